Source: an optimization exercise on an open RTL-to-GDS flow (aim: small area, a short achievable clock period and few clock cycles). Production flows keep margins and buffers that such runs may drop.
Where RTL was checked, it was by simulation tests only, not by an equivalence proof against the original.
The runs stand in the order in which they began. Some may have run side by side, so a run need not build on the results above it, and the first need not be the original design.
Some runs may be left out. An edit can pass the tests and still lose a function that they never use.
Only the layout flow was run in runs 1 to 17, 21, 23, 24, 26, 32, 33, 37, 38 and 42; the RTL was not checked for function there.
Power and IR drop assume default switching activity.

**flow/design.v**
```verilog
module and4(in1, in2, out);
	input [3:0] in1, in2;
	output[3:0] out;
	and a1(out[0], in1[0], in2[0]);
	and a2(out[1], in1[1], in2[1]);
	and a3(out[2], in1[2], in2[2]);
	and a4(out[3], in1[3], in2[3]);
endmodule
module and16(in1, in2, out);
	input [15:0] in1, in2;
	output[15:0] out;
	and4 a11(.in1(in1[3:0]), .in2(in2[3:0]), .out(out[3:0]));
	and4 a12(.in1(in1[7:4]), .in2(in2[7:4]), .out(out[7:4]));
	and4 a13(.in1(in1[11:8]), .in2(in2[11:8]), .out(out[11:8]));
	and4 a14(.in1(in1[15:12]), .in2(in2[15:12]), .out(out[15:12]));
endmodule
module or4(in1, in2, out);
	input [3:0] in1, in2;
	output[3:0] out;
	or a1(out[0], in1[0], in2[0]);
	or a2(out[1], in1[1], in2[1]);
	or a3(out[2], in1[2], in2[2]);
	or a4(out[3], in1[3], in2[3]);
endmodule
module or16(in1, in2, out);
	input [15:0] in1, in2;
	output[15:0] out;
	or4 a11(.in1(in1[3:0]), .in2(in2[3:0]), .out(out[3:0]));
	or4 a12(.in1(in1[7:4]), .in2(in2[7:4]), .out(out[7:4]));
	or4 a13(.in1(in1[11:8]), .in2(in2[11:8]), .out(out[11:8]));
	or4 a14(.in1(in1[15:12]), .in2(in2[15:12]), .out(out[15:12]));
endmodule
module complent(in, go, CK, reset, out, busy, fin);
	input  [15:0] in;
	input  go;
	input  CK, reset;
	output reg [15:0] out;
	output reg busy;
	output reg fin;
	reg [15:0] m;
	reg [15:0] o, mm, c;
	always@(posedge CK) begin
		if(reset) begin
			busy <= 1'b0;
			fin  <= 1'b0;
		end
		else begin
			fin <= 1'b0;
			if(busy == 1'b0) begin
				if(go) begin
					o  = 16'hffff ^ in;
					mm = 16'h0001;
					c  = o & mm;
					o  = o ^ mm;
					mm = c << 1;
					out  <= o;
					m    <= mm;
					busy <= 1'b1;
				end
			end
			else if(m == 16'h0000) begin
				busy <= 1'b0;
				fin  <= 1'b1;
			end
			else begin
				out <= out ^ m;
				m   <= (out & m) << 1;
			end
		end
	end
endmodule
module adder(in1, in2, go, CK, reset, out, busy, fin);
	input [15:0] in1, in2;
	input go;
	input CK, reset;
	output reg [15:0] out;
	output reg busy;
	output reg fin;
	reg [15:0] cc;
	reg [15:0] o, c, m;
	always@(posedge CK) begin
		if(reset) begin
			busy <= 1'b0;
			fin  <= 1'b0;
		end
		else begin
			fin <= 1'b0;
			if(busy == 1'b0) begin
				if(go) begin
					o = in1 ^ in2;
					c = in1 & in2;
					c = c << 1;
					if(c == 16'h0000) begin
						busy <= 1'b0;
						fin  <= 1'b1;
					end
					else begin
						m = o & c;
						o = o ^ c;
						c = m << 1;
						busy <= 1'b1;
					end
					out <= o;
					cc  <= c;
				end
			end
			else if(cc == 16'h0000) begin
				busy <= 1'b0;
				fin  <= 1'b1;
			end
			else begin
				out <= out ^ cc;
				cc  <= (out & cc) << 1;
			end
		end
	end
endmodule
module muler(in1, in2, go, CK, reset, out, busy, fin);
	input		[15:0] in1, in2;
	input		go;
	input  		CK, reset;
	output reg	[15:0] out;
	output reg  busy;
	output reg  fin;
	reg[15:0] m1, m2;
	reg[15:0] a1, a2, o;
	always @(posedge CK) begin
		if(reset) begin
			busy <= 1'b0;
			fin  <= 1'b0;
		end
		else begin
			fin <= 1'b0;
			if(busy == 1'b0 && go == 1'b0) begin
			end
			else begin
				if(busy == 1'b0) begin
					a1 = in1;
					a2 = in2;
					o  = 16'h0000;
				end
				else begin
					a1 = m1;
					a2 = m2;
					o  = out;
				end
				if(a2[0] == 1'b1)
					o = o + a1;
				a1 = a1 << 1;
				a2 = a2 >> 1;
				m1  <= a1;
				m2  <= a2;
				out <= o;
				if(a2 == 16'h0000) begin
					busy <= 1'b0;
					fin  <= 1'b1;
				end
				else
					busy <= 1'b1;
			end
		end
	end
endmodule
module diver(in1, in2, go, CK, reset, reminder, quotient, busy, fin);
	input [15:0] in1, in2;
	input go;
	input CK, reset;
	output reg [15:0] reminder, quotient;
	output reg busy;
	output reg fin;
	reg [31:0] m1, m2;
	reg [15:0] divisor;
	reg [4:0]  cnt;
	reg [31:0] t1, t2;
	reg [15:0] d;
	reg [4:0]  n;
	always @(posedge CK) begin
		if(reset) begin
			busy <= 1'b0;
			fin  <= 1'b0;
		end
		else begin
			fin <= 1'b0;
			if(busy == 1'b0 && go == 1'b0) begin
			end
			else begin
				if(busy == 1'b0) begin
					t1 = {16'h0000, in1};
					t2 = {in2, 16'h0000};
					d  = in2;
					n  = 5'b00000;
				end
				else begin
					t1 = m1;
					t2 = m2;
					d  = divisor;
					n  = cnt;
				end
				if(n < 5'b10001) begin
					if(t1[31:16] >= d)
						t1 = t1 - t2 + 1'b1;
					t1 = t1 << 1;
					n  = n + 1'b1;
					busy <= 1'b1;
				end
				else begin
					busy <= 1'b0;
					fin  <= 1'b1;
				end
				if(n == 5'b10000) begin
					if(t1[31:16] >= d)
						t1 = t1 - t2 + 1'b1;
					reminder <= t1[31:16];
					quotient <= t1[15:0];
				end
				m1      <= t1;
				m2      <= t2;
				divisor <= d;
				cnt     <= n;
			end
		end
	end
endmodule
module mux3to8(in, in1, in2, in3, in4, in5, in6, in7, select, out);
	input [15:0] in, in1, in2, in3, in4, in5, in6, in7;
	input [2:0]  select;
	output reg [15:0] out;
	always @(*) begin
		case(select)
			3'b000:out = in;
			3'b001:out = in1;
			3'b010:out = in2;
			3'b011:out = in3;
			3'b100:out = in4;
			3'b101:out = in5;
			3'b110:out = in6;
			3'b111:out = in7;
		endcase
	end
endmodule
module alu16(CK, reset, start, instruction, inputR1, inputR2, outputR, busy, done);
	input [15:0] inputR1, inputR2;
	input [2:0] instruction;
	input CK, reset, start;
	output[15:0] outputR;
	output busy;
	output done;
	reg  [2:0]  op;
	reg  [15:0] out5, out6;
	reg         finL;
	wire [3:0]  busyL;
	wire [3:0]  finU;
	wire        go;
	wire  [15:0] out, out1, out2, out3, out4, and_o, or_o;
	assign go = start & ~busy;
	adder add(
		.in1(inputR1),
		.in2(inputR2),
		.go(go & (instruction == 3'b000)),
		.CK(CK),
		.reset(reset),
		.out(out),
		.busy(busyL[0]),
		.fin(finU[0])
	);
	complent com(
		.in(inputR1),
		.go(go & (instruction == 3'b001)),
		.CK(CK),
		.reset(reset),
		.out(out1),
		.busy(busyL[1]),
		.fin(finU[1])
	);
	muler mul(
		.in1(inputR1),
		.in2(inputR2),
		.go(go & (instruction == 3'b010)),
		.CK(CK),
		.reset(reset),
		.out(out2),
		.busy(busyL[2]),
		.fin(finU[2])
	);
	diver div(
		.in1(inputR1),
		.in2(inputR2),
		.go(go & ((instruction == 3'b011) | (instruction == 3'b100))),
		.CK(CK),
		.reset(reset),
		.reminder(out3),
		.quotient(out4),
		.busy(busyL[3]),
		.fin(finU[3])
	);
	and16 and1(inputR1, inputR2, and_o);
	or16 or1(inputR1, inputR2, or_o);
	mux3to8 outp(
		.in(out),
		.in1(out1),
		.in2(out2),
		.in3(out3),
		.in4(out4),
		.in5(out5),
		.in6(out6),
		.in7(16'h0000),
		.select(op),
		.out(outputR)
	);
	always @(posedge CK) begin
		if(reset) begin
			finL <= 1'b0;
		end
		else begin
			finL <= go & ((instruction == 3'b101) | (instruction == 3'b110) | (instruction == 3'b111));
			if(go) begin
				op   <= instruction;
				out5 <= and_o;
				out6 <= or_o;
			end
		end
	end
	assign busy = busyL[0] | busyL[1] | busyL[2] | busyL[3];
	assign done = finL | finU[0] | finU[1] | finU[2] | finU[3];
endmodule
```
**flow/run.sh**
```bash
#!/bin/bash
# synth_recipe.tcl (not shown) runs the flow's synth.tcl, then flattens the netlist and writes it again
# the make line also repeats each setting of config.mk as NAME=value (left out here)
make -C /OpenROAD-flow-scripts/flow DESIGN_CONFIG=/design/flow/config.mk WORK_HOME=/design/flow/orfs CLKGATE_MAP_FILE= SYNTH_SCRIPT=/design/flow/synth_recipe.tcl finish
```
**flow/config.mk**
```make
export PLATFORM = sky130hd
export DESIGN_NAME = alu16
export DESIGN_NICKNAME = alu16
export VERILOG_FILES = /design/flow/design.v
export SDC_FILE = /design/flow/constraint.sdc
export NUM_CORES = 4
export LEC_CHECK = 0
export CAP_MARGIN = 20
export CORE_MARGIN = 2
export CORE_UTILIZATION = 40
export SLEW_MARGIN = 20
```
**flow/constraint.sdc**
```tcl
create_clock -name core_clock -period 7.5 [get_ports {CK}]
set_input_delay 1.5000 -clock core_clock [delete_from_list [all_inputs] [get_ports {CK}]]
set_output_delay 1.5000 -clock core_clock [all_outputs]
set_load 0.01 [all_outputs]
```
==> parameters.txt, run 1 <==
Parameter                              Value

Status
  Status  no timing/DRC/antenna violations

Power
  Power Dens Cells    205 nW/um^2
  Worst vdd ir    0.135 mV
  Sequential group share of total power    37.1%
  Combinational Power Share    26.6%
  Internal power    0.00331 W
  Net switching share of the total power    29.7%
  Switching Power    0.00140 W
  Leakage power    9.92 nW
  Clock Power Share    36.3%

Die
  Die Y-Extent    222 um
  Top-level I/O count    56
  Placeable Area    46800 sq um
  Die Wd    222 um
  Number of core rows    79
  Effective utilization at floorplan    40.7%
  Die area    49300 sq um

Timing
  Min Tclk post-route    7240 ps
  Setup total negative slack    0 ps
  Fin. Hold Viols    0
  Fin Hold WS    566 ps
  Max-slew headroom at the worst pin    26.5%
  Final Max Slew Viols    0
  Highest achievable clock rate    0.138 GHz
  Clock skew    28.8 ps
  # setup viols final    0
  Least-Margin Pin Slew    1090 ps
  Crit share post-route    96.6%

Worst setup path
  Number of cells on the worst reg-to-reg path    25
  Startpoint of the worst register-to-register path    div.busy
  Max stage delay on crit path    570 ps
  Critical path's most frequent cell    ha_1
  Worst setup startpoint    inputR2[7]
  Startpoint kind of the worst setup timing path    input port
  Worst setup path category    in -> reg
  Standard cell with the maximum stage delay on the critical path    clkdlybuf4s50_1
  FF-to-FF End    div.reminder[4]
  Crit Path Max Fanout    12
  CP required    7800 ps
  Worst reg-to-reg setup slack    810 ps
  CP Data Arrival Time    7540 ps
  Nature of the critical path endpoint    register

Global routing
  Maximum number of pins on one net before global-route repair    61
  Initial antenna violation count    0
  Via count of the first global-routing pass    14900
  Remaining Overflow, GRT    0
  First-pass GRT wire length    89900 um
  Global-route total usage across every layer    23.9%

Hold path
  Hold WC Path Type    reg -> reg
  Cells on Worst Hold Path    2
  Beginning of the worst hold path    mul.out[14]
  Worst min-delay path endpoint    mul.out[14]

Routing
  Ratio of routed vias to standard cells    5.48
  Total detailed-routing wirelength    59000 um
  DR vias    15200
  DRC violation count after routing    0
  Routed len/inst    21.3 um
  Number of DRC markers in iteration 0    1205
  Antenna Nets Post-Route    0
  Router iterations before antenna repair    5

Clocking
  Max H-tree Level    2
  Clock-pin slew on the worst setup and hold paths    60 ps
  Worst skew pair latency    560 ps
  Clock Tree Root    clkbuf_16
  Max clock buf depth    3
  Post-CTS Setup Repair Bufs    0
  Number of buffers added to fix hold violations after cts    0
  Clock buffers created by TritonCTS    34
  CTS sink count    269
  Clock tree from TritonCTS    built

Cells and area
  Fin util    49.3%
  Synthesis-to-finish area growth    21.0%
  Count of inserted antenna diode cells    0
  Area of the multi-input gates    10200 sq um
  Post-layout nets    2418
  Area of all sequential standard cells    7990 sq um
  Count of placed standard cells in the final layout, fillers left out    2771
  Filler Cells Inserted    4347
  Share of cells above drive strength 1    15.9%

Placement
  GP Congestion    0.955
  Inst Count DP    2709
  Port bufs    55
  Detailed placer's ending HPWL    46500 um

Yosys
  Average size of a mapped cell    10.0 sq um
  Syn Inst Count    1895
  Sequential fraction of the synthesis area    42.0%
  Combined area of all synthesized cells    19000 sq um
  Number of flops mapped to enable cells by yosys    260
  Share of flip-flops with an asynchronous set or reset    0%
  Net count after synthesis    2175
  Synth Register Bits    269
  Number of distinct library cell variants in the gate-level netlist after synthesis    78
  Synth warn    6
  Predominant post-synthesis flop cell    edfxtp_1

Flow run
  Maximum Capacitance Violations    0
## final cells by class
class	count	share of cell area (%)
inverters	164	2.68
flip-flops and latches	269	34.7
clock buffers	48	4.10
clock inverters	14	0.875
repair buffers	281	10.1
multi-input cells	1388	44.3
well taps	607	3.30
## critical path, delay by kind of cell
| kind | cells | cell delay (ps) |
|---|---|---|
| AOI/OAI and AO/OA | 14 | 3110 |
| xor gates and xnor gates | 1 | 150 |
| adders and majority gates | 3 | 1010 |
| buffers and inverters | 4 | 940 |
| muxes | 1 | 290 |
| and+or+nand+nor | 4 | 520 |
## through the flow
step | instance area [sq um] | power [W] | setup slack, ps
global route | 23000 | 0.00492 | -13.0
floorplan | 19000 | 0.00250 | 785
CTS | 23000 | 0.00473 | 75.8
global placement | 21800 | 0.00299 | -526
finish | 23000 | 0.00472 | 257
detailed placement | 21800 | 0.00301 | -554
## kinds of logic (layout without fill, tap and decap cells)
| group | Yosys count | count (layout) | share of synthesized area (%) |
|---|---|---|---|
| simple gates | 498 | 498 | 12.1 |
| compound gates | 461 | 461 | 14.7 |
| flops | 269 | 269 | 42.0 |
| fa+ha+maj | 242 | 242 | 16.0 |
| buf+inv | 238 | 507 | 4.79 |
| mux | 112 | 112 | 6.96 |
| xor+xnor | 73 | 73 | 3.36 |
| other cells | 2 | 2 | 0.0395 |
## layer usage
layer / track usage [%] / share of wire, % / vias to the layer above
met3: 2.62 / 5.5 / 86
met4: 9.70 / 3.8 / 0
li1: - / - / 7360
met1: 32.8 / 45 / 7270
met5: 0 / 0 / -
met2: 38.6 / 46 / 458
## worst max path at each step
stage,endpoint,cells past startpoint
after floorplan,div.reminder[15],31
after global placement,div.m1[24],27
after detailed placement,div.reminder[8],28
after CTS,div.reminder[8],28
after global routing,div.reminder[13],29
final,div.reminder[4],27
## layout by cell type, fill, tap and decap left out, drive strengths merged, types with 7 or more instances in the layout
cell / count
edfxtp: 260
ha: 239
buf: 226
nand2: 197
inv: 163
o21ai: 156
a21oi: 145
nor2: 123
mux2i: 76
clkdlybuf4s50: 55
and2: 50
clkbuf: 48
a21o: 43
xnor2: 41
xor2: 32
mux2: 22
nor3: 20
nor4: 19
nand2b: 16
nand3: 16
a31oi: 16
o211ai: 15
mux4: 14
nor2b: 13
o21a: 12
o21bai: 11
and3: 9
nand4: 9
dfxtp: 9
clkinv: 9
a211oi: 7
## flip-flops by register name (all words and copies together) (netlist names), 16 cells and up, named ones only
register      cells
add.out          16
div.reminder     16
div.m2           32
div.quotient     16
div.divisor      16
div.m1           32
out6             16
com.out          16
out5             16
## cell usage after synthesis (all sizes together) (11+ instances only)
master  count  area, sq um
o211ai     15          113
ha        239         2990
clkbuf     55          206
xnor2      41          359
a21oi     145          729
nand2     197          739
mux2i      76          761
nand2b     16          100
o21ai     156          785
edfxtp    260         7810
nand3      16         85.1
nor4       19          119
buf        19         90.1
mux2       22          248
and2       50          313
mux4       14          315
nor2      123          462
a31oi      16          121
inv       164          616
nor3       20          100
nor2b      13         81.3
xor2       32          280
o21a       12         90.1
a21o       43          323
o21bai     11         82.6
## repair_timing
item                                    4_1_cts  5_1_grt
hold endpoints to repair                      0        0
resized for setup                             1       13
endpoints found under the setup margin        2       18
## power groups by stage
stage          Combinational, W  Clock, W  Sequential, W
2_1_floorplan          0.000740         0        0.00176
3_3_place_gp            0.00122         0        0.00178
3_5_place_dp            0.00123         0        0.00178
4_1_cts                 0.00124   0.00174        0.00175
5_1_grt                 0.00138   0.00179        0.00175
6_report                0.00125   0.00171        0.00175
==> run 2: changes to the inputs <==
==> flow/design.v (replaced) <==
module alu16(CK, reset, start, instruction, inputR1, inputR2, outputR, busy, done);
	input [15:0] inputR1, inputR2;
	input [2:0] instruction;
	input CK, reset, start;
	output [15:0] outputR;
	output reg busy;
	output reg done;
	reg [15:0] ra, rb, rc;
	reg        st_alu, st_mul, st_pre, st_div;
	reg        sub, osel;
	reg [3:0]  cnt;
	wire go = start & ~busy;
	function [3:0] msb;
		input [15:0] v;
		integer i;
		begin
			msb = 4'd0;
			for (i = 0; i < 16; i = i + 1)
				if (v[i]) msb = i;
		end
	endfunction
	wire        m   = st_mul ? rb[0] : 1'b1;
	wire [16:0] P   = st_div ? {rc, ra[15]} : {1'b0, rc};
	wire [16:0] Q   = sub ? {1'b1, ~rb} : {1'b0, ra & {16{m}}};
	wire        cin = sub | st_pre;
	wire [17:0] S   = {1'b0, P} + {1'b0, Q} + {17'd0, cin};
	wire        ge  = S[17];
	wire [3:0]  pa = msb(ra);
	wire [3:0]  pb = msb(rb);
	wire        za = (ra == 16'd0);
	wire        zb = (rb == 16'd0);
	wire [4:0]  k  = (za | (pa < pb)) ? 5'd0 : {1'b0, pa} - {1'b0, pb} + 5'd1;
	wire [31:0] ini = {ra, 16'd0} >> k;
	wire sw = (inputR1 < inputR2);
	assign outputR = osel ? ra : rc;
	always @(posedge CK) begin
		if (reset) begin
			busy   <= 1'b0;
			done   <= 1'b0;
			st_alu <= 1'b0;
			st_mul <= 1'b0;
			st_pre <= 1'b0;
			st_div <= 1'b0;
		end
		else begin
			done <= 1'b0;
			if (go) begin
				ra   <= (instruction == 3'b010 && sw) ? inputR2 : inputR1;
				rb   <= (instruction == 3'b001 || (instruction == 3'b010 && sw)) ? inputR1 : inputR2;
				sub  <= (instruction == 3'b001);
				osel <= (instruction == 3'b100);
				case (instruction)
					3'b000, 3'b011, 3'b100: rc <= inputR2;
					3'b101: rc <= inputR1 & inputR2;
					3'b110: rc <= inputR1 | inputR2;
					default: rc <= 16'd0;
				endcase
				st_alu <= (instruction == 3'b000) | (instruction == 3'b001);
				st_mul <= (instruction == 3'b010);
				st_pre <= (instruction == 3'b011) | (instruction == 3'b100);
				busy   <= (instruction[2] == 1'b0) | (instruction == 3'b100);
				done   <= (instruction[2] == 1'b1) & (instruction != 3'b100);
			end
			else if (st_alu) begin
				rc     <= S[15:0];
				st_alu <= 1'b0;
				busy   <= 1'b0;
				done   <= 1'b1;
			end
			else if (st_mul) begin
				rc <= S[15:0];
				ra <= ra << 1;
				rb <= rb >> 1;
				if (rb[15:1] == 15'd0) begin
					st_mul <= 1'b0;
					busy   <= 1'b0;
					done   <= 1'b1;
				end
			end
			else if (st_pre) begin
				st_pre <= 1'b0;
				if (zb) begin
					rc   <= S[15:0];
					ra   <= 16'hffff;
					busy <= 1'b0;
					done <= 1'b1;
				end
				else begin
					{rc, ra} <= ini;
					cnt <= k[3:0] - 4'd1;
					sub <= 1'b1;
					if (k == 5'd0) begin
						busy <= 1'b0;
						done <= 1'b1;
					end
					else
						st_div <= 1'b1;
				end
			end
			else if (st_div) begin
				rc  <= ge ? S[15:0] : {rc[14:0], ra[15]};
				ra  <= {ra[14:0], ge};
				cnt <= cnt - 4'd1;
				if (cnt == 4'd0) begin
					st_div <= 1'b0;
					busy   <= 1'b0;
					done   <= 1'b1;
				end
			end
		end
	end
endmodule
==> parameters.txt, run 2 <==
Parameter                              Value

Power
  Worst vdd ir    0.114 mV (-16%)
  Leakage power    3.45 nW (-65%)
  Power Dens Cells    213 nW/um^2 (+3.9%)

Routing
  Total detailed-routing wirelength    29900 um (-49%)
  Antenna Nets Post-Route    0 (unchanged)
  DR vias    8154 (-46%)
  DRC violation count after routing    0 (unchanged)
  Routed len/inst    23.4 um (+9.8%)
  Ratio of routed vias to standard cells    6.39 (+17%)
  Router iterations before antenna repair    6 (+1)
  Number of DRC markers in iteration 0    903 (-25%)

Worst setup path
  Critical path's most frequent cell    a21boi_0
  Cells traversed along the worst timing path    or4_1 -> a21boi_0 -> ha_1 -> inv_1 -> fa_1 -> a21boi_0 -> a21oi_1 -> o211a_1 -> nor2_1 -> nand3_1 -> o31ai_1 -> a2111oi_0 -> o22ai_1
  Startpoint kind of the worst setup timing path    register
  Max stage delay on crit path    710 ps (+140 ps)
  Crit Path Max Fanout    16 (+4)
  Nature of the critical path endpoint    register
  CP required    7560 ps (-240 ps)
  CP Data Arrival Time    5620 ps (-1920 ps)
  Standard cell with the maximum stage delay on the critical path    a21oi_1
  Worst setup path category    reg -> reg

Global routing
  First-pass GRT wire length    45500 um (-49%)
  Met2 capacity usage during global routing    46.9% (+8.3 points)
  Via count of the first global-routing pass    7683 (-48%)
  Initial antenna violation count    2 (+2)
  Global-route total usage across every layer    29.3% (+5.3 points)
  Global routing's busiest layer    met2
  Met1 layer usage reported by global route    38.6% (+5.8 points)
  Remaining Overflow, GRT    0 (unchanged)
  Maximum number of pins on one net before global-route repair    56 (-8.2%)
  Met3 Usage GRT    5.00% (+2.4 points)

Timing
  Min Tclk post-route    5550 ps (-1690 ps)
  Final worst slack    1950 ps (+1690 ps)
  Clock skew    11.6 ps (-17.2 ps)
  Highest achievable clock rate    0.180 GHz (+30%)
  Crit share post-route    74.1% (-23 points)
  Max-slew headroom at the worst pin    32.3% (+5.8 points)
  Fin. Hold Viols    0 (unchanged)
  Least-Margin Pin Slew    1010 ps (-78.6 ps)
  Setup total negative slack    0 ps (unchanged)
  Setup repair after global routing missed its margin    no
  # setup viols final    0 (unchanged)
  Final Max Slew Viols    0 (unchanged)

Cells and area
  Post-layout nets    1119 (-54%)
  Registers with the most flip-flops    ra: 16 flops, rb: 16 flops, rc: 16 flops
  Share of cells above drive strength 1    8.01% (-7.8 points)
  Synthesis-to-finish area growth    13.6%
  Most frequent standard cell in the layout excluding fill and tap cells    nand2_1
  Commonest non-fill, non-tap cells in the layout    99 x nand2_1, 92 x o21ai_0, 89 x nor2_1, 71 x ha_1, 66 x inv_1
  Final instance area    8890 sq um (-61%)
  Count of placed standard cells in the final layout, fillers left out    1277 (-54%)

Yosys
  Most numerous cell in the Yosys netlist    nand2_1
  Predominant post-synthesis flop cell    edfxtp_1
  Syn Inst Count    992 (-48%)
  Combined area of all synthesized cells    7820 sq um (-59%)
  Number of flops mapped to enable cells by yosys    54 (-79%)
  Library cell with the largest summed area after synthesis    edfxtp_1
  Share of flip-flops with an asynchronous set or reset    0% (unchanged)
  Post-synth top cells    99 x nand2_1, 93 x o21ai_0, 89 x nor2_1
  Cells taking the most area after synthesis    edfxtp_1 21%, ha_1 11%, o21ai_0 5.9%
  Net count after synthesis    1105 (-49%)
  Synth Register Bits    60 (-78%)
  Average size of a mapped cell    7.89 sq um (-21%)
  Number of distinct library cell variants in the gate-level netlist after synthesis    76 (-2.6%)
  Synth warn    1 (-5)
  Sequential fraction of the synthesis area    22.3% (-20 points)
  Share of the synthesized area in the top cell type    20.7% (-20 points)

Clocking
  Clock tree from TritonCTS    built
  Worst skew pair latency    340 ps (-220 ps)
  Number of buffers added to fix hold violations after cts    0 (unchanged)
  Max H-tree Level    3 (+1)
  Clock-pin slew on the worst setup and hold paths    50 ps (about the same)
  Total of cells resized after clock tree synthesis    0 (-1)
  Post-CTS Setup Repair Bufs    0 (unchanged)
  CTS sink count    60 (-78%)
  Clock buffers created by TritonCTS    9 (-74%)
  Max clock buf depth    2 (-1)
  Clock Tree Root    clkbuf_16

Die
  Placeable Area    19300 sq um (-59%)
  Number of core rows    51 (-35%)
  Die Wd    144 um (-35%)
  Effective utilization at floorplan    40.5% (-0.25 points)
  Die area    20700 sq um (-58%)
  Die Y-Extent    144 um (-35%)
  Top-level I/O count    56 (unchanged)

Placement
  Detailed placer's ending HPWL    23100 um (-50%)
  Port bufs    55 (unchanged)
  Placed cell area    8550 sq um (-61%)
  Inst Count DP    1260 (-53%)
  GP Congestion    1.03 (+7.3%)
  Pre-CTS worst setup slack    2170 ps (+2730 ps)

Hold path
  Hold WC Path Type    reg -> reg

Flow run
  Maximum Capacitance Violations    0 (unchanged)

Status
  Status  no timing/DRC/antenna violations
## run 2: changes by cell type after synthesis, moves of 46 or more
cell,change
edfxtp_1,-206
ha_1,-168
inv_1,-98
nand2_1,-98
a21oi_1,-97
o21ai_0,-58
and2_1,-46
## run 2: layout make-up
cell class	count	area, sq um
Timing Repair Buffer	71	671
Antenna cell	1	2.50
Fill cell	1944	10400
Tap cell	265	332
Clock inverter	6	103
Clock buffer	10	229
Sequential cell	60	1740
Multi-Input combinational cell	797	5560
Inverter	67	251
## run 2: layer usage
layer	part of all wire [%]	up-vias
met5	0	-
met4	5.1	0
met2	45	471
met1	42	3844
li1	-	3737
met3	8.0	102
## run 2: metrics by stage
| step | hold slack [ps] | utilization [%] | total power (W) |
|---|---|---|---|
| floorplan | 518 | - | 0.00108 |
| global placement | 512 | 44.2 | 0.00139 |
| detailed placement | 511 | 44.2 | 0.00138 |
| CTS | 519 | 45.9 | 0.00186 |
| global route | 544 | 45.9 | 0.00198 |
| finish | 515 | 46.0 | 0.00189 |
## run 2: critical path, delay by kind of cell (launching register included)
kind,cells,cell delay [ps]
buffers and inverters,1,70
AO/OA/AOI/OAI,7,2940
AND/OR/NAND/NOR,3,1040
adder cells (fa/ha/maj),2,750
flip-flops,1,460
## run 2: cell families (layout without fill, tap and decap cells)
kind of cell             count (synthesis)  count (layout)  share of synthesized area, %
buffers and inverters                  135             154                          6.91
adder cells (fa/ha/maj)                 75              75                          12.4
multiplexers                            73              73                          10.0
other                                    0               1                             0
AO/OA/AOI/OAI                          326             326                          28.2
AND/OR/NAND/NOR                        309             309                          18.7
XOR/XNOR                                14              14                          1.57
flip-flops                              60              60                          22.3
## run 2: final timing paths
check / from / end / slack, ps / cells after the start
min reg2reg: busy / busy / 520 / 2
max reg2reg: rb[7] / ra[11] / 1950 / 13
max: rb[7] / ra[11] / 1950 / 13
min: busy / busy / 520 / 2
## run 2: power by group
group / internal, W / switching, W / total, W
Clock: 0.000322 / 0.000154 / 0.000476
Sequential: 0.000416 / 0.0000720 / 0.000488
Combinational: 0.000346 / 0.000581 / 0.000927
==> run 3: changes to the inputs <==
--- a/flow/config.mk
+++ b/flow/config.mk
@@ -5,7 +5,9 @@
 export SDC_FILE = /design/flow/constraint.sdc
 export NUM_CORES = 4
 export LEC_CHECK = 0
+export ABC_CLOCK_PERIOD_IN_PS = 3000
 export CAP_MARGIN = 20
 export CORE_MARGIN = 2
 export CORE_UTILIZATION = 40
+export SETUP_SLACK_MARGIN = 4.5
 export SLEW_MARGIN = 20
==> parameters.txt, run 3 <==
Parameter                              Value

Status
  Status  no timing/DRC/antenna violations

Placement
  Port bufs    55 (unchanged)
  GP Congestion    1.05 (+2.5%)
  Detailed placer's ending HPWL    24000 um (+3.8%)

Power
  Net switching share of the total power    43.9% (+1.2 points)
  Sequential group share of total power    18.4% (-7.4 points)
  Leakage power    4.71 nW (+37%)
  Internal power    0.00141 W (+30%)
  Power Dens Cells    209 nW/um^2 (-1.7%)
  Combinational Power Share    63.0% (+14 points)
  Worst vdd ir    0.127 mV (+12%)
  Clock Power Share    18.6% (-6.6 points)
  Switching Power    0.00110 W (+37%)

Yosys
  Number of flops mapped to enable cells by yosys    54 (unchanged)
  Net count after synthesis    1105 (unchanged)
  Share of the synthesized area in the top cell type    20.7% (unchanged)
  Share of flip-flops with an asynchronous set or reset    0% (unchanged)
  Library cell with the largest summed area after synthesis    edfxtp_1
  Synth warn    1 (unchanged)
  Predominant post-synthesis flop cell    edfxtp_1
  Syn Inst Count    992 (unchanged)
  Most numerous cell in the Yosys netlist    nand2_1
  Average size of a mapped cell    7.89 sq um (unchanged)
  Cells taking the most area after synthesis    edfxtp_1 21%, ha_1 11%, o21ai_0 5.9%
  Synth Register Bits    60 (unchanged)
  Combined area of all synthesized cells    7820 sq um (unchanged)
  Sequential fraction of the synthesis area    22.3% (unchanged)
  Number of distinct library cell variants in the gate-level netlist after synthesis    76 (unchanged)
  Post-synth top cells    99 x nand2_1, 93 x o21ai_0, 89 x nor2_1

Clocking
  Clock tree from TritonCTS    built
  CTS sink count    60 (unchanged)
  Worst skew pair latency    340 ps (about the same)
  Max clock buf depth    2 (unchanged)
  Clock Tree Root    clkbuf_16
  Clock buffers created by TritonCTS    9 (unchanged)
  Max H-tree Level    3 (unchanged)
  Clock-pin slew on the worst setup and hold paths    50 ps (about the same)

Die
  Die area    20700 sq um (unchanged)
  Placeable Area    19300 sq um (unchanged)
  Effective utilization at floorplan    40.5% (unchanged)
  Top-level I/O count    56 (unchanged)
  Die Wd    144 um (unchanged)
  Die Y-Extent    144 um (unchanged)
  Number of core rows    51 (unchanged)

Worst setup path
  Crit path buf inv count    3 (+2)
  Startpoint kind of the worst setup timing path    register
  CP required    7570 ps (about the same)
  Cells traversed along the worst timing path    nor2_1 -> o21ai_1 -> a211oi_1 -> nor3_1 -> o31a_1 -> ha_4 -> inv_2 -> ha_4 -> fa_2 -> buf_4 -> buf_6 -> nand3_4 -> o21ai_1 -> o22ai_2 -> nor2_2 -> nor3_2 -> or4_1
  Cell family with the largest share of critical-path delay    adder cells
  Worst setup path category    reg -> reg
  Max stage delay on crit path    660 ps (-50 ps)
  Nature of the critical path endpoint    register
  CP Data Arrival Time    4160 ps (-1460 ps)
  Crit Path Max Fanout    6 (-10)
  Standard cell with the maximum stage delay on the critical path    fa_2

Cells and area
  Post-layout nets    1289 (+15%)
  Registers with the most flip-flops    ra: 16 flops, rb: 16 flops, rc: 16 flops
  Synthesis-to-finish area growth    53.7%
  Commonest non-fill, non-tap cells in the layout    135 x buf_4, 89 x nand2_1, 69 x nor2_1, 63 x o21ai_0
  Share of cells above drive strength 1    42.6% (+35 points)
  Most frequent standard cell in the layout excluding fill and tap cells    buf_4
  Count of inserted antenna diode cells    0 (-1)
  Fin util    62.2% (+16 points)

Global routing
  Via count of the first global-routing pass    8878 (+16%)
  Initial antenna violation count    0 (-2)
  Global-route total usage across every layer    34.7% (+5.4 points)
  First-pass GRT wire length    53500 um (+18%)
  Maximum number of pins on one net before global-route repair    56 (unchanged)
  Remaining Overflow, GRT    0 (unchanged)

Timing
  Final Max Slew Viols    0 (unchanged)
  # setup viols final    0 (unchanged)
  Fin. Hold Viols    0 (unchanged)
  Setup repair after global routing missed its margin    yes
  Max-slew headroom at the worst pin    39.1% (+6.8 points)
  Least-Margin Pin Slew    913 ps (-100 ps)
  Min Tclk post-route    4090 ps (-1470 ps)
  Highest achievable clock rate    0.245 GHz (+36%)
  Crit share post-route    54.5% (-20 points)
  Clock skew    6.43 ps (-5.14 ps)
  Setup total negative slack    0 ps (unchanged)
  Fin Hold WS    517 ps (+2.48 ps)

Routing
  Router iterations before antenna repair    7 (+1)
  Antenna Nets Post-Route    0 (unchanged)
  Ratio of routed vias to standard cells    6.51 (+1.9%)
  Routed len/inst    25.8 um (+10%)
  DRC violation count after routing    0 (unchanged)
  Number of DRC markers in iteration 0    1089 (+21%)
  DR vias    9407 (+15%)
  Total detailed-routing wirelength    37400 um (+25%)

Hold path
  Hold WC Path Type    reg -> reg

Flow run
  Maximum Capacitance Violations    0 (unchanged)
-- run 3: power by group through the flow --
stage	clock, W	sequential, W	combinational (W)
final	0.000468	0.000462	0.00158
after floorplan	0	0.000442	0.000705
after detailed placement	0	0.000480	0.000969
after global placement	0	0.000479	0.000974
after CTS	0.000467	0.000456	0.00133
after global routing	0.000480	0.000464	0.00164
-- run 3: area by class of cell --
type                            instances  area (sq um)
Clock inverter                          4          72.6
Tap cell                              265           332
Multi-Input combinational cell        800          7100
Inverter                               67           293
Fill cell                            1607          7310
Clock buffer                           12           256
Timing Repair Buffer                  238          2230
Sequential cell                        60          1750
-- run 3: worst paths after layout --
path	start	to	slack (ps)	cells after the start
max	rb[4]	rc[0]	3410	17
min	busy	busy	520	2
max reg2reg	rb[4]	rc[0]	3410	17
min reg2reg	busy	busy	520	2
-- run 3: worst reg2reg max path: cells and delay by family (launching register included) --
family / cells / cell delay [ps]
buffers and inverters: 3 / 280
adder cells (fa/ha/maj): 3 / 1120
flip-flops: 1 / 470
AND/OR/NAND/NOR: 6 / 960
AO/OA/AOI/OAI: 5 / 1000
-- run 3: routing by layer --
metal	wire, um	global-route usage [%]	vias to the layer above
li1	-	-	4091
met1	13700	42.0	4499
met2	16500	55.0	614
met3	4350	9.63	203
met4	2770	20.5	0
met5	0	0	-
-- run 3: what timing repair did --
item,in CTS,in global routing
endpoints found under the setup margin,107,103
buffers inserted,118,46
cloned,3,3
resized for setup,409,126
hold buffers,0,0
pin swaps,60,64
-- run 3: cells by family after synthesis --
group	Yosys count	synth area share (%)
compound gates	326	28.2
simple gates	309	18.7
buf+inv	135	6.91
fa+ha+maj	75	12.4
mux	73	10.0
flops	60	22.3
xor+xnor	14	1.57
-- run 3: stage by stage --
step                cell area [sq um]  setup slack, ps  std cells  total power (W)
floorplan                        8250             3810        992          0.00115
global placement                 8850             2690       1260          0.00145
detailed placement               8850             2700       1260          0.00145
CTS                             11100             3510       1397          0.00226
global route                    12000             3340       1446          0.00259
finish                          12000             3410       1446          0.00251
==> run 4: changes to the inputs <==
==> flow/design.v (replaced) <==
module alu16(CK, reset, start, instruction, inputR1, inputR2, outputR, busy, done);
	input [15:0] inputR1, inputR2;
	input [2:0] instruction;
	input CK, reset, start;
	output [15:0] outputR;
	output reg busy;
	output reg done;
	reg [15:0] ra, rb, rc;
	reg        st_alu, st_mul, st_pre, st_div;
	reg        sub, osel;
	reg [3:0]  cnt;
	wire go = start & ~busy;
	function [3:0] msb;
		input [15:0] v;
		integer i;
		begin
			msb = 4'd0;
			for (i = 0; i < 16; i = i + 1)
				if (v[i]) msb = i;
		end
	endfunction
	function [3:0] nib;
		input [15:0] v;
		begin
			nib[3] = |v[15:12];
			nib[2] = |v[15:8];
			nib[1] = |v[15:4];
			nib[0] = |v;
		end
	endfunction
	wire        m   = ~st_mul | rb[0];
	wire [15:0] Q   = sub ? ~rb : (ra & {16{m}});
	wire        cin = sub | st_pre;
	wire [17:0] S2  = {1'b0, rc, 1'b1} + {1'b0, Q, cin};
	wire [15:0] S   = S2[16:1];
	wire        ge  = S2[17];
	wire [3:0]  pa = msb(rc);
	wire [3:0]  pb = msb(rb);
	wire        zb = (rb == 16'd0);
	wire        triv = (rc == 16'd0) | (pa < pb);
	wire [3:0]  d  = pa - pb;
	wire [3:0]  na = nib(inputR1);
	wire [3:0]  nb = nib(inputR2);
	wire        sw = ((na & ~nb) == 4'd0);    
	assign outputR = osel ? ra : rc;
	always @(posedge CK) begin
		if (reset) begin
			busy   <= 1'b0;
			done   <= 1'b0;
			st_alu <= 1'b0;
			st_mul <= 1'b0;
			st_pre <= 1'b0;
			st_div <= 1'b0;
		end
		else begin
			done <= 1'b0;
			if (go) begin
				sub  <= (instruction == 3'b001);
				osel <= (instruction == 3'b100);
				case (instruction)
					3'b000: begin ra <= inputR1; rc <= inputR2; end
					3'b001: begin rb <= inputR1; rc <= 16'd0; end
					3'b010: begin
						ra <= sw ? inputR2 : inputR1;
						rb <= sw ? inputR1 : inputR2;
						rc <= 16'd0;
					end
					3'b011, 3'b100: begin ra <= 16'd0; rb <= inputR2; rc <= inputR1; end
					3'b101: rc <= inputR1 & inputR2;
					3'b110: rc <= inputR1 | inputR2;
					default: rc <= 16'd0;
				endcase
				st_alu <= (instruction == 3'b000) | (instruction == 3'b001);
				st_mul <= (instruction == 3'b010);
				st_pre <= (instruction == 3'b011) | (instruction == 3'b100);
				busy   <= (instruction[2] == 1'b0) | (instruction == 3'b100);
				done   <= (instruction[2] == 1'b1) & (instruction != 3'b100);
			end
			else if (st_alu) begin
				rc     <= S;
				st_alu <= 1'b0;
				busy   <= 1'b0;
				done   <= 1'b1;
			end
			else if (st_mul) begin
				rc <= S;
				ra <= ra << 1;
				rb <= rb >> 1;
				if (rb[15:1] == 15'd0) begin
					st_mul <= 1'b0;
					busy   <= 1'b0;
					done   <= 1'b1;
				end
			end
			else if (st_pre) begin
				st_pre <= 1'b0;
				if (zb) begin
					rc   <= S;
					ra   <= 16'hffff;
					busy <= 1'b0;
					done <= 1'b1;
				end
				else if (triv) begin
					busy <= 1'b0;
					done <= 1'b1;
				end
				else begin
					rb     <= rb << d;
					cnt    <= d;
					sub    <= 1'b1;
					st_div <= 1'b1;
				end
			end
			else if (st_div) begin
				if (ge) rc <= S;
				ra  <= {ra[14:0], ge};
				rb  <= rb >> 1;
				cnt <= cnt - 4'd1;
				if (cnt == 4'd0) begin
					st_div <= 1'b0;
					busy   <= 1'b0;
					done   <= 1'b1;
				end
			end
		end
	end
endmodule
==> flow/config.mk (replaced) <==
export PLATFORM = sky130hd
export DESIGN_NAME = alu16
export DESIGN_NICKNAME = alu16
export VERILOG_FILES = /design/flow/design.v
export SDC_FILE = /design/flow/constraint.sdc
export NUM_CORES = 4
export LEC_CHECK = 0
export CAP_MARGIN = 20
export CORE_MARGIN = 2
export CORE_UTILIZATION = 40
export SETUP_SLACK_MARGIN = 2.5
export SLEW_MARGIN = 20
==> parameters.txt, run 4 <==
Parameter                              Value

Worst setup path
  CP required    7550 ps (-20 ps)
  Number of cells on the worst reg-to-reg path    12 (-5)
  CP Data Arrival Time    4460 ps (+300 ps)
  Nature of the critical path endpoint    register
  Worst reg-to-reg setup slack    3090 ps (-330 ps)
  Crit Path Max Fanout    13 (+7)
  FF-to-FF End    rb[13]
  Startpoint of the worst register-to-register path    rc[3]
  Startpoint kind of the worst setup timing path    register
  Worst setup path category    reg -> reg

Yosys
  Number of distinct library cell variants in the gate-level netlist after synthesis    59 (-22%)
  Library cell with the largest summed area after synthesis    edfxtp_1
  Share of flip-flops with an asynchronous set or reset    0% (unchanged)
  Synth warn    1 (unchanged)
  Share of the synthesized area in the top cell type    26.5% (+5.7 points)
  Synth Register Bits    60 (unchanged)
  Cells taking the most area after synthesis    edfxtp_1 26%, a21oi_1 7.4%, nand2_1 6.4%
  Sequential fraction of the synthesis area    28.4% (+6.2 points)
  Net count after synthesis    837 (-24%)
  Post-synth top cells    105 x nand2_1, 91 x a21oi_1, 54 x edfxtp_1, 54 x nor2_1, 49 x o21ai_0
  Most numerous cell in the Yosys netlist    nand2_1
  Predominant post-synthesis flop cell    edfxtp_1
  Syn Inst Count    776 (-22%)
  Average size of a mapped cell    7.90 sq um (+0.13%)
  Combined area of all synthesized cells    6130 sq um (-22%)
  Number of flops mapped to enable cells by yosys    54 (unchanged)

Global routing
  First-pass GRT wire length    36100 um (-33%)
  Maximum number of pins on one net before global-route repair    66 (+18%)
  Global-route total usage across every layer    28.8% (-5.9 points)
  Initial antenna violation count    0 (unchanged)
  Via count of the first global-routing pass    6266 (-29%)
  Remaining Overflow, GRT    0 (unchanged)

Clocking
  Number of buffers added to fix hold violations after cts    0 (unchanged)
  Clock-pin slew on the worst setup and hold paths    60 ps (about the same)
  Max clock buf depth    2 (unchanged)
  Clock Tree Root    clkbuf_16
  Total of cells resized after clock tree synthesis    0 (-100%)
  Post-CTS Setup Repair Bufs    0 (-100%)
  Clock tree from TritonCTS    built
  Clock buffers created by TritonCTS    9 (unchanged)
  Worst skew pair latency    350 ps (about the same)
  CTS sink count    60 (unchanged)
  Max H-tree Level    3 (unchanged)

Routing
  Router iterations before antenna repair    5 (-2)
  DR vias    6571 (-30%)
  Total detailed-routing wirelength    23600 um (-37%)
  Ratio of routed vias to standard cells    6.68 (+2.8%)
  DRC violation count after routing    0 (unchanged)
  Routed len/inst    24.0 um (-7.2%)
  Antenna Nets Post-Route    0 (unchanged)
  Number of DRC markers in iteration 0    858 (-21%)

Hold path
  Hold WC Path Type    reg -> reg
  Worst min-delay path endpoint    st_div
  Cells on Worst Hold Path    2 (unchanged)
  Beginning of the worst hold path    st_div

Timing
  Fin Hold WS    533 ps (+15.2 ps)
  Max-slew headroom at the worst pin    29.0% (-10 points)
  Crit share post-route    58.9% (+4.3 points)
  Highest achievable clock rate    0.227 GHz (-7.4%)
  Clock skew    11.5 ps (+5.10 ps)
  Min Tclk post-route    4410 ps (+326 ps)
  Least-Margin Pin Slew    1060 ps (+151 ps)
  Setup repair after global routing missed its margin    no
  Fin. Hold Viols    0 (unchanged)
  # setup viols final    0 (unchanged)
  Setup total negative slack    0 ps (unchanged)
  Final Max Slew Viols    0 (unchanged)

Flow run
  Maximum Capacitance Violations    0 (unchanged)

Placement
  Detailed placer's ending HPWL    17500 um (-27%)
  Port bufs    55 (unchanged)
  Placed cell area    6740 sq um (-24%)
  GP Congestion    0.980 (-6.8%)

Cells and area
  Commonest non-fill, non-tap cells in the layout    105 x nand2_1, 91 x a21oi_1, 55 x clkdlybuf4s50_1, 54 x edfxtp_1, 52 x nor2_1
  Count of inserted antenna diode cells    0 (unchanged)
  Synthesis-to-finish area growth    14.7%
  Post-layout nets    851 (-34%)
  Most frequent standard cell in the layout excluding fill and tap cells    nand2_1
  Registers with the most flip-flops    ra: 16 flops, rb: 16 flops, rc: 16 flops
  Share of cells above drive strength 1    7.42% (-35 points)
  Final instance area    7030 sq um (-42%)

Power
  Worst vdd ir    0.0994 mV (-22%)
  Leakage power    2.51 nW (-47%)
  Power Dens Cells    191 nW/um^2 (-8.6%)

Die
  Placeable Area    15100 sq um (-22%)
  Number of core rows    45 (-12%)
  Die area    16300 sq um (-21%)
  Effective utilization at floorplan    40.6% (+0.15 points)
  Die Y-Extent    128 um (-11%)
  Die Wd    128 um (-11%)
  Top-level I/O count    56 (unchanged)

Status
  Status  no timing/DRC/antenna violations
[run 4: worst max path at each step]
stage | start | to | slack [ps] | cells past startpoint
final | rc[3] | rb[13] | 3090 | 12
after global routing | sub | rc[6] | 2800 | 11
after CTS | instruction[2] | rb[14] | 2900 | 9
after detailed placement | instruction[2] | rb[14] | 2550 | 9
after global placement | instruction[2] | rb[15] | 2650 | 9
after floorplan | start | ra[0] | 3500 | 5
[run 4: cell families (layout without fill, tap and decap cells)]
family	Yosys count	in the layout	share of synthesized area, %
multiplexers	48	48	8.64
AND/OR/NAND/NOR	261	261	20.0
adder cells (fa/ha/maj)	23	23	4.94
buffers and inverters	77	96	5.06
XOR/XNOR	17	17	2.43
AO/OA/AOI/OAI	290	290	30.5
flip-flops	60	60	28.4
[run 4: stage by stage]
step | utilization, % | power (W) | cells | setup slack, ps
final | 46.6 | 0.00134 | 983 | 3090
after global placement | 44.7 | 0.000921 | 967 | 2650
after floorplan | - | 0.000770 | 776 | 3500
after CTS | 46.5 | 0.00133 | 983 | 2900
after global routing | 46.6 | 0.00140 | 983 | 2800
after detailed placement | 44.7 | 0.000932 | 967 | 2550
[run 4: cell type report]
class | instances | area (sq um)
clock buffer | 11 | 243
timing repair buffer | 62 | 603
fill | 1472 | 8060
inverter | 18 | 67.6
sequential | 60 | 1740
clock inverter | 5 | 27.5
multi-input combinational | 639 | 4110
tap | 188 | 235
[run 4: worst max-delay path, stage by stage (launching register included)]
cell      delay, ps
edfxtp_1        480
a21oi_1         200
o21bai_1         90
a21oi_1         210
o31ai_1         140
a221oi_1        400
ha_1            240
inv_1            60
fa_1            510
xnor2_1         840
o21ai_0         310
a222oi_1        460
a22oi_1         170
[run 4: routing by layer]
metal	GRT usage [%]	routed length [um]	part of all wire [%]
met4	12.0	875	3.7
met1	39.1	9700	41
met5	0	0	0
met2	45.1	10600	45
met3	5.30	2410	10
[run 4: power breakdown]
group | internal, W | switching, W
Sequential | 0.000401 | 0.0000364
Combinational | 0.000199 | 0.000308
Clock | 0.000230 | 0.000168
==> run 5: changes to the inputs <==
--- a/flow/config.mk
+++ b/flow/config.mk
@@ -8,5 +8,4 @@
 export CAP_MARGIN = 20
 export CORE_MARGIN = 2
 export CORE_UTILIZATION = 40
-export SETUP_SLACK_MARGIN = 2.5
 export SLEW_MARGIN = 20
==> parameters.txt, run 5 <==
Parameter                              Value

Clocking
  Worst skew pair latency    350 ps (about the same)
  Post-CTS Setup Repair Bufs    0 (unchanged)
  Clock buffers created by TritonCTS    9 (unchanged)
  CTS sink count    60 (unchanged)
  Total of cells resized after clock tree synthesis    0 (unchanged)
  Clock-pin slew on the worst setup and hold paths    60 ps (about the same)
  Max H-tree Level    3 (unchanged)
  Max clock buf depth    2 (unchanged)
  Number of buffers added to fix hold violations after cts    0 (unchanged)
  Clock Tree Root    clkbuf_16
  Clock tree from TritonCTS    built

Placement
  Port bufs    55 (unchanged)
  GP Congestion    0.980 (unchanged)
  Detailed placer's ending HPWL    17500 um (unchanged)
  Pre-CTS worst setup slack    2550 ps (unchanged)

Worst setup path
  Nature of the critical path endpoint    register
  Number of cells on the worst reg-to-reg path    12 (unchanged)
  Worst setup path category    reg -> reg
  CP Data Arrival Time    4460 ps (about the same)
  Startpoint kind of the worst setup timing path    register
  Crit Path Max Fanout    13 (unchanged)
  FF-to-FF End    rb[13]
  CP required    7550 ps (about the same)
  Startpoint of the worst register-to-register path    rc[3]
  Worst reg-to-reg setup slack    3090 ps (about the same)

Yosys
  Average size of a mapped cell    7.90 sq um (unchanged)
  Share of flip-flops with an asynchronous set or reset    0% (unchanged)
  Syn Inst Count    776 (unchanged)
  Most numerous cell in the Yosys netlist    nand2_1
  Library cell with the largest summed area after synthesis    edfxtp_1
  Combined area of all synthesized cells    6130 sq um (unchanged)
  Sequential fraction of the synthesis area    28.4% (unchanged)
  Synth Register Bits    60 (unchanged)
  Post-synth top cells    105 x nand2_1, 91 x a21oi_1, 54 x edfxtp_1, 54 x nor2_1, 49 x o21ai_0
  Net count after synthesis    837 (unchanged)
  Cells taking the most area after synthesis    edfxtp_1 26%, a21oi_1 7.4%, nand2_1 6.4%
  Synth warn    1 (unchanged)
  Number of distinct library cell variants in the gate-level netlist after synthesis    59 (unchanged)
  Share of the synthesized area in the top cell type    26.5% (unchanged)
  Predominant post-synthesis flop cell    edfxtp_1
  Number of flops mapped to enable cells by yosys    54 (unchanged)

Die
  Top-level I/O count    56 (unchanged)
  Die Wd    128 um (unchanged)
  Effective utilization at floorplan    40.6% (unchanged)
  Die area    16300 sq um (unchanged)
  Number of core rows    45 (unchanged)
  Placeable Area    15100 sq um (unchanged)
  Die Y-Extent    128 um (unchanged)

Routing
  Number of DRC markers in iteration 0    858 (unchanged)
  Routed len/inst    24.0 um (unchanged)
  Antenna Nets Post-Route    0 (unchanged)
  Ratio of routed vias to standard cells    6.68 (unchanged)
  Router iterations before antenna repair    5 (unchanged)
  DR vias    6571 (unchanged)
  DRC violation count after routing    0 (unchanged)
  Total detailed-routing wirelength    23600 um (unchanged)

Power
  Leakage power    2.51 nW (unchanged)
  Power Dens Cells    191 nW/um^2 (unchanged)
  Worst vdd ir    0.0994 mV (unchanged)
  Power, Total    0.00134 W (unchanged)

Global routing
  Global routing's busiest layer    met2
  Met3 Usage GRT    5.30% (unchanged)
  Maximum number of pins on one net before global-route repair    66 (unchanged)
  Met1 layer usage reported by global route    39.1% (unchanged)
  Met2 capacity usage during global routing    45.1% (unchanged)
  Remaining Overflow, GRT    0 (unchanged)
  Initial antenna violation count    0 (unchanged)
  Global-route total usage across every layer    28.8% (unchanged)
  First-pass GRT wire length    36100 um (unchanged)
  Via count of the first global-routing pass    6266 (unchanged)

Cells and area
  Post-layout nets    851 (unchanged)
  Area of all sequential standard cells    1740 sq um (unchanged)
  Registers with the most flip-flops    ra: 16 flops, rb: 16 flops, rc: 16 flops
  Area of the multi-input gates    4110 sq um (unchanged)
  Count of inserted antenna diode cells    0 (unchanged)
  Synthesis-to-finish area growth    14.7% (unchanged)
  Commonest non-fill, non-tap cells in the layout    105 x nand2_1, 91 x a21oi_1, 55 x clkdlybuf4s50_1, 54 x edfxtp_1, 52 x nor2_1
  Share of cells above drive strength 1    7.42% (unchanged)
  Filler Cells Inserted    1472 (unchanged)
  Most frequent standard cell in the layout excluding fill and tap cells    nand2_1

Hold path
  Beginning of the worst hold path    st_div
  Worst min-delay path endpoint    st_div
  Cells on Worst Hold Path    2 (unchanged)
  Hold WC Path Type    reg -> reg

Timing
  Final Max Slew Viols    0 (unchanged)
  Least-Margin Pin Slew    1060 ps (unchanged)
  Setup repair after global routing missed its margin    no
  Crit share post-route    58.9% (unchanged)
  Highest achievable clock rate    0.227 GHz (unchanged)
  # setup viols final    0 (unchanged)
  Max-slew headroom at the worst pin    29.0% (unchanged)
  Min Tclk post-route    4410 ps (unchanged)
  Setup total negative slack    0 ps (unchanged)
  Clock skew    11.5 ps (unchanged)
  Final worst slack    3090 ps (unchanged)
  Fin. Hold Viols    0 (unchanged)

Flow run
  Maximum Capacitance Violations    0 (unchanged)

Status
  Status  no timing/DRC/antenna violations
==> run 5: cell counts after synthesis <==
Identical to the previous run, type by type.
==> run 5: how the worst max path moves through the flow <==
stage                         from  endpoint  slack [ps]  depth (start not counted)
floorplan                    start     ra[0]        3500                          5
global placement    instruction[2]    rb[15]        2650                          9
detailed placement  instruction[2]    rb[14]        2550                          9
CTS                 instruction[2]    rb[14]        2900                          9
global route                   sub     rc[6]        2800                         11
finish                       rc[3]    rb[13]        3090                         12
==> run 5: cell type report <==
class | count | area share [%]
sequential | 60 | 24.8
multi-input combinational | 639 | 58.5
inverter | 18 | 0.962
timing repair buffer | 62 | 8.58
clock inverter | 5 | 0.392
clock buffer | 11 | 3.45
tap | 188 | 3.35
==> run 5: worst max-delay path: stages (launching register included) <==
cell and delay [ps]:
edfxtp_1 480, a21oi_1 200, o21bai_1 90, a21oi_1 210, o31ai_1 140, a221oi_1 400, ha_1 240, inv_1 60
fa_1 510, xnor2_1 840, o21ai_0 310, a222oi_1 460, a22oi_1 170
==> run 5: power by group <==
part,total [W],internal [W],leakage (nW),switching [W]
sequential,0.000438,0.000401,0.544,0.0000364
combinational,0.000507,0.000199,1.83,0.000308
clock,0.000398,0.000230,0.135,0.000168
==> run 5: per-layer routing <==
metal	vias up	routed length, um
met4	0	875
met3	60	2410
met5	-	0
li1	3015	-
met2	424	10600
met1	3072	9700
==> run 5: cell families after synthesis <==
family	Yosys count	synth area share [%]
AO/OA/AOI/OAI	290	30.5
AND/OR/NAND/NOR	261	20.0
buffers and inverters	77	5.06
flip-flops	60	28.4
multiplexers	48	8.64
adder cells (fa/ha/maj)	23	4.94
XOR/XNOR	17	2.43
==> run 5: through the flow <==
| step | hold slack [ps] | std cells | utilization (%) | instance area, sq um |
|---|---|---|---|---|
| 4_1_cts | 521 | 983 | 46.5 | 7010 |
| 3_3_place_gp | 492 | 967 | 44.7 | 6740 |
| 3_5_place_dp | 512 | 967 | 44.7 | 6740 |
| 6_report | 533 | 983 | 46.6 | 7030 |
| 2_1_floorplan | 472 | 776 | - | 6130 |
| 5_1_grt | 542 | 983 | 46.6 | 7030 |
==> run 6: changes to the inputs <==
--- a/flow/config.mk
+++ b/flow/config.mk
@@ -8,4 +8,5 @@
 export CAP_MARGIN = 20
 export CORE_MARGIN = 2
 export CORE_UTILIZATION = 40
+export SETUP_SLACK_MARGIN = 3.3
 export SLEW_MARGIN = 20
==> parameters.txt, run 6 <==
Parameter                              Value

Die
  Die Y-Extent    128 um (unchanged)
  Placeable Area    15100 sq um (unchanged)
  Effective utilization at floorplan    40.6% (unchanged)
  Die area    16300 sq um (unchanged)
  Number of core rows    45 (unchanged)
  Top-level I/O count    56 (unchanged)
  Die Wd    128 um (unchanged)

Timing
  Setup repair after global routing missed its margin    yes
  Crit share post-route    54.5% (-4.4 points)
  Min Tclk post-route    4090 ps (-328 ps)
  Least-Margin Pin Slew    985 ps (-79.9 ps)
  Max-slew headroom at the worst pin    34.1% (+5.1 points)
  Final worst slack    3410 ps (+328 ps)
  Setup total negative slack    0 ps (unchanged)
  # setup viols final    0 (unchanged)
  Final Max Slew Viols    0 (unchanged)
  Clock skew    8.21 ps (-3.32 ps)
  Fin. Hold Viols    0 (unchanged)
  Highest achievable clock rate    0.245 GHz (+8.0%)

Flow run
  Maximum Capacitance Violations    0 (unchanged)

Yosys
  Share of flip-flops with an asynchronous set or reset    0% (unchanged)
  Syn Inst Count    776 (unchanged)
  Net count after synthesis    837 (unchanged)
  Sequential fraction of the synthesis area    28.4% (unchanged)
  Most numerous cell in the Yosys netlist    nand2_1
  Post-synth top cells    105 x nand2_1, 91 x a21oi_1, 54 x edfxtp_1, 54 x nor2_1, 49 x o21ai_0
  Number of flops mapped to enable cells by yosys    54 (unchanged)
  Combined area of all synthesized cells    6130 sq um (unchanged)
  Share of the synthesized area in the top cell type    26.5% (unchanged)
  Library cell with the largest summed area after synthesis    edfxtp_1
  Predominant post-synthesis flop cell    edfxtp_1
  Cells taking the most area after synthesis    edfxtp_1 26%, a21oi_1 7.4%, nand2_1 6.4%
  Average size of a mapped cell    7.90 sq um (unchanged)
  Number of distinct library cell variants in the gate-level netlist after synthesis    59 (unchanged)
  Synth warn    1 (unchanged)
  Synth Register Bits    60 (unchanged)

Routing
  Router iterations before antenna repair    8 (+3)
  Number of DRC markers in iteration 0    909 (+5.9%)
  Routed len/inst    24.0 um (+0.14%)
  Ratio of routed vias to standard cells    6.77 (+1.2%)
  DRC violation count after routing    0 (unchanged)
  DR vias    6673 (+1.6%)
  Antenna Nets Post-Route    0 (unchanged)
  Total detailed-routing wirelength    23700 um (+0.45%)

Clocking
  Worst skew pair latency    350 ps (about the same)
  Number of buffers added to fix hold violations after cts    0 (unchanged)
  Max clock buf depth    2 (unchanged)
  Clock-pin slew on the worst setup and hold paths    60 ps (about the same)
  CTS sink count    60 (unchanged)
  Max H-tree Level    3 (unchanged)
  Clock Tree Root    clkbuf_16
  Clock tree from TritonCTS    built
  Clock buffers created by TritonCTS    9 (unchanged)

Cells and area
  Count of inserted antenna diode cells    0 (unchanged)
  Synthesis-to-finish area growth    15.5%
  Commonest non-fill, non-tap cells in the layout    105 x nand2_1, 91 x a21oi_1, 54 x edfxtp_1, 54 x clkdlybuf4s50_1, 52 x nor2_1
  Registers with the most flip-flops    ra: 16 flops, rb: 16 flops, rc: 16 flops
  Count of placed standard cells in the final layout, fillers left out    986 (+0.31%)
  Share of cells above drive strength 1    8.77% (+1.4 points)
  Filler Cells Inserted    1468 (-0.27%)
  Most frequent standard cell in the layout excluding fill and tap cells    nand2_1
  Post-layout nets    854 (+0.35%)

Placement
  Detailed placer's ending HPWL    17500 um (unchanged)
  GP Congestion    0.980 (unchanged)
  Inst Count DP    967 (unchanged)
  Pre-CTS worst setup slack    2550 ps (unchanged)
  Port bufs    55 (unchanged)

Global routing
  Global-route total usage across every layer    28.8% (about the same)
  Maximum number of pins on one net before global-route repair    66 (unchanged)
  Initial antenna violation count    1 (+1)
  Via count of the first global-routing pass    6255 (-0.18%)
  First-pass GRT wire length    36100 um (about the same)
  Remaining Overflow, GRT    0 (unchanged)

Power
  Leakage power    2.53 nW (+0.67%)
  Power Dens Cells    191 nW/um^2 (-0.25%)
  Power, Total    0.00135 W (+0.46%)
  Worst vdd ir    0.0996 mV (+0.23%)

Worst setup path
  Cell family with the largest share of critical-path delay    compound AO/OA/AOI/OAI gates
  Worst setup startpoint    rc[3]
  Startpoint of the worst register-to-register path    rc[3]
  Max stage delay on crit path    780 ps (-60 ps)
  Standard cell with the maximum stage delay on the critical path    fa_2
  Crit path buf inv count    2 (+1)
  Crit Path Max Fanout    16 (+3)
  Startpoint kind of the worst setup timing path    register
  Nature of the critical path endpoint    register
  CP Data Arrival Time    4140 ps (-320 ps)
  CP required    7550 ps (about the same)
  Worst setup path category    reg -> reg
  Cells traversed along the worst timing path    a21oi_1 -> o21bai_1 -> a21oi_1 -> o31ai_1 -> a221oi_1 -> ha_1 -> inv_1 -> fa_2 -> inv_2 -> mux2i_1 -> nand2_1 -> nand2_1 -> a222oi_1 -> a22oi_1

Status
  Status  no timing/DRC/antenna violations

Hold path
  Hold WC Path Type    reg -> reg
  Beginning of the worst hold path    st_div
[run 6: cell counts after synthesis]
Identical to the previous run, type by type.
[run 6: routing by layer]
metal  vias to the layer above  track usage, %  part of all wire, %
met1                      3160            39.3                   41
met4                         0            10.1                  3.4
met3                        66            6.01                  9.9
li1                       3015               -                    -
met2                       432            45.1                   45
met5                         -               0                    0
[run 6: final timing paths]
path	to	slack (ps)	cells past startpoint
hold / removal	st_div	530	2
hold reg to reg	st_div	530	2
setup reg to reg	rb[13]	3410	14
setup / recovery	rb[13]	3410	14
[run 6: worst min-delay path: cells and delay by family, from the launching register on]
kind               cells  cell delay (ps)
DFF                    1              350
AOI/OAI and AO/OA      1               60
and+or+nand+nor        1               70
[run 6: what timing repair did]
action | CTS | global route
resized for setup | 6 | 8
setup endpoints to repair | 46 | 51
buffers inserted | 0 | 2
gates cloned | 0 | 1
[run 6: power breakdown]
group	internal [W]	switching, W
Sequential	0.000401	0.0000361
Combinational	0.000202	0.000311
Clock	0.000230	0.000168
[run 6: area by class of cell]
class                   count  area, sq um  share of cell area [%]
multi-input cells         639         4140                    58.5
repair buffers             64          613                    8.66
inverters                  18         71.3                    1.01
clock buffers              11          243                    3.43
well taps                 188          235                    3.32
repair inverters            1         5.00                  0.0707
flip-flops and latches     60         1740                    24.6
clock inverters             5         27.5                   0.389
[run 6: logic make-up after synthesis]
family                   count (synthesis)  share of synthesized area [%]
AND/OR/NAND/NOR                        261                           20.0
multiplexers                            48                           8.64
adder cells (fa/ha/maj)                 23                           4.94
buffers and inverters                   77                           5.06
AO/OA/AOI/OAI                          290                           30.5
flip-flops                              60                           28.4
XOR/XNOR                                17                           2.43
[run 6: metrics by stage]
stage	cell area [sq um]	hold WS, ps	util (%)
floorplan	6130	472	-
global placement	6740	492	44.7
detailed placement	6740	512	44.7
CTS	7040	521	46.6
global route	7080	542	46.9
finish	7080	526	46.9
==> run 7: changes to the inputs <==
--- a/flow/config.mk
+++ b/flow/config.mk
@@ -8,5 +8,5 @@
 export CAP_MARGIN = 20
 export CORE_MARGIN = 2
 export CORE_UTILIZATION = 40
-export SETUP_SLACK_MARGIN = 3.3
+export SETUP_SLACK_MARGIN = 3.8
 export SLEW_MARGIN = 20
==> parameters.txt, run 7 <==
Parameter                              Value

Status
  Status  no timing/DRC/antenna violations

Yosys
  Library cell with the largest summed area after synthesis    edfxtp_1
  Post-synth top cells    105 x nand2_1, 91 x a21oi_1, 54 x edfxtp_1, 54 x nor2_1, 49 x o21ai_0
  Sequential fraction of the synthesis area    28.4% (unchanged)
  Cells taking the most area after synthesis    edfxtp_1 26%, a21oi_1 7.4%, nand2_1 6.4%
  Number of distinct library cell variants in the gate-level netlist after synthesis    59 (unchanged)
  Most numerous cell in the Yosys netlist    nand2_1
  Average size of a mapped cell    7.90 sq um (unchanged)
  Predominant post-synthesis flop cell    edfxtp_1
  Share of flip-flops with an asynchronous set or reset    0% (unchanged)
  Net count after synthesis    837 (unchanged)
  Synth warn    1 (unchanged)
  Share of the synthesized area in the top cell type    26.5% (unchanged)
  Number of flops mapped to enable cells by yosys    54 (unchanged)
  Syn Inst Count    776 (unchanged)
  Combined area of all synthesized cells    6130 sq um (unchanged)
  Synth Register Bits    60 (unchanged)

Hold path
  Hold WC Path Type    reg -> reg

Cells and area
  Final instance area    7420 sq um (+4.8%)
  Count of placed standard cells in the final layout, fillers left out    1001 (+1.5%)
  Registers with the most flip-flops    ra: 16 flops, rb: 16 flops, rc: 16 flops
  Synthesis-to-finish area growth    21.0%
  Share of cells above drive strength 1    12.8% (+4.0 points)
  Post-layout nets    869 (+1.8%)
  Count of inserted antenna diode cells    0 (unchanged)
  Filler Cells Inserted    1504 (+2.5%)
  Commonest non-fill, non-tap cells in the layout    104 x nand2_1, 89 x a21oi_1, 54 x edfxtp_1, 51 x nor2_1
  Fin util    49.1% (+2.2 points)
  Most frequent standard cell in the layout excluding fill and tap cells    nand2_1

Routing
  Total detailed-routing wirelength    23500 um (-0.58%)
  Router iterations before antenna repair    7 (-1)
  DR vias    6755 (+1.2%)
  Number of DRC markers in iteration 0    913 (+0.44%)
  DRC violation count after routing    0 (unchanged)
  Routed len/inst    23.5 um (-2.1%)
  Ratio of routed vias to standard cells    6.75 (-0.29%)
  Antenna Nets Post-Route    0 (unchanged)

Clocking
  Clock-pin slew on the worst setup and hold paths    60 ps (about the same)
  Worst skew pair latency    340 ps (about the same)
  Clock Tree Root    clkbuf_16
  Clock buffers created by TritonCTS    9 (unchanged)
  CTS sink count    60 (unchanged)
  Max H-tree Level    3 (unchanged)
  Clock tree from TritonCTS    built
  Number of buffers added to fix hold violations after cts    0 (unchanged)
  Max clock buf depth    2 (unchanged)

Timing
  # setup viols final    0 (unchanged)
  Clock skew    10.8 ps (+2.62 ps)
  Final Max Slew Viols    0 (unchanged)
  Min Tclk post-route    3670 ps (-414 ps)
  Setup total negative slack    0 ps (unchanged)
  Crit share post-route    49.0% (-5.5 points)
  Fin. Hold Viols    0 (unchanged)
  Highest achievable clock rate    0.272 GHz (+11%)
  Fin Hold WS    521 ps (-5.20 ps)
  Setup repair after global routing missed its margin    yes
  Least-Margin Pin Slew    855 ps (-129 ps)
  Max-slew headroom at the worst pin    42.8% (+8.7 points)

Global routing
  Global-route total usage across every layer    28.7% (-0.087 points)
  First-pass GRT wire length    35900 um (-0.44%)
  Via count of the first global-routing pass    6120 (-2.2%)
  Initial antenna violation count    1 (unchanged)
  Maximum number of pins on one net before global-route repair    66 (unchanged)
  Remaining Overflow, GRT    0 (unchanged)

Worst setup path
  CP Data Arrival Time    3800 ps (-340 ps)
  Cells traversed along the worst timing path    clkdlybuf4s50_1 -> or4_1 -> nor2_2 -> nand4_4 -> nand3b_1 -> buf_4 -> a211oi_1 -> nor3_1
  Crit path buf inv count    2 (unchanged)
  Startpoint kind of the worst setup timing path    input port
  CP required    7620 ps (+70 ps)
  Max stage delay on crit path    590 ps (-190 ps)
  Crit Path Max Fanout    12 (-4)
  Standard cell with the maximum stage delay on the critical path    or4_1
  Nature of the critical path endpoint    register
  Worst setup path category    in -> reg
  Cell family with the largest share of critical-path delay    simple AND/OR/NAND/NOR gates

Die
  Placeable Area    15100 sq um (unchanged)
  Die area    16300 sq um (unchanged)
  Top-level I/O count    56 (unchanged)
  Die Wd    128 um (unchanged)
  Number of core rows    45 (unchanged)
  Die Y-Extent    128 um (unchanged)
  Effective utilization at floorplan    40.6% (unchanged)

Placement
  GP Congestion    0.944 (-3.6%)
  Placed cell area    6740 sq um (unchanged)
  Port bufs    55 (unchanged)
  Detailed placer's ending HPWL    17000 um (-2.6%)
  Inst Count DP    967 (unchanged)

Power
  Worst vdd ir    0.146 mV (+46%)
  Leakage power    2.68 nW (+6.0%)
  Power Dens Cells    187 nW/um^2 (-1.9%)

Flow run
  Maximum Capacitance Violations    0 (unchanged)
==> run 7: cell families (layout without fill, tap and decap cells) <==
kind of cell / after synthesis / count (layout) / synth area share [%]
xor+xnor: 17 / 17 / 2.43
simple gates: 261 / 263 / 20.0
buf+inv: 77 / 112 / 5.06
flops: 60 / 60 / 28.4
compound gates: 290 / 290 / 30.5
mux: 48 / 48 / 8.64
fa+ha+maj: 23 / 23 / 4.94
==> run 7: timing repair <==
| action | 4_1_cts | 5_1_grt |
|---|---|---|
| endpoints found under the setup margin | 81 | 75 |
| gates cloned | 3 | 0 |
| resized for setup | 26 | 31 |
| buffers inserted | 13 | 2 |
| pin swaps | 5 | 3 |
==> run 7: power breakdown <==
part / switching, W / leakage (nW) / internal, W
combinational: 0.000319 / 2.00 / 0.000221
clock: 0.000155 / 0.137 / 0.000254
sequential: 0.0000370 / 0.544 / 0.000401
total: 0.000511 / 2.68 / 0.000876
==> run 7: metal layers <==
metal	vias up	global-route usage [%]	wire length, um
li1	3056	-	-
met4	0	12.2	963
met1	3210	38.2	9650
met3	76	4.72	2230
met2	413	46.1	10700
met5	-	0	0
==> run 7: cell type report <==
cell class              instances  area [sq um]  area share [%]
repair inverters                1          5.00          0.0675
clock inverters                 6          55.1           0.742
inverters                      18          75.1            1.01
clock buffers                  10           229            3.09
well taps                     188           235            3.17
multi-input cells             641          4320            58.2
repair buffers                 77           756            10.2
flip-flops and latches         60          1740            23.5
==> run 7: worst min-delay path, delay by kind of cell (launching register included) <==
family / cells / cell delay (ps)
flops: 1 / 340
simple gates: 1 / 70
compound gates: 1 / 60
==> run 7: metrics by stage <==
stage | setup WS [ps] | total power (W)
after floorplan | 4020 | 0.000770
after global placement | 2630 | 0.000923
after detailed placement | 2540 | 0.000930
after CTS | 3790 | 0.00136
after global routing | 3710 | 0.00145
final | 3830 | 0.00139
==> run 7: final timing paths <==
kind	start	endpoint	slack, ps	cells after the start
hold / removal	st_div	st_div	520	2
hold reg to reg	st_div	st_div	520	2
setup / recovery	inputR2[0]	ra[13]	3830	8
setup reg to reg	rc[3]	rb[13]	3910	14
==> run 8: changes to the inputs <==
--- a/flow/config.mk
+++ b/flow/config.mk
@@ -8,5 +8,5 @@
 export CAP_MARGIN = 20
 export CORE_MARGIN = 2
 export CORE_UTILIZATION = 40
-export SETUP_SLACK_MARGIN = 3.8
+export SETUP_SLACK_MARGIN = 4.3
 export SLEW_MARGIN = 20
==> parameters.txt, run 8 <==
Parameter                              Value

Global routing
  Initial antenna violation count    0 (-1)
  Maximum number of pins on one net before global-route repair    66 (unchanged)
  Global routing's busiest layer    met2
  Met3 Usage GRT    6.26% (+1.5 points)
  Remaining Overflow, GRT    0 (unchanged)
  Met1 layer usage reported by global route    41.2% (+3.0 points)
  Via count of the first global-routing pass    6905 (+13%)
  First-pass GRT wire length    39800 um (+11%)
  Met2 capacity usage during global routing    50.5% (+4.3 points)
  Global-route total usage across every layer    32.1% (+3.4 points)

Timing
  Fin. Hold Viols    0 (unchanged)
  Setup total negative slack    0 ps (unchanged)
  Clock skew    11.5 ps (+0.680 ps)
  Fin Hold WS    519 ps (-2.19 ps)
  Final Max Slew Viols    0 (unchanged)
  Setup repair after global routing missed its margin    yes
  # setup viols final    0 (unchanged)
  Crit share post-route    46.2% (-2.7 points)
  Least-Margin Pin Slew    703 ps (-152 ps)
  Highest achievable clock rate    0.288 GHz (+5.9%)
  Min Tclk post-route    3470 ps (-204 ps)
  Max-slew headroom at the worst pin    52.7% (+9.9 points)

Yosys
  Sequential fraction of the synthesis area    28.4% (unchanged)
  Number of flops mapped to enable cells by yosys    54 (unchanged)
  Number of distinct library cell variants in the gate-level netlist after synthesis    59 (unchanged)
  Synth Register Bits    60 (unchanged)
  Average size of a mapped cell    7.90 sq um (unchanged)
  Combined area of all synthesized cells    6130 sq um (unchanged)
  Cells taking the most area after synthesis    edfxtp_1 26%, a21oi_1 7.4%, nand2_1 6.4%
  Synth warn    1 (unchanged)
  Share of the synthesized area in the top cell type    26.5% (unchanged)
  Library cell with the largest summed area after synthesis    edfxtp_1
  Post-synth top cells    105 x nand2_1, 91 x a21oi_1, 54 x edfxtp_1, 54 x nor2_1, 49 x o21ai_0
  Most numerous cell in the Yosys netlist    nand2_1
  Predominant post-synthesis flop cell    edfxtp_1
  Syn Inst Count    776 (unchanged)
  Share of flip-flops with an asynchronous set or reset    0% (unchanged)
  Net count after synthesis    837 (unchanged)

Power
  Sequential group share of total power    28.5% (-3.1 points)
  Clock Power Share    27.3% (-2.2 points)
  Switching Power    0.000585 W (+14%)
  Power Dens Cells    184 nW/um^2 (-1.7%)
  Net switching share of the total power    38.2% (+1.4 points)
  Internal power    0.000946 W (+8.0%)
  Combinational Power Share    44.2% (+5.3 points)
  Worst vdd ir    0.118 mV (-19%)
  Leakage power    3.12 nW (+17%)

Die
  Die Y-Extent    128 um (unchanged)
  Die Wd    128 um (unchanged)
  Number of core rows    45 (unchanged)
  Effective utilization at floorplan    40.6% (unchanged)
  Placeable Area    15100 sq um (unchanged)
  Top-level I/O count    56 (unchanged)
  Die area    16300 sq um (unchanged)

Routing
  DR vias    7278 (+7.7%)
  Ratio of routed vias to standard cells    6.84 (+1.4%)
  Routed len/inst    25.1 um (+6.9%)
  DRC violation count after routing    0 (unchanged)
  Antenna Nets Post-Route    0 (unchanged)
  Number of DRC markers in iteration 0    1039 (+14%)
  Router iterations before antenna repair    5 (-2)
  Total detailed-routing wirelength    26800 um (+14%)

Placement
  GP Congestion    0.966 (+2.3%)
  Detailed placer's ending HPWL    17400 um (+2.1%)
  Placed cell area    6770 sq um (+0.35%)
  Port bufs    55 (unchanged)

Flow run
  Maximum Capacitance Violations    0 (unchanged)

Cells and area
  Filler Cells Inserted    1365 (-9.2%)
  Area of all sequential standard cells    1740 sq um (about the same)
  Area of the multi-input gates    4780 sq um (+11%)
  Synthesis-to-finish area growth    36.0%
  Final instance area    8330 sq um (+12%)
  Post-layout nets    933 (+7.4%)
  Commonest non-fill, non-tap cells in the layout    101 x nand2_1, 83 x a21oi_1, 66 x buf_4, 54 x edfxtp_1, 47 x nor2_1
  Count of inserted antenna diode cells    0 (unchanged)
  Registers with the most flip-flops    ra: 16 flops, rb: 16 flops, rc: 16 flops
  Fin util    55.2% (+6.1 points)
  Share of cells above drive strength 1    27.4% (+15 points)
  Most frequent standard cell in the layout excluding fill and tap cells    nand2_1

Worst setup path
  Worst setup path category    reg -> reg
  Number of cells on the worst reg-to-reg path    14 (unchanged)
  CP required    7570 ps (-50 ps)
  Crit Path Max Fanout    7 (-5)
  Startpoint kind of the worst setup timing path    register
  Nature of the critical path endpoint    register
  CP Data Arrival Time    3540 ps (-260 ps)

Clocking
  CTS sink count    60 (unchanged)
  Max H-tree Level    3 (unchanged)
  Clock tree from TritonCTS    built
  Max clock buf depth    2 (unchanged)
  Clock-pin slew on the worst setup and hold paths    60 ps (about the same)
  Clock buffers created by TritonCTS    9 (unchanged)
  Clock Tree Root    clkbuf_16
  Worst skew pair latency    350 ps (about the same)

Hold path
  Hold WC Path Type    reg -> reg
  Cells on Worst Hold Path    2 (unchanged)

Status
  Status  no timing/DRC/antenna violations
run 8: logic make-up (layout without fill, tap and decap cells):
family,count (synthesis),in the layout,share of synthesized area (%)
compound gates,290,290,30.5
xor+xnor,17,17,2.43
fa+ha+maj,23,23,4.94
buf+inv,77,172,5.06
flops,60,60,28.4
mux,48,48,8.64
simple gates,261,266,20.0
run 8: layout make-up:
type,count,share of cell area (%)
Timing Repair Buffer,138,14.5
Clock buffer,10,2.75
Tap cell,188,2.82
Timing Repair inverter,1,0.0901
Clock inverter,5,0.646
Inverter,18,0.961
Sequential cell,60,20.9
Multi-Input combinational cell,644,57.3
run 8: power by group through the flow:
stage	Combinational (W)	Clock [W]	Sequential (W)
after global routing	0.000721	0.000431	0.000437
after floorplan	0.000350	0	0.000424
after CTS	0.000609	0.000415	0.000433
after detailed placement	0.000490	0	0.000444
after global placement	0.000479	0	0.000443
final	0.000677	0.000418	0.000437
run 8: worst max-delay path: stages, from the launching register on:
cell,delay [ps]
edfxtp_1,430
a21oi_2,150
o21bai_1,100
a21oi_2,230
o31ai_4,100
a221oi_4,290
ha_4,180
inv_2,40
fa_2,720
inv_6,90
mux2i_1,160
nand2_1,100
nand2_1,80
a222oi_1,380
a22oi_1,140
run 8: per-stage QoR:
| step | power [W] | cells | setup slack [ps] |
|---|---|---|---|
| 5_1_grt | 0.00159 | 1064 | 3850 |
| 2_1_floorplan | 0.000773 | 776 | 4160 |
| 3_5_place_dp | 0.000934 | 965 | 2760 |
| 6_report | 0.00153 | 1064 | 4030 |
| 3_3_place_gp | 0.000922 | 965 | 2900 |
| 4_1_cts | 0.00146 | 1041 | 4030 |
run 8: final timing paths:
path	start	endpoint	slack, ps
worst min-delay path	st_div	st_div	520
worst min register to register	st_div	st_div	520
worst max-delay path	rc[1]	rb[13]	4030
worst max register to register	rc[1]	rb[13]	4030
run 8: layer usage:
metal  vias to the layer above  share of wire (%)
met5                         -                  0
li1                       3187                  -
met2                       515                 45
met1                      3461                 39
met4                         0                5.9
met3                       115                 10
run 8: timing repair:
action,4_1_cts,5_1_grt
gates cloned,6,2
setup endpoints to repair,124,109
resized for setup,178,81
endpoints found under the hold margin,0,0
pin swaps,35,31
hold buffers,0,0
setup buffers,55,21
==> run 9: changes to the inputs <==
--- a/flow/config.mk
+++ b/flow/config.mk
@@ -8,5 +8,5 @@
 export CAP_MARGIN = 20
 export CORE_MARGIN = 2
 export CORE_UTILIZATION = 40
-export SETUP_SLACK_MARGIN = 4.3
+export SETUP_SLACK_MARGIN = 4.8
 export SLEW_MARGIN = 20
==> parameters.txt, run 9 <==
Parameter                              Value

Die
  Effective utilization at floorplan    40.6% (unchanged)
  Top-level I/O count    56 (unchanged)
  Die Wd    128 um (unchanged)
  Number of core rows    45 (unchanged)
  Die area    16300 sq um (unchanged)
  Die Y-Extent    128 um (unchanged)
  Placeable Area    15100 sq um (unchanged)

Global routing
  Remaining Overflow, GRT    0 (unchanged)
  Maximum number of pins on one net before global-route repair    42 (-36%)
  Initial antenna violation count    0 (unchanged)
  Via count of the first global-routing pass    6876 (-0.42%)
  First-pass GRT wire length    40500 um (+1.6%)
  Global-route total usage across every layer    32.6% (+0.53 points)

Worst setup path
  Crit Path Max Fanout    4 (-3)
  Worst setup path category    reg -> reg
  CP required    7560 ps (about the same)
  Startpoint kind of the worst setup timing path    register
  CP Data Arrival Time    3580 ps (+40 ps)
  Nature of the critical path endpoint    register

Routing
  Total detailed-routing wirelength    28800 um (+7.6%)
  DRC violation count after routing    0 (unchanged)
  Ratio of routed vias to standard cells    6.96 (+1.7%)
  Number of DRC markers in iteration 0    1076 (+3.6%)
  Antenna Nets Post-Route    0 (unchanged)
  DR vias    7750 (+6.5%)
  Router iterations before antenna repair    5 (unchanged)
  Routed len/inst    25.8 um (+2.8%)

Clocking
  Clock buffers created by TritonCTS    9 (unchanged)
  Number of buffers added to fix hold violations after cts    0 (unchanged)
  Clock Tree Root    clkbuf_16
  Max H-tree Level    3 (unchanged)
  Clock-pin slew on the worst setup and hold paths    60 ps (about the same)
  Worst skew pair latency    340 ps (about the same)
  Max clock buf depth    2 (unchanged)
  CTS sink count    60 (unchanged)
  Clock tree from TritonCTS    built

Power
  Net switching share of the total power    39.2% (+0.96 points)
  Internal power    0.00100 W (+5.7%)
  Combinational Power Share    50.4% (+6.2 points)
  Switching Power    0.000644 W (+10%)
  Worst vdd ir    0.107 mV (-9.5%)
  Power Dens Cells    175 nW/um^2 (-4.8%)
  Sequential group share of total power    26.4% (-2.1 points)
  Clock Power Share    23.2% (-4.1 points)
  Leakage power    3.53 nW (+13%)

Cells and area
  Registers with the most flip-flops    ra: 16 flops, rb: 16 flops, rc: 16 flops
  Count of inserted antenna diode cells    0 (unchanged)
  Count of placed standard cells in the final layout, fillers left out    1114 (+4.7%)
  Post-layout nets    982 (+5.3%)
  Synthesis-to-finish area growth    53.5%
  Most frequent standard cell in the layout excluding fill and tap cells    nand2_1
  Share of cells above drive strength 1    42.5% (+15 points)
  Commonest non-fill, non-tap cells in the layout    92 x nand2_1, 85 x buf_4, 73 x a21oi_1, 54 x edfxtp_1, 45 x nor2_1

Timing
  Max-slew headroom at the worst pin    32.9% (-20 points)
  # setup viols final    0 (unchanged)
  Min Tclk post-route    3510 ps (+44.3 ps)
  Setup total negative slack    0 ps (unchanged)
  Least-Margin Pin Slew    1000 ps (+301 ps)
  Highest achievable clock rate    0.285 GHz (-1.3%)
  Clock skew    9.07 ps (-2.44 ps)
  Setup repair after global routing missed its margin    yes
  Crit share post-route    46.8% (+0.59 points)
  Fin. Hold Viols    0 (unchanged)
  Final Max Slew Viols    0 (unchanged)

Yosys
  Synth warn    1 (unchanged)
  Number of distinct library cell variants in the gate-level netlist after synthesis    59 (unchanged)
  Share of flip-flops with an asynchronous set or reset    0% (unchanged)
  Sequential fraction of the synthesis area    28.4% (unchanged)
  Combined area of all synthesized cells    6130 sq um (unchanged)
  Post-synth top cells    105 x nand2_1, 91 x a21oi_1, 54 x edfxtp_1, 54 x nor2_1, 49 x o21ai_0
  Cells taking the most area after synthesis    edfxtp_1 26%, a21oi_1 7.4%, nand2_1 6.4%
  Net count after synthesis    837 (unchanged)
  Synth Register Bits    60 (unchanged)
  Share of the synthesized area in the top cell type    26.5% (unchanged)
  Average size of a mapped cell    7.90 sq um (unchanged)
  Syn Inst Count    776 (unchanged)
  Most numerous cell in the Yosys netlist    nand2_1
  Predominant post-synthesis flop cell    edfxtp_1
  Library cell with the largest summed area after synthesis    edfxtp_1
  Number of flops mapped to enable cells by yosys    54 (unchanged)

Placement
  Detailed placer's ending HPWL    17100 um (-1.7%)
  Inst Count DP    965 (unchanged)
  GP Congestion    0.994 (+2.9%)
  Port bufs    55 (unchanged)

Hold path
  Hold WC Path Type    reg -> reg

Flow run
  Maximum Capacitance Violations    0 (unchanged)

Status
  Status  no timing/DRC/antenna violations
run 9: cell counts after synthesis:
Identical to the previous run, type by type.
run 9: timing repair:
action / in CTS / in global routing
setup buffers: 74 / 44
endpoints found under the setup margin: 128 / 120
gates cloned: 12 / 3
endpoints found under the hold margin: 0 / 0
pin swaps: 45 / 53
resized for setup: 307 / 158
run 9: cells by family after synthesis:
family	share of synthesized area [%]
adders and majority gates	4.94
DFF	28.4
AOI/OAI and AO/OA	30.5
muxes	8.64
and+or+nand+nor	20.0
xor gates and xnor gates	2.43
buffers and inverters	5.06
run 9: final timing paths:
kind	end	slack [ps]	start	depth (start not counted)
min reg2reg	st_div	550	st_div	2
min	st_div	550	st_div	2
max reg2reg	rb[11]	3990	rc[1]	14
max	rb[11]	3990	rc[1]	14
run 9: per-layer routing:
metal	global-route usage, %	vias up	share of wire, %
met3	5.38	160	12
met5	0	-	0
li1	-	3292	-
met1	43.3	3638	37
met2	51.2	660	45
met4	16.9	0	6.6
run 9: area by class of cell:
class | instances | area, sq um
Tap cell | 188 | 235
Multi-Input combinational cell | 648 | 5310
Timing Repair Buffer | 184 | 1770
Fill cell | 1254 | 5680
Clock inverter | 6 | 31.3
Clock buffer | 10 | 229
Inverter | 18 | 87.6
Sequential cell | 60 | 1750
run 9: worst max-delay path, cell delays in order (launching register included):
cell,delay (ps)
edfxtp_1,440
a21oi_2,150
o21bai_1,80
a21oi_2,180
o31ai_2,100
a221oi_2,400
ha_4,200
inv_2,30
fa_2,620
buf_4,150
mux4_2,300
nand2_1,80
nand2_1,60
a221oi_2,330
a22oi_1,100
run 9: per-stage QoR:
step	area, sq um	util, %	hold slack (ps)	setup slack (ps)	power (W)
2_1_floorplan	6500	-	481	4180	0.000802
3_3_place_gp	6990	46.3	503	2970	0.000947
3_5_place_dp	6990	46.3	513	2850	0.000953
4_1_cts	8570	56.8	524	4110	0.00146
5_1_grt	9410	62.3	567	3890	0.00169
6_report	9410	62.3	550	3990	0.00164
run 9: power by group through the flow:
stage	logic, W	clock network [W]	registers (W)
5_1_grt	0.000870	0.000387	0.000435
3_3_place_gp	0.000505	0	0.000442
2_1_floorplan	0.000378	0	0.000424
6_report	0.000829	0.000381	0.000435
3_5_place_dp	0.000510	0	0.000442
4_1_cts	0.000662	0.000373	0.000428
==> run 10: changes to the inputs <==
==> flow/design.v (replaced) <==
module alu16(CK, reset, start, instruction, inputR1, inputR2, outputR, busy, done);
	input [15:0] inputR1, inputR2;
	input [2:0] instruction;
	input CK, reset, start;
	output [15:0] outputR;
	output reg busy;
	output reg done;
	reg [15:0] ra;		 
	reg [15:0] rb;		 
	reg [15:0] rc;		 
	reg        st_mul, st_pre, st_div, osel;
	wire go = start & ~busy;
	function [3:0] msb;
		input [15:0] v;
		integer i;
		begin
			msb = 4'd0;
			for (i = 0; i < 16; i = i + 1)
				if (v[i]) msb = i;
		end
	endfunction
	function [3:0] nib;
		input [15:0] v;
		begin
			nib[3] = |v[15:12];
			nib[2] = |v[15:8];
			nib[1] = |v[15:4];
			nib[0] = |v;
		end
	endfunction
	wire [15:0] A = inputR1;
	wire [15:0] B = inputR2;
	wire op_add = (instruction == 3'b000);
	wire op_neg = (instruction == 3'b001);
	wire op_mul = (instruction == 3'b010);
	wire op_div = (instruction == 3'b011) | (instruction == 3'b100);
	wire [15:0] ia  = op_neg ? ~A : A;
	wire [15:0] ib  = op_add ? B : 16'd0;
	wire [16:0] is2 = {ia, 1'b1} + {ib, ~op_add};
	wire [15:0] isum = is2[16:1];
	wire [3:0]  na = nib(A);
	wire [3:0]  nb = nib(B);
	wire        sw = ((na & ~nb) == 4'd0);    
	wire [15:0] mc = sw ? B : A;              
	wire [15:0] mp = sw ? A : B;              
	wire        mul1 = (mp[15:1] == 15'd0);   
	wire        bz   = (B == 16'd0);
	wire        dv0  = ((nb & ~na) != 4'd0);  
	wire        slow = (op_mul & ~mul1) | (op_div & ~bz & ~dv0);
	wire [15:0] Q   = st_div ? ~rb : (ra & {16{rb[0]}});
	wire [17:0] S2  = {1'b0, rc, 1'b1} + {1'b0, Q, st_div};
	wire [15:0] S   = S2[16:1];
	wire        ge  = S2[17];
	wire [3:0]  pa = msb(rc);
	wire [3:0]  pb = msb(rb);
	wire        triv = (pa < pb);
	wire [3:0]  d  = pa - pb;
	assign outputR = osel ? ra : rc;
	always @(posedge CK) begin
		if (reset) begin
			busy   <= 1'b0;
			done   <= 1'b0;
			st_mul <= 1'b0;
			st_pre <= 1'b0;
			st_div <= 1'b0;
		end
		else begin
			done <= 1'b0;
			if (go) begin
				osel   <= (instruction == 3'b100);
				st_mul <= op_mul & ~mul1;
				st_pre <= op_div & ~bz & ~dv0;
				busy   <= slow;
				done   <= ~slow;
				case (instruction)
					3'b000, 3'b001: rc <= isum;
					3'b010: begin
						ra <= {mc[14:0], 1'b0};
						rb <= {1'b0, mp[15:1]};
						rc <= mc & {16{mp[0]}};
					end
					3'b011, 3'b100: begin
						ra <= bz ? 16'hffff : 16'd0;
						rb <= B;
						rc <= bz ? isum : A;
					end
					3'b101: rc <= A & B;
					3'b110: rc <= A | B;
					default: rc <= 16'd0;
				endcase
			end
			else if (st_mul) begin
				rc <= S;
				ra <= ra << 1;
				rb <= rb >> 1;
				if (rb[15:1] == 15'd0) begin
					st_mul <= 1'b0;
					busy   <= 1'b0;
					done   <= 1'b1;
				end
			end
			else if (st_pre) begin
				st_pre <= 1'b0;
				if (triv) begin
					busy <= 1'b0;
					done <= 1'b1;
				end
				else begin
					rb     <= rb << d;
					ra     <= 16'h8000 >> d;
					st_div <= 1'b1;
				end
			end
			else if (st_div) begin
				if (ge) rc <= S;
				ra <= {ra[14:0], ge};
				rb <= rb >> 1;
				if (ra[15]) begin
					st_div <= 1'b0;
					busy   <= 1'b0;
					done   <= 1'b1;
				end
			end
		end
	end
endmodule
--- a/flow/config.mk
+++ b/flow/config.mk
@@ -8,5 +8,5 @@
 export CAP_MARGIN = 20
 export CORE_MARGIN = 2
 export CORE_UTILIZATION = 40
-export SETUP_SLACK_MARGIN = 4.8
+export SETUP_SLACK_MARGIN = 3.8
 export SLEW_MARGIN = 20
==> parameters.txt, run 10 <==
Parameter                              Value

Timing
  Clock skew    11.3 ps (+2.25 ps)
  Min Tclk post-route    4020 ps (+511 ps)
  Fin. Hold Viols    0 (unchanged)
  Setup repair after global routing missed its margin    yes
  Least-Margin Pin Slew    1000 ps (-3.59 ps)
  Highest achievable clock rate    0.248 GHz (-13%)
  Max-slew headroom at the worst pin    32.4% (-0.48 points)
  Final Max Slew Viols    0 (unchanged)
  Crit share post-route    53.7% (+6.8 points)
  # setup viols final    0 (unchanged)
  Setup total negative slack    0 ps (unchanged)

Die
  Die Y-Extent    134 um (+5.0%)
  Number of core rows    47 (+4.4%)
  Top-level I/O count    56 (unchanged)
  Die Wd    134 um (+5.0%)
  Die area    18000 sq um (+10%)
  Effective utilization at floorplan    40.9% (+0.27 points)
  Placeable Area    16600 sq um (+9.9%)

Cells and area
  Share of cells above drive strength 1    26.6% (-16 points)
  Registers with the most flip-flops    ra: 16 flops, rb: 16 flops, rc: 16 flops
  Post-layout nets    1018 (+3.7%)
  Fin util    53.5% (-8.8 points)
  Commonest non-fill, non-tap cells in the layout    74 x nand2_1, 69 x nor2_1, 68 x buf_4, 56 x a21oi_1, 49 x edfxtp_1
  Most frequent standard cell in the layout excluding fill and tap cells    nand2_1
  Count of placed standard cells in the final layout, fillers left out    1163 (+4.4%)
  Synthesis-to-finish area growth    30.9%
  Count of inserted antenna diode cells    0 (unchanged)

Flow run
  Maximum Capacitance Violations    0 (unchanged)

Routing
  Ratio of routed vias to standard cells    6.42 (-7.7%)
  DR vias    7466 (-3.7%)
  Total detailed-routing wirelength    26900 um (-6.6%)
  Routed len/inst    23.1 um (-11%)
  DRC violation count after routing    0 (unchanged)
  Number of DRC markers in iteration 0    828 (-23%)
  Antenna Nets Post-Route    0 (unchanged)
  Router iterations before antenna repair    6 (+1)

Yosys
  Share of the synthesized area in the top cell type    21.7% (-4.8 points)
  Synth Register Bits    54 (-10%)
  Combined area of all synthesized cells    6780 sq um (+11%)
  Predominant post-synthesis flop cell    edfxtp_1
  Number of flops mapped to enable cells by yosys    49 (-9.3%)
  Average size of a mapped cell    7.96 sq um (+0.77%)
  Library cell with the largest summed area after synthesis    edfxtp_1
  Most numerous cell in the Yosys netlist    nand2_1
  Synth warn    1 (unchanged)
  Number of distinct library cell variants in the gate-level netlist after synthesis    65 (+10%)
  Cells taking the most area after synthesis    edfxtp_1 22%, ha_1 6.5%, mux2i_1 6.2%
  Net count after synthesis    928 (+11%)
  Post-synth top cells    79 x nand2_1, 75 x nor2_1, 72 x a21oi_1
  Syn Inst Count    852 (+9.8%)
  Sequential fraction of the synthesis area    23.2% (-5.2 points)
  Share of flip-flops with an asynchronous set or reset    0% (unchanged)

Global routing
  Initial antenna violation count    0 (unchanged)
  Via count of the first global-routing pass    6675 (-2.9%)
  First-pass GRT wire length    39600 um (-2.0%)
  Maximum number of pins on one net before global-route repair    43 (+2.4%)
  Remaining Overflow, GRT    0 (unchanged)
  Global-route total usage across every layer    28.7% (-3.9 points)

Worst setup path
  Worst setup path category    in -> reg
  Startpoint kind of the worst setup timing path    input port
  CP required    7530 ps (-30 ps)
  Nature of the critical path endpoint    register
  Crit Path Max Fanout    7 (+3)
  CP Data Arrival Time    4060 ps (+480 ps)

Status
  Status  no timing/DRC/antenna violations

Placement
  Port bufs    55 (unchanged)
  GP Congestion    0.950 (-4.4%)
  Detailed placer's ending HPWL    18800 um (+10%)
  Inst Count DP    1085 (+12%)

Clocking
  Max H-tree Level    2 (-1)
  Max clock buf depth    2 (unchanged)
  Number of buffers added to fix hold violations after cts    0 (unchanged)
  CTS sink count    54 (-10%)
  Clock Tree Root    clkbuf_16
  Worst skew pair latency    310 ps (-30 ps)
  Clock-pin slew on the worst setup and hold paths    80 ps (+20 ps)
  Clock buffers created by TritonCTS    5 (-4)
  Clock tree from TritonCTS    built

Hold path
  Hold WC Path Type    reg -> reg

Power
  Leakage power    3.36 nW (-4.7%)
  Power Dens Cells    155 nW/um^2 (-11%)
  Worst vdd ir    0.100 mV (-5.9%)
run 10: metrics by stage:
stage | cell area, sq um | power [W] | hold slack, ps | worst slack [ps]
floorplan | 6930 | 0.000775 | 523 | 3510
global placement | 7590 | 0.000953 | 542 | 1530
detailed placement | 7590 | 0.000951 | 551 | 1530
CTS | 8350 | 0.00126 | 565 | 3540
global route | 8880 | 0.00144 | 595 | 3360
finish | 8880 | 0.00138 | 558 | 3480
run 10: worst paths after layout:
kind              cells after the start      startpoint  slack (ps)      to
hold reg to reg                       2            busy         560    busy
setup / recovery                     15  instruction[0]        3480  rc[13]
setup reg to reg                     18           rb[4]        3790  rb[10]
hold / removal                        2            busy         560    busy
run 10: what timing repair did:
item                                    CTS  global route
buffers inserted                         40            26
gates resized for setup                 242            64
endpoints found under the setup margin  100            92
cloned                                    1             3
pin swaps                                33            43
run 10: power by group:
group	switching [W]	internal, W
clock	0.000124	0.000147
sequential	0.0000371	0.000362
combinational	0.000401	0.000306
run 10: cells by family (layout without fill, tap and decap cells):
| logic type | Yosys count | in the layout | share of synthesized area, % |
|---|---|---|---|
| AOI/OAI and AO/OA | 294 | 295 | 28.3 |
| xor gates and xnor gates | 44 | 44 | 5.68 |
| adders and majority gates | 38 | 38 | 7.34 |
| buffers and inverters | 68 | 158 | 3.82 |
| DFF | 54 | 54 | 23.2 |
| muxes | 76 | 76 | 11.8 |
| and+or+nand+nor | 278 | 278 | 19.8 |
run 10: layout make-up:
cell class,count,area [sq um]
fill,1570,7710
multi-input combinational,731,5520
sequential,54,1570
timing repair buffer,133,1260
tap,220,275
clock buffer,6,150
inverter,17,80.1
clock inverter,2,17.5
run 10: layer usage:
metal	up-vias	routed length, um	global-route usage (%)
li1	3423	-	-
met1	3502	11400	42.2
met2	477	11600	43.1
met3	64	2970	4.04
met4	0	878	9.71
met5	-	0	0
run 10: worst max-delay path: stages:
cell	delay, ps
buf_16	100
clkinv_8	50
nor3_4	210
buf_12	150
xor2_2	140
inv_1	70
fa_2	330
nand2b_4	160
a21oi_4	170
o211ai_1	140
nand3_1	160
a41oi_2	110
xnor2_1	160
a222oi_1	480
o22ai_1	120
==> run 11: changes to the inputs <==
--- a/flow/config.mk
+++ b/flow/config.mk
@@ -8,5 +8,5 @@
 export CAP_MARGIN = 20
 export CORE_MARGIN = 2
 export CORE_UTILIZATION = 40
-export SETUP_SLACK_MARGIN = 3.8
+export SETUP_SLACK_MARGIN = 4.3
 export SLEW_MARGIN = 20
==> parameters.txt, run 11 <==
Parameter                              Value

Yosys
  Share of the synthesized netlist area taken by xor and xnor gates    5.68% (unchanged)
  Simple logic cell fraction of the synthesized area    19.8% (unchanged)
  Synth Register Bits    54 (unchanged)
  Number of distinct library cell variants in the gate-level netlist after synthesis    65 (unchanged)
  Syn Inst Count    852 (unchanged)
  Number of flops mapped to enable cells by yosys    49 (unchanged)
  Predominant post-synthesis flop cell    edfxtp_1
  Combined area of all synthesized cells    6780 sq um (unchanged)
  Share of flip-flops with an asynchronous set or reset    0% (unchanged)
  Fraction of the mapped netlist area in compound gates    28.3% (unchanged)
  Net count after synthesis    928 (unchanged)
  Library cell with the largest summed area after synthesis    edfxtp_1
  Cells taking the most area after synthesis    edfxtp_1 22%, ha_1 6.5%, mux2i_1 6.2%
  Average size of a mapped cell    7.96 sq um (unchanged)
  Multiplexer share of the synthesized area    11.8% (unchanged)
  Synth warn    1 (unchanged)
  Share of synthesized cell area in full adder, half adder and majority cells    7.34% (unchanged)
  Share of the synthesized area in the top cell type    21.7% (unchanged)
  Most numerous cell in the Yosys netlist    nand2_1
  Dominant combinational cell family by area after synthesis    compound AO/OA/AOI/OAI gates
  Sequential fraction of the synthesis area    23.2% (unchanged)
  Post-synth top cells    79 x nand2_1, 75 x nor2_1, 72 x a21oi_1

Cells and area
  Share of cells above drive strength 1    39.4% (+13 points)
  Filler Cells Inserted    1403 (-11%)
  Commonest non-fill, non-tap cells in the layout    99 x buf_4, 70 x nand2_1, 60 x nor2_1, 55 x a21oi_1, 49 x edfxtp_1
  Most frequent standard cell in the layout excluding fill and tap cells    buf_4
  Registers with the most flip-flops    ra: 16 flops, rb: 16 flops, rc: 16 flops
  Count of placed standard cells in the final layout, fillers left out    1231 (+5.8%)
  Count of inserted antenna diode cells    0 (unchanged)
  Synthesis-to-finish area growth    50.2%
  Post-layout nets    1086 (+6.7%)

Timing
  Crit share post-route    53.3% (-0.33 points)
  Least-Margin Pin Slew    1180 ps (+181 ps)
  Fin. Hold Viols    0 (unchanged)
  Setup total negative slack    0 ps (unchanged)
  Min Tclk post-route    4000 ps (-24.6 ps)
  Fin Hold WS    553 ps (-5.32 ps)
  Max-slew headroom at the worst pin    21.1% (-11 points)
  Final Max Slew Viols    0 (unchanged)
  Highest achievable clock rate    0.250 GHz (+0.62%)
  # setup viols final    0 (unchanged)
  Clock skew    11.9 ps (+0.604 ps)
  Setup repair after global routing missed its margin    yes

Global routing
  Global-route total usage across every layer    31.3% (+2.6 points)
  Remaining Overflow, GRT    0 (unchanged)
  Maximum number of pins on one net before global-route repair    43 (unchanged)
  Via count of the first global-routing pass    7226 (+8.3%)
  Initial antenna violation count    0 (unchanged)
  First-pass GRT wire length    43200 um (+8.9%)

Routing
  DRC violation count after routing    0 (unchanged)
  Antenna Nets Post-Route    0 (unchanged)
  DR vias    7892 (+5.7%)
  Number of DRC markers in iteration 0    972 (+17%)
  Routed len/inst    23.6 um (+2.3%)
  Total detailed-routing wirelength    29100 um (+8.3%)
  Router iterations before antenna repair    8 (+2)
  Ratio of routed vias to standard cells    6.41 (-0.13%)

Worst setup path
  CP Data Arrival Time    4040 ps (-20 ps)
  Worst reg-to-reg setup slack    3820 ps (+30 ps)
  FF-to-FF End    rb[8]
  Crit path buf inv count    5 (+1)
  Worst setup path category    in -> reg
  Max stage delay on crit path    350 ps (-130 ps)
  Cell family with the largest share of critical-path delay    compound AO/OA/AOI/OAI gates
  Crit Path Max Fanout    5 (-2)
  CP required    7540 ps (about the same)
  Cells traversed along the worst timing path    buf_16 -> clkinv_8 -> nor3_4 -> buf_6 -> xor2_2 -> inv_2 -> fa_2 -> nand2b_4 -> a21oi_4 -> o211ai_1 -> nand3_1 -> buf_4 -> nand2_4 -> xnor2_1 -> a222oi_1 -> o22ai_1
  Nature of the critical path endpoint    register
  Startpoint kind of the worst setup timing path    input port
  Startpoint of the worst register-to-register path    rb[2]
  Standard cell with the maximum stage delay on the critical path    fa_2
  Number of cells on the worst reg-to-reg path    25 (+7)

Placement
  Inst Count DP    1084 (-0.092%)
  Port bufs    55 (unchanged)
  GP Congestion    0.976 (+2.8%)
  Detailed placer's ending HPWL    19000 um (+0.72%)

Power
  Leakage power    3.97 nW (+18%)
  Power Dens Cells    148 nW/um^2 (-4.4%)
  Worst vdd ir    0.100 mV (-0.10%)

Clocking
  CTS sink count    54 (unchanged)
  Clock buffers created by TritonCTS    5 (unchanged)
  Max clock buf depth    2 (unchanged)
  Clock tree from TritonCTS    built
  Number of buffers added to fix hold violations after cts    0 (unchanged)
  Clock Tree Root    clkbuf_16
  Clock-pin slew on the worst setup and hold paths    90 ps (about the same)
  Worst skew pair latency    330 ps (+20 ps)
  Max H-tree Level    2 (unchanged)

Hold path
  Worst min-delay path endpoint    busy
  Cells on Worst Hold Path    2 (unchanged)
  Hold WC Path Type    reg -> reg
  Beginning of the worst hold path    busy

Flow run
  Maximum Capacitance Violations    0 (unchanged)

Die
  Top-level I/O count    56 (unchanged)
  Effective utilization at floorplan    40.9% (unchanged)
  Number of core rows    47 (unchanged)
  Die Y-Extent    134 um (unchanged)
  Die Wd    134 um (unchanged)
  Placeable Area    16600 sq um (unchanged)
  Die area    18000 sq um (unchanged)

Status
  Status  no timing/DRC/antenna violations
[run 11: cell type report]
class	instances	area, sq um	area share, %
Multi-Input combinational cell	730	6010	59.0
Timing Repair Buffer	202	2090	20.5
Sequential cell	54	1570	15.4
Tap cell	220	275	2.70
Clock buffer	5	125	1.23
Inverter	17	83.8	0.823
Clock inverter	3	28.8	0.283
[run 11: worst max path at each step]
| stage | from | end | slack, ps | cells after the start |
|---|---|---|---|---|
| global route | instruction[0] | rc[13] | 3440 | 15 |
| CTS | instruction[2] | rc[13] | 3730 | 14 |
| floorplan | instruction[1] | rc[13] | 3510 | 13 |
| finish | instruction[0] | rc[11] | 3500 | 16 |
| global placement | instruction[0] | rc[14] | 1850 | 13 |
| detailed placement | instruction[0] | rc[13] | 1730 | 14 |
[run 11: cell families after synthesis]
| kind of cell | count (synthesis) |
|---|---|
| xor gates and xnor gates | 44 |
| and+or+nand+nor | 278 |
| DFF | 54 |
| buffers and inverters | 68 |
| adders and majority gates | 38 |
| muxes | 76 |
| AOI/OAI and AO/OA | 294 |
[run 11: metal layers]
layer | global-route usage, % | part of all wire, % | vias to the layer above
met4 | 10.1 | 3.6 | 0
met2 | 49.1 | 45 | 455
met5 | 0 | 0 | -
li1 | - | - | 3577
met1 | 44.8 | 43 | 3773
met3 | 3.89 | 8.8 | 87
[run 11: power breakdown]
group | total [W] | switching (W) | internal [W]
Sequential | 0.000397 | 0.0000350 | 0.000362
Clock | 0.000266 | 0.000137 | 0.000129
Combinational | 0.000847 | 0.000458 | 0.000389
Total | 0.00151 | 0.000630 | 0.000880
[run 11: stage by stage]
stage	power, W	util [%]	worst slack (ps)	cell area, sq um
after floorplan	0.000791	-	3510	7130
after global placement	0.000969	46.7	1850	7740
after detailed placement	0.000968	46.7	1730	7740
after CTS	0.00140	57.0	3730	9450
after global routing	0.00158	61.4	3440	10200
final	0.00151	61.4	3500	10200
[run 11: tightest hold or removal path, cell delays in order, from the launching register on]
cell	delay, ps
dfxtp_1	360
a21oi_2	120
nor2_1	40
[run 11: repair_timing]
item / in CTS / in global routing
resized for setup: 386 / 104
buffers inserted: 86 / 41
setup endpoints to repair: 117 / 110
pin swaps: 89 / 69
cloned: 10 / 2
==> run 12: changes to the inputs <==
==> flow/design.v (replaced) <==
module alu16(CK, reset, start, instruction, inputR1, inputR2, outputR, busy, done);
	input [15:0] inputR1, inputR2;
	input [2:0] instruction;
	input CK, reset, start;
	output [15:0] outputR;
	output reg busy;
	output reg done;
	reg [15:0] ra, rb, rc;
	reg        st_alu, st_mul, st_pre, st_div;
	reg        sub, osel;
	reg [3:0]  cnt;
	wire go = start & ~busy;
	function [3:0] msb;
		input [15:0] v;
		integer i;
		begin
			msb = 4'd0;
			for (i = 0; i < 16; i = i + 1)
				if (v[i]) msb = i;
		end
	endfunction
	function [3:0] nib;
		input [15:0] v;
		begin
			nib[3] = |v[15:12];
			nib[2] = |v[15:8];
			nib[1] = |v[15:4];
			nib[0] = |v;
		end
	endfunction
	wire        m   = ~st_mul | rb[0];
	wire [15:0] Q   = sub ? ~rb : (ra & {16{m}});
	wire        cin = sub | st_pre;
	wire [17:0] S2  = {1'b0, rc, 1'b1} + {1'b0, Q, cin};
	wire [15:0] S   = S2[16:1];
	wire        ge  = S2[17];
	wire [3:0]  pa = msb(rc);
	wire [3:0]  pb = msb(rb);
	wire        zb = (rb == 16'd0);
	wire        triv = (pa < pb);
	wire [3:0]  d  = pa - pb;
	wire [3:0]  na = nib(inputR1);
	wire [3:0]  nb = nib(inputR2);
	wire        sw = ((na & ~nb) == 4'd0);    
	wire [15:0] mc = sw ? inputR2 : inputR1;  
	wire [15:0] mp = sw ? inputR1 : inputR2;  
	wire        mul1 = (mp[15:1] == 15'd0);   
	wire        dv0  = ((nb & ~na) != 4'd0);  
	wire        fast = ((instruction == 3'b010) & mul1) | (((instruction == 3'b011) | (instruction == 3'b100)) & dv0);
	assign outputR = osel ? ra : rc;
	always @(posedge CK) begin
		if (reset) begin
			busy   <= 1'b0;
			done   <= 1'b0;
			st_alu <= 1'b0;
			st_mul <= 1'b0;
			st_pre <= 1'b0;
			st_div <= 1'b0;
		end
		else begin
			done <= 1'b0;
			if (go) begin
				sub  <= (instruction == 3'b001);
				osel <= (instruction == 3'b100);
				case (instruction)
					3'b000: begin ra <= inputR1; rc <= inputR2; end
					3'b001: begin rb <= inputR1; rc <= 16'd0; end
					3'b010: begin
						ra <= {mc[14:0], 1'b0};
						rb <= {1'b0, mp[15:1]};
						rc <= mc & {16{mp[0]}};
					end
					3'b011, 3'b100: begin ra <= 16'd0; rb <= inputR2; rc <= inputR1; end
					3'b101: rc <= inputR1 & inputR2;
					3'b110: rc <= inputR1 | inputR2;
					default: rc <= 16'd0;
				endcase
				st_alu <= (instruction == 3'b000) | (instruction == 3'b001);
				st_mul <= (instruction == 3'b010) & ~mul1;
				st_pre <= ((instruction == 3'b011) | (instruction == 3'b100)) & ~dv0;
				busy   <= ((instruction[2] == 1'b0) | (instruction == 3'b100)) & ~fast;
				done   <= ((instruction[2] == 1'b1) & (instruction != 3'b100)) | fast;
			end
			else if (st_alu) begin
				rc     <= S;
				st_alu <= 1'b0;
				busy   <= 1'b0;
				done   <= 1'b1;
			end
			else if (st_mul) begin
				rc <= S;
				ra <= ra << 1;
				rb <= rb >> 1;
				if (rb[15:1] == 15'd0) begin
					st_mul <= 1'b0;
					busy   <= 1'b0;
					done   <= 1'b1;
				end
			end
			else if (st_pre) begin
				st_pre <= 1'b0;
				if (zb) begin
					rc   <= S;
					ra   <= 16'hffff;
					busy <= 1'b0;
					done <= 1'b1;
				end
				else if (triv) begin
					busy <= 1'b0;
					done <= 1'b1;
				end
				else begin
					rb     <= rb << d;
					cnt    <= d;
					sub    <= 1'b1;
					st_div <= 1'b1;
				end
			end
			else if (st_div) begin
				if (ge) rc <= S;
				ra  <= {ra[14:0], ge};
				rb  <= rb >> 1;
				cnt <= cnt - 4'd1;
				if (cnt == 4'd0) begin
					st_div <= 1'b0;
					busy   <= 1'b0;
					done   <= 1'b1;
				end
			end
		end
	end
endmodule
--- a/flow/config.mk
+++ b/flow/config.mk
@@ -8,5 +8,5 @@
 export CAP_MARGIN = 20
 export CORE_MARGIN = 2
 export CORE_UTILIZATION = 40
-export SETUP_SLACK_MARGIN = 4.3
+export SETUP_SLACK_MARGIN = 3.8
 export SLEW_MARGIN = 20
==> parameters.txt, run 12 <==
Parameter                              Value

Timing
  Fin. Hold Viols    0 (unchanged)
  Setup total negative slack    0 ps (unchanged)
  Final Max Slew Viols    0 (unchanged)
  Min Tclk post-route    3700 ps (-301 ps)
  Setup repair after global routing missed its margin    yes
  Clock skew    10.5 ps (-1.45 ps)
  Max-slew headroom at the worst pin    40.8% (+20 points)
  # setup viols final    0 (unchanged)
  Highest achievable clock rate    0.270 GHz (+8.1%)
  Crit share post-route    49.3% (-4.0 points)
  Least-Margin Pin Slew    886 ps (-295 ps)

Die
  Effective utilization at floorplan    41.1% (+0.17 points)
  Die Y-Extent    132 um (-1.7%)
  Die area    17400 sq um (-3.4%)
  Top-level I/O count    56 (unchanged)
  Number of core rows    46 (-2.1%)
  Die Wd    132 um (-1.7%)
  Placeable Area    15900 sq um (-3.9%)

Global routing
  Global routing's busiest layer    met1
  Initial antenna violation count    0 (unchanged)
  First-pass GRT wire length    37900 um (-12%)
  Remaining Overflow, GRT    0 (unchanged)
  Maximum number of pins on one net before global-route repair    49 (+14%)
  Via count of the first global-routing pass    6251 (-13%)
  Met2 capacity usage during global routing    39.6% (-9.5 points)
  Met3 Usage GRT    4.34% (+0.45 points)
  Met1 layer usage reported by global route    42.2% (-2.6 points)
  Global-route total usage across every layer    28.1% (-3.2 points)

Yosys
  Share of the synthesized area in the top cell type    24.8% (+3.1 points)
  Synth Register Bits    60 (+11%)
  Net count after synthesis    837 (-9.8%)
  Cells taking the most area after synthesis    edfxtp_1 25%, a21oi_1 5.4%, mux2i_1 5.2%
  Predominant post-synthesis flop cell    edfxtp_1
  Sequential fraction of the synthesis area    26.6% (+3.4 points)
  Average size of a mapped cell    8.43 sq um (+6.0%)
  Syn Inst Count    776 (-8.9%)
  Combined area of all synthesized cells    6550 sq um (-3.5%)
  Number of distinct library cell variants in the gate-level netlist after synthesis    78 (+20%)
  Share of flip-flops with an asynchronous set or reset    0% (unchanged)
  Library cell with the largest summed area after synthesis    edfxtp_1
  Number of flops mapped to enable cells by yosys    54 (+10%)
  Post-synth top cells    71 x a21oi_1, 67 x nand2_1, 64 x nor2_1
  Most numerous cell in the Yosys netlist    a21oi_1
  Synth warn    1 (unchanged)

Worst setup path
  Startpoint of the worst register-to-register path    rc[3]
  Number of cells on the worst reg-to-reg path    15 (-40%)
  Crit Path Max Fanout    13 (+8)
  End of the critical path    rb[5]
  Worst reg-to-reg setup slack    3820 ps (about the same)
  Startpoint kind of the worst setup timing path    input port
  Nature of the critical path endpoint    register
  CP Data Arrival Time    3790 ps (-250 ps)
  FF-to-FF End    rb[13]
  Worst setup startpoint    inputR1[4]
  Worst setup path category    in -> reg
  CP required    7590 ps (+50 ps)

Cells and area
  Registers with the most flip-flops    ra: 16 flops, rb: 16 flops, rc: 16 flops
  Most frequent standard cell in the layout excluding fill and tap cells    a21oi_1
  Commonest non-fill, non-tap cells in the layout    70 x a21oi_1, 65 x nand2_1, 60 x nor2_1, 54 x edfxtp_1, 46 x o21ai_0
  Share of cells above drive strength 1    20.4% (-19 points)
  Synthesis-to-finish area growth    22.7%
  Count of placed standard cells in the final layout, fillers left out    1054 (-14%)
  Count of inserted antenna diode cells    0 (unchanged)
  Post-layout nets    894 (-18%)

Clocking
  Clock buffers created by TritonCTS    9 (+4)
  Clock tree from TritonCTS    built
  Number of buffers added to fix hold violations after cts    0 (unchanged)
  Worst skew pair latency    340 ps (about the same)
  CTS sink count    60 (+11%)
  Clock Tree Root    clkbuf_16
  Max clock buf depth    2 (unchanged)
  Clock-pin slew on the worst setup and hold paths    60 ps (-30 ps)
  Max H-tree Level    3 (+1)

Placement
  Port bufs    55 (unchanged)
  Detailed placer's ending HPWL    17600 um (-7.0%)
  Inst Count DP    999 (-7.8%)
  GP Congestion    0.974 (-0.20%)

Status
  Status  no timing/DRC/antenna violations

Routing
  Total detailed-routing wirelength    25000 um (-14%)
  Router iterations before antenna repair    5 (-3)
  Number of DRC markers in iteration 0    991 (+2.0%)
  Ratio of routed vias to standard cells    6.63 (+3.4%)
  DR vias    6985 (-11%)
  DRC violation count after routing    0 (unchanged)
  Routed len/inst    23.7 um (+0.34%)
  Antenna Nets Post-Route    0 (unchanged)

Hold path
  Hold WC Path Type    reg -> reg

Power
  Leakage power    2.93 nW (-26%)
  Power Dens Cells    185 nW/um^2 (+25%)
  Worst vdd ir    0.166 mV (+66%)

Flow run
  Maximum Capacitance Violations    0 (unchanged)
## run 12: cell type report
type,count,area [sq um]
Fill cell,1525,7920
Multi-Input combinational cell,640,4750
Sequential cell,60,1740
Timing Repair Buffer,102,887
Tap cell,216,270
Clock buffer,9,225
Inverter,20,78.8
Clock inverter,7,76.3
## run 12: timing repair
| item | 4_1_cts | 5_1_grt |
|---|---|---|
| gates resized for setup | 81 | 50 |
| pin swaps | 13 | 17 |
| endpoints found under the setup margin | 84 | 80 |
| gates cloned | 2 | 0 |
| buffers inserted | 16 | 21 |
## run 12: routing by layer
layer,routed length [um],part of all wire [%],vias to the layer above
met4,1040,4.2,0
met5,0,0,-
met1,10900,43,3332
met3,2680,11,56
li1,-,-,3171
met2,10400,42,426
## run 12: kinds of logic after synthesis
group	synth area share, %
fa+ha+maj	4.63
xor+xnor	2.01
buf+inv	4.65
mux	11.2
flops	26.6
simple gates	20.0
compound gates	31.0
## run 12: critical path, stage by stage
cell and delay, ps:
buf_2 140, or4_4 590, buf_4 170, a211oi_4 320, o22ai_4 150, bufbuf_16 320, mux2_4 300, a221oi_2 220
a21oi_1 60
## run 12: through the flow
| step | hold WS, ps | instance area, sq um | total power [W] | worst slack [ps] | util [%] |
|---|---|---|---|---|---|
| floorplan | 537 | 6570 | 0.000832 | 3810 | - |
| global placement | 569 | 7240 | 0.00101 | 2400 | 45.4 |
| detailed placement | 577 | 7240 | 0.00101 | 2290 | 45.4 |
| CTS | 584 | 7800 | 0.00145 | 3800 | 48.9 |
| global route | 615 | 8030 | 0.00156 | 3720 | 50.4 |
| finish | 582 | 8030 | 0.00149 | 3800 | 50.4 |
## run 12: worst min path at each step
stage	from	endpoint	slack, ps	cells after the start
after floorplan	st_div	st_div	540	2
after global placement	st_div	st_div	570	2
after detailed placement	busy	busy	580	1
after CTS	st_div	st_div	580	2
after global routing	busy	busy	610	1
final	busy	busy	580	1
## run 12: power by group
group / switching, W / internal [W]
clock: 0.000168 / 0.000259
combinational: 0.000359 / 0.000264
sequential: 0.0000361 / 0.000402
total: 0.000563 / 0.000925
==> run 13: changes to the inputs <==
==> flow/design.v: back to that of run 10 <==
--- a/flow/config.mk
+++ b/flow/config.mk
@@ -8,5 +8,5 @@
 export CAP_MARGIN = 20
 export CORE_MARGIN = 2
 export CORE_UTILIZATION = 40
-export SETUP_SLACK_MARGIN = 3.8
+export SETUP_SLACK_MARGIN = 3.0
 export SLEW_MARGIN = 20
==> parameters.txt, run 13 <==
Parameter                              Value

Yosys
  Syn Inst Count    852 (+9.8%)
  Share of flip-flops with an asynchronous set or reset    0% (unchanged)
  Share of the synthesized area in the top cell type    21.7% (-3.1 points)
  Net count after synthesis    928 (+11%)
  Predominant post-synthesis flop cell    edfxtp_1
  Number of distinct library cell variants in the gate-level netlist after synthesis    65 (-17%)
  Most numerous cell in the Yosys netlist    nand2_1
  Library cell with the largest summed area after synthesis    edfxtp_1
  Sequential fraction of the synthesis area    23.2% (-3.4 points)
  Synth warn    1 (unchanged)
  Average size of a mapped cell    7.96 sq um (-5.6%)
  Number of flops mapped to enable cells by yosys    49 (-9.3%)
  Cells taking the most area after synthesis    edfxtp_1 22%, ha_1 6.5%, mux2i_1 6.2%
  Post-synth top cells    79 x nand2_1, 75 x nor2_1, 72 x a21oi_1
  Combined area of all synthesized cells    6780 sq um (+3.6%)
  Synth Register Bits    54 (-10%)

Worst setup path
  CP required    7530 ps (-60 ps)
  Nature of the critical path endpoint    register
  Max stage delay on crit path    680 ps (+90 ps)
  End of the critical path    rc[13]
  Depth of the critical timing path with buffers and inverters included    12 (+3)
  Crit Path Max Fanout    6 (-7)
  CP Data Arrival Time    4420 ps (+630 ps)
  Cell family with the largest share of critical-path delay    compound AO/OA/AOI/OAI gates
  Crit path buf inv count    2 (-1)
  Worst setup startpoint    inputR1[0]
  Worst reg-to-reg setup slack    3290 ps (-530 ps)
  Cells traversed along the worst timing path    clkdlybuf4s50_1 -> xor2_1 -> inv_1 -> fa_1 -> nand2b_1 -> a21oi_2 -> o211ai_1 -> nand3_1 -> a41oi_1 -> xnor2_1 -> a222oi_1 -> o22ai_1
  Startpoint kind of the worst setup timing path    input port
  FF-to-FF End    rb[10]
  Worst setup path category    in -> reg
  Standard cell with the maximum stage delay on the critical path    clkdlybuf4s50_1
  Startpoint of the worst register-to-register path    rb[2]
  Number of cells on the worst reg-to-reg path    18 (+3)

Cells and area
  Count of inserted antenna diode cells    0 (unchanged)
  Share of cells above drive strength 1    9.95% (-10 points)
  Commonest non-fill, non-tap cells in the layout    79 x nand2_1, 75 x nor2_1, 71 x a21oi_1, 56 x o21ai_0, 49 x edfxtp_1
  Area of the multi-input gates    5060 sq um (+6.5%)
  Post-layout nets    959 (+7.3%)
  Registers with the most flip-flops    ra: 16 flops, rb: 16 flops, rc: 16 flops
  Synthesis-to-finish area growth    15.8%
  Filler Cells Inserted    1651 (+8.3%)
  Most frequent standard cell in the layout excluding fill and tap cells    nand2_1
  Final instance area    7850 sq um (-2.2%)
  Area of all sequential standard cells    1570 sq um (-9.8%)

Power
  Worst vdd ir    0.0916 mV (-45%)
  Combinational Power Share    46.5% (+4.6 points)
  Internal power    0.000712 W (-23%)
  Net switching share of the total power    41.3% (+3.5 points)
  Power Dens Cells    155 nW/um^2 (-17%)
  Switching Power    0.000502 W (-11%)
  Clock Power Share    20.4% (-8.2 points)
  Leakage power    3.02 nW (+3.1%)
  Sequential group share of total power    33.0% (+3.5 points)
  Power, Total    0.00121 W (-18%)

Routing
  Antenna Nets Post-Route    0 (unchanged)
  DRC violation count after routing    0 (unchanged)
  DR vias    7109 (+1.8%)
  Total detailed-routing wirelength    25200 um (+0.59%)
  Ratio of routed vias to standard cells    6.44 (-2.8%)
  Routed len/inst    22.8 um (-4.0%)
  Number of DRC markers in iteration 0    694 (-30%)
  Router iterations before antenna repair    5 (unchanged)

Clocking
  Max H-tree Level    2 (-1)
  CTS sink count    54 (-10%)
  Clock tree from TritonCTS    built
  Clock buffers created by TritonCTS    5 (-4)
  Clock Tree Root    clkbuf_16
  Worst skew pair latency    320 ps (-20 ps)
  Number of buffers added to fix hold violations after cts    0 (unchanged)
  Clock-pin slew on the worst setup and hold paths    80 ps (+20 ps)
  Max clock buf depth    2 (unchanged)

Global routing
  Remaining Overflow, GRT    0 (unchanged)
  Initial antenna violation count    0 (unchanged)
  First-pass GRT wire length    39300 um (+3.7%)
  Via count of the first global-routing pass    6662 (+6.6%)
  Global-route total usage across every layer    28.1% (about the same)
  Maximum number of pins on one net before global-route repair    43 (-12%)

Timing
  Max-slew headroom at the worst pin    27.4% (-13 points)
  Fin. Hold Viols    0 (unchanged)
  Least-Margin Pin Slew    1080 ps (+189 ps)
  Clock skew    15.6 ps (+5.15 ps)
  Min Tclk post-route    4390 ps (+692 ps)
  Final Max Slew Viols    0 (unchanged)
  Setup total negative slack    0 ps (unchanged)
  # setup viols final    0 (unchanged)
  Crit share post-route    58.5% (+9.2 points)
  Setup repair after global routing missed its margin    yes
  Highest achievable clock rate    0.228 GHz (-16%)

Flow run
  Maximum Capacitance Violations    0 (unchanged)

Placement
  Detailed placer's ending HPWL    18700 um (+6.1%)
  Placed cell area    7540 sq um (+4.1%)
  GP Congestion    0.946 (-2.8%)
  Port bufs    55 (unchanged)

Die
  Effective utilization at floorplan    40.9% (-0.17 points)
  Number of core rows    47 (+2.2%)
  Placeable Area    16600 sq um (+4.0%)
  Top-level I/O count    56 (unchanged)
  Die Y-Extent    134 um (+1.7%)
  Die area    18000 sq um (+3.5%)
  Die Wd    134 um (+1.7%)

Hold path
  Beginning of the worst hold path    busy
  Hold WC Path Type    reg -> reg

Status
  Status  no timing/DRC/antenna violations
[run 13: changes by cell type in the layout (fill, tap and decap cells not counted), sizes merged, moves of 17 or more]
cell           change
and2              +17
a221oi            -17
xor2              +18
a22oi             +17
a211oi            +18
buf               -33
clkdlybuf4s50     +17
[run 13: logic make-up (layout without fill, tap and decap cells)]
group,Yosys count,in the layout,share of synthesized area (%)
compound gates,294,294,28.3
xor+xnor,44,44,5.68
fa+ha+maj,38,38,7.34
buf+inv,68,100,3.82
flops,54,54,23.2
mux,76,76,11.8
simple gates,278,278,19.8
[run 13: worst min-delay path, delay by kind of cell, from the launching register on]
| family | cells | cell delay [ps] |
|---|---|---|
| simple gates | 1 | 40 |
| compound gates | 1 | 130 |
| flops | 1 | 340 |
[run 13: power groups by stage]
stage	registers [W]	logic (W)	clock network (W)
2_1_floorplan	0.000386	0.000381	0
3_3_place_gp	0.000406	0.000544	0
3_5_place_dp	0.000405	0.000541	0
4_1_cts	0.000399	0.000546	0.000250
5_1_grt	0.000402	0.000619	0.000260
6_report	0.000401	0.000565	0.000248
[run 13: final cells by class]
cell class | instances | area share [%]
tap | 220 | 3.51
timing repair buffer | 75 | 9.39
multi-input combinational | 730 | 64.4
clock buffer | 6 | 1.64
clock inverter | 2 | 0.175
sequential | 54 | 20.0
inverter | 17 | 0.829
[run 13: metrics by stage]
stage                     setup slack, ps  util (%)  cells  hold WS, ps
after floorplan                      3050         -    852          523
after global placement               1820      45.5   1088          536
after detailed placement             1780      45.5   1088          539
after CTS                            3000      46.5   1097          554
after global routing                 2820      47.3   1104          605
final                                3110      47.3   1104          550
[run 13: timing repair]
action                     in CTS  in global routing
hold endpoints to repair        0                  0
setup endpoints to repair      38                 33
pin swaps                       2                  5
buffers inserted                1                  7
gates resized for setup        15                 25
[run 13: worst min-delay path by stage]
stage / to / slack (ps) / cells after the start
final: busy / 550 / 2
after global routing: busy / 600 / 2
after CTS: busy / 550 / 2
after detailed placement: busy / 540 / 2
after global placement: busy / 540 / 2
after floorplan: st_pre / 520 / 2
[run 13: routing by layer]
| metal | GRT usage [%] | up-vias | wire length [um] |
|---|---|---|---|
| met1 | 40.7 | 3376 | 11200 |
| met3 | 4.69 | 25 | 2350 |
| met4 | 6.43 | 0 | 428 |
| met2 | 43.8 | 396 | 11100 |
| met5 | 0 | - | 0 |
| li1 | - | 3312 | - |
==> run 14: changes to the inputs <==
==> flow/design.v (replaced) <==
module alu16(CK, reset, start, instruction, inputR1, inputR2, outputR, busy, done);
	input [15:0] inputR1, inputR2;
	input [2:0] instruction;
	input CK, reset, start;
	output [15:0] outputR;
	output reg busy;
	output reg done;
	reg [15:0] ra;		 
	reg [15:0] rb;		 
	reg [15:0] rc;		 
	reg        st_alu, st_mul, st_pre, st_div, sub, osel;
	wire go = start & ~busy;
	function [3:0] msb;
		input [15:0] v;
		integer i;
		begin
			msb = 4'd0;
			for (i = 0; i < 16; i = i + 1)
				if (v[i]) msb = i;
		end
	endfunction
	function [3:0] nib;
		input [15:0] v;
		begin
			nib[3] = |v[15:12];
			nib[2] = |v[15:8];
			nib[1] = |v[15:4];
			nib[0] = |v;
		end
	endfunction
	wire [15:0] A = inputR1;
	wire [15:0] B = inputR2;
	wire op_mul = (instruction == 3'b010);
	wire op_div = (instruction == 3'b011) | (instruction == 3'b100);
	wire        mul1 = (B[15:1] == 15'd0);    
	wire        dv0  = ((nib(B) & ~nib(A)) != 4'd0);  
	wire        fast = (op_mul & mul1) | (op_div & dv0);
	wire [15:0] x   = sub ? ~rb : (ra & {16{~st_mul | rb[0]}});
	wire [15:0] y   = (ra << 1) & {16{st_mul & rb[1]}};
	wire [15:0] cs  = rc ^ x ^ y;
	wire [16:0] cc  = {(rc & x) | (rc & y) | (x & y), 1'b0};
	wire [17:0] S2  = {1'b0, cs, 1'b1} + {cc, sub | st_pre};
	wire [15:0] S   = S2[16:1];
	wire        ge  = S2[17];
	wire [3:0]  pa = msb(rc);
	wire [3:0]  pb = msb(rb);
	wire        zb = (rb == 16'd0);
	wire        triv = (pa < pb);
	wire [3:0]  d  = pa - pb;
	assign outputR = osel ? ra : rc;
	always @(posedge CK) begin
		if (reset) begin
			busy   <= 1'b0;
			done   <= 1'b0;
			st_alu <= 1'b0;
			st_mul <= 1'b0;
			st_pre <= 1'b0;
			st_div <= 1'b0;
		end
		else begin
			done <= 1'b0;
			if (go) begin
				sub  <= (instruction == 3'b001);
				osel <= (instruction == 3'b100);
				case (instruction)
					3'b000: begin ra <= A; rc <= B; end
					3'b001: begin rb <= A; rc <= 16'd0; end
					3'b010: begin
						ra <= {A[14:0], 1'b0};
						rb <= {1'b0, B[15:1]};
						rc <= A & {16{B[0]}};
					end
					3'b011, 3'b100: begin ra <= 16'd0; rb <= B; rc <= A; end
					3'b101: rc <= A & B;
					3'b110: rc <= A | B;
					default: rc <= 16'd0;
				endcase
				st_alu <= (instruction == 3'b000) | (instruction == 3'b001);
				st_mul <= op_mul & ~mul1;
				st_pre <= op_div & ~dv0;
				busy   <= ((instruction[2] == 1'b0) | (instruction == 3'b100)) & ~fast;
				done   <= ((instruction[2] == 1'b1) & (instruction != 3'b100)) | fast;
			end
			else if (st_alu) begin
				rc     <= S;
				st_alu <= 1'b0;
				busy   <= 1'b0;
				done   <= 1'b1;
			end
			else if (st_mul) begin
				rc <= S;
				ra <= ra << 2;
				rb <= rb >> 2;
				if (rb[15:2] == 14'd0) begin
					st_mul <= 1'b0;
					busy   <= 1'b0;
					done   <= 1'b1;
				end
			end
			else if (st_pre) begin
				st_pre <= 1'b0;
				if (zb) begin
					rc   <= S;
					ra   <= 16'hffff;
					busy <= 1'b0;
					done <= 1'b1;
				end
				else if (triv) begin
					busy <= 1'b0;
					done <= 1'b1;
				end
				else begin
					rb     <= rb << d;
					ra     <= 16'h8000 >> d;
					sub    <= 1'b1;
					st_div <= 1'b1;
				end
			end
			else if (st_div) begin
				if (ge) rc <= S;
				ra <= {ra[14:0], ge};
				rb <= rb >> 1;
				if (ra[15]) begin
					st_div <= 1'b0;
					busy   <= 1'b0;
					done   <= 1'b1;
				end
			end
		end
	end
endmodule
--- a/flow/config.mk
+++ b/flow/config.mk
@@ -8,5 +8,5 @@
 export CAP_MARGIN = 20
 export CORE_MARGIN = 2
 export CORE_UTILIZATION = 40
-export SETUP_SLACK_MARGIN = 3.0
+export SETUP_SLACK_MARGIN = 3.8
 export SLEW_MARGIN = 20
==> parameters.txt, run 14 <==
Parameter                              Value

Status
  Status  no timing/DRC/antenna violations

Yosys
  Number of distinct library cell variants in the gate-level netlist after synthesis    76 (+17%)
  Post-synth top cells    81 x nand2_1, 65 x o21ai_0, 53 x a21oi_1
  Syn Inst Count    802 (-5.9%)
  Share of flip-flops with an asynchronous set or reset    0% (unchanged)
  Average size of a mapped cell    8.14 sq um (+2.3%)
  Sequential fraction of the synthesis area    24.8% (+1.7 points)
  Net count after synthesis    877 (-5.5%)
  Predominant post-synthesis flop cell    edfxtp_1
  Synth warn    1 (unchanged)
  Combined area of all synthesized cells    6530 sq um (-3.7%)
  Number of flops mapped to enable cells by yosys    50 (+2.0%)
  Share of the synthesized area in the top cell type    23.0% (+1.3 points)
  Most numerous cell in the Yosys netlist    nand2_1
  Synth Register Bits    56 (+3.7%)
  Library cell with the largest summed area after synthesis    edfxtp_1
  Cells taking the most area after synthesis    edfxtp_1 23%, o21ai_0 5.0%, fa_1 4.9%

Timing
  Clock skew    8.86 ps (-6.76 ps)
  Crit share post-route    50.8% (-7.7 points)
  Min Tclk post-route    3810 ps (-579 ps)
  Max-slew headroom at the worst pin    34.4% (+7.0 points)
  Setup total negative slack    0 ps (unchanged)
  Fin. Hold Viols    0 (unchanged)
  Final Max Slew Viols    0 (unchanged)
  Fin Hold WS    630 ps (+80.2 ps)
  Setup repair after global routing missed its margin    yes
  # setup viols final    0 (unchanged)
  Highest achievable clock rate    0.262 GHz (+15%)
  Least-Margin Pin Slew    984 ps (-91.1 ps)

Cells and area
  Area of all sequential standard cells    1630 sq um (+3.4%)
  Area of the multi-input gates    5160 sq um (+2.0%)
  Share of cells above drive strength 1    24.3% (+14 points)
  Fin util    53.7% (+6.4 points)
  Commonest non-fill, non-tap cells in the layout    73 x nand2_1, 53 x clkdlybuf4s50_1, 51 x buf_4, 50 x edfxtp_1, 47 x o21ai_0
  Synthesis-to-finish area growth    31.1%
  Count of inserted antenna diode cells    0 (unchanged)
  Most frequent standard cell in the layout excluding fill and tap cells    nand2_1
  Post-layout nets    941 (-1.9%)
  Registers with the most flip-flops    ra: 16 flops, rb: 16 flops, rc: 16 flops
  Filler Cells Inserted    1423 (-14%)

Worst setup path
  Max stage delay on crit path    560 ps (-120 ps)
  Standard cell with the maximum stage delay on the critical path    fa_2
  Startpoint kind of the worst setup timing path    register
  Critical path's most frequent cell    a21oi_2
  Startpoint of the worst register-to-register path    rb[2]
  CP Data Arrival Time    3840 ps (-580 ps)
  Worst setup path category    reg -> reg
  Nature of the critical path endpoint    register
  CP required    7530 ps (about the same)
  Cells traversed along the worst timing path    nand2b_4 -> a21oi_2 -> nor2_1 -> o21bai_1 -> a221oi_2 -> o31ai_1 -> ha_2 -> inv_2 -> fa_2 -> buf_8 -> mux4_2 -> nor2_4 -> a21oi_2 -> nand3_1 -> o311a_1 -> o22ai_1
  Crit Path Max Fanout    7 (+1)
  Worst setup startpoint    rb[2]

Routing
  Ratio of routed vias to standard cells    6.93 (+7.5%)
  Antenna Nets Post-Route    0 (unchanged)
  DR vias    7500 (+5.5%)
  Total detailed-routing wirelength    27700 um (+10%)
  DRC violation count after routing    0 (unchanged)
  Number of DRC markers in iteration 0    947 (+36%)
  Router iterations before antenna repair    7 (+2)
  Routed len/inst    25.6 um (+12%)

Die
  Number of core rows    46 (-2.1%)
  Placeable Area    15900 sq um (-3.9%)
  Die Y-Extent    132 um (-1.8%)
  Top-level I/O count    56 (unchanged)
  Die area    17400 sq um (-3.6%)
  Die Wd    132 um (-1.8%)
  Effective utilization at floorplan    41.0% (+0.073 points)

Power
  Leakage power    3.15 nW (+4.6%)
  Power Dens Cells    205 nW/um^2 (+32%)
  Worst vdd ir    0.0976 mV (+6.6%)

Global routing
  Initial antenna violation count    0 (unchanged)
  Maximum number of pins on one net before global-route repair    57 (+33%)
  Via count of the first global-routing pass    6840 (+2.7%)
  First-pass GRT wire length    41000 um (+4.4%)
  Remaining Overflow, GRT    0 (unchanged)
  Global-route total usage across every layer    29.9% (+1.8 points)

Hold path
  Hold WC Path Type    reg -> reg
  Beginning of the worst hold path    st_alu

Placement
  Port bufs    55 (unchanged)
  Detailed placer's ending HPWL    19100 um (+2.3%)
  GP Congestion    0.975 (+3.1%)

Clocking
  Number of buffers added to fix hold violations after cts    0 (unchanged)
  Clock Tree Root    clkbuf_16
  Clock buffers created by TritonCTS    5 (unchanged)
  Max H-tree Level    2 (unchanged)
  CTS sink count    56 (+3.7%)
  Clock-pin slew on the worst setup and hold paths    80 ps (about the same)
  Max clock buf depth    2 (unchanged)
  Clock tree from TritonCTS    built
  Worst skew pair latency    300 ps (-20 ps)

Flow run
  Maximum Capacitance Violations    0 (unchanged)
[run 14: cell count changes in the layout (fill, tap and decap cells not counted), moves of 22 or more]
| cell | delta |
|---|---|
| buf_4 | +33 |
| mux2i_1 | -31 |
| nor2_1 | -30 |
| ha_1 | -28 |
| a21oi_1 | -25 |
| mux2_2 | -25 |
| o21ai_1 | +22 |
[run 14: area by class of cell]
type,instances,area share (%)
Clock buffer,6,1.51
Clock inverter,2,0.409
Multi-Input combinational cell,649,60.3
Tap cell,216,3.16
Timing Repair Buffer,122,14.2
Inverter,32,1.52
Sequential cell,56,19.0
[run 14: logic make-up (layout without fill, tap and decap cells)]
group                      after synthesis  count (layout)  synth area share (%)
DFF                                     56              56                  24.8
muxes                                   30              30                  5.67
AOI/OAI and AO/OA                      338             339                  35.5
xor gates and xnor gates                15              15                  2.01
and+or+nand+nor                        228             228                  17.0
buffers and inverters                   98             162                  6.05
adders and majority gates               37              37                  8.93
[run 14: through the flow]
stage | area [sq um] | total power [W] | cells | setup WS, ps
global placement | 7260 | 0.00120 | 1017 | 2760
global route | 8560 | 0.00182 | 1083 | 3590
detailed placement | 7270 | 0.00121 | 1017 | 2700
CTS | 8130 | 0.00161 | 1063 | 3740
finish | 8560 | 0.00175 | 1083 | 3690
floorplan | 6680 | 0.000979 | 802 | 3790
[run 14: critical path: cells and delay by family, from the launching register on]
family	cells	cell delay, ps
compound gates	7	970
fa+ha+maj	2	800
mux	1	550
flops	1	520
simple gates	4	490
buf+inv	2	190
[run 14: power by group]
group	leakage (nW)	switching, W	internal, W	total, W
sequential	0.519	0.0000577	0.000386	0.000444
clock	0.0808	0.000119	0.000158	0.000277
combinational	2.55	0.000570	0.000461	0.00103
total	3.15	0.000747	0.00101	0.00175
[run 14: timing repair]
item | 4_1_cts | 5_1_grt
pin swaps | 20 | 38
buffers inserted | 34 | 19
gates resized for setup | 77 | 73
gates cloned | 4 | 1
setup endpoints to repair | 96 | 68
[run 14: routing by layer]
metal,share of wire [%],track usage [%]
met5,0,0
met3,11,5.81
met2,45,47.7
met4,5.0,11.0
met1,39,40.4
[run 14: path summary, 6_finish.rpt]
| kind | endpoint | slack (ps) | depth (start not counted) |
|---|---|---|---|
| hold reg to reg | st_pre | 630 | 2 |
| hold / removal | st_pre | 630 | 2 |
| setup reg to reg | rb[14] | 3690 | 16 |
| setup / recovery | rb[14] | 3690 | 16 |
==> run 15: changes to the inputs <==
==> flow/design.v (replaced) <==
module alu16(CK, reset, start, instruction, inputR1, inputR2, outputR, busy, done);
	input [15:0] inputR1, inputR2;
	input [2:0] instruction;
	input CK, reset, start;
	output [15:0] outputR;
	output reg busy;
	output reg done;
	reg [15:0] ra, rb, rc;
	reg        st_alu, st_mul, st_pre, st_div;
	reg        sub, osel;
	reg [3:0]  cnt;
	reg        triv;
	wire go = start & ~busy;
	function [3:0] msb;
		input [15:0] v;
		integer i;
		begin
			msb = 4'd0;
			for (i = 0; i < 16; i = i + 1)
				if (v[i]) msb = i;
		end
	endfunction
	function [3:0] nib;
		input [15:0] v;
		begin
			nib[3] = |v[15:12];
			nib[2] = |v[15:8];
			nib[1] = |v[15:4];
			nib[0] = |v;
		end
	endfunction
	wire        m   = ~st_mul | rb[0];
	wire [15:0] Q   = sub ? ~rb : (ra & {16{m}});
	wire        cin = sub | st_pre;
	wire [17:0] S2  = {1'b0, rc, 1'b1} + {1'b0, Q, cin};
	wire [15:0] S   = S2[16:1];
	wire        ge  = S2[17];
	wire [3:0]  pa = msb(inputR1);
	wire [3:0]  pb = msb(inputR2);
	wire        zb = (rb == 16'd0);
	wire [3:0]  na = nib(inputR1);
	wire [3:0]  nb = nib(inputR2);
	wire        sw = ((na & ~nb) == 4'd0);    
	wire [15:0] mc = sw ? inputR2 : inputR1;  
	wire [15:0] mp = sw ? inputR1 : inputR2;  
	wire        mul1 = (mp[15:1] == 15'd0);   
	wire        dv0  = ((nb & ~na) != 4'd0);  
	wire        fast = ((instruction == 3'b010) & mul1) | (((instruction == 3'b011) | (instruction == 3'b100)) & dv0);
	assign outputR = osel ? ra : rc;
	always @(posedge CK) begin
		if (reset) begin
			busy   <= 1'b0;
			done   <= 1'b0;
			st_alu <= 1'b0;
			st_mul <= 1'b0;
			st_pre <= 1'b0;
			st_div <= 1'b0;
		end
		else begin
			done <= 1'b0;
			if (go) begin
				sub  <= (instruction == 3'b001);
				osel <= (instruction == 3'b100);
				case (instruction)
					3'b000: begin ra <= inputR1; rc <= inputR2; end
					3'b001: begin rb <= inputR1; rc <= 16'd0; end
					3'b010: begin
						ra <= {mc[14:0], 1'b0};
						rb <= {1'b0, mp[15:1]};
						rc <= mc & {16{mp[0]}};
					end
					3'b011, 3'b100: begin
						ra   <= 16'd0;
						rb   <= inputR2;
						rc   <= inputR1;
						cnt  <= pa - pb;
						triv <= (pa < pb);
					end
					3'b101: rc <= inputR1 & inputR2;
					3'b110: rc <= inputR1 | inputR2;
					default: rc <= 16'd0;
				endcase
				st_alu <= (instruction == 3'b000) | (instruction == 3'b001);
				st_mul <= (instruction == 3'b010) & ~mul1;
				st_pre <= ((instruction == 3'b011) | (instruction == 3'b100)) & ~dv0;
				busy   <= ((instruction[2] == 1'b0) | (instruction == 3'b100)) & ~fast;
				done   <= ((instruction[2] == 1'b1) & (instruction != 3'b100)) | fast;
			end
			else if (st_alu) begin
				rc     <= S;
				st_alu <= 1'b0;
				busy   <= 1'b0;
				done   <= 1'b1;
			end
			else if (st_mul) begin
				rc <= S;
				ra <= ra << 1;
				rb <= rb >> 1;
				if (rb[15:1] == 15'd0) begin
					st_mul <= 1'b0;
					busy   <= 1'b0;
					done   <= 1'b1;
				end
			end
			else if (st_pre) begin
				st_pre <= 1'b0;
				if (zb) begin
					rc   <= S;
					ra   <= 16'hffff;
					busy <= 1'b0;
					done <= 1'b1;
				end
				else if (triv) begin
					busy <= 1'b0;
					done <= 1'b1;
				end
				else begin
					rb     <= rb << cnt;
					sub    <= 1'b1;
					st_div <= 1'b1;
				end
			end
			else if (st_div) begin
				if (ge) rc <= S;
				ra  <= {ra[14:0], ge};
				rb  <= rb >> 1;
				cnt <= cnt - 4'd1;
				if (cnt == 4'd0) begin
					st_div <= 1'b0;
					busy   <= 1'b0;
					done   <= 1'b1;
				end
			end
		end
	end
endmodule
==> parameters.txt, run 15 <==
Parameter                              Value

Status
  Status  no timing/DRC/antenna violations

Yosys
  Synth warn    1 (unchanged)
  Number of flops mapped to enable cells by yosys    55 (+10%)
  Number of distinct library cell variants in the gate-level netlist after synthesis    64 (-16%)
  Sequential fraction of the synthesis area    28.1% (+3.2 points)
  Average size of a mapped cell    8.09 sq um (-0.63%)
  Share of flip-flops with an asynchronous set or reset    0% (unchanged)
  Most numerous cell in the Yosys netlist    a21oi_1
  Combined area of all synthesized cells    6310 sq um (-3.4%)
  Net count after synthesis    842 (-4.0%)
  Post-synth top cells    94 x a21oi_1, 67 x nor2_1, 60 x o21ai_0
  Cells taking the most area after synthesis    edfxtp_1 26%, a21oi_1 7.5%, a221oi_1 5.4%
  Library cell with the largest summed area after synthesis    edfxtp_1
  Synth Register Bits    61 (+8.9%)
  Predominant post-synthesis flop cell    edfxtp_1
  Share of the synthesized area in the top cell type    26.2% (+3.2 points)
  Syn Inst Count    780 (-2.7%)

Cells and area
  Registers with the most flip-flops    ra: 16 flops, rb: 16 flops, rc: 16 flops
  Filler Cells Inserted    1476 (+3.7%)
  Post-layout nets    880 (-6.5%)
  Count of inserted antenna diode cells    0 (unchanged)
  Most frequent standard cell in the layout excluding fill and tap cells    a21oi_1
  Fin util    50.9% (-2.8 points)
  Share of cells above drive strength 1    20.9% (-3.4 points)
  Commonest non-fill, non-tap cells in the layout    81 x a21oi_1, 64 x nor2_1, 56 x o21ai_0, 55 x edfxtp_1, 50 x nand2_1
  Synthesis-to-finish area growth    23.4%

Die
  Die area    16800 sq um (-3.3%)
  Top-level I/O count    56 (unchanged)
  Die Y-Extent    130 um (-1.6%)
  Die Wd    130 um (-1.6%)
  Number of core rows    45 (-2.2%)
  Placeable Area    15300 sq um (-3.9%)
  Effective utilization at floorplan    41.2% (+0.25 points)

Clocking
  Clock buffers created by TritonCTS    9 (+4)
  Number of buffers added to fix hold violations after cts    0 (unchanged)
  Clock Tree Root    clkbuf_16
  CTS sink count    61 (+8.9%)
  Max H-tree Level    3 (+1)
  Worst skew pair latency    340 ps (+40 ps)
  Clock-pin slew on the worst setup and hold paths    60 ps (-20 ps)
  Clock tree from TritonCTS    built
  Max clock buf depth    2 (unchanged)

Global routing
  Via count of the first global-routing pass    6040 (-12%)
  Remaining Overflow, GRT    0 (unchanged)
  Maximum number of pins on one net before global-route repair    56 (-1.8%)
  Initial antenna violation count    0 (unchanged)
  First-pass GRT wire length    35900 um (-13%)
  Global-route total usage across every layer    28.0% (-1.9 points)

Power
  Combinational Power Share    34.4% (-25 points)
  Worst vdd ir    0.127 mV (+30%)
  Clock Power Share    32.9% (+17 points)
  Sequential group share of total power    32.7% (+7.4 points)
  Net switching share of the total power    33.8% (-8.8 points)
  Switching Power    0.000456 W (-39%)
  Leakage power    2.80 nW (-11%)
  Power Dens Cells    173 nW/um^2 (-16%)
  Power, Total    0.00135 W (-23%)
  Internal power    0.000892 W (-11%)

Timing
  # setup viols final    0 (unchanged)
  Final Max Slew Viols    0 (unchanged)
  Highest achievable clock rate    0.267 GHz (+1.6%)
  Setup total negative slack    0 ps (unchanged)
  Crit share post-route    50.0% (-0.82 points)
  Fin. Hold Viols    0 (unchanged)
  Setup repair after global routing missed its margin    yes
  Least-Margin Pin Slew    904 ps (-80.8 ps)
  Max-slew headroom at the worst pin    39.8% (+5.4 points)
  Clock skew    8.10 ps (-0.752 ps)
  Min Tclk post-route    3750 ps (-61.8 ps)

Routing
  Antenna Nets Post-Route    0 (unchanged)
  Router iterations before antenna repair    8 (+1)
  Ratio of routed vias to standard cells    6.61 (-4.6%)
  Routed len/inst    22.9 um (-11%)
  Total detailed-routing wirelength    23600 um (-15%)
  DRC violation count after routing    0 (unchanged)
  Number of DRC markers in iteration 0    1146 (+21%)
  DR vias    6823 (-9.0%)

Hold path
  Hold WC Path Type    reg -> reg

Flow run
  Maximum Capacitance Violations    0 (unchanged)

Worst setup path
  Crit Path Max Fanout    9 (+2)
  Worst setup path category    in -> reg
  Startpoint kind of the worst setup timing path    input port
  Standard cell with the maximum stage delay on the critical path    a222oi_1
  CP Data Arrival Time    3820 ps (-20 ps)
  CP required    7570 ps (+40 ps)
  Cells traversed along the worst timing path    clkdlybuf4s15_2 -> nor4_4 -> nand4_1 -> o2111ai_4 -> a21oi_4 -> buf_12 -> buf_16 -> mux2_4 -> a222oi_1 -> o21ai_1
  Max stage delay on crit path    400 ps (-160 ps)
  Nature of the critical path endpoint    register

Placement
  Detailed placer's ending HPWL    16100 um (-16%)
  Port bufs    55 (unchanged)
  GP Congestion    1.00 (+2.6%)
## run 15: changes by cell type after synthesis, sizes merged, moves of 17 or more
cell   before  now
mux2       13   30
a22oi      25    3
nand2      81   50
a21oi      53   95
nor3       13   38
o22ai      25    3
## run 15: cell families after synthesis
group | count (synthesis) | share of synthesized area [%]
buf+inv | 112 | 7.36
compound gates | 295 | 30.7
mux | 59 | 10.4
xor+xnor | 16 | 2.22
simple gates | 213 | 16.3
flops | 61 | 28.1
fa+ha+maj | 24 | 5.00
## run 15: path summary, 6_finish.rpt
path                                  start    end  slack, ps  cells past startpoint
worst max register to register       st_mul  rc[2]       3860                     15
worst max-delay path            inputR1[12]  rb[8]       3750                     10
worst min-delay path                   busy   busy        520                      2
worst min register to register         busy   busy        520                      2
## run 15: worst max-delay path, delay by kind of cell
family / cells / cell delay (ps)
multiplexers: 1 / 290
buffers and inverters: 3 / 570
AND/OR/NAND/NOR: 2 / 510
AO/OA/AOI/OAI: 4 / 960
## run 15: layout make-up
| class | count | area (sq um) | share of cell area [%] |
|---|---|---|---|
| Inverter | 34 | 135 | 1.73 |
| Multi-Input combinational cell | 610 | 4370 | 56.1 |
| Clock buffer | 10 | 229 | 2.94 |
| Sequential cell | 61 | 1770 | 22.7 |
| Timing Repair inverter | 1 | 5.00 | 0.0642 |
| Tap cell | 211 | 264 | 3.39 |
| Clock inverter | 5 | 76.3 | 0.980 |
| Timing Repair Buffer | 101 | 941 | 12.1 |
## run 15: power by group through the flow
stage	clock network (W)	registers [W]	logic, W
floorplan	0	0.000431	0.000294
global placement	0	0.000447	0.000407
detailed placement	0	0.000448	0.000415
CTS	0.000445	0.000440	0.000433
global route	0.000462	0.000442	0.000497
finish	0.000443	0.000441	0.000464
## run 15: what timing repair did
| item | CTS | global route |
|---|---|---|
| endpoints found under the setup margin | 109 | 87 |
| gates resized for setup | 136 | 68 |
| pin swaps | 16 | 22 |
| setup buffers | 22 | 15 |
| gates cloned | 5 | 1 |
## run 15: layer usage
layer | share of wire [%] | GRT usage [%] | vias up
met4 | 2.6 | 8.29 | 0
met1 | 42 | 40.7 | 3234
met2 | 43 | 41.3 | 475
met5 | 0 | 0 | -
met3 | 11 | 6.36 | 52
li1 | - | - | 3062
## run 15: through the flow
| step | instance area (sq um) | instances | setup WS [ps] | hold slack [ps] |
|---|---|---|---|---|
| floorplan | 6370 | 780 | 3620 | 500 |
| global placement | 6910 | 975 | 2460 | 505 |
| detailed placement | 6910 | 975 | 2300 | 514 |
| CTS | 7540 | 1017 | 3780 | 521 |
| global route | 7790 | 1033 | 3660 | 560 |
| finish | 7790 | 1033 | 3750 | 516 |
==> run 16: changes to the inputs <==
==> flow/flow/run.sh (new file) <==
#!/bin/bash
# Standard layout, with the port buffers built from a regular buffer cell
# instead of the delay cell the resizer picks by default.
export BUFFER_PORTS_ARGS="-buffer_cell sky130_fd_sc_hd__buf_4"
bash standard.sh > standard.log 2>&1
==> flow/standard.sh (new file) <==
#!/bin/bash
# synth_recipe.tcl (not shown) runs the flow's synth.tcl, then flattens the netlist and writes it again
# the make line also repeats each setting of config.mk as NAME=value (left out here)
make -C /OpenROAD-flow-scripts/flow DESIGN_CONFIG=/design/flow/config.mk WORK_HOME=/design/flow/orfs CLKGATE_MAP_FILE= SYNTH_SCRIPT=/design/flow/synth_recipe.tcl "${@:-finish}"
removed: flow/run.sh
==> parameters.txt, run 16 <==
Parameter                              Value

Status
  Status  no timing/DRC/antenna violations

Routing
  Number of DRC markers in iteration 0    996 (-13%)
  DRC violation count after routing    0 (unchanged)
  Routed len/inst    22.9 um (+0.30%)
  DR vias    6711 (-1.6%)
  Ratio of routed vias to standard cells    6.59 (-0.19%)
  Router iterations before antenna repair    9 (+1)
  Antenna Nets Post-Route    0 (unchanged)
  Total detailed-routing wirelength    23400 um (-1.2%)

Yosys
  Average size of a mapped cell    8.09 sq um (unchanged)
  Multiplexer share of the synthesized area    10.4% (unchanged)
  Sequential fraction of the synthesis area    28.1% (unchanged)
  Predominant post-synthesis flop cell    edfxtp_1
  Syn Inst Count    780 (unchanged)
  Post-synth top cells    94 x a21oi_1, 67 x nor2_1, 60 x o21ai_0
  Simple logic cell fraction of the synthesized area    16.3% (unchanged)
  Number of distinct library cell variants in the gate-level netlist after synthesis    64 (unchanged)
  Fraction of the mapped netlist area in compound gates    30.7% (unchanged)
  Dominant combinational cell family by area after synthesis    compound AO/OA/AOI/OAI gates
  Share of the synthesized area in the top cell type    26.2% (unchanged)
  Synth warn    1 (unchanged)
  Number of flops mapped to enable cells by yosys    55 (unchanged)
  Net count after synthesis    842 (unchanged)
  Most numerous cell in the Yosys netlist    a21oi_1
  Share of flip-flops with an asynchronous set or reset    0% (unchanged)
  Combined area of all synthesized cells    6310 sq um (unchanged)
  Share of the synthesized netlist area taken by xor and xnor gates    2.22% (unchanged)
  Share of synthesized cell area in full adder, half adder and majority cells    5.00% (unchanged)
  Synth Register Bits    61 (unchanged)
  Cells taking the most area after synthesis    edfxtp_1 26%, a21oi_1 7.5%, a221oi_1 5.4%
  Library cell with the largest summed area after synthesis    edfxtp_1

Worst setup path
  Cells traversed along the worst timing path    buf_6 -> nor4_4 -> nand4_1 -> o2111ai_4 -> a21oi_4 -> buf_12 -> buf_16 -> mux2_4 -> a222oi_1 -> a21oi_1
  Crit Path Max Fanout    9 (unchanged)
  Number of cells on the worst reg-to-reg path    16 (+1)
  Worst reg-to-reg setup slack    3930 ps (+70 ps)
  Max stage delay on crit path    390 ps (about the same)
  Worst setup startpoint    inputR1[10]
  Startpoint kind of the worst setup timing path    input port
  FF-to-FF End    rc[13]
  CP Data Arrival Time    3780 ps (-40 ps)
  Startpoint of the worst register-to-register path    rb[0]
  CP required    7570 ps (about the same)
  Worst setup path category    in -> reg
  Standard cell with the maximum stage delay on the critical path    a222oi_1
  Nature of the critical path endpoint    register

Hold path
  Beginning of the worst hold path    busy
  Worst min-delay path endpoint    busy
  Hold WC Path Type    reg -> reg
  Cells on Worst Hold Path    2 (unchanged)

Global routing
  Initial antenna violation count    0 (unchanged)
  First-pass GRT wire length    35300 um (-1.4%)
  Global-route total usage across every layer    27.6% (-0.40 points)
  Remaining Overflow, GRT    0 (unchanged)
  Maximum number of pins on one net before global-route repair    55 (-1.8%)
  Via count of the first global-routing pass    6184 (+2.4%)

Power
  Power Dens Cells    168 nW/um^2 (-2.9%)
  Worst vdd ir    0.115 mV (-9.3%)
  Leakage power    2.74 nW (-2.3%)

Timing
  Clock skew    10.4 ps (+2.25 ps)
  Fin Hold WS    514 ps (-2.10 ps)
  Least-Margin Pin Slew    1090 ps (+187 ps)
  Setup repair after global routing missed its margin    yes
  Crit share post-route    49.5% (-0.52 points)
  # setup viols final    0 (unchanged)
  Fin. Hold Viols    0 (unchanged)
  Setup total negative slack    0 ps (unchanged)
  Max-slew headroom at the worst pin    27.0% (-13 points)
  Min Tclk post-route    3710 ps (-38.8 ps)
  Highest achievable clock rate    0.269 GHz (+1.0%)
  Final Max Slew Viols    0 (unchanged)

Clocking
  Clock tree from TritonCTS    built
  Clock Tree Root    clkbuf_16
  CTS sink count    61 (unchanged)
  Worst skew pair latency    340 ps (about the same)
  Max clock buf depth    2 (unchanged)
  Clock-pin slew on the worst setup and hold paths    60 ps (about the same)
  Max H-tree Level    3 (unchanged)
  Clock buffers created by TritonCTS    9 (unchanged)

Die
  Placeable Area    15300 sq um (unchanged)
  Die area    16800 sq um (unchanged)
  Die Wd    130 um (unchanged)
  Number of core rows    45 (unchanged)
  Effective utilization at floorplan    41.2% (unchanged)
  Die Y-Extent    130 um (unchanged)
  Top-level I/O count    56 (unchanged)

Cells and area
  Share of cells above drive strength 1    21.2% (+0.27 points)
  Commonest non-fill, non-tap cells in the layout    87 x a21oi_1, 72 x buf_4, 66 x nor2_1, 56 x o21ai_0, 55 x edfxtp_1
  Post-layout nets    865 (-1.7%)
  Synthesis-to-finish area growth    18.9%
  Registers with the most flip-flops    ra: 16 flops, rb: 16 flops, rc: 16 flops
  Filler Cells Inserted    1497 (+1.4%)
  Most frequent standard cell in the layout excluding fill and tap cells    a21oi_1
  Fin util    49.0% (-1.9 points)
  Count of inserted antenna diode cells    0 (unchanged)

Placement
  Detailed placer's ending HPWL    16300 um (+1.3%)
  GP Congestion    0.933 (-6.8%)
  Port bufs    55 (unchanged)

Flow run
  Maximum Capacitance Violations    0 (unchanged)
==> run 16: cells by family after synthesis <==
group / after synthesis
flops: 61
xor+xnor: 16
fa+ha+maj: 24
simple gates: 213
mux: 59
buf+inv: 112
compound gates: 295
==> run 16: worst max-delay path: cells and delay by family <==
| family | cells | cell delay, ps |
|---|---|---|
| simple gates | 2 | 630 |
| mux | 1 | 290 |
| buf+inv | 3 | 410 |
| compound gates | 4 | 950 |
==> run 16: worst max-delay path by stage <==
stage | slack, ps | endpoint
2_1_floorplan | 3620 | rc[5]
3_3_place_gp | 2930 | rc[5]
3_5_place_dp | 2850 | rc[5]
4_1_cts | 3780 | rb[7]
5_1_grt | 3670 | rb[7]
6_report | 3790 | rb[7]
==> run 16: stage by stage <==
step	cells	instance area (sq um)	power, W	setup WS (ps)
2_1_floorplan	780	6370	0.000724	3620
3_3_place_gp	974	6760	0.000845	2930
3_5_place_dp	974	6760	0.000853	2850
4_1_cts	1007	7300	0.00124	3780
5_1_grt	1018	7500	0.00131	3670
6_report	1018	7500	0.00126	3790
==> run 16: layout make-up <==
cell class,instances,area [sq um],area share (%)
multi-input cells,609,4300,57.2
inverters,34,131,1.75
clock buffers,11,233,3.10
clock inverters,4,26.3,0.350
flip-flops and latches,61,1770,23.6
repair buffers,88,783,10.4
well taps,211,264,3.52
==> run 16: timing repair <==
action,CTS,global route
pin swaps,11,21
resized for setup,19,36
hold buffers,0,0
buffers inserted,16,9
endpoints found under the setup margin,64,62
cloned,2,2
==> run 16: layer usage <==
metal / up-vias / wire (um) / part of all wire (%) / GRT usage, %
li1: 3036 / - / - / -
met1: 3178 / 10100 / 43 / 39.4
met2: 439 / 10100 / 43 / 40.6
met3: 58 / 2230 / 9.5 / 5.78
met4: 0 / 927 / 4.0 / 11.0
met5: - / 0 / 0 / 0
==> run 16: where the power goes <==
| part | switching [W] | leakage [nW] | internal, W |
|---|---|---|---|
| Clock | 0.000152 | 0.125 | 0.000221 |
| Sequential | 0.0000312 | 0.558 | 0.000411 |
| Combinational | 0.000261 | 2.06 | 0.000185 |
| Total | 0.000443 | 2.74 | 0.000817 |
==> run 17: changes to the inputs <==
--- a/flow/config.mk
+++ b/flow/config.mk
@@ -8,5 +8,5 @@
 export CAP_MARGIN = 20
 export CORE_MARGIN = 2
 export CORE_UTILIZATION = 40
-export SETUP_SLACK_MARGIN = 3.8
+export SETUP_SLACK_MARGIN = 4.2
 export SLEW_MARGIN = 20
==> parameters.txt, run 17 <==
Parameter                              Value

Cells and area
  Count of inserted antenna diode cells    0 (unchanged)
  Area of the multi-input gates    4710 sq um (+9.6%)
  Synthesis-to-finish area growth    32.7%
  Registers with the most flip-flops    ra: 16 flops, rb: 16 flops, rc: 16 flops
  Most frequent standard cell in the layout excluding fill and tap cells    buf_4
  Filler Cells Inserted    1391 (-7.1%)
  Commonest non-fill, non-tap cells in the layout    79 x buf_4, 61 x a21oi_1, 55 x edfxtp_1, 52 x nor2_1, 51 x o21ai_0
  Share of cells above drive strength 1    33.2% (+12 points)
  Final instance area    8370 sq um (+12%)
  Area of all sequential standard cells    1770 sq um (about the same)
  Post-layout nets    901 (+4.2%)
  Count of placed standard cells in the final layout, fillers left out    1054 (+3.5%)

Clocking
  Max clock buf depth    2 (unchanged)
  Clock buffers created by TritonCTS    9 (unchanged)
  Clock-pin slew on the worst setup and hold paths    50 ps (about the same)
  CTS sink count    61 (unchanged)
  Clock tree from TritonCTS    built
  Clock Tree Root    clkbuf_16
  Max H-tree Level    3 (unchanged)
  Number of buffers added to fix hold violations after cts    0 (unchanged)
  Worst skew pair latency    330 ps (about the same)

Timing
  Fin. Hold Viols    0 (unchanged)
  Min Tclk post-route    3770 ps (+58.9 ps)
  Setup repair after global routing missed its margin    yes
  Final Max Slew Viols    0 (unchanged)
  Crit share post-route    50.3% (+0.78 points)
  # setup viols final    0 (unchanged)
  Clock skew    7.49 ps (-2.87 ps)
  Setup total negative slack    0 ps (unchanged)
  Max-slew headroom at the worst pin    23.6% (-3.4 points)
  Final worst slack    3730 ps (-58.9 ps)
  Least-Margin Pin Slew    1140 ps (+52.0 ps)
  Highest achievable clock rate    0.265 GHz (-1.6%)

Yosys
  Synth Register Bits    61 (unchanged)
  Share of the synthesized area in the top cell type    26.2% (unchanged)
  Library cell with the largest summed area after synthesis    edfxtp_1
  Average size of a mapped cell    8.09 sq um (unchanged)
  Sequential fraction of the synthesis area    28.1% (unchanged)
  Share of flip-flops with an asynchronous set or reset    0% (unchanged)
  Number of flops mapped to enable cells by yosys    55 (unchanged)
  Net count after synthesis    842 (unchanged)
  Combined area of all synthesized cells    6310 sq um (unchanged)
  Number of distinct library cell variants in the gate-level netlist after synthesis    64 (unchanged)
  Post-synth top cells    94 x a21oi_1, 67 x nor2_1, 60 x o21ai_0
  Syn Inst Count    780 (unchanged)
  Predominant post-synthesis flop cell    edfxtp_1
  Cells taking the most area after synthesis    edfxtp_1 26%, a21oi_1 7.5%, a221oi_1 5.4%
  Synth warn    1 (unchanged)
  Most numerous cell in the Yosys netlist    a21oi_1

Die
  Number of core rows    45 (unchanged)
  Placeable Area    15300 sq um (unchanged)
  Top-level I/O count    56 (unchanged)
  Die Wd    130 um (unchanged)
  Die area    16800 sq um (unchanged)
  Effective utilization at floorplan    41.2% (unchanged)
  Die Y-Extent    130 um (unchanged)

Hold path
  Hold WC Path Type    reg -> reg
  Worst min-delay path endpoint    busy
  Cells on Worst Hold Path    2 (unchanged)
  Beginning of the worst hold path    busy

Worst setup path
  Cells traversed along the worst timing path    buf_12 -> or4_4 -> nor2_4 -> o2111ai_4 -> a21oi_4 -> buf_12 -> mux2_4 -> a222oi_1 -> a21oi_1
  Crit Path Max Fanout    7 (-2)
  Worst setup path category    in -> reg
  Worst reg-to-reg setup slack    3890 ps (-40 ps)
  FF-to-FF End    rc[0]
  CP Data Arrival Time    3810 ps (+30 ps)
  Nature of the critical path endpoint    register
  Number of cells on the worst reg-to-reg path    16 (unchanged)
  CP required    7540 ps (-30 ps)
  Critical path's most frequent cell    buf_12
  Startpoint of the worst register-to-register path    rb[0]
  Standard cell with the maximum stage delay on the critical path    a222oi_1
  Max stage delay on crit path    570 ps (+180 ps)
  Startpoint kind of the worst setup timing path    input port

Power
  Switching Power    0.000475 W (+7.1%)
  Internal power    0.000917 W (+12%)
  Sequential group share of total power    31.7% (-3.4 points)
  Clock Power Share    32.0% (+2.4 points)
  Net switching share of the total power    34.1% (-1.1 points)
  Power Dens Cells    166 nW/um^2 (-1.0%)
  Leakage power    3.03 nW (+11%)
  Worst vdd ir    0.108 mV (-5.8%)
  Combinational Power Share    36.3% (+1.0 points)

Global routing
  Remaining Overflow, GRT    0 (unchanged)
  Initial antenna violation count    0 (unchanged)
  First-pass GRT wire length    37500 um (+6.0%)
  Global-route total usage across every layer    29.0% (+1.4 points)
  Maximum number of pins on one net before global-route repair    56 (+1.8%)
  Via count of the first global-routing pass    6478 (+4.8%)

Routing
  Antenna Nets Post-Route    0 (unchanged)
  Routed len/inst    23.5 um (+2.5%)
  Number of DRC markers in iteration 0    1077 (+8.1%)
  Total detailed-routing wirelength    24800 um (+6.1%)
  Router iterations before antenna repair    9 (unchanged)
  DR vias    7004 (+4.4%)
  Ratio of routed vias to standard cells    6.65 (+0.80%)
  DRC violation count after routing    0 (unchanged)

Placement
  Inst Count DP    973 (-0.10%)
  Detailed placer's ending HPWL    16300 um (about the same)
  GP Congestion    0.919 (-1.5%)
  Port bufs    55 (unchanged)
  Pre-CTS worst setup slack    2790 ps (-60.9 ps)
  Placed cell area    6810 sq um (+0.67%)

Status
  Status  no timing/DRC/antenna violations

Flow run
  Maximum Capacitance Violations    0 (unchanged)
-- run 17: cell type report --
cell class	count	area share, %
multi-input combinational	610	56.2
sequential	61	21.2
timing repair buffer	122	14.1
tap	211	3.15
clock buffer	10	2.73
inverter	34	1.64
clock inverter	5	0.912
timing repair inverter	1	0.0598
-- run 17: power by group through the flow --
stage	clock, W	sequential (W)	combinational [W]
floorplan	0	0.000431	0.000300
global placement	0	0.000447	0.000400
detailed placement	0	0.000448	0.000408
CTS	0.000445	0.000439	0.000463
global route	0.000459	0.000443	0.000540
finish	0.000445	0.000441	0.000506
-- run 17: worst max-delay path, delay by kind of cell --
| family | cells | cell delay [ps] |
|---|---|---|
| AND/OR/NAND/NOR | 2 | 720 |
| multiplexers | 1 | 290 |
| AO/OA/AOI/OAI | 4 | 1040 |
| buffers and inverters | 2 | 250 |
-- run 17: logic make-up (layout without fill, tap and decap cells) --
family / Yosys count / in the layout / synth area share (%)
AOI/OAI and AO/OA: 295 / 297 / 30.7
and+or+nand+nor: 213 / 214 / 16.3
xor gates and xnor gates: 16 / 16 / 2.22
muxes: 59 / 59 / 10.4
adders and majority gates: 24 / 24 / 5.00
DFF: 61 / 61 / 28.1
buffers and inverters: 112 / 172 / 7.36
-- run 17: stage by stage --
stage | util [%] | power (W) | hold slack [ps]
floorplan | - | 0.000731 | 500
global placement | 44.4 | 0.000847 | 503
detailed placement | 44.4 | 0.000855 | 521
CTS | 52.2 | 0.00135 | 525
global route | 54.7 | 0.00144 | 550
finish | 54.7 | 0.00139 | 517
-- run 17: metal layers --
metal	up-vias	share of wire (%)	global-route usage, %
li1	3121	-	-
met4	0	4.6	12.1
met2	520	44	44.3
met5	-	0	0
met3	88	10	4.21
met1	3275	41	41.0
-- run 17: repair_timing --
action	in CTS	in global routing
buffers inserted	45	16
cloned	5	0
endpoints found under the setup margin	121	84
endpoints found under the hold margin	0	0
pin swaps	63	46
resized for setup	110	60
-- run 17: worst max path at each step --
| stage | startpoint | endpoint | slack, ps | cells past startpoint |
|---|---|---|---|---|
| 2_1_floorplan | inputR2[4] | rc[4] | 3650 | 9 |
| 3_3_place_gp | inputR2[4] | rb[4] | 2830 | 8 |
| 3_5_place_dp | inputR2[4] | rb[6] | 2790 | 8 |
| 4_1_cts | inputR2[6] | rb[6] | 3800 | 9 |
| 5_1_grt | inputR2[10] | rb[6] | 3730 | 9 |
| 6_report | inputR2[10] | rb[6] | 3730 | 9 |
==> run 18: changes to the inputs <==
--- a/flow/design.v
+++ b/flow/design.v
@@ -40,7 +40,7 @@
 	wire        zb = (rb == 16'd0);
 	wire [3:0]  na = nib(inputR1);
 	wire [3:0]  nb = nib(inputR2);
-	wire        sw = ((na & ~nb) == 4'd0);    
+	wire        sw = ~na[2] | nb[2];          
 	wire [15:0] mc = sw ? inputR2 : inputR1;  
 	wire [15:0] mp = sw ? inputR1 : inputR2;  
 	wire        mul1 = (mp[15:1] == 15'd0);   
--- a/flow/config.mk
+++ b/flow/config.mk
@@ -8,5 +8,5 @@
 export CAP_MARGIN = 20
 export CORE_MARGIN = 2
 export CORE_UTILIZATION = 40
-export SETUP_SLACK_MARGIN = 4.2
+export SETUP_SLACK_MARGIN = 4.1
 export SLEW_MARGIN = 20
==> parameters.txt, run 18 <==
Parameter                              Value

Die
  Die Y-Extent    129 um (-0.50%)
  Effective utilization at floorplan    40.9% (-0.27 points)
  Number of core rows    45 (unchanged)
  Placeable Area    15300 sq um (-0.37%)
  Die area    16600 sq um (-1.0%)
  Top-level I/O count    56 (unchanged)
  Die Wd    129 um (-0.50%)

Yosys
  Combined area of all synthesized cells    6250 sq um (-1.0%)
  Net count after synthesis    840 (-0.24%)
  Predominant post-synthesis flop cell    edfxtp_1
  Cells taking the most area after synthesis    edfxtp_1 26%, a21oi_1 7.7%, a221oi_1 6.2%
  Share of the synthesized area in the top cell type    26.4% (+0.27 points)
  Library cell with the largest summed area after synthesis    edfxtp_1
  Synth Register Bits    61 (unchanged)
  Number of distinct library cell variants in the gate-level netlist after synthesis    71 (+11%)
  Most numerous cell in the Yosys netlist    a21oi_1
  Syn Inst Count    778 (-0.26%)
  Post-synth top cells    96 x a21oi_1, 77 x nand2_1, 70 x nor2_1
  Average size of a mapped cell    8.03 sq um (-0.78%)
  Number of flops mapped to enable cells by yosys    55 (unchanged)
  Share of flip-flops with an asynchronous set or reset    0% (unchanged)
  Synth warn    1 (unchanged)
  Sequential fraction of the synthesis area    28.4% (+0.29 points)

Timing
  Min Tclk post-route    3390 ps (-382 ps)
  Fin. Hold Viols    0 (unchanged)
  Crit share post-route    45.2% (-5.1 points)
  Final worst slack    4110 ps (+382 ps)
  Least-Margin Pin Slew    1060 ps (-79.5 ps)
  Final Max Slew Viols    0 (unchanged)
  Setup repair after global routing missed its margin    yes
  Setup total negative slack    0 ps (unchanged)
  Clock skew    8.65 ps (+1.16 ps)
  Highest achievable clock rate    0.295 GHz (+11%)
  # setup viols final    0 (unchanged)
  Max-slew headroom at the worst pin    27.3% (+3.6 points)

Power
  Power Dens Cells    175 nW/um^2 (+5.4%)
  Clock Power Share    30.5% (-1.5 points)
  Internal power    0.000853 W (-7.0%)
  Switching Power    0.000452 W (-4.8%)
  Leakage power    2.76 nW (-9.0%)
  Net switching share of the total power    34.6% (+0.52 points)
  Sequential group share of total power    34.3% (+2.6 points)
  Combinational Power Share    35.2% (-1.1 points)
  Worst vdd ir    0.112 mV (+3.3%)

Global routing
  First-pass GRT wire length    35600 um (-5.0%)
  Via count of the first global-routing pass    6082 (-6.1%)
  Maximum number of pins on one net before global-route repair    56 (unchanged)
  Remaining Overflow, GRT    0 (unchanged)
  Initial antenna violation count    0 (unchanged)
  Global-route total usage across every layer    28.1% (-0.85 points)

Clocking
  Number of buffers added to fix hold violations after cts    0 (unchanged)
  Clock buffers created by TritonCTS    9 (unchanged)
  Clock-pin slew on the worst setup and hold paths    50 ps (about the same)
  Clock Tree Root    clkbuf_16
  Worst skew pair latency    340 ps (about the same)
  Max clock buf depth    2 (unchanged)
  Clock tree from TritonCTS    built
  Max H-tree Level    3 (unchanged)
  CTS sink count    61 (unchanged)

Worst setup path
  CP required    7590 ps (+50 ps)
  Worst reg-to-reg setup slack    4180 ps (+290 ps)
  Max stage delay on crit path    530 ps (-40 ps)
  CP Data Arrival Time    3480 ps (-330 ps)
  Nature of the critical path endpoint    register
  Cells traversed along the worst timing path    buf_4 -> or4_4 -> buf_6 -> a211oi_4 -> mux2_4 -> and2b_4 -> a21oi_2 -> nor2_1 -> a31o_1
  Worst setup path category    in -> reg
  Worst setup startpoint    inputR2[15]
  FF-to-FF End    rc[12]
  End of the critical path    rc[12]
  Startpoint of the worst register-to-register path    rb[0]
  Standard cell with the maximum stage delay on the critical path    or4_4
  Crit Path Max Fanout    8 (+1)
  Number of cells on the worst reg-to-reg path    13 (-3)
  Startpoint kind of the worst setup timing path    input port

Hold path
  Hold WC Path Type    reg -> reg

Flow run
  Maximum Capacitance Violations    0 (unchanged)

Placement
  Pre-CTS worst setup slack    3160 ps (+366 ps)
  Port bufs    55 (unchanged)
  GP Congestion    0.937 (+2.1%)
  Detailed placer's ending HPWL    16600 um (+2.0%)

Status
  Status  no timing/DRC/antenna violations

Cells and area
  Registers with the most flip-flops    ra: 16 flops, rb: 16 flops, rc: 16 flops
  Share of cells above drive strength 1    23.5% (-9.7 points)
  Commonest non-fill, non-tap cells in the layout    91 x a21oi_1, 78 x buf_4, 77 x nand2_1, 66 x nor2_1, 57 x o21ai_0
  Most frequent standard cell in the layout excluding fill and tap cells    a21oi_1
  Count of inserted antenna diode cells    0 (unchanged)
  Synthesis-to-finish area growth    19.3%
  Post-layout nets    866 (-3.9%)

Routing
  Ratio of routed vias to standard cells    6.61 (-0.60%)
  Antenna Nets Post-Route    0 (unchanged)
  Total detailed-routing wirelength    23600 um (-4.8%)
  Number of DRC markers in iteration 0    884 (-18%)
  DR vias    6731 (-3.9%)
  Routed len/inst    23.2 um (-1.5%)
  Router iterations before antenna repair    6 (-3)
  DRC violation count after routing    0 (unchanged)
-- run 18: worst max-delay path: cells and delay by family --
family,cells,cell delay [ps]
buf+inv,2,300
simple gates,3,780
mux,1,340
compound gates,3,550
-- run 18: cells by family (layout without fill, tap and decap cells) --
family | count (synthesis) | after routing | synth area share, %
mux | 47 | 47 | 9.64
flops | 61 | 61 | 28.4
xor+xnor | 13 | 13 | 1.82
fa+ha+maj | 24 | 24 | 5.05
buf+inv | 104 | 133 | 6.93
compound gates | 296 | 297 | 30.9
simple gates | 233 | 233 | 17.3
-- run 18: worst min-delay path by stage --
stage	slack, ps	endpoint	depth (start not counted)	startpoint
finish	550	st_div	2	st_div
floorplan	500	st_div	2	st_div
CTS	550	st_div	2	st_div
detailed placement	540	st_div	2	st_div
global route	590	st_div	2	st_div
global placement	530	st_div	2	st_div
-- run 18: what timing repair did --
item,4_1_cts,5_1_grt
gates resized for setup,23,37
setup endpoints to repair,74,49
cloned,1,0
pin swaps,16,28
buffers inserted,11,15
-- run 18: cell type report --
class	count	area [sq um]
timing repair buffer	87	712
clock buffer	9	225
inverter	31	120
multi-input combinational	614	4300
fill	1497	7810
tap	211	264
clock inverter	6	55.1
sequential	61	1770
-- run 18: power groups by stage --
stage / sequential, W / combinational [W] / clock, W
floorplan: 0.000433 / 0.000298 / 0
global placement: 0.000453 / 0.000409 / 0
detailed placement: 0.000453 / 0.000414 / 0
CTS: 0.000446 / 0.000429 / 0.000400
global route: 0.000450 / 0.000499 / 0.000414
finish: 0.000448 / 0.000459 / 0.000398
-- run 18: through the flow --
| step | std cells | hold slack (ps) | instance area, sq um | util [%] | total power, W |
|---|---|---|---|---|---|
| finish | 1019 | 550 | 7450 | 48.8 | 0.00131 |
| global route | 1019 | 590 | 7450 | 48.8 | 0.00136 |
| CTS | 1004 | 545 | 7180 | 47.1 | 0.00128 |
| detailed placement | 977 | 538 | 6720 | 44.1 | 0.000867 |
| global placement | 977 | 529 | 6720 | 44.1 | 0.000862 |
| floorplan | 778 | 498 | 6350 | - | 0.000731 |
-- run 18: routing by layer --
| layer | vias to the layer above | track usage, % | wire length [um] |
|---|---|---|---|
| li1 | 3000 | - | - |
| met5 | - | 0 | 0 |
| met2 | 481 | 41.3 | 10100 |
| met3 | 60 | 6.57 | 2770 |
| met4 | 0 | 9.46 | 746 |
| met1 | 3190 | 40.7 | 9960 |
Testbench counts for the RTL of run 18, summed over its fixed seeds: cycles 21,521.
==> run 19: changes to the inputs <==
--- a/flow/config.mk
+++ b/flow/config.mk
@@ -8,5 +8,5 @@
 export CAP_MARGIN = 20
 export CORE_MARGIN = 2
 export CORE_UTILIZATION = 40
-export SETUP_SLACK_MARGIN = 4.1
+export SETUP_SLACK_MARGIN = 3.6
 export SLEW_MARGIN = 20
==> parameters.txt, run 19 <==
Parameter                              Value

Yosys
  Number of flops mapped to enable cells by yosys    55 (unchanged)
  Sequential fraction of the synthesis area    28.4% (unchanged)
  Net count after synthesis    840 (unchanged)
  Number of distinct library cell variants in the gate-level netlist after synthesis    71 (unchanged)
  Synth Register Bits    61 (unchanged)
  Syn Inst Count    778 (unchanged)
  Average size of a mapped cell    8.03 sq um (unchanged)
  Cells taking the most area after synthesis    edfxtp_1 26%, a21oi_1 7.7%, a221oi_1 6.2%
  Library cell with the largest summed area after synthesis    edfxtp_1
  Most numerous cell in the Yosys netlist    a21oi_1
  Synth warn    1 (unchanged)
  Post-synth top cells    96 x a21oi_1, 77 x nand2_1, 70 x nor2_1
  Predominant post-synthesis flop cell    edfxtp_1
  Share of the synthesized area in the top cell type    26.4% (unchanged)
  Combined area of all synthesized cells    6250 sq um (unchanged)
  Share of flip-flops with an asynchronous set or reset    0% (unchanged)

Routing
  Number of DRC markers in iteration 0    903 (+2.1%)
  DR vias    6528 (-3.0%)
  Routed len/inst    23.4 um (+1.2%)
  Ratio of routed vias to standard cells    6.55 (-0.88%)
  DRC violation count after routing    0 (unchanged)
  Router iterations before antenna repair    5 (-1)
  Antenna Nets Post-Route    0 (unchanged)
  Total detailed-routing wirelength    23400 um (-0.96%)

Clocking
  Max clock buf depth    2 (unchanged)
  Clock buffers created by TritonCTS    9 (unchanged)
  CTS sink count    61 (unchanged)
  Max H-tree Level    3 (unchanged)
  Clock Tree Root    clkbuf_16
  Clock tree from TritonCTS    built
  Clock-pin slew on the worst setup and hold paths    60 ps (about the same)
  Number of buffers added to fix hold violations after cts    0 (unchanged)
  Worst skew pair latency    340 ps (about the same)

Power
  Clock Power Share    31.2% (+0.7 points)
  Switching Power    0.000447 W (-1.1%)
  Power, Total    0.00127 W (-2.6%)
  Power Dens Cells    181 nW/um^2 (+3.4%)
  Combinational Power Share    33.6% (-1.6 points)
  Internal power    0.000824 W (-3.4%)
  Worst vdd ir    0.124 mV (+11%)
  Net switching share of the total power    35.1% (+0.52 points)
  Sequential group share of total power    35.2% (+0.9 points)
  Leakage power    2.58 nW (-6.4%)

Cells and area
  Count of inserted antenna diode cells    0 (unchanged)
  Area of the multi-input gates    4100 sq um (-4.6%)
  Most frequent standard cell in the layout excluding fill and tap cells    a21oi_1
  Synthesis-to-finish area growth    12.3%
  Commonest non-fill, non-tap cells in the layout    96 x a21oi_1, 77 x nand2_1, 70 x nor2_1, 68 x o21ai_0, 64 x buf_4
  Area of all sequential standard cells    1770 sq um (unchanged)
  Final instance area    7020 sq um (-5.8%)
  Fin util    46.0% (-2.8 points)
  Filler Cells Inserted    1508 (+0.73%)
  Post-layout nets    843 (-2.7%)
  Registers with the most flip-flops    ra: 16 flops, rb: 16 flops, rc: 16 flops
  Share of cells above drive strength 1    16.4% (-7.1 points)

Timing
  # setup viols final    0 (unchanged)
  Final Max Slew Viols    0 (unchanged)
  Highest achievable clock rate    0.265 GHz (-10%)
  Setup repair after global routing missed its margin    no
  Crit share post-route    50.4% (+5.2 points)
  Min Tclk post-route    3780 ps (+392 ps)
  Clock skew    6.72 ps (-1.93 ps)
  Setup total negative slack    0 ps (unchanged)
  Least-Margin Pin Slew    956 ps (-108 ps)
  Max-slew headroom at the worst pin    34.6% (+7.4 points)
  Fin. Hold Viols    0 (unchanged)

Global routing
  Global-route total usage across every layer    28.5% (+0.36 points)
  First-pass GRT wire length    36000 um (+1.2%)
  Maximum number of pins on one net before global-route repair    56 (unchanged)
  Via count of the first global-routing pass    6131 (+0.81%)
  Initial antenna violation count    0 (unchanged)
  Remaining Overflow, GRT    0 (unchanged)

Worst setup path
  FF-to-FF End    rc[2]
  Cells traversed along the worst timing path    buf_4 -> or4_1 -> nor2_4 -> nand2_2 -> nand2_1 -> o21ai_0 -> a222oi_1 -> a21oi_1
  Worst setup path category    in -> reg
  Nature of the critical path endpoint    register
  Number of cells on the worst reg-to-reg path    14 (+1)
  Crit Path Max Fanout    16 (+8)
  Standard cell with the maximum stage delay on the critical path    or4_1
  Startpoint of the worst register-to-register path    rb[0]
  Startpoint kind of the worst setup timing path    input port
  Max stage delay on crit path    710 ps (+180 ps)
  Worst reg-to-reg setup slack    3860 ps (-320 ps)
  CP Data Arrival Time    3850 ps (+370 ps)
  CP required    7570 ps (-20 ps)

Hold path
  Hold WC Path Type    reg -> reg
  Beginning of the worst hold path    st_div
  Cells on Worst Hold Path    2 (unchanged)
  Worst min-delay path endpoint    st_div

Die
  Die Y-Extent    129 um (unchanged)
  Die area    16600 sq um (unchanged)
  Die Wd    129 um (unchanged)
  Top-level I/O count    56 (unchanged)
  Placeable Area    15300 sq um (unchanged)
  Effective utilization at floorplan    40.9% (unchanged)
  Number of core rows    45 (unchanged)

Placement
  Placed cell area    6700 sq um (-0.32%)
  GP Congestion    0.944 (+0.69%)
  Port bufs    55 (unchanged)
  Detailed placer's ending HPWL    16700 um (+0.73%)

Flow run
  Maximum Capacitance Violations    0 (unchanged)

Status
  Status  no timing/DRC/antenna violations
[run 19: cell counts after synthesis]
No cell type changed its count.
[run 19: cell type report]
cell class                 instances  area share, %
multi-input combinational        614           58.5
clock buffer                      13           3.71
timing repair buffer              64           6.85
sequential                        61           25.2
clock inverter                     3          0.285
inverter                          31           1.66
tap                              211           3.76
[run 19: logic make-up after synthesis]
kind of cell | synth area share [%]
xor+xnor | 1.82
compound gates | 30.9
fa+ha+maj | 5.05
buf+inv | 6.93
simple gates | 17.3
flops | 28.4
mux | 9.64
[run 19: worst max path at each step]
stage	from	slack [ps]	to
2_1_floorplan	instruction[1]	3810	rb[14]
3_3_place_gp	inputR2[8]	3160	rc[12]
3_5_place_dp	inputR2[8]	3110	rc[12]
4_1_cts	inputR2[8]	3640	rb[0]
5_1_grt	inputR2[8]	3640	rb[0]
6_report	inputR2[8]	3720	rb[0]
[run 19: through the flow]
stage	setup slack [ps]	hold slack [ps]	instances
global placement	3160	522	979
floorplan	3810	498	778
CTS	3640	548	997
detailed placement	3110	533	979
global route	3640	566	997
finish	3720	556	997
[run 19: critical path: cells and delay by family]
family / cells / cell delay (ps)
buffers and inverters: 1 / 140
AO/OA/AOI/OAI: 3 / 830
AND/OR/NAND/NOR: 4 / 1380
[run 19: power groups by stage]
stage                     Clock, W  Sequential (W)  Combinational (W)
after floorplan                  0        0.000434           0.000291
after CTS                 0.000397        0.000446           0.000415
after global placement           0        0.000452           0.000407
after detailed placement         0        0.000453           0.000412
after global routing      0.000414        0.000449           0.000463
final                     0.000397        0.000447           0.000427
[run 19: timing repair]
action,CTS,global route
endpoints found under the setup margin,5,4
pin swaps,1,0
resized for setup,0,3
setup buffers,1,0
gates cloned,1,0
[run 19: per-layer routing]
| layer | vias up | part of all wire [%] | GRT usage (%) |
|---|---|---|---|
| li1 | 2954 | - | - |
| met2 | 471 | 43 | 42.4 |
| met3 | 42 | 11 | 5.53 |
| met5 | - | 0 | 0 |
| met1 | 3061 | 43 | 41.5 |
| met4 | 0 | 2.6 | 9.21 |
==> run 20: changes to the inputs <==
--- a/flow/config.mk
+++ b/flow/config.mk
@@ -8,5 +8,5 @@
 export CAP_MARGIN = 20
 export CORE_MARGIN = 2
 export CORE_UTILIZATION = 40
-export SETUP_SLACK_MARGIN = 3.6
+export SETUP_SLACK_MARGIN = 3.8
 export SLEW_MARGIN = 20
==> parameters.txt, run 20 <==
Parameter                              Value

Placement
  Placed cell area    6700 sq um (unchanged)
  Port bufs    55 (unchanged)
  GP Congestion    0.944 (unchanged)
  Detailed placer's ending HPWL    16700 um (unchanged)
  Inst Count DP    979 (unchanged)
  Pre-CTS worst setup slack    3110 ps (unchanged)

Yosys
  Sequential fraction of the synthesis area    28.4% (unchanged)
  Share of the synthesized area in the top cell type    26.4% (unchanged)
  Cells taking the most area after synthesis    edfxtp_1 26%, a21oi_1 7.7%, a221oi_1 6.2%
  Most numerous cell in the Yosys netlist    a21oi_1
  Combined area of all synthesized cells    6250 sq um (unchanged)
  Share of flip-flops with an asynchronous set or reset    0% (unchanged)
  Average size of a mapped cell    8.03 sq um (unchanged)
  Net count after synthesis    840 (unchanged)
  Library cell with the largest summed area after synthesis    edfxtp_1
  Number of flops mapped to enable cells by yosys    55 (unchanged)
  Post-synth top cells    96 x a21oi_1, 77 x nand2_1, 70 x nor2_1
  Synth Register Bits    61 (unchanged)
  Syn Inst Count    778 (unchanged)
  Number of distinct library cell variants in the gate-level netlist after synthesis    71 (unchanged)
  Synth warn    1 (unchanged)
  Predominant post-synthesis flop cell    edfxtp_1

Die
  Die Y-Extent    129 um (unchanged)
  Top-level I/O count    56 (unchanged)
  Die area    16600 sq um (unchanged)
  Placeable Area    15300 sq um (unchanged)
  Effective utilization at floorplan    40.9% (unchanged)
  Number of core rows    45 (unchanged)
  Die Wd    129 um (unchanged)

Worst setup path
  Number of cells on the worst reg-to-reg path    14 (unchanged)
  Standard cell with the maximum stage delay on the critical path    or4_4
  Crit Path Max Fanout    8 (-8)
  Worst setup path category    in -> reg
  Crit path buf inv count    1 (unchanged)
  Max stage delay on crit path    610 ps (-100 ps)
  Startpoint kind of the worst setup timing path    input port
  FF-to-FF End    rc[1]
  Startpoint of the worst register-to-register path    rb[0]
  CP required    7600 ps (+30 ps)
  Nature of the critical path endpoint    register
  Cells traversed along the worst timing path    buf_4 -> or4_4 -> a211oi_4 -> mux2_4 -> and2b_1 -> a21oi_2 -> nor2_1 -> a31o_1
  Worst reg-to-reg setup slack    3960 ps (+100 ps)
  CP Data Arrival Time    3680 ps (-170 ps)
  Cell family with the largest share of critical-path delay    simple AND/OR/NAND/NOR gates

Routing
  Router iterations before antenna repair    5 (unchanged)
  Routed len/inst    23.4 um (about the same)
  Ratio of routed vias to standard cells    6.59 (+0.58%)
  Number of DRC markers in iteration 0    853 (-5.5%)
  Total detailed-routing wirelength    23500 um (+0.53%)
  Antenna Nets Post-Route    0 (unchanged)
  DR vias    6599 (+1.1%)
  DRC violation count after routing    0 (unchanged)

Power
  Power Dens Cells    180 nW/um^2 (-0.38%)
  Power, Total    0.00128 W (+0.47%)
  Leakage power    2.61 nW (+1.2%)
  Worst vdd ir    0.124 mV (about the same)

Timing
  Crit share post-route    47.7% (-2.6 points)
  Min Tclk post-route    3580 ps (-199 ps)
  Final Max Slew Viols    0 (unchanged)
  Clock skew    6.85 ps (+0.127 ps)
  Fin. Hold Viols    0 (unchanged)
  Final worst slack    3920 ps (+199 ps)
  # setup viols final    0 (unchanged)
  Setup repair after global routing missed its margin    no
  Highest achievable clock rate    0.279 GHz (+5.5%)
  Setup total negative slack    0 ps (unchanged)
  Max-slew headroom at the worst pin    35.6% (+0.91 points)
  Least-Margin Pin Slew    942 ps (-13.3 ps)

Clocking
  CTS sink count    61 (unchanged)
  Max clock buf depth    2 (unchanged)
  Clock tree from TritonCTS    built
  Clock buffers created by TritonCTS    9 (unchanged)
  Max H-tree Level    3 (unchanged)
  Clock-pin slew on the worst setup and hold paths    60 ps (about the same)
  Clock Tree Root    clkbuf_16
  Worst skew pair latency    340 ps (about the same)

Global routing
  Maximum number of pins on one net before global-route repair    56 (unchanged)
  Initial antenna violation count    0 (unchanged)
  Remaining Overflow, GRT    0 (unchanged)
  First-pass GRT wire length    36100 um (about the same)
  Global-route total usage across every layer    28.5% (unchanged)
  Via count of the first global-routing pass    6125 (-0.098%)

Cells and area
  Final instance area    7080 sq um (+0.86%)
  Synthesis-to-finish area growth    13.3%
  Count of placed standard cells in the final layout, fillers left out    1002 (+0.50%)
  Count of inserted antenna diode cells    0 (unchanged)
  Commonest non-fill, non-tap cells in the layout    96 x a21oi_1, 77 x nand2_1, 70 x nor2_1, 69 x buf_4, 68 x o21ai_0
  Most frequent standard cell in the layout excluding fill and tap cells    a21oi_1
  Post-layout nets    848 (+0.59%)
  Share of cells above drive strength 1    17.3% (+0.91 points)
  Registers with the most flip-flops    ra: 16 flops, rb: 16 flops, rc: 16 flops

Flow run
  Maximum Capacitance Violations    0 (unchanged)

Hold path
  Hold WC Path Type    reg -> reg
  Worst min-delay path endpoint    st_div
  Cells on Worst Hold Path    2 (unchanged)
  Beginning of the worst hold path    st_div

Status
  Status  no timing/DRC/antenna violations
-- run 20: how the worst max path moves through the flow --
stage | slack, ps | from | to | cells after the start
finish | 3920 | inputR2[8] | rc[12] | 8
detailed placement | 3110 | inputR2[8] | rc[12] | 8
global placement | 3160 | inputR2[8] | rc[12] | 8
CTS | 3810 | inputR2[8] | rb[0] | 8
floorplan | 3810 | instruction[1] | rb[14] | 6
global route | 3790 | inputR2[3] | cnt[3] | 13
-- run 20: layout make-up --
type / instances / area (sq um)
Timing Repair Buffer: 69 / 518
Inverter: 31 / 116
Sequential cell: 61 / 1770
Fill cell: 1509 / 8180
Tap cell: 211 / 264
Clock inverter: 3 / 20.0
Multi-Input combinational cell: 614 / 4130
Clock buffer: 13 / 260
-- run 20: report_power, final --
part / switching (W) / internal (W) / total [W] / leakage (nW)
Combinational: 0.000260 / 0.000173 / 0.000432 / 1.92
Clock: 0.000157 / 0.000241 / 0.000398 / 0.132
Sequential: 0.0000342 / 0.000413 / 0.000447 / 0.557
-- run 20: tightest hold or removal path: cells and delay by family, from the launching register on --
| kind | cells | cell delay, ps |
|---|---|---|
| DFF | 1 | 350 |
| AOI/OAI and AO/OA | 2 | 150 |
-- run 20: per-layer routing --
| metal | up-vias | part of all wire, % | global-route usage, % |
|---|---|---|---|
| met3 | 50 | 11 | 5.49 |
| met1 | 3136 | 43 | 41.6 |
| met5 | - | 0 | 0 |
| li1 | 2965 | - | - |
| met2 | 448 | 43 | 42.4 |
| met4 | 0 | 2.8 | 9.21 |
-- run 20: kinds of logic (layout without fill, tap and decap cells) --
| group | after synthesis | in the layout | synth area share [%] |
|---|---|---|---|
| simple gates | 233 | 233 | 17.3 |
| flops | 61 | 61 | 28.4 |
| mux | 47 | 47 | 9.64 |
| compound gates | 296 | 297 | 30.9 |
| buf+inv | 104 | 116 | 6.93 |
| xor+xnor | 13 | 13 | 1.82 |
| fa+ha+maj | 24 | 24 | 5.05 |
-- run 20: timing repair --
| action | in CTS | in global routing |
|---|---|---|
| endpoints found under the setup margin | 27 | 22 |
| setup buffers | 1 | 5 |
| resized for setup | 3 | 4 |
| hold buffers | 0 | 0 |
| pin swaps | 2 | 3 |
| endpoints found under the hold margin | 0 | 0 |
| cloned | 1 | 0 |
-- run 20: per-stage QoR --
step / hold slack, ps / utilization, %
global placement: 522 / 43.8
detailed placement: 533 / 43.9
global route: 566 / 46.4
floorplan: 498 / -
finish: 550 / 46.4
CTS: 548 / 46.0
==> run 21: changes to the inputs <==
--- a/flow/design.v
+++ b/flow/design.v
@@ -46,6 +46,13 @@
 	wire        mul1 = (mp[15:1] == 15'd0);   
 	wire        dv0  = ((nb & ~na) != 4'd0);  
 	wire        fast = ((instruction == 3'b010) & mul1) | (((instruction == 3'b011) | (instruction == 3'b100)) & dv0);
+	reg [15:0] negA;
+	integer j;
+	always @(*) begin
+		negA[0] = inputR1[0];
+		for (j = 1; j < 16; j = j + 1)
+			negA[j] = inputR1[j] ^ (|(inputR1 & ((16'd1 << j) - 16'd1)));
+	end
 	assign outputR = osel ? ra : rc;
 	always @(posedge CK) begin
 		if (reset) begin
@@ -59,11 +66,11 @@
 		else begin
 			done <= 1'b0;
 			if (go) begin
-				sub  <= (instruction == 3'b001);
+				sub  <= 1'b0;
 				osel <= (instruction == 3'b100);
 				case (instruction)
 					3'b000: begin ra <= inputR1; rc <= inputR2; end
-					3'b001: begin rb <= inputR1; rc <= 16'd0; end
+					3'b001: rc <= negA;
 					3'b010: begin
 						ra <= {mc[14:0], 1'b0};
 						rb <= {1'b0, mp[15:1]};
@@ -80,11 +87,11 @@
 					3'b110: rc <= inputR1 | inputR2;
 					default: rc <= 16'd0;
 				endcase
-				st_alu <= (instruction == 3'b000) | (instruction == 3'b001);
+				st_alu <= (instruction == 3'b000);
 				st_mul <= (instruction == 3'b010) & ~mul1;
 				st_pre <= ((instruction == 3'b011) | (instruction == 3'b100)) & ~dv0;
-				busy   <= ((instruction[2] == 1'b0) | (instruction == 3'b100)) & ~fast;
-				done   <= ((instruction[2] == 1'b1) & (instruction != 3'b100)) | fast;
+				busy   <= ((instruction[2:1] == 2'b01) | (instruction == 3'b000) | (instruction == 3'b100)) & ~fast;
+				done   <= ((instruction[2] == 1'b1) & (instruction != 3'b100)) | (instruction == 3'b001) | fast;
 			end
 			else if (st_alu) begin
 				rc     <= S;
--- a/flow/config.mk
+++ b/flow/config.mk
@@ -8,5 +8,5 @@
 export CAP_MARGIN = 20
 export CORE_MARGIN = 2
 export CORE_UTILIZATION = 40
-export SETUP_SLACK_MARGIN = 3.8
+export SETUP_SLACK_MARGIN = 4.1
 export SLEW_MARGIN = 20
==> parameters.txt, run 21 <==
Parameter                              Value

Status
  Status  no timing/DRC/antenna violations

Clocking
  CTS sink count    61 (unchanged)
  Number of buffers added to fix hold violations after cts    0 (unchanged)
  Clock buffers created by TritonCTS    9 (unchanged)
  Worst skew pair latency    330 ps (about the same)
  Clock-pin slew on the worst setup and hold paths    50 ps (about the same)
  Max H-tree Level    3 (unchanged)
  Clock tree from TritonCTS    built
  Max clock buf depth    2 (unchanged)
  Clock Tree Root    clkbuf_16

Timing
  Fin Hold WS    525 ps (-25.0 ps)
  Setup repair after global routing missed its margin    yes
  Least-Margin Pin Slew    985 ps (+42.4 ps)
  Crit share post-route    45.9% (-1.9 points)
  Clock skew    6.52 ps (-0.333 ps)
  Setup total negative slack    0 ps (unchanged)
  Highest achievable clock rate    0.291 GHz (+4.1%)
  Fin. Hold Viols    0 (unchanged)
  Max-slew headroom at the worst pin    34.1% (-1.4 points)
  Min Tclk post-route    3440 ps (-142 ps)
  # setup viols final    0 (unchanged)
  Final Max Slew Viols    0 (unchanged)

Power
  Power Dens Cells    165 nW/um^2 (-8.6%)
  Net switching share of the total power    34.6% (-0.64 points)
  Sequential group share of total power    33.7% (-1.3 points)
  Leakage power    3.05 nW (+17%)
  Switching Power    0.000456 W (+1.2%)
  Combinational Power Share    37.2% (+3.4 points)
  Worst vdd ir    0.0942 mV (-24%)
  Internal power    0.000861 W (+4.1%)
  Power, Total    0.00132 W (+3.1%)
  Clock Power Share    29.0% (-2.2 points)

Global routing
  Met3 Usage GRT    3.74% (-1.7 points)
  Initial antenna violation count    0 (unchanged)
  First-pass GRT wire length    37300 um (+3.6%)
  Remaining Overflow, GRT    0 (unchanged)
  Via count of the first global-routing pass    6244 (+1.9%)
  Global-route total usage across every layer    27.4% (-1.1 points)
  Met1 layer usage reported by global route    41.6% (about the same)
  Global routing's busiest layer    met1
  Met2 capacity usage during global routing    40.8% (-1.6 points)
  Maximum number of pins on one net before global-route repair    47 (-16%)

Placement
  Detailed placer's ending HPWL    17300 um (+3.1%)
  GP Congestion    0.955 (+1.2%)
  Port bufs    55 (unchanged)
  Placed cell area    7000 sq um (+4.5%)

Routing
  Total detailed-routing wirelength    24200 um (+3.0%)
  Routed len/inst    21.7 um (-7.6%)
  DRC violation count after routing    0 (unchanged)
  Antenna Nets Post-Route    0 (unchanged)
  Ratio of routed vias to standard cells    6.32 (-4.0%)
  DR vias    7067 (+7.1%)
  Number of DRC markers in iteration 0    841 (-1.4%)
  Router iterations before antenna repair    5 (unchanged)

Worst setup path
  Startpoint kind of the worst setup timing path    input port
  Startpoint of the worst register-to-register path    sub
  Nature of the critical path endpoint    register
  Crit Path Max Fanout    5 (-3)
  Worst setup path category    in -> reg
  FF-to-FF End    rc[10]
  CP Data Arrival Time    3510 ps (-170 ps)
  Number of cells on the worst reg-to-reg path    14 (unchanged)
  CP required    7570 ps (-30 ps)
  Worst reg-to-reg setup slack    4090 ps (+130 ps)

Die
  Top-level I/O count    56 (unchanged)
  Die Wd    131 um (+2.0%)
  Placeable Area    15900 sq um (+4.1%)
  Number of core rows    46 (+2.2%)
  Die Y-Extent    131 um (+2.0%)
  Die area    17300 sq um (+3.9%)
  Effective utilization at floorplan    40.9% (about the same)

Yosys
  Combined area of all synthesized cells    6500 sq um (+4.1%)
  Share of the synthesized area in the top cell type    25.4% (-1.0 points)
  Number of distinct library cell variants in the gate-level netlist after synthesis    74 (+4.2%)
  Synth Register Bits    61 (unchanged)
  Net count after synthesis    913 (+8.7%)
  Share of flip-flops with an asynchronous set or reset    0% (unchanged)
  Post-synth top cells    98 x a21oi_1, 96 x nand2_1, 71 x nor2_1
  Syn Inst Count    847 (+8.9%)
  Sequential fraction of the synthesis area    27.3% (-1.1 points)
  Library cell with the largest summed area after synthesis    edfxtp_1
  Synth warn    1 (unchanged)
  Cells taking the most area after synthesis    edfxtp_1 25%, a21oi_1 7.5%, nand2_1 5.5%
  Average size of a mapped cell    7.67 sq um (-4.4%)
  Predominant post-synthesis flop cell    edfxtp_1
  Number of flops mapped to enable cells by yosys    55 (unchanged)
  Most numerous cell in the Yosys netlist    a21oi_1

Cells and area
  Synthesis-to-finish area growth    22.8%
  Commonest non-fill, non-tap cells in the layout    96 x buf_4, 93 x nand2_1, 85 x a21oi_1, 68 x nor2_1, 59 x o21ai_0
  Share of cells above drive strength 1    24.2% (+6.8 points)
  Most frequent standard cell in the layout excluding fill and tap cells    buf_4
  Post-layout nets    963 (+14%)
  Registers with the most flip-flops    ra: 16 flops, rb: 16 flops, rc: 16 flops
  Filler Cells Inserted    1581 (+4.8%)
  Final instance area    7990 sq um (+13%)
  Count of inserted antenna diode cells    0 (unchanged)

Flow run
  Maximum Capacitance Violations    0 (unchanged)

Hold path
  Cells on Worst Hold Path    2 (unchanged)
  Worst min-delay path endpoint    st_div
  Beginning of the worst hold path    st_div
  Hold WC Path Type    reg -> reg
[run 21: timing repair]
| action | CTS | global route |
|---|---|---|
| resized for setup | 57 | 31 |
| pin swaps | 32 | 27 |
| setup endpoints to repair | 105 | 66 |
| buffers inserted | 25 | 19 |
| cloned | 3 | 0 |
[run 21: cells by family (layout without fill, tap and decap cells)]
family | count (synthesis) | in the layout | synth area share (%)
DFF | 61 | 61 | 27.3
adders and majority gates | 28 | 28 | 5.62
and+or+nand+nor | 263 | 264 | 18.8
muxes | 41 | 41 | 7.06
buffers and inverters | 111 | 165 | 7.18
xor gates and xnor gates | 19 | 19 | 2.56
AOI/OAI and AO/OA | 324 | 324 | 31.6
[run 21: power groups by stage]
stage,logic (W),clock network [W],registers [W]
after CTS,0.000461,0.000389,0.000442
after global routing,0.000530,0.000398,0.000446
after floorplan,0.000302,0,0.000432
after detailed placement,0.000422,0,0.000450
final,0.000490,0.000382,0.000444
after global placement,0.000423,0,0.000450
[run 21: cell type report]
class / count / area (sq um) / area share, %
inverter: 40 / 165 / 2.07
timing repair inverter: 1 / 5.00 / 0.0627
sequential: 61 / 1780 / 22.2
timing repair buffer: 108 / 881 / 11.0
clock inverter: 2 / 10.0 / 0.125
multi-input combinational: 676 / 4610 / 57.8
clock buffer: 14 / 264 / 3.31
tap: 216 / 270 / 3.38
[run 21: worst max-delay path, stage by stage]
cell and delay, ps:
buf_4 150, nor2_4 130, o21ai_0 110, a211oi_2 280, nor3_2 100, o311ai_2 270
ha_1 280, a21o_1 190, a21oi_2 120, xor2_1 280, o21ai_1 100
[run 21: how the worst max path moves through the flow]
stage,start,endpoint,slack [ps]
3_3_place_gp,start,rb[15],3050
2_1_floorplan,inputR1[5],cnt[3],4110
6_report,inputR1[5],cnt[3],4060
4_1_cts,rb[0],rc[10],4060
3_5_place_dp,start,rb[14],3000
5_1_grt,inputR1[1],cnt[2],3930
[run 21: metal layers]
metal  wire length, um  vias up
met3              2310       47
met1             10800     3326
met5                 0        -
li1                  -     3281
met2             10600      413
met4               457        0
[run 21: stage by stage]
stage	cells	worst slack (ps)	util (%)
detailed placement	1055	3000	44.1
global placement	1055	3050	44.1
CTS	1099	4060	48.6
finish	1118	4060	50.3
floorplan	847	4110	-
global route	1118	3930	50.3
==> run 22: changes to the inputs <==
--- a/flow/design.v
+++ b/flow/design.v
@@ -46,13 +46,6 @@
 	wire        mul1 = (mp[15:1] == 15'd0);   
 	wire        dv0  = ((nb & ~na) != 4'd0);  
 	wire        fast = ((instruction == 3'b010) & mul1) | (((instruction == 3'b011) | (instruction == 3'b100)) & dv0);
-	reg [15:0] negA;
-	integer j;
-	always @(*) begin
-		negA[0] = inputR1[0];
-		for (j = 1; j < 16; j = j + 1)
-			negA[j] = inputR1[j] ^ (|(inputR1 & ((16'd1 << j) - 16'd1)));
-	end
 	assign outputR = osel ? ra : rc;
 	always @(posedge CK) begin
 		if (reset) begin
@@ -66,11 +59,11 @@
 		else begin
 			done <= 1'b0;
 			if (go) begin
-				sub  <= 1'b0;
+				sub  <= (instruction == 3'b001);
 				osel <= (instruction == 3'b100);
 				case (instruction)
 					3'b000: begin ra <= inputR1; rc <= inputR2; end
-					3'b001: rc <= negA;
+					3'b001: begin rb <= inputR1; rc <= 16'd0; end
 					3'b010: begin
 						ra <= {mc[14:0], 1'b0};
 						rb <= {1'b0, mp[15:1]};
@@ -87,11 +80,11 @@
 					3'b110: rc <= inputR1 | inputR2;
 					default: rc <= 16'd0;
 				endcase
-				st_alu <= (instruction == 3'b000);
+				st_alu <= (instruction == 3'b000) | (instruction == 3'b001);
 				st_mul <= (instruction == 3'b010) & ~mul1;
 				st_pre <= ((instruction == 3'b011) | (instruction == 3'b100)) & ~dv0;
-				busy   <= ((instruction[2:1] == 2'b01) | (instruction == 3'b000) | (instruction == 3'b100)) & ~fast;
-				done   <= ((instruction[2] == 1'b1) & (instruction != 3'b100)) | (instruction == 3'b001) | fast;
+				busy   <= ((instruction[2] == 1'b0) | (instruction == 3'b100)) & ~fast;
+				done   <= ((instruction[2] == 1'b1) & (instruction != 3'b100)) | fast;
 			end
 			else if (st_alu) begin
 				rc     <= S;
--- a/flow/config.mk
+++ b/flow/config.mk
@@ -7,6 +7,7 @@
 export LEC_CHECK = 0
 export CAP_MARGIN = 20
 export CORE_MARGIN = 2
-export CORE_UTILIZATION = 40
+export CORE_UTILIZATION = 65
+export PLACE_DENSITY = 0.75
 export SETUP_SLACK_MARGIN = 4.1
 export SLEW_MARGIN = 20
==> parameters.txt, run 22 <==
Parameter                              Value

Status
  Status  no timing/DRC/antenna violations

Global routing
  Maximum number of pins on one net before global-route repair    56 (+19%)
  Global-route total usage across every layer    42.8% (+15 points)
  Via count of the first global-routing pass    6261 (+0.27%)
  First-pass GRT wire length    34200 um (-8.4%)
  Initial antenna violation count    0 (unchanged)
  Remaining Overflow, GRT    0 (unchanged)

Yosys
  Net count after synthesis    840 (-8.0%)
  Number of distinct library cell variants in the gate-level netlist after synthesis    71 (-4.1%)
  Number of flops mapped to enable cells by yosys    55 (unchanged)
  Library cell with the largest summed area after synthesis    edfxtp_1
  Most numerous cell in the Yosys netlist    a21oi_1
  Post-synth top cells    96 x a21oi_1, 77 x nand2_1, 70 x nor2_1
  Average size of a mapped cell    8.03 sq um (+4.6%)
  Syn Inst Count    778 (-8.1%)
  Share of the synthesized area in the top cell type    26.4% (+1.0 points)
  Cells taking the most area after synthesis    edfxtp_1 26%, a21oi_1 7.7%, a221oi_1 6.2%
  Synth Register Bits    61 (unchanged)
  Synth warn    1 (unchanged)
  Combined area of all synthesized cells    6250 sq um (-3.9%)
  Share of flip-flops with an asynchronous set or reset    0% (unchanged)
  Predominant post-synthesis flop cell    edfxtp_1
  Sequential fraction of the synthesis area    28.4% (+1.1 points)

Timing
  Least-Margin Pin Slew    902 ps (-82.7 ps)
  # setup viols final    0 (unchanged)
  Fin Hold WS    550 ps (+24.1 ps)
  Fin. Hold Viols    0 (unchanged)
  Highest achievable clock rate    0.293 GHz (+0.65%)
  Setup total negative slack    0 ps (unchanged)
  Min Tclk post-route    3420 ps (-22.2 ps)
  Crit share post-route    45.6% (-0.30 points)
  Max-slew headroom at the worst pin    39.9% (+5.8 points)
  Final Max Slew Viols    0 (unchanged)
  Setup repair after global routing missed its margin    yes
  Clock skew    14.9 ps (+8.39 ps)

Cells and area
  Most frequent standard cell in the layout excluding fill and tap cells    a21oi_1
  Count of inserted antenna diode cells    0 (unchanged)
  Commonest non-fill, non-tap cells in the layout    93 x a21oi_1, 77 x nand2_1, 74 x buf_4, 66 x nor2_1, 58 x o21ai_0
  Synthesis-to-finish area growth    16.0%
  Share of cells above drive strength 1    21.7% (-2.5 points)
  Post-layout nets    865 (-10%)
  Registers with the most flip-flops    ra: 16 flops, rb: 16 flops, rc: 16 flops

Clocking
  Clock buffers created by TritonCTS    9 (unchanged)
  Max H-tree Level    3 (unchanged)
  Number of buffers added to fix hold violations after cts    0 (unchanged)
  Max clock buf depth    2 (unchanged)
  Clock Tree Root    clkbuf_8
  CTS sink count    61 (unchanged)
  Clock-pin slew on the worst setup and hold paths    80 ps (+30 ps)
  Worst skew pair latency    350 ps (+20 ps)
  Clock tree from TritonCTS    built

Worst setup path
  Worst setup path category    in -> reg
  CP Data Arrival Time    3510 ps (about the same)
  Nature of the critical path endpoint    register
  Startpoint kind of the worst setup timing path    input port
  Worst reg-to-reg setup slack    4170 ps (+80 ps)
  Crit Path Max Fanout    8 (+3)
  CP required    7590 ps (+20 ps)

Die
  Die Wd    102 um (-22%)
  Number of core rows    35 (-24%)
  Die Y-Extent    102 um (-22%)
  Placeable Area    9280 sq um (-42%)
  Top-level I/O count    56 (unchanged)
  Die area    10400 sq um (-40%)
  Effective utilization at floorplan    67.3% (+26 points)

Power
  Net switching share of the total power    36.4% (+1.8 points)
  Switching Power    0.000442 W (-3.1%)
  Combinational Power Share    37.5% (+0.3 points)
  Leakage power    2.71 nW (-11%)
  Worst vdd ir    0.105 mV (+11%)
  Clock Power Share    25.6% (-3.4 points)
  Internal power    0.000773 W (-10%)
  Sequential group share of total power    36.9% (+3.2 points)
  Power, Total    0.00121 W (-7.8%)
  Power Dens Cells    168 nW/um^2 (+1.7%)

Routing
  Routed len/inst    23.8 um (+10%)
  DRC violation count after routing    0 (unchanged)
  Antenna Nets Post-Route    0 (unchanged)
  Number of DRC markers in iteration 0    967 (+15%)
  Router iterations before antenna repair    6 (+1)
  Ratio of routed vias to standard cells    7.45 (+18%)
  DR vias    6985 (-1.2%)
  Total detailed-routing wirelength    22300 um (-7.8%)

Placement
  GP Congestion    1.02 (+7.1%)
  Detailed placer's ending HPWL    15200 um (-12%)
  Port bufs    55 (unchanged)

Flow run
  Maximum Capacitance Violations    0 (unchanged)

Hold path
  Hold WC Path Type    reg -> reg
## run 22: cell type report
| cell class | instances | area [sq um] |
|---|---|---|
| multi-input combinational | 614 | 4240 |
| tap | 129 | 161 |
| timing repair buffer | 86 | 742 |
| sequential | 61 | 1770 |
| clock inverter | 2 | 35.0 |
| inverter | 31 | 136 |
| clock buffer | 14 | 163 |
| fill | 637 | 2040 |
## run 22: repair_timing
| action | in CTS | in global routing |
|---|---|---|
| pin swaps | 6 | 31 |
| endpoints found under the setup margin | 66 | 53 |
| resized for setup | 16 | 37 |
| cloned | 1 | 0 |
| setup buffers | 7 | 18 |
## run 22: final timing paths
check                               to        start  depth (start not counted)
worst max-delay path            rc[12]  inputR2[13]                          9
worst min-delay path            st_div       st_div                          2
worst max register to register  rc[12]          sub                         10
worst min register to register  st_div       st_div                          2
## run 22: critical path: stages
cell,delay [ps]
buf_8,110
or4_4,540
buf_6,140
a211oi_4,220
mux2_4,330
and2b_2,260
a21oi_2,130
nor2_1,50
a31o_1,210
## run 22: cell families (layout without fill, tap and decap cells)
kind of cell    Yosys count  after routing  share of synthesized area [%]
fa+ha+maj                24             24                           5.05
mux                      47             47                           9.64
compound gates          296            297                           30.9
xor+xnor                 13             13                           1.82
flops                    61             61                           28.4
simple gates            233            233                           17.3
buf+inv                 104            133                           6.93
## run 22: metal layers
metal	GRT usage, %	vias to the layer above	wire (um)
li1	-	3000	-
met1	59.1	3172	8090
met2	62.1	688	9480
met3	13.1	125	3540
met4	19.3	0	1200
met5	0	-	0
## run 22: through the flow
step	cells	utilization [%]	cell area, sq um	setup slack [ps]
floorplan	778	-	6350	3900
global placement	895	71.3	6620	3280
detailed placement	895	71.3	6620	3200
CTS	919	75.3	6990	4070
global route	937	78.0	7250	3990
finish	937	78.0	7250	4080
## run 22: power by group through the flow
stage	clock (W)	sequential [W]	combinational, W
after floorplan	0	0.000433	0.000298
after global routing	0.000317	0.000449	0.000486
after global placement	0	0.000451	0.000393
final	0.000311	0.000448	0.000455
after detailed placement	0	0.000452	0.000405
after CTS	0.000304	0.000445	0.000422
Testbench counts for the RTL of run 22, summed over its fixed seeds: cycles 21,521.
==> run 23: changes to the inputs <==
--- a/flow/design.v
+++ b/flow/design.v
@@ -59,27 +59,6 @@
 		else begin
 			done <= 1'b0;
 			if (go) begin
-				sub  <= (instruction == 3'b001);
-				osel <= (instruction == 3'b100);
-				case (instruction)
-					3'b000: begin ra <= inputR1; rc <= inputR2; end
-					3'b001: begin rb <= inputR1; rc <= 16'd0; end
-					3'b010: begin
-						ra <= {mc[14:0], 1'b0};
-						rb <= {1'b0, mp[15:1]};
-						rc <= mc & {16{mp[0]}};
-					end
-					3'b011, 3'b100: begin
-						ra   <= 16'd0;
-						rb   <= inputR2;
-						rc   <= inputR1;
-						cnt  <= pa - pb;
-						triv <= (pa < pb);
-					end
-					3'b101: rc <= inputR1 & inputR2;
-					3'b110: rc <= inputR1 | inputR2;
-					default: rc <= 16'd0;
-				endcase
 				st_alu <= (instruction == 3'b000) | (instruction == 3'b001);
 				st_mul <= (instruction == 3'b010) & ~mul1;
 				st_pre <= ((instruction == 3'b011) | (instruction == 3'b100)) & ~dv0;
@@ -87,15 +66,11 @@
 				done   <= ((instruction[2] == 1'b1) & (instruction != 3'b100)) | fast;
 			end
 			else if (st_alu) begin
-				rc     <= S;
 				st_alu <= 1'b0;
 				busy   <= 1'b0;
 				done   <= 1'b1;
 			end
 			else if (st_mul) begin
-				rc <= S;
-				ra <= ra << 1;
-				rb <= rb >> 1;
 				if (rb[15:1] == 15'd0) begin
 					st_mul <= 1'b0;
 					busy   <= 1'b0;
@@ -104,27 +79,14 @@
 			end
 			else if (st_pre) begin
 				st_pre <= 1'b0;
-				if (zb) begin
-					rc   <= S;
-					ra   <= 16'hffff;
+				if (zb | triv) begin
 					busy <= 1'b0;
 					done <= 1'b1;
 				end
-				else if (triv) begin
-					busy <= 1'b0;
-					done <= 1'b1;
-				end
-				else begin
-					rb     <= rb << cnt;
-					sub    <= 1'b1;
+				else
 					st_div <= 1'b1;
-				end
 			end
 			else if (st_div) begin
-				if (ge) rc <= S;
-				ra  <= {ra[14:0], ge};
-				rb  <= rb >> 1;
-				cnt <= cnt - 4'd1;
 				if (cnt == 4'd0) begin
 					st_div <= 1'b0;
 					busy   <= 1'b0;
@@ -133,4 +95,48 @@
 			end
 		end
 	end
+	always @(posedge CK) begin
+		triv <= (pa < pb);	 
+		if (!busy) begin
+			sub  <= (instruction == 3'b001);
+			osel <= (instruction == 3'b100);
+			cnt  <= pa - pb;
+			ra   <= inputR1;
+			rb   <= inputR2;
+			case (instruction)
+				3'b001: begin rb <= inputR1; rc <= 16'd0; end
+				3'b010: begin
+					ra <= {mc[14:0], 1'b0};
+					rb <= {1'b0, mp[15:1]};
+					rc <= mc & {16{mp[0]}};
+				end
+				3'b011, 3'b100: begin
+					ra <= 16'd0;
+					rb <= inputR2;
+					rc <= inputR1;
+				end
+				3'b101: rc <= inputR1 & inputR2;
+				3'b110: rc <= inputR1 | inputR2;
+				3'b111: rc <= 16'd0;
+				default: begin ra <= inputR1; rc <= inputR2; end
+			endcase
+		end
+		else if (st_pre) begin
+			if (zb) rc <= S;
+			ra  <= {16{zb}};
+			rb  <= rb << cnt;
+			sub <= 1'b1;
+		end
+		else if (st_alu | st_mul) begin
+			rc <= S;
+			ra <= ra << 1;
+			rb <= rb >> 1;
+		end
+		else begin
+			if (ge) rc <= S;
+			ra  <= {ra[14:0], ge};
+			rb  <= rb >> 1;
+			cnt <= cnt - 4'd1;
+		end
+	end
 endmodule
--- a/flow/config.mk
+++ b/flow/config.mk
@@ -7,7 +7,6 @@
 export LEC_CHECK = 0
 export CAP_MARGIN = 20
 export CORE_MARGIN = 2
-export CORE_UTILIZATION = 65
-export PLACE_DENSITY = 0.75
+export CORE_UTILIZATION = 40
 export SETUP_SLACK_MARGIN = 4.1
 export SLEW_MARGIN = 20
==> parameters.txt, run 23 <==
Parameter                              Value

Worst setup path
  Worst setup path category    in -> reg
  Startpoint of the worst register-to-register path    sub
  CP required    7690 ps (+100 ps)
  CP Data Arrival Time    3580 ps (+70 ps)
  Crit Path Max Fanout    10 (+2)
  Startpoint kind of the worst setup timing path    input port
  Nature of the critical path endpoint    register
  Worst setup startpoint    inputR2[14]

Cells and area
  Area of the multi-input gates    4780 sq um (+13%)
  Share of cells above drive strength 1    21.2% (-0.46 points)
  Post-layout nets    906 (+4.7%)
  Count of inserted antenna diode cells    0 (unchanged)
  Commonest non-fill, non-tap cells in the layout    93 x nand2_1, 72 x buf_4, 60 x o21ai_0, 58 x nor2_1, 55 x a21oi_1
  Area of all sequential standard cells    1460 sq um (-17%)
  Final instance area    7600 sq um (+4.9%)
  Filler Cells Inserted    1593 (+150%)
  Fin util    48.0% (-30 points)
  Synthesis-to-finish area growth    17.5%
  Most frequent standard cell in the layout excluding fill and tap cells    nand2_1
  Registers with the most flip-flops    ra: 16 flops, rb: 16 flops, rc: 16 flops

Yosys
  Library cell with the largest summed area after synthesis    dfxtp_1
  Synth Register Bits    61 (unchanged)
  Combined area of all synthesized cells    6470 sq um (+3.5%)
  Most numerous cell in the Yosys netlist    nand2_1
  Share of flip-flops with an asynchronous set or reset    0% (unchanged)
  Synth warn    1 (unchanged)
  Syn Inst Count    835 (+7.3%)
  Post-synth top cells    93 x nand2_1, 65 x o21ai_0, 62 x a21oi_1
  Share of the synthesized area in the top cell type    11.5% (-15 points)
  Number of distinct library cell variants in the gate-level netlist after synthesis    74 (+4.2%)
  Average size of a mapped cell    7.74 sq um (-3.5%)
  Predominant post-synthesis flop cell    dfxtp_1
  Net count after synthesis    897 (+6.8%)
  Sequential fraction of the synthesis area    22.6% (-5.8 points)
  Number of flops mapped to enable cells by yosys    24 (-56%)
  Cells taking the most area after synthesis    dfxtp_1 11%, edfxtp_1 11%, mux2i_1 6.5%

Power
  Sequential group share of total power    28.0% (-8.9 points)
  Power Dens Cells    245 nW/um^2 (+46%)
  Clock Power Share    23.9% (-1.7 points)
  Worst vdd ir    0.107 mV (+2.3%)
  Net switching share of the total power    40.3% (+3.9 points)
  Combinational Power Share    48.1% (+11 points)
  Switching Power    0.000750 W (+70%)
  Internal power    0.00111 W (+44%)
  Leakage power    2.98 nW (+9.7%)

Timing
  Setup repair after global routing missed its margin    yes
  Final Max Slew Viols    0 (unchanged)
  Crit share post-route    45.2% (-0.39 points)
  Least-Margin Pin Slew    991 ps (+89.4 ps)
  Highest achievable clock rate    0.295 GHz (+0.86%)
  Min Tclk post-route    3390 ps (-29.0 ps)
  Clock skew    8.05 ps (-6.86 ps)
  Fin. Hold Viols    0 (unchanged)
  Max-slew headroom at the worst pin    33.4% (-6.5 points)
  # setup viols final    0 (unchanged)
  Setup total negative slack    0 ps (unchanged)

Die
  Die Y-Extent    131 um (+29%)
  Effective utilization at floorplan    40.9% (-26 points)
  Die area    17200 sq um (+65%)
  Top-level I/O count    56 (unchanged)
  Placeable Area    15800 sq um (+70%)
  Number of core rows    46 (+31%)
  Die Wd    131 um (+29%)

Global routing
  Initial antenna violation count    1 (+1)
  Via count of the first global-routing pass    6285 (+0.38%)
  First-pass GRT wire length    35300 um (+3.4%)
  Remaining Overflow, GRT    0 (unchanged)
  Maximum number of pins on one net before global-route repair    54 (-3.6%)
  Global-route total usage across every layer    25.9% (-17 points)

Routing
  Number of DRC markers in iteration 0    500 (-48%)
  Total detailed-routing wirelength    22900 um (+2.8%)
  Routed len/inst    21.5 um (-9.6%)
  Router iterations before antenna repair    8 (+2)
  DRC violation count after routing    0 (unchanged)
  DR vias    6798 (-2.7%)
  Antenna Nets Post-Route    0 (unchanged)
  Ratio of routed vias to standard cells    6.38 (-14%)

Clocking
  Clock Tree Root    clkbuf_16
  Worst skew pair latency    330 ps (-20 ps)
  Clock buffers created by TritonCTS    9 (unchanged)
  CTS sink count    61 (unchanged)
  Max H-tree Level    3 (unchanged)
  Clock tree from TritonCTS    built
  Clock-pin slew on the worst setup and hold paths    50 ps (-30 ps)
  Max clock buf depth    2 (unchanged)

Status
  Status  no timing/DRC/antenna violations

Placement
  Placed cell area    6830 sq um (+3.2%)
  Port bufs    55 (unchanged)
  Detailed placer's ending HPWL    16500 um (+8.6%)
  GP Congestion    0.935 (-8.6%)

Hold path
  Hold WC Path Type    reg -> reg
  Beginning of the worst hold path    st_div

Flow run
  Maximum Capacitance Violations    0 (unchanged)
-- run 23: cell types whose count changed after synthesis, sizes merged, moves of 13 or more --
cell / delta
nand2: +15
a211oi: +19
a21oi: -35
mux2i: +26
dfxtp: +31
buf: +18
edfxtp: -31
a221oi: -34
a31oi: +27
nor3: -13
-- run 23: timing repair --
| item | CTS | global route |
|---|---|---|
| buffers inserted | 11 | 7 |
| gates resized for setup | 22 | 38 |
| pin swaps | 5 | 28 |
| endpoints found under the setup margin | 44 | 40 |
| cloned | 0 | 1 |
| hold buffers | 0 | 0 |
-- run 23: cell type report --
class                      count  area share (%)
timing repair buffer          80            8.71
clock buffer                  10            3.15
multi-input combinational    666            62.9
inverter                      26            1.33
clock inverter                 6            1.14
tap                          216            3.56
sequential                    61            19.3
-- run 23: power by group through the flow --
| stage | clock [W] | sequential, W | combinational (W) |
|---|---|---|---|
| final | 0.000445 | 0.000521 | 0.000896 |
| after global placement | 0 | 0.000525 | 0.000829 |
| after CTS | 0.000450 | 0.000518 | 0.000859 |
| after floorplan | 0 | 0.000465 | 0.000643 |
| after global routing | 0.000466 | 0.000530 | 0.000983 |
| after detailed placement | 0 | 0.000524 | 0.000830 |
-- run 23: path summary, 6_finish.rpt --
kind | to | slack, ps | cells past startpoint
max | rc[7] | 4110 | 8
min | st_div | 510 | 2
max reg2reg | rc[6] | 4280 | 10
min reg2reg | st_div | 510 | 2
-- run 23: kinds of logic after synthesis --
group	share of synthesized area (%)
xor gates and xnor gates	1.90
adders and majority gates	5.50
and+or+nand+nor	18.5
AOI/OAI and AO/OA	31.9
buffers and inverters	8.01
DFF	22.6
muxes	11.6
-- run 23: per-layer routing --
| metal | GRT usage (%) | wire (um) | vias up |
|---|---|---|---|
| met5 | 0 | 13 | - |
| met4 | 9.00 | 588 | 2 |
| met3 | 4.94 | 2160 | 52 |
| met2 | 39.0 | 10000 | 352 |
| met1 | 36.8 | 10200 | 3203 |
| li1 | - | - | 3189 |
-- run 23: worst max-delay path, cell delays in order --
cell      delay, ps
buf_4           150
or4_4           580
a211oi_4        290
buf_12          190
mux2i_4         360
nor3b_2         220
o221ai_1        160
nand3b_1        120
-- run 23: per-stage QoR --
stage | hold slack [ps] | worst slack [ps] | std cells | power [W]
global route | 532 | 4060 | 1065 | 0.00198
global placement | 502 | 3240 | 1029 | 0.00135
detailed placement | 500 | 3060 | 1030 | 0.00135
floorplan | 476 | 4030 | 835 | 0.00111
finish | 507 | 4110 | 1065 | 0.00186
CTS | 509 | 4090 | 1057 | 0.00183
==> run 24: changes to the inputs <==
==> flow/design.v (replaced) <==
module alu16(CK, reset, start, instruction, inputR1, inputR2, outputR, busy, done);
	input [15:0] inputR1, inputR2;
	input [2:0] instruction;
	input CK, reset, start;
	output [15:0] outputR;
	output reg busy;
	output reg done;
	reg [15:0] ra;		 
	reg [15:0] rb;		 
	reg [15:0] rc;		 
	reg        rs;		 
	reg        st_alu, st_mul, st_pre, st_div, st_fix;
	reg        sub, osel;
	reg [3:0]  cnt;
	reg        triv;
	wire go = start & ~busy;
	function [3:0] msb;
		input [15:0] v;
		integer i;
		begin
			msb = 4'd0;
			for (i = 0; i < 16; i = i + 1)
				if (v[i]) msb = i;
		end
	endfunction
	function [3:0] nib;
		input [15:0] v;
		begin
			nib[3] = |v[15:12];
			nib[2] = |v[15:8];
			nib[1] = |v[15:4];
			nib[0] = |v;
		end
	endfunction
	wire        m   = ~st_mul | rb[0];
	wire        inv = sub & ~rs;
	wire [16:0] Q   = sub ? ({1'b0, rb} ^ {17{inv}}) : {1'b0, ra & {16{m}}};
	wire        cin = inv | st_pre;
	wire [17:0] S2  = {rs, rc, 1'b1} + {Q, cin};
	wire [16:0] S   = S2[17:1];
	wire [3:0]  pa = msb(inputR1);
	wire [3:0]  pb = msb(inputR2);
	wire        zb = (rb == 16'd0);
	wire [3:0]  na = nib(inputR1);
	wire [3:0]  nb = nib(inputR2);
	wire        sw = ~na[2] | nb[2];          
	wire [15:0] mc = sw ? inputR2 : inputR1;  
	wire [15:0] mp = sw ? inputR1 : inputR2;  
	wire        mul1 = (mp[15:1] == 15'd0);   
	wire        dv0  = ((nb & ~na) != 4'd0);  
	wire        fast = ((instruction == 3'b010) & mul1) | (((instruction == 3'b011) | (instruction == 3'b100)) & dv0);
	assign outputR = osel ? ra : rc;
	always @(posedge CK) begin
		if (reset) begin
			busy   <= 1'b0;
			done   <= 1'b0;
			st_alu <= 1'b0;
			st_mul <= 1'b0;
			st_pre <= 1'b0;
			st_div <= 1'b0;
			st_fix <= 1'b0;
		end
		else begin
			done <= 1'b0;
			if (go) begin
				sub  <= (instruction == 3'b001);
				osel <= (instruction == 3'b100);
				rs   <= 1'b0;
				case (instruction)
					3'b000: begin ra <= inputR1; rc <= inputR2; end
					3'b001: begin rb <= inputR1; rc <= 16'd0; end
					3'b010: begin
						ra <= {mc[14:0], 1'b0};
						rb <= {1'b0, mp[15:1]};
						rc <= mc & {16{mp[0]}};
					end
					3'b011, 3'b100: begin
						ra   <= 16'd0;
						rb   <= inputR2;
						rc   <= inputR1;
						cnt  <= pa - pb;
						triv <= (pa < pb);
					end
					3'b101: rc <= inputR1 & inputR2;
					3'b110: rc <= inputR1 | inputR2;
					default: rc <= 16'd0;
				endcase
				st_alu <= (instruction == 3'b000) | (instruction == 3'b001);
				st_mul <= (instruction == 3'b010) & ~mul1;
				st_pre <= ((instruction == 3'b011) | (instruction == 3'b100)) & ~dv0;
				busy   <= ((instruction[2] == 1'b0) | (instruction == 3'b100)) & ~fast;
				done   <= ((instruction[2] == 1'b1) & (instruction != 3'b100)) | fast;
			end
			else if (st_alu) begin
				rc     <= S[15:0];
				st_alu <= 1'b0;
				busy   <= 1'b0;
				done   <= 1'b1;
			end
			else if (st_mul) begin
				rc <= S[15:0];
				ra <= ra << 1;
				rb <= rb >> 1;
				if (rb[15:1] == 15'd0) begin
					st_mul <= 1'b0;
					busy   <= 1'b0;
					done   <= 1'b1;
				end
			end
			else if (st_pre) begin
				st_pre <= 1'b0;
				if (zb) begin
					rc   <= S[15:0];
					ra   <= 16'hffff;
					busy <= 1'b0;
					done <= 1'b1;
				end
				else if (triv) begin
					busy <= 1'b0;
					done <= 1'b1;
				end
				else begin
					rb     <= rb << cnt;
					sub    <= 1'b1;
					st_div <= 1'b1;
				end
			end
			else if (st_div) begin
				{rs, rc} <= S;
				ra  <= {ra[14:0], ~S[16]};
				cnt <= cnt - 4'd1;
				if (cnt == 4'd0) begin
					st_div <= 1'b0;
					if (~osel & S[16])
						st_fix <= 1'b1;
					else begin
						busy <= 1'b0;
						done <= 1'b1;
					end
				end
				else
					rb <= rb >> 1;
			end
			else if (st_fix) begin
				rc     <= S[15:0];
				st_fix <= 1'b0;
				busy   <= 1'b0;
				done   <= 1'b1;
			end
		end
	end
endmodule
==> parameters.txt, run 24 <==
Parameter                              Value

Yosys
  Average size of a mapped cell    8.03 sq um (+3.7%)
  Post-synth top cells    98 x a21oi_1, 77 x nand2_1, 65 x nor2_1
  Number of flops mapped to enable cells by yosys    56 (+130%)
  Library cell with the largest summed area after synthesis    edfxtp_1
  Most numerous cell in the Yosys netlist    a21oi_1
  Synth Register Bits    63 (+3.3%)
  Cells taking the most area after synthesis    edfxtp_1 26%, a21oi_1 7.4%, a221oi_1 7.2%
  Share of flip-flops with an asynchronous set or reset    0% (unchanged)
  Synth warn    1 (unchanged)
  Sequential fraction of the synthesis area    27.7% (+5.1 points)
  Number of distinct library cell variants in the gate-level netlist after synthesis    77 (+4.1%)
  Share of the synthesized area in the top cell type    25.5% (+14 points)
  Syn Inst Count    820 (-1.8%)
  Predominant post-synthesis flop cell    edfxtp_1
  Net count after synthesis    883 (-1.6%)
  Combined area of all synthesized cells    6580 sq um (+1.8%)

Clocking
  CTS sink count    63 (+3.3%)
  Worst skew pair latency    340 ps (about the same)
  Clock buffers created by TritonCTS    9 (unchanged)
  Clock-pin slew on the worst setup and hold paths    60 ps (about the same)
  Max H-tree Level    3 (unchanged)
  Max clock buf depth    2 (unchanged)
  Clock Tree Root    clkbuf_16
  Clock tree from TritonCTS    built

Worst setup path
  CP required    7570 ps (-120 ps)
  Worst setup startpoint    inputR1[5]
  Number of cells on the worst reg-to-reg path    11 (+1)
  Worst reg-to-reg setup slack    4280 ps (about the same)
  Worst setup path category    in -> reg
  Crit Path Max Fanout    9 (-1)
  Startpoint of the worst register-to-register path    sub
  Nature of the critical path endpoint    register
  CP Data Arrival Time    3420 ps (-160 ps)
  Startpoint kind of the worst setup timing path    input port
  FF-to-FF End    ra[0]

Timing
  Min Tclk post-route    3350 ps (-40.9 ps)
  Final worst slack    4150 ps (+40.9 ps)
  Setup repair after global routing missed its margin    yes
  Fin. Hold Viols    0 (unchanged)
  Crit share post-route    44.6% (-0.55 points)
  Least-Margin Pin Slew    1070 ps (+82.7 ps)
  Setup total negative slack    0 ps (unchanged)
  # setup viols final    0 (unchanged)
  Highest achievable clock rate    0.299 GHz (+1.2%)
  Final Max Slew Viols    0 (unchanged)
  Clock skew    10.8 ps (+2.72 ps)
  Max-slew headroom at the worst pin    28.3% (-5.2 points)

Die
  Number of core rows    46 (unchanged)
  Top-level I/O count    56 (unchanged)
  Placeable Area    16000 sq um (+1.1%)
  Die Wd    132 um (+0.88%)
  Die Y-Extent    132 um (+0.88%)
  Effective utilization at floorplan    41.1% (+0.29 points)
  Die area    17500 sq um (+1.8%)

Routing
  Ratio of routed vias to standard cells    6.47 (+1.4%)
  Antenna Nets Post-Route    0 (unchanged)
  DRC violation count after routing    0 (unchanged)
  DR vias    6807 (+0.13%)
  Routed len/inst    22.1 um (+2.7%)
  Total detailed-routing wirelength    23300 um (+1.5%)
  Number of DRC markers in iteration 0    907 (+81%)
  Router iterations before antenna repair    7 (-1)

Global routing
  Via count of the first global-routing pass    6339 (+0.86%)
  Initial antenna violation count    0 (-1)
  Remaining Overflow, GRT    0 (unchanged)
  First-pass GRT wire length    36200 um (+2.5%)
  Maximum number of pins on one net before global-route repair    58 (+7.4%)
  Global-route total usage across every layer    26.1% (+0.28 points)

Placement
  Port bufs    55 (unchanged)
  Pre-CTS worst setup slack    3180 ps (+117 ps)
  GP Congestion    0.950 (+1.6%)
  Detailed placer's ending HPWL    17000 um (+2.7%)

Cells and area
  Filler Cells Inserted    1610 (+1.1%)
  Count of inserted antenna diode cells    0 (unchanged)
  Post-layout nets    894 (-1.3%)
  Share of cells above drive strength 1    19.4% (-1.8 points)
  Registers with the most flip-flops    ra: 16 flops, rb: 16 flops, rc: 16 flops
  Fin util    47.9% (-0.10 points)
  Most frequent standard cell in the layout excluding fill and tap cells    a21oi_1
  Commonest non-fill, non-tap cells in the layout    91 x a21oi_1, 77 x nand2_1, 73 x buf_4, 63 x nor2_1, 56 x edfxtp_1
  Synthesis-to-finish area growth    16.4%

Power
  Power Dens Cells    199 nW/um^2 (-19%)
  Worst vdd ir    0.105 mV (-2.0%)
  Leakage power    2.86 nW (-3.9%)
  Power, Total    0.00153 W (-18%)

Status
  Status  no timing/DRC/antenna violations

Hold path
  Cells on Worst Hold Path    2 (unchanged)
  Hold WC Path Type    reg -> reg
  Beginning of the worst hold path    busy
  Worst min-delay path endpoint    busy

Flow run
  Maximum Capacitance Violations    0 (unchanged)
[run 24: worst max-delay path by stage]
stage                   to  cells past startpoint
CTS                 rc[14]                      9
finish              cnt[2]                     13
floorplan           cnt[2]                     14
global placement     ra[5]                      5
global route        cnt[2]                     15
detailed placement   ra[5]                      5
[run 24: worst max-delay path, cell delays in order]
cell	delay (ps)
buf_4	150
o21bai_1	160
a21oi_1	160
nor2_1	60
nor2_1	130
o21bai_2	110
a221oi_2	250
ha_2	200
inv_2	40
fa_2	370
xor2_1	150
nand2_1	60
o21ai_1	60
[run 24: timing repair]
| action | in CTS | in global routing |
|---|---|---|
| gates resized for setup | 10 | 18 |
| hold buffers | 0 | 0 |
| endpoints found under the hold margin | 0 | 0 |
| cloned | 0 | 2 |
| setup buffers | 9 | 10 |
| pin swaps | 5 | 14 |
| setup endpoints to repair | 52 | 53 |
[run 24: layout make-up]
class / count / area [sq um] / share of cell area (%)
multi-input combinational: 636 / 4420 / 57.6
timing repair buffer: 80 / 659 / 8.60
sequential: 63 / 1820 / 23.8
tap: 216 / 270 / 3.53
inverter: 41 / 156 / 2.04
clock inverter: 3 / 26.3 / 0.343
clock buffer: 13 / 314 / 4.10
[run 24: routing by layer]
metal  up-vias  track usage (%)  share of wire [%]  routed length (um)
met3        54             3.23                8.7                2030
li1       3106                -                  -                   -
met4         0             8.60                3.0                 693
met2       389             41.8                 47               11000
met5         -                0                  0                   0
met1      3258             36.7                 41                9600
[run 24: cells by family (layout without fill, tap and decap cells)]
family / count (synthesis) / count (layout) / share of synthesized area, %
buffers and inverters: 123 / 137 / 7.72
XOR/XNOR: 32 / 32 / 4.26
adder cells (fa/ha/maj): 25 / 25 / 4.98
multiplexers: 39 / 40 / 6.92
flip-flops: 63 / 63 / 27.7
AND/OR/NAND/NOR: 230 / 231 / 17.1
AO/OA/AOI/OAI: 308 / 308 / 31.3
[run 24: stage by stage]
stage / cell area, sq um / hold slack, ps / cells
2_1_floorplan: 6690 / 507 / 820
3_3_place_gp: 7020 / 536 / 1015
3_5_place_dp: 7020 / 567 / 1015
4_1_cts: 7480 / 575 / 1040
5_1_grt: 7660 / 598 / 1052
6_report: 7660 / 568 / 1052
[run 24: power by group]
part | internal, W | switching, W
clock | 0.000296 | 0.000171
combinational | 0.000246 | 0.000337
sequential | 0.000436 | 0.0000407
total | 0.000978 | 0.000549
==> run 25: changes to the inputs <==
==> flow/design.v (replaced) <==
module alu16(CK, reset, start, instruction, inputR1, inputR2, outputR, busy, done);
	input [15:0] inputR1, inputR2;
	input [2:0] instruction;
	input CK, reset, start;
	output [15:0] outputR;
	output reg busy;
	output reg done;
	reg [15:0] ra, rb, rc;
	reg        st_alu, st_mul, st_pre, st_div;
	reg        sub, osel;
	reg [3:0]  cnt;
	reg        triv;
	wire go = start & ~busy;
	function [3:0] msb;
		input [15:0] v;
		integer i;
		begin
			msb = 4'd0;
			for (i = 0; i < 16; i = i + 1)
				if (v[i]) msb = i;
		end
	endfunction
	function [3:0] nib;
		input [15:0] v;
		begin
			nib[3] = |v[15:12];
			nib[2] = |v[15:8];
			nib[1] = |v[15:4];
			nib[0] = |v;
		end
	endfunction
	wire [15:0] mq  = (~st_mul | rb[0]) ? ra : (rb[1] ? {ra[14:0], 1'b0} : 16'd0);
	wire [15:0] Q   = sub ? ~rb : mq;
	wire        m1  = (rb[1:0] == 2'b11);     
	wire        cin = sub | st_pre;
	wire [17:0] S2  = {1'b0, rc, 1'b1} + {1'b0, Q, cin};
	wire [15:0] S   = S2[16:1];
	wire        ge  = S2[17];
	wire [3:0]  pa = msb(inputR1);
	wire [3:0]  pb = msb(inputR2);
	wire        zb = (rb == 16'd0);
	wire [3:0]  na = nib(inputR1);
	wire [3:0]  nb = nib(inputR2);
	wire        t1   = (inputR2[1:0] == 2'b11);   
	wire        mul1 = t1 ? (inputR2[15:1] == 15'd0) : (inputR2[15:2] == 14'd0);  
	wire        dv0  = ((nb & ~na) != 4'd0);  
	wire        fast = ((instruction == 3'b010) & mul1) | (((instruction == 3'b011) | (instruction == 3'b100)) & dv0);
	assign outputR = osel ? ra : rc;
	always @(posedge CK) begin
		if (reset) begin
			busy   <= 1'b0;
			done   <= 1'b0;
			st_alu <= 1'b0;
			st_mul <= 1'b0;
			st_pre <= 1'b0;
			st_div <= 1'b0;
		end
		else begin
			done <= 1'b0;
			if (go) begin
				sub  <= (instruction == 3'b001);
				osel <= (instruction == 3'b100);
				case (instruction)
					3'b000: begin ra <= inputR1; rc <= inputR2; end
					3'b001: begin rb <= inputR1; rc <= 16'd0; end
					3'b010: begin
						ra <= t1 ? {inputR1[14:0], 1'b0} : {inputR1[13:0], 2'b00};
						rb <= t1 ? {1'b0, inputR2[15:1]} : {2'b00, inputR2[15:2]};
						rc <= inputR2[0] ? inputR1 : (inputR2[1] ? {inputR1[14:0], 1'b0} : 16'd0);
					end
					3'b011, 3'b100: begin
						ra   <= 16'd0;
						rb   <= inputR2;
						rc   <= inputR1;
						cnt  <= pa - pb;
						triv <= (pa < pb);
					end
					3'b101: rc <= inputR1 & inputR2;
					3'b110: rc <= inputR1 | inputR2;
					default: rc <= 16'd0;
				endcase
				st_alu <= (instruction == 3'b000) | (instruction == 3'b001);
				st_mul <= (instruction == 3'b010) & ~mul1;
				st_pre <= ((instruction == 3'b011) | (instruction == 3'b100)) & ~dv0;
				busy   <= ((instruction[2] == 1'b0) | (instruction == 3'b100)) & ~fast;
				done   <= ((instruction[2] == 1'b1) & (instruction != 3'b100)) | fast;
			end
			else if (st_alu) begin
				rc     <= S;
				st_alu <= 1'b0;
				busy   <= 1'b0;
				done   <= 1'b1;
			end
			else if (st_mul) begin
				rc <= S;
				ra <= m1 ? {ra[14:0], 1'b0} : {ra[13:0], 2'b00};
				rb <= m1 ? {1'b0, rb[15:1]} : {2'b00, rb[15:2]};
				if (m1 ? (rb[15:1] == 15'd0) : (rb[15:2] == 14'd0)) begin
					st_mul <= 1'b0;
					busy   <= 1'b0;
					done   <= 1'b1;
				end
			end
			else if (st_pre) begin
				st_pre <= 1'b0;
				if (zb) begin
					rc   <= S;
					ra   <= 16'hffff;
					busy <= 1'b0;
					done <= 1'b1;
				end
				else if (triv) begin
					busy <= 1'b0;
					done <= 1'b1;
				end
				else begin
					rb     <= rb << cnt;
					sub    <= 1'b1;
					st_div <= 1'b1;
				end
			end
			else if (st_div) begin
				if (ge) rc <= S;
				ra  <= {ra[14:0], ge};
				rb  <= rb >> 1;
				cnt <= cnt - 4'd1;
				if (cnt == 4'd0) begin
					st_div <= 1'b0;
					busy   <= 1'b0;
					done   <= 1'b1;
				end
			end
		end
	end
endmodule
==> parameters.txt, run 25 <==
Parameter                              Value

Status
  Status  no timing/DRC/antenna violations

Yosys
  Simple logic cell fraction of the synthesized area    17.0% (-0.12 points)
  Cells taking the most area after synthesis    edfxtp_1 26%, a21oi_1 8.5%, mux2_2 5.9%
  Share of the synthesized netlist area taken by xor and xnor gates    2.17% (-2.1 points)
  Predominant post-synthesis flop cell    edfxtp_1
  Share of synthesized cell area in full adder, half adder and majority cells    4.88% (-0.094 points)
  Combined area of all synthesized cells    6450 sq um (-2.0%)
  Fraction of the mapped netlist area in compound gates    31.9% (+0.59 points)
  Synth warn    1 (unchanged)
  Multiplexer share of the synthesized area    10.2% (+3.3 points)
  Net count after synthesis    870 (-1.5%)
  Library cell with the largest summed area after synthesis    edfxtp_1
  Share of the synthesized area in the top cell type    25.6% (+0.045 points)
  Share of flip-flops with an asynchronous set or reset    0% (unchanged)
  Number of flops mapped to enable cells by yosys    55 (-1.8%)
  Sequential fraction of the synthesis area    27.4% (-0.22 points)
  Dominant combinational cell family by area after synthesis    compound AO/OA/AOI/OAI gates
  Most numerous cell in the Yosys netlist    a21oi_1
  Post-synth top cells    110 x a21oi_1, 84 x nand2_1, 62 x nor2_1
  Syn Inst Count    808 (-1.5%)
  Number of distinct library cell variants in the gate-level netlist after synthesis    68 (-12%)
  Average size of a mapped cell    7.99 sq um (-0.50%)
  Synth Register Bits    61 (-3.2%)

Cells and area
  Share of cells above drive strength 1    18.9% (-0.51 points)
  Post-layout nets    884 (-1.1%)
  Commonest non-fill, non-tap cells in the layout    105 x a21oi_1, 84 x nand2_1, 69 x buf_4, 61 x nor2_1, 55 x edfxtp_1
  Synthesis-to-finish area growth    13.4%
  Count of inserted antenna diode cells    0 (unchanged)
  Most frequent standard cell in the layout excluding fill and tap cells    a21oi_1
  Registers with the most flip-flops    ra: 16 flops, rb: 16 flops, rc: 16 flops

Timing
  Final Max Slew Viols    0 (unchanged)
  Max-slew headroom at the worst pin    24.0% (-4.2 points)
  Least-Margin Pin Slew    1140 ps (+63.2 ps)
  Highest achievable clock rate    0.302 GHz (+0.96%)
  Min Tclk post-route    3320 ps (-31.8 ps)
  Clock skew    7.44 ps (-3.33 ps)
  Fin Hold WS    569 ps (+0.878 ps)
  Setup repair after global routing missed its margin    no
  Setup total negative slack    0 ps (unchanged)
  Crit share post-route    44.2% (-0.42 points)
  Fin. Hold Viols    0 (unchanged)
  # setup viols final    0 (unchanged)

Die
  Top-level I/O count    56 (unchanged)
  Effective utilization at floorplan    40.8% (-0.37 points)
  Die Wd    131 um (-0.96%)
  Die Y-Extent    131 um (-0.96%)
  Placeable Area    15800 sq um (-1.1%)
  Die area    17200 sq um (-1.9%)
  Number of core rows    46 (unchanged)

Worst setup path
  Worst setup path category    in -> reg
  Nature of the critical path endpoint    register
  Crit Path Max Fanout    15 (+6)
  CP required    7560 ps (about the same)
  CP Data Arrival Time    3370 ps (-50 ps)
  Startpoint kind of the worst setup timing path    input port

Hold path
  Hold WC Path Type    reg -> reg

Routing
  Number of DRC markers in iteration 0    976 (+7.6%)
  Metal2 WL    11600 um (+6.1%)
  DRC violation count after routing    0 (unchanged)
  Wire length on met1    10700 um (+12%)
  Highest layer used for signal routing    met4
  Routed length on met3    2370 um (+17%)
  Antenna Nets Post-Route    0 (unchanged)
  Ratio of routed vias to standard cells    6.69 (+3.4%)
  DR vias    6977 (+2.5%)
  Routed len/inst    24.3 um (+10%)
  Total detailed-routing wirelength    25400 um (+9.0%)
  Router iterations before antenna repair    8 (+1)

Clocking
  Max H-tree Level    3 (unchanged)
  Clock buffers created by TritonCTS    9 (unchanged)
  Clock Tree Root    clkbuf_16
  Clock tree from TritonCTS    built
  Worst skew pair latency    340 ps (about the same)
  Number of buffers added to fix hold violations after cts    0 (unchanged)
  CTS sink count    61 (-3.2%)
  Max clock buf depth    2 (unchanged)
  Clock-pin slew on the worst setup and hold paths    50 ps (about the same)

Power
  Leakage power    2.67 nW (-6.8%)
  Power Dens Cells    177 nW/um^2 (-11%)
  Worst vdd ir    0.0978 mV (-6.9%)

Flow run
  Maximum Capacitance Violations    0 (unchanged)

Global routing
  First-pass GRT wire length    37900 um (+4.5%)
  Via count of the first global-routing pass    6232 (-1.7%)
  Remaining Overflow, GRT    0 (unchanged)
  Global-route total usage across every layer    29.4% (+3.3 points)
  Initial antenna violation count    0 (unchanged)
  Maximum number of pins on one net before global-route repair    55 (-5.2%)

Placement
  Port bufs    55 (unchanged)
  Detailed placer's ending HPWL    18600 um (+9.5%)
  GP Congestion    1.05 (+10%)
-- run 25: changes by cell type after synthesis, sizes merged, moves of 14 or more --
cell / before / now
a211oi: 6 / 20
xnor2: 23 / 6
a22o: 15 / 0
inv: 41 / 21
a22oi: 2 / 29
mux2: 19 / 40
a221oi: 55 / 14
-- run 25: cells by family (layout without fill, tap and decap cells) --
kind of cell | Yosys count | count (layout)
flops | 61 | 61
fa+ha+maj | 24 | 24
simple gates | 234 | 234
buf+inv | 91 | 110
mux | 61 | 61
xor+xnor | 16 | 16
compound gates | 321 | 321
-- run 25: repair_timing --
| item | CTS | global route |
|---|---|---|
| setup endpoints to repair | 22 | 35 |
| setup buffers | 3 | 5 |
| gates resized for setup | 7 | 12 |
| pin swaps | 1 | 6 |
-- run 25: layout make-up --
| type | count | area, sq um |
|---|---|---|
| timing repair buffer | 73 | 572 |
| tap | 216 | 270 |
| clock buffer | 11 | 233 |
| multi-input combinational | 656 | 4370 |
| fill | 1565 | 8510 |
| inverter | 21 | 78.8 |
| clock inverter | 5 | 27.5 |
| sequential | 61 | 1770 |
-- run 25: final timing paths --
check                 startpoint     end  slack, ps  cells past startpoint
setup reg to reg          st_mul  rc[13]       4280                     12
hold / removal              busy    busy        570                      2
setup / recovery  instruction[1]   rc[8]       4180                      6
hold reg to reg             busy    busy        570                      2
-- run 25: layer usage --
metal  vias to the layer above  track usage [%]
met5                         -                0
met4                         0             9.39
met3                        57             5.33
met2                       427             46.8
met1                      3344             40.6
li1                       3149                -
-- run 25: power by group --
part           switching (W)  leakage, nW  total [W]  internal (W)
sequential         0.0000380        0.561   0.000452      0.000414
combinational       0.000282         1.98   0.000466      0.000184
clock               0.000154        0.129   0.000375      0.000221
-- run 25: metrics by stage --
| stage | cell area [sq um] | power (W) | utilization [%] | setup slack, ps | std cells |
|---|---|---|---|---|---|
| floorplan | 6480 | 0.000746 | - | 4030 | 808 |
| global placement | 6910 | 0.000891 | 43.7 | 3520 | 1019 |
| detailed placement | 6910 | 0.000894 | 43.7 | 3420 | 1019 |
| CTS | 7230 | 0.00127 | 45.7 | 4110 | 1038 |
| global route | 7320 | 0.00135 | 46.2 | 4100 | 1043 |
| finish | 7320 | 0.00129 | 46.2 | 4180 | 1043 |
-- run 25: critical path, cell delays in order --
cell      delay [ps]
buf_4            180
inv_2            160
nand3_1          490
o21ai_0          190
a222oi_1         670
o22ai_1          180
Testbench counts for the RTL of run 25, summed over its fixed seeds: cycles 20,712.
==> run 26: changes to the inputs <==
--- a/flow/design.v
+++ b/flow/design.v
@@ -45,6 +45,13 @@
 	wire        mul1 = t1 ? (inputR2[15:1] == 15'd0) : (inputR2[15:2] == 14'd0);  
 	wire        dv0  = ((nb & ~na) != 4'd0);  
 	wire        fast = ((instruction == 3'b010) & mul1) | (((instruction == 3'b011) | (instruction == 3'b100)) & dv0);
+	reg [15:0] negA;
+	integer j;
+	always @(*) begin
+		negA[0] = inputR1[0];
+		for (j = 1; j < 16; j = j + 1)
+			negA[j] = inputR1[j] ^ (|(inputR1 & ((16'd1 << j) - 16'd1)));
+	end
 	assign outputR = osel ? ra : rc;
 	always @(posedge CK) begin
 		if (reset) begin
@@ -58,11 +65,11 @@
 		else begin
 			done <= 1'b0;
 			if (go) begin
-				sub  <= (instruction == 3'b001);
+				sub  <= 1'b0;
 				osel <= (instruction == 3'b100);
 				case (instruction)
 					3'b000: begin ra <= inputR1; rc <= inputR2; end
-					3'b001: begin rb <= inputR1; rc <= 16'd0; end
+					3'b001: rc <= negA;
 					3'b010: begin
 						ra <= t1 ? {inputR1[14:0], 1'b0} : {inputR1[13:0], 2'b00};
 						rb <= t1 ? {1'b0, inputR2[15:1]} : {2'b00, inputR2[15:2]};
@@ -79,11 +86,11 @@
 					3'b110: rc <= inputR1 | inputR2;
 					default: rc <= 16'd0;
 				endcase
-				st_alu <= (instruction == 3'b000) | (instruction == 3'b001);
+				st_alu <= (instruction == 3'b000);
 				st_mul <= (instruction == 3'b010) & ~mul1;
 				st_pre <= ((instruction == 3'b011) | (instruction == 3'b100)) & ~dv0;
-				busy   <= ((instruction[2] == 1'b0) | (instruction == 3'b100)) & ~fast;
-				done   <= ((instruction[2] == 1'b1) & (instruction != 3'b100)) | fast;
+				busy   <= ((instruction[2:1] == 2'b01) | (instruction == 3'b000) | (instruction == 3'b100)) & ~fast;
+				done   <= ((instruction[2] == 1'b1) & (instruction != 3'b100)) | (instruction == 3'b001) | fast;
 			end
 			else if (st_alu) begin
 				rc     <= S;
==> parameters.txt, run 26 <==
Parameter                              Value

Status
  Status  no timing/DRC/antenna violations

Worst setup path
  Crit Path Max Fanout    11 (-4)
  End of the critical path    rc[14]
  Cells traversed along the worst timing path    buf_4 -> nor4_4 -> nand3_2 -> or3_4 -> nor2_4 -> nand3b_1 -> a21oi_1 -> or4_1
  Startpoint of the worst register-to-register path    sub
  Max stage delay on crit path    520 ps (-150 ps)
  Nature of the critical path endpoint    register
  FF-to-FF End    rc[14]
  Worst setup startpoint    inputR1[6]
  Startpoint kind of the worst setup timing path    input port
  CP Data Arrival Time    3590 ps (+220 ps)
  Number of cells on the worst reg-to-reg path    10 (-2)
  CP required    7570 ps (about the same)
  Worst setup path category    in -> reg
  Worst reg-to-reg setup slack    4190 ps (-90 ps)
  Standard cell with the maximum stage delay on the critical path    or4_1

Timing
  Final Max Slew Viols    0 (unchanged)
  Max-slew headroom at the worst pin    37.3% (+13 points)
  Final worst slack    3980 ps (-202 ps)
  Setup total negative slack    0 ps (unchanged)
  Crit share post-route    46.9% (+2.7 points)
  # setup viols final    0 (unchanged)
  Min Tclk post-route    3520 ps (+202 ps)
  Highest achievable clock rate    0.284 GHz (-5.7%)
  Fin. Hold Viols    0 (unchanged)
  Clock skew    7.56 ps (+0.117 ps)
  Least-Margin Pin Slew    933 ps (-204 ps)
  Setup repair after global routing missed its margin    yes

Clocking
  Max H-tree Level    3 (unchanged)
  Clock-pin slew on the worst setup and hold paths    50 ps (about the same)
  Worst skew pair latency    340 ps (about the same)
  CTS sink count    61 (unchanged)
  Clock buffers created by TritonCTS    9 (unchanged)
  Clock Tree Root    clkbuf_16
  Max clock buf depth    2 (unchanged)
  Clock tree from TritonCTS    built
  Number of buffers added to fix hold violations after cts    0 (unchanged)

Die
  Effective utilization at floorplan    41.1% (+0.32 points)
  Placeable Area    16600 sq um (+5.1%)
  Number of core rows    47 (+2.2%)
  Die Wd    135 um (+2.9%)
  Die area    18200 sq um (+5.8%)
  Die Y-Extent    135 um (+2.9%)
  Top-level I/O count    56 (unchanged)

Cells and area
  Most frequent standard cell in the layout excluding fill and tap cells    nand2_1
  Commonest non-fill, non-tap cells in the layout    116 x nand2_1, 93 x a21oi_1, 72 x buf_4, 62 x nor2_1
  Synthesis-to-finish area growth    16.9%
  Count of inserted antenna diode cells    0 (unchanged)
  Share of cells above drive strength 1    17.8% (-1.0 points)
  Post-layout nets    964 (+9.0%)
  Filler Cells Inserted    1625 (+3.8%)
  Registers with the most flip-flops    ra: 16 flops, rb: 16 flops, rc: 16 flops

Yosys
  Synth Register Bits    61 (unchanged)
  Most numerous cell in the Yosys netlist    nand2_1
  Cells taking the most area after synthesis    edfxtp_1 24%, a21oi_1 7.0%, nand2_1 6.4%
  Average size of a mapped cell    7.69 sq um (-3.8%)
  Post-synth top cells    116 x nand2_1, 96 x a21oi_1, 67 x clkbuf_1
  Share of the synthesized area in the top cell type    24.1% (-1.4 points)
  Sequential fraction of the synthesis area    25.9% (-1.5 points)
  Combined area of all synthesized cells    6840 sq um (+6.0%)
  Net count after synthesis    956 (+9.9%)
  Predominant post-synthesis flop cell    edfxtp_1
  Library cell with the largest summed area after synthesis    edfxtp_1
  Share of flip-flops with an asynchronous set or reset    0% (unchanged)
  Number of flops mapped to enable cells by yosys    55 (unchanged)
  Synth warn    1 (unchanged)
  Number of distinct library cell variants in the gate-level netlist after synthesis    77 (+13%)
  Syn Inst Count    890 (+10%)

Routing
  Number of DRC markers in iteration 0    818 (-16%)
  DRC violation count after routing    0 (unchanged)
  Antenna Nets Post-Route    0 (unchanged)
  Ratio of routed vias to standard cells    6.31 (-5.6%)
  DR vias    7088 (+1.6%)
  Router iterations before antenna repair    6 (-2)
  Routed len/inst    20.9 um (-14%)
  Total detailed-routing wirelength    23500 um (-7.6%)

Placement
  Port bufs    55 (unchanged)
  GP Congestion    0.962 (-8.3%)
  Pre-CTS worst setup slack    3080 ps (-332 ps)
  Detailed placer's ending HPWL    17200 um (-7.6%)

Global routing
  Remaining Overflow, GRT    0 (unchanged)
  Initial antenna violation count    0 (unchanged)
  Global-route total usage across every layer    25.7% (-3.8 points)
  Maximum number of pins on one net before global-route repair    48 (-13%)
  First-pass GRT wire length    36300 um (-4.2%)
  Via count of the first global-routing pass    6224 (-0.13%)

Hold path
  Hold WC Path Type    reg -> reg

Power
  Leakage power    2.99 nW (+12%)
  Power Dens Cells    183 nW/um^2 (+3.8%)
  Switching Power    0.000482 W (+1.8%)
  Internal power    0.000983 W (+20%)
  Sequential group share of total power    31.3% (-3.7 points)
  Clock Power Share    34.5% (+5.5 points)
  Net switching share of the total power    32.9% (-3.7 points)
  Worst vdd ir    0.115 mV (+18%)
  Combinational Power Share    34.1% (-1.9 points)

Flow run
  Maximum Capacitance Violations    0 (unchanged)
[run 26: changes by cell type in the layout (fill, tap and decap cells not counted), moves of 13 or more]
cell      before  now
o21ai_0       36   55
nand2_1       84  116
a211oi_1      19   35
nor3_1        12   27
a22oi_1       29    9
nand3_1       20    7
[run 26: power by group through the flow]
stage               logic [W]  clock network [W]  registers (W)
CTS                  0.000482           0.000509       0.000458
global route         0.000549           0.000524       0.000462
finish               0.000500           0.000506       0.000459
detailed placement   0.000461                  0       0.000466
global placement     0.000463                  0       0.000467
floorplan            0.000345                  0       0.000439
[run 26: area by class of cell]
cell class,count,area (sq um),share of cell area (%)
Clock inverter,7,138,1.72
Timing Repair Buffer,78,634,7.94
Clock buffer,9,225,2.82
Timing Repair inverter,1,5.00,0.0626
Sequential cell,61,1780,22.2
Tap cell,220,275,3.44
Multi-Input combinational cell,719,4810,60.2
Inverter,28,130,1.63
[run 26: worst max-delay path: cells and delay by family]
kind            cells  cell delay [ps]
compound gates      1              110
buf+inv             1              160
simple gates        6             1820
[run 26: cell families (layout without fill, tap and decap cells)]
group                      after synthesis  in the layout  synth area share (%)
AOI/OAI and AO/OA                      331            331                  31.2
xor gates and xnor gates                21             21                  2.69
adders and majority gates               28             28                  5.34
buffers and inverters                  111            123                  6.51
DFF                                     61             61                  25.9
muxes                                   49             49                  8.14
and+or+nand+nor                        289            290                  20.2
[run 26: per-stage QoR]
| stage | power (W) | std cells | util (%) | cell area [sq um] | hold slack, ps |
|---|---|---|---|---|---|
| floorplan | 0.000784 | 890 | - | 6950 | 494 |
| finish | 0.00147 | 1123 | 48.0 | 7990 | 557 |
| global placement | 0.000931 | 1090 | 44.1 | 7340 | 559 |
| detailed placement | 0.000927 | 1090 | 44.1 | 7340 | 546 |
| global route | 0.00154 | 1123 | 48.0 | 7990 | 582 |
| CTS | 0.00145 | 1117 | 47.4 | 7880 | 554 |
[run 26: what timing repair did]
action                     4_1_cts  5_1_grt
setup buffers                    9        6
hold endpoints to repair         0        0
pin swaps                        6        8
setup endpoints to repair       98       48
gates resized for setup         16       17
cloned                           2        0
[run 26: how the worst min path moves through the flow]
stage          slack, ps  cells after the start    from  endpoint
2_1_floorplan        490                      2  st_div    st_div
3_3_place_gp         560                      2  st_div    st_div
3_5_place_dp         550                      2  st_div    st_div
4_1_cts              550                      2  st_div    st_div
5_1_grt              580                      2  st_div    st_div
6_report             560                      2  st_div    st_div
[run 26: per-layer routing]
layer  share of wire, %  GRT usage [%]  wire (um)  vias up
met5                  0              0          0        -
met3                7.9           2.48       1850       34
li1                   -              -          -     3387
met1                 45           38.3      10600     3313
met4                2.4           7.84        564        0
met2                 45           39.1      10400      354
==> run 27: changes to the inputs <==
--- a/flow/design.v
+++ b/flow/design.v
@@ -45,13 +45,6 @@
 	wire        mul1 = t1 ? (inputR2[15:1] == 15'd0) : (inputR2[15:2] == 14'd0);  
 	wire        dv0  = ((nb & ~na) != 4'd0);  
 	wire        fast = ((instruction == 3'b010) & mul1) | (((instruction == 3'b011) | (instruction == 3'b100)) & dv0);
-	reg [15:0] negA;
-	integer j;
-	always @(*) begin
-		negA[0] = inputR1[0];
-		for (j = 1; j < 16; j = j + 1)
-			negA[j] = inputR1[j] ^ (|(inputR1 & ((16'd1 << j) - 16'd1)));
-	end
 	assign outputR = osel ? ra : rc;
 	always @(posedge CK) begin
 		if (reset) begin
@@ -65,11 +58,11 @@
 		else begin
 			done <= 1'b0;
 			if (go) begin
-				sub  <= 1'b0;
+				sub  <= (instruction == 3'b001);
 				osel <= (instruction == 3'b100);
 				case (instruction)
 					3'b000: begin ra <= inputR1; rc <= inputR2; end
-					3'b001: rc <= negA;
+					3'b001: begin rb <= inputR1; rc <= 16'd0; end
 					3'b010: begin
 						ra <= t1 ? {inputR1[14:0], 1'b0} : {inputR1[13:0], 2'b00};
 						rb <= t1 ? {1'b0, inputR2[15:1]} : {2'b00, inputR2[15:2]};
@@ -86,11 +79,11 @@
 					3'b110: rc <= inputR1 | inputR2;
 					default: rc <= 16'd0;
 				endcase
-				st_alu <= (instruction == 3'b000);
+				st_alu <= (instruction == 3'b000) | (instruction == 3'b001);
 				st_mul <= (instruction == 3'b010) & ~mul1;
 				st_pre <= ((instruction == 3'b011) | (instruction == 3'b100)) & ~dv0;
-				busy   <= ((instruction[2:1] == 2'b01) | (instruction == 3'b000) | (instruction == 3'b100)) & ~fast;
-				done   <= ((instruction[2] == 1'b1) & (instruction != 3'b100)) | (instruction == 3'b001) | fast;
+				busy   <= ((instruction[2] == 1'b0) | (instruction == 3'b100)) & ~fast;
+				done   <= ((instruction[2] == 1'b1) & (instruction != 3'b100)) | fast;
 			end
 			else if (st_alu) begin
 				rc     <= S;
--- a/flow/config.mk
+++ b/flow/config.mk
@@ -7,6 +7,7 @@
 export LEC_CHECK = 0
 export CAP_MARGIN = 20
 export CORE_MARGIN = 2
-export CORE_UTILIZATION = 40
+export CORE_UTILIZATION = 65
+export PLACE_DENSITY = 0.75
 export SETUP_SLACK_MARGIN = 4.1
 export SLEW_MARGIN = 20
==> parameters.txt, run 27 <==
Parameter                              Value

Worst setup path
  CP required    7590 ps (+20 ps)
  Critical path's most frequent cell    a21oi_1
  Crit Path Max Fanout    8 (-3)
  Standard cell with the maximum stage delay on the critical path    fa_2
  Max stage delay on crit path    360 ps (-160 ps)
  Worst setup path category    in -> reg
  Cell family with the largest share of critical-path delay    compound AO/OA/AOI/OAI gates
  Cells traversed along the worst timing path    buf_4 -> inv_1 -> a21oi_1 -> o21bai_1 -> a21oi_1 -> o31ai_1 -> a221oi_2 -> ha_2 -> inv_2 -> fa_2 -> xor2_1 -> nand2_1 -> o21ai_1
  Startpoint kind of the worst setup timing path    input port
  Crit path buf inv count    3 (+2)
  Nature of the critical path endpoint    register
  CP Data Arrival Time    3520 ps (-70 ps)

Yosys
  Net count after synthesis    870 (-9.0%)
  Most numerous cell in the Yosys netlist    a21oi_1
  Synth Register Bits    61 (unchanged)
  Average size of a mapped cell    7.99 sq um (+3.9%)
  Sequential fraction of the synthesis area    27.4% (+1.5 points)
  Library cell with the largest summed area after synthesis    edfxtp_1
  Cells taking the most area after synthesis    edfxtp_1 26%, a21oi_1 8.5%, mux2_2 5.9%
  Number of distinct library cell variants in the gate-level netlist after synthesis    68 (-12%)
  Number of flops mapped to enable cells by yosys    55 (unchanged)
  Synth warn    1 (unchanged)
  Syn Inst Count    808 (-9.2%)
  Share of flip-flops with an asynchronous set or reset    0% (unchanged)
  Share of the synthesized area in the top cell type    25.6% (+1.4 points)
  Post-synth top cells    110 x a21oi_1, 84 x nand2_1, 62 x nor2_1
  Predominant post-synthesis flop cell    edfxtp_1
  Combined area of all synthesized cells    6450 sq um (-5.6%)

Timing
  Max-slew headroom at the worst pin    32.1% (-5.2 points)
  Final Max Slew Viols    0 (unchanged)
  Least-Margin Pin Slew    1020 ps (+85.3 ps)
  Clock skew    13.9 ps (+6.38 ps)
  Setup repair after global routing missed its margin    yes
  Fin. Hold Viols    0 (unchanged)
  Setup total negative slack    0 ps (unchanged)
  Highest achievable clock rate    0.292 GHz (+2.7%)
  # setup viols final    0 (unchanged)
  Crit share post-route    45.7% (-1.2 points)
  Min Tclk post-route    3430 ps (-90.9 ps)

Power
  Leakage power    2.69 nW (-10%)
  Clock Power Share    27.1% (-7.4 points)
  Worst vdd ir    0.0777 mV (-32%)
  Combinational Power Share    37.2% (+3.1 points)
  Net switching share of the total power    36.9% (+4.0 points)
  Sequential group share of total power    35.7% (+4.4 points)
  Power, Total    0.00126 W (-14%)
  Power Dens Cells    174 nW/um^2 (-5.3%)
  Switching Power    0.000466 W (-3.3%)
  Internal power    0.000796 W (-19%)

Routing
  Router iterations before antenna repair    10 (+4)
  DR vias    7282 (+2.7%)
  DRC violation count after routing    0 (unchanged)
  Ratio of routed vias to standard cells    7.55 (+20%)
  Number of DRC markers in iteration 0    1432 (+75%)
  Total detailed-routing wirelength    23900 um (+1.9%)
  Routed len/inst    24.8 um (+19%)
  Antenna Nets Post-Route    0 (unchanged)

Cells and area
  Count of placed standard cells in the final layout, fillers left out    965 (-14%)
  Fin util    75.1% (+27 points)
  Share of cells above drive strength 1    20.0% (+2.1 points)
  Synthesis-to-finish area growth    12.7%
  Count of inserted antenna diode cells    0 (unchanged)
  Most frequent standard cell in the layout excluding fill and tap cells    a21oi_1
  Registers with the most flip-flops    ra: 16 flops, rb: 16 flops, rc: 16 flops
  Post-layout nets    889 (-7.8%)
  Filler Cells Inserted    728 (-55%)
  Commonest non-fill, non-tap cells in the layout    105 x a21oi_1, 84 x nand2_1, 71 x buf_4, 58 x nor2_1, 55 x edfxtp_1

Global routing
  Remaining Overflow, GRT    0 (unchanged)
  Initial antenna violation count    0 (unchanged)
  First-pass GRT wire length    36300 um (+0.21%)
  Maximum number of pins on one net before global-route repair    55 (+15%)
  Via count of the first global-routing pass    6388 (+2.6%)
  Global-route total usage across every layer    43.2% (+18 points)

Die
  Placeable Area    9680 sq um (-42%)
  Effective utilization at floorplan    66.7% (+26 points)
  Die Y-Extent    104 um (-23%)
  Die Wd    104 um (-23%)
  Die area    10700 sq um (-41%)
  Top-level I/O count    56 (unchanged)
  Number of core rows    36 (-23%)

Placement
  GP Congestion    1.05 (+9.0%)
  Inst Count DP    932 (-14%)
  Port bufs    55 (unchanged)
  Detailed placer's ending HPWL    16900 um (-1.4%)

Flow run
  Maximum Capacitance Violations    0 (unchanged)

Clocking
  Clock-pin slew on the worst setup and hold paths    80 ps (+30 ps)
  Clock Tree Root    clkbuf_8
  Max clock buf depth    2 (unchanged)
  CTS sink count    61 (unchanged)
  Worst skew pair latency    350 ps (about the same)
  Max H-tree Level    3 (unchanged)
  Clock tree from TritonCTS    built
  Clock buffers created by TritonCTS    9 (unchanged)

Hold path
  Hold WC Path Type    reg -> reg

Status
  Status  no timing/DRC/antenna violations
run 27: changes by cell type after synthesis, moves of 10 or more:
cell / previous run / this run
nand2_1: 116 / 84
o21ai_0: 58 / 36
clkbuf_1: 67 / 46
a22oi_1: 9 / 29
nor3_1: 31 / 13
a211oi_1: 36 / 19
a21oi_1: 96 / 110
nand3_1: 7 / 20
mux2_2: 22 / 34
a31oi_1: 15 / 4
and3_1: 13 / 2
o21ai_1: 9 / 20
inv_1: 25 / 15
run 27: cell families (layout without fill, tap and decap cells):
| logic type | count (synthesis) | count (layout) | synth area share (%) |
|---|---|---|---|
| XOR/XNOR | 16 | 16 | 2.17 |
| AND/OR/NAND/NOR | 234 | 235 | 17.0 |
| flip-flops | 61 | 61 | 27.4 |
| multiplexers | 61 | 61 | 10.2 |
| adder cells (fa/ha/maj) | 24 | 24 | 4.88 |
| AO/OA/AOI/OAI | 321 | 321 | 31.9 |
| buffers and inverters | 91 | 114 | 6.34 |
run 27: final timing paths:
check | start | to | slack [ps] | cells after the start
hold / removal | busy | busy | 570 | 2
setup / recovery | inputR1[2] | cnt[2] | 4070 | 13
hold reg to reg | busy | busy | 570 | 2
setup reg to reg | rb[0] | rc[13] | 4150 | 11
run 27: tightest hold or removal path: cells and delay by family (launching register included):
| family | cells | cell delay, ps |
|---|---|---|
| compound gates | 2 | 160 |
| flops | 1 | 370 |
run 27: what timing repair did:
action                     CTS  global route
pin swaps                    3            12
gates resized for setup     13            17
hold buffers                 0             0
gates cloned                 0             1
setup endpoints to repair   45            29
buffers inserted             3            12
run 27: layout make-up:
cell class	count	area (sq um)	area share, %
inverters	21	91.3	1.26
clock inverters	6	86.3	1.19
repair buffers	77	619	8.52
flip-flops and latches	61	1770	24.4
multi-input cells	657	4400	60.5
well taps	133	166	2.29
clock buffers	10	138	1.89
run 27: metrics by stage:
stage / area, sq um / worst slack, ps / hold WS [ps]
final: 7270 / 4070 / 565
after global routing: 7270 / 4020 / 626
after CTS: 7090 / 4100 / 565
after detailed placement: 6780 / 3220 / 548
after global placement: 6780 / 3350 / 540
after floorplan: 6480 / 4030 / 512
run 27: metal layers:
metal  vias to the layer above  GRT usage (%)  part of all wire (%)
li1                       3149              -                     -
met1                      3243           59.2                    36
met2                       736           65.6                    42
met3                       154           10.1                    15
met4                         0           18.3                   7.1
met5                         -              0                     0
run 27: power by group through the flow:
stage	sequential, W	clock, W	combinational [W]
after floorplan	0.000436	0	0.000310
after CTS	0.000450	0.000338	0.000437
after global routing	0.000451	0.000354	0.000503
after detailed placement	0.000459	0	0.000423
final	0.000450	0.000342	0.000470
after global placement	0.000458	0	0.000412
Testbench counts for the RTL of run 27, summed over its fixed seeds: cycles 20,712.
==> run 28: changes to the inputs <==
==> flow/flow/run.sh (replaced) <==
#!/bin/bash
# Standard layout, with the port buffers built from a regular buffer cell
# instead of the delay cell the resizer picks by default, and the resizer
# free to swap cells across footprints.
export BUFFER_PORTS_ARGS="-buffer_cell sky130_fd_sc_hd__buf_4"
bash standard.sh MATCH_CELL_FOOTPRINT=0 finish > standard.log 2>&1
--- a/flow/config.mk
+++ b/flow/config.mk
@@ -7,7 +7,6 @@
 export LEC_CHECK = 0
 export CAP_MARGIN = 20
 export CORE_MARGIN = 2
-export CORE_UTILIZATION = 65
-export PLACE_DENSITY = 0.75
+export CORE_UTILIZATION = 40
 export SETUP_SLACK_MARGIN = 4.1
 export SLEW_MARGIN = 20
==> parameters.txt, run 28 <==
Parameter                              Value

Power
  Clock Power Share    32.2% (+5.1 points)
  Power Dens Cells    184 nW/um^2 (+6.1%)
  Combinational Power Share    34.6% (-2.6 points)
  Internal power    0.000872 W (+9.6%)
  Power, Total    0.00136 W (+7.7%)
  Leakage power    2.71 nW (+0.67%)
  Net switching share of the total power    35.8% (-1.1 points)
  Switching Power    0.000487 W (+4.4%)
  Sequential group share of total power    33.3% (-2.4 points)
  Worst vdd ir    0.114 mV (+47%)

Routing
  Routed len/inst    24.3 um (-2.1%)
  Router iterations before antenna repair    6 (-4)
  Number of DRC markers in iteration 0    952 (-34%)
  DR vias    7029 (-3.5%)
  Total detailed-routing wirelength    25400 um (+6.2%)
  Ratio of routed vias to standard cells    6.72 (-11%)
  Antenna Nets Post-Route    0 (unchanged)
  DRC violation count after routing    0 (unchanged)

Yosys
  Syn Inst Count    808 (unchanged)
  Cells taking the most area after synthesis    edfxtp_1 26%, a21oi_1 8.5%, mux2_2 5.9%
  Post-synth top cells    110 x a21oi_1, 84 x nand2_1, 62 x nor2_1
  Share of flip-flops with an asynchronous set or reset    0% (unchanged)
  Share of the synthesized area in the top cell type    25.6% (unchanged)
  Sequential fraction of the synthesis area    27.4% (unchanged)
  Number of flops mapped to enable cells by yosys    55 (unchanged)
  Predominant post-synthesis flop cell    edfxtp_1
  Number of distinct library cell variants in the gate-level netlist after synthesis    68 (unchanged)
  Library cell with the largest summed area after synthesis    edfxtp_1
  Net count after synthesis    870 (unchanged)
  Average size of a mapped cell    7.99 sq um (unchanged)
  Combined area of all synthesized cells    6450 sq um (unchanged)
  Synth warn    1 (unchanged)
  Most numerous cell in the Yosys netlist    a21oi_1
  Synth Register Bits    61 (unchanged)

Cells and area
  Synthesis-to-finish area growth    14.4%
  Count of inserted antenna diode cells    0 (unchanged)
  Commonest non-fill, non-tap cells in the layout    106 x a21oi_1, 84 x nand2_1, 73 x buf_4, 61 x nor2_1, 55 x edfxtp_1
  Filler Cells Inserted    1566 (+120%)
  Most frequent standard cell in the layout excluding fill and tap cells    a21oi_1
  Post-layout nets    887 (-0.22%)
  Share of cells above drive strength 1    19.3% (-0.67 points)
  Registers with the most flip-flops    ra: 16 flops, rb: 16 flops, rc: 16 flops

Clocking
  CTS sink count    61 (unchanged)
  Clock buffers created by TritonCTS    9 (unchanged)
  Max clock buf depth    2 (unchanged)
  Worst skew pair latency    350 ps (about the same)
  Clock tree from TritonCTS    built
  Clock Tree Root    clkbuf_16
  Number of buffers added to fix hold violations after cts    0 (unchanged)
  Clock-pin slew on the worst setup and hold paths    60 ps (-20 ps)
  Max H-tree Level    3 (unchanged)

Placement
  Detailed placer's ending HPWL    18300 um (+8.1%)
  Port bufs    55 (unchanged)
  GP Congestion    0.995 (-5.1%)

Die
  Number of core rows    46 (+28%)
  Effective utilization at floorplan    40.8% (-26 points)
  Die Y-Extent    131 um (+26%)
  Die Wd    131 um (+26%)
  Top-level I/O count    56 (unchanged)
  Die area    17200 sq um (+60%)
  Placeable Area    15800 sq um (+63%)

Worst setup path
  Critical path's most frequent cell    buf_4
  Nature of the critical path endpoint    register
  Crit Path Max Fanout    33 (+25)
  Worst setup path category    in -> reg
  Startpoint kind of the worst setup timing path    input port
  Max stage delay on crit path    740 ps (+380 ps)
  CP required    7570 ps (-20 ps)
  Cell family with the largest share of critical-path delay    compound AO/OA/AOI/OAI gates
  Crit path buf inv count    2 (-1)
  Standard cell with the maximum stage delay on the critical path    a222oi_1
  CP Data Arrival Time    3430 ps (-90 ps)
  Cells traversed along the worst timing path    buf_4 -> nor3b_2 -> buf_4 -> and2_1 -> and2b_4 -> a222oi_1 -> o22ai_1

Timing
  Setup total negative slack    0 ps (unchanged)
  Highest achievable clock rate    0.298 GHz (+1.9%)
  Fin. Hold Viols    0 (unchanged)
  # setup viols final    0 (unchanged)
  Clock skew    9.63 ps (-4.31 ps)
  Min Tclk post-route    3360 ps (-65.0 ps)
  Crit share post-route    44.8% (-0.87 points)
  Max-slew headroom at the worst pin    18.9% (-13 points)
  Setup repair after global routing missed its margin    no
  Least-Margin Pin Slew    1210 ps (+195 ps)
  Final Max Slew Viols    0 (unchanged)

Flow run
  Maximum Capacitance Violations    0 (unchanged)

Global routing
  Remaining Overflow, GRT    0 (unchanged)
  Global-route total usage across every layer    29.3% (-14 points)
  Maximum number of pins on one net before global-route repair    55 (unchanged)
  Via count of the first global-routing pass    6326 (-0.97%)
  Initial antenna violation count    0 (unchanged)
  First-pass GRT wire length    37300 um (+2.7%)

Status
  Status  no timing/DRC/antenna violations

Hold path
  Hold WC Path Type    reg -> reg
==> run 28: metrics by stage <==
step	instances	cell area, sq um	utilization (%)	hold slack, ps	setup slack [ps]
4_1_cts	1038	7280	46.0	565	4100
5_1_grt	1046	7380	46.6	588	4100
2_1_floorplan	808	6480	-	512	4040
3_3_place_gp	1019	6910	43.7	532	3600
3_5_place_dp	1019	6910	43.7	555	3500
6_report	1046	7380	46.6	567	4140
==> run 28: cell families (layout without fill, tap and decap cells) <==
| logic type | count (synthesis) | after routing | synth area share, % |
|---|---|---|---|
| compound gates | 321 | 321 | 31.9 |
| buf+inv | 91 | 113 | 6.34 |
| xor+xnor | 16 | 16 | 2.17 |
| simple gates | 234 | 234 | 17.0 |
| fa+ha+maj | 24 | 24 | 4.88 |
| mux | 61 | 61 | 10.2 |
| flops | 61 | 61 | 27.4 |
==> run 28: power by group through the flow <==
| stage | sequential [W] | clock, W | combinational (W) |
|---|---|---|---|
| detailed placement | 0.000460 | 0 | 0.000432 |
| CTS | 0.000453 | 0.000435 | 0.000444 |
| global route | 0.000454 | 0.000452 | 0.000505 |
| global placement | 0.000460 | 0 | 0.000430 |
| finish | 0.000452 | 0.000437 | 0.000470 |
| floorplan | 0.000436 | 0 | 0.000310 |
==> run 28: routing by layer <==
layer / global-route usage, % / vias up / part of all wire (%)
li1: - / 3138 / -
met1: 40.9 / 3287 / 41
met2: 42.0 / 514 / 42
met3: 6.23 / 90 / 11
met4: 16.2 / 0 / 5.7
met5: 0 / - / 0
==> run 28: final cells by class <==
cell class | count | area (sq um) | share of cell area (%)
tap | 216 | 270 | 3.66
clock inverter | 5 | 48.8 | 0.661
clock buffer | 11 | 253 | 3.42
inverter | 21 | 78.8 | 1.07
sequential | 61 | 1770 | 24.0
multi-input combinational | 656 | 4370 | 59.2
timing repair buffer | 76 | 591 | 8.00
==> run 28: tightest hold or removal path: cells and delay by family, from the launching register on <==
kind           cells  cell delay (ps)
AO/OA/AOI/OAI      2              160
flip-flops         1              360
==> run 28: worst paths after layout <==
path | cells after the start | slack [ps] | startpoint | endpoint
worst min register to register | 2 | 570 | busy | busy
worst max register to register | 12 | 4300 | st_mul | rc[13]
worst max-delay path | 7 | 4140 | instruction[1] | rc[5]
worst min-delay path | 2 | 570 | busy | busy
==> run 28: timing repair <==
| item | 4_1_cts | 5_1_grt |
|---|---|---|
| pin swaps | 1 | 6 |
| endpoints found under the setup margin | 23 | 45 |
| setup buffers | 3 | 8 |
| gates resized for setup | 7 | 12 |
==> run 29: changes to the inputs <==
==> flow/flow/run.sh (replaced) <==
#!/bin/bash
# Standard layout, with the port buffers built from a regular buffer cell
# instead of the delay cell the resizer picks by default.
export BUFFER_PORTS_ARGS="-buffer_cell sky130_fd_sc_hd__buf_4"
bash standard.sh > standard.log 2>&1
--- a/flow/config.mk
+++ b/flow/config.mk
@@ -8,5 +8,5 @@
 export CAP_MARGIN = 20
 export CORE_MARGIN = 2
 export CORE_UTILIZATION = 40
-export SETUP_SLACK_MARGIN = 4.1
+export SETUP_SLACK_MARGIN = 4.3
 export SLEW_MARGIN = 20
==> parameters.txt, run 29 <==
Parameter                              Value

Clocking
  Max clock buf depth    2 (unchanged)
  Max H-tree Level    3 (unchanged)
  Worst skew pair latency    350 ps (about the same)
  Clock Tree Root    clkbuf_16
  Number of buffers added to fix hold violations after cts    0 (unchanged)
  Clock-pin slew on the worst setup and hold paths    60 ps (about the same)
  Clock tree from TritonCTS    built
  Clock buffers created by TritonCTS    9 (unchanged)
  CTS sink count    61 (unchanged)

Timing
  Setup total negative slack    0 ps (unchanged)
  Least-Margin Pin Slew    885 ps (-329 ps)
  Min Tclk post-route    3320 ps (-44.3 ps)
  # setup viols final    0 (unchanged)
  Highest achievable clock rate    0.302 GHz (+1.3%)
  Clock skew    7.90 ps (-1.73 ps)
  Fin. Hold Viols    0 (unchanged)
  Fin Hold WS    566 ps (-1.48 ps)
  Final Max Slew Viols    0 (unchanged)
  Setup repair after global routing missed its margin    yes
  Max-slew headroom at the worst pin    40.8% (+22 points)
  Crit share post-route    44.2% (-0.59 points)

Worst setup path
  Startpoint of the worst register-to-register path    rb[0]
  Cells traversed along the worst timing path    buf_12 -> inv_4 -> a21oi_2 -> o21bai_1 -> a21oi_1 -> o31ai_1 -> a221oi_2 -> ha_2 -> inv_2 -> fa_2 -> xor2_2 -> nand2_1 -> o21ai_1
  Worst reg-to-reg setup slack    4380 ps (+80 ps)
  Startpoint kind of the worst setup timing path    input port
  CP required    7580 ps (about the same)
  Crit Path Max Fanout    4 (-88%)
  Worst setup path category    in -> reg
  CP Data Arrival Time    3400 ps (-30 ps)
  Max stage delay on crit path    360 ps (-380 ps)
  Standard cell with the maximum stage delay on the critical path    a221oi_2
  Number of cells on the worst reg-to-reg path    11 (-1)
  Nature of the critical path endpoint    register
  Worst setup startpoint    inputR1[2]
  FF-to-FF End    rc[15]
  End of the critical path    cnt[2]

Cells and area
  Registers with the most flip-flops    ra: 16 flops, rb: 16 flops, rc: 16 flops
  Synthesis-to-finish area growth    21.2%
  Commonest non-fill, non-tap cells in the layout    103 x a21oi_1, 84 x nand2_1, 78 x buf_4, 57 x nor2_1, 55 x edfxtp_1
  Count of inserted antenna diode cells    0 (unchanged)
  Most frequent standard cell in the layout excluding fill and tap cells    a21oi_1
  Share of cells above drive strength 1    23.6% (+4.4 points)
  Filler Cells Inserted    1475 (-5.8%)
  Post-layout nets    903 (+1.8%)

Global routing
  Remaining Overflow, GRT    0 (unchanged)
  Via count of the first global-routing pass    6530 (+3.2%)
  Maximum number of pins on one net before global-route repair    55 (unchanged)
  First-pass GRT wire length    39200 um (+5.0%)
  Global-route total usage across every layer    30.4% (+1.1 points)
  Initial antenna violation count    1 (+1)

Placement
  GP Congestion    0.979 (-1.6%)
  Detailed placer's ending HPWL    18200 um (-0.41%)
  Port bufs    55 (unchanged)

Yosys
  Library cell with the largest summed area after synthesis    edfxtp_1
  Average size of a mapped cell    7.99 sq um (unchanged)
  Syn Inst Count    808 (unchanged)
  Net count after synthesis    870 (unchanged)
  Predominant post-synthesis flop cell    edfxtp_1
  Synth Register Bits    61 (unchanged)
  Number of distinct library cell variants in the gate-level netlist after synthesis    68 (unchanged)
  Synth warn    1 (unchanged)
  Combined area of all synthesized cells    6450 sq um (unchanged)
  Share of the synthesized area in the top cell type    25.6% (unchanged)
  Sequential fraction of the synthesis area    27.4% (unchanged)
  Share of flip-flops with an asynchronous set or reset    0% (unchanged)
  Cells taking the most area after synthesis    edfxtp_1 26%, a21oi_1 8.5%, mux2_2 5.9%
  Post-synth top cells    110 x a21oi_1, 84 x nand2_1, 62 x nor2_1
  Number of flops mapped to enable cells by yosys    55 (unchanged)
  Most numerous cell in the Yosys netlist    a21oi_1

Routing
  Total detailed-routing wirelength    25900 um (+2.0%)
  Router iterations before antenna repair    7 (+1)
  DRC violation count after routing    0 (unchanged)
  Metal2 WL    11400 um (+6.9%)
  Antenna Nets Post-Route    0 (unchanged)
  Wire length on met1    10500 um (-0.35%)
  Number of DRC markers in iteration 0    921 (-3.3%)
  Routed length on met3    2630 um (-3.8%)
  DR vias    7143 (+1.6%)
  Ratio of routed vias to standard cells    6.73 (about the same)
  Routed len/inst    24.4 um (+0.50%)
  Highest layer used for signal routing    met5

Die
  Placeable Area    15800 sq um (unchanged)
  Die area    17200 sq um (unchanged)
  Top-level I/O count    56 (unchanged)
  Number of core rows    46 (unchanged)
  Effective utilization at floorplan    40.8% (unchanged)
  Die Y-Extent    131 um (unchanged)
  Die Wd    131 um (unchanged)

Status
  Status  no timing/DRC/antenna violations

Hold path
  Hold WC Path Type    reg -> reg

Power
  Net switching share of the total power    35.0% (-0.84 points)
  Sequential group share of total power    31.0% (-2.3 points)
  Combinational Power Share    34.6% (about the same)
  Power Dens Cells    185 nW/um^2 (+0.71%)
  Internal power    0.000943 W (+8.1%)
  Switching Power    0.000507 W (+4.2%)
  Clock Power Share    34.4% (+2.2 points)
  Leakage power    2.86 nW (+5.6%)
  Worst vdd ir    0.105 mV (-8.0%)

Flow run
  Maximum Capacitance Violations    0 (unchanged)
## run 29: worst min-delay path by stage
stage	depth (start not counted)	slack, ps	from	endpoint
global placement	2	540	busy	busy
global route	2	600	st_div	st_div
detailed placement	2	550	busy	busy
finish	2	570	busy	busy
CTS	2	570	busy	busy
floorplan	2	510	st_div	st_div
## run 29: routing by layer
layer | track usage (%) | up-vias
li1 | - | 3193
met1 | 40.9 | 3407
met2 | 46.5 | 463
met3 | 6.15 | 78
met4 | 15.3 | 2
met5 | 0 | -
## run 29: layout make-up
class                   instances  area (sq um)  area share, %
clock inverters                 7           123           1.57
repair buffers                 91           807           10.3
multi-input cells             657          4540           58.0
well taps                     216           270           3.45
flip-flops and latches         61          1780           22.7
clock buffers                   9           225           2.88
inverters                      21          81.3           1.04
## run 29: power groups by stage
stage          logic [W]  registers (W)  clock network (W)
3_3_place_gp    0.000430       0.000461                  0
3_5_place_dp    0.000433       0.000461                  0
5_1_grt         0.000542       0.000451           0.000514
6_report        0.000502       0.000449           0.000499
4_1_cts         0.000468       0.000448           0.000499
2_1_floorplan   0.000311       0.000436                  0
## run 29: critical path, delay by kind of cell
| family | cells | cell delay (ps) |
|---|---|---|
| compound gates | 6 | 880 |
| xor+xnor | 1 | 160 |
| simple gates | 1 | 70 |
| buf+inv | 3 | 170 |
| fa+ha+maj | 2 | 620 |
## run 29: per-stage QoR
stage,total power (W),setup WS [ps],std cells,instance area [sq um],utilization (%)
5_1_grt,0.00151,4150,1062,7820,49.4
3_3_place_gp,0.000890,3150,1017,6900,43.6
2_1_floorplan,0.000747,4030,808,6490,-
6_report,0.00145,4180,1062,7820,49.4
4_1_cts,0.00141,4220,1054,7610,48.1
3_5_place_dp,0.000894,3020,1017,6900,43.6
## run 29: logic make-up (layout without fill, tap and decap cells)
family | count (synthesis) | count (layout) | share of synthesized area (%)
AO/OA/AOI/OAI | 321 | 321 | 31.9
AND/OR/NAND/NOR | 234 | 235 | 17.0
buffers and inverters | 91 | 128 | 6.34
multiplexers | 61 | 61 | 10.2
flip-flops | 61 | 61 | 27.4
adder cells (fa/ha/maj) | 24 | 24 | 4.88
XOR/XNOR | 16 | 16 | 2.17
## run 29: what timing repair did
action,in CTS,in global routing
pin swaps,19,7
resized for setup,45,32
gates cloned,1,1
endpoints found under the setup margin,73,36
buffers inserted,20,7
==> run 30: changes to the inputs <==
==> flow/flow/run.sh (replaced) <==
#!/bin/bash
# Standard layout, with the port buffers built from the smallest regular
# buffer (the resizer sizes them up where timing needs it) instead of the
# delay cell the resizer picks by default.
export BUFFER_PORTS_ARGS="-buffer_cell sky130_fd_sc_hd__buf_1"
bash standard.sh > standard.log 2>&1
--- a/flow/config.mk
+++ b/flow/config.mk
@@ -8,5 +8,5 @@
 export CAP_MARGIN = 20
 export CORE_MARGIN = 2
 export CORE_UTILIZATION = 40
-export SETUP_SLACK_MARGIN = 4.3
+export SETUP_SLACK_MARGIN = 4.1
 export SLEW_MARGIN = 20
==> parameters.txt, run 30 <==
Parameter                              Value

Yosys
  Cells taking the most area after synthesis    edfxtp_1 26%, a21oi_1 8.5%, mux2_2 5.9%
  Combined area of all synthesized cells    6450 sq um (unchanged)
  Number of distinct library cell variants in the gate-level netlist after synthesis    68 (unchanged)
  Most numerous cell in the Yosys netlist    a21oi_1
  Syn Inst Count    808 (unchanged)
  Library cell with the largest summed area after synthesis    edfxtp_1
  Predominant post-synthesis flop cell    edfxtp_1
  Synth Register Bits    61 (unchanged)
  Net count after synthesis    870 (unchanged)
  Share of the synthesized area in the top cell type    25.6% (unchanged)
  Share of flip-flops with an asynchronous set or reset    0% (unchanged)
  Synth warn    1 (unchanged)
  Sequential fraction of the synthesis area    27.4% (unchanged)
  Number of flops mapped to enable cells by yosys    55 (unchanged)
  Average size of a mapped cell    7.99 sq um (unchanged)
  Post-synth top cells    110 x a21oi_1, 84 x nand2_1, 62 x nor2_1

Flow run
  Maximum Capacitance Violations    0 (unchanged)

Worst setup path
  Crit Path Max Fanout    7 (+3)
  Number of cells on the worst reg-to-reg path    12 (+1)
  Nature of the critical path endpoint    register
  CP Data Arrival Time    3570 ps (+170 ps)
  Cells traversed along the worst timing path    buf_1 -> or4_4 -> nor4b_4 -> a21oi_2 -> a211oi_2 -> o2111ai_1 -> and2_1
  CP required    7740 ps (+160 ps)
  Worst reg-to-reg setup slack    4250 ps (-130 ps)
  Worst setup path category    in -> reg
  Crit path buf inv count    1 (-2)
  Startpoint kind of the worst setup timing path    input port
  Standard cell with the maximum stage delay on the critical path    or4_4
  Startpoint of the worst register-to-register path    rb[0]
  Max stage delay on crit path    660 ps (+300 ps)
  FF-to-FF End    rc[13]
  Cell family with the largest share of critical-path delay    simple AND/OR/NAND/NOR gates

Cells and area
  Synthesis-to-finish area growth    12.5%
  Most frequent standard cell in the layout excluding fill and tap cells    a21oi_1
  Post-layout nets    891 (-1.3%)
  Commonest non-fill, non-tap cells in the layout    106 x a21oi_1, 84 x nand2_1, 60 x nor2_1, 55 x edfxtp_1, 38 x buf_1
  Share of cells above drive strength 1    15.8% (-7.8 points)
  Registers with the most flip-flops    ra: 16 flops, rb: 16 flops, rc: 16 flops
  Count of inserted antenna diode cells    0 (unchanged)

Clocking
  Worst skew pair latency    350 ps (about the same)
  Max clock buf depth    2 (unchanged)
  Clock tree from TritonCTS    built
  Clock-pin slew on the worst setup and hold paths    60 ps (about the same)
  CTS sink count    61 (unchanged)
  Number of buffers added to fix hold violations after cts    0 (unchanged)
  Clock Tree Root    clkbuf_16
  Max H-tree Level    3 (unchanged)
  Clock buffers created by TritonCTS    9 (unchanged)

Die
  Effective utilization at floorplan    40.8% (unchanged)
  Top-level I/O count    56 (unchanged)
  Die area    17200 sq um (unchanged)
  Number of core rows    46 (unchanged)
  Die Y-Extent    131 um (unchanged)
  Die Wd    131 um (unchanged)
  Placeable Area    15800 sq um (unchanged)

Placement
  Port bufs    55 (unchanged)
  Detailed placer's ending HPWL    18000 um (-1.3%)
  GP Congestion    1.00 (+2.3%)

Routing
  Total detailed-routing wirelength    25200 um (-2.7%)
  Router iterations before antenna repair    9 (+2)
  DR vias    7012 (-1.8%)
  Number of DRC markers in iteration 0    1241 (+35%)
  Antenna Nets Post-Route    0 (unchanged)
  Ratio of routed vias to standard cells    6.68 (-0.71%)
  DRC violation count after routing    0 (unchanged)
  Routed len/inst    24.0 um (-1.6%)

Timing
  Crit share post-route    44.5% (+0.27 points)
  Clock skew    10.8 ps (+2.89 ps)
  Least-Margin Pin Slew    984 ps (+99.1 ps)
  Max-slew headroom at the worst pin    34.2% (-6.6 points)
  Setup repair after global routing missed its margin    no
  Setup total negative slack    0 ps (unchanged)
  # setup viols final    0 (unchanged)
  Highest achievable clock rate    0.300 GHz (-0.60%)
  Fin. Hold Viols    0 (unchanged)
  Final Max Slew Viols    0 (unchanged)
  Min Tclk post-route    3340 ps (+20.0 ps)

Hold path
  Hold WC Path Type    reg -> reg
  Worst min-delay path endpoint    busy
  Beginning of the worst hold path    busy
  Cells on Worst Hold Path    2 (unchanged)

Power
  Worst vdd ir    0.110 mV (+5.1%)
  Power, Total    0.00129 W (-11%)
  Leakage power    2.56 nW (-10%)
  Power Dens Cells    178 nW/um^2 (-3.9%)

Status
  Status  no timing/DRC/antenna violations

Global routing
  Initial antenna violation count    3 (+2)
  Global-route total usage across every layer    29.8% (-0.60 points)
  First-pass GRT wire length    38100 um (-2.8%)
  Via count of the first global-routing pass    6176 (-5.4%)
  Maximum number of pins on one net before global-route repair    55 (unchanged)
  Remaining Overflow, GRT    0 (unchanged)
## run 30: cell counts after synthesis
No cell type changed its count.
## run 30: final cells by class
class,count,area [sq um]
Timing Repair Buffer,80,455
Clock buffer,11,233
Inverter,21,78.8
Sequential cell,61,1770
Clock inverter,5,27.5
Tap cell,216,270
Multi-Input combinational cell,656,4430
Fill cell,1570,8560
## run 30: worst max-delay path by stage
stage	cells after the start	startpoint	endpoint	slack, ps
3_5_place_dp	6	instruction[2]	cnt[2]	3410
4_1_cts	10	inputR2[4]	cnt[3]	4100
3_3_place_gp	7	instruction[1]	rb[8]	3300
5_1_grt	11	inputR2[3]	cnt[3]	4090
6_report	7	inputR2[14]	done	4160
2_1_floorplan	12	inputR1[3]	cnt[3]	4030
## run 30: cells by family after synthesis
| group | synth area share, % |
|---|---|
| XOR/XNOR | 2.17 |
| AO/OA/AOI/OAI | 31.9 |
| flip-flops | 27.4 |
| AND/OR/NAND/NOR | 17.0 |
| buffers and inverters | 6.34 |
| multiplexers | 10.2 |
| adder cells (fa/ha/maj) | 4.88 |
## run 30: worst min-delay path, delay by kind of cell, from the launching register on
family             cells  cell delay (ps)
AOI/OAI and AO/OA      2              150
DFF                    1              360
## run 30: what timing repair did
action / 4_1_cts / 5_1_grt
pin swaps: 1 / 16
cloned: 0 / 1
setup endpoints to repair: 82 / 37
resized for setup: 20 / 44
buffers inserted: 3 / 11
## run 30: where the power goes
part | switching [W] | leakage, nW | internal (W)
Sequential | 0.0000376 | 0.561 | 0.000414
Combinational | 0.000287 | 1.87 | 0.000174
Clock | 0.000160 | 0.129 | 0.000221
## run 30: metal layers
metal  track usage [%]  wire length (um)  up-vias
li1                  -                 -     3163
met1              42.2             10400     3256
met2              44.3             10800      510
met3              6.19              2950       81
met4              12.2              1050        2
met5                 0                13        -
## run 30: stage by stage
stage	utilization, %	area (sq um)	worst slack [ps]	hold slack [ps]	instances
finish	45.9	7260	4160	551	1050
global route	45.9	7260	4090	580	1050
CTS	44.6	7060	4100	546	1038
detailed placement	42.4	6710	3410	535	1019
global placement	42.3	6700	3300	543	1018
floorplan	-	6480	4030	512	808
==> run 31: changes to the inputs <==
==> flow/flow/run.sh (replaced) <==
#!/bin/bash
# Standard layout, with the port buffers built from the smallest regular
# buffer (the resizer sizes them up where timing needs it) instead of the
# delay cell the resizer picks by default.
export BUFFER_PORTS_ARGS="-buffer_cell sky130_fd_sc_hd__buf_2"
bash standard.sh > standard.log 2>&1
==> parameters.txt, run 31 <==
Parameter                              Value

Yosys
  Share of the synthesized area in the top cell type    25.6% (unchanged)
  Cells taking the most area after synthesis    edfxtp_1 26%, a21oi_1 8.5%, mux2_2 5.9%
  Synth warn    1 (unchanged)
  Average size of a mapped cell    7.99 sq um (unchanged)
  Library cell with the largest summed area after synthesis    edfxtp_1
  Post-synth top cells    110 x a21oi_1, 84 x nand2_1, 62 x nor2_1
  Sequential fraction of the synthesis area    27.4% (unchanged)
  Syn Inst Count    808 (unchanged)
  Number of flops mapped to enable cells by yosys    55 (unchanged)
  Most numerous cell in the Yosys netlist    a21oi_1
  Predominant post-synthesis flop cell    edfxtp_1
  Number of distinct library cell variants in the gate-level netlist after synthesis    68 (unchanged)
  Net count after synthesis    870 (unchanged)
  Share of flip-flops with an asynchronous set or reset    0% (unchanged)
  Combined area of all synthesized cells    6450 sq um (unchanged)
  Synth Register Bits    61 (unchanged)

Clocking
  Max clock buf depth    2 (unchanged)
  Worst skew pair latency    350 ps (about the same)
  Clock-pin slew on the worst setup and hold paths    50 ps (about the same)
  Clock buffers created by TritonCTS    9 (unchanged)
  Clock Tree Root    clkbuf_16
  Number of buffers added to fix hold violations after cts    0 (unchanged)
  Max H-tree Level    3 (unchanged)
  Clock tree from TritonCTS    built
  CTS sink count    61 (unchanged)

Routing
  DR vias    6843 (-2.4%)
  Antenna Nets Post-Route    0 (unchanged)
  Routed len/inst    23.5 um (-2.0%)
  Ratio of routed vias to standard cells    6.54 (-2.0%)
  Number of DRC markers in iteration 0    1085 (-13%)
  Router iterations before antenna repair    5 (-4)
  DRC violation count after routing    0 (unchanged)
  Total detailed-routing wirelength    24600 um (-2.4%)

Worst setup path
  CP required    7560 ps (-180 ps)
  Cell family with the largest share of critical-path delay    compound AO/OA/AOI/OAI gates
  Worst setup path category    in -> reg
  Nature of the critical path endpoint    register
  Standard cell with the maximum stage delay on the critical path    a21oi_1
  End of the critical path    ra[6]
  Crit Path Max Fanout    19 (+12)
  Number of cells on the worst reg-to-reg path    12 (unchanged)
  FF-to-FF End    rc[14]
  Startpoint of the worst register-to-register path    rb[0]
  Depth of the critical timing path with buffers and inverters included    7 (unchanged)
  Worst reg-to-reg setup slack    4280 ps (+30 ps)
  Startpoint kind of the worst setup timing path    input port
  Worst setup startpoint    instruction[2]
  Cells traversed along the worst timing path    buf_2 -> inv_2 -> nor3_1 -> nor2_1 -> buf_4 -> a21oi_1 -> a22oi_1
  Crit path buf inv count    3 (+2)
  Max stage delay on crit path    520 ps (-140 ps)
  CP Data Arrival Time    3440 ps (-130 ps)

Power
  Power Dens Cells    187 nW/um^2 (+5.0%)
  Net switching share of the total power    35.6% (-1.9 points)
  Worst vdd ir    0.116 mV (+5.2%)
  Combinational Power Share    33.3% (-2.3 points)
  Clock Power Share    33.5% (+4.0 points)
  Leakage power    2.66 nW (+3.8%)
  Sequential group share of total power    33.2% (-1.7 points)
  Switching Power    0.000485 W (about the same)
  Internal power    0.000878 W (+8.5%)

Timing
  Crit share post-route    45.1% (+0.63 points)
  Max-slew headroom at the worst pin    34.7% (+0.49 points)
  Final worst slack    4120 ps (-47.2 ps)
  Least-Margin Pin Slew    979 ps (-5.28 ps)
  Highest achievable clock rate    0.296 GHz (-1.4%)
  Setup repair after global routing missed its margin    yes
  Clock skew    8.49 ps (-2.30 ps)
  Min Tclk post-route    3380 ps (+47.2 ps)
  Setup total negative slack    0 ps (unchanged)
  Final Max Slew Viols    0 (unchanged)
  # setup viols final    0 (unchanged)
  Fin. Hold Viols    0 (unchanged)

Cells and area
  Post-layout nets    887 (-0.45%)
  Count of inserted antenna diode cells    0 (unchanged)
  Registers with the most flip-flops    ra: 16 flops, rb: 16 flops, rc: 16 flops
  Most frequent standard cell in the layout excluding fill and tap cells    a21oi_1
  Synthesis-to-finish area growth    12.9%
  Share of cells above drive strength 1    19.9% (+4.1 points)
  Commonest non-fill, non-tap cells in the layout    103 x a21oi_1, 84 x nand2_1, 61 x nor2_1, 55 x edfxtp_1, 52 x buf_2

Global routing
  Maximum number of pins on one net before global-route repair    55 (unchanged)
  Met1 layer usage reported by global route    41.9% (-0.27 points)
  Global routing's busiest layer    met2
  Initial antenna violation count    1 (-2)
  Met2 capacity usage during global routing    42.6% (-1.7 points)
  Via count of the first global-routing pass    6124 (-0.84%)
  First-pass GRT wire length    37000 um (-2.9%)
  Global-route total usage across every layer    29.0% (-0.82 points)
  Remaining Overflow, GRT    0 (unchanged)
  Met3 Usage GRT    5.37% (-0.81 points)

Flow run
  Maximum Capacitance Violations    0 (unchanged)

Die
  Die area    17200 sq um (unchanged)
  Die Wd    131 um (unchanged)
  Die Y-Extent    131 um (unchanged)
  Effective utilization at floorplan    40.8% (unchanged)
  Number of core rows    46 (unchanged)
  Top-level I/O count    56 (unchanged)
  Placeable Area    15800 sq um (unchanged)

Hold path
  Hold WC Path Type    reg -> reg

Placement
  GP Congestion    0.976 (-2.6%)
  Pre-CTS worst setup slack    3510 ps (+104 ps)
  Port bufs    55 (unchanged)
  Detailed placer's ending HPWL    17800 um (-1.2%)

Status
  Status  no timing/DRC/antenna violations
[run 31: cell types whose count changed in the layout (fill, tap and decap cells not counted), moves of 2 or more]
cell / before / now
buf_4: 23 / 18
a21oi_2: 4 / 8
bufinv_16: 0 / 2
buf_1: 38 / 0
buf_2: 7 / 52
nor3_1: 9 / 12
clkbuf_2: 5 / 0
nor3_2: 4 / 1
nor2_4: 2 / 0
a21oi_1: 106 / 103
clkbuf_1: 2 / 0
[run 31: area by class of cell]
type / count / area [sq um]
flip-flops and latches: 61 / 1770
fillers: 1593 / 8540
multi-input cells: 656 / 4380
clock inverters: 7 / 90.1
inverters: 21 / 78.8
well taps: 216 / 270
repair buffers: 76 / 468
clock buffers: 9 / 225
[run 31: worst register-to-register path: stages (launching register included)]
cell and delay (ps):
edfxtp_1 420, nand2b_1 150, buf_6 240, nor2_1 90, a211oi_1 210, a21oi_1 80
ha_1 400, a21oi_2 270, a21oi_1 120, a2111oi_0 440, o21ai_1 220, xnor2_1 200
o22ai_1 110
[run 31: metrics by stage]
stage / total power (W) / hold slack [ps] / utilization (%) / cells / instance area [sq um]
after floorplan: 0.000746 / 512 / - / 808 / 6480
after global placement: 0.000880 / 541 / 42.9 / 1020 / 6780
after detailed placement: 0.000879 / 531 / 42.9 / 1020 / 6780
after CTS: 0.00134 / 544 / 45.3 / 1039 / 7170
after global routing: 0.00142 / 561 / 46.0 / 1046 / 7290
final: 0.00136 / 542 / 46.0 / 1046 / 7290
[run 31: power groups by stage]
stage / Sequential [W] / Clock, W / Combinational [W]
after global placement: 0.000460 / 0 / 0.000420
after CTS: 0.000453 / 0.000457 / 0.000430
final: 0.000452 / 0.000457 / 0.000454
after global routing: 0.000454 / 0.000473 / 0.000494
after detailed placement: 0.000461 / 0 / 0.000418
after floorplan: 0.000436 / 0 / 0.000310
[run 31: worst min-delay path by stage]
stage | startpoint | to | slack, ps | cells after the start
floorplan | st_div | st_div | 510 | 2
global placement | busy | busy | 540 | 2
detailed placement | busy | busy | 530 | 2
CTS | busy | busy | 540 | 2
global route | busy | busy | 560 | 2
finish | busy | busy | 540 | 2
[run 31: kinds of logic (layout without fill, tap and decap cells)]
logic type                 Yosys count  after routing  share of synthesized area (%)
AOI/OAI and AO/OA                  321            321                           31.9
buffers and inverters               91            113                           6.34
xor gates and xnor gates            16             16                           2.17
DFF                                 61             61                           27.4
muxes                               61             61                           10.2
adders and majority gates           24             24                           4.88
and+or+nand+nor                    234            234                           17.0
[run 31: per-layer routing]
layer,part of all wire [%],wire length [um]
met5,0.053,13
met4,4.2,1020
met3,11,2640
met2,42,10400
met1,43,10500
[run 31: repair_timing]
action,4_1_cts,5_1_grt
resized for setup,10,19
setup buffers,3,7
setup endpoints to repair,28,39
hold endpoints to repair,0,0
pin swaps,3,8
==> run 32: changes to the inputs <==
--- a/flow/design.v
+++ b/flow/design.v
@@ -60,8 +60,12 @@
 			if (go) begin
 				sub  <= (instruction == 3'b001);
 				osel <= (instruction == 3'b100);
+				ra   <= inputR1;
+				rb   <= inputR2;
+				cnt  <= pa - pb;
+				triv <= (pa < pb);
 				case (instruction)
-					3'b000: begin ra <= inputR1; rc <= inputR2; end
+					3'b000: rc <= inputR2;
 					3'b001: begin rb <= inputR1; rc <= 16'd0; end
 					3'b010: begin
 						ra <= t1 ? {inputR1[14:0], 1'b0} : {inputR1[13:0], 2'b00};
@@ -69,11 +73,8 @@
 						rc <= inputR2[0] ? inputR1 : (inputR2[1] ? {inputR1[14:0], 1'b0} : 16'd0);
 					end
 					3'b011, 3'b100: begin
-						ra   <= 16'd0;
-						rb   <= inputR2;
-						rc   <= inputR1;
-						cnt  <= pa - pb;
-						triv <= (pa < pb);
+						ra <= 16'd0;
+						rc <= inputR1;
 					end
 					3'b101: rc <= inputR1 & inputR2;
 					3'b110: rc <= inputR1 | inputR2;
==> flow/flow/run.sh (replaced) <==
#!/bin/bash
# Standard layout, with the port buffers built from a regular buffer cell
# instead of the delay cell the resizer picks by default.
export BUFFER_PORTS_ARGS="-buffer_cell sky130_fd_sc_hd__buf_4"
bash standard.sh > standard.log 2>&1
==> parameters.txt, run 32 <==
Parameter                              Value

Yosys
  Predominant post-synthesis flop cell    edfxtp_1
  Syn Inst Count    844 (+4.5%)
  Share of flip-flops with an asynchronous set or reset    0% (unchanged)
  Share of the synthesized area in the top cell type    25.0% (-0.58 points)
  Library cell with the largest summed area after synthesis    edfxtp_1
  Cells taking the most area after synthesis    edfxtp_1 25%, a21oi_1 8.1%, nand2_1 5.7%
  Number of distinct library cell variants in the gate-level netlist after synthesis    67 (-1.5%)
  Synth Register Bits    61 (unchanged)
  Net count after synthesis    906 (+4.1%)
  Most numerous cell in the Yosys netlist    a21oi_1
  Synth warn    1 (unchanged)
  Post-synth top cells    107 x a21oi_1, 100 x nand2_1, 71 x clkbuf_1
  Combined area of all synthesized cells    6610 sq um (+2.3%)
  Sequential fraction of the synthesis area    26.8% (-0.62 points)
  Average size of a mapped cell    7.83 sq um (-2.0%)
  Number of flops mapped to enable cells by yosys    55 (unchanged)

Routing
  Number of DRC markers in iteration 0    1047 (-3.5%)
  DRC violation count after routing    0 (unchanged)
  Ratio of routed vias to standard cells    6.65 (+1.7%)
  Routed len/inst    23.2 um (-1.6%)
  Antenna Nets Post-Route    0 (unchanged)
  Router iterations before antenna repair    7 (+2)
  DR vias    7067 (+3.3%)
  Total detailed-routing wirelength    24600 um (about the same)

Worst setup path
  Crit path buf inv count    3 (unchanged)
  Critical path's most frequent cell    inv_2
  Standard cell with the maximum stage delay on the critical path    fa_2
  CP required    7560 ps (about the same)
  Worst setup path category    in -> reg
  Cell family with the largest share of critical-path delay    compound AO/OA/AOI/OAI gates
  Nature of the critical path endpoint    register
  CP Data Arrival Time    3440 ps (about the same)
  Cells traversed along the worst timing path    buf_6 -> inv_2 -> a21oi_2 -> o21bai_1 -> a21oi_1 -> o31ai_2 -> a221oi_2 -> ha_2 -> inv_2 -> fa_2 -> xor2_1 -> nand2_1 -> o21ai_0
  Startpoint kind of the worst setup timing path    input port
  Max stage delay on crit path    360 ps (-160 ps)
  Crit Path Max Fanout    8 (-11)

Placement
  Placed cell area    7030 sq um (+3.7%)
  Inst Count DP    1036 (+1.6%)
  Detailed placer's ending HPWL    17700 um (-0.25%)
  Port bufs    55 (unchanged)
  GP Congestion    1.01 (+3.4%)

Clocking
  Max clock buf depth    2 (unchanged)
  CTS sink count    61 (unchanged)
  Clock Tree Root    clkbuf_16
  Max H-tree Level    3 (unchanged)
  Clock buffers created by TritonCTS    9 (unchanged)
  Clock tree from TritonCTS    built
  Number of buffers added to fix hold violations after cts    0 (unchanged)
  Clock-pin slew on the worst setup and hold paths    50 ps (about the same)
  Worst skew pair latency    330 ps (-20 ps)

Global routing
  Remaining Overflow, GRT    0 (unchanged)
  Global-route total usage across every layer    27.2% (-1.8 points)
  Via count of the first global-routing pass    6299 (+2.9%)
  Initial antenna violation count    0 (-1)
  First-pass GRT wire length    37300 um (+0.69%)
  Maximum number of pins on one net before global-route repair    43 (-22%)

Power
  Worst vdd ir    0.103 mV (-11%)
  Power, Total    0.00137 W (+0.19%)
  Leakage power    2.76 nW (+3.7%)
  Power Dens Cells    182 nW/um^2 (-2.9%)

Flow run
  Maximum Capacitance Violations    0 (unchanged)

Die
  Die area    17600 sq um (+2.3%)
  Die Wd    133 um (+1.1%)
  Die Y-Extent    133 um (+1.1%)
  Number of core rows    46 (unchanged)
  Placeable Area    16000 sq um (+1.1%)
  Effective utilization at floorplan    41.3% (+0.50 points)
  Top-level I/O count    56 (unchanged)

Cells and area
  Synthesis-to-finish area growth    13.8%
  Count of inserted antenna diode cells    0 (unchanged)
  Count of placed standard cells in the final layout, fillers left out    1062 (+1.5%)
  Registers with the most flip-flops    ra: 16 flops, rb: 16 flops, rc: 16 flops
  Post-layout nets    903 (+1.8%)
  Final instance area    7520 sq um (+3.2%)
  Share of cells above drive strength 1    16.8% (-3.1 points)
  Fin util    47.0% (+0.96 points)
  Most frequent standard cell in the layout excluding fill and tap cells    a21oi_1
  Commonest non-fill, non-tap cells in the layout    103 x a21oi_1, 99 x nand2_1, 65 x buf_4, 64 x nor2_1, 55 x edfxtp_1

Timing
  Highest achievable clock rate    0.296 GHz (about the same)
  Clock skew    8.25 ps (-0.241 ps)
  Final Max Slew Viols    0 (unchanged)
  Setup repair after global routing missed its margin    yes
  Max-slew headroom at the worst pin    33.1% (-1.6 points)
  Fin. Hold Viols    0 (unchanged)
  # setup viols final    0 (unchanged)
  Setup total negative slack    0 ps (unchanged)
  Least-Margin Pin Slew    1000 ps (+24.2 ps)
  Min Tclk post-route    3380 ps (-0.480 ps)
  Crit share post-route    45.1% (about the same)

Hold path
  Hold WC Path Type    reg -> reg

Status
  Status  no timing/DRC/antenna violations
run 32: final timing paths:
kind | from | endpoint | slack, ps | cells after the start
max | inputR1[2] | cnt[2] | 4120 | 13
min | st_div | st_div | 600 | 2
max reg2reg | rb[0] | rc[15] | 4250 | 11
min reg2reg | st_div | st_div | 600 | 2
run 32: worst register-to-register path: stages (launching register included):
cell and delay, ps:
edfxtp_1 500, nand2b_4 280, nor2_1 70, a211oi_1 210, a21oi_1 70, ha_1 400
a211o_1 350, o221a_1 280, o31ai_4 80, and3_2 280, a2111oi_0 90, or3_1 380
run 32: cell type report:
cell class | instances | area [sq um]
Tap cell | 216 | 270
Fill cell | 1582 | 8480
Clock inverter | 5 | 51.3
Timing Repair Buffer | 68 | 531
Multi-Input combinational cell | 685 | 4600
Inverter | 16 | 60.1
Sequential cell | 61 | 1780
Clock buffer | 11 | 233
run 32: power by group:
part           internal [W]  total [W]  leakage [nW]  switching (W)
Sequential         0.000416   0.000464         0.564      0.0000472
Clock              0.000255   0.000411         0.137       0.000156
Combinational      0.000202   0.000491          2.06       0.000288
Total              0.000874    0.00137          2.76       0.000491
run 32: kinds of logic (layout without fill, tap and decap cells):
group           count (synthesis)  count (layout)  synth area share [%]
simple gates                  272             274                  19.7
flops                          61              61                  26.8
xor+xnor                       14              14                  1.86
compound gates                315             315                  31.1
mux                            58              58                  9.77
buf+inv                       100             100                  5.89
fa+ha+maj                      24              24                  4.77
run 32: through the flow:
stage	hold slack [ps]	setup WS, ps
after floorplan	518	4040
after global placement	566	3450
after detailed placement	583	3350
after CTS	591	4130
after global routing	651	4010
final	595	4120
run 32: per-layer routing:
layer,part of all wire (%),track usage (%),wire length (um),vias to the layer above
met1,43,38.7,10600,3365
met3,9.3,4.06,2290,71
met2,42,40.5,10400,430
met4,5.4,12.9,1340,0
li1,-,-,-,3201
met5,0,0,0,-
run 32: what timing repair did:
| action | in CTS | in global routing |
|---|---|---|
| gates resized for setup | 11 | 18 |
| setup buffers | 5 | 3 |
| endpoints found under the setup margin | 58 | 29 |
| cloned | 1 | 1 |
| pin swaps | 3 | 5 |
==> run 33: changes to the inputs <==
--- a/flow/design.v
+++ b/flow/design.v
@@ -8,8 +8,8 @@
 	reg [15:0] ra, rb, rc;
 	reg        st_alu, st_mul, st_pre, st_div;
 	reg        sub, osel;
-	reg [3:0]  cnt;
-	reg        triv;
+	reg [3:0]  cnt;		 
+	reg [3:0]  pbr;		 
 	wire go = start & ~busy;
 	function [3:0] msb;
 		input [15:0] v;
@@ -39,6 +39,8 @@
 	wire [3:0]  pa = msb(inputR1);
 	wire [3:0]  pb = msb(inputR2);
 	wire        zb = (rb == 16'd0);
+	wire        triv = (cnt < pbr);
+	wire [3:0]  d    = cnt - pbr;
 	wire [3:0]  na = nib(inputR1);
 	wire [3:0]  nb = nib(inputR2);
 	wire        t1   = (inputR2[1:0] == 2'b11);   
@@ -60,12 +62,8 @@
 			if (go) begin
 				sub  <= (instruction == 3'b001);
 				osel <= (instruction == 3'b100);
-				ra   <= inputR1;
-				rb   <= inputR2;
-				cnt  <= pa - pb;
-				triv <= (pa < pb);
 				case (instruction)
-					3'b000: rc <= inputR2;
+					3'b000: begin ra <= inputR1; rc <= inputR2; end
 					3'b001: begin rb <= inputR1; rc <= 16'd0; end
 					3'b010: begin
 						ra <= t1 ? {inputR1[14:0], 1'b0} : {inputR1[13:0], 2'b00};
@@ -73,8 +71,11 @@
 						rc <= inputR2[0] ? inputR1 : (inputR2[1] ? {inputR1[14:0], 1'b0} : 16'd0);
 					end
 					3'b011, 3'b100: begin
-						ra <= 16'd0;
-						rc <= inputR1;
+						ra   <= 16'd0;
+						rb   <= inputR2;
+						rc   <= inputR1;
+						cnt  <= pa;
+						pbr  <= pb;
 					end
 					3'b101: rc <= inputR1 & inputR2;
 					3'b110: rc <= inputR1 | inputR2;
@@ -115,7 +116,8 @@
 					done <= 1'b1;
 				end
 				else begin
-					rb     <= rb << cnt;
+					rb     <= rb << d;
+					cnt    <= d;
 					sub    <= 1'b1;
 					st_div <= 1'b1;
 				end
--- a/flow/config.mk
+++ b/flow/config.mk
@@ -8,5 +8,5 @@
 export CAP_MARGIN = 20
 export CORE_MARGIN = 2
 export CORE_UTILIZATION = 40
-export SETUP_SLACK_MARGIN = 4.1
+export SETUP_SLACK_MARGIN = 4.3
 export SLEW_MARGIN = 20
==> parameters.txt, run 33 <==
Parameter                              Value

Status
  Status  no timing/DRC/antenna violations

Timing
  Setup total negative slack    0 ps (unchanged)
  Clock skew    10.3 ps (+2.05 ps)
  Final Max Slew Viols    0 (unchanged)
  Max-slew headroom at the worst pin    27.0% (-6.2 points)
  Crit share post-route    43.3% (-1.9 points)
  Highest achievable clock rate    0.308 GHz (+4.3%)
  Final worst slack    4260 ps (+139 ps)
  Min Tclk post-route    3240 ps (-139 ps)
  Fin. Hold Viols    0 (unchanged)
  # setup viols final    0 (unchanged)
  Setup repair after global routing missed its margin    yes
  Least-Margin Pin Slew    1100 ps (+92.5 ps)

Placement
  Placed cell area    7300 sq um (+3.8%)
  Detailed placer's ending HPWL    18300 um (+3.3%)
  Port bufs    55 (unchanged)
  Pre-CTS worst setup slack    3600 ps (+249 ps)
  GP Congestion    0.952 (-5.7%)

Yosys
  Number of flops mapped to enable cells by yosys    58 (+5.5%)
  Number of distinct library cell variants in the gate-level netlist after synthesis    76 (+13%)
  Share of the synthesized area in the top cell type    25.6% (+0.60 points)
  Sequential fraction of the synthesis area    27.4% (+0.55 points)
  Post-synth top cells    149 x nand2_1, 132 x a21oi_1, 70 x clkbuf_1
  Synth Register Bits    64 (+4.9%)
  Share of flip-flops with an asynchronous set or reset    0% (unchanged)
  Predominant post-synthesis flop cell    edfxtp_1
  Combined area of all synthesized cells    6800 sq um (+3.0%)
  Syn Inst Count    894 (+5.9%)
  Net count after synthesis    956 (+5.5%)
  Cells taking the most area after synthesis    edfxtp_1 26%, a21oi_1 9.7%, nand2_1 8.2%
  Library cell with the largest summed area after synthesis    edfxtp_1
  Most numerous cell in the Yosys netlist    nand2_1
  Average size of a mapped cell    7.61 sq um (-2.8%)
  Synth warn    1 (unchanged)

Routing
  DRC violation count after routing    0 (unchanged)
  Antenna Nets Post-Route    0 (unchanged)
  Ratio of routed vias to standard cells    6.68 (+0.34%)
  Number of DRC markers in iteration 0    1235 (+18%)
  Total detailed-routing wirelength    27300 um (+11%)
  DR vias    7699 (+8.9%)
  Routed len/inst    23.6 um (+2.1%)
  Router iterations before antenna repair    12 (+5)

Worst setup path
  Startpoint kind of the worst setup timing path    register
  CP Data Arrival Time    3320 ps (-120 ps)
  Crit path buf inv count    2 (-1)
  Standard cell with the maximum stage delay on the critical path    edfxtp_1
  Worst setup path category    reg -> reg
  Cell family with the largest share of critical-path delay    compound AO/OA/AOI/OAI gates
  Crit Path Max Fanout    8 (unchanged)
  Cells traversed along the worst timing path    nand2b_4 -> a211oi_2 -> a21oi_1 -> ha_1 -> o211ai_1 -> a21oi_4 -> o2111ai_4 -> nand2_2 -> a31oi_4 -> a2111oi_4 -> buf_4 -> buf_8
  Nature of the critical path endpoint    register
  Max stage delay on crit path    510 ps (+150 ps)
  CP required    7570 ps (about the same)

Global routing
  Remaining Overflow, GRT    0 (unchanged)
  First-pass GRT wire length    41000 um (+9.9%)
  Initial antenna violation count    0 (unchanged)
  Maximum number of pins on one net before global-route repair    62 (+44%)
  Global-route total usage across every layer    29.7% (+2.5 points)
  Via count of the first global-routing pass    6844 (+8.7%)

Die
  Die area    18100 sq um (+2.9%)
  Die Y-Extent    134 um (+1.4%)
  Placeable Area    16600 sq um (+3.6%)
  Top-level I/O count    56 (unchanged)
  Effective utilization at floorplan    41.0% (-0.27 points)
  Number of core rows    47 (+2.2%)
  Die Wd    134 um (+1.4%)

Clocking
  CTS sink count    64 (+4.9%)
  Clock Tree Root    clkbuf_16
  Clock tree from TritonCTS    built
  Clock-pin slew on the worst setup and hold paths    60 ps (about the same)
  Worst skew pair latency    360 ps (+30 ps)
  Clock buffers created by TritonCTS    9 (unchanged)
  Number of buffers added to fix hold violations after cts    0 (unchanged)
  Max clock buf depth    2 (unchanged)
  Max H-tree Level    3 (unchanged)

Cells and area
  Synthesis-to-finish area growth    19.1%
  Most frequent standard cell in the layout excluding fill and tap cells    nand2_1
  Post-layout nets    990 (+9.6%)
  Final instance area    8100 sq um (+7.7%)
  Filler Cells Inserted    1701 (+7.5%)
  Share of cells above drive strength 1    20.6% (+3.8 points)
  Registers with the most flip-flops    ra: 16 flops, rb: 16 flops, rc: 16 flops
  Count of inserted antenna diode cells    0 (unchanged)
  Commonest non-fill, non-tap cells in the layout    146 x nand2_1, 126 x a21oi_1, 94 x buf_4, 58 x edfxtp_1, 57 x nor2_1
  Fin util    48.8% (+1.8 points)

Power
  Net switching share of the total power    36.6% (+0.66 points)
  Leakage power    3.02 nW (+9.5%)
  Internal power    0.000914 W (+4.6%)
  Power Dens Cells    178 nW/um^2 (-1.9%)
  Power, Total    0.00144 W (+5.7%)
  Sequential group share of total power    32.6% (-1.4 points)
  Switching Power    0.000529 W (+7.6%)
  Clock Power Share    29.4% (-0.7 points)
  Combinational Power Share    38.1% (+2.2 points)
  Worst vdd ir    0.119 mV (+15%)

Flow run
  Maximum Capacitance Violations    0 (unchanged)

Hold path
  Hold WC Path Type    reg -> reg
-- run 33: worst reg2reg max path: cells and delay by family (launching register included) --
family,cells,cell delay (ps)
AO/OA/AOI/OAI,7,1390
flip-flops,1,510
AND/OR/NAND/NOR,2,390
adder cells (fa/ha/maj),1,350
buffers and inverters,2,340
-- run 33: stage by stage --
stage | hold slack, ps | std cells
global route | 523 | 1153
detailed placement | 492 | 1098
floorplan | 507 | 894
global placement | 496 | 1098
finish | 495 | 1153
CTS | 499 | 1139
-- run 33: kinds of logic after synthesis --
| group | Yosys count | synth area share [%] |
|---|---|---|
| AOI/OAI and AO/OA | 324 | 30.3 |
| DFF | 64 | 27.4 |
| xor gates and xnor gates | 16 | 2.06 |
| muxes | 34 | 6.81 |
| buffers and inverters | 109 | 6.97 |
| and+or+nand+nor | 323 | 21.9 |
| adders and majority gates | 24 | 4.64 |
-- run 33: path summary, 6_finish.rpt --
check	start	endpoint	slack (ps)	cells past startpoint
max	rb[0]	rc[1]	4260	12
min	busy	busy	500	2
max reg2reg	rb[0]	rc[1]	4260	12
min reg2reg	busy	busy	500	2
-- run 33: power groups by stage --
stage | registers [W] | logic (W) | clock network, W
finish | 0.000470 | 0.000549 | 0.000424
global route | 0.000471 | 0.000588 | 0.000444
CTS | 0.000468 | 0.000504 | 0.000422
detailed placement | 0.000482 | 0.000463 | 0
global placement | 0.000482 | 0.000462 | 0
floorplan | 0.000457 | 0.000342 | 0
-- run 33: layer usage --
layer / track usage [%] / wire length [um]
met5: 0 / 0
met3: 3.89 / 2940
met1: 43.6 / 11200
met2: 43.1 / 11900
met4: 13.7 / 1250
-- run 33: repair_timing --
action | CTS | global route
gates resized for setup | 15 | 29
endpoints found under the setup margin | 58 | 40
pin swaps | 14 | 20
cloned | 3 | 1
buffers inserted | 22 | 13
-- run 33: final cells by class --
cell class              instances  area, sq um  area share, %
repair buffers                106          892           11.0
clock inverters                 4         45.0          0.556
inverters                      23         86.3           1.07
clock buffers                  12          236           2.92
flip-flops and latches         64         1870           23.0
multi-input cells             724         4700           58.0
well taps                     220          275           3.40
==> run 34: changes to the inputs <==
--- a/flow/design.v
+++ b/flow/design.v
@@ -8,8 +8,8 @@
 	reg [15:0] ra, rb, rc;
 	reg        st_alu, st_mul, st_pre, st_div;
 	reg        sub, osel;
-	reg [3:0]  cnt;		 
-	reg [3:0]  pbr;		 
+	reg [3:0]  cnt;
+	reg        triv;
 	wire go = start & ~busy;
 	function [3:0] msb;
 		input [15:0] v;
@@ -39,8 +39,6 @@
 	wire [3:0]  pa = msb(inputR1);
 	wire [3:0]  pb = msb(inputR2);
 	wire        zb = (rb == 16'd0);
-	wire        triv = (cnt < pbr);
-	wire [3:0]  d    = cnt - pbr;
 	wire [3:0]  na = nib(inputR1);
 	wire [3:0]  nb = nib(inputR2);
 	wire        t1   = (inputR2[1:0] == 2'b11);   
@@ -74,8 +72,8 @@
 						ra   <= 16'd0;
 						rb   <= inputR2;
 						rc   <= inputR1;
-						cnt  <= pa;
-						pbr  <= pb;
+						cnt  <= pa - pb;
+						triv <= (pa < pb);
 					end
 					3'b101: rc <= inputR1 & inputR2;
 					3'b110: rc <= inputR1 | inputR2;
@@ -116,8 +114,7 @@
 					done <= 1'b1;
 				end
 				else begin
-					rb     <= rb << d;
-					cnt    <= d;
+					rb     <= rb << cnt;
 					sub    <= 1'b1;
 					st_div <= 1'b1;
 				end
==> flow/flow/run.sh (replaced) <==
#!/bin/bash
# Standard layout, with the port buffers built from the smallest regular
# buffer (the resizer sizes them up where timing needs it) instead of the
# delay cell the resizer picks by default.
export BUFFER_PORTS_ARGS="-buffer_cell sky130_fd_sc_hd__buf_1"
bash standard.sh > standard.log 2>&1
--- a/flow/config.mk
+++ b/flow/config.mk
@@ -8,5 +8,8 @@
 export CAP_MARGIN = 20
 export CORE_MARGIN = 2
 export CORE_UTILIZATION = 40
-export SETUP_SLACK_MARGIN = 4.3
+export CTS_BUF_LIST = sky130_fd_sc_hd__clkbuf_8
+export CTS_CLUSTER_DIAMETER = 200
+export CTS_CLUSTER_SIZE = 80
+export SETUP_SLACK_MARGIN = 4.1
 export SLEW_MARGIN = 20
==> parameters.txt, run 34 <==
Parameter                              Value

Global routing
  Global routing's busiest layer    met2
  First-pass GRT wire length    38100 um (-7.1%)
  Initial antenna violation count    3 (+3)
  Met1 layer usage reported by global route    42.5% (-1.1 points)
  Met3 Usage GRT    5.50% (+1.6 points)
  Global-route total usage across every layer    29.7% (+0.056 points)
  Via count of the first global-routing pass    6194 (-9.5%)
  Remaining Overflow, GRT    0 (unchanged)
  Maximum number of pins on one net before global-route repair    55 (-11%)
  Met2 capacity usage during global routing    44.5% (+1.4 points)

Cells and area
  Most frequent standard cell in the layout excluding fill and tap cells    a21oi_1
  Commonest non-fill, non-tap cells in the layout    106 x a21oi_1, 84 x nand2_1, 61 x nor2_1, 55 x edfxtp_1, 38 x buf_1
  Registers with the most flip-flops    ra: 16 flops, rb: 16 flops, rc: 16 flops
  Synthesis-to-finish area growth    10.6%
  Count of inserted antenna diode cells    0 (unchanged)
  Share of cells above drive strength 1    15.4% (-5.2 points)
  Filler Cells Inserted    1594 (-6.3%)
  Count of placed standard cells in the final layout, fillers left out    1047 (-9.2%)
  Post-layout nets    888 (-10%)

Yosys
  Net count after synthesis    870 (-9.0%)
  Most numerous cell in the Yosys netlist    a21oi_1
  Combined area of all synthesized cells    6450 sq um (-5.1%)
  Number of flops mapped to enable cells by yosys    55 (-5.2%)
  Share of flip-flops with an asynchronous set or reset    0% (unchanged)
  Library cell with the largest summed area after synthesis    edfxtp_1
  Synth Register Bits    61 (-4.7%)
  Post-synth top cells    110 x a21oi_1, 84 x nand2_1, 62 x nor2_1
  Synth warn    1 (unchanged)
  Sequential fraction of the synthesis area    27.4% (+0.074 points)
  Syn Inst Count    808 (-9.6%)
  Cells taking the most area after synthesis    edfxtp_1 26%, a21oi_1 8.5%, mux2_2 5.9%
  Number of distinct library cell variants in the gate-level netlist after synthesis    68 (-11%)
  Predominant post-synthesis flop cell    edfxtp_1
  Average size of a mapped cell    7.99 sq um (+5.0%)
  Share of the synthesized area in the top cell type    25.6% (about the same)

Die
  Effective utilization at floorplan    40.8% (-0.23 points)
  Number of core rows    46 (-2.1%)
  Die Wd    131 um (-2.5%)
  Placeable Area    15800 sq um (-4.6%)
  Die area    17200 sq um (-5.0%)
  Die Y-Extent    131 um (-2.5%)
  Top-level I/O count    56 (unchanged)

Timing
  Fin. Hold Viols    0 (unchanged)
  # setup viols final    0 (unchanged)
  Min Tclk post-route    3300 ps (+58.2 ps)
  Max-slew headroom at the worst pin    40.3% (+13 points)
  Setup total negative slack    0 ps (unchanged)
  Final Max Slew Viols    0 (unchanged)
  Clock skew    16.8 ps (+6.55 ps)
  Highest achievable clock rate    0.303 GHz (-1.8%)
  Setup repair after global routing missed its margin    yes
  Least-Margin Pin Slew    894 ps (-202 ps)
  Crit share post-route    44.0% (+0.78 points)

Clocking
  Clock-pin slew on the worst setup and hold paths    70 ps (about the same)
  Max H-tree Level    3 (unchanged)
  Clock tree from TritonCTS    built
  Max clock buf depth    2 (unchanged)
  Clock buffers created by TritonCTS    9 (unchanged)
  CTS sink count    61 (-4.7%)
  Clock Tree Root    clkbuf_8
  Worst skew pair latency    380 ps (+20 ps)
  Number of buffers added to fix hold violations after cts    0 (unchanged)

Worst setup path
  Startpoint of the worst register-to-register path    rb[0]
  Worst setup startpoint    osel
  Startpoint kind of the worst setup timing path    register
  Worst setup path category    reg -> out
  Crit Path Max Fanout    17 (+9)
  CP required    6000 ps (-1570 ps)
  Nature of the critical path endpoint    output pin
  CP Data Arrival Time    1800 ps (-1520 ps)

Placement
  Detailed placer's ending HPWL    18000 um (-1.8%)
  Port bufs    55 (unchanged)
  GP Congestion    1.00 (+5.3%)
  Inst Count DP    1019 (-7.2%)

Routing
  Routed len/inst    24.0 um (+1.4%)
  DRC violation count after routing    0 (unchanged)
  Ratio of routed vias to standard cells    6.66 (-0.23%)
  Router iterations before antenna repair    8 (-4)
  Number of DRC markers in iteration 0    1196 (-3.2%)
  DR vias    6975 (-9.4%)
  Antenna Nets Post-Route    0 (unchanged)
  Total detailed-routing wirelength    25100 um (-7.9%)

Hold path
  Beginning of the worst hold path    busy
  Hold WC Path Type    reg -> reg

Power
  Worst vdd ir    0.0824 mV (-31%)
  Leakage power    2.51 nW (-17%)
  Power Dens Cells    165 nW/um^2 (-7.3%)

Status
  Status  no timing/DRC/antenna violations

Flow run
  Maximum Capacitance Violations    0 (unchanged)
==> run 34: logic make-up (layout without fill, tap and decap cells) <==
kind of cell / count (synthesis) / count (layout) / share of synthesized area [%]
AO/OA/AOI/OAI: 321 / 321 / 31.9
XOR/XNOR: 16 / 16 / 2.17
adder cells (fa/ha/maj): 24 / 24 / 4.88
buffers and inverters: 91 / 114 / 6.34
flip-flops: 61 / 61 / 27.4
multiplexers: 61 / 61 / 10.2
AND/OR/NAND/NOR: 234 / 234 / 17.0
==> run 34: worst max-delay path, stage by stage (launching register included) <==
cell      delay (ps)
edfxtp_1         870
mux2_2           430
buf_1            130
==> run 34: timing repair <==
item | 4_1_cts | 5_1_grt
resized for setup | 19 | 32
setup endpoints to repair | 68 | 36
setup buffers | 3 | 9
cloned | 0 | 0
pin swaps | 1 | 9
==> run 34: path summary, 6_finish.rpt <==
path / endpoint / slack, ps / cells past startpoint
max reg2reg: rc[13] / 4240 / 12
min reg2reg: busy / 550 / 2
max: outputR[2] / 4200 / 2
min: busy / 550 / 2
==> run 34: area by class of cell <==
cell class	instances	area (sq um)	area share [%]
multi-input combinational	656	4420	61.9
sequential	61	1770	24.8
timing repair buffer	77	440	6.17
tap	216	270	3.79
clock buffer	9	124	1.74
inverter	21	78.8	1.10
clock inverter	7	35.0	0.491
==> run 34: per-layer routing <==
layer  routed length, um  vias up
li1                    -     3152
met1               10600     3286
met2               10800      464
met3                2760       71
met4                 898        2
met5                  13        -
==> run 34: stage by stage <==
stage               power (W)  utilization, %  setup slack [ps]  hold slack, ps  instance area [sq um]
global route          0.00123            45.1              4090             583                   7140
floorplan            0.000746               -              4030             512                   6480
CTS                   0.00114            44.0              4110             548                   6960
detailed placement   0.000874            42.4              3410             535                   6710
finish                0.00118            45.1              4200             548                   7140
global placement     0.000875            42.3              3300             543                   6700
==> run 34: report_power, final <==
| part | switching, W | internal, W |
|---|---|---|
| registers | 0.0000371 | 0.000413 |
| logic | 0.000286 | 0.000174 |
| clock network | 0.000153 | 0.000115 |
| total | 0.000476 | 0.000702 |
Testbench counts for the RTL of run 34, summed over its fixed seeds: cycles 20,712.
==> run 35: changes to the inputs <==
--- a/flow/config.mk
+++ b/flow/config.mk
@@ -9,7 +9,7 @@
 export CORE_MARGIN = 2
 export CORE_UTILIZATION = 40
 export CTS_BUF_LIST = sky130_fd_sc_hd__clkbuf_8
-export CTS_CLUSTER_DIAMETER = 200
-export CTS_CLUSTER_SIZE = 80
+export CTS_CLUSTER_DIAMETER = 100
+export CTS_CLUSTER_SIZE = 40
 export SETUP_SLACK_MARGIN = 4.1
 export SLEW_MARGIN = 20
==> parameters.txt, run 35 <==
Parameter                              Value

Routing
  Routed len/inst    24.0 um (unchanged)
  DRC violation count after routing    0 (unchanged)
  Ratio of routed vias to standard cells    6.66 (unchanged)
  Router iterations before antenna repair    8 (unchanged)
  DR vias    6975 (unchanged)
  Antenna Nets Post-Route    0 (unchanged)
  Total detailed-routing wirelength    25100 um (unchanged)
  Number of DRC markers in iteration 0    1196 (unchanged)

Yosys
  Synth Register Bits    61 (unchanged)
  Most numerous cell in the Yosys netlist    a21oi_1
  Average size of a mapped cell    7.99 sq um (unchanged)
  Sequential fraction of the synthesis area    27.4% (unchanged)
  Share of flip-flops with an asynchronous set or reset    0% (unchanged)
  Combined area of all synthesized cells    6450 sq um (unchanged)
  Cells taking the most area after synthesis    edfxtp_1 26%, a21oi_1 8.5%, mux2_2 5.9%
  Synth warn    1 (unchanged)
  Number of distinct library cell variants in the gate-level netlist after synthesis    68 (unchanged)
  Number of flops mapped to enable cells by yosys    55 (unchanged)
  Share of the synthesized area in the top cell type    25.6% (unchanged)
  Library cell with the largest summed area after synthesis    edfxtp_1
  Post-synth top cells    110 x a21oi_1, 84 x nand2_1, 62 x nor2_1
  Syn Inst Count    808 (unchanged)
  Net count after synthesis    870 (unchanged)
  Predominant post-synthesis flop cell    edfxtp_1

Timing
  Fin. Hold Viols    0 (unchanged)
  Least-Margin Pin Slew    894 ps (unchanged)
  Crit share post-route    44.0% (unchanged)
  Min Tclk post-route    3300 ps (unchanged)
  Clock skew    16.8 ps (unchanged)
  Max-slew headroom at the worst pin    40.3% (unchanged)
  Highest achievable clock rate    0.303 GHz (unchanged)
  Setup repair after global routing missed its margin    yes
  # setup viols final    0 (unchanged)
  Final Max Slew Viols    0 (unchanged)
  Setup total negative slack    0 ps (unchanged)

Worst setup path
  Number of cells on the worst reg-to-reg path    12 (unchanged)
  CP required    6000 ps (about the same)
  CP Data Arrival Time    1800 ps (about the same)
  Worst setup path category    reg -> out
  Startpoint kind of the worst setup timing path    register
  Crit Path Max Fanout    17 (unchanged)
  Nature of the critical path endpoint    output pin

Cells and area
  Share of cells above drive strength 1    15.4% (unchanged)
  Synthesis-to-finish area growth    10.6% (unchanged)
  Count of inserted antenna diode cells    0 (unchanged)
  Registers with the most flip-flops    ra: 16 flops, rb: 16 flops, rc: 16 flops
  Post-layout nets    888 (unchanged)
  Commonest non-fill, non-tap cells in the layout    106 x a21oi_1, 84 x nand2_1, 61 x nor2_1, 55 x edfxtp_1, 38 x buf_1
  Most frequent standard cell in the layout excluding fill and tap cells    a21oi_1

Clocking
  Number of buffers added to fix hold violations after cts    0 (unchanged)
  CTS sink count    61 (unchanged)
  Worst skew pair latency    380 ps (about the same)
  Clock tree from TritonCTS    built
  Max clock buf depth    2 (unchanged)
  Max H-tree Level    3 (unchanged)
  Clock buffers created by TritonCTS    9 (unchanged)
  Clock Tree Root    clkbuf_8
  Clock-pin slew on the worst setup and hold paths    70 ps (about the same)

Power
  Power Dens Cells    165 nW/um^2 (unchanged)
  Worst vdd ir    0.0824 mV (unchanged)
  Power, Total    0.00118 W (unchanged)
  Leakage power    2.51 nW (unchanged)

Global routing
  First-pass GRT wire length    38100 um (unchanged)
  Via count of the first global-routing pass    6194 (unchanged)
  Global-route total usage across every layer    29.7% (unchanged)
  Remaining Overflow, GRT    0 (unchanged)
  Maximum number of pins on one net before global-route repair    55 (unchanged)
  Initial antenna violation count    3 (unchanged)

Placement
  GP Congestion    1.00 (unchanged)
  Port bufs    55 (unchanged)
  Detailed placer's ending HPWL    18000 um (unchanged)

Status
  Status  no timing/DRC/antenna violations

Die
  Die area    17200 sq um (unchanged)
  Effective utilization at floorplan    40.8% (unchanged)
  Die Y-Extent    131 um (unchanged)
  Die Wd    131 um (unchanged)
  Number of core rows    46 (unchanged)
  Placeable Area    15800 sq um (unchanged)
  Top-level I/O count    56 (unchanged)

Hold path
  Hold WC Path Type    reg -> reg
  Cells on Worst Hold Path    2 (unchanged)

Flow run
  Maximum Capacitance Violations    0 (unchanged)
-- run 35: cell counts in the layout (fill, tap and decap cells not counted) --
Identical to the previous run, type by type.
-- run 35: path summary, 6_finish.rpt --
check / from / endpoint / slack (ps)
setup / recovery: osel / outputR[2] / 4200
hold / removal: busy / busy / 550
setup reg to reg: rb[0] / rc[13] / 4240
hold reg to reg: busy / busy / 550
-- run 35: what timing repair did --
item | in CTS | in global routing
pin swaps | 1 | 9
endpoints found under the setup margin | 68 | 36
resized for setup | 19 | 32
setup buffers | 3 | 9
-- run 35: worst max-delay path: stages, from the launching register on --
cell	delay (ps)
edfxtp_1	870
mux2_2	430
buf_1	130
-- run 35: through the flow --
step                      util (%)  worst slack [ps]  area [sq um]  hold slack [ps]  std cells
after global routing          45.1              4090          7140              583       1047
after global placement        42.3              3300          6700              543       1018
final                         45.1              4200          7140              548       1047
after detailed placement      42.4              3410          6710              535       1019
after floorplan                  -              4030          6480              512        808
after CTS                     44.0              4110          6960              548       1038
-- run 35: final cells by class --
| class | instances | area, sq um |
|---|---|---|
| clock buffers | 9 | 124 |
| clock inverters | 7 | 35.0 |
| fillers | 1594 | 8690 |
| inverters | 21 | 78.8 |
| multi-input cells | 656 | 4420 |
| flip-flops and latches | 61 | 1770 |
| well taps | 216 | 270 |
| repair buffers | 77 | 440 |
-- run 35: power breakdown --
| part | total [W] | switching, W | internal (W) |
|---|---|---|---|
| clock | 0.000268 | 0.000153 | 0.000115 |
| combinational | 0.000460 | 0.000286 | 0.000174 |
| sequential | 0.000450 | 0.0000371 | 0.000413 |
| total | 0.00118 | 0.000476 | 0.000702 |
-- run 35: cells by family after synthesis --
group / count (synthesis) / share of synthesized area [%]
AOI/OAI and AO/OA: 321 / 31.9
xor gates and xnor gates: 16 / 2.17
adders and majority gates: 24 / 4.88
buffers and inverters: 91 / 6.34
DFF: 61 / 27.4
muxes: 61 / 10.2
and+or+nand+nor: 234 / 17.0
-- run 35: metal layers --
metal  GRT usage, %  wire [um]  share of wire [%]  vias to the layer above
met3           5.50       2760                 11                       71
met4           11.6        898                3.6                        2
met2           44.5      10800                 43                      464
met5              0         13              0.052                        -
met1           42.5      10600                 42                     3286
li1               -          -                  -                     3152
==> run 36: changes to the inputs <==
--- a/flow/config.mk
+++ b/flow/config.mk
@@ -9,7 +9,5 @@
 export CORE_MARGIN = 2
 export CORE_UTILIZATION = 40
 export CTS_BUF_LIST = sky130_fd_sc_hd__clkbuf_8
-export CTS_CLUSTER_DIAMETER = 100
-export CTS_CLUSTER_SIZE = 40
-export SETUP_SLACK_MARGIN = 4.1
+export SETUP_SLACK_MARGIN = 4.2
 export SLEW_MARGIN = 20
==> parameters.txt, run 36 <==
Parameter                              Value

Power
  Switching Power    0.000476 W (-0.15%)
  Sequential group share of total power    36.7% (-1.5 points)
  Worst vdd ir    0.0755 mV (-8.5%)
  Leakage power    2.59 nW (+3.1%)
  Power Dens Cells    166 nW/um^2 (+0.79%)
  Internal power    0.000742 W (+5.6%)
  Clock Power Share    24.7% (+2.0 points)
  Net switching share of the total power    39.1% (-1.4 points)
  Combinational Power Share    38.6% (-0.5 points)
  Power, Total    0.00122 W (+3.3%)

Worst setup path
  Critical path's most frequent cell    a21oi_1
  Number of cells on the worst reg-to-reg path    13 (+1)
  Nature of the critical path endpoint    register
  Standard cell with the maximum stage delay on the critical path    fa_2
  CP required    7610 ps (+1610 ps)
  Crit Path Max Fanout    8 (-9)
  Max stage delay on crit path    340 ps (-530 ps)
  FF-to-FF End    rc[6]
  Worst reg-to-reg setup slack    4330 ps (+90 ps)
  Cells traversed along the worst timing path    buf_2 -> a21oi_1 -> o21bai_1 -> a21oi_1 -> o31ai_2 -> a221oi_2 -> ha_2 -> inv_2 -> fa_2 -> xor2_1 -> nand2_1 -> o21ai_1
  CP Data Arrival Time    3370 ps (+1570 ps)
  Startpoint of the worst register-to-register path    rb[0]
  Cell family with the largest share of critical-path delay    compound AO/OA/AOI/OAI gates
  Crit path buf inv count    2 (+1)
  Worst setup path category    in -> reg
  Startpoint kind of the worst setup timing path    input port

Yosys
  Net count after synthesis    870 (unchanged)
  Simple logic cell fraction of the synthesized area    17.0% (unchanged)
  Predominant post-synthesis flop cell    edfxtp_1
  Number of flops mapped to enable cells by yosys    55 (unchanged)
  Post-synth top cells    110 x a21oi_1, 84 x nand2_1, 62 x nor2_1
  Synth Register Bits    61 (unchanged)
  Most numerous cell in the Yosys netlist    a21oi_1
  Fraction of the mapped netlist area in compound gates    31.9% (unchanged)
  Synth warn    1 (unchanged)
  Share of the synthesized netlist area taken by xor and xnor gates    2.17% (unchanged)
  Share of the synthesized area in the top cell type    25.6% (unchanged)
  Dominant combinational cell family by area after synthesis    compound AO/OA/AOI/OAI gates
  Share of flip-flops with an asynchronous set or reset    0% (unchanged)
  Average size of a mapped cell    7.99 sq um (unchanged)
  Cells taking the most area after synthesis    edfxtp_1 26%, a21oi_1 8.5%, mux2_2 5.9%
  Sequential fraction of the synthesis area    27.4% (unchanged)
  Share of synthesized cell area in full adder, half adder and majority cells    4.88% (unchanged)
  Number of distinct library cell variants in the gate-level netlist after synthesis    68 (unchanged)
  Library cell with the largest summed area after synthesis    edfxtp_1
  Combined area of all synthesized cells    6450 sq um (unchanged)
  Multiplexer share of the synthesized area    10.2% (unchanged)
  Syn Inst Count    808 (unchanged)

Cells and area
  Post-layout nets    898 (+1.1%)
  Most frequent standard cell in the layout excluding fill and tap cells    a21oi_1
  Commonest non-fill, non-tap cells in the layout    102 x a21oi_1, 84 x nand2_1, 60 x nor2_1, 55 x edfxtp_1, 38 x buf_1
  Registers with the most flip-flops    ra: 16 flops, rb: 16 flops, rc: 16 flops
  Count of inserted antenna diode cells    0 (unchanged)
  Synthesis-to-finish area growth    13.3%
  Count of placed standard cells in the final layout, fillers left out    1057 (+0.96%)
  Fin util    46.2% (+1.1 points)
  Share of cells above drive strength 1    17.0% (+1.6 points)

Clocking
  Clock tree from TritonCTS    built
  Max clock buf depth    2 (unchanged)
  Worst skew pair latency    380 ps (about the same)
  Clock-pin slew on the worst setup and hold paths    80 ps (about the same)
  Clock Tree Root    clkbuf_8
  CTS sink count    61 (unchanged)
  Clock buffers created by TritonCTS    9 (unchanged)
  Max H-tree Level    3 (unchanged)

Hold path
  Beginning of the worst hold path    busy
  Cells on Worst Hold Path    2 (unchanged)
  Hold WC Path Type    reg -> reg
  Worst min-delay path endpoint    busy

Timing
  Highest achievable clock rate    0.307 GHz (+1.5%)
  # setup viols final    0 (unchanged)
  Setup total negative slack    0 ps (unchanged)
  Setup repair after global routing missed its margin    yes
  Least-Margin Pin Slew    1130 ps (+235 ps)
  Fin. Hold Viols    0 (unchanged)
  Min Tclk post-route    3250 ps (-47.9 ps)
  Clock skew    10.9 ps (-5.99 ps)
  Crit share post-route    43.4% (-0.64 points)
  Final Max Slew Viols    0 (unchanged)
  Max-slew headroom at the worst pin    24.6% (-16 points)
  Final worst slack    4250 ps (+47.9 ps)

Global routing
  Via count of the first global-routing pass    6125 (-1.1%)
  First-pass GRT wire length    36800 um (-3.4%)
  Maximum number of pins on one net before global-route repair    55 (unchanged)
  Global-route total usage across every layer    28.8% (-0.97 points)
  Met2 capacity usage during global routing    42.9% (-1.6 points)
  Global routing's busiest layer    met2
  Initial antenna violation count    0 (-3)
  Met3 Usage GRT    6.51% (+1.0 points)
  Remaining Overflow, GRT    0 (unchanged)
  Met1 layer usage reported by global route    40.3% (-2.2 points)

Routing
  DRC violation count after routing    0 (unchanged)
  Number of DRC markers in iteration 0    1001 (-16%)
  Routed len/inst    23.4 um (-2.4%)
  Router iterations before antenna repair    6 (-2)
  DR vias    7034 (+0.85%)
  Antenna Nets Post-Route    0 (unchanged)
  Ratio of routed vias to standard cells    6.65 (-0.11%)
  Total detailed-routing wirelength    24700 um (-1.5%)

Die
  Effective utilization at floorplan    40.8% (unchanged)
  Top-level I/O count    56 (unchanged)
  Placeable Area    15800 sq um (unchanged)
  Die Y-Extent    131 um (unchanged)
  Die area    17200 sq um (unchanged)
  Die Wd    131 um (unchanged)
  Number of core rows    46 (unchanged)

Placement
  Pre-CTS worst setup slack    3370 ps (-37.7 ps)
  Detailed placer's ending HPWL    17500 um (-2.7%)
  Port bufs    55 (unchanged)
  GP Congestion    0.968 (-3.4%)
  Inst Count DP    1018 (-0.098%)

Flow run
  Maximum Capacitance Violations    0 (unchanged)

Status
  Status  no timing/DRC/antenna violations
-- run 36: what timing repair did --
item,CTS,global route
hold buffers,0,0
buffers inserted,5,17
setup endpoints to repair,93,59
cloned,0,1
gates resized for setup,31,45
pin swaps,5,18
-- run 36: worst max-delay path by stage --
stage                    start     end  slack (ps)  cells after the start
floorplan           inputR1[3]  cnt[3]        4030                     12
global placement         start  rc[12]        3350                      7
detailed placement       start  rc[12]        3370                      7
CTS                        sub  rc[13]        4210                      9
global route        inputR1[5]  cnt[3]        4170                     11
finish              inputR1[1]  cnt[2]        4250                     12
-- run 36: stage by stage --
stage / hold WS, ps / cell area (sq um)
floorplan: 512 / 6490
global placement: 549 / 6700
detailed placement: 546 / 6700
CTS: 558 / 7040
global route: 593 / 7310
finish: 557 / 7310
-- run 36: cell type report --
| cell class | count | area [sq um] |
|---|---|---|
| Tap cell | 216 | 270 |
| Timing Repair Buffer | 87 | 552 |
| Clock buffer | 9 | 124 |
| Clock inverter | 7 | 58.8 |
| Inverter | 21 | 83.8 |
| Fill cell | 1586 | 8510 |
| Sequential cell | 61 | 1780 |
| Multi-Input combinational cell | 656 | 4450 |
-- run 36: power groups by stage --
stage / clock network, W / registers (W) / logic [W]
finish: 0.000300 / 0.000447 / 0.000471
global route: 0.000313 / 0.000449 / 0.000511
CTS: 0.000300 / 0.000449 / 0.000434
detailed placement: 0 / 0.000460 / 0.000411
global placement: 0 / 0.000461 / 0.000412
floorplan: 0 / 0.000436 / 0.000311
-- run 36: cell families (layout without fill, tap and decap cells) --
| family | Yosys count | in the layout |
|---|---|---|
| fa+ha+maj | 24 | 24 |
| compound gates | 321 | 321 |
| xor+xnor | 16 | 16 |
| simple gates | 234 | 234 |
| buf+inv | 91 | 124 |
| flops | 61 | 61 |
| mux | 61 | 61 |
-- run 36: metal layers --
| layer | share of wire [%] | up-vias |
|---|---|---|
| li1 | - | 3172 |
| met1 | 41 | 3304 |
| met2 | 44 | 502 |
| met3 | 12 | 56 |
| met4 | 3.4 | 0 |
| met5 | 0 | - |
-- run 36: worst reg2reg max path: stages (launching register included) --
cell and delay, ps:
edfxtp_1 420, nand2b_1 200, buf_12 180, nor2_1 140, a211oi_2 60, a21oi_1 140
ha_1 300, o211ai_1 140, a21oi_1 140, o21ai_2 360, o21ai_4 140, a2111oi_4 460
nor2_4 80, buf_12 170
==> run 37: changes to the inputs <==
--- a/flow/design.v
+++ b/flow/design.v
@@ -7,6 +7,7 @@
 	output reg done;
 	reg [15:0] ra, rb, rc;
 	reg        st_alu, st_mul, st_pre, st_div;
+	reg        bp;		 
 	reg        sub, osel;
 	reg [3:0]  cnt;
 	reg        triv;
@@ -29,10 +30,12 @@
 			nib[0] = |v;
 		end
 	endfunction
-	wire [15:0] mq  = (~st_mul | rb[0]) ? ra : (rb[1] ? {ra[14:0], 1'b0} : 16'd0);
-	wire [15:0] Q   = sub ? ~rb : mq;
-	wire        m1  = (rb[1:0] == 2'b11);     
-	wire        cin = sub | st_pre;
+	wire        bm2 = (rb[1] & ~rb[0] & ~bp) | (~rb[1] & rb[0] & bp);
+	wire        bm1 = rb[0] ^ bp;
+	wire        bng = st_mul & rb[1] & ~(rb[0] & bp);
+	wire [15:0] mq  = ~st_mul ? ra : (bm2 ? {ra[14:0], 1'b0} : (bm1 ? ra : 16'd0));
+	wire [15:0] Q   = sub ? ~rb : (mq ^ {16{bng}});
+	wire        cin = sub | st_pre | bng;
 	wire [17:0] S2  = {1'b0, rc, 1'b1} + {1'b0, Q, cin};
 	wire [15:0] S   = S2[16:1];
 	wire        ge  = S2[17];
@@ -67,6 +70,7 @@
 						ra <= t1 ? {inputR1[14:0], 1'b0} : {inputR1[13:0], 2'b00};
 						rb <= t1 ? {1'b0, inputR2[15:1]} : {2'b00, inputR2[15:2]};
 						rc <= inputR2[0] ? inputR1 : (inputR2[1] ? {inputR1[14:0], 1'b0} : 16'd0);
+						bp <= 1'b0;
 					end
 					3'b011, 3'b100: begin
 						ra   <= 16'd0;
@@ -93,9 +97,10 @@
 			end
 			else if (st_mul) begin
 				rc <= S;
-				ra <= m1 ? {ra[14:0], 1'b0} : {ra[13:0], 2'b00};
-				rb <= m1 ? {1'b0, rb[15:1]} : {2'b00, rb[15:2]};
-				if (m1 ? (rb[15:1] == 15'd0) : (rb[15:2] == 14'd0)) begin
+				ra <= {ra[13:0], 2'b00};
+				rb <= {2'b00, rb[15:2]};
+				bp <= rb[1];
+				if ((rb[15:2] == 14'd0) & ~rb[1]) begin
 					st_mul <= 1'b0;
 					busy   <= 1'b0;
 					done   <= 1'b1;
--- a/flow/config.mk
+++ b/flow/config.mk
@@ -9,5 +9,7 @@
 export CORE_MARGIN = 2
 export CORE_UTILIZATION = 40
 export CTS_BUF_LIST = sky130_fd_sc_hd__clkbuf_8
-export SETUP_SLACK_MARGIN = 4.2
+export CTS_CLUSTER_DIAMETER = 100
+export CTS_CLUSTER_SIZE = 40
+export SETUP_SLACK_MARGIN = 4.1
 export SLEW_MARGIN = 20
==> parameters.txt, run 37 <==
Parameter                              Value

Cells and area
  Share of cells above drive strength 1    21.3% (+4.2 points)
  Most frequent standard cell in the layout excluding fill and tap cells    nand2_1
  Final instance area    8020 sq um (+9.6%)
  Post-layout nets    953 (+6.1%)
  Fin util    48.7% (+2.5 points)
  Commonest non-fill, non-tap cells in the layout    110 x nand2_1, 75 x a21oi_1, 56 x edfxtp_1, 53 x buf_4, 45 x mux2i_1
  Count of placed standard cells in the final layout, fillers left out    1114 (+5.4%)
  Synthesis-to-finish area growth    19.8%
  Count of inserted antenna diode cells    0 (unchanged)
  Registers with the most flip-flops    ra: 16 flops, rb: 16 flops, rc: 16 flops

Worst setup path
  FF-to-FF End    rc[4]
  Crit Path Max Fanout    14 (+6)
  Worst setup path category    reg -> reg
  Nature of the critical path endpoint    register
  CP Data Arrival Time    3820 ps (+450 ps)
  Worst reg-to-reg setup slack    3780 ps (-550 ps)
  Number of cells on the worst reg-to-reg path    14 (+1)
  Startpoint kind of the worst setup timing path    register
  CP required    7600 ps (about the same)
  Startpoint of the worst register-to-register path    rb[0]

Clocking
  Number of buffers added to fix hold violations after cts    0 (unchanged)
  Max H-tree Level    3 (unchanged)
  Clock buffers created by TritonCTS    9 (unchanged)
  Clock Tree Root    clkbuf_8
  Max clock buf depth    2 (unchanged)
  Worst skew pair latency    360 ps (-20 ps)
  Clock-pin slew on the worst setup and hold paths    80 ps (about the same)
  CTS sink count    62 (+1.6%)
  Clock tree from TritonCTS    built

Timing
  Least-Margin Pin Slew    1070 ps (-59.8 ps)
  Fin. Hold Viols    0 (unchanged)
  Setup repair after global routing missed its margin    yes
  Fin Hold WS    622 ps (+65.4 ps)
  Final Max Slew Viols    0 (unchanged)
  Crit share post-route    49.7% (+6.3 points)
  Clock skew    11.6 ps (+0.728 ps)
  Setup total negative slack    0 ps (unchanged)
  Highest achievable clock rate    0.269 GHz (-13%)
  Max-slew headroom at the worst pin    28.5% (+3.9 points)
  Min Tclk post-route    3720 ps (+470 ps)
  # setup viols final    0 (unchanged)

Yosys
  Sequential fraction of the synthesis area    26.9% (-0.51 points)
  Share of the synthesized area in the top cell type    25.1% (-0.45 points)
  Combined area of all synthesized cells    6690 sq um (+3.6%)
  Most numerous cell in the Yosys netlist    nand2_1
  Number of flops mapped to enable cells by yosys    56 (+1.8%)
  Syn Inst Count    845 (+4.6%)
  Synth warn    1 (unchanged)
  Predominant post-synthesis flop cell    edfxtp_1
  Net count after synthesis    909 (+4.5%)
  Synth Register Bits    62 (+1.6%)
  Cells taking the most area after synthesis    edfxtp_1 25%, mux2i_1 6.7%, a21oi_1 6.4%
  Share of flip-flops with an asynchronous set or reset    0% (unchanged)
  Average size of a mapped cell    7.92 sq um (-0.91%)
  Number of distinct library cell variants in the gate-level netlist after synthesis    71 (+4.4%)
  Library cell with the largest summed area after synthesis    edfxtp_1
  Post-synth top cells    113 x nand2_1, 86 x a21oi_1, 62 x clkbuf_1

Die
  Placeable Area    16500 sq um (+4.0%)
  Effective utilization at floorplan    40.6% (-0.16 points)
  Top-level I/O count    56 (unchanged)
  Die area    17800 sq um (+3.5%)
  Die Y-Extent    133 um (+1.7%)
  Number of core rows    47 (+2.2%)
  Die Wd    133 um (+1.7%)

Placement
  Inst Count DP    1054 (+3.5%)
  Detailed placer's ending HPWL    18000 um (+2.8%)
  GP Congestion    0.937 (-3.2%)
  Port bufs    55 (unchanged)
  Placed cell area    7030 sq um (+4.9%)

Global routing
  Initial antenna violation count    0 (unchanged)
  First-pass GRT wire length    39600 um (+7.5%)
  Via count of the first global-routing pass    6568 (+7.2%)
  Maximum number of pins on one net before global-route repair    59 (+7.3%)
  Remaining Overflow, GRT    0 (unchanged)
  Global-route total usage across every layer    28.7% (-0.12 points)

Routing
  Total detailed-routing wirelength    26000 um (+5.1%)
  DR vias    7354 (+4.5%)
  Number of DRC markers in iteration 0    1003 (+0.20%)
  Ratio of routed vias to standard cells    6.60 (-0.80%)
  Router iterations before antenna repair    7 (+1)
  DRC violation count after routing    0 (unchanged)
  Antenna Nets Post-Route    0 (unchanged)
  Routed len/inst    23.3 um (-0.25%)

Hold path
  Worst min-delay path endpoint    st_div
  Hold WC Path Type    reg -> reg
  Beginning of the worst hold path    st_div
  Cells on Worst Hold Path    2 (unchanged)

Power
  Worst vdd ir    0.0662 mV (-12%)
  Leakage power    3.00 nW (+16%)
  Power Dens Cells    166 nW/um^2 (about the same)

Flow run
  Maximum Capacitance Violations    0 (unchanged)

Status
  Status  no timing/DRC/antenna violations
-- run 37: how the worst max path moves through the flow --
stage	startpoint	endpoint	slack [ps]	cells past startpoint
2_1_floorplan	rb[0]	rc[0]	3930	15
3_3_place_gp	rb[0]	rc[13]	3270	13
3_5_place_dp	rb[0]	rc[9]	3190	13
4_1_cts	rb[0]	rc[0]	3840	14
5_1_grt	rb[0]	rc[4]	3650	14
6_report	rb[0]	rc[4]	3780	14
-- run 37: where the power goes --
| group | internal [W] | leakage [nW] | switching (W) | total [W] |
|---|---|---|---|---|
| Sequential | 0.000422 | 0.572 | 0.0000450 | 0.000467 |
| Clock | 0.000135 | 0.0939 | 0.000151 | 0.000286 |
| Combinational | 0.000247 | 2.34 | 0.000333 | 0.000580 |
| Total | 0.000805 | 3.00 | 0.000529 | 0.00133 |
-- run 37: worst max-delay path, cell delays in order, from the launching register on --
cell       delay, ps
edfxtp_1         460
ha_1             330
inv_2             70
o21ai_4           70
buf_12           170
a22oi_2          160
mux2i_1          250
a21oi_2           90
ha_4             320
a21oi_4          170
o22ai_1          100
o41a_1           450
a2111oi_4        250
nor3b_2          130
o31a_4           440
-- run 37: cell families (layout without fill, tap and decap cells) --
family                   count (synthesis)  in the layout  share of synthesized area [%]
AND/OR/NAND/NOR                        258            258                           18.2
buffers and inverters                  101            149                           5.72
AO/OA/AOI/OAI                          311            312                           30.8
XOR/XNOR                                18             18                           2.36
adder cells (fa/ha/maj)                 26             26                           5.09
multiplexers                            69             69                           10.9
flip-flops                              62             62                           26.9
-- run 37: cell type report --
class                           instances  area [sq um]
Sequential cell                        62          1800
Tap cell                              220           275
Fill cell                            1622          8450
Clock inverter                          5          27.5
Inverter                               26           100
Timing Repair Buffer                  107           698
Multi-Input combinational cell        683          4960
Clock buffer                           11           151
-- run 37: metal layers --
layer	up-vias	global-route usage, %	share of wire, %
met2	460	42.8	45
met5	-	0	0
met4	0	9.40	3.1
li1	3306	-	-
met3	59	3.50	9.1
met1	3529	42.8	43
-- run 37: what timing repair did --
item	4_1_cts	5_1_grt
buffers inserted	20	23
gates resized for setup	60	60
cloned	1	0
pin swaps	25	44
endpoints found under the setup margin	87	52
-- run 37: metrics by stage --
step / total power [W] / setup WS, ps
after floorplan: 0.000802 / 3930
after global placement: 0.000937 / 3270
after detailed placement: 0.000934 / 3190
after CTS: 0.00126 / 3840
after global routing: 0.00139 / 3650
final: 0.00133 / 3780
==> run 38: changes to the inputs <==
--- a/flow/design.v
+++ b/flow/design.v
@@ -7,10 +7,9 @@
 	output reg done;
 	reg [15:0] ra, rb, rc;
 	reg        st_alu, st_mul, st_pre, st_div;
-	reg        bp;		 
 	reg        sub, osel;
-	reg [3:0]  cnt;
-	reg        triv;
+	reg [3:0]  cnt;		 
+	reg [3:0]  pbr;		 
 	wire go = start & ~busy;
 	function [3:0] msb;
 		input [15:0] v;
@@ -30,18 +29,18 @@
 			nib[0] = |v;
 		end
 	endfunction
-	wire        bm2 = (rb[1] & ~rb[0] & ~bp) | (~rb[1] & rb[0] & bp);
-	wire        bm1 = rb[0] ^ bp;
-	wire        bng = st_mul & rb[1] & ~(rb[0] & bp);
-	wire [15:0] mq  = ~st_mul ? ra : (bm2 ? {ra[14:0], 1'b0} : (bm1 ? ra : 16'd0));
-	wire [15:0] Q   = sub ? ~rb : (mq ^ {16{bng}});
-	wire        cin = sub | st_pre | bng;
+	wire [15:0] mq  = (~st_mul | rb[0]) ? ra : (rb[1] ? {ra[14:0], 1'b0} : 16'd0);
+	wire [15:0] Q   = sub ? ~rb : mq;
+	wire        m1  = (rb[1:0] == 2'b11);     
+	wire        cin = sub | st_pre;
 	wire [17:0] S2  = {1'b0, rc, 1'b1} + {1'b0, Q, cin};
 	wire [15:0] S   = S2[16:1];
 	wire        ge  = S2[17];
 	wire [3:0]  pa = msb(inputR1);
 	wire [3:0]  pb = msb(inputR2);
 	wire        zb = (rb == 16'd0);
+	wire        triv = (cnt < pbr);
+	wire [3:0]  d    = cnt - pbr;
 	wire [3:0]  na = nib(inputR1);
 	wire [3:0]  nb = nib(inputR2);
 	wire        t1   = (inputR2[1:0] == 2'b11);   
@@ -70,14 +69,13 @@
 						ra <= t1 ? {inputR1[14:0], 1'b0} : {inputR1[13:0], 2'b00};
 						rb <= t1 ? {1'b0, inputR2[15:1]} : {2'b00, inputR2[15:2]};
 						rc <= inputR2[0] ? inputR1 : (inputR2[1] ? {inputR1[14:0], 1'b0} : 16'd0);
-						bp <= 1'b0;
 					end
 					3'b011, 3'b100: begin
 						ra   <= 16'd0;
 						rb   <= inputR2;
 						rc   <= inputR1;
-						cnt  <= pa - pb;
-						triv <= (pa < pb);
+						cnt  <= pa;
+						pbr  <= pb;
 					end
 					3'b101: rc <= inputR1 & inputR2;
 					3'b110: rc <= inputR1 | inputR2;
@@ -97,10 +95,9 @@
 			end
 			else if (st_mul) begin
 				rc <= S;
-				ra <= {ra[13:0], 2'b00};
-				rb <= {2'b00, rb[15:2]};
-				bp <= rb[1];
-				if ((rb[15:2] == 14'd0) & ~rb[1]) begin
+				ra <= m1 ? {ra[14:0], 1'b0} : {ra[13:0], 2'b00};
+				rb <= m1 ? {1'b0, rb[15:1]} : {2'b00, rb[15:2]};
+				if (m1 ? (rb[15:1] == 15'd0) : (rb[15:2] == 14'd0)) begin
 					st_mul <= 1'b0;
 					busy   <= 1'b0;
 					done   <= 1'b1;
@@ -119,7 +116,8 @@
 					done <= 1'b1;
 				end
 				else begin
-					rb     <= rb << cnt;
+					rb     <= rb << d;
+					cnt    <= d;
 					sub    <= 1'b1;
 					st_div <= 1'b1;
 				end
==> parameters.txt, run 38 <==
Parameter                              Value

Status
  Status  no timing/DRC/antenna violations

Yosys
  Average size of a mapped cell    7.61 sq um (-3.9%)
  Predominant post-synthesis flop cell    edfxtp_1
  Synth warn    1 (unchanged)
  Cells taking the most area after synthesis    edfxtp_1 26%, a21oi_1 9.7%, nand2_1 8.2%
  Share of flip-flops with an asynchronous set or reset    0% (unchanged)
  Number of flops mapped to enable cells by yosys    58 (+3.6%)
  Synth Register Bits    64 (+3.2%)
  Most numerous cell in the Yosys netlist    nand2_1
  Share of the synthesized area in the top cell type    25.6% (+0.47 points)
  Number of distinct library cell variants in the gate-level netlist after synthesis    76 (+7.0%)
  Combined area of all synthesized cells    6800 sq um (+1.7%)
  Net count after synthesis    956 (+5.2%)
  Post-synth top cells    149 x nand2_1, 132 x a21oi_1, 70 x clkbuf_1
  Sequential fraction of the synthesis area    27.4% (+0.44 points)
  Syn Inst Count    894 (+5.8%)
  Library cell with the largest summed area after synthesis    edfxtp_1

Timing
  # setup viols final    0 (unchanged)
  Fin. Hold Viols    0 (unchanged)
  Fin Hold WS    522 ps (-99.9 ps)
  Final Max Slew Viols    0 (unchanged)
  Crit share post-route    44.5% (-5.1 points)
  Setup total negative slack    0 ps (unchanged)
  Min Tclk post-route    3340 ps (-384 ps)
  Setup repair after global routing missed its margin    no
  Highest achievable clock rate    0.299 GHz (+12%)
  Max-slew headroom at the worst pin    34.1% (+5.6 points)
  Clock skew    13.9 ps (+2.31 ps)
  Least-Margin Pin Slew    986 ps (-82.7 ps)

Routing
  Router iterations before antenna repair    6 (-1)
  DRC violation count after routing    0 (unchanged)
  Antenna Nets Post-Route    0 (unchanged)
  DR vias    7426 (+0.98%)
  Number of DRC markers in iteration 0    1144 (+14%)
  Total detailed-routing wirelength    25500 um (-1.8%)
  Routed len/inst    22.5 um (-3.5%)
  Ratio of routed vias to standard cells    6.55 (-0.80%)

Hold path
  Hold WC Path Type    reg -> reg
  Cells on Worst Hold Path    2 (unchanged)

Cells and area
  Registers with the most flip-flops    ra: 16 flops, rb: 16 flops, rc: 16 flops
  Count of inserted antenna diode cells    0 (unchanged)
  Most frequent standard cell in the layout excluding fill and tap cells    nand2_1
  Share of cells above drive strength 1    11.6% (-9.7 points)
  Synthesis-to-finish area growth    10.8%
  Post-layout nets    971 (+1.9%)
  Commonest non-fill, non-tap cells in the layout    149 x nand2_1, 130 x a21oi_1, 59 x nor2_1, 58 x edfxtp_1, 53 x buf_1

Die
  Number of core rows    47 (unchanged)
  Placeable Area    16600 sq um (+0.71%)
  Die Wd    134 um (+0.81%)
  Effective utilization at floorplan    41.0% (+0.39 points)
  Die Y-Extent    134 um (+0.81%)
  Die area    18100 sq um (+1.6%)
  Top-level I/O count    56 (unchanged)

Clocking
  Clock buffers created by TritonCTS    9 (unchanged)
  CTS sink count    64 (+3.2%)
  Worst skew pair latency    370 ps (about the same)
  Clock Tree Root    clkbuf_8
  Clock-pin slew on the worst setup and hold paths    80 ps (about the same)
  Number of buffers added to fix hold violations after cts    0 (unchanged)
  Max clock buf depth    2 (unchanged)
  Clock tree from TritonCTS    built
  Max H-tree Level    3 (unchanged)

Global routing
  Remaining Overflow, GRT    0 (unchanged)
  Maximum number of pins on one net before global-route repair    39 (-34%)
  First-pass GRT wire length    38700 um (-2.2%)
  Global-route total usage across every layer    27.9% (-0.76 points)
  Initial antenna violation count    0 (unchanged)
  Via count of the first global-routing pass    6428 (-2.1%)

Placement
  GP Congestion    0.967 (+3.2%)
  Detailed placer's ending HPWL    17800 um (-1.2%)
  Port bufs    55 (unchanged)

Worst setup path
  Worst setup path category    reg -> reg
  CP Data Arrival Time    3450 ps (-370 ps)
  Crit Path Max Fanout    6 (-8)
  Nature of the critical path endpoint    register
  Startpoint kind of the worst setup timing path    register
  Number of cells on the worst reg-to-reg path    12 (-2)
  CP required    7610 ps (about the same)

Flow run
  Maximum Capacitance Violations    0 (unchanged)

Power
  Power Dens Cells    166 nW/um^2 (about the same)
  Worst vdd ir    0.0951 mV (+44%)
  Leakage power    2.69 nW (-10%)
  Power, Total    0.00125 W (-5.9%)
[run 38: final cells by class]
type                    instances  area (sq um)
repair buffers                 89           536
well taps                     220           275
flip-flops and latches         64          1870
clock inverters                 7          57.6
inverters                      23          86.3
multi-input cells             722          4590
clock buffers                   9           124
fillers                      1695          9050
[run 38: layer usage]
layer	share of wire [%]	GRT usage, %
met2	44	40.8
met3	11	6.05
met5	0	0
met4	3.0	10.3
met1	42	40.3
[run 38: timing repair]
item	4_1_cts	5_1_grt
setup endpoints to repair	47	39
pin swaps	1	6
gates cloned	1	1
gates resized for setup	9	13
buffers inserted	5	13
[run 38: worst max-delay path, cell delays in order, from the launching register on]
cell,delay [ps]
edfxtp_1,410
nand2b_4,210
buf_4,140
nand2_1,60
mux2i_1,230
inv_1,90
fa_1,390
nand2b_1,170
a211oi_1,560
o31ai_1,230
o311ai_1,320
xnor2_1,160
o22ai_1,100
[run 38: final timing paths]
| check | startpoint | end | slack [ps] |
|---|---|---|---|
| setup / recovery | rb[0] | rc[13] | 4160 |
| hold / removal | busy | busy | 520 |
| setup reg to reg | rb[0] | rc[13] | 4160 |
| hold reg to reg | busy | busy | 520 |
[run 38: power by group]
group / total (W) / internal (W) / switching (W) / leakage [nW]
clock: 0.000301 / 0.000149 / 0.000152 / 0.105
combinational: 0.000486 / 0.000188 / 0.000298 / 1.99
sequential: 0.000468 / 0.000432 / 0.0000354 / 0.590
[run 38: cells by family after synthesis]
| group | Yosys count | share of synthesized area, % |
|---|---|---|
| AOI/OAI and AO/OA | 324 | 30.3 |
| xor gates and xnor gates | 16 | 2.06 |
| adders and majority gates | 24 | 4.64 |
| buffers and inverters | 109 | 6.97 |
| DFF | 64 | 27.4 |
| muxes | 34 | 6.81 |
| and+or+nand+nor | 323 | 21.9 |
[run 38: metrics by stage]
stage                     area (sq um)  setup WS [ps]  utilization (%)  cells
final                             7540           4160             45.4   1134
after detailed placement          7050           3310             42.5   1097
after floorplan                   6850           4110                -    894
after CTS                         7330           4100             44.2   1119
after global placement            7040           3390             42.5   1097
after global routing              7540           4070             45.4   1134
==> run 39: changes to the inputs <==
--- a/flow/design.v
+++ b/flow/design.v
@@ -8,8 +8,8 @@
 	reg [15:0] ra, rb, rc;
 	reg        st_alu, st_mul, st_pre, st_div;
 	reg        sub, osel;
-	reg [3:0]  cnt;		 
-	reg [3:0]  pbr;		 
+	reg [3:0]  cnt;
+	reg        triv;
 	wire go = start & ~busy;
 	function [3:0] msb;
 		input [15:0] v;
@@ -39,8 +39,6 @@
 	wire [3:0]  pa = msb(inputR1);
 	wire [3:0]  pb = msb(inputR2);
 	wire        zb = (rb == 16'd0);
-	wire        triv = (cnt < pbr);
-	wire [3:0]  d    = cnt - pbr;
 	wire [3:0]  na = nib(inputR1);
 	wire [3:0]  nb = nib(inputR2);
 	wire        t1   = (inputR2[1:0] == 2'b11);   
@@ -74,8 +72,8 @@
 						ra   <= 16'd0;
 						rb   <= inputR2;
 						rc   <= inputR1;
-						cnt  <= pa;
-						pbr  <= pb;
+						cnt  <= pa - pb;
+						triv <= (pa < pb);
 					end
 					3'b101: rc <= inputR1 & inputR2;
 					3'b110: rc <= inputR1 | inputR2;
@@ -116,8 +114,7 @@
 					done <= 1'b1;
 				end
 				else begin
-					rb     <= rb << d;
-					cnt    <= d;
+					rb     <= rb << cnt;
 					sub    <= 1'b1;
 					st_div <= 1'b1;
 				end
--- a/flow/config.mk
+++ b/flow/config.mk
@@ -11,5 +11,6 @@
 export CTS_BUF_LIST = sky130_fd_sc_hd__clkbuf_8
 export CTS_CLUSTER_DIAMETER = 100
 export CTS_CLUSTER_SIZE = 40
+export GPL_ROUTABILITY_DRIVEN = 0
 export SETUP_SLACK_MARGIN = 4.1
 export SLEW_MARGIN = 20
==> parameters.txt, run 39 <==
Parameter                              Value

Status
  Status  no timing/DRC/antenna violations

Worst setup path
  Max stage delay on crit path    390 ps (-170 ps)
  Worst setup path category    in -> reg
  Number of cells on the worst reg-to-reg path    12 (unchanged)
  Crit path buf inv count    3 (+1)
  Standard cell with the maximum stage delay on the critical path    fa_2
  Cell family with the largest share of critical-path delay    compound AO/OA/AOI/OAI gates
  CP required    7610 ps (about the same)
  Nature of the critical path endpoint    register
  Startpoint kind of the worst setup timing path    input port
  CP Data Arrival Time    3430 ps (-20 ps)
  FF-to-FF End    rc[1]
  Startpoint of the worst register-to-register path    rb[1]
  Cells traversed along the worst timing path    clkbuf_2 -> inv_1 -> a21oi_1 -> o21bai_1 -> a21oi_1 -> o31a_1 -> o31ai_2 -> ha_2 -> inv_1 -> fa_2 -> xor2_1 -> nand2_1 -> o21ai_1
  Crit Path Max Fanout    7 (+1)
  Worst reg-to-reg setup slack    4260 ps (+100 ps)

Cells and area
  Share of cells above drive strength 1    14.7% (+3.1 points)
  Count of placed standard cells in the final layout, fillers left out    1044 (-7.9%)
  Synthesis-to-finish area growth    10.3%
  Filler Cells Inserted    1627 (-4.0%)
  Commonest non-fill, non-tap cells in the layout    105 x a21oi_1, 84 x nand2_1, 60 x nor2_1, 55 x edfxtp_1, 38 x buf_1
  Most frequent standard cell in the layout excluding fill and tap cells    a21oi_1
  Final instance area    7120 sq um (-5.5%)
  Registers with the most flip-flops    ra: 16 flops, rb: 16 flops, rc: 16 flops
  Post-layout nets    885 (-8.9%)
  Count of inserted antenna diode cells    0 (unchanged)

Clocking
  CTS sink count    61 (-4.7%)
  Clock Tree Root    clkbuf_8
  Worst skew pair latency    370 ps (about the same)
  Max clock buf depth    2 (unchanged)
  Clock buffers created by TritonCTS    9 (unchanged)
  Max H-tree Level    3 (unchanged)
  Clock tree from TritonCTS    built
  Clock-pin slew on the worst setup and hold paths    80 ps (about the same)

Hold path
  Hold WC Path Type    reg -> reg
  Worst min-delay path endpoint    busy
  Cells on Worst Hold Path    2 (unchanged)
  Beginning of the worst hold path    busy

Die
  Die area    17200 sq um (-5.0%)
  Top-level I/O count    56 (unchanged)
  Effective utilization at floorplan    40.8% (-0.23 points)
  Die Y-Extent    131 um (-2.5%)
  Placeable Area    15800 sq um (-4.6%)
  Number of core rows    46 (-2.1%)
  Die Wd    131 um (-2.5%)

Routing
  DR vias    6871 (-7.5%)
  Router iterations before antenna repair    10 (+4)
  Number of DRC markers in iteration 0    1037 (-9.4%)
  Ratio of routed vias to standard cells    6.58 (+0.50%)
  Antenna Nets Post-Route    0 (unchanged)
  Routed len/inst    23.4 um (+3.9%)
  Total detailed-routing wirelength    24400 um (-4.3%)
  DRC violation count after routing    0 (unchanged)

Power
  Switching Power    0.000458 W (-5.5%)
  Internal power    0.000776 W (+0.87%)
  Combinational Power Share    35.6% (-3.2 points)
  Power Dens Cells    173 nW/um^2 (+4.1%)
  Clock Power Share    27.9% (+3.9 points)
  Net switching share of the total power    37.1% (-1.5 points)
  Worst vdd ir    0.0937 mV (-1.5%)
  Leakage power    2.51 nW (-6.5%)
  Sequential group share of total power    36.5% (-0.8 points)

Yosys
  Cells taking the most area after synthesis    edfxtp_1 26%, a21oi_1 8.5%, mux2_2 5.9%
  Number of flops mapped to enable cells by yosys    55 (-5.2%)
  Most numerous cell in the Yosys netlist    a21oi_1
  Synth warn    1 (unchanged)
  Average size of a mapped cell    7.99 sq um (+5.0%)
  Number of distinct library cell variants in the gate-level netlist after synthesis    68 (-11%)
  Sequential fraction of the synthesis area    27.4% (+0.074 points)
  Net count after synthesis    870 (-9.0%)
  Post-synth top cells    110 x a21oi_1, 84 x nand2_1, 62 x nor2_1
  Share of the synthesized area in the top cell type    25.6% (about the same)
  Share of flip-flops with an asynchronous set or reset    0% (unchanged)
  Predominant post-synthesis flop cell    edfxtp_1
  Combined area of all synthesized cells    6450 sq um (-5.1%)
  Syn Inst Count    808 (-9.6%)
  Library cell with the largest summed area after synthesis    edfxtp_1
  Synth Register Bits    61 (-4.7%)

Timing
  Final worst slack    4190 ps (+24.9 ps)
  # setup viols final    0 (unchanged)
  Highest achievable clock rate    0.302 GHz (+0.75%)
  Clock skew    7.86 ps (-6.04 ps)
  Setup total negative slack    0 ps (unchanged)
  Fin. Hold Viols    0 (unchanged)
  Min Tclk post-route    3310 ps (-24.9 ps)
  Setup repair after global routing missed its margin    no
  Final Max Slew Viols    0 (unchanged)
  Crit share post-route    44.2% (-0.33 points)
  Least-Margin Pin Slew    1140 ps (+155 ps)
  Max-slew headroom at the worst pin    22.0% (-12 points)

Placement
  Placed cell area    6710 sq um (-4.9%)
  Detailed placer's ending HPWL    17500 um (-1.5%)
  Port bufs    55 (unchanged)
  Inst Count DP    1019 (-7.1%)
  Pre-CTS worst setup slack    3210 ps (-103 ps)

Global routing
  Maximum number of pins on one net before global-route repair    55 (+41%)
  Via count of the first global-routing pass    6070 (-5.6%)
  Remaining Overflow, GRT    0 (unchanged)
  First-pass GRT wire length    36900 um (-4.7%)
  Global-route total usage across every layer    28.7% (+0.84 points)
  Initial antenna violation count    0 (unchanged)

Flow run
  Maximum Capacitance Violations    0 (unchanged)
[run 39: changes by cell type after synthesis, sizes merged, moves of 10 or more]
cell    change
mux2       +22
clkbuf     -24
nand2      -66
a21oi      -22
mux2i      +13
a32oi      -10
a221oi     +12
or3        -11
a22oi      +12
[run 39: cells by family after synthesis]
group                    count (synthesis)  synth area share, %
adder cells (fa/ha/maj)                 24                 4.88
buffers and inverters                   91                 6.34
AND/OR/NAND/NOR                        234                 17.0
flip-flops                              61                 27.4
multiplexers                            61                 10.2
AO/OA/AOI/OAI                          321                 31.9
XOR/XNOR                                16                 2.17
[run 39: worst reg2reg max path: cells and delay by family, from the launching register on]
kind / cells / cell delay [ps]
simple gates: 5 / 810
compound gates: 4 / 660
flops: 1 / 620
buf+inv: 2 / 490
fa+ha+maj: 1 / 380
[run 39: layer usage]
metal	global-route usage (%)	wire length (um)	vias to the layer above
li1	-	-	3141
met1	41.3	10300	3214
met2	43.0	10600	458
met3	4.48	2590	58
met4	12.0	914	0
met5	0	0	-
[run 39: power groups by stage]
stage | Clock, W | Sequential, W | Combinational [W]
after global placement | 0 | 0.000458 | 0.000413
final | 0.000345 | 0.000451 | 0.000439
after global routing | 0.000357 | 0.000453 | 0.000480
after floorplan | 0 | 0.000436 | 0.000310
after CTS | 0.000347 | 0.000451 | 0.000419
after detailed placement | 0 | 0.000458 | 0.000411
[run 39: cell type report]
| class | count | area (sq um) | share of cell area (%) |
|---|---|---|---|
| Multi-Input combinational cell | 657 | 4390 | 61.6 |
| Sequential cell | 61 | 1770 | 24.9 |
| Timing Repair Buffer | 73 | 390 | 5.48 |
| Tap cell | 216 | 270 | 3.79 |
| Clock buffer | 10 | 138 | 1.93 |
| Clock inverter | 6 | 86.3 | 1.21 |
| Inverter | 21 | 78.8 | 1.11 |
[run 39: worst max-delay path by stage]
| stage | from | end | slack, ps | depth (start not counted) |
|---|---|---|---|---|
| 3_3_place_gp | st_mul | rc[5] | 3260 | 9 |
| 4_1_cts | rb[1] | rc[5] | 4120 | 12 |
| 6_report | inputR2[2] | cnt[2] | 4190 | 13 |
| 3_5_place_dp | rb[0] | rc[7] | 3210 | 11 |
| 5_1_grt | inputR1[2] | cnt[2] | 4080 | 13 |
| 2_1_floorplan | inputR1[3] | cnt[3] | 4030 | 12 |
[run 39: metrics by stage]
stage	utilization, %	hold WS (ps)	total power [W]
CTS	44.2	552	0.00122
finish	45.0	544	0.00123
global placement	42.4	538	0.000871
detailed placement	42.4	539	0.000869
global route	45.0	582	0.00129
floorplan	-	512	0.000746
[run 39: what timing repair did]
| item | in CTS | in global routing |
|---|---|---|
| endpoints found under the setup margin | 49 | 30 |
| gates resized for setup | 18 | 27 |
| pin swaps | 2 | 10 |
| hold buffers | 0 | 0 |
| gates cloned | 1 | 1 |
| setup buffers | 3 | 4 |
Testbench counts for the RTL of run 39, summed over its fixed seeds: cycles 20,712.
==> run 40: changes to the inputs <==
--- a/flow/config.mk
+++ b/flow/config.mk
@@ -11,6 +11,6 @@
 export CTS_BUF_LIST = sky130_fd_sc_hd__clkbuf_8
 export CTS_CLUSTER_DIAMETER = 100
 export CTS_CLUSTER_SIZE = 40
-export GPL_ROUTABILITY_DRIVEN = 0
+export PLACE_DENSITY = 0.8
 export SETUP_SLACK_MARGIN = 4.1
 export SLEW_MARGIN = 20
==> parameters.txt, run 40 <==
Parameter                              Value

Global routing
  Met2 capacity usage during global routing    40.9% (-2.1 points)
  Met3 Usage GRT    4.36% (-0.12 points)
  Via count of the first global-routing pass    6271 (+3.3%)
  Remaining Overflow, GRT    0 (unchanged)
  Global-route total usage across every layer    26.8% (-1.9 points)
  Initial antenna violation count    0 (unchanged)
  First-pass GRT wire length    35300 um (-4.3%)
  Global routing's busiest layer    met2
  Met1 layer usage reported by global route    36.4% (-4.9 points)
  Maximum number of pins on one net before global-route repair    55 (unchanged)

Worst setup path
  CP required    7610 ps (about the same)
  Critical path's most frequent cell    buf_4
  Worst reg-to-reg setup slack    4230 ps (-30 ps)
  Number of cells on the worst reg-to-reg path    11 (-1)
  Startpoint kind of the worst setup timing path    input port
  Worst setup path category    in -> reg
  Standard cell with the maximum stage delay on the critical path    a2111oi_1
  Crit Path Max Fanout    46 (+39)
  Nature of the critical path endpoint    register
  Max stage delay on crit path    490 ps (+100 ps)
  CP Data Arrival Time    3450 ps (+20 ps)
  Cells traversed along the worst timing path    buf_1 -> nor2b_4 -> buf_4 -> nor4_1 -> inv_1 -> a2111oi_1 -> nor2_2 -> buf_4

Routing
  DR vias    7043 (+2.5%)
  Ratio of routed vias to standard cells    6.71 (+1.9%)
  Number of DRC markers in iteration 0    1036 (-0.096%)
  Routed len/inst    21.6 um (-7.7%)
  DRC violation count after routing    0 (unchanged)
  Antenna Nets Post-Route    0 (unchanged)
  Router iterations before antenna repair    9 (-1)
  Total detailed-routing wirelength    22700 um (-7.2%)

Power
  Worst vdd ir    0.0755 mV (-19%)
  Leakage power    2.52 nW (+0.33%)
  Power Dens Cells    166 nW/um^2 (-4.0%)

Timing
  Setup repair after global routing missed its margin    yes
  # setup viols final    0 (unchanged)
  Crit share post-route    44.5% (+0.31 points)
  Highest achievable clock rate    0.300 GHz (-0.69%)
  Clock skew    17.2 ps (+9.39 ps)
  Min Tclk post-route    3340 ps (+23.1 ps)
  Fin. Hold Viols    0 (unchanged)
  Least-Margin Pin Slew    967 ps (-174 ps)
  Final Max Slew Viols    0 (unchanged)
  Max-slew headroom at the worst pin    33.9% (+12 points)
  Setup total negative slack    0 ps (unchanged)

Yosys
  Syn Inst Count    808 (unchanged)
  Combined area of all synthesized cells    6450 sq um (unchanged)
  Net count after synthesis    870 (unchanged)
  Average size of a mapped cell    7.99 sq um (unchanged)
  Share of the synthesized area in the top cell type    25.6% (unchanged)
  Post-synth top cells    110 x a21oi_1, 84 x nand2_1, 62 x nor2_1
  Library cell with the largest summed area after synthesis    edfxtp_1
  Share of flip-flops with an asynchronous set or reset    0% (unchanged)
  Number of flops mapped to enable cells by yosys    55 (unchanged)
  Most numerous cell in the Yosys netlist    a21oi_1
  Number of distinct library cell variants in the gate-level netlist after synthesis    68 (unchanged)
  Predominant post-synthesis flop cell    edfxtp_1
  Cells taking the most area after synthesis    edfxtp_1 26%, a21oi_1 8.5%, mux2_2 5.9%
  Synth warn    1 (unchanged)
  Synth Register Bits    61 (unchanged)
  Sequential fraction of the synthesis area    27.4% (unchanged)

Placement
  Detailed placer's ending HPWL    16200 um (-7.5%)
  GP Congestion    1.08
  Placed cell area    6680 sq um (-0.34%)
  Port bufs    55 (unchanged)
  Inst Count DP    1015 (-0.39%)

Cells and area
  Registers with the most flip-flops    ra: 16 flops, rb: 16 flops, rc: 16 flops
  Fin util    45.5% (+0.46 points)
  Synthesis-to-finish area growth    11.5%
  Share of cells above drive strength 1    15.8% (+1.1 points)
  Most frequent standard cell in the layout excluding fill and tap cells    a21oi_1
  Commonest non-fill, non-tap cells in the layout    104 x a21oi_1, 83 x nand2_1, 58 x nor2_1, 55 x edfxtp_1, 40 x buf_1
  Count of inserted antenna diode cells    0 (unchanged)
  Count of placed standard cells in the final layout, fillers left out    1050 (+0.57%)
  Final instance area    7190 sq um (+1.0%)
  Post-layout nets    891 (+0.68%)

Die
  Die Wd    131 um (unchanged)
  Top-level I/O count    56 (unchanged)
  Number of core rows    46 (unchanged)
  Die Y-Extent    131 um (unchanged)
  Die area    17200 sq um (unchanged)
  Placeable Area    15800 sq um (unchanged)
  Effective utilization at floorplan    40.8% (unchanged)

Clocking
  Max H-tree Level    3 (unchanged)
  Clock tree from TritonCTS    built
  Number of buffers added to fix hold violations after cts    0 (unchanged)
  Clock-pin slew on the worst setup and hold paths    70 ps (about the same)
  CTS sink count    61 (unchanged)
  Clock Tree Root    clkbuf_8
  Worst skew pair latency    360 ps (about the same)
  Max clock buf depth    2 (unchanged)
  Clock buffers created by TritonCTS    9 (unchanged)

Hold path
  Cells on Worst Hold Path    2 (unchanged)
  Hold WC Path Type    reg -> reg

Flow run
  Maximum Capacitance Violations    0 (unchanged)

Status
  Status  no timing/DRC/antenna violations
==> run 40: cell counts after synthesis <==
No cell type changed its count.
==> run 40: critical path, delay by kind of cell <==
kind | cells | cell delay, ps
AOI/OAI and AO/OA | 1 | 490
buffers and inverters | 4 | 800
and+or+nand+nor | 3 | 640
==> run 40: power by group <==
group / total [W] / internal, W / switching (W)
Combinational: 0.000446 / 0.000173 / 0.000274
Sequential: 0.000449 / 0.000413 / 0.0000358
Clock: 0.000302 / 0.000161 / 0.000141
==> run 40: metrics by stage <==
stage               worst slack (ps)  hold slack [ps]  total power (W)
floorplan                       4030              512         0.000746
global placement                3370              544         0.000857
detailed placement              3260              552         0.000861
CTS                             4110              564          0.00117
global route                    4070              597          0.00125
finish                          4160              563          0.00120
==> run 40: layout make-up <==
| class | instances | area (sq um) |
|---|---|---|
| clock inverters | 6 | 62.6 |
| well taps | 216 | 270 |
| repair buffers | 79 | 458 |
| inverters | 21 | 91.3 |
| fillers | 1504 | 8630 |
| flip-flops and latches | 61 | 1770 |
| multi-input cells | 657 | 4400 |
| clock buffers | 10 | 138 |
==> run 40: cells by family after synthesis <==
logic type,after synthesis,synth area share (%)
AOI/OAI and AO/OA,321,31.9
and+or+nand+nor,234,17.0
buffers and inverters,91,6.34
muxes,61,10.2
DFF,61,27.4
adders and majority gates,24,4.88
xor gates and xnor gates,16,2.17
==> run 40: final timing paths <==
check | from | to
worst max-delay path | start | rc[2]
worst min-delay path | busy | busy
worst max register to register | st_mul | rc[2]
worst min register to register | busy | busy
==> run 40: timing repair <==
action	4_1_cts	5_1_grt
buffers inserted	6	12
pin swaps	2	12
gates resized for setup	20	41
gates cloned	1	0
endpoints found under the setup margin	63	39
==> run 40: routing by layer <==
layer / share of wire, % / vias up / wire length (um)
li1: - / 3163 / -
met1: 38 / 3162 / 8670
met2: 43 / 591 / 9670
met3: 13 / 127 / 2970
met4: 6.0 / 0 / 1360
met5: 0 / - / 0
==> run 41: changes to the inputs <==
--- a/flow/design.v
+++ b/flow/design.v
@@ -29,9 +29,8 @@
 			nib[0] = |v;
 		end
 	endfunction
-	wire [15:0] mq  = (~st_mul | rb[0]) ? ra : (rb[1] ? {ra[14:0], 1'b0} : 16'd0);
-	wire [15:0] Q   = sub ? ~rb : mq;
-	wire        m1  = (rb[1:0] == 2'b11);     
+	wire        m   = ~st_mul | rb[0];
+	wire [15:0] Q   = sub ? ~rb : (ra & {16{m}});
 	wire        cin = sub | st_pre;
 	wire [17:0] S2  = {1'b0, rc, 1'b1} + {1'b0, Q, cin};
 	wire [15:0] S   = S2[16:1];
@@ -41,8 +40,10 @@
 	wire        zb = (rb == 16'd0);
 	wire [3:0]  na = nib(inputR1);
 	wire [3:0]  nb = nib(inputR2);
-	wire        t1   = (inputR2[1:0] == 2'b11);   
-	wire        mul1 = t1 ? (inputR2[15:1] == 15'd0) : (inputR2[15:2] == 14'd0);  
+	wire        sw = ~na[2] | nb[2];          
+	wire [15:0] mc = sw ? inputR2 : inputR1;  
+	wire [15:0] mp = sw ? inputR1 : inputR2;  
+	wire        mul1 = (mp[15:1] == 15'd0);   
 	wire        dv0  = ((nb & ~na) != 4'd0);  
 	wire        fast = ((instruction == 3'b010) & mul1) | (((instruction == 3'b011) | (instruction == 3'b100)) & dv0);
 	assign outputR = osel ? ra : rc;
@@ -64,9 +65,9 @@
 					3'b000: begin ra <= inputR1; rc <= inputR2; end
 					3'b001: begin rb <= inputR1; rc <= 16'd0; end
 					3'b010: begin
-						ra <= t1 ? {inputR1[14:0], 1'b0} : {inputR1[13:0], 2'b00};
-						rb <= t1 ? {1'b0, inputR2[15:1]} : {2'b00, inputR2[15:2]};
-						rc <= inputR2[0] ? inputR1 : (inputR2[1] ? {inputR1[14:0], 1'b0} : 16'd0);
+						ra <= {mc[14:0], 1'b0};
+						rb <= {1'b0, mp[15:1]};
+						rc <= mc & {16{mp[0]}};
 					end
 					3'b011, 3'b100: begin
 						ra   <= 16'd0;
@@ -93,9 +94,9 @@
 			end
 			else if (st_mul) begin
 				rc <= S;
-				ra <= m1 ? {ra[14:0], 1'b0} : {ra[13:0], 2'b00};
-				rb <= m1 ? {1'b0, rb[15:1]} : {2'b00, rb[15:2]};
-				if (m1 ? (rb[15:1] == 15'd0) : (rb[15:2] == 14'd0)) begin
+				ra <= ra << 1;
+				rb <= rb >> 1;
+				if (rb[15:1] == 15'd0) begin
 					st_mul <= 1'b0;
 					busy   <= 1'b0;
 					done   <= 1'b1;
--- a/flow/config.mk
+++ b/flow/config.mk
@@ -11,6 +11,5 @@
 export CTS_BUF_LIST = sky130_fd_sc_hd__clkbuf_8
 export CTS_CLUSTER_DIAMETER = 100
 export CTS_CLUSTER_SIZE = 40
-export PLACE_DENSITY = 0.8
 export SETUP_SLACK_MARGIN = 4.1
 export SLEW_MARGIN = 20
==> parameters.txt, run 41 <==
Parameter                              Value

Status
  Status  no timing/DRC/antenna violations

Yosys
  Net count after synthesis    840 (-3.4%)
  Predominant post-synthesis flop cell    edfxtp_1
  Number of distinct library cell variants in the gate-level netlist after synthesis    71 (+4.4%)
  Syn Inst Count    778 (-3.7%)
  Cells taking the most area after synthesis    edfxtp_1 26%, a21oi_1 7.7%, a221oi_1 6.2%
  Synth Register Bits    61 (unchanged)
  Combined area of all synthesized cells    6250 sq um (-3.2%)
  Number of flops mapped to enable cells by yosys    55 (unchanged)
  Share of the synthesized area in the top cell type    26.4% (+0.86 points)
  Library cell with the largest summed area after synthesis    edfxtp_1
  Average size of a mapped cell    8.03 sq um (+0.49%)
  Sequential fraction of the synthesis area    28.4% (+0.92 points)
  Share of flip-flops with an asynchronous set or reset    0% (unchanged)
  Most numerous cell in the Yosys netlist    a21oi_1
  Post-synth top cells    96 x a21oi_1, 77 x nand2_1, 70 x nor2_1
  Synth warn    1 (unchanged)

Timing
  Highest achievable clock rate    0.295 GHz (-1.6%)
  Least-Margin Pin Slew    1020 ps (+57.4 ps)
  Max-slew headroom at the worst pin    30.0% (-3.9 points)
  Crit share post-route    45.3% (+0.74 points)
  Fin. Hold Viols    0 (unchanged)
  Min Tclk post-route    3390 ps (+55.8 ps)
  Setup total negative slack    0 ps (unchanged)
  Clock skew    14.9 ps (-2.39 ps)
  Setup repair after global routing missed its margin    yes
  Final Max Slew Viols    0 (unchanged)
  # setup viols final    0 (unchanged)

Worst setup path
  CP Data Arrival Time    3510 ps (+60 ps)
  Startpoint of the worst register-to-register path    st_mul
  Worst reg-to-reg setup slack    4240 ps (about the same)
  Worst setup startpoint    inputR2[9]
  Cells traversed along the worst timing path    buf_12 -> or4_4 -> a211oi_4 -> mux2_4 -> and2b_2 -> a21oi_2 -> nor2_1 -> a31o_1
  Nature of the critical path endpoint    register
  FF-to-FF End    rc[12]
  Number of cells on the worst reg-to-reg path    12 (+1)
  Startpoint kind of the worst setup timing path    input port
  Worst setup path category    in -> reg
  Max stage delay on crit path    570 ps (+80 ps)
  Standard cell with the maximum stage delay on the critical path    or4_4
  Crit Path Max Fanout    7 (-85%)
  End of the critical path    rc[12]
  CP required    7620 ps (about the same)

Cells and area
  Post-layout nets    867 (-2.7%)
  Synthesis-to-finish area growth    14.2%
  Count of inserted antenna diode cells    0 (unchanged)
  Most frequent standard cell in the layout excluding fill and tap cells    a21oi_1
  Commonest non-fill, non-tap cells in the layout    94 x a21oi_1, 76 x nand2_1, 65 x nor2_1, 60 x o21ai_0, 55 x edfxtp_1
  Area of the multi-input gates    4250 sq um (-3.6%)
  Area of all sequential standard cells    1770 sq um (about the same)
  Share of cells above drive strength 1    18.5% (+2.7 points)
  Filler Cells Inserted    1493 (-0.73%)
  Fin util    46.7% (+1.3 points)
  Registers with the most flip-flops    ra: 16 flops, rb: 16 flops, rc: 16 flops

Clocking
  Max clock buf depth    2 (unchanged)
  Worst skew pair latency    370 ps (about the same)
  Clock tree from TritonCTS    built
  Max H-tree Level    3 (unchanged)
  Clock buffers created by TritonCTS    9 (unchanged)
  CTS sink count    61 (unchanged)
  Clock Tree Root    clkbuf_8
  Clock-pin slew on the worst setup and hold paths    70 ps (about the same)

Global routing
  Remaining Overflow, GRT    0 (unchanged)
  Via count of the first global-routing pass    6091 (-2.9%)
  First-pass GRT wire length    36200 um (+2.5%)
  Global-route total usage across every layer    28.6% (+1.8 points)
  Maximum number of pins on one net before global-route repair    38 (-31%)
  Initial antenna violation count    0 (unchanged)

Power
  Leakage power    2.57 nW (+2.0%)
  Worst vdd ir    0.0972 mV (+29%)
  Power Dens Cells    161 nW/um^2 (-3.0%)

Hold path
  Hold WC Path Type    reg -> reg

Die
  Die Wd    129 um (-1.6%)
  Placeable Area    15300 sq um (-3.6%)
  Number of core rows    45 (-2.2%)
  Die area    16600 sq um (-3.1%)
  Die Y-Extent    129 um (-1.6%)
  Top-level I/O count    56 (unchanged)
  Effective utilization at floorplan    40.9% (+0.15 points)

Routing
  DRC violation count after routing    0 (unchanged)
  Routed length on met3    2820 um (-4.9%)
  Routed len/inst    23.3 um (+8.1%)
  Ratio of routed vias to standard cells    6.60 (-1.7%)
  DR vias    6728 (-4.5%)
  Antenna Nets Post-Route    0 (unchanged)
  Metal2 WL    10300 um (+6.8%)
  Highest layer used for signal routing    met4
  Number of DRC markers in iteration 0    914 (-12%)
  Router iterations before antenna repair    5 (-4)
  Total detailed-routing wirelength    23800 um (+5.0%)
  Wire length on met1    9950 um (+15%)

Flow run
  Maximum Capacitance Violations    0 (unchanged)

Placement
  GP Congestion    0.951 (-12%)
  Port bufs    55 (unchanged)
  Detailed placer's ending HPWL    16700 um (+3.0%)
==> run 41: cell types whose count changed after synthesis, moves of 12 or more <==
cell / before / now
o21ai_0: 36 / 68
nor3_1: 13 / 32
inv_1: 15 / 30
o21ai_1: 20 / 3
nand3_1: 20 / 3
a211oi_1: 19 / 3
mux2_2: 34 / 21
a21oi_1: 110 / 96
a22oi_1: 29 / 2
o22ai_1: 22 / 6
a221oi_1: 14 / 44
clkbuf_1: 46 / 58
==> run 41: per-stage QoR <==
stage	setup WS, ps	power (W)	hold slack, ps	instances	area [sq um]
6_report	4110	0.00115	554	1020	7130
4_1_cts	4050	0.00113	553	1013	6950
5_1_grt	4020	0.00120	587	1020	7130
3_5_place_dp	2970	0.000849	540	979	6530
3_3_place_gp	3060	0.000844	525	979	6530
2_1_floorplan	3900	0.000731	498	778	6350
==> run 41: area by class of cell <==
class | instances | area share [%]
clock buffer | 9 | 1.74
clock inverter | 6 | 0.579
inverter | 31 | 1.63
multi-input combinational | 615 | 59.5
sequential | 61 | 24.8
tap | 211 | 3.70
timing repair buffer | 87 | 7.97
==> run 41: critical path: cells and delay by family <==
family / cells / cell delay, ps
simple gates: 3 / 890
buf+inv: 1 / 100
compound gates: 3 / 680
mux: 1 / 340
==> run 41: kinds of logic (layout without fill, tap and decap cells) <==
| group | count (synthesis) | in the layout | share of synthesized area [%] |
|---|---|---|---|
| multiplexers | 47 | 47 | 9.64 |
| AND/OR/NAND/NOR | 233 | 234 | 17.3 |
| AO/OA/AOI/OAI | 296 | 297 | 30.9 |
| adder cells (fa/ha/maj) | 24 | 24 | 5.05 |
| flip-flops | 61 | 61 | 28.4 |
| buffers and inverters | 104 | 133 | 6.93 |
| XOR/XNOR | 13 | 13 | 1.82 |
==> run 41: worst min-delay path by stage <==
stage / from / to / slack (ps) / cells past startpoint
3_5_place_dp: st_div / st_div / 540 / 2
2_1_floorplan: st_div / st_div / 500 / 2
6_report: st_div / st_div / 550 / 2
5_1_grt: st_div / st_div / 590 / 2
3_3_place_gp: st_div / st_div / 520 / 2
4_1_cts: st_div / st_div / 550 / 2
==> run 41: timing repair <==
action / 4_1_cts / 5_1_grt
setup endpoints to repair: 89 / 58
gates resized for setup: 34 / 48
hold buffers: 0 / 0
cloned: 2 / 0
setup buffers: 17 / 7
pin swaps: 19 / 15
==> run 41: routing by layer <==
metal / vias up / global-route usage, %
met2: 471 / 43.0
li1: 2998 / -
met5: - / 0
met4: 0 / 8.76
met1: 3202 / 41.2
met3: 57 / 6.40
==> run 41: report_power, final <==
group	internal, W	leakage [nW]	switching [W]
logic	0.000173	1.94	0.000266
registers	0.000412	0.557	0.0000342
clock network	0.000117	0.0771	0.000149
total	0.000703	2.57	0.000449
Testbench counts for the RTL of run 41, summed over its fixed seeds: cycles 21,521.
==> run 42: changes to the inputs <==
--- a/flow/design.v
+++ b/flow/design.v
@@ -40,9 +40,8 @@
 	wire        zb = (rb == 16'd0);
 	wire [3:0]  na = nib(inputR1);
 	wire [3:0]  nb = nib(inputR2);
-	wire        sw = ~na[2] | nb[2];          
-	wire [15:0] mc = sw ? inputR2 : inputR1;  
-	wire [15:0] mp = sw ? inputR1 : inputR2;  
+	wire [15:0] mc = inputR1;                 
+	wire [15:0] mp = inputR2;                 
 	wire        mul1 = (mp[15:1] == 15'd0);   
 	wire        dv0  = ((nb & ~na) != 4'd0);  
 	wire        fast = ((instruction == 3'b010) & mul1) | (((instruction == 3'b011) | (instruction == 3'b100)) & dv0);
==> parameters.txt, run 42 <==
Parameter                              Value

Timing
  Fin. Hold Viols    0 (unchanged)
  Final worst slack    4180 ps (+77.2 ps)
  Max-slew headroom at the worst pin    41.8% (+12 points)
  Crit share post-route    44.2% (-1.0 points)
  Setup total negative slack    0 ps (unchanged)
  Highest achievable clock rate    0.302 GHz (+2.3%)
  Final Max Slew Viols    0 (unchanged)
  Min Tclk post-route    3320 ps (-77.2 ps)
  # setup viols final    0 (unchanged)
  Clock skew    12.6 ps (-2.27 ps)
  Setup repair after global routing missed its margin    no
  Least-Margin Pin Slew    873 ps (-152 ps)

Worst setup path
  CP required    7600 ps (-20 ps)
  Startpoint kind of the worst setup timing path    input port
  Max stage delay on crit path    320 ps (-250 ps)
  Standard cell with the maximum stage delay on the critical path    ha_1
  Crit path buf inv count    1 (unchanged)
  Cell family with the largest share of critical-path delay    compound AO/OA/AOI/OAI gates
  Nature of the critical path endpoint    register
  Critical path's most frequent cell    nor3_1
  CP Data Arrival Time    3420 ps (-90 ps)
  Crit Path Max Fanout    8 (+1)
  Worst reg-to-reg setup slack    4230 ps (about the same)
  Cells traversed along the worst timing path    buf_2 -> nor2_1 -> a211oi_1 -> nor3_1 -> nor3_1 -> nor3_2 -> ha_1 -> a21o_1 -> a21oi_2 -> xor2_1 -> a21oi_1
  Worst setup path category    in -> reg

Global routing
  Global-route total usage across every layer    28.1% (-0.57 points)
  Via count of the first global-routing pass    5968 (-2.0%)
  Remaining Overflow, GRT    0 (unchanged)
  Maximum number of pins on one net before global-route repair    56 (+47%)
  First-pass GRT wire length    34300 um (-5.3%)
  Initial antenna violation count    0 (unchanged)

Yosys
  Average size of a mapped cell    8.05 sq um (+0.30%)
  Predominant post-synthesis flop cell    edfxtp_1
  Number of flops mapped to enable cells by yosys    55 (unchanged)
  Synth Register Bits    61 (unchanged)
  Share of the synthesized area in the top cell type    28.0% (+1.6 points)
  Syn Inst Count    732 (-5.9%)
  Number of distinct library cell variants in the gate-level netlist after synthesis    74 (+4.2%)
  Share of the synthesized netlist area taken by xor and xnor gates    1.93% (+0.11 points)
  Most numerous cell in the Yosys netlist    a21oi_1
  Fraction of the mapped netlist area in compound gates    26.5% (-4.4 points)
  Share of synthesized cell area in full adder, half adder and majority cells    5.35% (+0.30 points)
  Synth warn    1 (unchanged)
  Cells taking the most area after synthesis    edfxtp_1 28%, a21oi_1 7.4%, mux2i_1 5.6%
  Share of flip-flops with an asynchronous set or reset    0% (unchanged)
  Post-synth top cells    87 x a21oi_1, 81 x nand2_1, 60 x nor2_1
  Simple logic cell fraction of the synthesized area    20.8% (+3.5 points)
  Dominant combinational cell family by area after synthesis    compound AO/OA/AOI/OAI gates
  Net count after synthesis    794 (-5.5%)
  Sequential fraction of the synthesis area    30.1% (+1.7 points)
  Multiplexer share of the synthesized area    9.42% (-0.21 points)
  Library cell with the largest summed area after synthesis    edfxtp_1
  Combined area of all synthesized cells    5890 sq um (-5.6%)

Cells and area
  Post-layout nets    823 (-5.1%)
  Filler Cells Inserted    1468 (-1.7%)
  Most frequent standard cell in the layout excluding fill and tap cells    a21oi_1
  Count of inserted antenna diode cells    0 (unchanged)
  Synthesis-to-finish area growth    12.3%
  Commonest non-fill, non-tap cells in the layout    84 x a21oi_1, 81 x nand2_1, 58 x nor2_1, 55 x edfxtp_1, 48 x o21ai_0
  Registers with the most flip-flops    ra: 16 flops, rb: 16 flops, rc: 16 flops
  Fin util    45.7% (-1.0 points)
  Share of cells above drive strength 1    14.9% (-3.7 points)

Die
  Die Y-Extent    125 um (-2.8%)
  Top-level I/O count    56 (unchanged)
  Die area    15700 sq um (-5.5%)
  Number of core rows    44 (-2.2%)
  Effective utilization at floorplan    40.7% (-0.22 points)
  Die Wd    125 um (-2.8%)
  Placeable Area    14500 sq um (-5.1%)

Hold path
  Hold WC Path Type    reg -> reg

Placement
  GP Congestion    0.992 (+4.2%)
  Port bufs    55 (unchanged)
  Pre-CTS worst setup slack    3240 ps (+276 ps)
  Detailed placer's ending HPWL    15900 um (-4.6%)

Routing
  Ratio of routed vias to standard cells    6.59 (-0.12%)
  Antenna Nets Post-Route    0 (unchanged)
  Routed len/inst    23.4 um (+0.42%)
  DRC violation count after routing    0 (unchanged)
  Total detailed-routing wirelength    22300 um (-6.5%)
  DR vias    6259 (-7.0%)
  Number of DRC markers in iteration 0    827 (-9.5%)
  Router iterations before antenna repair    8 (+3)

Status
  Status  no timing/DRC/antenna violations

Clocking
  Clock Tree Root    clkbuf_8
  Clock-pin slew on the worst setup and hold paths    60 ps (about the same)
  Clock tree from TritonCTS    built
  Number of buffers added to fix hold violations after cts    0 (unchanged)
  Max H-tree Level    3 (unchanged)
  Max clock buf depth    2 (unchanged)
  CTS sink count    61 (unchanged)
  Clock buffers created by TritonCTS    9 (unchanged)
  Worst skew pair latency    370 ps (about the same)

Flow run
  Maximum Capacitance Violations    0 (unchanged)

Power
  Power Dens Cells    169 nW/um^2 (+4.7%)
  Leakage power    2.41 nW (-6.2%)
  Worst vdd ir    0.0867 mV (-11%)
[run 42: per-stage QoR]
| stage | area [sq um] | instances | total power, W | hold slack (ps) |
|---|---|---|---|---|
| after detailed placement | 6170 | 919 | 0.000829 | 564 |
| after global placement | 6150 | 919 | 0.000819 | 557 |
| after global routing | 6620 | 950 | 0.00117 | 599 |
| after floorplan | 5920 | 732 | 0.000712 | 523 |
| after CTS | 6420 | 940 | 0.00109 | 574 |
| final | 6620 | 950 | 0.00112 | 573 |
[run 42: path summary, 6_finish.rpt]
path | startpoint | endpoint | cells after the start
setup reg to reg | rb[0] | rc[4] | 13
hold / removal | busy | busy | 2
hold reg to reg | busy | busy | 2
setup / recovery | inputR2[7] | cnt[3] | 11
[run 42: final cells by class]
type	instances	area (sq um)	area share, %
Clock inverter	7	26.3	0.397
Inverter	23	90.1	1.36
Timing Repair Buffer	77	462	6.97
Sequential cell	61	1770	26.8
Clock buffer	9	124	1.87
Multi-Input combinational cell	589	3920	59.1
Tap cell	184	230	3.48
[run 42: where the power goes]
part	total, W	internal, W	switching (W)
Combinational	0.000423	0.000163	0.000260
Clock	0.000254	0.000112	0.000142
Sequential	0.000442	0.000412	0.0000306
[run 42: timing repair]
action / 4_1_cts / 5_1_grt
pin swaps: 3 / 19
resized for setup: 21 / 37
setup buffers: 5 / 10
endpoints found under the setup margin: 58 / 35
endpoints found under the hold margin: 0 / 0
gates cloned: 0 / 0
[run 42: logic make-up after synthesis]
family          count (synthesis)
compound gates                245
xor+xnor                       13
fa+ha+maj                      24
buf+inv                        82
flops                          61
mux                            52
simple gates                  255
[run 42: metal layers]
metal  global-route usage [%]  part of all wire [%]  vias to the layer above
met5                        0                     0                        -
met4                     10.4                   3.5                        0
met3                     5.78                   9.5                       57
met2                     43.3                    44                      355
met1                     38.9                    43                     3036
li1                         -                     -                     2811
[run 42: tightest hold or removal path: cells and delay by family, from the launching register on]
family	cells	cell delay (ps)
flip-flops	1	350
AO/OA/AOI/OAI	2	180

-- separate check: timing with driven ports --
No port has a modelled driver above. Below, the same layouts with a new extraction and two added sets of constraints.
Step 1 (the two cells are an assumption about what drives the block):
set clk [get_ports {CK}]
set_driving_cell -lib_cell sky130_fd_sc_hd__clkbuf_16 $clk
set_driving_cell -lib_cell sky130_fd_sc_hd__buf_2 [delete_from_list [all_inputs] $clk]
Step 2, shift: input delay + t, output delay - t, t = (earliest + latest rising clock arrival at the registers) / 2. This alone moves slack from input paths to output paths.
Slacks: ideal ports / drivers / drivers and shift; pairs: ideal ports / drivers.
| run | shift t [ns] | slack for setup (ns) | worst setup path after step 2 | latest minus earliest clock arrival (ns) | worst slew at a driven data input, ns |
|---|---|---|---|---|---|
| run 1 | 0.611 | 0.257 / 0.287 / -0.324 | input to register | 0.029 / 0.029 | 0.07 |
| run 2 | 0.379 | 1.946 / 1.946 / 1.946 | register to register | 0.011 / 0.012 | 0.04 |
| run 3 | 0.383 | 3.411 / 3.411 / 3.387 | input to register | 0.006 / 0.007 | 0.06 |
| run 4 | 0.386 | 3.085 / 3.085 / 2.745 | input to register | 0.012 / 0.012 | 0.03 |
| run 5 | 0.386 | 3.085 / 3.085 / 2.745 | input to register | 0.012 / 0.012 | 0.03 |
| run 6 | 0.383 | 3.413 / 3.413 / 3.117 | input to register | 0.008 / 0.008 | 0.03 |
| run 7 | 0.383 | 3.828 / 3.850 / 3.470 | input to register | 0.011 / 0.011 | 0.04 |
| run 8 | 0.387 | 4.031 / 4.031 / 3.940 | input to register | 0.012 / 0.011 | 0.04 |
| run 9 | 0.379 | 3.987 / 3.987 / 3.972 | input to register | 0.009 / 0.009 | 0.07 |
| run 10 | 0.348 | 3.476 / 3.433 / 3.085 | input to register | 0.011 / 0.012 | 0.08 |
| run 11 | 0.359 | 3.500 / 3.452 / 3.093 | input to register | 0.012 / 0.012 | 0.08 |
| run 12 | 0.382 | 3.801 / 3.764 / 3.446 | input to register | 0.010 / 0.010 | 0.03 |
| run 13 | 0.348 | 3.109 / 3.121 / 2.773 | input to register | 0.015 / 0.015 | 0.04 |
| run 14 | 0.341 | 3.689 / 3.689 / 3.619 | input to register | 0.008 / 0.009 | 0.03 |
| run 15 | 0.377 | 3.750 / 3.755 / 3.378 | input to register | 0.008 / 0.008 | 0.05 |
| run 16 | 0.372 | 3.789 / 3.790 / 3.418 | input to register | 0.010 / 0.011 | 0.06 |
| run 17 | 0.375 | 3.730 / 3.733 / 3.358 | input to register | 0.008 / 0.008 | 0.06 |
| run 18 | 0.376 | 4.112 / 4.103 / 3.751 | input to register | 0.009 / 0.008 | 0.06 |
| run 19 | 0.385 | 3.720 / 3.744 / 3.359 | input to register | 0.007 / 0.006 | 0.04 |
| run 20 | 0.386 | 3.919 / 3.942 / 3.557 | input to register | 0.007 / 0.007 | 0.04 |
| run 21 | 0.367 | 4.061 / 4.072 / 3.704 | input to register | 0.006 / 0.007 | 0.05 |
| run 22 | 0.373 | 4.083 / 4.070 / 3.696 | input to register | 0.015 / 0.015 | 0.07 |
| run 23 | 0.367 | 4.112 / 4.130 / 3.763 | input to register | 0.008 / 0.008 | 0.06 |
| run 24 | 0.372 | 4.153 / 4.136 / 3.764 | input to register | 0.011 / 0.011 | 0.06 |
| run 25 | 0.378 | 4.185 / 4.186 / 3.824 | input to register | 0.007 / 0.007 | 0.03 |
| run 26 | 0.370 | 3.983 / 3.997 / 3.627 | input to register | 0.007 / 0.007 | 0.06 |
| run 27 | 0.381 | 4.074 / 4.083 / 3.702 | input to register | 0.014 / 0.014 | 0.06 |
| run 28 | 0.387 | 4.139 / 4.127 / 3.771 | input to register | 0.010 / 0.010 | 0.04 |
| run 29 | 0.380 | 4.183 / 4.157 / 3.777 | input to register | 0.008 / 0.008 | 0.06 |
| run 30 | 0.378 | 4.163 / 4.177 / 3.800 | input to register | 0.010 / 0.011 | 0.04 |
| run 31 | 0.386 | 4.116 / 4.133 / 3.748 | input to register | 0.009 / 0.009 | 0.04 |
| run 32 | 0.363 | 4.117 / 4.111 / 3.748 | input to register | 0.009 / 0.008 | 0.04 |
| run 33 | 0.391 | 4.256 / 4.256 / 3.925 | input to register | 0.010 / 0.010 | 0.04 |
| run 34 | 0.404 | 4.198 / 4.163 / 3.842 | input to register | 0.017 / 0.017 | 0.03 |
| run 35 | 0.404 | 4.198 / 4.163 / 3.842 | input to register | 0.017 / 0.017 | 0.03 |
| run 36 | 0.404 | 4.246 / 4.241 / 3.837 | input to register | 0.011 / 0.011 | 0.06 |
| run 37 | 0.382 | 3.776 / 3.776 / 3.776 | register to register | 0.011 / 0.012 | 0.07 |
| run 38 | 0.405 | 4.160 / 4.160 / 3.818 | input to register | 0.014 / 0.014 | 0.04 |
| run 39 | 0.403 | 4.185 / 4.166 / 3.796 | input to register | 0.008 / 0.007 | 0.04 |
| run 40 | 0.386 | 4.162 / 4.169 / 3.783 | input to register | 0.017 / 0.017 | 0.06 |
| run 41 | 0.399 | 4.106 / 4.088 / 3.690 | input to register | 0.015 / 0.015 | 0.07 |
| run 42 | 0.404 | 4.183 / 4.198 / 3.793 | input to register | 0.013 / 0.013 | 0.04 |
Met with ideal ports but missed after step 2: setup timing in run 1. The setup slack of run 1, which loses most, moves by +0.030 ns with the drivers and by -0.581 ns with both steps.
